From an optimization exercise on the open Yosys and OpenROAD flow, aimed at small area and a short achievable clock period; shortcuts taken in it are not production practice. RTL that was checked went through simulation tests only; none was proved equivalent to the original. Order is by start time. A run may have started before the one above it ended, and the first run may already hold edits. Not every run is shown, and edits may drop behaviour that the tests do not exercise. For runs 9, 10 and 18 to 20, only the layout was checked, not whether the RTL still works. Power is estimated from default activity; no workload was simulated.

`design/flow/run.sh`:
```
#!/bin/bash
# synth_recipe.tcl (not shown) runs the flow's synth.tcl, then flattens the netlist and writes it again
# the make line also repeats each setting of config.mk as NAME=value (left out here)
make -C /OpenROAD-flow-scripts/flow DESIGN_CONFIG=/design/flow/config.mk WORK_HOME=/design/flow/orfs CLKGATE_MAP_FILE= SYNTH_SCRIPT=/design/flow/synth_recipe.tcl finish
```
`design/flow/config.mk`:
```
export PLATFORM = sky130hd
export DESIGN_NAME = ipod_player
export DESIGN_NICKNAME = ipod_player
export VERILOG_FILES = /design/flow/design.v
export SDC_FILE = /design/flow/constraint.sdc
export NUM_CORES = 4
export LEC_CHECK = 0
export CAP_MARGIN = 20
export CORE_MARGIN = 2
export CORE_UTILIZATION = 40
export SETUP_SLACK_MARGIN = 5
export SLEW_MARGIN = 20
```
`design/flow/constraint.sdc`:
```
create_clock -name core_clock -period 100.0 [get_ports {clk}]
set_input_delay 20.0000 -clock core_clock [delete_from_list [all_inputs] [get_ports {clk}]]
set_output_delay 20.0000 -clock core_clock [all_outputs]
set_load 0.01 [all_outputs]
```
`design/flow/design.v`:
```
module fsm(
input logic CLK_50M,
output logic [15:0] audiodata,
input logic [31:0] flash_mem_readdata,
input logic flash_mem_readdatavalid,
input logic reset,
input logic direction,
output logic [6:0] state,
input logic newclock1,
output flash_mem_read,
input logic idle,
output logic [15:0] out,
output [3:0] flash_mem_byteenable
);
parameter [6:0] start = 7'b000_0000;
parameter [6:0] read = 7'b010_0000;
parameter [6:0] waitread = 7'b110_1111;
parameter [6:0] play1 = 7'b101_1111;
parameter [6:0] play2 = 7'b111_1111;
always_ff @ (posedge CLK_50M, posedge reset)
	begin
	if (reset) begin
		state<=start;
		audiodata<=16'b0;
		end
	else 
		begin
		case(state)
		start: if(idle)begin
			state<=read;
			end
			else
			state<=start;
		read:begin
			state<=waitread;
			end
		waitread:begin
			if ( flash_mem_readdatavalid==1'b1) state<= play1;
			end	
		play1:
			begin 
			if (direction)
				begin
				if(newclock1) 
					begin
					state<=start;
					audiodata<= flash_mem_readdata [31:16];
					end
				else 
				audiodata<= flash_mem_readdata [31:16];
				end
			else
				begin 
				if(newclock1) 
					begin
					audiodata<= flash_mem_readdata [15:0];
					state<=play2;
					end
				else
				audiodata<= flash_mem_readdata [15:0];
				end
			end
		play2:
			begin 
			if (direction)
				begin
				if(newclock1) 
					begin
					state<=start;
					audiodata<= flash_mem_readdata [15:0];
					end
				else 
				audiodata<= flash_mem_readdata [15:0];
				end
			else
				begin
				if(newclock1) 
					begin
					state<=start;
					audiodata<= flash_mem_readdata [31:16];
					end
				else 
				audiodata<= flash_mem_readdata [31:16];
				end
			end
		default: state<=start;
		endcase
end 
		end 
assign flash_mem_read=~state[4];
assign flash_mem_byteenable={~state[3],~state[2],~state[1],~state[0]};
assign out =flash_mem_readdata[15:0];
endmodule 
module clockdiv (input logic [31:0] d,input logic [31:0] desiredfreq,input logic clk, input logic rst, output logic reset, output logic newclock);
always_ff @ (posedge clk, posedge rst)
begin
	if (rst)
		begin
		newclock<=1'b0;
		reset<=1'b0;
		end
	else if (d==((32'd25000000/(desiredfreq))-32'd1))
		begin
		newclock<=1'b1;
		reset<=1'b0;
		end
	else if (d>=((32'd50000000/(desiredfreq))-32'b1))
		begin
		newclock<=1'b0;
		reset<=1'b1;
		end
	else
		begin
		newclock<= newclock;
		reset<=1'b0;
		end
end
endmodule
module counter(input logic clk, input logic rst, input logic reset, output logic [31:0] Q);
always_ff @ (posedge clk, posedge rst)
begin 
	if (rst)
		Q<=32'b0;
	else if (reset)
		begin
		Q<=32'b1;
		end
	else
		Q<=Q+32'b1;
end
endmodule
module flipflop #(parameter width = 23)(input logic clk, input logic rst, input logic [width-1:0] d, output logic [width-1:0] q);
always_ff @(posedge clk, posedge rst)
if (rst) q<={width{1'b0}};
else q<=d;
endmodule
module keyboardaddr (input logic [22:0]  currentaddr,
	input logic D, E, B, F, R,
	output logic [1:0] state,
	input logic clk,
	input logic rst,
	input logic en,
output logic idle,
	output logic [22:0] nextaddr
	);
	parameter idleFW = 2'b00;
	parameter idleBW = 2'b01;
	parameter FW = 2'b10;
	parameter BW = 2'b11;
assign idle=state[1];	
	always_ff @ (posedge clk, posedge rst)
	begin
				if (rst) begin
					state<=idleFW;
					nextaddr<=23'b0;
				end
				else if (en)
					case(state)
					idleFW:	 
							if(R) begin		 
								state<=idleFW;
								nextaddr<=1'b0;
								end
							else if(B) begin  
								state<=idleBW;
								nextaddr<=currentaddr;	
								end
							else if(E) begin	 
								state<=FW;
								nextaddr<=currentaddr+1'b1;
								end
							else begin		 
								state<=idleFW;
								nextaddr<=currentaddr;
								end
					idleBW:
							if(R) begin		 
								state<=idleBW;
								nextaddr<=1'b0;
								end
							else if(F) begin		 
								state<=idleFW;
								nextaddr<=currentaddr;	
								end
							else if(B) begin		 
								state<=BW;
								nextaddr<=currentaddr+1'b1;
								end
							else begin		 
								state<=idleBW;
								nextaddr<=currentaddr;
								end
					FW:			
							if(currentaddr==32'h7ffff) begin
						nextaddr<=32'b0;
							end
							else if(R) begin		 
									state<=FW;
									nextaddr<=32'b0;
								end
								else if(B) begin		 
									state<=BW;
									nextaddr<=currentaddr-1'b1;	
								end
								else if(D) begin		 
									state<=idleFW;
									nextaddr<=currentaddr;
								end
								else begin		 
									state<=FW;
									nextaddr<=currentaddr+1'b1;						
								end
					BW:
			if(currentaddr==32'b0) begin
				nextaddr<=32'h7ffff;
				end
							else if(R) begin 
								state<=BW;
								nextaddr<=32'h7ffff;
								end
							else if(F) begin		 
								state<=FW;
								nextaddr<=currentaddr+1'b1;	
								end
							else if(D) begin		 
								state<=idleBW;
								nextaddr<=currentaddr;
								end
							else begin		 
								state<=BW;
								nextaddr<=currentaddr-1'b1;
								end
						default: state<= idleFW;
				endcase
			end
endmodule
module vDFF(clk, rst, en, in, out);
	input logic clk;
	input logic rst;
	input logic en;
	input logic [22:0] in;
	output logic [22:0] out;
	always_ff @(posedge clk, posedge rst)
		if (rst) out<=23'b0;
		else if (en) out<=in;
endmodule 
module keyboardint(kbd, D,E,B,F,R);
	input logic [7:0] kbd;
	output D,E,B,F,R;
parameter character_B =8'h42;
parameter character_D =8'h44;
parameter character_E =8'h45;
parameter character_F =8'h46;
parameter character_R =8'h52;
parameter character_lowercase_b= 8'h62;
parameter character_lowercase_d= 8'h64;
parameter character_lowercase_e= 8'h65;
parameter character_lowercase_f= 8'h66;
parameter character_lowercase_r= 8'h72;
		assign D = (character_D == kbd)| (character_lowercase_d == kbd);
		assign E = (character_E == kbd)| (character_lowercase_e == kbd);
		assign B = (character_B == kbd)| (character_lowercase_b == kbd);
		assign F = (character_F == kbd)| (character_lowercase_f == kbd);
		assign R = (character_R == kbd)| (character_lowercase_r == kbd);
endmodule
module keyintegration(clk,rst,addvalue,prevaddvalue,keys);
	input logic clk;
	input logic rst;
	input logic [2:0] keys;
	output logic [31:0] addvalue;
	input logic [31:0] prevaddvalue;
	always_ff @(posedge clk, posedge rst)begin
			if(rst) begin
				addvalue<=0;
			end
			else if(keys[2]) begin
				addvalue<=0;
			end
			else if(keys[1]) begin
				addvalue<=prevaddvalue+32'd1000;
			end
			else if(keys[0]) begin
				addvalue<=prevaddvalue-32'd1000;
			end
			else begin
				addvalue<=prevaddvalue;
			end
		end
endmodule
`default_nettype none
module ipod_player(
    input  logic        clk,
    input  logic        reset,
    input  logic [7:0]  kbd_ascii,
    input  logic        speed_up,
    input  logic        speed_down,
    input  logic        speed_reset,
    input  logic        direction,
    input  logic [31:0] flash_readdata,
    input  logic        flash_readdatavalid,
    output logic        flash_read,
    output logic [3:0]  flash_byteenable,
    output logic [22:0] flash_address,
    output logic [15:0] audio_data,
    output logic        sample_clk
);
logic D,B,E,F,R;
logic [1:0] state2;
logic idle;
logic [6:0] state;
logic [15:0] out;
logic [22:0] nextaddress;
logic [22:0] currentaddress;
logic newclock1;
logic newclock1_q;
logic addr_en;
logic [31:0] d1;
logic resetcounter1;
logic [31:0] prevaddvalue;
logic [31:0] addvalue;
logic edgeclock1;
keyintegration speedcontrol(.clk(clk),.rst(reset),.addvalue(addvalue),.prevaddvalue(prevaddvalue),.keys({speed_reset,speed_up,speed_down}));
flipflop #(32) addvalueff (.clk(clk), .rst(reset), .d(addvalue), .q(prevaddvalue));
clockdiv div1 (.d(d1),.desiredfreq(32'd22000+addvalue),.clk(clk),.rst(reset),.reset(resetcounter1),.newclock(newclock1));
counter counter1 (.clk(clk), .rst(reset), .reset(resetcounter1), .Q(d1));
always_ff @(posedge clk, posedge reset)
    if (reset) newclock1_q <= 1'b0;
    else       newclock1_q <= newclock1;
assign addr_en = newclock1 & ~newclock1_q;
keyboardaddr addressset (.currentaddr(currentaddress),.clk(clk),.rst(reset),.en(addr_en),.idle(idle),.state(state2),.D(D),.E(E),.B(B),.F(F),.R(R),.nextaddr(nextaddress));
keyboardint keyboardinput (.kbd(kbd_ascii), .D(D), .E(E), .B(B), .F(F), .R(R));
vDFF addrVDFF(.clk(clk),.rst(reset),.en(addr_en),.in(nextaddress),.out(currentaddress));
doublesync newclock_doublsync(.indata(newclock1), .outdata(edgeclock1), .clk(clk), .reset(reset));
fsm flash(
.CLK_50M(clk),
.direction(direction),
.audiodata(audio_data),
.flash_mem_readdata(flash_readdata),
.flash_mem_readdatavalid(flash_readdatavalid),
.reset(reset),
.state(state),
.out(out),
.idle(idle),
.newclock1(edgeclock1),
.flash_mem_byteenable(flash_byteenable),
.flash_mem_read(flash_read)
);
assign flash_address = currentaddress[22:0];
assign sample_clk = newclock1;
endmodule
module doublesync(input logic indata, input logic clk, input logic reset, output logic outdata);
logic reg1;
always_ff @(posedge clk, posedge reset)
    if (reset) begin
        reg1 <= 1'b0;
        outdata <= 1'b0;
    end else begin
        reg1 <= indata;
        outdata <= reg1;
    end
endmodule
`default_nettype wire
```
==> results of run 1 <==
==> repair_timing <==
item | 4_1_cts | 5_1_grt
buffers inserted | 0 | 15
setup endpoints to repair | 2 | 2
pin swaps | 1 | 5
gates resized for setup | 7 | 83
cloned | 1 | 0
hold buffers | 0 | 0
==> area by class of cell <==
type	count	area [µm²]
Fill cell	18300	101000
Tap cell	2355	2950
Clock inverter	13	151
Multi-Input combinational cell	9605	65200
Timing Repair Buffer	341	2810
Sequential cell	171	4290
Clock buffer	19	443
Inverter	359	1360
Antenna cell	1	2.50
==> registers in the layout (all words and copies together) (netlist names) <==
name and count:
speedcontrol.addvalue 32, newclock1_q 1, addvalueff.q 32, flash.state 7
addrVDFF.out 23, div1.newclock 1, div1.reset 1, addressset.state 2
newclock_doublsync.outdata 1, counter1.Q 32, flash.audiodata 16, addressset.nextaddr 23
==> worst reg2reg max path, delay by kind of cell (launching register included) <==
family          cells  cell delay, ns
compound gates    162           46.08
fa+ha+maj          32           10.69
flops               1            0.61
mux                 5            1.73
simple gates      102           24.29
xor+xnor            2            0.24
buf+inv            26            6.52
==> cells by family (layout without fill, tap and decap cells) <==
logic type,Yosys count,in the layout,synth area share (%)
compound gates,3557,3558,32.5
simple gates,3955,3955,26.0
flops,171,171,5.97
mux,200,200,3.01
buf+inv,749,732,4.07
fa+ha+maj,1011,1011,17.6
xor+xnor,880,880,10.8
other cells,1,2,0.00523
==> final timing paths <==
kind | from | end | cells after the start
setup / recovery | speedcontrol.addvalue[4] | div1.reset | 329
hold / removal | newclock1_q | newclock_doublsync.outdata | 0
setup reg to reg | speedcontrol.addvalue[4] | div1.reset | 329
hold reg to reg | newclock1_q | newclock_doublsync.outdata | 0
max in group asynchronous | reset | counter1.Q[15] | 3
min in group asynchronous | reset | counter1.Q[1] | 2
==> synth_stat cells, drive strengths merged (42+ instances only) <==
cell type,instances,area [µm²]
o211ai,90,681
clkbuf,268,1010
nand4,114,747
nand3,300,1500
mux2i,74,741
o22ai,63,407
nand2b,162,1010
o21bai,84,631
a211o,48,420
ha,1011,12600
dfrtp,171,4280
and2,75,469
or2,70,438
a31o,42,368
o21a,249,1870
or3,139,870
a21boi,47,353
nor2,1200,4510
and3,130,813
nor3,324,1650
a31oi,155,976
o21ai,737,3700
a21oi,941,4710
mux2,126,1420
a211oi,99,748
buf,122,567
a21o,402,3020
xnor2,554,4860
o31ai,108,821
nand2,1101,4140
inv,358,1340
xor2,326,2860
nor4,79,528
nor2b,113,707
==> layer usage <==
layer	track usage (%)	share of wire, %	vias up
met2	49.6	44	3447
met4	13.7	5.1	0
met3	3.37	7.6	688
li1	-	-	39000
met5	0	0	-
met1	41.1	43	39000
==> per-stage QoR <==
stage	worst slack, ns	std cells	utilization (%)
5_1_grt	4.91	12900	43.3
2_1_floorplan	16.96	10500	-
3_5_place_dp	4.32	12800	42.7
6_report	9.68	12900	43.3
3_3_place_gp	5.00	12800	42.7
4_1_cts	5.11	12800	43.1
==> results by group, run 1 <==
STA
  – RSZ-0062 raised after global routing: no
  – Sum Neg Setup Slack: 0 ns
  – Final hold violation count: 0
  – Final Cycle Share: 90.3%
  – Clock skew: 0.0146 ns
  – Max frequency: around 11 MHz
  – Fin crit period: approximately 90 ns
  – Tightest Pin Transition: 1.10 ns
  – Relative slew margins: 25.1%
  – Slew Viols, Final: 0
  – WHS: between 0.4 and 0.5 ns
  – Endpoints failing setup: 0

Layout
  – Nets: 11600
  – Area grow syn2layout: 7.74%
  – Commonest non-fill, non-tap cells in the layout: nor2_1 (1179), nand2_1 (1094), ha_1 (1010), a21oi_1 (931), o21ai_0 (707)
  – Layout cells sized above 1: 6.91%
  – Fin area: approximately 0.077 mm²
  – Most common cell after layout, fill and taps aside: nor2_1

Placed design
  – Post-DP HPWL: between 200000 and 250000 µm
  – Area after DPL: around 0.076 mm²
  – Number of buffers added on ports: 90
  – Gpl congestion: ~1.0

Hold path
  – Hold Crit Class: reg2reg

Clock network
  – Clock buffer depth: 2
  – Worst-Skew Late Latency: about 0.47 ns
  – CTS Sinks: around 170
  – Inserted Clock Buffers: 17
  – Root buffer cell: clkbuf_16
  – H-tree lvl count: 4
  – CTS tree: built
  – Clock slew at reported path FFs: 0.07 ns

Worst setup path
  – Crit Path Class: reg2reg
  – Top delay family on crit path: compound AO/OA/AOI/OAI gates
  – CP Max Fanout: 35
  – Startpoint Class: register
  – Crit path top cell by count: ha_1
  – Reg2reg setup slack: just under 10 ns
  – Buf/Inv on CP: 26
  – Setup crit end kind: register
  – Arr. time, crit path: between 90 and 100 ns
  – Cell at the slowest stage of the critical path: o31ai_1
  – Worst EP required: between 100 and 150 ns
  – Max incr delay on CP: around 0.69 ns

Synthesis
  – Post-Syn Area: between 0.07 and 0.08 mm²
  – Sequential-to-total area share from yosys stat: under 10%
  – Syn_area_per_cell: around 6.8 µm²
  – Cells after Synth: between 10000 and 15000
  – Post-synthesis async set-or-reset flop share: 100%
  – Synth Flop Type: dfrtp_1
  – FF+latch count, synth: 171
  – Post-synthesis cell type count: approximately 120
  – Synth warn: 9
  – EDFF count, synth: 0

Route
  – DRC violations left: 0
  – Vias/cell: roughly 6.4
  – Via count: 82200
  – Final wirelength: roughly 300000 µm
  – Initial DRC Count: 8164
  – Routed len/inst: 22.8 µm
  – Pre-Repair DR Iteration Count: 6
  – Antenna-violating nets left: 0

Global routing
  – Largest net degree at the start of global routing: 98
  – First-pass GRT wire length: 447000 µm
  – Number of global-route vias before repair: about 76000
  – Grt total ovfl: 0
  – Tot GR Track Use: a little under a third
  – Initial antenna violation count: 3

Die
  – Core area: approximately 0.18 mm²
  – Starting Density: a little over 40%
  – DIE HEIGHT: between 400 and 500 µm
  – IO Count: 92
  – Die area: 0.183 mm²
  – Row count: about 160
  – Die W: around 430 µm

Flow run
  – Maxcap violations: 0

Run status
  – Status: no timing/DRC/antenna violations
Power of run 1 is not shown: default switching activity piles up to over one toggle a cycle in this logic, so the estimate is an artifact.
==> inputs of run 2 (changes only) <==
==> design/flow/design.v (replaced) <==
`default_nettype none
module rate_divider(
    input  logic clk,
    input  logic rst,
    input  logic speed_up,
    input  logic speed_down,
    input  logic speed_reset,
    output logic newclock
);
localparam logic [16:0] SAT = 17'h1FFFF;
logic [15:0] mA, mP;
logic [31:0] d;
logic        rc;
logic [16:0] WA, WP;
function automatic logic [16:0] sat17(input logic [17:0] x);
    sat17 = x[17] ? SAT : x[16:0];
endfunction
logic [15:0] mA_n;
always_comb
    if (speed_reset)     mA_n = 16'd22;
    else if (speed_up)   mA_n = mP + 16'd1;
    else if (speed_down) mA_n = mP - 16'd1;
    else                 mA_n = mP;
wire [31:0] e    = d + 32'd1;
wire        dmax = &d;
wire        ebig = |e[31:16];
wire [17:0] VA       = {1'b0, WA} + {2'b0, mA};       
wire        mA_gt25k = mA > 16'd25000;
wire        mA_gt50k = mA > 16'd50000;
wire        mP_gt50k = mP > 16'd50000;
wire        E1 = dmax ? mA_gt25k
                      : (~mA_gt50k & ~ebig & (WA <= 17'd25000) & (VA > 18'd25000));
wire        E2 = dmax | (~mA_gt50k & (ebig | (VA > 18'd50000)));
wire [17:0] B   = {1'b0, WP} + {2'b0, mP};                  
wire [17:0] Gp  = B + {2'b0, e[15:0]} + 18'd1;              
wire [17:0] Gm  = B + {2'b11, ~e[15:0]};                    
wire [12:0] x13 = {1'b0, e[11:0]} + 13'd1;                  
wire [17:0] T22 = {5'b0, x13} * 18'd22;                     
logic [16:0] WA_n;
always_comb
    if (rc)                   WA_n = {mA_n, 1'b0};
    else if (speed_reset)     WA_n = (|e[31:12]) ? SAT : T22[16:0];
    else if (mP_gt50k | ebig) WA_n = SAT;
    else if (speed_up)        WA_n = sat17(Gp);
    else if (speed_down)      WA_n = sat17(Gm);
    else                      WA_n = sat17(B);
always_ff @(posedge clk, posedge rst)
    if (rst) begin
        mA <= 16'd22;
        mP <= 16'd22;
        d  <= 32'd0;
        rc <= 1'b0;
        newclock <= 1'b0;
        WA <= 17'd22;
        WP <= 17'd22;
    end else begin
        mA <= mA_n;
        mP <= mA;
        d  <= rc ? 32'd1 : e;
        WA <= WA_n;
        WP <= rc ? {mA, 1'b0} : sat17(VA);
        if (E1) begin
            newclock <= 1'b1;
            rc <= 1'b0;
        end else if (E2) begin
            newclock <= 1'b0;
            rc <= 1'b1;
        end else begin
            rc <= 1'b0;
        end
    end
endmodule
module address_gen(
    input  logic        clk,
    input  logic        rst,
    input  logic        en,
    input  logic [7:0]  kbd,
    output logic        idle,
    output logic [22:0] addr
);
localparam logic [1:0] idleFW = 2'b00, idleBW = 2'b01, FW = 2'b10, BW = 2'b11;
logic [1:0]  state;
logic [22:0] nextaddr;
wire D = (kbd == 8'h44) | (kbd == 8'h64);
wire E = (kbd == 8'h45) | (kbd == 8'h65);
wire B = (kbd == 8'h42) | (kbd == 8'h62);
wire F = (kbd == 8'h46) | (kbd == 8'h66);
wire R = (kbd == 8'h52) | (kbd == 8'h72);
wire wrapF = addr == 23'h7ffff;
wire wrapB = addr == 23'd0;
assign idle = state[1];
logic [1:0] state_n;
logic       clear, top, step, down;
always_comb begin
    state_n = state;
    clear = 1'b0; top = 1'b0; step = 1'b0; down = 1'b0;
    case (state)
    idleFW:
        if (R)      clear = 1'b1;
        else if (B) state_n = idleBW;
        else if (E) begin state_n = FW; step = 1'b1; end
    idleBW:
        if (R)      clear = 1'b1;
        else if (F) state_n = idleFW;
        else if (B) begin state_n = BW; step = 1'b1; end
    FW:
        if (wrapF | R) clear = 1'b1;
        else if (B) begin state_n = BW; step = 1'b1; down = 1'b1; end
        else if (D) state_n = idleFW;
        else        step = 1'b1;
    default:  
        if (wrapB | R) top = 1'b1;
        else if (F) begin state_n = FW; step = 1'b1; end
        else if (D) state_n = idleBW;
        else        begin step = 1'b1; down = 1'b1; end
    endcase
end
wire [22:0] t = addr ^ {23{down}};
logic [22:0] flip;
always_comb begin
    flip[0] = 1'b1;
    for (int i = 1; i < 23; i++) flip[i] = flip[i-1] & t[i-1];
end
wire [22:0] next_n = clear ? 23'd0 :
                     top   ? 23'h7ffff :
                     addr ^ (flip & {23{step}});
always_ff @(posedge clk, posedge rst)
    if (rst) begin
        state    <= idleFW;
        nextaddr <= 23'd0;
        addr     <= 23'd0;
    end else if (en) begin
        addr     <= nextaddr;
        nextaddr <= next_n;
        state    <= state_n;
    end
endmodule
module flash_fsm(
    input  logic        clk,
    input  logic        rst,
    input  logic        direction,
    input  logic [31:0] readdata,
    input  logic        readdatavalid,
    input  logic        idle,
    input  logic        newclock1,
    output logic [15:0] audiodata,
    output logic        flash_read,
    output logic [3:0]  flash_byteenable
);
localparam logic [2:0] START = 3'b110, READ = 3'b111, WAITREAD = 3'b100,
                       PLAY1 = 3'b000, PLAY2 = 3'b001;
logic [2:0] state;
always_ff @(posedge clk, posedge rst)
    if (rst) begin
        state     <= START;
        audiodata <= 16'b0;
    end else
        case (state)
        START:    if (idle) state <= READ;
        READ:     state <= WAITREAD;
        WAITREAD: if (readdatavalid) state <= PLAY1;
        PLAY1: begin
            audiodata <= direction ? readdata[31:16] : readdata[15:0];
            if (newclock1) state <= direction ? START : PLAY2;
        end
        PLAY2: begin
            audiodata <= direction ? readdata[15:0] : readdata[31:16];
            if (newclock1) state <= START;
        end
        default:  state <= START;
        endcase
assign flash_read       = state[2];
assign flash_byteenable = {4{state[1]}};
endmodule
`default_nettype wire
`default_nettype none
module ipod_player(
    input  logic        clk,
    input  logic        reset,
    input  logic [7:0]  kbd_ascii,
    input  logic        speed_up,
    input  logic        speed_down,
    input  logic        speed_reset,
    input  logic        direction,
    input  logic [31:0] flash_readdata,
    input  logic        flash_readdatavalid,
    output logic        flash_read,
    output logic [3:0]  flash_byteenable,
    output logic [22:0] flash_address,
    output logic [15:0] audio_data,
    output logic        sample_clk
);
logic newclock1;      
logic newclock1_q;    
logic edgeclock1;     
logic idle;
rate_divider div1 (
    .clk(clk), .rst(reset),
    .speed_up(speed_up), .speed_down(speed_down), .speed_reset(speed_reset),
    .newclock(newclock1)
);
always_ff @(posedge clk, posedge reset)
    if (reset) begin
        newclock1_q <= 1'b0;
        edgeclock1  <= 1'b0;
    end else begin
        newclock1_q <= newclock1;
        edgeclock1  <= newclock1_q;
    end
address_gen addressset (
    .clk(clk), .rst(reset),
    .en(newclock1 & ~newclock1_q),
    .kbd(kbd_ascii),
    .idle(idle),
    .addr(flash_address)
);
flash_fsm flash (
    .clk(clk), .rst(reset),
    .direction(direction),
    .readdata(flash_readdata),
    .readdatavalid(flash_readdatavalid),
    .idle(idle),
    .newclock1(edgeclock1),
    .audiodata(audio_data),
    .flash_read(flash_read),
    .flash_byteenable(flash_byteenable)
);
assign sample_clk = newclock1;
endmodule
`default_nettype wire
==> results by group, run 2 <==
Layout
  – Number of diodes: 0 (-1)
  – Fill cells: 3289 (-82%)
  – Most common cell after layout, fill and taps aside: dfrtp_1
  – Area grow syn2layout: 13.7%
  – Regs by FF count: div1.d x32, addressset.addr x23, addressset.nextaddr x23
  – Layout cells sized above 1: 8.02% (+1.1 points)
  – Nets: 1753 (-85%)
  – Commonest non-fill, non-tap cells in the layout: dfrtp_1 (154), nor2_1 (138), nand2_1 (118), inv_1 (115), ha_1 (96)
  – Fin cells: 2057 (-84%)
  – Most flops, register: div1.d
  – Fin area: 0.0153 mm² (-80%)
  – Finished Core Util: 45.9% (+2.6 points)
  – Max FFs per register: 32

Run status
  – Status: no timing/DRC/antenna violations

Route
  – Vias/cell: 5.46 (-14%)
  – Initial DRC Count: 696 (-91%)
  – Via count: 11200 (-86%)
  – Antenna-violating nets left: 0 (unchanged)
  – Pre-Repair DR Iteration Count: 6 (unchanged)
  – Routed len/inst: 16.6 µm (-27%)
  – DRC violations left: 0 (unchanged)
  – Final wirelength: 34200 µm (-88%)

STA
  – WHS: 0.373 ns (-0.0386 ns)
  – Relative slew margins: 37.7% (+13 points)
  – Tightest Pin Transition: 0.928 ns (-0.167 ns)
  – Sum Neg Setup Slack: 0 ns (unchanged)
  – Fin crit period: 22.90 ns (-67.42 ns)
  – Endpoints failing setup: 0 (unchanged)
  – Clock skew: 0.0154 ns (+0.000766 ns)
  – RSZ-0062 raised after global routing: no
  – Final Cycle Share: 22.9% (-67 points)
  – Max frequency: 43.7 MHz (+290%)
  – Final hold violation count: 0 (unchanged)
  – Slew Viols, Final: 0 (unchanged)

Synthesis
  – Largest cells by area after synthesis: dfrtp_1 (29%), ha_1 (8.9%), xnor2_1 (5.7%), xor2_1 (3.9%), nor2_1 (3.9%)
  – Cell with the most instances after synthesis: dfrtp_1
  – Commonest cells post-synth: dfrtp_1 (155), nor2_1 (138), nand2_1 (118)
  – Cell accounting for the most synthesized area: dfrtp_1
  – EDFF count, synth: 0 (unchanged)
  – Syn_area_per_cell: 8.71 µm² (+28%)
  – Post-Syn Area: 0.0134 mm² (-81%)
  – Sequential-to-total area share from yosys stat: 31.6% (+26 points)
  – Post-synthesis cell type count: 90 (-23%)
  – FF+latch count, synth: 169 (-1.2%)
  – Synth warn: 4 (-5)
  – Synth Flop Type: dfrtp_1
  – Post-synth top area share: 28.9% (+11 points)
  – Post-synthesis async set-or-reset flop share: 100% (unchanged)
  – Cells after Synth: 1543 (-85%)

Placed design
  – Placed insts: 2025 (-84%)
  – Area after DPL: 0.0147 mm² (-81%)
  – Post-DP HPWL: 25800 µm (-89%)
  – Number of buffers added on ports: 90 (unchanged)
  – Gpl congestion: 0.856 (-16%)

Worst setup path
  – Arr. time, crit path: 23.25 ns (-67.39 ns)
  – Crit Path Class: in2reg
  – Worst EP required: 100.35 ns (+0.02 ns)
  – Crit path top cell by count: nor3b_1
  – Max incr delay on CP: 0.57 ns (-0.12 ns)
  – Cell at the slowest stage of the critical path: nor4b_1
  – Crit-path cells: clkdlybuf4s50_1 > nor4b_1 > nor3b_1 > a21boi_0 > o221ai_2 > buf_4 > nor3b_1 > o211a_1 > and2b_1 > nand2_1 > xor2_1 > o21ai_1
  – Setup crit end kind: register
  – Startpoint Class: input pin
  – CP Max Fanout: 28 (-20%)
  – Reg2reg setup slack: 94.41 ns (+84.73 ns)

Power
  – Combinational power share: 62.3%
  – Fraction of power spent switching nets: approximately 46%
  – Int Power: ~250 µW
  – Power per cell area: 29.9 mW/mm²
  – Lkg Pwr: a little under 0.007 µW
  – Reg power frac: roughly a quarter
  – Switch Pwr: about 210 µW
  – Clock Power Share: roughly 14%
  – VDD IR max: 0.0000333 V

Global routing
  – Number of global-route vias before repair: 11000 (-86%)
  – Tot GR Track Use: 19.9% (-11 points)
  – Grt total ovfl: 0 (unchanged)
  – Initial antenna violation count: 0 (-3)
  – Largest net degree at the start of global routing: 99 (+1.0%)
  – First-pass GRT wire length: 57000 µm (-87%)

Die
  – Die area: 0.0351 mm² (-81%)
  – Starting Density: 40.4% (+0.15 points)
  – DIE HEIGHT: 187 µm (-56%)
  – Row count: 67 (-57%)
  – IO Count: 92 (unchanged)
  – Core area: 0.0333 mm² (-81%)
  – Die W: 187 µm (-56%)

Flow run
  – Maxcap violations: 0 (unchanged)

Hold path
  – Hold Crit Class: reg2reg

Clock network
  – Setup Fix Bufs, Post-CTS: 0 (unchanged)
  – Post-CTS Resized: 0 (-7)
  – Inserted Clock Buffers: 17 (unchanged)
  – CTS Sinks: 169 (-1.2%)
  – Hold buffers post-CTS: 0 (unchanged)
  – Root buffer cell: clkbuf_16
  – H-tree lvl count: 4 (unchanged)
  – Clock buffer depth: 2 (unchanged)
  – CTS tree: built
  – Clock slew at reported path FFs: 0.06 ns (about the same)
  – Worst-Skew Late Latency: 0.44 ns (-0.03 ns)
## run 2: changes by cell type in the layout (fill, tap and decap cells not counted), moves of 235 or more
cell and change:
nand3_1 -269, xor2_1 -263, a21oi_1 -841, nor2_1 -1041
a21o_1 -369, xnor2_1 -457, buf_4 -239, o21ai_0 -621
ha_1 -914, nand2_1 -976, o21a_1 -235, nor3_1 -268
## run 2: metal layers
layer  wire length, µm  up-vias  GRT usage [%]
met5                 0        -              0
met4               488        0           4.73
met3              1470       29           3.21
met2             16100      223           33.6
met1             16100     5387           26.7
li1                  -     5595              -
## run 2: per-stage QoR
stage               total power [µW]  setup WS (ns)
floorplan                        317          75.45
global placement                 387          76.78
detailed placement               391          76.69
CTS                              459          77.13
global route                     498          76.76
finish                           456          77.10
## run 2: cells by family (layout without fill, tap and decap cells)
family                   after synthesis  in the layout  share of synthesized area [%]
AND/OR/NAND/NOR                      501            501                           19.0
AO/OA/AOI/OAI                        385            385                           19.4
buffers and inverters                181            247                           5.44
flip-flops                           169            169                           31.6
XOR/XNOR                             148            148                           9.65
adder cells (fa/ha/maj)              110            110                           11.0
multiplexers                          49             49                           3.92
## run 2: area by class of cell
| type | count | area [µm²] | area share, % |
|---|---|---|---|
| Clock buffer | 20 | 467 | 3.06 |
| Clock inverter | 12 | 108 | 0.705 |
| Inverter | 116 | 440 | 2.88 |
| Multi-Input combinational cell | 1193 | 8480 | 55.5 |
| Sequential cell | 169 | 4250 | 27.8 |
| Tap cell | 448 | 561 | 3.67 |
| Timing Repair Buffer | 99 | 968 | 6.34 |
## run 2: power groups by stage
stage / Clock [µW] / Combinational (µW) / Sequential [µW]
finish: 64.8 / 284 / 107
global route: 69.8 / 318 / 110
CTS: 66.8 / 285 / 107
detailed placement: 0 / 283 / 109
global placement: 0 / 279 / 108
floorplan: 0 / 215 / 102
## run 2: worst max-delay path: cells and delay by family
kind / cells / cell delay, ns
and+or+nand+nor: 5 / 1.60
xor gates and xnor gates: 1 / 0.14
AOI/OAI and AO/OA: 4 / 0.70
buffers and inverters: 2 / 0.78
## run 2: path summary, 6_finish.rpt
check / startpoint / cells after the start / end
setup / recovery: kbd_ascii[4] / 12 / addressset.nextaddr[22]
hold / removal: newclock1_q / 0 / edgeclock1
setup reg to reg: div1.d[0] / 22 / div1.WA[16]
hold reg to reg: newclock1_q / 0 / edgeclock1
max in group asynchronous: reset / 3 / edgeclock1
min in group asynchronous: reset / 2 / flash.audiodata[10]
==> inputs of run 3 (changes only) <==
--- a/design/flow/design.v
+++ b/design/flow/design.v
@@ -7,13 +7,13 @@
     input  logic speed_reset,
     output logic newclock
 );
-localparam logic [16:0] SAT = 17'h1FFFF;
+localparam logic [15:0] SAT = 16'hFFFF;
 logic [15:0] mA, mP;
 logic [31:0] d;
 logic        rc;
-logic [16:0] WA, WP;
-function automatic logic [16:0] sat17(input logic [17:0] x);
-    sat17 = x[17] ? SAT : x[16:0];
+logic [15:0] WA, WP;
+function automatic logic [15:0] sat16(input logic [17:0] x);
+    sat16 = (|x[17:16]) ? SAT : x[15:0];
 endfunction
 logic [15:0] mA_n;
 always_comb
@@ -21,29 +21,30 @@
     else if (speed_up)   mA_n = mP + 16'd1;
     else if (speed_down) mA_n = mP - 16'd1;
     else                 mA_n = mP;
-wire [31:0] e    = d + 32'd1;
-wire        dmax = &d;
+wire [32:0] e33  = {1'b0, d} + 33'd1;
+wire [31:0] e    = e33[31:0];
+wire        dmax = e33[32];
 wire        ebig = |e[31:16];
-wire [17:0] VA       = {1'b0, WA} + {2'b0, mA};       
+wire [16:0] VA       = {1'b0, WA} + {1'b0, mA};       
 wire        mA_gt25k = mA > 16'd25000;
 wire        mA_gt50k = mA > 16'd50000;
 wire        mP_gt50k = mP > 16'd50000;
 wire        E1 = dmax ? mA_gt25k
-                      : (~mA_gt50k & ~ebig & (WA <= 17'd25000) & (VA > 18'd25000));
-wire        E2 = dmax | (~mA_gt50k & (ebig | (VA > 18'd50000)));
-wire [17:0] B   = {1'b0, WP} + {2'b0, mP};                  
+                      : (~mA_gt50k & ~ebig & (WA <= 16'd25000) & (VA > 17'd25000));
+wire        E2 = dmax | (~mA_gt50k & (ebig | (VA > 17'd50000)));
+wire [17:0] B   = {2'b0, WP} + {2'b0, mP};                  
 wire [17:0] Gp  = B + {2'b0, e[15:0]} + 18'd1;              
 wire [17:0] Gm  = B + {2'b11, ~e[15:0]};                    
 wire [12:0] x13 = {1'b0, e[11:0]} + 13'd1;                  
 wire [17:0] T22 = {5'b0, x13} * 18'd22;                     
-logic [16:0] WA_n;
+logic [15:0] WA_n;
 always_comb
-    if (rc)                   WA_n = {mA_n, 1'b0};
-    else if (speed_reset)     WA_n = (|e[31:12]) ? SAT : T22[16:0];
+    if (rc)                   WA_n = (mA_n[15]) ? SAT : {mA_n[14:0], 1'b0};
+    else if (speed_reset)     WA_n = (|e[31:12]) ? SAT : sat16(T22);
     else if (mP_gt50k | ebig) WA_n = SAT;
-    else if (speed_up)        WA_n = sat17(Gp);
-    else if (speed_down)      WA_n = sat17(Gm);
-    else                      WA_n = sat17(B);
+    else if (speed_up)        WA_n = sat16(Gp);
+    else if (speed_down)      WA_n = sat16(Gm);
+    else                      WA_n = sat16(B);
 always_ff @(posedge clk, posedge rst)
     if (rst) begin
         mA <= 16'd22;
@@ -51,14 +52,14 @@
         d  <= 32'd0;
         rc <= 1'b0;
         newclock <= 1'b0;
-        WA <= 17'd22;
-        WP <= 17'd22;
+        WA <= 16'd22;
+        WP <= 16'd22;
     end else begin
         mA <= mA_n;
         mP <= mA;
         d  <= rc ? 32'd1 : e;
         WA <= WA_n;
-        WP <= rc ? {mA, 1'b0} : sat17(VA);
+        WP <= rc ? ((mA[15]) ? SAT : {mA[14:0], 1'b0}) : sat16({1'b0, VA});
         if (E1) begin
             newclock <= 1'b1;
             rc <= 1'b0;
@@ -115,15 +116,18 @@
         else        begin step = 1'b1; down = 1'b1; end
     endcase
 end
-wire [22:0] t = addr ^ {23{down}};
-logic [22:0] flip;
+logic [22:0] flip_up, flip_dn;
 always_comb begin
-    flip[0] = 1'b1;
-    for (int i = 1; i < 23; i++) flip[i] = flip[i-1] & t[i-1];
+    flip_up[0] = 1'b1;
+    flip_dn[0] = 1'b1;
+    for (int i = 1; i < 23; i++) begin
+        flip_up[i] = flip_up[i-1] & addr[i-1];
+        flip_dn[i] = flip_dn[i-1] & ~addr[i-1];
+    end
 end
 wire [22:0] next_n = clear ? 23'd0 :
                      top   ? 23'h7ffff :
-                     addr ^ (flip & {23{step}});
+                     addr ^ ((flip_up & {23{step & ~down}}) | (flip_dn & {23{step & down}}));
 always_ff @(posedge clk, posedge rst)
     if (rst) begin
         state    <= idleFW;
==> results by group, run 3 <==
Flow run
  – Maxcap violations: 0 (unchanged)

STA
  – Final Cycle Share: 23.0% (+0.11 points)
  – Fin crit period: 23.01 ns (+0.110 ns)
  – Max frequency: 43.5 MHz (-0.48%)
  – Relative slew margins: 40.5% (+2.8 points)
  – Clock skew: 0.0188 ns (+0.00346 ns)
  – Sum Neg Setup Slack: 0 ns (unchanged)
  – Final hold violation count: 0 (unchanged)
  – Setup WS post-layout: 76.99 ns (-0.110 ns)
  – Tightest Pin Transition: 0.885 ns (-0.0431 ns)
  – RSZ-0062 raised after global routing: no
  – Slew Viols, Final: 0 (unchanged)
  – Endpoints failing setup: 0 (unchanged)

Hold path
  – Hold depth: 0 (unchanged)
  – Hold Crit Class: reg2reg

Clock network
  – Clock buffer depth: 2 (unchanged)
  – Clock slew at reported path FFs: 0.07 ns (about the same)
  – Setup Fix Bufs, Post-CTS: 0 (unchanged)
  – H-tree lvl count: 4 (unchanged)
  – CTS tree: built
  – Root buffer cell: clkbuf_16
  – Hold buffers post-CTS: 0 (unchanged)
  – Inserted Clock Buffers: 17 (unchanged)
  – CTS Sinks: 167 (-1.2%)
  – Worst-Skew Late Latency: 0.43 ns (about the same)
  – Post-CTS Resized: 0 (unchanged)

Layout
  – Layout cells sized above 1: 7.53% (-0.49 points)
  – Fill cells: 3243 (-1.4%)
  – Multi-input logic area: 0.00861 mm² (+1.5%)
  – Most common cell after layout, fill and taps aside: dfrtp_1
  – FF/Latch Area: 0.00420 mm² (-1.2%)
  – Number of diodes: 0 (unchanged)
  – Most flops, register: div1.d
  – Max FFs per register: 32 (unchanged)
  – Commonest non-fill, non-tap cells in the layout: dfrtp_1 (153), nor2_1 (136), nand2_1 (117), inv_1 (101), o21ai_0 (99)
  – Regs by FF count: div1.d x32, addressset.addr x23, addressset.nextaddr x23
  – Finished Core Util: 46.0% (+0.15 points)
  – Area grow syn2layout: 13.7% (about the same)
  – Nets: 1779 (+1.5%)

Placed design
  – Number of buffers added on ports: 90 (unchanged)
  – Gpl congestion: 0.869 (+1.4%)
  – Post-DP HPWL: 27300 µm (+5.5%)
  – DP Worst Slack: 76.71 ns (+0.0208 ns)

Synthesis
  – Cells after Synth: 1572 (+1.9%)
  – Mux cell area share after synthesis: 3.63% (-0.29 points)
  – Cell accounting for the most synthesized area: dfrtp_1
  – Main combinational cell family by area after synthesis: simple AND/OR/NAND/NOR gates
  – Cell with the most instances after synthesis: dfrtp_1
  – Post-Syn Area: 0.0135 mm² (+0.54%)
  – Largest cells by area after synthesis: dfrtp_1 (28%), ha_1 (9.1%), xnor2_1 (5.1%), nor2_1 (3.8%), o21ai_0 (3.7%)
  – Synth Flop Type: dfrtp_1
  – Post-synthesis cell type count: 95 (+5.6%)
  – FF+latch count, synth: 167 (-1.2%)
  – Post-synthesis async set-or-reset flop share: 100% (unchanged)
  – Synth warn: 4 (unchanged)
  – Synth Area in Compound Gates: 19.6% (+0.18 points)
  – XOR/XNOR share of the synthesized area: 8.43% (-1.2 points)
  – Syn_area_per_cell: 8.59 µm² (-1.3%)
  – Post-Synth Adder-Cell Area: 11.2% (+0.13 points)
  – Commonest cells post-synth: dfrtp_1 (153), nor2_1 (136), nand2_1 (117)
  – Post-Synth Simple-Gate Area: 20.8% (+1.9 points)
  – Post-synth top area share: 28.3% (-0.53 points)
  – Sequential-to-total area share from yosys stat: 31.1% (-0.54 points)
  – EDFF count, synth: 0 (unchanged)

Run status
  – Status: no timing/DRC/antenna violations

Power
  – VDD IR max: 0.0000605 V (+81%)
  – Lkg Pwr: 0.00676 µW (-2.7%)
  – Design Power: 506 µW (+11%)
  – Power per cell area: 32.9 mW/mm² (+10%)

Global routing
  – First-pass GRT wire length: 59200 µm (+3.8%)
  – Largest net degree at the start of global routing: 101 (+2.0%)
  – Grt total ovfl: 0 (unchanged)
  – Initial antenna violation count: 0 (unchanged)
  – Number of global-route vias before repair: 11400 (+3.9%)
  – Tot GR Track Use: 20.6% (+0.69 points)

Die
  – IO Count: 92 (unchanged)
  – Die W: 188 µm (+0.26%)
  – Core area: 0.0334 mm² (+0.25%)
  – Die area: 0.0353 mm² (+0.53%)
  – Starting Density: 40.5% (+0.12 points)
  – DIE HEIGHT: 188 µm (+0.26%)
  – Row count: 67 (unchanged)

Route
  – Pre-Repair DR Iteration Count: 5 (-1)
  – DRC violations left: 0 (unchanged)
  – Antenna-violating nets left: 0 (unchanged)
  – Routed len/inst: 17.3 µm (+4.1%)
  – Final wirelength: 36000 µm (+5.3%)
  – Highest routed layer: met4
  – Routed wl met3: 1530 µm (+3.9%)
  – Via count: 11700 (+4.1%)
  – Vias/cell: 5.62 (+2.9%)
  – Initial DRC Count: 825 (+19%)
  – Metal2 WL: 16800 µm (+4.5%)
  – Met1 WL: 17000 µm (+5.1%)

Worst setup path
  – Setup crit end kind: register
  – Worst EP required: 100.28 ns (-0.07 ns)
  – R2R cell count: 24 (+9.1%)
  – Startpoint Class: input pin
  – Cell at the slowest stage of the critical path: clkdlybuf4s50_1
  – Reg2reg setup slack: 93.37 ns (-1.04 ns)
  – Crit-path cells: clkdlybuf4s50_1 > nor2b_1 > nand4_1 > nor4_1 > a31oi_1 > or2_0 > a21oi_1 > nand2b_1 > nand2_1 > a311oi_1
  – Max incr delay on CP: 0.91 ns (+0.34 ns)
  – Arr. time, crit path: 23.28 ns (+0.03 ns)
  – CP Max Fanout: 16 (-43%)
  – Crit Path Class: in2reg
## run 3: cell types whose count changed after synthesis, moves of 10 or more
cell     before  now
nand3_1      27   47
inv_1       116  102
a21o_1       31   15
a21oi_1      90   80
o21ai_0      86   99
a31oi_1      14   25
## run 3: final cells by class
| class | count | area share (%) |
|---|---|---|
| clock buffer | 17 | 2.77 |
| clock inverter | 15 | 1.14 |
| inverter | 104 | 2.57 |
| multi-input combinational | 1227 | 56.0 |
| sequential | 167 | 27.3 |
| tap | 448 | 3.65 |
| timing repair buffer | 103 | 6.52 |
## run 3: critical path, delay by kind of cell
kind                   cells  cell delay (ns)
AND/OR/NAND/NOR            6             1.65
buffers and inverters      1             0.91
AO/OA/AOI/OAI              3             0.70
## run 3: worst paths after layout
kind                             from                   to
max                        speed_down           div1.WA[0]
min reg2reg                div1.mA[4]           div1.mP[4]
min                        div1.mA[4]           div1.mP[4]
max in group asynchronous       reset          div1.WA[15]
max reg2reg                 div1.d[0]           div1.WA[5]
min in group asynchronous       reset  flash.audiodata[14]
## run 3: kinds of logic after synthesis
logic type,after synthesis
simple gates,542
compound gates,397
buf+inv,178
flops,167
xor+xnor,130
fa+ha+maj,112
mux,46
## run 3: metal layers
metal	track usage, %	up-vias
met3	2.70	41
met5	0	-
met1	28.0	5582
met4	5.45	0
li1	-	5774
met2	34.5	296
## run 3: power breakdown
group | leakage (µW) | switching, µW | internal (µW)
Combinational | 0.00433 | 189 | 139
Clock | 0.000289 | 32.0 | 35.9
Sequential | 0.00215 | 21.6 | 89.2
## run 3: through the flow
step                cell area (µm²)  cells  hold slack [ns]
detailed placement            14800   2049            0.395
finish                        15400   2081            0.411
CTS                           15400   2081            0.410
global route                  15400   2081            0.418
global placement              14800   2048            0.395
floorplan                     13500   1572            0.346
==> inputs of run 4 (changes only) <==
--- a/design/flow/config.mk
+++ b/design/flow/config.mk
@@ -5,6 +5,7 @@
 export SDC_FILE = /design/flow/constraint.sdc
 export NUM_CORES = 4
 export LEC_CHECK = 0
+export ABC_AREA = 1
 export CAP_MARGIN = 20
 export CORE_MARGIN = 2
 export CORE_UTILIZATION = 40
==> results by group, run 4 <==
Worst setup path
  – Worst EP required: 100.32 ns (+0.04 ns)
  – Arr. time, crit path: 23.02 ns (-0.26 ns)
  – CP Max Fanout: 17 (+1)
  – Startpoint Class: input pin
  – Setup crit end kind: register
  – Crit Path Class: in2reg

Clock network
  – H-tree lvl count: 4 (unchanged)
  – Worst-Skew Late Latency: 0.44 ns (about the same)
  – Hold buffers post-CTS: 0 (unchanged)
  – CTS Sinks: 167 (unchanged)
  – Clock buffer depth: 2 (unchanged)
  – Post-CTS Resized: 0 (unchanged)
  – Root buffer cell: clkbuf_16
  – CTS tree: built
  – Inserted Clock Buffers: 17 (unchanged)
  – Clock slew at reported path FFs: 0.07 ns (about the same)
  – Setup Fix Bufs, Post-CTS: 0 (unchanged)

Route
  – DRC violations left: 0 (unchanged)
  – Routed len/inst: 15.5 µm (-11%)
  – Vias/cell: 5.21 (-7.2%)
  – Initial DRC Count: 1040 (+26%)
  – Pre-Repair DR Iteration Count: 5 (unchanged)
  – Via count: 14200 (+21%)
  – Antenna-violating nets left: 0 (unchanged)
  – Final wirelength: 42000 µm (+17%)

STA
  – Final hold violation count: 0 (unchanged)
  – Fin crit period: 22.70 ns (-0.307 ns)
  – Relative slew margins: 39.1% (-1.5 points)
  – Slew Viols, Final: 0 (unchanged)
  – Setup WS post-layout: 77.30 ns (+0.307 ns)
  – Clock skew: 0.0171 ns (-0.00170 ns)
  – Final Cycle Share: 22.7% (-0.31 points)
  – Tightest Pin Transition: 0.914 ns (+0.0287 ns)
  – Max frequency: 44.1 MHz (+1.4%)
  – RSZ-0062 raised after global routing: no
  – Sum Neg Setup Slack: 0 ns (unchanged)
  – Endpoints failing setup: 0 (unchanged)

Synthesis
  – Synth warn: 4 (unchanged)
  – Post-Synth Adder-Cell Area: 10.5% (-0.69 points)
  – Post-Syn Area: 0.0144 mm² (+6.6%)
  – Commonest cells post-synth: nand2_1 (605), inv_1 (313), nor2_1 (217)
  – Largest cells by area after synthesis: dfrtp_1 (27%), nand2_1 (16%), ha_1 (8.5%), inv_1 (8.2%), nand3_1 (6.4%)
  – XOR/XNOR share of the synthesized area: 4.08% (-4.4 points)
  – Main combinational cell family by area after synthesis: simple AND/OR/NAND/NOR gates
  – Mux cell area share after synthesis: 0% (-3.6 points)
  – Cell with the most instances after synthesis: nand2_1
  – Cell accounting for the most synthesized area: dfrtp_1
  – Cells after Synth: 2181 (+39%)
  – Post-synth top area share: 26.6% (-1.7 points)
  – Post-synthesis async set-or-reset flop share: 100% (unchanged)
  – Sequential-to-total area share from yosys stat: 29.2% (-1.9 points)
  – Synth Area in Compound Gates: 13.3% (-6.3 points)
  – Synth Flop Type: dfrtp_1
  – FF+latch count, synth: 167 (unchanged)
  – Post-synthesis cell type count: 53 (-44%)
  – Syn_area_per_cell: 6.60 µm² (-23%)
  – Post-Synth Simple-Gate Area: 33.0% (+12 points)
  – EDFF count, synth: 0 (unchanged)

Power
  – Lkg Pwr: 0.00844 µW (+25%)
  – Fraction of power spent switching nets: 51.7% (+3.8 points)
  – VDD IR max: 0.0000383 V (-37%)
  – Combinational power share: 67.8% (+3.1 points)
  – Int Power: 261 µW (-0.99%)
  – Clock Power Share: 12.5% (-0.9 points)
  – Reg power frac: 19.7% (-2.2 points)
  – Power per cell area: 33.1 mW/mm² (+0.60%)
  – Switch Pwr: 280 µW (+15%)

Placed design
  – Gpl congestion: 0.922 (+6.2%)
  – DP Worst Slack: 76.96 ns (+0.249 ns)
  – Area after DPL: 0.0157 mm² (+6.5%)
  – Number of buffers added on ports: 90 (unchanged)
  – Post-DP HPWL: 32900 µm (+21%)

Die
  – Row count: 69 (+3.0%)
  – Starting Density: 40.6% (+0.083 points)
  – IO Count: 92 (unchanged)
  – Die area: 0.0375 mm² (+6.4%)
  – DIE HEIGHT: 194 µm (+3.2%)
  – Core area: 0.0355 mm² (+6.3%)
  – Die W: 194 µm (+3.2%)

Global routing
  – Largest net degree at the start of global routing: 94 (-6.9%)
  – Grt total ovfl: 0 (unchanged)
  – Number of global-route vias before repair: 13600 (+19%)
  – Tot GR Track Use: 22.9% (+2.3 points)
  – Initial antenna violation count: 0 (unchanged)
  – First-pass GRT wire length: 70200 µm (+19%)

Layout
  – Fill cells: 3709 (+14%)
  – Number of diodes: 0 (unchanged)
  – Regs by FF count: div1.d x32, addressset.addr x23, addressset.nextaddr x23
  – Commonest non-fill, non-tap cells in the layout: nand2_1 (605), inv_1 (312), nor2_1 (216), nand3_1 (183), dfrtp_1 (153)
  – Max FFs per register: 32 (unchanged)
  – Most flops, register: div1.d
  – Nets: 2405 (+35%)
  – Area grow syn2layout: 13.4%
  – Layout cells sized above 1: 3.90% (-3.6 points)
  – Fin area: 0.0163 mm² (+6.2%)
  – Most common cell after layout, fill and taps aside: nand2_1

Flow run
  – Maxcap violations: 0 (unchanged)

Run status
  – Status: no timing/DRC/antenna violations

Hold path
  – Hold Crit Class: reg2reg
## run 4: cell types whose count changed after synthesis, sizes merged, moves of 24 or more
cell / previous run / this run
o21ai: 100 / 139
a21oi: 80 / 119
or3: 25 / 1
nand3: 48 / 184
xnor2: 79 / 15
mux2: 24 / 0
nor2: 136 / 226
inv: 102 / 318
nand2: 117 / 607
## run 4: per-stage QoR
stage	util [%]	power (µW)	cells	hold WS, ns
floorplan	-	365	2181	0.354
global placement	44.3	468	2688	0.384
detailed placement	44.3	473	2688	0.387
CTS	46.0	544	2720	0.398
global route	46.0	598	2720	0.407
finish	46.0	541	2720	0.398
## run 4: area by class of cell
cell class	instances	area [µm²]	share of cell area, %
tap	461	577	3.53
multi-input combinational	1641	8770	53.8
timing repair buffer	99	968	5.93
inverter	320	1210	7.39
clock buffer	18	429	2.63
clock inverter	14	169	1.04
sequential	167	4200	25.7
## run 4: path summary, 6_finish.rpt
path	from	end	slack, ns	cells past startpoint
worst min-delay path	div1.mA[2]	div1.mP[2]	0.40	0
min in group asynchronous	reset	flash.audiodata[10]	20.14	2
worst min register to register	div1.mA[2]	div1.mP[2]	0.40	0
worst max register to register	div1.d[0]	div1.WA[9]	94.11	24
max in group asynchronous	reset	div1.mP[14]	78.37	3
worst max-delay path	speed_down	div1.WA[6]	77.30	12
## run 4: worst max-delay path, cell delays in order
cell and delay (ns):
clkdlybuf4s50_1 0.84, inv_1 0.40, nor2_1 0.20, nand4_1 0.20
nor3_1 0.33, nand4_1 0.14, o21ai_0 0.13, a21oi_1 0.08
o21ai_0 0.08, inv_1 0.26, o21ai_0 0.25, nand2_1 0.09
## run 4: cell families (layout without fill, tap and decap cells)
kind of cell	Yosys count	after routing
adders and majority gates	112	112
and+or+nand+nor	1124	1124
DFF	167	167
xor gates and xnor gates	67	67
AOI/OAI and AO/OA	338	338
buffers and inverters	373	451
## run 4: metal layers
layer  track usage (%)  part of all wire [%]
met1              32.0                    48
met2              37.6                    45
met3              2.73                   5.3
met4              5.85                   1.7
met5                 0                     0
## run 4: power groups by stage
| stage | sequential [µW] | combinational [µW] | clock [µW] |
|---|---|---|---|
| 2_1_floorplan | 105 | 260 | 0 |
| 3_3_place_gp | 108 | 361 | 0 |
| 3_5_place_dp | 108 | 365 | 0 |
| 4_1_cts | 107 | 367 | 69.7 |
| 5_1_grt | 109 | 417 | 72.3 |
| 6_report | 106 | 367 | 67.6 |
==> inputs of run 5 (changes only) <==
--- a/design/flow/design.v
+++ b/design/flow/design.v
@@ -12,39 +12,90 @@
 logic [31:0] d;
 logic        rc;
 logic [15:0] WA, WP;
-function automatic logic [15:0] sat16(input logic [17:0] x);
-    sat16 = (|x[17:16]) ? SAT : x[15:0];
+function automatic logic gt16(input logic [15:0] a, input logic [15:0] c);
+    logic g;
+    g = 1'b0;
+    for (int i = 0; i < 16; i++) g = c[i] ? (a[i] & g) : (a[i] | g);
+    gt16 = g;
 endfunction
+function automatic logic gt17(input logic [16:0] a, input logic [16:0] c);
+    logic g;
+    g = 1'b0;
+    for (int i = 0; i < 17; i++) g = c[i] ? (a[i] & g) : (a[i] | g);
+    gt17 = g;
+endfunction
+logic [15:0] mP_inc, mP_dec;
+logic [16:0] ci, cd;
+always_comb begin
+    ci[0] = 1'b1;
+    cd[0] = 1'b1;
+    for (int i = 0; i < 16; i++) begin
+        mP_inc[i] = mP[i] ^ ci[i];
+        mP_dec[i] = mP[i] ^ cd[i];
+        ci[i+1] = ci[i] & mP[i];
+        cd[i+1] = cd[i] & ~mP[i];
+    end
+end
 logic [15:0] mA_n;
 always_comb
     if (speed_reset)     mA_n = 16'd22;
-    else if (speed_up)   mA_n = mP + 16'd1;
-    else if (speed_down) mA_n = mP - 16'd1;
+    else if (speed_up)   mA_n = mP_inc;
+    else if (speed_down) mA_n = mP_dec;
     else                 mA_n = mP;
-wire [32:0] e33  = {1'b0, d} + 33'd1;
-wire [31:0] e    = e33[31:0];
-wire        dmax = e33[32];
-wire        ebig = |e[31:16];
-wire [16:0] VA       = {1'b0, WA} + {1'b0, mA};       
-wire        mA_gt25k = mA > 16'd25000;
-wire        mA_gt50k = mA > 16'd50000;
-wire        mP_gt50k = mP > 16'd50000;
+logic [31:0] e;
+logic [32:0] ce;
+always_comb begin
+    ce[0] = 1'b1;
+    for (int i = 0; i < 32; i++) begin
+        e[i] = d[i] ^ ce[i];
+        ce[i+1] = ce[i] & d[i];
+    end
+end
+wire dmax = ce[32];
+wire ebig = |e[31:16];
+wire [15:0] VA_s;
+wire        VA_c;
+rca #(16) addVA (.a(WA), .b(mA), .ci(1'b0), .s(VA_s), .co(VA_c));
+wire [16:0] VA = {VA_c, VA_s};                           
+wire        mA_gt25k = gt16(mA, 16'd25000);
+wire        mA_gt50k = gt16(mA, 16'd50000);
+wire        mP_gt50k = gt16(mP, 16'd50000);
 wire        E1 = dmax ? mA_gt25k
-                      : (~mA_gt50k & ~ebig & (WA <= 16'd25000) & (VA > 17'd25000));
-wire        E2 = dmax | (~mA_gt50k & (ebig | (VA > 17'd50000)));
-wire [17:0] B   = {2'b0, WP} + {2'b0, mP};                  
-wire [17:0] Gp  = B + {2'b0, e[15:0]} + 18'd1;              
-wire [17:0] Gm  = B + {2'b11, ~e[15:0]};                    
-wire [12:0] x13 = {1'b0, e[11:0]} + 13'd1;                  
-wire [17:0] T22 = {5'b0, x13} * 18'd22;                     
+                      : (~mA_gt50k & ~ebig & ~gt16(WA, 16'd25000) & gt17(VA, 17'd25000));
+wire        E2 = dmax | (~mA_gt50k & (ebig | gt17(VA, 17'd50000)));
+wire [15:0] B_s;
+wire        B_c;
+rca #(16) addB (.a(WP), .b(mP), .ci(1'b0), .s(B_s), .co(B_c));
+wire [16:0] B = {B_c, B_s};                              
+wire [16:0] Gp_s, Gm_s;
+wire        Gp_c, Gm_c;
+rca #(17) addGp (.a(B), .b({1'b0, e[15:0]}), .ci(1'b1), .s(Gp_s), .co(Gp_c));   
+rca #(17) addGm (.a(B), .b({1'b1, ~e[15:0]}), .ci(1'b0), .s(Gm_s), .co(Gm_c));   
+logic [12:0] x;
+logic [12:0] cx;
+always_comb begin
+    cx[0] = 1'b1;
+    for (int i = 0; i < 12; i++) begin
+        x[i] = e[i] ^ cx[i];
+        cx[i+1] = cx[i] & e[i];
+    end
+    x[12] = cx[12];
+end
+wire [13:0] x3_s;
+wire        x3_c;
+rca #(14) add3x (.a({1'b0, x}), .b({x, 1'b0}), .ci(1'b0), .s(x3_s), .co(x3_c));
+wire [12:0] x11_s;
+wire        x11_c;
+rca #(13) add11x (.a({x3_c, x3_s[13:3]}), .b(x), .ci(1'b0), .s(x11_s), .co(x11_c));
+wire [16:0] x11 = {x11_c, x11_s, x3_s[2:0]};             
 logic [15:0] WA_n;
 always_comb
-    if (rc)                   WA_n = (mA_n[15]) ? SAT : {mA_n[14:0], 1'b0};
-    else if (speed_reset)     WA_n = (|e[31:12]) ? SAT : sat16(T22);
+    if (rc)                   WA_n = mA_n[15] ? SAT : {mA_n[14:0], 1'b0};
+    else if (speed_reset)     WA_n = ((|e[31:12]) | x11[16] | x11[15]) ? SAT : {x11[14:0], 1'b0};
     else if (mP_gt50k | ebig) WA_n = SAT;
-    else if (speed_up)        WA_n = sat16(Gp);
-    else if (speed_down)      WA_n = sat16(Gm);
-    else                      WA_n = sat16(B);
+    else if (speed_up)        WA_n = (Gp_c | Gp_s[16]) ? SAT : Gp_s[15:0];
+    else if (speed_down)      WA_n = Gm_s[16] ? SAT : Gm_s[15:0];
+    else                      WA_n = B_c ? SAT : B_s;
 always_ff @(posedge clk, posedge rst)
     if (rst) begin
         mA <= 16'd22;
@@ -59,7 +110,7 @@
         mP <= mA;
         d  <= rc ? 32'd1 : e;
         WA <= WA_n;
-        WP <= rc ? ((mA[15]) ? SAT : {mA[14:0], 1'b0}) : sat16({1'b0, VA});
+        WP <= rc ? (mA[15] ? SAT : {mA[14:0], 1'b0}) : (VA_c ? SAT : VA_s);
         if (E1) begin
             newclock <= 1'b1;
             rc <= 1'b0;
@@ -70,6 +121,21 @@
             rc <= 1'b0;
         end
     end
+endmodule
+module rca #(parameter int N = 8) (
+    input  logic [N-1:0] a,
+    input  logic [N-1:0] b,
+    input  logic         ci,
+    output logic [N-1:0] s,
+    output logic         co
+);
+logic [N:0] c;
+assign c[0] = ci;
+for (genvar i = 0; i < N; i++) begin : g_bit
+    assign s[i]   = a[i] ^ b[i] ^ c[i];
+    assign c[i+1] = (a[i] & b[i]) | (c[i] & (a[i] ^ b[i]));
+end
+assign co = c[N];
 endmodule
 module address_gen(
     input  logic        clk,
--- a/design/flow/config.mk
+++ b/design/flow/config.mk
@@ -5,7 +5,6 @@
 export SDC_FILE = /design/flow/constraint.sdc
 export NUM_CORES = 4
 export LEC_CHECK = 0
-export ABC_AREA = 1
 export CAP_MARGIN = 20
 export CORE_MARGIN = 2
 export CORE_UTILIZATION = 40
==> results by group, run 5 <==
Clock network
  – Clock buffer depth: 2 (unchanged)
  – Post-CTS Resized: 0 (unchanged)
  – Setup Fix Bufs, Post-CTS: 0 (unchanged)
  – Root buffer cell: clkbuf_16
  – CTS Sinks: 167 (unchanged)
  – Hold buffers post-CTS: 0 (unchanged)
  – Inserted Clock Buffers: 17 (unchanged)
  – CTS tree: built
  – Worst-Skew Late Latency: 0.44 ns (about the same)
  – Clock slew at reported path FFs: 0.07 ns (about the same)
  – H-tree lvl count: 4 (unchanged)

STA
  – Fin crit period: 22.89 ns (+0.190 ns)
  – Endpoints failing setup: 0 (unchanged)
  – Clock skew: 0.0177 ns (+0.000599 ns)
  – RSZ-0062 raised after global routing: no
  – Slew Viols, Final: 0 (unchanged)
  – Relative slew margins: 37.4% (-1.7 points)
  – Max frequency: 43.7 MHz (-0.83%)
  – Tightest Pin Transition: 0.931 ns (+0.0169 ns)
  – Final hold violation count: 0 (unchanged)
  – Sum Neg Setup Slack: 0 ns (unchanged)
  – WHS: 0.367 ns (-0.0308 ns)
  – Final Cycle Share: 22.9% (+0.19 points)

Placed design
  – Post-DP HPWL: 19200 µm (-42%)
  – Area after DPL: 0.0128 mm² (-19%)
  – Gpl congestion: 0.847 (-8.2%)
  – Number of buffers added on ports: 90 (unchanged)
  – Placed insts: 1559 (-42%)

Synthesis
  – Synth Flop Type: dfrtp_1
  – Commonest cells post-synth: dfrtp_1 (153), inv_1 (125), ha_1 (83)
  – EDFF count, synth: 0 (unchanged)
  – Cells after Synth: 1141 (-48%)
  – Post-synth top area share: 33.0% (+6.4 points)
  – Cell with the most instances after synthesis: dfrtp_1
  – Post-synthesis async set-or-reset flop share: 100% (unchanged)
  – Sequential-to-total area share from yosys stat: 36.2% (+7.0 points)
  – Syn_area_per_cell: 10.2 µm² (+54%)
  – Post-Syn Area: 0.0116 mm² (-19%)
  – FF+latch count, synth: 167 (unchanged)
  – Largest cells by area after synthesis: dfrtp_1 (33%), fa_1 (14%), ha_1 (9.0%), inv_1 (4.0%), mux2_2 (3.3%)
  – Synth warn: 5 (+1)
  – Post-synthesis cell type count: 77 (+45%)
  – Cell accounting for the most synthesized area: dfrtp_1

Layout
  – Max FFs per register: 32 (unchanged)
  – FF/Latch Area: 0.00420 mm² (about the same)
  – Most flops, register: div1.d
  – Regs by FF count: div1.d x32, addressset.addr x23, addressset.nextaddr x23
  – Layout cells sized above 1: 9.36% (+5.5 points)
  – Number of diodes: 0 (unchanged)
  – Fill cells: 2649 (-29%)
  – Area grow syn2layout: 15.3%
  – Fin cells: 1591 (-42%)
  – Multi-input logic area: 0.00668 mm² (-24%)
  – Commonest non-fill, non-tap cells in the layout: dfrtp_1 (152), inv_1 (124), clkdlybuf4s50_1 (90), ha_1 (83), fa_1 (79)
  – Nets: 1403 (-42%)
  – Most common cell after layout, fill and taps aside: dfrtp_1
  – Fin area: 0.0134 mm² (-18%)

Global routing
  – Largest net degree at the start of global routing: 100 (+6.4%)
  – Tot GR Track Use: 18.2% (-4.7 points)
  – First-pass GRT wire length: 44800 µm (-36%)
  – Number of global-route vias before repair: 8682 (-36%)
  – Grt total ovfl: 0 (unchanged)
  – Initial antenna violation count: 0 (unchanged)

Worst setup path
  – Reg2reg setup slack: 90.53 ns (-3.58 ns)
  – Worst Setup EP: addressset.nextaddr[15]
  – Worst EP required: 100.30 ns (-0.02 ns)
  – Worst r2r src: div1.mP[1]
  – Worst r2r dst: div1.WA[15]
  – R2R cell count: 26 (+8.3%)
  – Worst Setup SP: kbd_ascii[6]
  – Arr. time, crit path: 23.19 ns (+0.17 ns)
  – Setup crit end kind: register
  – Crit Path Class: in2reg
  – CP Max Fanout: 12 (-5)
  – Startpoint Class: input pin

Route
  – DRC violations left: 0 (unchanged)
  – Pre-Repair DR Iteration Count: 5 (unchanged)
  – Vias/cell: 5.36 (+2.8%)
  – Final wirelength: 26000 µm (-38%)
  – Initial DRC Count: 577 (-45%)
  – Routed len/inst: 16.4 µm (+5.9%)
  – Via count: 8530 (-40%)
  – Antenna-violating nets left: 0 (unchanged)

Power
  – Design Power: 368 µW (-32%)
  – Lkg Pwr: 0.00621 µW (-26%)
  – Power per cell area: 27.5 mW/mm² (-17%)
  – VDD IR max: 0.0000163 V (-58%)

Die
  – Starting Density: 40.5% (-0.050 points)
  – Die area: 0.0304 mm² (-19%)
  – Die W: 174 µm (-10%)
  – Row count: 62 (-10%)
  – IO Count: 92 (unchanged)
  – Core area: 0.0286 mm² (-19%)
  – DIE HEIGHT: 174 µm (-10%)

Hold path
  – Hold Crit Class: reg2reg

Flow run
  – Maxcap violations: 0 (unchanged)

Run status
  – Status: no timing/DRC/antenna violations
run 5: changes by cell type after synthesis, sizes merged, moves of 65 or more:
cell   change
nand2    -542
inv      -193
nand3    -169
nor2     -165
a21oi     -71
o21ai     -70
fa        +65
run 5: metal layers:
metal	track usage [%]	routed length [µm]	up-vias
met5	0	0	-
met4	4.62	319	0
met3	3.13	1380	26
met2	28.3	11600	223
met1	26.5	12800	4183
li1	-	-	4098
run 5: power by group:
| group | total [µW] | switching [µW] | internal (µW) |
|---|---|---|---|
| sequential | 104 | 16.1 | 87.9 |
| combinational | 199 | 106 | 92.9 |
| clock | 65.0 | 31.6 | 33.4 |
| total | 368 | 154 | 214 |
run 5: area by class of cell:
class                           count  area share [%]
Clock buffer                       17            3.18
Clock inverter                     15            1.19
Multi-Input combinational cell    786            50.0
Tap cell                          384            3.59
Sequential cell                   167            31.4
Timing Repair Buffer               97            7.13
Inverter                          125            3.55
run 5: how the worst min path moves through the flow:
stage | from | cells past startpoint | endpoint
final | newclock1_q | 0 | edgeclock1
after global routing | newclock1_q | 0 | edgeclock1
after CTS | newclock1_q | 0 | edgeclock1
after detailed placement | newclock1_q | 0 | edgeclock1
after global placement | newclock1_q | 0 | edgeclock1
after floorplan | newclock1_q | 0 | edgeclock1
run 5: kinds of logic after synthesis:
kind of cell,Yosys count,synth area share (%)
DFF,167,36.2
muxes,54,5.03
buffers and inverters,188,6.47
and+or+nand+nor,312,14.7
xor gates and xnor gates,21,1.59
adders and majority gates,162,22.6
AOI/OAI and AO/OA,237,13.4
run 5: stage by stage:
step | util, % | setup slack, ns
floorplan | - | 75.50
global placement | 44.6 | 76.77
detailed placement | 44.6 | 76.70
CTS | 46.7 | 77.16
global route | 46.7 | 76.85
finish | 46.7 | 77.11
run 5: critical path, cell delays in order:
cell	delay [ns]
clkdlybuf4s50_1	0.46
or3b_1	0.46
nor4b_1	0.60
o21a_1	0.48
nand2_1	0.27
or3_1	0.40
a2111oi_0	0.41
nor3_1	0.11
==> inputs of run 6 (changes only) <==
==> design/flow/flow/run.sh (new file) <==
#!/bin/bash
# The standard layout, with the port buffers made from the smallest
# buffer cell (buf_1) instead of the one buffer_ports picks by itself.
set -euo pipefail
export BUFFER_PORTS_ARGS="-buffer_cell sky130_fd_sc_hd__buf_1"
bash standard.sh finish > standard_flow.log 2>&1
==> design/flow/standard.sh (new file) <==
#!/bin/bash
# synth_recipe.tcl (not shown) runs the flow's synth.tcl, then flattens the netlist and writes it again
# the make line also repeats each setting of config.mk as NAME=value (left out here)
make -C /OpenROAD-flow-scripts/flow DESIGN_CONFIG=/design/flow/config.mk WORK_HOME=/design/flow/orfs CLKGATE_MAP_FILE= SYNTH_SCRIPT=/design/flow/synth_recipe.tcl "${@:-finish}"
removed: design/flow/run.sh
==> results by group, run 6 <==
Clock network
  – Post-CTS Resized: 0 (unchanged)
  – Inserted Clock Buffers: 17 (unchanged)
  – Clock buffer depth: 2 (unchanged)
  – Root buffer cell: clkbuf_16
  – Setup Fix Bufs, Post-CTS: 0 (unchanged)
  – Worst-Skew Late Latency: 0.44 ns (about the same)
  – CTS tree: built
  – H-tree lvl count: 4 (unchanged)
  – Hold buffers post-CTS: 0 (unchanged)
  – CTS Sinks: 167 (unchanged)
  – Clock slew at reported path FFs: 0.07 ns (about the same)

Layout
  – Area grow syn2layout: 10.2%
  – Most flops, register: div1.d
  – Nets: 1402 (-0.071%)
  – Fin area: 0.0128 mm² (-4.4%)
  – Commonest non-fill, non-tap cells in the layout: dfrtp_1 (152), inv_1 (124), buf_1 (89), ha_1 (83), fa_1 (79)
  – Number of diodes: 0 (unchanged)
  – Layout cells sized above 1: 9.29% (-0.075 points)
  – Max FFs per register: 32 (unchanged)
  – Regs by FF count: div1.d x32, addressset.addr x23, addressset.nextaddr x23
  – Fin cells: 1590 (-0.063%)
  – Most common cell after layout, fill and taps aside: dfrtp_1

Synthesis
  – Cell with the most instances after synthesis: dfrtp_1
  – EDFF count, synth: 0 (unchanged)
  – Synth warn: 5 (unchanged)
  – Largest cells by area after synthesis: dfrtp_1 (33%), fa_1 (14%), ha_1 (9.0%), inv_1 (4.0%), mux2_2 (3.3%)
  – Sequential-to-total area share from yosys stat: 36.2% (unchanged)
  – Cells after Synth: 1141 (unchanged)
  – Synth Flop Type: dfrtp_1
  – Post-synthesis cell type count: 77 (unchanged)
  – FF+latch count, synth: 167 (unchanged)
  – Cell accounting for the most synthesized area: dfrtp_1
  – Post-synthesis async set-or-reset flop share: 100% (unchanged)
  – Syn_area_per_cell: 10.2 µm² (unchanged)
  – Post-Syn Area: 0.0116 mm² (unchanged)
  – Commonest cells post-synth: dfrtp_1 (153), inv_1 (125), ha_1 (83)
  – Post-synth top area share: 33.0% (unchanged)

Worst setup path
  – Startpoint Class: input pin
  – Setup crit end kind: register
  – CP Max Fanout: 12 (unchanged)
  – Arr. time, crit path: 22.86 ns (-0.33 ns)
  – Crit Path Class: in2reg
  – Worst EP required: 100.31 ns (about the same)

Placed design
  – Number of buffers added on ports: 90 (unchanged)
  – Gpl congestion: 0.837 (-1.3%)
  – DP Worst Slack: 77.11 ns (+0.408 ns)
  – Area after DPL: 0.0122 mm² (-4.4%)
  – Placed insts: 1558 (-0.064%)
  – Post-DP HPWL: 19000 µm (-1.2%)

Global routing
  – First-pass GRT wire length: 43700 µm (-2.4%)
  – Initial antenna violation count: 0 (unchanged)
  – Largest net degree at the start of global routing: 93 (-7.0%)
  – Grt total ovfl: 0 (unchanged)
  – Tot GR Track Use: 17.9% (-0.37 points)
  – Number of global-route vias before repair: 8551 (-1.5%)

Die
  – Core area: 0.0286 mm² (unchanged)
  – DIE HEIGHT: 174 µm (unchanged)
  – Starting Density: 40.5% (unchanged)
  – IO Count: 92 (unchanged)
  – Die W: 174 µm (unchanged)
  – Row count: 62 (unchanged)
  – Die area: 0.0304 mm² (unchanged)

Route
  – Antenna-violating nets left: 0 (unchanged)
  – Met1 WL: 12500 µm (-2.0%)
  – Via count: 8514 (-0.19%)
  – Metal2 WL: 11600 µm (-0.19%)
  – Routed len/inst: 16.2 µm (-1.1%)
  – Highest routed layer: met4
  – Initial DRC Count: 477 (-17%)
  – DRC violations left: 0 (unchanged)
  – Pre-Repair DR Iteration Count: 5 (unchanged)
  – Final wirelength: 25800 µm (-1.1%)
  – Vias/cell: 5.35 (-0.12%)
  – Routed wl met3: 1360 µm (-1.2%)

STA
  – Fin crit period: 22.55 ns (-0.339 ns)
  – Clock skew: 0.0116 ns (-0.00608 ns)
  – Final Cycle Share: 22.6% (-0.34 points)
  – Setup WS post-layout: 77.45 ns (+0.339 ns)
  – WHS: 0.368 ns (+0.000895 ns)
  – Endpoints failing setup: 0 (unchanged)
  – Final hold violation count: 0 (unchanged)
  – RSZ-0062 raised after global routing: no
  – Relative slew margins: 29.3% (-8.1 points)
  – Tightest Pin Transition: 1.06 ns (+0.129 ns)
  – Slew Viols, Final: 0 (unchanged)
  – Sum Neg Setup Slack: 0 ns (unchanged)
  – Max frequency: 44.3 MHz (+1.5%)

Run status
  – Status: no timing/DRC/antenna violations

Hold path
  – Hold Crit Class: reg2reg

Power
  – Lkg Pwr: 0.00596 µW (-3.9%)
  – Power per cell area: 27.9 mW/mm² (+1.5%)
  – VDD IR max: 0.0000141 V (-13%)

Flow run
  – Maxcap violations: 0 (unchanged)
==> run 6: logic make-up after synthesis <==
logic type      share of synthesized area, %
simple gates                            14.7
mux                                     5.03
buf+inv                                 6.47
fa+ha+maj                               22.6
flops                                   36.2
xor+xnor                                1.59
compound gates                          13.4
==> run 6: path summary, 6_finish.rpt <==
check	from	slack, ns	cells after the start	endpoint
hold reg to reg	newclock1_q	0.37	0	edgeclock1
setup reg to reg	div1.mP[1]	90.49	25	div1.WA[3]
setup / recovery	kbd_ascii[3]	77.45	8	addressset.nextaddr[15]
hold / removal	newclock1_q	0.37	0	edgeclock1
min in group asynchronous	reset	19.75	2	div1.mA[3]
max in group asynchronous	reset	78.69	3	div1.rc
==> run 6: cell type report <==
cell class                 count  area (µm²)
fill                        2714       15800
multi-input combinational    786        6670
sequential                   167        4200
tap                          384         480
inverter                     125         474
clock buffer                  18         429
timing repair buffer          96         384
clock inverter                14         139
==> run 6: where the power goes <==
group	leakage, µW	switching (µW)	total [µW]	internal [µW]
registers	0.00216	18.4	106	87.9
logic	0.00353	103	186	82.6
clock network	0.000276	29.7	64.8	35.0
==> run 6: through the flow <==
| stage | total power [µW] | util [%] |
|---|---|---|
| finish | 357 | 44.6 |
| global route | 394 | 44.6 |
| CTS | 360 | 44.6 |
| detailed placement | 292 | 42.6 |
| global placement | 287 | 42.6 |
| floorplan | 245 | - |
==> run 6: layer usage <==
layer	vias to the layer above	global-route usage, %
met3	21	2.84
met5	-	0
met2	233	28.0
met4	0	4.66
met1	4175	25.9
li1	4085	-
==> run 6: critical path: stages <==
cell       delay [ns]
buf_1            0.08
or3b_1           0.49
nor4b_1          0.60
o21a_1           0.47
nand2_1          0.29
or3_1            0.40
a2111oi_0        0.42
nor3_1           0.11
==> inputs of run 7 (changes only) <==
--- a/design/flow/config.mk
+++ b/design/flow/config.mk
@@ -8,5 +8,6 @@
 export CAP_MARGIN = 20
 export CORE_MARGIN = 2
 export CORE_UTILIZATION = 40
+export CTS_BUF_LIST = sky130_fd_sc_hd__clkbuf_8
 export SETUP_SLACK_MARGIN = 5
 export SLEW_MARGIN = 20
==> results by group, run 7 <==
Run status
  – Status: no timing/DRC/antenna violations

Route
  – Met1 WL: 12300 µm (-1.7%)
  – Antenna-violating nets left: 0 (unchanged)
  – Final wirelength: 25700 µm (-0.33%)
  – Metal2 WL: 11600 µm (+0.60%)
  – Vias/cell: 5.37 (+0.33%)
  – Pre-Repair DR Iteration Count: 8 (+3)
  – Via count: 8542 (+0.33%)
  – Initial DRC Count: 521 (+9.2%)
  – Highest routed layer: met4
  – Routed len/inst: 16.1 µm (-0.33%)
  – DRC violations left: 0 (unchanged)
  – Routed wl met3: 1510 µm (+10%)

Layout
  – Number of diodes: 0 (unchanged)
  – Regs by FF count: div1.d x32, addressset.addr x23, addressset.nextaddr x23
  – FF/Latch Area: 0.00420 mm² (unchanged)
  – Most common cell after layout, fill and taps aside: dfrtp_1
  – Multi-input logic area: 0.00667 mm² (unchanged)
  – Finished Core Util: 44.0% (-0.67 points)
  – Nets: 1402 (unchanged)
  – Max FFs per register: 32 (unchanged)
  – Fin cells: 1590 (unchanged)
  – Layout cells sized above 1: 9.29% (unchanged)
  – Area grow syn2layout: 8.53%
  – Fill cells: 2741 (+0.99%)
  – Commonest non-fill, non-tap cells in the layout: dfrtp_1 (152), inv_1 (125), buf_1 (89), ha_1 (83), fa_1 (79)
  – Most flops, register: div1.d

Global routing
  – Grt total ovfl: 0 (unchanged)
  – Largest net degree at the start of global routing: 93 (unchanged)
  – First-pass GRT wire length: 43700 µm (about the same)
  – Initial antenna violation count: 0 (unchanged)
  – Number of global-route vias before repair: 8535 (-0.19%)
  – Tot GR Track Use: 17.9% (about the same)

STA
  – Final hold violation count: 0 (unchanged)
  – Endpoints failing setup: 0 (unchanged)
  – RSZ-0062 raised after global routing: no
  – Sum Neg Setup Slack: 0 ns (unchanged)
  – Tightest Pin Transition: 1.06 ns (-0.000000238 ns)
  – Slew Viols, Final: 0 (unchanged)
  – Max frequency: 44.4 MHz (+0.19%)
  – Clock skew: 0.0180 ns (+0.00639 ns)
  – Fin crit period: 22.51 ns (-0.0433 ns)
  – Setup WS post-layout: 77.49 ns (+0.0433 ns)
  – Final Cycle Share: 22.5% (-0.043 points)
  – Relative slew margins: 29.3% (about the same)

Synthesis
  – Commonest cells post-synth: dfrtp_1 (153), inv_1 (125), ha_1 (83)
  – EDFF count, synth: 0 (unchanged)
  – Post-synthesis cell type count: 77 (unchanged)
  – Post-synthesis async set-or-reset flop share: 100% (unchanged)
  – Cell with the most instances after synthesis: dfrtp_1
  – Sequential-to-total area share from yosys stat: 36.2% (unchanged)
  – Post-Syn Area: 0.0116 mm² (unchanged)
  – Post-Synth Simple-Gate Area: 14.7% (unchanged)
  – Post-Synth Adder-Cell Area: 22.6% (unchanged)
  – Post-synth top area share: 33.0% (unchanged)
  – Cells after Synth: 1141 (unchanged)
  – FF+latch count, synth: 167 (unchanged)
  – Main combinational cell family by area after synthesis: adder cells
  – Mux cell area share after synthesis: 5.03% (unchanged)
  – Syn_area_per_cell: 10.2 µm² (unchanged)
  – Synth warn: 5 (unchanged)
  – Synth Flop Type: dfrtp_1
  – Largest cells by area after synthesis: dfrtp_1 (33%), fa_1 (14%), ha_1 (9.0%), inv_1 (4.0%), mux2_2 (3.3%)
  – Cell accounting for the most synthesized area: dfrtp_1
  – XOR/XNOR share of the synthesized area: 1.59% (unchanged)
  – Synth Area in Compound Gates: 13.4% (unchanged)

Power
  – Int Power: 191 µW (-7.3%)
  – VDD IR max: 0.0000147 V (+4.5%)
  – Clock Power Share: 14.2% (-3.9 points)
  – Power per cell area: 27.0 mW/mm² (-3.4%)
  – Combinational power share: 54.6% (+2.5 points)
  – Fraction of power spent switching nets: 43.9% (+1.5 points)
  – Reg power frac: 31.3% (+1.5 points)
  – Lkg Pwr: 0.00588 µW (-1.4%)
  – Switch Pwr: 149 µW (-1.6%)

Die
  – IO Count: 92 (unchanged)
  – Die area: 0.0304 mm² (unchanged)
  – Row count: 62 (unchanged)
  – Die W: 174 µm (unchanged)
  – DIE HEIGHT: 174 µm (unchanged)
  – Starting Density: 40.5% (unchanged)
  – Core area: 0.0286 mm² (unchanged)

Worst setup path
  – Max incr delay on CP: 0.60 ns (about the same)
  – Worst r2r src: div1.mP[1]
  – Worst Setup SP: kbd_ascii[3]
  – Worst Setup EP: addressset.nextaddr[15]
  – Arr. time, crit path: 22.87 ns (about the same)
  – Crit Path Class: in2reg
  – Cell at the slowest stage of the critical path: nor4b_1
  – Worst r2r dst: div1.WA[3]
  – Reg2reg setup slack: 90.53 ns (+0.04 ns)
  – Startpoint Class: input pin
  – CP Max Fanout: 12 (unchanged)
  – Setup crit end kind: register
  – Worst EP required: 100.36 ns (+0.05 ns)
  – R2R cell count: 25 (unchanged)
  – Crit-path cells: buf_1 > or3b_1 > nor4b_1 > o21a_1 > nand2_1 > or3_1 > a2111oi_0 > nor3_1

Flow run
  – Maxcap violations: 0 (unchanged)

Clock network
  – Hold buffers post-CTS: 0 (unchanged)
  – H-tree lvl count: 4 (unchanged)
  – Inserted Clock Buffers: 17 (unchanged)
  – Worst-Skew Late Latency: 0.49 ns (+0.05 ns)
  – CTS tree: built
  – CTS Sinks: 167 (unchanged)
  – Root buffer cell: clkbuf_8
  – Clock buffer depth: 2 (unchanged)
  – Clock slew at reported path FFs: 0.10 ns (+0.03 ns)
  – Post-CTS Resized: 0 (unchanged)
  – Setup Fix Bufs, Post-CTS: 0 (unchanged)

Placed design
  – Gpl congestion: 0.837 (unchanged)
  – Placed insts: 1558 (unchanged)
  – DP Worst Slack: 77.11 ns (unchanged)
  – Post-DP HPWL: 19000 µm (unchanged)
  – Number of buffers added on ports: 90 (unchanged)

Hold path
  – Hold depth: 0 (unchanged)
  – Hold Crit Class: reg2reg
==> run 7: cell counts after synthesis <==
No cell type changed its count.
==> run 7: worst min-delay path by stage <==
stage | start | endpoint | slack, ns
after floorplan | newclock1_q | edgeclock1 | 0.35
after global placement | newclock1_q | edgeclock1 | 0.35
after detailed placement | newclock1_q | edgeclock1 | 0.35
after CTS | newclock1_q | edgeclock1 | 0.38
after global routing | newclock1_q | edgeclock1 | 0.39
final | newclock1_q | edgeclock1 | 0.38
==> run 7: layout make-up <==
cell class / instances / share of cell area [%]
multi-input cells: 786 / 53.0
well taps: 384 / 3.82
inverters: 125 / 3.77
flip-flops and latches: 167 / 33.4
repair buffers: 96 / 3.05
clock inverters: 15 / 1.13
clock buffers: 17 / 1.86
==> run 7: power by group through the flow <==
stage                     registers (µW)  clock network (µW)  logic (µW)
after floorplan                      102                   0         144
after detailed placement             108                   0         185
final                                106                48.1         185
after global placement               107                   0         180
after CTS                            106                50.0         186
after global routing                 110                52.9         215
==> run 7: critical path: cells and delay by family <==
family	cells	cell delay, ns
simple gates	5	1.89
buf+inv	1	0.08
compound gates	2	0.89
==> run 7: per-stage QoR <==
stage	power, µW	hold WS, ns	cell area (µm²)
final	340	0.376	12600
after global placement	287	0.350	12200
after global routing	377	0.392	12600
after floorplan	245	0.346	11600
after CTS	343	0.376	12600
after detailed placement	292	0.351	12200
==> run 7: cell families after synthesis <==
group | Yosys count
compound gates | 237
xor+xnor | 21
fa+ha+maj | 162
buf+inv | 188
flops | 167
mux | 54
simple gates | 312
==> run 7: routing by layer <==
layer / GRT usage (%) / vias to the layer above
li1: - / 4085
met1: 25.8 / 4187
met2: 28.0 / 257
met3: 3.06 / 13
met4: 4.52 / 0
met5: 0 / -
==> inputs of run 8 (changes only) <==
--- a/design/flow/design.v
+++ b/design/flow/design.v
@@ -88,14 +88,17 @@
 wire        x11_c;
 rca #(13) add11x (.a({x3_c, x3_s[13:3]}), .b(x), .ci(1'b0), .s(x11_s), .co(x11_c));
 wire [16:0] x11 = {x11_c, x11_s, x3_s[2:0]};             
-logic [15:0] WA_n;
-always_comb
-    if (rc)                   WA_n = mA_n[15] ? SAT : {mA_n[14:0], 1'b0};
-    else if (speed_reset)     WA_n = ((|e[31:12]) | x11[16] | x11[15]) ? SAT : {x11[14:0], 1'b0};
-    else if (mP_gt50k | ebig) WA_n = SAT;
-    else if (speed_up)        WA_n = (Gp_c | Gp_s[16]) ? SAT : Gp_s[15:0];
-    else if (speed_down)      WA_n = Gm_s[16] ? SAT : Gm_s[15:0];
-    else                      WA_n = B_c ? SAT : B_s;
+wire [15:0] W_rc  = mA_n[15] ? SAT : {mA_n[14:0], 1'b0};
+wire [15:0] W_sr  = ((|e[31:12]) | x11[16] | x11[15]) ? SAT : {x11[14:0], 1'b0};
+wire        big   = mP_gt50k | ebig;
+wire [15:0] W_up  = (big | Gp_c | Gp_s[16]) ? SAT : Gp_s[15:0];
+wire [15:0] W_dn  = (big | Gm_s[16]) ? SAT : Gm_s[15:0];
+wire [15:0] W_hd  = (big | B_c) ? SAT : B_s;
+wire [15:0] WA_n  = rc ? W_rc
+                  : ({16{speed_reset}} & W_sr)
+                  | ({16{~speed_reset & speed_up}} & W_up)
+                  | ({16{~speed_reset & ~speed_up & speed_down}} & W_dn)
+                  | ({16{~speed_reset & ~speed_up & ~speed_down}} & W_hd);
 always_ff @(posedge clk, posedge rst)
     if (rst) begin
         mA <= 16'd22;
@@ -156,30 +159,28 @@
 wire wrapF = addr == 23'h7ffff;
 wire wrapB = addr == 23'd0;
 assign idle = state[1];
+wire s_iF = state == idleFW;
+wire s_iB = state == idleBW;
+wire s_F  = state == FW;
+wire s_B  = state == BW;
+wire sel_up   = (s_iF & E) | (s_iB & B) | (s_F & ~wrapF & ~R & ~B & ~D)
+              | (s_B & ~wrapB & ~R & F);
+wire sel_dn   = (s_F & ~wrapF & ~R & B) | (s_B & ~wrapB & ~R & ~F & ~D);
+wire sel_top  = s_B & (wrapB | R);
+wire sel_hold = ((s_iF | s_iB) & ~R & ~sel_up)
+              | ((s_F | s_B) & ~(s_F ? wrapF : wrapB) & ~R & D);
 logic [1:0] state_n;
-logic       clear, top, step, down;
 always_comb begin
     state_n = state;
-    clear = 1'b0; top = 1'b0; step = 1'b0; down = 1'b0;
     case (state)
-    idleFW:
-        if (R)      clear = 1'b1;
-        else if (B) state_n = idleBW;
-        else if (E) begin state_n = FW; step = 1'b1; end
-    idleBW:
-        if (R)      clear = 1'b1;
-        else if (F) state_n = idleFW;
-        else if (B) begin state_n = BW; step = 1'b1; end
-    FW:
-        if (wrapF | R) clear = 1'b1;
-        else if (B) begin state_n = BW; step = 1'b1; down = 1'b1; end
-        else if (D) state_n = idleFW;
-        else        step = 1'b1;
-    default:  
-        if (wrapB | R) top = 1'b1;
-        else if (F) begin state_n = FW; step = 1'b1; end
-        else if (D) state_n = idleBW;
-        else        begin step = 1'b1; down = 1'b1; end
+    idleFW: if (~R & B) state_n = idleBW;
+            else if (~R & E) state_n = FW;
+    idleBW: if (~R & F) state_n = idleFW;
+            else if (~R & B) state_n = BW;
+    FW:     if (~wrapF & ~R & B) state_n = BW;
+            else if (~wrapF & ~R & D) state_n = idleFW;
+    default: if (~wrapB & ~R & F) state_n = FW;
+            else if (~wrapB & ~R & D) state_n = idleBW;
     endcase
 end
 logic [22:0] flip_up, flip_dn;
@@ -191,9 +192,10 @@
         flip_dn[i] = flip_dn[i-1] & ~addr[i-1];
     end
 end
-wire [22:0] next_n = clear ? 23'd0 :
-                     top   ? 23'h7ffff :
-                     addr ^ ((flip_up & {23{step & ~down}}) | (flip_dn & {23{step & down}}));
+wire [22:0] next_n = ({23{sel_up}}   & (addr ^ flip_up))
+                   | ({23{sel_dn}}   & (addr ^ flip_dn))
+                   | ({23{sel_hold}} & addr)
+                   | ({23{sel_top}}  & 23'h7ffff);
 always_ff @(posedge clk, posedge rst)
     if (rst) begin
         state    <= idleFW;
==> results by group, run 8 <==
Run status
  – Status: no timing/DRC/antenna violations

Synthesis
  – Post-synthesis async set-or-reset flop share: 100% (unchanged)
  – Largest cells by area after synthesis: dfrtp_1 (33%), ha_1 (14%), fa_1 (14%), inv_1 (4.9%), nand2_1 (3.3%)
  – EDFF count, synth: 0 (unchanged)
  – Post-Syn Area: 0.0114 mm² (-1.4%)
  – Post-synthesis cell type count: 63 (-18%)
  – Commonest cells post-synth: dfrtp_1 (153), inv_1 (149), ha_1 (129)
  – Sequential-to-total area share from yosys stat: 36.7% (+0.51 points)
  – Post-synth top area share: 33.5% (+0.47 points)
  – Cell accounting for the most synthesized area: dfrtp_1
  – Synth Flop Type: dfrtp_1
  – Synth warn: 5 (unchanged)
  – Syn_area_per_cell: 10.2 µm² (about the same)
  – FF+latch count, synth: 167 (unchanged)
  – Cells after Synth: 1126 (-1.3%)
  – Cell with the most instances after synthesis: dfrtp_1

Layout
  – Regs by FF count: div1.d x32, addressset.addr x23, addressset.nextaddr x23
  – Fin area: 0.0125 mm² (-0.48%)
  – Most flops, register: div1.d
  – Layout cells sized above 1: 6.32% (-3.0 points)
  – Most common cell after layout, fill and taps aside: dfrtp_1
  – Max FFs per register: 32 (unchanged)
  – Fill cells: 2674 (-2.4%)
  – Nets: 1446 (+3.1%)
  – Area grow syn2layout: 9.54%
  – Commonest non-fill, non-tap cells in the layout: dfrtp_1 (153), inv_1 (148), ha_1 (129), nand2_1 (100), buf_1 (90)
  – Number of diodes: 0 (unchanged)

Route
  – Vias/cell: 5.11 (-4.9%)
  – Via count: 8076 (-5.5%)
  – Pre-Repair DR Iteration Count: 5 (-3)
  – Final wirelength: 24400 µm (-4.9%)
  – DRC violations left: 0 (unchanged)
  – Antenna-violating nets left: 0 (unchanged)
  – Initial DRC Count: 484 (-7.1%)
  – Routed len/inst: 15.4 µm (-4.4%)

Die
  – Starting Density: 40.9% (+0.42 points)
  – Row count: 61 (-1.6%)
  – IO Count: 92 (unchanged)
  – Core area: 0.0279 mm² (-2.4%)
  – Die area: 0.0300 mm² (-1.4%)
  – Die W: 173 µm (-0.68%)
  – DIE HEIGHT: 173 µm (-0.68%)

Worst setup path
  – CP Max Fanout: 24 (+12)
  – Setup crit end kind: register
  – Startpoint Class: input pin
  – Worst EP required: 100.40 ns (+0.04 ns)
  – Arr. time, crit path: 22.70 ns (-0.17 ns)
  – Crit Path Class: in2reg

STA
  – RSZ-0062 raised after global routing: no
  – Final Cycle Share: 22.3% (-0.21 points)
  – Endpoints failing setup: 0 (unchanged)
  – Sum Neg Setup Slack: 0 ns (unchanged)
  – Max frequency: 44.8 MHz (+0.93%)
  – Slew Viols, Final: 0 (unchanged)
  – Tightest Pin Transition: 1.05 ns (-0.00614 ns)
  – Fin crit period: 22.30 ns (-0.208 ns)
  – Final hold violation count: 0 (unchanged)
  – Clock skew: 0.0241 ns (+0.00608 ns)
  – Relative slew margins: 29.8% (+0.47 points)

Power
  – Lkg Pwr: 0.00603 µW (+2.5%)
  – Clock Power Share: 13.4% (-0.8 points)
  – Fraction of power spent switching nets: 44.5% (+0.60 points)
  – Switch Pwr: 166 µW (+11%)
  – VDD IR max: 0.0000168 V (+14%)
  – Reg power frac: 29.6% (-1.7 points)
  – Int Power: 207 µW (+8.5%)
  – Combinational power share: 57.0% (+2.4 points)
  – Power per cell area: 29.7 mW/mm² (+10%)

Placed design
  – Number of buffers added on ports: 90 (unchanged)
  – Area after DPL: 0.0121 mm² (-0.81%)
  – Post-DP HPWL: 18000 µm (-5.3%)
  – Gpl congestion: 0.812 (-2.9%)

Clock network
  – Post-CTS Resized: 0 (unchanged)
  – Hold buffers post-CTS: 0 (unchanged)
  – Inserted Clock Buffers: 17 (unchanged)
  – Setup Fix Bufs, Post-CTS: 0 (unchanged)
  – Clock slew at reported path FFs: 0.11 ns (about the same)
  – Clock buffer depth: 2 (unchanged)
  – Worst-Skew Late Latency: 0.49 ns (about the same)
  – H-tree lvl count: 4 (unchanged)
  – CTS tree: built
  – Root buffer cell: clkbuf_8
  – CTS Sinks: 167 (unchanged)

Global routing
  – Largest net degree at the start of global routing: 95 (+2.2%)
  – Tot GR Track Use: 17.4% (-0.47 points)
  – Initial antenna violation count: 0 (unchanged)
  – First-pass GRT wire length: 42300 µm (-3.2%)
  – Grt total ovfl: 0 (unchanged)
  – Number of global-route vias before repair: 8314 (-2.6%)

Flow run
  – Maxcap violations: 0 (unchanged)

Hold path
  – Hold Crit Class: reg2reg
## run 8: area by class of cell
| cell class | instances | area (µm²) | share of cell area, % |
|---|---|---|---|
| clock buffers | 17 | 234 | 1.87 |
| clock inverters | 15 | 171 | 1.37 |
| inverters | 149 | 564 | 4.50 |
| multi-input cells | 757 | 6490 | 51.8 |
| flip-flops and latches | 167 | 4200 | 33.5 |
| well taps | 378 | 473 | 3.78 |
| repair buffers | 98 | 398 | 3.18 |
## run 8: per-layer routing
layer | vias up | wire, µm | global-route usage [%]
li1 | 3945 | - | -
met1 | 3940 | 11900 | 24.1
met4 | 0 | 283 | 4.38
met3 | 27 | 910 | 3.03
met2 | 164 | 11300 | 28.5
met5 | - | 0 | 0
## run 8: stage by stage
stage	hold WS [ns]	instances	power, µW	worst slack (ns)	utilization [%]
after floorplan	0.366	1126	270	75.50	-
after global placement	0.384	1549	316	77.25	43.3
after detailed placement	0.382	1549	323	77.24	43.3
after CTS	0.387	1581	375	77.74	44.8
after global routing	0.407	1581	417	77.54	44.8
final	0.388	1581	373	77.70	44.8
## run 8: power by group through the flow
| stage | logic [µW] | registers, µW | clock network, µW |
|---|---|---|---|
| CTS | 214 | 110 | 51.5 |
| global placement | 206 | 111 | 0 |
| detailed placement | 212 | 112 | 0 |
| global route | 249 | 114 | 54.4 |
| finish | 212 | 110 | 50.0 |
| floorplan | 160 | 110 | 0 |
## run 8: critical path: stages
cell and delay, ns:
buf_1 0.09, nor4b_2 0.56, nand3_1 0.21, a211oi_2 0.39, a311o_1 0.88, nor2b_1 0.25, nor4b_2 0.06, o31ai_1 0.25
## run 8: final timing paths
kind                                           end  slack, ns  cells after the start    startpoint
max                        addressset.nextaddr[22]      77.70                      8  kbd_ascii[3]
min                                     div1.mP[4]       0.39                      0    div1.mA[4]
max reg2reg                            div1.WA[15]      89.81                     24    div1.mP[1]
min reg2reg                             div1.mP[4]       0.39                      0    div1.mA[4]
max in group asynchronous               div1.d[30]      78.83                      3         reset
min in group asynchronous      flash.audiodata[13]      19.68                      2         reset
## run 8: cells by family (layout without fill, tap and decap cells)
group                    count (synthesis)  after routing  share of synthesized area, %
AND/OR/NAND/NOR                        268            268                          11.3
AO/OA/AOI/OAI                          248            248                          14.3
adder cells (fa/ha/maj)                209            209                          28.1
buffers and inverters                  202            279                          6.82
flip-flops                             167            167                          36.7
multiplexers                            24             24                          2.17
XOR/XNOR                                 8              8                         0.613
==> inputs of run 9 (changes only) <==
--- a/design/flow/design.v
+++ b/design/flow/design.v
@@ -9,7 +9,8 @@
 );
 localparam logic [15:0] SAT = 16'hFFFF;
 logic [15:0] mA, mP;
-logic [31:0] d;
+logic [15:0] d;        
+logic        hi;       
 logic        rc;
 logic [15:0] WA, WP;
 function automatic logic gt16(input logic [15:0] a, input logic [15:0] c);
@@ -42,13 +43,14 @@
     else if (speed_up)   mA_n = mP_inc;
     else if (speed_down) mA_n = mP_dec;
     else                 mA_n = mP;
+wire [15:0] d_hi = hi ? WP : 16'd0;
 logic [31:0] e;
 logic [32:0] ce;
 always_comb begin
     ce[0] = 1'b1;
     for (int i = 0; i < 32; i++) begin
-        e[i] = d[i] ^ ce[i];
-        ce[i+1] = ce[i] & d[i];
+        e[i] = (i < 16 ? d[i % 16] : d_hi[i % 16]) ^ ce[i];
+        ce[i+1] = ce[i] & (i < 16 ? d[i % 16] : d_hi[i % 16]);
     end
 end
 wire dmax = ce[32];
@@ -103,7 +105,8 @@
     if (rst) begin
         mA <= 16'd22;
         mP <= 16'd22;
-        d  <= 32'd0;
+        d  <= 16'd0;
+        hi <= 1'b0;
         rc <= 1'b0;
         newclock <= 1'b0;
         WA <= 16'd22;
@@ -111,9 +114,10 @@
     end else begin
         mA <= mA_n;
         mP <= mA;
-        d  <= rc ? 32'd1 : e;
+        d  <= rc ? 16'd1 : e[15:0];
+        hi <= ~rc & ebig;
         WA <= WA_n;
-        WP <= rc ? (mA[15] ? SAT : {mA[14:0], 1'b0}) : (VA_c ? SAT : VA_s);
+        WP <= rc ? (mA[15] ? SAT : {mA[14:0], 1'b0}) : ebig ? e[31:16] : (VA_c ? SAT : VA_s);
         if (E1) begin
             newclock <= 1'b1;
             rc <= 1'b0;
==> design/flow/flow/run.sh (replaced) <==
#!/bin/bash
# The standard layout, with the port buffers made from the smallest
# buffer cell (buf_1), and timing repair aimed at a larger setup margin so
# that it also works on the paths from the inputs and to the outputs.
set -euo pipefail
export BUFFER_PORTS_ARGS="-buffer_cell sky130_fd_sc_hd__buf_1"
bash standard.sh finish SETUP_SLACK_MARGIN=78.8 > standard_flow.log 2>&1
==> results by group, run 9 <==
Clock network
  – CTS tree: built
  – Worst-Skew Late Latency: 0.47 ns (-0.02 ns)
  – Clock buffer depth: 2 (unchanged)
  – CTS Sinks: 152 (-9.0%)
  – Root buffer cell: clkbuf_8
  – Clock slew at reported path FFs: 0.10 ns (about the same)
  – Inserted Clock Buffers: 17 (unchanged)
  – H-tree lvl count: 4 (unchanged)

Synthesis
  – Cell accounting for the most synthesized area: dfrtp_1
  – Sequential-to-total area share from yosys stat: 34.1% (-2.6 points)
  – Commonest cells post-synth: inv_1 (146), dfrtp_1 (138), ha_1 (129)
  – FF+latch count, synth: 152 (-9.0%)
  – Post-synthesis cell type count: 66 (+4.8%)
  – Syn_area_per_cell: 9.66 µm² (-4.9%)
  – Synth Flop Type: dfrtp_1
  – EDFF count, synth: 0 (unchanged)
  – Largest cells by area after synthesis: dfrtp_1 (31%), ha_1 (14%), fa_1 (14%), inv_1 (4.9%), nor2_1 (4.0%)
  – Synth warn: 5 (unchanged)
  – Post-Syn Area: 0.0112 mm² (-2.1%)
  – Cell with the most instances after synthesis: inv_1
  – Post-synth top area share: 30.8% (-2.6 points)
  – Post-synthesis async set-or-reset flop share: 100% (unchanged)
  – Cells after Synth: 1160 (+3.0%)

STA
  – Tightest Pin Transition: 1.06 ns (+0.00594 ns)
  – Final Cycle Share: 21.5% (-0.79 points)
  – Setup WS post-layout: 78.49 ns (+0.786 ns)
  – Relative slew margins: 29.1% (-0.66 points)
  – Max frequency: 46.5 MHz (+3.7%)
  – Endpoints failing setup: 0 (unchanged)
  – Clock skew: 0.0212 ns (-0.00290 ns)
  – Sum Neg Setup Slack: 0 ns (unchanged)
  – Slew Viols, Final: 0 (unchanged)
  – WHS: 0.398 ns (+0.00994 ns)
  – Final hold violation count: 0 (unchanged)
  – Fin crit period: 21.51 ns (-0.786 ns)
  – RSZ-0062 raised after global routing: yes

Die
  – Core area: 0.0277 mm² (-0.82%)
  – Starting Density: 40.4% (-0.51 points)
  – IO Count: 92 (unchanged)
  – Die W: 171 µm (-1.0%)
  – DIE HEIGHT: 171 µm (-1.0%)
  – Die area: 0.0294 mm² (-2.0%)
  – Row count: 61 (unchanged)

Route
  – Vias/cell: 5.17 (+1.2%)
  – Initial DRC Count: 524 (+8.3%)
  – DRC violations left: 0 (unchanged)
  – Routed len/inst: 15.7 µm (+1.8%)
  – Pre-Repair DR Iteration Count: 5 (unchanged)
  – Antenna-violating nets left: 0 (unchanged)
  – Via count: 8471 (+4.9%)
  – Final wirelength: 25800 µm (+5.5%)

Global routing
  – Grt total ovfl: 0 (unchanged)
  – Grt peak-use layer: met2
  – Number of global-route vias before repair: 8573 (+3.1%)
  – First-pass GRT wire length: 42500 µm (+0.52%)
  – Tot GR Track Use: 18.4% (+0.96 points)
  – Routing usage on met3: 3.41% (+0.37 points)
  – Largest net degree at the start of global routing: 74 (-22%)
  – Met2 Use GR: 29.7% (+1.2 points)
  – Initial antenna violation count: 0 (unchanged)
  – Met1 Usage GRT: 25.1% (+1.1 points)

Worst setup path
  – Arr. time, crit path: 21.90 ns (-0.80 ns)
  – Crit Path Class: in2reg
  – Setup crit end kind: register
  – Max incr delay on CP: 0.56 ns (-0.32 ns)
  – CP Max Fanout: 6 (-75%)
  – R2R cell count: 27 (+13%)
  – Startpoint Class: input pin
  – Cell at the slowest stage of the critical path: or4b_4
  – Crit-path cells: buf_8 > or4b_4 > nor2_4 > buf_4 > nand2_4 > o31ai_4 > buf_6 > buf_16 > nand2_1 > a31oi_1
  – Worst EP required: 100.39 ns (about the same)

Hold path
  – Hold Crit Class: reg2reg
  – Hold depth: 0 (unchanged)

Layout
  – Commonest non-fill, non-tap cells in the layout: inv_1 (145), dfrtp_1 (135), ha_1 (129), nor2_1 (117), buf_1 (81)
  – FF/Latch Area: 0.00382 mm² (-8.9%)
  – Layout cells sized above 1: 11.3% (+4.9 points)
  – Area grow syn2layout: 14.6%
  – Number of diodes: 0 (unchanged)
  – Fill cells: 2635 (-1.5%)
  – Most common cell after layout, fill and taps aside: inv_1
  – Regs by FF count: addressset.addr x23, addressset.nextaddr x23
  – Nets: 1504 (+4.0%)
  – Finished Core Util: 46.3% (+1.5 points)
  – Multi-input logic area: 0.00686 mm² (+5.6%)

Placed design
  – Post-DP HPWL: 18900 µm (+5.1%)
  – Number of buffers added on ports: 90 (unchanged)
  – DP Worst Slack: 77.43 ns (+0.192 ns)
  – Gpl congestion: 0.878 (+8.1%)

Flow run
  – Maxcap violations: 0 (unchanged)

Power
  – VDD IR max: 0.0000259 V (+54%)
  – Power per cell area: 29.7 mW/mm² (-0.23%)
  – Lkg Pwr: 0.00614 µW (+1.8%)

Run status
  – Status: no timing/DRC/antenna violations
run 9: metal layers:
metal / routed length (µm) / share of wire (%) / vias to the layer above
li1: - / - / 4130
met1: 12400 / 48 / 4091
met2: 11700 / 45 / 218
met3: 1220 / 4.7 / 32
met4: 430 / 1.7 / 0
met5: 0 / 0 / -
run 9: area by class of cell:
type                            count  share of cell area [%]
Clock buffer                       17                    1.82
Tap cell                          378                    3.68
Sequential cell                   152                    29.8
Multi-Input combinational cell    811                    53.4
Inverter                          146                    4.30
Clock inverter                     15                    1.41
Timing Repair Buffer              120                    5.56
run 9: metrics by stage:
| step | area, µm² | std cells | total power, µW |
|---|---|---|---|
| floorplan | 11300 | 1160 | 266 |
| global placement | 11900 | 1583 | 312 |
| detailed placement | 11900 | 1583 | 319 |
| CTS | 12700 | 1634 | 381 |
| global route | 12800 | 1639 | 427 |
| finish | 12800 | 1639 | 381 |
run 9: final timing paths:
kind	startpoint	end	slack, ns
setup / recovery	kbd_ascii[7]	addressset.nextaddr[5]	78.49
hold / removal	div1.mA[4]	div1.mP[4]	0.40
setup reg to reg	div1.WP[0]	div1.WA[5]	90.43
hold reg to reg	div1.mA[4]	div1.mP[4]	0.40
max in group asynchronous	reset	addressset.addr[2]	79.23
min in group asynchronous	reset	flash.audiodata[14]	19.51
run 9: power breakdown:
part           switching (µW)  total [µW]  internal, µW
sequential               18.4         104          85.8
clock                    27.4        50.6          23.2
combinational             125         226           101
run 9: worst max-delay path: cells and delay by family:
kind,cells,cell delay (ns)
buf+inv,4,0.51
simple gates,4,0.85
compound gates,2,0.52
run 9: timing repair:
action	CTS	global route
gates resized for setup	37	24
endpoints found under the hold margin	0	0
buffers inserted	16	4
hold buffers	0	0
setup endpoints to repair	44	48
gates cloned	3	1
pin swaps	19	16
run 9: logic make-up after synthesis:
| family | after synthesis | synth area share (%) |
|---|---|---|
| xor+xnor | 8 | 0.625 |
| fa+ha+maj | 209 | 28.7 |
| mux | 23 | 2.11 |
| flops | 152 | 34.1 |
| buf+inv | 199 | 6.97 |
| compound gates | 266 | 14.7 |
| simple gates | 303 | 12.7 |
==> inputs of run 10 (changes only) <==
==> design/flow/flow/run.sh (replaced) <==
#!/bin/bash
# The standard layout, with the port buffers made from the smallest
# buffer cell (buf_1) instead of the one buffer_ports picks by itself.
set -euo pipefail
export BUFFER_PORTS_ARGS="-buffer_cell sky130_fd_sc_hd__buf_1"
bash standard.sh finish > standard_flow.log 2>&1
==> results by group, run 10 <==
Clock network
  – H-tree lvl count: 4 (unchanged)
  – Clock slew at reported path FFs: 0.09 ns (about the same)
  – Inserted Clock Buffers: 17 (unchanged)
  – CTS tree: built
  – Root buffer cell: clkbuf_8
  – Post-CTS Resized: 0 (-100%)
  – Hold buffers post-CTS: 0 (unchanged)
  – Clock buffer depth: 2 (unchanged)
  – Setup Fix Bufs, Post-CTS: 0 (-16)
  – Worst-Skew Late Latency: 0.46 ns (about the same)
  – CTS Sinks: 152 (unchanged)

Die
  – Die W: 171 µm (unchanged)
  – DIE HEIGHT: 171 µm (unchanged)
  – Row count: 61 (unchanged)
  – IO Count: 92 (unchanged)
  – Die area: 0.0294 mm² (unchanged)
  – Starting Density: 40.4% (unchanged)
  – Core area: 0.0277 mm² (unchanged)

Placed design
  – Placed insts: 1583 (unchanged)
  – DP Worst Slack: 77.31 ns (-0.121 ns)
  – Post-DP HPWL: 18800 µm (-0.35%)
  – Gpl congestion: 0.864 (-1.6%)
  – Number of buffers added on ports: 90 (unchanged)
  – Area after DPL: 0.0119 mm² (-0.59%)

STA
  – Setup WS post-layout: 77.80 ns (-0.685 ns)
  – Relative slew margins: 27.2% (-2.0 points)
  – Fin crit period: 22.20 ns (+0.685 ns)
  – Slew Viols, Final: 0 (unchanged)
  – RSZ-0062 raised after global routing: no
  – Tightest Pin Transition: 1.09 ns (+0.0302 ns)
  – Final hold violation count: 0 (unchanged)
  – Clock skew: 0.0137 ns (-0.00751 ns)
  – Max frequency: 45.0 MHz (-3.1%)
  – Final Cycle Share: 22.2% (+0.69 points)
  – Endpoints failing setup: 0 (unchanged)
  – Sum Neg Setup Slack: 0 ns (unchanged)

Synthesis
  – Largest cells by area after synthesis: dfrtp_1 (31%), ha_1 (14%), fa_1 (14%), inv_1 (4.9%), nor2_1 (4.0%)
  – Synth Flop Type: dfrtp_1
  – Post-synthesis cell type count: 66 (unchanged)
  – Cells after Synth: 1160 (unchanged)
  – Syn_area_per_cell: 9.66 µm² (unchanged)
  – Post-synth top area share: 30.8% (unchanged)
  – Cell accounting for the most synthesized area: dfrtp_1
  – Cell with the most instances after synthesis: inv_1
  – EDFF count, synth: 0 (unchanged)
  – Commonest cells post-synth: inv_1 (146), dfrtp_1 (138), ha_1 (129)
  – Sequential-to-total area share from yosys stat: 34.1% (unchanged)
  – Post-synthesis async set-or-reset flop share: 100% (unchanged)
  – Synth warn: 5 (unchanged)
  – Post-Syn Area: 0.0112 mm² (unchanged)
  – FF+latch count, synth: 152 (unchanged)

Layout
  – Layout cells sized above 1: 5.58% (-5.7 points)
  – Most common cell after layout, fill and taps aside: inv_1
  – Nets: 1480 (-1.6%)
  – Commonest non-fill, non-tap cells in the layout: inv_1 (148), dfrtp_1 (138), ha_1 (129), nor2_1 (118), buf_1 (90)
  – Number of diodes: 0 (unchanged)
  – Fin area: 0.0123 mm² (-4.3%)
  – Fin cells: 1615 (-1.5%)
  – Fill cells: 2683 (+1.8%)
  – Area grow syn2layout: 9.66%
  – Regs by FF count: addressset.addr x23, addressset.nextaddr x23

Route
  – Pre-Repair DR Iteration Count: 5 (unchanged)
  – DRC violations left: 0 (unchanged)
  – Via count: 8300 (-2.0%)
  – Antenna-violating nets left: 0 (unchanged)
  – Final wirelength: 24700 µm (-4.2%)
  – Vias/cell: 5.14 (-0.56%)
  – Initial DRC Count: 428 (-18%)
  – Routed len/inst: 15.3 µm (-2.8%)

Worst setup path
  – Crit-path cells: buf_1 > nor4b_1 > nand4_1 > a21oi_1 > a311o_1 > a22oi_1 > o311ai_1
  – Buf/Inv on CP: 1 (-3)
  – CP Max Fanout: 24 (+18)
  – Setup crit end kind: register
  – Worst EP required: 100.36 ns (-0.03 ns)
  – Startpoint Class: input pin
  – Max incr delay on CP: 0.88 ns (+0.32 ns)
  – Cell at the slowest stage of the critical path: a311o_1
  – Crit Path Class: in2reg
  – Top delay family on crit path: compound AO/OA/AOI/OAI gates
  – Arr. time, crit path: 22.56 ns (+0.66 ns)

Hold path
  – Hold Crit Class: reg2reg

Global routing
  – First-pass GRT wire length: 41700 µm (-1.9%)
  – Largest net degree at the start of global routing: 80 (+8.1%)
  – Met1 Usage GRT: 25.6% (+0.45 points)
  – Grt peak-use layer: met2
  – Met2 Use GR: 28.6% (-1.0 points)
  – Number of global-route vias before repair: 8362 (-2.5%)
  – Initial antenna violation count: 0 (unchanged)
  – Grt total ovfl: 0 (unchanged)
  – Routing usage on met3: 2.55% (-0.85 points)
  – Tot GR Track Use: 17.9% (-0.50 points)

Power
  – Lkg Pwr: 0.00591 µW (-3.7%)
  – Power per cell area: 29.7 mW/mm² (about the same)
  – VDD IR max: 0.0000167 V (-36%)

Run status
  – Status: no timing/DRC/antenna violations

Flow run
  – Maxcap violations: 0 (unchanged)
-- run 10: cell count changes in the layout (fill, tap and decap cells not counted), sizes merged --
cell      before  now
buf          119   98
inv          153  150
a311o          3    2
bufinv         2    3
clkbuf        18   19
clkinv         4    3
clkinvlp       2    3
o31ai          8    7
-- run 10: stage by stage --
stage / power, µW / hold WS [ns] / utilization, %
final: 364 / 0.397 / 44.3
after floorplan: 264 / 0.361 / -
after global routing: 411 / 0.406 / 44.3
after CTS: 368 / 0.397 / 44.3
after global placement: 312 / 0.381 / 42.8
after detailed placement: 317 / 0.385 / 42.8
-- run 10: routing by layer --
layer | part of all wire, % | vias to the layer above | wire length [µm]
li1 | - | 4067 | -
met1 | 50 | 4003 | 12300
met2 | 45 | 209 | 11100
met3 | 4.0 | 21 | 995
met4 | 1.2 | 0 | 289
met5 | 0 | - | 0
-- run 10: where the power goes --
part	switching, µW	internal (µW)
Clock	23.9	25.8
Sequential	19.2	85.8
Combinational	118	91.6
-- run 10: logic make-up after synthesis --
kind of cell | after synthesis | synth area share [%]
AOI/OAI and AO/OA | 266 | 14.7
xor gates and xnor gates | 8 | 0.625
and+or+nand+nor | 303 | 12.7
buffers and inverters | 199 | 6.97
DFF | 152 | 34.1
adders and majority gates | 209 | 28.7
muxes | 23 | 2.11
-- run 10: path summary, 6_finish.rpt --
| kind | start | endpoint | slack (ns) | cells after the start |
|---|---|---|---|---|
| max | kbd_ascii[4] | addressset.nextaddr[22] | 77.80 | 7 |
| min reg2reg | div1.mA[4] | div1.mP[4] | 0.40 | 0 |
| max in group asynchronous | reset | addressset.nextaddr[12] | 79.19 | 3 |
| min in group asynchronous | reset | div1.newclock | 19.66 | 2 |
| min | div1.mA[4] | div1.mP[4] | 0.40 | 0 |
| max reg2reg | div1.WP[0] | div1.WA[9] | 90.43 | 27 |
-- run 10: layout make-up --
cell class / instances / area [µm²] / share of cell area, %
clock inverter: 13 / 155 / 1.26
multi-input combinational: 809 / 6620 / 53.9
inverter: 146 / 553 / 4.50
timing repair buffer: 98 / 402 / 3.27
sequential: 152 / 3820 / 31.1
tap: 378 / 473 / 3.85
clock buffer: 19 / 262 / 2.13
==> inputs of run 11 (changes only) <==
--- a/design/flow/design.v
+++ b/design/flow/design.v
@@ -9,7 +9,7 @@
 );
 localparam logic [15:0] SAT = 16'hFFFF;
 logic [15:0] mA, mP;
-logic [15:0] d;        
+logic [15:0] el;       
 logic        hi;       
 logic        rc;
 logic [15:0] WA, WP;
@@ -43,18 +43,20 @@
     else if (speed_up)   mA_n = mP_inc;
     else if (speed_down) mA_n = mP_dec;
     else                 mA_n = mP;
-wire [15:0] d_hi = hi ? WP : 16'd0;
-logic [31:0] e;
-logic [32:0] ce;
+wire [15:0] e_hi = hi ? WP : 16'd0;
+wire [31:0] e    = {e_hi, el};
+logic [31:0] x;
+logic [32:0] cx;
 always_comb begin
-    ce[0] = 1'b1;
+    cx[0] = 1'b1;
     for (int i = 0; i < 32; i++) begin
-        e[i] = (i < 16 ? d[i % 16] : d_hi[i % 16]) ^ ce[i];
-        ce[i+1] = ce[i] & (i < 16 ? d[i % 16] : d_hi[i % 16]);
+        x[i] = e[i] ^ cx[i];
+        cx[i+1] = cx[i] & e[i];
     end
 end
-wire dmax = ce[32];
-wire ebig = |e[31:16];
+wire dmax  = ~hi & ~(|el);
+wire ebig  = hi;
+wire xbig  = |x[31:16];    
 wire [15:0] VA_s;
 wire        VA_c;
 rca #(16) addVA (.a(WA), .b(mA), .ci(1'b0), .s(VA_s), .co(VA_c));
@@ -73,25 +75,15 @@
 wire        Gp_c, Gm_c;
 rca #(17) addGp (.a(B), .b({1'b0, e[15:0]}), .ci(1'b1), .s(Gp_s), .co(Gp_c));   
 rca #(17) addGm (.a(B), .b({1'b1, ~e[15:0]}), .ci(1'b0), .s(Gm_s), .co(Gm_c));   
-logic [12:0] x;
-logic [12:0] cx;
-always_comb begin
-    cx[0] = 1'b1;
-    for (int i = 0; i < 12; i++) begin
-        x[i] = e[i] ^ cx[i];
-        cx[i+1] = cx[i] & e[i];
-    end
-    x[12] = cx[12];
-end
 wire [13:0] x3_s;
 wire        x3_c;
-rca #(14) add3x (.a({1'b0, x}), .b({x, 1'b0}), .ci(1'b0), .s(x3_s), .co(x3_c));
+rca #(14) add3x (.a({1'b0, x[12:0]}), .b({x[12:0], 1'b0}), .ci(1'b0), .s(x3_s), .co(x3_c));
 wire [12:0] x11_s;
 wire        x11_c;
-rca #(13) add11x (.a({x3_c, x3_s[13:3]}), .b(x), .ci(1'b0), .s(x11_s), .co(x11_c));
+rca #(13) add11x (.a({1'b0, x3_c, x3_s[13:3]}), .b(x[12:0]), .ci(1'b0), .s(x11_s), .co(x11_c));
 wire [16:0] x11 = {x11_c, x11_s, x3_s[2:0]};             
 wire [15:0] W_rc  = mA_n[15] ? SAT : {mA_n[14:0], 1'b0};
-wire [15:0] W_sr  = ((|e[31:12]) | x11[16] | x11[15]) ? SAT : {x11[14:0], 1'b0};
+wire [15:0] W_sr  = ((|x[31:12]) | x11[16] | x11[15]) ? SAT : {x11[14:0], 1'b0};
 wire        big   = mP_gt50k | ebig;
 wire [15:0] W_up  = (big | Gp_c | Gp_s[16]) ? SAT : Gp_s[15:0];
 wire [15:0] W_dn  = (big | Gm_s[16]) ? SAT : Gm_s[15:0];
@@ -105,7 +97,7 @@
     if (rst) begin
         mA <= 16'd22;
         mP <= 16'd22;
-        d  <= 16'd0;
+        el <= 16'd1;
         hi <= 1'b0;
         rc <= 1'b0;
         newclock <= 1'b0;
@@ -114,10 +106,10 @@
     end else begin
         mA <= mA_n;
         mP <= mA;
-        d  <= rc ? 16'd1 : e[15:0];
-        hi <= ~rc & ebig;
+        el <= rc ? 16'd2 : x[15:0];
+        hi <= ~rc & xbig;
         WA <= WA_n;
-        WP <= rc ? (mA[15] ? SAT : {mA[14:0], 1'b0}) : ebig ? e[31:16] : (VA_c ? SAT : VA_s);
+        WP <= rc ? (mA[15] ? SAT : {mA[14:0], 1'b0}) : xbig ? x[31:16] : (VA_c ? SAT : VA_s);
         if (E1) begin
             newclock <= 1'b1;
             rc <= 1'b0;
--- a/design/flow/config.mk
+++ b/design/flow/config.mk
@@ -8,6 +8,8 @@
 export CAP_MARGIN = 20
 export CORE_MARGIN = 2
 export CORE_UTILIZATION = 40
-export CTS_BUF_LIST = sky130_fd_sc_hd__clkbuf_8
+export CTS_BUF_LIST = sky130_fd_sc_hd__clkbuf_16
+export CTS_CLUSTER_DIAMETER = 100
+export CTS_CLUSTER_SIZE = 40
 export SETUP_SLACK_MARGIN = 5
 export SLEW_MARGIN = 20
==> results by group, run 11 <==
Run status
  – Status: no timing/DRC/antenna violations

Layout
  – Nets: 1439 (-2.8%)
  – Area grow syn2layout: 11.2%
  – Most common cell after layout, fill and taps aside: inv_1
  – Fill cells: 2634 (-1.8%)
  – Multi-input logic area: 0.00651 mm² (-1.6%)
  – Commonest non-fill, non-tap cells in the layout: inv_1 (151), dfrtp_1 (137), nor2_1 (129), ha_1 (118), buf_1 (90)
  – Number of diodes: 0 (unchanged)
  – Fin cells: 1585 (-1.9%)
  – Regs by FF count: addressset.addr x23, addressset.nextaddr x23
  – FF/Latch Area: 0.00382 mm² (about the same)
  – Layout cells sized above 1: 8.53% (+3.0 points)
  – Finished Core Util: 44.8% (+0.50 points)

STA
  – WHS: 0.396 ns (-0.000811 ns)
  – RSZ-0062 raised after global routing: no
  – Clock skew: 0.0133 ns (-0.000436 ns)
  – Endpoints failing setup: 0 (unchanged)
  – Sum Neg Setup Slack: 0 ns (unchanged)
  – Fin crit period: 21.89 ns (-0.309 ns)
  – Relative slew margins: 30.6% (+3.5 points)
  – Tightest Pin Transition: 1.04 ns (-0.0498 ns)
  – Slew Viols, Final: 0 (unchanged)
  – Max frequency: 45.7 MHz (+1.4%)
  – Final hold violation count: 0 (unchanged)
  – Final Cycle Share: 21.9% (-0.31 points)

Die
  – Starting Density: 40.3% (-0.11 points)
  – DIE HEIGHT: 171 µm (-0.40%)
  – IO Count: 92 (unchanged)
  – Die area: 0.0291 mm² (-0.79%)
  – Core area: 0.0276 mm² (-0.55%)
  – Die W: 171 µm (-0.40%)
  – Row count: 61 (unchanged)

Power
  – Lkg Pwr: 0.00581 µW (-1.7%)
  – Power per cell area: 28.6 mW/mm² (-3.6%)
  – Design Power: 353 µW (-3.1%)
  – VDD IR max: 0.0000125 V (-25%)

Global routing
  – Routing usage on met3: 3.26% (+0.71 points)
  – Initial antenna violation count: 0 (unchanged)
  – Largest net degree at the start of global routing: 84 (+5.0%)
  – Grt peak-use layer: met2
  – Number of global-route vias before repair: 8033 (-3.9%)
  – Tot GR Track Use: 18.0% (+0.082 points)
  – First-pass GRT wire length: 41000 µm (-1.7%)
  – Met2 Use GR: 28.4% (-0.18 points)
  – Grt total ovfl: 0 (unchanged)
  – Met1 Usage GRT: 24.8% (-0.82 points)

Flow run
  – Maxcap violations: 0 (unchanged)

Worst setup path
  – Cell at the slowest stage of the critical path: a21bo_2
  – Arr. time, crit path: 22.25 ns (-0.31 ns)
  – CP Max Fanout: 23 (-4.2%)
  – Worst EP required: 100.36 ns (about the same)
  – Crit path top cell by count: nor2_1
  – Startpoint Class: input pin
  – Max incr delay on CP: 0.71 ns (-0.17 ns)
  – Setup crit end kind: register
  – Crit Path Class: in2reg
  – Crit-path cells: buf_1 > nor4b_2 > nand3b_1 > nor2_1 > o21ai_1 > a21bo_2 > a221oi_1 > nor2_1

Synthesis
  – Cell accounting for the most synthesized area: dfrtp_1
  – Sequential-to-total area share from yosys stat: 34.4% (+0.29 points)
  – Post-synth top area share: 30.9% (about the same)
  – Post-Synth Adder-Cell Area: 27.7% (-1.0 points)
  – FF+latch count, synth: 152 (unchanged)
  – Main combinational cell family by area after synthesis: adder cells
  – Synth warn: 4 (-1)
  – EDFF count, synth: 0 (unchanged)
  – Syn_area_per_cell: 9.86 µm² (+2.1%)
  – Cell with the most instances after synthesis: inv_1
  – Mux cell area share after synthesis: 2.64% (+0.52 points)
  – Post-Syn Area: 0.0111 mm² (-0.82%)
  – Commonest cells post-synth: inv_1 (152), dfrtp_1 (137), nor2_1 (129)
  – Post-Synth Simple-Gate Area: 11.7% (-1.0 points)
  – Synth Area in Compound Gates: 15.5% (+0.76 points)
  – Largest cells by area after synthesis: dfrtp_1 (31%), fa_1 (14%), ha_1 (13%), inv_1 (5.1%), nor2_1 (4.4%)
  – Synth Flop Type: dfrtp_1
  – Post-synthesis async set-or-reset flop share: 100% (unchanged)
  – Post-synthesis cell type count: 69 (+4.5%)
  – Cells after Synth: 1127 (-2.8%)
  – XOR/XNOR share of the synthesized area: 0.788% (+0.16 points)

Clock network
  – Inserted Clock Buffers: 17 (unchanged)
  – CTS tree: built
  – Setup Fix Bufs, Post-CTS: 0 (unchanged)
  – Hold buffers post-CTS: 0 (unchanged)
  – H-tree lvl count: 4 (unchanged)
  – Clock buffer depth: 2 (unchanged)
  – Worst-Skew Late Latency: 0.44 ns (-0.02 ns)
  – Root buffer cell: clkbuf_16
  – Post-CTS Resized: 0 (unchanged)
  – CTS Sinks: 152 (unchanged)
  – Clock slew at reported path FFs: 0.07 ns (-0.02 ns)

Hold path
  – Hold Crit Class: reg2reg

Placed design
  – Placed insts: 1553 (-1.9%)
  – Number of buffers added on ports: 90 (unchanged)
  – Gpl congestion: 0.832 (-3.8%)
  – Post-DP HPWL: 18700 µm (-0.55%)

Route
  – Via count: 8096 (-2.5%)
  – Antenna-violating nets left: 0 (unchanged)
  – DRC violations left: 0 (unchanged)
  – Routed len/inst: 15.7 µm (+2.5%)
  – Final wirelength: 24800 µm (+0.56%)
  – Vias/cell: 5.11 (-0.61%)
  – Initial DRC Count: 401 (-6.3%)
  – Pre-Repair DR Iteration Count: 5 (unchanged)
==> run 11: cell count changes in the layout (fill, tap and decap cells not counted), sizes merged, moves of 11 or more <==
cell and change:
a21o -11, a211oi -11, ha -11, nor2b -11
nand2 -24, o221ai +12, nor2 +11, a31oi -13
a221oi +15
==> run 11: worst max-delay path, delay by kind of cell <==
kind            cells  cell delay, ns
compound gates      3            1.01
buf+inv             1            0.09
simple gates        4            1.14
==> run 11: layer usage <==
layer	vias up	part of all wire (%)
met2	166	45
met1	3903	49
met5	-	0
met3	35	3.5
met4	0	2.4
li1	3992	-
==> run 11: path summary, 6_finish.rpt <==
check / start / endpoint / slack, ns / cells past startpoint
max: kbd_ascii[3] / addressset.nextaddr[19] / 78.11 / 8
min: div1.mA[1] / div1.mP[1] / 0.40 / 0
max reg2reg: div1.mP[1] / div1.WA[6] / 90.56 / 24
min reg2reg: div1.mA[1] / div1.mP[1] / 0.40 / 0
max in group asynchronous: reset / div1.WA[5] / 79.12 / 3
min in group asynchronous: reset / addressset.addr[3] / 19.65 / 2
==> run 11: cell families (layout without fill, tap and decap cells) <==
logic type	after synthesis	in the layout
DFF	152	152
xor gates and xnor gates	10	10
AOI/OAI and AO/OA	255	255
adders and majority gates	198	198
and+or+nand+nor	278	278
muxes	28	28
buffers and inverters	206	286
==> run 11: layout make-up <==
class / instances / share of cell area [%]
clock inverter: 15 / 0.962
clock buffer: 17 / 3.44
inverter: 153 / 4.69
sequential: 152 / 30.9
tap: 378 / 3.83
multi-input combinational: 769 / 52.7
timing repair buffer: 101 / 3.43
==> run 11: metrics by stage <==
step                      cell area [µm²]  setup WS, ns
after floorplan                     11100         75.93
after global placement              11800         77.72
after detailed placement            11800         77.73
after CTS                           12300         78.17
after global routing                12400         77.96
final                               12400         78.11
==> run 11: power breakdown <==
group | total (µW) | leakage, µW | switching [µW] | internal [µW]
logic | 185 | 0.00367 | 109 | 76.3
clock network | 60.6 | 0.000259 | 28.4 | 32.2
registers | 107 | 0.00188 | 20.8 | 86.5
total | 353 | 0.00581 | 158 | 195
==> inputs of run 12 (changes only) <==
==> design/flow/flow/run.sh (replaced) <==
#!/bin/bash
# Layout flow: the standard synthesis, then its combinational logic is
# mapped again by ABC with an area-oriented script (registers, their names and
# cell types are left as the standard synthesis made them), then the standard flow's
# standard layout with port buffers made from buf_1.
set -euo pipefail
WORK=$(pwd)
R=$WORK/orfs/results/sky130hd/ipod_player/base
LIB=$FLOW_HOME/platforms/sky130hd/lib/sky130_fd_sc_hd__tt_025C_1v80.lib
YOSYS=$FLOW_HOME/../tools/install/yosys/bin/yosys
export BUFFER_PORTS_ARGS="-buffer_cell sky130_fd_sc_hd__buf_1"

# 1. standard synthesis
bash standard.sh synth > flow_1_synth.log 2>&1
cp $R/1_2_yosys.v $WORK/netlist_standard.v

# 2. re-map the combinational cells
python3 flow/genmodels.py $LIB $WORK/comb_models.v > flow_2_models.log 2>&1
DONT_USE=$(sed 's/^/-dont_use /' flow/dont_use.txt | tr '\n' ' ')
cat > $WORK/remap.ys <<EOS
read_liberty -lib $LIB
read_verilog $WORK/netlist_standard.v
hierarchy -top $FLOW_TOP
techmap -map $WORK/comb_models.v
opt -purge
techmap
opt -fast -purge
abc -liberty $LIB $DONT_USE -script $WORK/flow/abc_area.script
splitnets
opt_clean -purge
hilomap -singleton -hicell sky130_fd_sc_hd__conb_1 HI -locell sky130_fd_sc_hd__conb_1 LO
insbuf -buf sky130_fd_sc_hd__buf_4 A X
check -assert -mapped
stat -liberty $LIB
write_verilog -noattr -nohex -nodec $WORK/netlist_remapped.v
EOS
$YOSYS -s $WORK/remap.ys > flow_3_remap_yosys.log 2>&1
cp $WORK/netlist_remapped.v $R/1_2_yosys.v
rm -f $R/1_synth.odb

# 3. standard layout of the re-mapped netlist
bash standard.sh finish > flow_4_layout.log 2>&1
==> design/flow/flow/abc_area.script (new file) <==
strash
&get -n
&fraig -x
&put
scorr
dc2
strash
&get -n
&dch -f
&nf -R 1000
&put
==> design/flow/flow/dont_use.txt (new file) <==
sky130_fd_sc_hd__probe_p_8
sky130_fd_sc_hd__probec_p_8
sky130_fd_sc_hd__lpflow_bleeder_1
sky130_fd_sc_hd__lpflow_clkbufkapwr_1
sky130_fd_sc_hd__lpflow_clkbufkapwr_16
sky130_fd_sc_hd__lpflow_clkbufkapwr_2
sky130_fd_sc_hd__lpflow_clkbufkapwr_4
sky130_fd_sc_hd__lpflow_clkbufkapwr_8
sky130_fd_sc_hd__lpflow_clkinvkapwr_1
sky130_fd_sc_hd__lpflow_clkinvkapwr_16
sky130_fd_sc_hd__lpflow_clkinvkapwr_2
sky130_fd_sc_hd__lpflow_clkinvkapwr_4
sky130_fd_sc_hd__lpflow_clkinvkapwr_8
sky130_fd_sc_hd__lpflow_decapkapwr_12
sky130_fd_sc_hd__lpflow_decapkapwr_3
sky130_fd_sc_hd__lpflow_decapkapwr_4
sky130_fd_sc_hd__lpflow_decapkapwr_6
sky130_fd_sc_hd__lpflow_decapkapwr_8
sky130_fd_sc_hd__lpflow_inputiso0n_1
sky130_fd_sc_hd__lpflow_inputiso0p_1
sky130_fd_sc_hd__lpflow_inputiso1n_1
sky130_fd_sc_hd__lpflow_inputiso1p_1
sky130_fd_sc_hd__lpflow_inputisolatch_1
sky130_fd_sc_hd__lpflow_isobufsrc_1
sky130_fd_sc_hd__lpflow_isobufsrc_16
sky130_fd_sc_hd__lpflow_isobufsrc_2
sky130_fd_sc_hd__lpflow_isobufsrc_4
sky130_fd_sc_hd__lpflow_isobufsrc_8
sky130_fd_sc_hd__lpflow_isobufsrckapwr_16
sky130_fd_sc_hd__lpflow_lsbuf_lh_hl_isowell_tap_1
sky130_fd_sc_hd__lpflow_lsbuf_lh_hl_isowell_tap_2
sky130_fd_sc_hd__lpflow_lsbuf_lh_hl_isowell_tap_4
sky130_fd_sc_hd__lpflow_lsbuf_lh_isowell_4
sky130_fd_sc_hd__lpflow_lsbuf_lh_isowell_tap_1
sky130_fd_sc_hd__lpflow_lsbuf_lh_isowell_tap_2
sky130_fd_sc_hd__lpflow_lsbuf_lh_isowell_tap_4
sky130_fd_sc_hd__fill_1
sky130_fd_sc_hd__fill_2
sky130_fd_sc_hd__fill_4
sky130_fd_sc_hd__fill_8
==> design/flow/flow/genmodels.py (new file) <==
# Writes Verilog models (one assign per output, from the liberty 'function')
# of the combinational cells of a liberty file.
# usage: genmodels.py LIBERTY OUT.v
import re, sys
lib = open(sys.argv[1]).read()
out = []
names = []
pos = 0
for m in re.finditer(r'\n\s*cell\s*\(\s*"?(\w+)"?\s*\)\s*\{', lib):
    name = m.group(1)
    # find the cell body by brace matching
    i = m.end(); depth = 1
    while depth:
        c = lib[i]
        if c == '{': depth += 1
        elif c == '}': depth -= 1
        i += 1
    body = lib[m.end():i]
    if re.search(r'\b(ff|latch|statetable)\s*\(', body) or 'three_state' in body: continue
    pins = []
    for pm in re.finditer(r'\n\s*pin\s*\(\s*"?(\w+)"?\s*\)\s*\{', body):
        j = pm.end(); d = 1
        while d:
            c = body[j]
            if c == '{': d += 1
            elif c == '}': d -= 1
            j += 1
        pb = body[pm.end():j]
        dirm = re.search(r'direction\s*:\s*"?(\w+)"?', pb)
        fm = re.search(r'\bfunction\s*:\s*"([^"]*)"', pb)
        pins.append((pm.group(1), dirm.group(1) if dirm else None, fm.group(1) if fm else None))
    outs = [p for p in pins if p[1] == 'output']
    ins = [p for p in pins if p[1] == 'input']
    if not outs or any(o[2] is None for o in outs): continue
    def conv(f):
        f = f.replace('!', '~').replace('*', '&').replace('+', '|')
        # juxtaposition AND: "A B" -> "A & B"
        f = re.sub(r'(\w|\))\s+(?=(\w|\(|~))', r'\1 & ', f)
        return f
    decl = ', '.join([f'input {p[0]}' for p in ins] + [f'output {p[0]}' for p in outs])
    lines = [f'module {name}({decl});'] + [f'  assign {o[0]} = {conv(o[2])};' for o in outs] + ['endmodule']
    out.append('\n'.join(lines)); names.append(name)
open(sys.argv[2], 'w').write('\n'.join(out) + '\n')
print(len(names), 'models')
--- a/design/flow/config.mk
+++ b/design/flow/config.mk
@@ -8,8 +8,6 @@
 export CAP_MARGIN = 20
 export CORE_MARGIN = 2
 export CORE_UTILIZATION = 40
-export CTS_BUF_LIST = sky130_fd_sc_hd__clkbuf_16
-export CTS_CLUSTER_DIAMETER = 100
-export CTS_CLUSTER_SIZE = 40
+export CTS_BUF_LIST = sky130_fd_sc_hd__clkbuf_8
 export SETUP_SLACK_MARGIN = 5
 export SLEW_MARGIN = 20
==> results by group, run 12 <==
Layout
  – Fin area: 0.0117 mm² (-5.3%)
  – Number of diodes: 0 (unchanged)
  – Fin cells: 1769 (+12%)
  – Layout cells sized above 1: 4.46% (-4.1 points)
  – Most common cell after layout, fill and taps aside: nor2_1
  – Nets: 1468 (+2.0%)
  – Regs by FF count: addressset.addr x23, addressset.nextaddr x23
  – Area grow syn2layout: 11.9%
  – Commonest non-fill, non-tap cells in the layout: nor2_1 (174), a21oi_1 (171), nand2_1 (146), dfrtp_1 (137), o21ai_0 (96)
  – Finished Core Util: 45.3% (+0.44 points)

Route
  – Final wirelength: 28100 µm (+13%)
  – Via count: 9958 (+23%)
  – Routed len/inst: 15.9 µm (+1.4%)
  – Vias/cell: 5.63 (+10%)
  – Pre-Repair DR Iteration Count: 5 (unchanged)
  – DRC violations left: 0 (unchanged)
  – Initial DRC Count: 693 (+73%)
  – Antenna-violating nets left: 0 (unchanged)

Worst setup path
  – Cell at the slowest stage of the critical path: nand2_1
  – CP Max Fanout: 16 (-30%)
  – Setup crit end kind: register
  – Max incr delay on CP: 0.45 ns (-0.26 ns)
  – Worst EP required: 100.37 ns (about the same)
  – Crit-path cells: buf_1 > nand2_1 > nor3_1 > nand2_1 > nor3_1 > nand3b_1 > or3_1 > mux2i_1 > nor2_1 > nor2_1 > nand2_1 > nand2_1 > nor2_1 > a31oi_1
  – Arr. time, crit path: 22.99 ns (+0.74 ns)
  – Crit Path Class: in2reg
  – Crit path top cell by count: nand2_1
  – Startpoint Class: input pin

Clock network
  – H-tree lvl count: 4 (unchanged)
  – Setup Fix Bufs, Post-CTS: 0 (unchanged)
  – Clock slew at reported path FFs: 0.09 ns (+0.02 ns)
  – Worst-Skew Late Latency: 0.46 ns (+0.02 ns)
  – Root buffer cell: clkbuf_8
  – CTS Sinks: 152 (unchanged)
  – Hold buffers post-CTS: 0 (unchanged)
  – CTS tree: built
  – Clock buffer depth: 2 (unchanged)
  – Post-CTS Resized: 0 (unchanged)
  – Inserted Clock Buffers: 17 (unchanged)

Global routing
  – Largest net degree at the start of global routing: 83 (-1.2%)
  – First-pass GRT wire length: 46700 µm (+14%)
  – Number of global-route vias before repair: 9455 (+18%)
  – Tot GR Track Use: 20.5% (+2.5 points)
  – Initial antenna violation count: 0 (unchanged)
  – Grt total ovfl: 0 (unchanged)

Power
  – Combinational power share: 52.6% (about the same)
  – VDD IR max: 0.0000165 V (+32%)
  – Fraction of power spent switching nets: 47.1% (+2.3 points)
  – Reg power frac: 33.3% (+2.9 points)
  – Clock Power Share: 14.1% (-3.1 points)
  – Lkg Pwr: 0.00451 µW (-22%)
  – Switch Pwr: 163 µW (+3.0%)
  – Power per cell area: 29.6 mW/mm² (+3.4%)
  – Int Power: 183 µW (-6.2%)

Placed design
  – Post-DP HPWL: 20500 µm (+9.7%)
  – Gpl congestion: 0.855 (+2.7%)
  – Placed insts: 1737 (+12%)
  – Area after DPL: 0.0113 mm² (-4.3%)
  – Number of buffers added on ports: 90 (unchanged)
  – DP Worst Slack: 76.99 ns (-0.738 ns)

STA
  – Sum Neg Setup Slack: 0 ns (unchanged)
  – Final Cycle Share: 22.6% (+0.72 points)
  – Tightest Pin Transition: 1.08 ns (+0.0421 ns)
  – Setup WS post-layout: 77.38 ns (-0.725 ns)
  – Final hold violation count: 0 (unchanged)
  – Relative slew margins: 27.2% (-3.4 points)
  – Slew Viols, Final: 0 (unchanged)
  – Max frequency: 44.2 MHz (-3.2%)
  – Endpoints failing setup: 0 (unchanged)
  – Fin crit period: 22.62 ns (+0.725 ns)
  – RSZ-0062 raised after global routing: no
  – Clock skew: 0.0186 ns (+0.00534 ns)

Synthesis
  – Syn_area_per_cell: 8.01 µm² (-19%)
  – Synth warn: 4 (unchanged)
  – Cells after Synth: 1305 (+16%)
  – Post-Syn Area: 0.0105 mm² (-5.9%)

Die
  – Die area: 0.0274 mm² (-5.8%)
  – Core area: 0.0258 mm² (-6.2%)
  – Die W: 166 µm (-2.9%)
  – DIE HEIGHT: 166 µm (-2.9%)
  – Row count: 59 (-3.3%)
  – IO Count: 92 (unchanged)
  – Starting Density: 40.5% (+0.14 points)

Run status
  – Status: no timing/DRC/antenna violations

Hold path
  – Hold Crit Class: reg2reg

Flow run
  – Maxcap violations: 0 (unchanged)
## run 12: layout make-up
cell class,count,area [µm²]
Fill cell,2667,14100
Multi-Input combinational cell,1114,6500
Sequential cell,152,3820
Timing Repair Buffer,101,420
Tap cell,335,419
Clock buffer,18,248
Clock inverter,14,154
Inverter,35,136
## run 12: final timing paths
path,startpoint,endpoint,slack (ns),cells past startpoint
min in group asynchronous,reset,flash.audiodata[6],19.67,2
setup reg to reg,div1.el[0],div1.WA[13],91.46,32
max in group asynchronous,reset,addressset.addr[19],78.94,3
hold / removal,div1.mA[4],div1.mP[4],0.41,0
hold reg to reg,div1.mA[4],div1.mP[4],0.41,0
setup / recovery,speed_down,div1.WA[3],77.38,14
## run 12: power groups by stage
stage	logic (µW)	registers, µW	clock network, µW
6_report	182	115	48.8
5_1_grt	206	119	52.5
4_1_cts	182	115	50.3
3_5_place_dp	181	116	0
3_3_place_gp	178	115	0
2_1_floorplan	138	112	0
## run 12: critical path, delay by kind of cell
kind            cells  cell delay [ns]
simple gates       11             2.19
compound gates      1             0.20
mux                 1             0.20
buf+inv             1             0.39
## run 12: stage by stage
| stage | hold slack [ns] | power [µW] |
|---|---|---|
| global route | 0.427 | 378 |
| finish | 0.414 | 346 |
| floorplan | 0.354 | 250 |
| CTS | 0.420 | 347 |
| detailed placement | 0.404 | 297 |
| global placement | 0.404 | 292 |
## run 12: per-layer routing
metal  track usage [%]  up-vias  routed length [µm]
li1                  -     4970                   -
met1              27.3     4728               13300
met2              34.3      230               13100
met3              3.08       30                1060
met4              6.39        0                 605
met5                 0        -                   0
==> inputs of run 13 (changes only) <==
==> design/flow/flow/run.sh (replaced) <==
#!/bin/bash
# The standard layout, with the port buffers made from the smallest
# buffer cell (buf_1) instead of the one buffer_ports picks by itself.
set -euo pipefail
export BUFFER_PORTS_ARGS="-buffer_cell sky130_fd_sc_hd__buf_1"
bash standard.sh finish > standard_flow.log 2>&1
removed: design/flow/flow/abc_area.script
removed: design/flow/flow/dont_use.txt
removed: design/flow/flow/genmodels.py
==> results by group, run 13 <==
Die
  – Row count: 61 (+3.4%)
  – Die area: 0.0291 mm² (+6.1%)
  – Core area: 0.0276 mm² (+6.6%)
  – IO Count: 92 (unchanged)
  – Die W: 171 µm (+3.0%)
  – DIE HEIGHT: 171 µm (+3.0%)
  – Starting Density: 40.3% (-0.14 points)

Synthesis
  – Post-synth top area share: 30.9%
  – EDFF count, synth: 0
  – Cells after Synth: 1127 (-14%)
  – Post-Syn Area: 0.0111 mm² (+6.3%)
  – Syn_area_per_cell: 9.86 µm² (+23%)
  – Post-synthesis cell type count: 69
  – Synth warn: 4 (unchanged)
  – FF+latch count, synth: about 150
  – Sequential-to-total area share from yosys stat: 34.4%
  – Synth Flop Type: dfrtp_1
  – Cell accounting for the most synthesized area: dfrtp_1
  – Commonest cells post-synth: inv_1 (152), dfrtp_1 (137), nor2_1 (129)
  – Largest cells by area after synthesis: dfrtp_1 (31%), fa_1 (14%), ha_1 (13%), inv_1 (5.1%), nor2_1 (4.4%)
  – Post-synthesis async set-or-reset flop share: 100%
  – Cell with the most instances after synthesis: inv_1

Worst setup path
  – R2R cell count: 25 (-22%)
  – Worst r2r src: div1.mP[0]
  – CP Max Fanout: 23 (+7)
  – Setup crit end kind: register
  – Worst Setup EP: addressset.nextaddr[19]
  – Worst Setup SP: kbd_ascii[3]
  – Reg2reg setup slack: 90.61 ns (-0.85 ns)
  – Worst EP required: 100.38 ns (about the same)
  – Startpoint Class: input pin
  – Arr. time, crit path: 22.23 ns (-0.76 ns)
  – Crit Path Class: in2reg
  – Worst r2r dst: div1.WA[15]

STA
  – Clock skew: 0.0197 ns (+0.00110 ns)
  – Tightest Pin Transition: 1.04 ns (-0.0421 ns)
  – Slew Viols, Final: 0 (unchanged)
  – Max frequency: 45.8 MHz (+3.5%)
  – Endpoints failing setup: 0 (unchanged)
  – Final Cycle Share: 21.9% (-0.77 points)
  – RSZ-0062 raised after global routing: no
  – Final hold violation count: 0 (unchanged)
  – Relative slew margins: 30.6% (+3.4 points)
  – Sum Neg Setup Slack: 0 ns (unchanged)
  – Fin crit period: 21.85 ns (-0.765 ns)

Clock network
  – Setup Fix Bufs, Post-CTS: 0 (unchanged)
  – Clock buffer depth: 2 (unchanged)
  – Worst-Skew Late Latency: 0.46 ns (about the same)
  – Post-CTS Resized: 0 (unchanged)
  – CTS tree: built
  – CTS Sinks: 152 (unchanged)
  – Inserted Clock Buffers: 17 (unchanged)
  – Clock slew at reported path FFs: 0.09 ns (about the same)
  – Hold buffers post-CTS: 0 (unchanged)
  – H-tree lvl count: 4 (unchanged)
  – Root buffer cell: clkbuf_8

Layout
  – Most common cell after layout, fill and taps aside: inv_1
  – Number of diodes: 0 (unchanged)
  – Fill cells: 2666 (-0.037%)
  – Regs by FF count: addressset.addr x23, addressset.nextaddr x23
  – Commonest non-fill, non-tap cells in the layout: inv_1 (151), dfrtp_1 (137), nor2_1 (129), ha_1 (118), buf_1 (90)
  – Nets: 1439 (-2.0%)
  – Layout cells sized above 1: 8.70% (+4.2 points)
  – Area grow syn2layout: 9.64%

Route
  – Initial DRC Count: 399 (-42%)
  – Antenna-violating nets left: 0 (unchanged)
  – Pre-Repair DR Iteration Count: 5 (unchanged)
  – DRC violations left: 0 (unchanged)
  – Via count: 8076 (-19%)
  – Vias/cell: 5.10 (-9.5%)
  – Final wirelength: 24600 µm (-12%)
  – Routed len/inst: 15.5 µm (-2.1%)

Flow run
  – Maxcap violations: 0 (unchanged)

Global routing
  – Number of global-route vias before repair: 8041 (-15%)
  – Largest net degree at the start of global routing: 84 (+1.2%)
  – Tot GR Track Use: 17.8% (-2.7 points)
  – Grt total ovfl: 0 (unchanged)
  – Initial antenna violation count: 0 (unchanged)
  – First-pass GRT wire length: 40900 µm (-12%)

Hold path
  – Hold Crit Class: reg2reg

Placed design
  – Number of buffers added on ports: 90 (unchanged)
  – Gpl congestion: 0.832 (-2.7%)
  – Post-DP HPWL: 18700 µm (-8.8%)

Power
  – Lkg Pwr: 0.00573 µW (+27%)
  – VDD IR max: 0.0000110 V (-33%)
  – Power per cell area: 27.7 mW/mm² (-6.3%)
  – Design Power: 337 µW (-2.4%)

Run status
  – Status: no timing/DRC/antenna violations
[run 13: how the worst min path moves through the flow]
stage / start / to / slack [ns] / depth (start not counted)
6_report: div1.mA[4] / div1.mP[4] / 0.40 / 0
5_1_grt: div1.mA[1] / div1.mP[1] / 0.41 / 0
4_1_cts: div1.mA[1] / div1.mP[1] / 0.40 / 0
3_5_place_dp: div1.mA[1] / div1.mP[1] / 0.39 / 0
3_3_place_gp: div1.mA[1] / div1.mP[1] / 0.39 / 0
2_1_floorplan: newclock1_q / edgeclock1 / 0.37 / 0
[run 13: cell families (layout without fill, tap and decap cells)]
family                     Yosys count  in the layout  synth area share [%]
AOI/OAI and AO/OA                  255            255                  15.5
xor gates and xnor gates            10             10                 0.788
adders and majority gates          198            198                  27.7
buffers and inverters              206            286                  7.26
DFF                                152            152                  34.4
muxes                               28             28                  2.64
and+or+nand+nor                    278            278                  11.7
[run 13: power breakdown]
| group | leakage [µW] | switching (µW) | internal [µW] | total [µW] |
|---|---|---|---|---|
| logic | 0.00367 | 108 | 76.3 | 185 |
| registers | 0.00188 | 20.8 | 86.4 | 107 |
| clock network | 0.000183 | 26.3 | 19.1 | 45.5 |
[run 13: per-stage QoR]
stage	hold slack, ns	instance area, µm²	worst slack (ns)	util (%)	instances
2_1_floorplan	0.366	11100	75.93	-	1127
3_5_place_dp	0.388	11800	77.73	42.8	1553
3_3_place_gp	0.385	11800	77.72	42.8	1553
5_1_grt	0.408	12200	78.00	44.2	1585
4_1_cts	0.399	12200	78.22	44.2	1585
6_report	0.400	12200	78.15	44.2	1585
[run 13: worst max-delay path, stage by stage]
cell and delay, ns:
buf_1 0.09, nor4b_2 0.59, nand3b_1 0.25, nor2_1 0.15, o21ai_1 0.07, a21bo_2 0.71
a221oi_1 0.23, nor2_1 0.13
[run 13: area by class of cell]
type	instances	area, µm²	share of cell area, %
timing repair buffer	101	424	3.48
inverter	153	579	4.76
clock inverter	13	111	0.914
tap	378	473	3.88
sequential	152	3820	31.4
multi-input combinational	769	6510	53.4
clock buffer	19	262	2.15
[run 13: per-layer routing]
metal | wire length, µm | vias to the layer above | GRT usage, %
li1 | - | 3985 | -
met1 | 12000 | 3877 | 24.8
met2 | 11100 | 178 | 28.4
met3 | 977 | 36 | 3.05
met4 | 540 | 0 | 5.61
met5 | 0 | - | 0
==> inputs of run 14 (changes only) <==
==> design/flow/flow/run.sh (replaced) <==
#!/bin/bash
# Layout flow: the standard synthesis, then its combinational logic is
# mapped again by ABC with an area-oriented script (registers, their names and
# cell types are left as the standard synthesis made them), then the standard flow's
# standard layout with port buffers made from buf_1.
set -euo pipefail
WORK=$(pwd)
R=$WORK/orfs/results/sky130hd/ipod_player/base
LIB=$FLOW_HOME/platforms/sky130hd/lib/sky130_fd_sc_hd__tt_025C_1v80.lib
YOSYS=$FLOW_HOME/../tools/install/yosys/bin/yosys
export BUFFER_PORTS_ARGS="-buffer_cell sky130_fd_sc_hd__buf_1"

# 1. standard synthesis
bash standard.sh synth > flow_1_synth.log 2>&1
cp $R/1_2_yosys.v $WORK/netlist_standard.v

# 2. re-map the combinational cells
python3 flow/genmodels.py $LIB $WORK/comb_models.v > flow_2_models.log 2>&1
DONT_USE=$(sed 's/^/-dont_use /' flow/dont_use.txt | tr '\n' ' ')
cat > $WORK/remap.ys <<EOS
read_liberty -lib $LIB
read_verilog $WORK/netlist_standard.v
hierarchy -top $FLOW_TOP
techmap -map $WORK/comb_models.v
opt -purge
techmap
opt -fast -purge
abc -liberty $LIB $DONT_USE -script $WORK/flow/abc_area.script
splitnets
opt_clean -purge
hilomap -singleton -hicell sky130_fd_sc_hd__conb_1 HI -locell sky130_fd_sc_hd__conb_1 LO
insbuf -buf sky130_fd_sc_hd__buf_4 A X
check -assert -mapped
stat -liberty $LIB
write_verilog -noattr -nohex -nodec $WORK/netlist_remapped.v
EOS
$YOSYS -s $WORK/remap.ys > flow_3_remap_yosys.log 2>&1
cp $WORK/netlist_remapped.v $R/1_2_yosys.v
rm -f $R/1_synth.odb

# 3. standard layout of the re-mapped netlist
bash standard.sh finish SETUP_SLACK_MARGIN=78.3 > flow_4_layout.log 2>&1
==> design/flow/flow/abc_area.script (new file) <==
strash
&get -n
&fraig -x
&put
scorr
dc2
strash
&get -n
&dch -f
&nf -R 1000
&put
==> design/flow/flow/dont_use.txt (new file) <==
sky130_fd_sc_hd__probe_p_8
sky130_fd_sc_hd__probec_p_8
sky130_fd_sc_hd__lpflow_bleeder_1
sky130_fd_sc_hd__lpflow_clkbufkapwr_1
sky130_fd_sc_hd__lpflow_clkbufkapwr_16
sky130_fd_sc_hd__lpflow_clkbufkapwr_2
sky130_fd_sc_hd__lpflow_clkbufkapwr_4
sky130_fd_sc_hd__lpflow_clkbufkapwr_8
sky130_fd_sc_hd__lpflow_clkinvkapwr_1
sky130_fd_sc_hd__lpflow_clkinvkapwr_16
sky130_fd_sc_hd__lpflow_clkinvkapwr_2
sky130_fd_sc_hd__lpflow_clkinvkapwr_4
sky130_fd_sc_hd__lpflow_clkinvkapwr_8
sky130_fd_sc_hd__lpflow_decapkapwr_12
sky130_fd_sc_hd__lpflow_decapkapwr_3
sky130_fd_sc_hd__lpflow_decapkapwr_4
sky130_fd_sc_hd__lpflow_decapkapwr_6
sky130_fd_sc_hd__lpflow_decapkapwr_8
sky130_fd_sc_hd__lpflow_inputiso0n_1
sky130_fd_sc_hd__lpflow_inputiso0p_1
sky130_fd_sc_hd__lpflow_inputiso1n_1
sky130_fd_sc_hd__lpflow_inputiso1p_1
sky130_fd_sc_hd__lpflow_inputisolatch_1
sky130_fd_sc_hd__lpflow_isobufsrc_1
sky130_fd_sc_hd__lpflow_isobufsrc_16
sky130_fd_sc_hd__lpflow_isobufsrc_2
sky130_fd_sc_hd__lpflow_isobufsrc_4
sky130_fd_sc_hd__lpflow_isobufsrc_8
sky130_fd_sc_hd__lpflow_isobufsrckapwr_16
sky130_fd_sc_hd__lpflow_lsbuf_lh_hl_isowell_tap_1
sky130_fd_sc_hd__lpflow_lsbuf_lh_hl_isowell_tap_2
sky130_fd_sc_hd__lpflow_lsbuf_lh_hl_isowell_tap_4
sky130_fd_sc_hd__lpflow_lsbuf_lh_isowell_4
sky130_fd_sc_hd__lpflow_lsbuf_lh_isowell_tap_1
sky130_fd_sc_hd__lpflow_lsbuf_lh_isowell_tap_2
sky130_fd_sc_hd__lpflow_lsbuf_lh_isowell_tap_4
sky130_fd_sc_hd__fill_1
sky130_fd_sc_hd__fill_2
sky130_fd_sc_hd__fill_4
sky130_fd_sc_hd__fill_8
==> design/flow/flow/genmodels.py (new file) <==
# Writes Verilog models (one assign per output, from the liberty 'function')
# of the combinational cells of a liberty file.
# usage: genmodels.py LIBERTY OUT.v
import re, sys
lib = open(sys.argv[1]).read()
out = []
names = []
pos = 0
for m in re.finditer(r'\n\s*cell\s*\(\s*"?(\w+)"?\s*\)\s*\{', lib):
    name = m.group(1)
    # find the cell body by brace matching
    i = m.end(); depth = 1
    while depth:
        c = lib[i]
        if c == '{': depth += 1
        elif c == '}': depth -= 1
        i += 1
    body = lib[m.end():i]
    if re.search(r'\b(ff|latch|statetable)\s*\(', body) or 'three_state' in body: continue
    pins = []
    for pm in re.finditer(r'\n\s*pin\s*\(\s*"?(\w+)"?\s*\)\s*\{', body):
        j = pm.end(); d = 1
        while d:
            c = body[j]
            if c == '{': d += 1
            elif c == '}': d -= 1
            j += 1
        pb = body[pm.end():j]
        dirm = re.search(r'direction\s*:\s*"?(\w+)"?', pb)
        fm = re.search(r'\bfunction\s*:\s*"([^"]*)"', pb)
        pins.append((pm.group(1), dirm.group(1) if dirm else None, fm.group(1) if fm else None))
    outs = [p for p in pins if p[1] == 'output']
    ins = [p for p in pins if p[1] == 'input']
    if not outs or any(o[2] is None for o in outs): continue
    def conv(f):
        f = f.replace('!', '~').replace('*', '&').replace('+', '|')
        # juxtaposition AND: "A B" -> "A & B"
        f = re.sub(r'(\w|\))\s+(?=(\w|\(|~))', r'\1 & ', f)
        return f
    decl = ', '.join([f'input {p[0]}' for p in ins] + [f'output {p[0]}' for p in outs])
    lines = [f'module {name}({decl});'] + [f'  assign {o[0]} = {conv(o[2])};' for o in outs] + ['endmodule']
    out.append('\n'.join(lines)); names.append(name)
open(sys.argv[2], 'w').write('\n'.join(out) + '\n')
print(len(names), 'models')
==> results by group, run 14 <==
Placed design
  – Placed insts: 1736 (+12%)
  – Area after DPL: 0.0114 mm² (-3.4%)
  – Number of buffers added on ports: 90 (unchanged)
  – Gpl congestion: 0.862 (+3.6%)
  – Post-DP HPWL: 20500 µm (+9.7%)

Layout
  – Fill cells: 2555 (-4.2%)
  – Most common cell after layout, fill and taps aside: a21oi_1
  – Area grow syn2layout: 16.1%
  – Fin area: 0.0121 mm² (-0.36%)
  – Fin cells: 1794 (+13%)
  – Number of diodes: 0 (unchanged)
  – Nets: 1493 (+3.8%)
  – Layout cells sized above 1: 8.43% (-0.27 points)
  – Commonest non-fill, non-tap cells in the layout: a21oi_1 (169), nor2_1 (167), nand2_1 (140), dfrtp_1 (137), o21ai_0 (93)
  – Regs by FF count: addressset.addr x23, addressset.nextaddr x23

Worst setup path
  – Buf/Inv on CP: 13 (+12)
  – R2R cell count: 33 (+32%)
  – Worst Setup SP: speed_down
  – Crit path top cell by count: buf_4
  – Reg2reg setup slack: 91.87 ns (+1.26 ns)
  – Arr. time, crit path: 22.11 ns (-0.12 ns)
  – Crit-path cells: buf_12 > nand2_8 > nor3_4 > buf_4 > buf_4 > buf_4 > buf_4 > buf_4 > buf_4 > buf_4 > buf_4 > buf_4 > buf_4 > buf_4 > buf_4 > nor2_2 > a211oi_2 > o22a_1
  – Crit Path Class: in2reg
  – CP Max Fanout: 6 (-74%)
  – Worst EP required: 100.40 ns (+0.02 ns)
  – Crit. path cell count: 18 (+10)
  – Worst r2r dst: div1.WA[1]
  – Worst Setup EP: div1.WA[4]
  – Cell at the slowest stage of the critical path: o22a_1
  – Setup crit end kind: register
  – Top delay family on crit path: buffers and inverters
  – Max incr delay on CP: 0.23 ns (-0.48 ns)
  – Startpoint Class: input pin
  – Worst r2r src: div1.el[0]

Power
  – Fraction of power spent switching nets: 47.0% (+0.91 points)
  – Int Power: 187 µW (+3.1%)
  – Design Power: 354 µW (+4.8%)
  – Combinational power share: 52.9% (-1.9 points)
  – Power per cell area: 29.1 mW/mm² (+5.2%)
  – Reg power frac: 32.6% (+0.8 points)
  – Clock Power Share: 14.4% (+0.9 points)
  – VDD IR max: 0.0000176 V (+60%)
  – Switch Pwr: 166 µW (+6.9%)
  – Lkg Pwr: 0.00471 µW (-18%)

STA
  – RSZ-0062 raised after global routing: yes
  – Final hold violation count: 0 (unchanged)
  – Final Cycle Share: 21.7% (-0.14 points)
  – Clock skew: 0.0203 ns (+0.000566 ns)
  – Max frequency: 46.1 MHz (+0.63%)
  – Tightest Pin Transition: 1.03 ns (-0.0144 ns)
  – Fin crit period: 21.71 ns (-0.136 ns)
  – Slew Viols, Final: 0 (unchanged)
  – Relative slew margins: 31.0% (+0.39 points)
  – Sum Neg Setup Slack: 0 ns (unchanged)
  – Endpoints failing setup: 0 (unchanged)

Die
  – Starting Density: 40.5% (+0.14 points)
  – DIE HEIGHT: 166 µm (-2.9%)
  – Core area: 0.0258 mm² (-6.2%)
  – Die area: 0.0274 mm² (-5.8%)
  – IO Count: 92 (unchanged)
  – Row count: 59 (-3.3%)
  – Die W: 166 µm (-2.9%)

Route
  – DRC violations left: 0 (unchanged)
  – Antenna-violating nets left: 0 (unchanged)
  – Routed len/inst: 16.2 µm (+4.3%)
  – Pre-Repair DR Iteration Count: 5 (unchanged)
  – Vias/cell: 5.61 (+10%)
  – Initial DRC Count: 746 (+87%)
  – Via count: 10100 (+25%)
  – Final wirelength: 29100 µm (+18%)

Global routing
  – Tot GR Track Use: 20.8% (+3.0 points)
  – Grt total ovfl: 0 (unchanged)
  – First-pass GRT wire length: 47400 µm (+16%)
  – Largest net degree at the start of global routing: 92 (+9.5%)
  – Initial antenna violation count: 0 (unchanged)
  – Number of global-route vias before repair: 9237 (+15%)

Hold path
  – Hold Crit Class: reg2reg
  – Hold depth: 0 (unchanged)

Clock network
  – Worst-Skew Late Latency: 0.47 ns (about the same)
  – Inserted Clock Buffers: 17 (unchanged)
  – CTS Sinks: 152 (unchanged)
  – Clock slew at reported path FFs: 0.10 ns (about the same)
  – Hold buffers post-CTS: 0 (unchanged)
  – Root buffer cell: clkbuf_8
  – H-tree lvl count: 4 (unchanged)
  – CTS tree: built
  – Clock buffer depth: 2 (unchanged)

Synthesis
  – Syn_area_per_cell: 8.01 µm² (-19%)
  – Post-Syn Area: 0.0105 mm² (-5.9%)
  – Synth warn: 4 (unchanged)
  – Cells after Synth: 1305 (+16%)

Flow run
  – Maxcap violations: 0 (unchanged)

Run status
  – Status: no timing/DRC/antenna violations
-- run 14: cell types whose count changed in the layout (fill, tap and decap cells not counted), sizes merged, moves of 26 or more --
cell,delta
a21oi,+103
clkinv,+31
fa,-80
ha,-118
inv,-147
nand2,+85
nand3,+26
nor2,+47
nor3,+29
xnor2,+57
xor2,+33
-- run 14: power by group through the flow --
| stage | clock (µW) | combinational [µW] | sequential (µW) |
|---|---|---|---|
| after floorplan | 0 | 140 | 112 |
| after global placement | 0 | 180 | 115 |
| after detailed placement | 0 | 183 | 116 |
| after CTS | 52.4 | 184 | 115 |
| after global routing | 55.3 | 211 | 120 |
| final | 51.1 | 187 | 115 |
-- run 14: layout make-up --
type                    instances  area [µm²]  share of cell area [%]
multi-input cells            1116        6730                    55.5
inverters                      35         136                    1.12
clock inverters                15         179                    1.47
repair buffers                124         613                    5.05
well taps                     335         419                    3.45
flip-flops and latches        152        3820                    31.5
clock buffers                  17         234                    1.93
-- run 14: per-stage QoR --
step	hold slack (ns)	setup WS, ns	utilization [%]
2_1_floorplan	0.354	78.20	-
3_3_place_gp	0.406	77.48	44.1
3_5_place_dp	0.404	77.48	44.1
4_1_cts	0.414	78.27	46.2
5_1_grt	0.430	78.26	47.0
6_report	0.412	78.29	47.0
-- run 14: worst min path at each step --
stage / start / endpoint / slack, ns
after floorplan: newclock1_q / edgeclock1 / 0.35
after global placement: div1.mA[4] / div1.mP[4] / 0.41
after detailed placement: div1.mA[4] / div1.mP[4] / 0.40
after CTS: div1.mA[4] / div1.mP[4] / 0.41
after global routing: div1.mA[1] / div1.mP[1] / 0.43
final: div1.mA[4] / div1.mP[4] / 0.41
-- run 14: timing repair --
item,4_1_cts,5_1_grt
resized for setup,10,18
buffers inserted,13,11
setup endpoints to repair,20,39
cloned,1,1
pin swaps,6,11
-- run 14: layer usage --
layer | global-route usage (%) | part of all wire [%]
met1 | 29.6 | 48
met2 | 32.8 | 45
met3 | 3.18 | 4.2
met4 | 6.43 | 2.3
met5 | 0 | 0
-- run 14: worst reg2reg max path: cells and delay by family (launching register included) --
kind	cells	cell delay, ns
and+or+nand+nor	27	5.99
AOI/OAI and AO/OA	3	0.85
DFF	1	0.66
buffers and inverters	3	0.55
==> inputs of run 15 (changes only) <==
--- a/design/flow/flow/run.sh
+++ b/design/flow/flow/run.sh
@@ -39,4 +39,4 @@
 rm -f $R/1_synth.odb
 
 # 3. standard layout of the re-mapped netlist
-bash standard.sh finish SETUP_SLACK_MARGIN=78.3 > flow_4_layout.log 2>&1
+bash standard.sh finish SETUP_SLACK_MARGIN=78.6 > flow_4_layout.log 2>&1
==> results by group, run 15 <==
Die
  – Die area: 0.0274 mm² (unchanged)
  – Core area: 0.0258 mm² (unchanged)
  – Row count: 59 (unchanged)
  – DIE HEIGHT: 166 µm (unchanged)
  – IO Count: 92 (unchanged)
  – Die W: 166 µm (unchanged)
  – Starting Density: 40.5% (unchanged)

Worst setup path
  – Setup crit end kind: register
  – Reg2reg setup slack: 91.86 ns (about the same)
  – R2R cell count: 33 (unchanged)
  – Worst r2r dst: div1.WA[1]
  – Cell at the slowest stage of the critical path: or3_4
  – CP Max Fanout: 8 (+2)
  – Startpoint Class: input pin
  – Max incr delay on CP: 0.41 ns (+0.18 ns)
  – Worst EP required: 100.41 ns (about the same)
  – Crit Path Class: in2reg
  – Arr. time, crit path: 22.01 ns (-0.10 ns)
  – Crit-path cells: buf_12 > nand2_8 > nor3_4 > nand2_2 > nor3_4 > nand3b_1 > or3_4 > mux2i_4 > nor2_2 > nor2_2 > nand2_4 > buf_12 > nand2_8 > o32a_1
  – Worst r2r src: div1.el[0]

STA
  – Sum Neg Setup Slack: 0 ns (unchanged)
  – Final hold violation count: 0 (unchanged)
  – Endpoints failing setup: 0 (unchanged)
  – Max frequency: 46.3 MHz (+0.53%)
  – Fin crit period: 21.60 ns (-0.114 ns)
  – Relative slew margins: 30.6% (-0.42 points)
  – Final Cycle Share: 21.6% (-0.11 points)
  – Tightest Pin Transition: 1.03 ns (+0.00621 ns)
  – Slew Viols, Final: 0 (unchanged)
  – RSZ-0062 raised after global routing: yes
  – Clock skew: 0.0207 ns (+0.000378 ns)

Clock network
  – Root buffer cell: clkbuf_8
  – CTS tree: built
  – Clock slew at reported path FFs: 0.10 ns (about the same)
  – CTS Sinks: 152 (unchanged)
  – H-tree lvl count: 4 (unchanged)
  – Worst-Skew Late Latency: 0.49 ns (+0.02 ns)
  – Clock buffer depth: 2 (unchanged)
  – Hold buffers post-CTS: 0 (unchanged)
  – Inserted Clock Buffers: 17 (unchanged)

Layout
  – Commonest non-fill, non-tap cells in the layout: nor2_1 (157), a21oi_1 (153), nand2_1 (138), dfrtp_1 (137), buf_1 (86)
  – Finished Core Util: 48.9% (+1.9 points)
  – Fill cells: 2517 (-1.5%)
  – Fin area: 0.0126 mm² (+4.1%)
  – Number of diodes: 0 (unchanged)
  – Area grow syn2layout: 20.9%
  – Regs by FF count: addressset.addr x23, addressset.nextaddr x23
  – Layout cells sized above 1: 12.9% (+4.4 points)
  – Most common cell after layout, fill and taps aside: nor2_1
  – Nets: 1510 (+1.1%)

Hold path
  – Worst hold endpoint: div1.mP[1]
  – Hold Crit Class: reg2reg
  – Hold_sp: div1.mA[1]
  – Hold depth: 0 (unchanged)

Run status
  – Status: no timing/DRC/antenna violations

Synthesis
  – Syn_area_per_cell: 8.01 µm² (unchanged)
  – Post-Syn Area: 0.0105 mm² (unchanged)
  – Cells after Synth: 1305 (unchanged)
  – Synth warn: 4 (unchanged)

Power
  – Lkg Pwr: 0.00488 µW (+3.8%)
  – VDD IR max: 0.0000181 V (+2.7%)
  – Power per cell area: 29.0 mW/mm² (-0.50%)

Placed design
  – Area after DPL: 0.0114 mm² (+0.46%)
  – Post-DP HPWL: 20900 µm (+1.6%)
  – Gpl congestion: 0.873 (+1.3%)
  – Number of buffers added on ports: 90 (unchanged)

Route
  – Via count: 10200 (+1.7%)
  – Vias/cell: 5.65 (+0.71%)
  – Initial DRC Count: 705 (-5.5%)
  – DRC violations left: 0 (unchanged)
  – Routed len/inst: 16.7 µm (+2.7%)
  – Pre-Repair DR Iteration Count: 5 (unchanged)
  – Antenna-violating nets left: 0 (unchanged)
  – Final wirelength: 30200 µm (+3.7%)

Global routing
  – Tot GR Track Use: 21.8% (+0.94 points)
  – Number of global-route vias before repair: 9592 (+3.8%)
  – Grt total ovfl: 0 (unchanged)
  – Initial antenna violation count: 0 (unchanged)
  – First-pass GRT wire length: 49200 µm (+3.8%)
  – Largest net degree at the start of global routing: 79 (-14%)

Flow run
  – Maxcap violations: 0 (unchanged)
run 15: cell type report:
cell class                 instances  area [µm²]  area share, %
clock inverter                    15         170           1.35
timing repair buffer             139         817           6.47
clock buffer                      17         234           1.85
tap                              335         419           3.32
sequential                       152        3820           30.2
multi-input combinational       1118        7040           55.7
inverter                          35         136           1.08
run 15: repair_timing:
action                                  CTS  global route
resized for setup                        35            67
setup buffers                            23            16
endpoints found under the setup margin   44            60
pin swaps                                18            43
gates cloned                              4             0
run 15: where the power goes:
part / switching, µW / leakage (µW) / internal, µW
logic: 117 / 0.00286 / 85.3
registers: 30.0 / 0.00182 / 85.7
clock network: 29.5 / 0.000203 / 19.2
run 15: critical path: cells and delay by family:
family / cells / cell delay [ns]
muxes: 1 / 0.16
buffers and inverters: 2 / 0.24
AOI/OAI and AO/OA: 1 / 0.19
and+or+nand+nor: 10 / 1.43
run 15: worst max-delay path by stage:
stage | from | to | slack [ns] | cells after the start
floorplan | kbd_ascii[7] | addressset.nextaddr[21] | 78.22 | 11
global placement | speed_down | div1.WA[12] | 77.47 | 14
detailed placement | speed_down | div1.WA[12] | 77.48 | 14
CTS | speed_down | div1.WA[12] | 78.44 | 14
global route | speed_down | div1.WA[1] | 78.34 | 14
finish | speed_down | div1.WA[1] | 78.40 | 14
run 15: through the flow:
stage | hold slack [ns] | cells | setup WS (ns) | total power (µW)
6_report | 0.421 | 1811 | 78.40 | 366
5_1_grt | 0.428 | 1811 | 78.34 | 399
4_1_cts | 0.419 | 1794 | 78.44 | 357
3_5_place_dp | 0.405 | 1735 | 77.48 | 299
3_3_place_gp | 0.403 | 1735 | 77.47 | 295
2_1_floorplan | 0.354 | 1305 | 78.22 | 252
run 15: per-layer routing:
metal	share of wire [%]	GRT usage (%)	vias up
li1	-	-	5080
met1	47	30.0	4815
met2	46	35.2	287
met3	5.6	3.66	45
met4	2.2	6.35	0
met5	0	0	-
==> inputs of run 16 (changes only) <==
--- a/design/flow/flow/run.sh
+++ b/design/flow/flow/run.sh
@@ -39,4 +39,4 @@
 rm -f $R/1_synth.odb
 
 # 3. standard layout of the re-mapped netlist
-bash standard.sh finish SETUP_SLACK_MARGIN=78.6 > flow_4_layout.log 2>&1
+bash standard.sh finish SETUP_SLACK_MARGIN=78.3 CTS_ARGS="-sink_clustering_enable -repair_clock_nets -buf_list sky130_fd_sc_hd__clkbuf_8 -dont_use_dummy_load" > flow_4_layout.log 2>&1
==> results by group, run 16 <==
Run status
  – Status: no timing/DRC/antenna violations

Route
  – Pre-Repair DR Iteration Count: 5 (unchanged)
  – Via count: 10100 (-1.6%)
  – Routed len/inst: 16.3 µm (-2.2%)
  – Final wirelength: 29100 µm (-3.6%)
  – Antenna-violating nets left: 0 (unchanged)
  – DRC violations left: 0 (unchanged)
  – Vias/cell: 5.64 (-0.18%)
  – Initial DRC Count: 788 (+12%)

Worst setup path
  – Worst Setup EP: div1.WA[4]
  – Buf/Inv on CP: 13 (+11)
  – Worst Setup SP: speed_down
  – Crit-path cells: buf_12 > nand2_8 > nor3_4 > buf_4 > buf_4 > buf_4 > buf_4 > buf_4 > buf_4 > buf_4 > buf_4 > buf_4 > buf_4 > buf_4 > buf_4 > nor2_2 > a211oi_2 > o22a_1
  – Crit path top cell by count: buf_4
  – R2R cell count: 33 (unchanged)
  – Max incr delay on CP: 0.23 ns (-0.18 ns)
  – Arr. time, crit path: 22.11 ns (+0.10 ns)
  – Reg2reg setup slack: 91.91 ns (+0.05 ns)
  – Setup crit end kind: register
  – Worst r2r dst: div1.WA[1]
  – Crit Path Class: in2reg
  – Worst r2r src: div1.el[0]
  – Top delay family on crit path: buffers and inverters
  – Crit. path cell count: 18 (+4)
  – Startpoint Class: input pin
  – CP Max Fanout: 6 (-2)
  – Cell at the slowest stage of the critical path: o22a_1
  – Worst EP required: 100.38 ns (-0.03 ns)

Power
  – Design Power: 340 µW (-7.2%)
  – VDD IR max: 0.0000175 V (-3.1%)
  – Power per cell area: 28.2 mW/mm² (-2.8%)
  – Lkg Pwr: 0.00467 µW (-4.5%)

Synthesis
  – Syn_area_per_cell: 8.01 µm² (unchanged)
  – Cells after Synth: 1305 (unchanged)
  – Synth warn: 4 (unchanged)
  – Post-Syn Area: 0.0105 mm² (unchanged)

Global routing
  – Initial antenna violation count: 0 (unchanged)
  – Tot GR Track Use: 20.9% (-0.85 points)
  – Grt total ovfl: 0 (unchanged)
  – Largest net degree at the start of global routing: 92 (+16%)
  – Number of global-route vias before repair: 9253 (-3.5%)
  – First-pass GRT wire length: 47700 µm (-3.1%)

Die
  – Row count: 59 (unchanged)
  – IO Count: 92 (unchanged)
  – Die W: 166 µm (unchanged)
  – Core area: 0.0258 mm² (unchanged)
  – Starting Density: 40.5% (unchanged)
  – DIE HEIGHT: 166 µm (unchanged)
  – Die area: 0.0274 mm² (unchanged)

Placed design
  – Number of buffers added on ports: 90 (unchanged)
  – Gpl congestion: 0.862 (-1.2%)
  – Post-DP HPWL: 20500 µm (-1.6%)

STA
  – Final Cycle Share: 21.7% (+0.13 points)
  – Relative slew margins: 28.5% (-2.1 points)
  – Max frequency: 46.0 MHz (-0.60%)
  – Final hold violation count: 0 (unchanged)
  – Tightest Pin Transition: 1.06 ns (+0.0306 ns)
  – Sum Neg Setup Slack: 0 ns (unchanged)
  – Slew Viols, Final: 0 (unchanged)
  – RSZ-0062 raised after global routing: yes
  – Endpoints failing setup: 0 (unchanged)
  – Fin crit period: 21.73 ns (+0.130 ns)
  – Clock skew: 0.0422 ns (+0.0215 ns)

Clock network
  – Root buffer cell: clkbuf_8
  – H-tree lvl count: 4 (unchanged)
  – Clock buffer depth: 2 (unchanged)
  – Worst-Skew Late Latency: 0.46 ns (-0.03 ns)
  – Inserted Clock Buffers: 17 (unchanged)
  – CTS Sinks: 152 (unchanged)
  – CTS tree: built
  – Clock slew at reported path FFs: 0.08 ns (-0.02 ns)
  – Hold buffers post-CTS: 0 (unchanged)

Layout
  – Area grow syn2layout: 15.4%
  – Layout cells sized above 1: 8.07% (-4.8 points)
  – Number of diodes: 0 (unchanged)
  – Commonest non-fill, non-tap cells in the layout: a21oi_1 (168), nor2_1 (166), nand2_1 (140), dfrtp_1 (137), o21ai_0 (93)
  – Fill cells: 2565 (+1.9%)
  – Regs by FF count: addressset.addr x23, addressset.nextaddr x23
  – Nets: 1499 (-0.73%)
  – Most common cell after layout, fill and taps aside: a21oi_1

Hold path
  – Hold_sp: div1.mA[1]
  – Hold Crit Class: reg2reg

Flow run
  – Maxcap violations: 0 (unchanged)
-- run 16: per-stage QoR --
stage / instance area (µm²) / utilization [%] / setup WS, ns / instances / hold slack (ns)
3_5_place_dp: 11400 / 44.1 / 77.48 / 1736 / 0.404
6_report: 12100 / 46.7 / 78.27 / 1785 / 0.418
3_3_place_gp: 11400 / 44.1 / 77.48 / 1736 / 0.406
4_1_cts: 11800 / 45.6 / 78.29 / 1768 / 0.419
2_1_floorplan: 10600 / - / 78.20 / 1305 / 0.354
5_1_grt: 12100 / 46.7 / 78.19 / 1785 / 0.428
-- run 16: repair_timing --
item | 4_1_cts | 5_1_grt
setup buffers | 13 | 16
gates cloned | 2 | 1
endpoints found under the setup margin | 20 | 30
gates resized for setup | 13 | 22
pin swaps | 7 | 14
-- run 16: layout make-up --
class	count	area, µm²	share of cell area, %
multi-input combinational	1117	6790	56.3
sequential	152	3820	31.7
timing repair buffer	129	663	5.50
tap	335	419	3.47
clock buffer	17	234	1.94
inverter	35	136	1.13
-- run 16: routing by layer --
layer  GRT usage [%]  vias up  share of wire, %
met5               0        -                 0
met4            5.67        0               1.9
met3            3.25       27               4.1
met2            33.2      227                46
met1            29.7     4780                48
li1                -     5028                 -
-- run 16: worst min-delay path by stage --
stage	to	slack, ns	cells after the start
floorplan	edgeclock1	0.35	0
global placement	div1.mP[4]	0.41	0
detailed placement	div1.mP[4]	0.40	0
CTS	div1.mP[1]	0.42	0
global route	div1.mP[1]	0.43	0
finish	div1.mP[1]	0.42	0
-- run 16: power by group --
part,switching [µW],internal (µW)
sequential,29.8,85.8
combinational,109,79.0
clock,21.1,15.0
total,160,180
==> inputs of run 17 (changes only) <==
--- a/design/flow/flow/run.sh
+++ b/design/flow/flow/run.sh
@@ -39,4 +39,4 @@
 rm -f $R/1_synth.odb
 
 # 3. standard layout of the re-mapped netlist
-bash standard.sh finish SETUP_SLACK_MARGIN=78.3 CTS_ARGS="-sink_clustering_enable -repair_clock_nets -buf_list sky130_fd_sc_hd__clkbuf_8 -dont_use_dummy_load" > flow_4_layout.log 2>&1
+bash standard.sh finish SETUP_SLACK_MARGIN=78.3 CTS_ARGS="-sink_clustering_enable -repair_clock_nets -buf_list sky130_fd_sc_hd__clkbuf_8 -dont_use_dummy_load -sink_buffer_max_cap_derate 0.5" > flow_4_layout.log 2>&1
==> results by group, run 17 <==
STA
  – Final Cycle Share: 21.7% (unchanged)
  – Endpoints failing setup: 0 (unchanged)
  – Fin crit period: 21.73 ns (unchanged)
  – Max frequency: 46.0 MHz (unchanged)
  – WHS: 0.418 ns (unchanged)
  – Tightest Pin Transition: 1.06 ns (unchanged)
  – RSZ-0062 raised after global routing: yes
  – Sum Neg Setup Slack: 0 ns (unchanged)
  – Clock skew: 0.0422 ns (unchanged)
  – Relative slew margins: 28.5% (unchanged)
  – Final hold violation count: 0 (unchanged)
  – Slew Viols, Final: 0 (unchanged)
  – Setup WS post-layout: 78.27 ns (unchanged)

Synthesis
  – Syn_area_per_cell: 8.01 µm² (unchanged)
  – Cells after Synth: 1305 (unchanged)
  – Post-Syn Area: 0.0105 mm² (unchanged)
  – Synth warn: 4 (unchanged)

Clock network
  – Clock buffer depth: 2 (unchanged)
  – Clock slew at reported path FFs: 0.08 ns (about the same)
  – Inserted Clock Buffers: 17 (unchanged)
  – Hold buffers post-CTS: 0 (unchanged)
  – CTS Sinks: 152 (unchanged)
  – Root buffer cell: clkbuf_8
  – CTS tree: built
  – H-tree lvl count: 4 (unchanged)
  – Worst-Skew Late Latency: 0.46 ns (about the same)

Layout
  – Area grow syn2layout: 15.4% (unchanged)
  – Layout cells sized above 1: 8.07% (unchanged)
  – Most common cell after layout, fill and taps aside: a21oi_1
  – Number of diodes: 0 (unchanged)
  – Regs by FF count: addressset.addr x23, addressset.nextaddr x23
  – Nets: 1499 (unchanged)
  – Commonest non-fill, non-tap cells in the layout: a21oi_1 (168), nor2_1 (166), nand2_1 (140), dfrtp_1 (137), o21ai_0 (93)
  – Fin cells: 1785 (unchanged)

Die
  – IO Count: 92 (unchanged)
  – Die W: 166 µm (unchanged)
  – Starting Density: 40.5% (unchanged)
  – Core area: 0.0258 mm² (unchanged)
  – DIE HEIGHT: 166 µm (unchanged)
  – Row count: 59 (unchanged)
  – Die area: 0.0274 mm² (unchanged)

Worst setup path
  – Arr. time, crit path: 22.11 ns (about the same)
  – Crit Path Class: in2reg
  – Worst r2r src: div1.el[0]
  – Setup crit end kind: register
  – CP Max Fanout: 6 (unchanged)
  – Startpoint Class: input pin
  – Worst Setup SP: speed_down
  – Worst EP required: 100.38 ns (about the same)

Flow run
  – Maxcap violations: 0 (unchanged)

Power
  – Power per cell area: 28.2 mW/mm² (unchanged)
  – VDD IR max: 0.0000175 V (unchanged)
  – Lkg Pwr: 0.00467 µW (unchanged)

Placed design
  – Number of buffers added on ports: 90 (unchanged)
  – Post-DP HPWL: 20500 µm (unchanged)
  – DP Worst Slack: 77.48 ns (unchanged)
  – Gpl congestion: 0.862 (unchanged)
  – Placed insts: 1736 (unchanged)

Route
  – Pre-Repair DR Iteration Count: 5 (unchanged)
  – Via count: 10100 (unchanged)
  – Vias/cell: 5.64 (unchanged)
  – DRC violations left: 0 (unchanged)
  – Initial DRC Count: 788 (unchanged)
  – Antenna-violating nets left: 0 (unchanged)
  – Routed len/inst: 16.3 µm (unchanged)
  – Final wirelength: 29100 µm (unchanged)

Global routing
  – First-pass GRT wire length: 47700 µm (unchanged)
  – Number of global-route vias before repair: 9253 (unchanged)
  – Grt total ovfl: 0 (unchanged)
  – Largest net degree at the start of global routing: 92 (unchanged)
  – Grt peak-use layer: met2
  – Tot GR Track Use: 20.9% (unchanged)
  – Initial antenna violation count: 0 (unchanged)
  – Routing usage on met3: 3.25% (unchanged)
  – Met1 Usage GRT: 29.7% (unchanged)
  – Met2 Use GR: 33.2% (unchanged)

Hold path
  – Hold_sp: div1.mA[1]
  – Hold Crit Class: reg2reg

Run status
  – Status: no timing/DRC/antenna violations
run 17: power breakdown:
part	internal (µW)	switching (µW)	total, µW
sequential	85.8	29.8	116
clock	15.0	21.1	36.1
combinational	79.0	109	188
total	180	160	340
run 17: area by class of cell:
type	instances	area, µm²
multi-input cells	1117	6790
inverters	35	136
clock buffers	17	234
fillers	2565	13800
flip-flops and latches	152	3820
well taps	335	419
repair buffers	129	663
run 17: final timing paths:
path / end / slack (ns) / cells past startpoint
setup / recovery: div1.WA[4] / 78.27 / 18
hold / removal: div1.mP[1] / 0.42 / 0
setup reg to reg: div1.WA[1] / 91.91 / 33
hold reg to reg: div1.mP[1] / 0.42 / 0
max in group asynchronous: div1.mA[9] / 78.86 / 3
min in group asynchronous: addressset.addr[10] / 19.66 / 2
run 17: routing by layer:
layer / wire, µm / share of wire [%] / up-vias
met4: 541 / 1.9 / 0
met1: 14100 / 48 / 4780
met2: 13300 / 46 / 227
met3: 1200 / 4.1 / 27
li1: - / - / 5028
met5: 0 / 0 / -
run 17: what timing repair did:
item | 4_1_cts | 5_1_grt
gates resized for setup | 13 | 22
buffers inserted | 13 | 16
pin swaps | 7 | 14
setup endpoints to repair | 20 | 30
cloned | 2 | 1
run 17: critical path, cell delays in order:
cell,delay [ns]
buf_12,0.12
nand2_8,0.06
nor3_4,0.05
buf_4,0.14
buf_4,0.12
buf_4,0.12
buf_4,0.12
buf_4,0.13
buf_4,0.12
buf_4,0.12
buf_4,0.12
buf_4,0.12
buf_4,0.12
buf_4,0.12
buf_4,0.12
nor2_2,0.09
a211oi_2,0.09
o22a_1,0.23
run 17: per-stage QoR:
step | area [µm²] | util [%] | power (µW)
3_3_place_gp | 11400 | 44.1 | 294
5_1_grt | 12100 | 46.7 | 372
2_1_floorplan | 10600 | - | 252
3_5_place_dp | 11400 | 44.1 | 298
6_report | 12100 | 46.7 | 340
4_1_cts | 11800 | 45.6 | 337
==> inputs of run 18 (changes only) <==
--- a/design/flow/design.v
+++ b/design/flow/design.v
@@ -85,14 +85,12 @@
 wire [15:0] W_rc  = mA_n[15] ? SAT : {mA_n[14:0], 1'b0};
 wire [15:0] W_sr  = ((|x[31:12]) | x11[16] | x11[15]) ? SAT : {x11[14:0], 1'b0};
 wire        big   = mP_gt50k | ebig;
-wire [15:0] W_up  = (big | Gp_c | Gp_s[16]) ? SAT : Gp_s[15:0];
-wire [15:0] W_dn  = (big | Gm_s[16]) ? SAT : Gm_s[15:0];
-wire [15:0] W_hd  = (big | B_c) ? SAT : B_s;
-wire [15:0] WA_n  = rc ? W_rc
-                  : ({16{speed_reset}} & W_sr)
-                  | ({16{~speed_reset & speed_up}} & W_up)
-                  | ({16{~speed_reset & ~speed_up & speed_down}} & W_dn)
-                  | ({16{~speed_reset & ~speed_up & ~speed_down}} & W_hd);
+wire        s_up  = ~speed_reset & speed_up;
+wire        s_dn  = ~speed_reset & ~speed_up & speed_down;
+wire        s_hd  = ~speed_reset & ~speed_up & ~speed_down;
+wire [15:0] G     = ({16{s_up}} & Gp_s[15:0]) | ({16{s_dn}} & Gm_s[15:0]) | ({16{s_hd}} & B_s);
+wire        G_sat = big | (s_up & (Gp_c | Gp_s[16])) | (s_dn & Gm_s[16]) | (s_hd & B_c);
+wire [15:0] WA_n  = rc ? W_rc : speed_reset ? W_sr : (G | {16{G_sat}});
 always_ff @(posedge clk, posedge rst)
     if (rst) begin
         mA <= 16'd22;
@@ -152,9 +150,18 @@
 wire B = (kbd == 8'h42) | (kbd == 8'h62);
 wire F = (kbd == 8'h46) | (kbd == 8'h66);
 wire R = (kbd == 8'h52) | (kbd == 8'h72);
-wire wrapF = addr == 23'h7ffff;
-wire wrapB = addr == 23'd0;
 assign idle = state[1];
+logic [23:0] flip_up, flip_dn;
+always_comb begin
+    flip_up[0] = 1'b1;
+    flip_dn[0] = 1'b1;
+    for (int i = 1; i < 24; i++) begin
+        flip_up[i] = flip_up[i-1] & addr[i-1];
+        flip_dn[i] = flip_dn[i-1] & ~addr[i-1];
+    end
+end
+wire wrapF = flip_up[19] & ~(|addr[22:19]);
+wire wrapB = flip_dn[23];
 wire s_iF = state == idleFW;
 wire s_iB = state == idleBW;
 wire s_F  = state == FW;
@@ -179,19 +186,9 @@
             else if (~wrapB & ~R & D) state_n = idleBW;
     endcase
 end
-logic [22:0] flip_up, flip_dn;
-always_comb begin
-    flip_up[0] = 1'b1;
-    flip_dn[0] = 1'b1;
-    for (int i = 1; i < 23; i++) begin
-        flip_up[i] = flip_up[i-1] & addr[i-1];
-        flip_dn[i] = flip_dn[i-1] & ~addr[i-1];
-    end
-end
-wire [22:0] next_n = ({23{sel_up}}   & (addr ^ flip_up))
-                   | ({23{sel_dn}}   & (addr ^ flip_dn))
-                   | ({23{sel_hold}} & addr)
-                   | ({23{sel_top}}  & 23'h7ffff);
+wire        keep   = sel_up | sel_dn | sel_hold;
+wire [22:0] flip   = ({23{sel_up}} & flip_up[22:0]) | ({23{sel_dn}} & flip_dn[22:0]);
+wire [22:0] next_n = ({23{keep}} & (addr ^ flip)) | ({23{sel_top}} & 23'h7ffff);
 always_ff @(posedge clk, posedge rst)
     if (rst) begin
         state    <= idleFW;
--- a/design/flow/flow/run.sh
+++ b/design/flow/flow/run.sh
@@ -14,8 +14,8 @@
 bash standard.sh synth > flow_1_synth.log 2>&1
 cp $R/1_2_yosys.v $WORK/netlist_standard.v
 
-# 2. re-map the combinational cells
-python3 flow/genmodels.py $LIB $WORK/comb_models.v > flow_2_models.log 2>&1
+# 2. re-map the combinational cells (the full adders are kept as they are)
+python3 flow/genmodels.py $LIB $WORK/comb_models.v '__fa_[0-9]' > flow_2_models.log 2>&1
 DONT_USE=$(sed 's/^/-dont_use /' flow/dont_use.txt | tr '\n' ' ')
 cat > $WORK/remap.ys <<EOS
 read_liberty -lib $LIB
@@ -39,4 +39,4 @@
 rm -f $R/1_synth.odb
 
 # 3. standard layout of the re-mapped netlist
-bash standard.sh finish SETUP_SLACK_MARGIN=78.3 CTS_ARGS="-sink_clustering_enable -repair_clock_nets -buf_list sky130_fd_sc_hd__clkbuf_8 -dont_use_dummy_load -sink_buffer_max_cap_derate 0.5" > flow_4_layout.log 2>&1
+bash standard.sh finish SETUP_SLACK_MARGIN=78.3 CTS_ARGS="-sink_clustering_enable -repair_clock_nets -buf_list sky130_fd_sc_hd__clkbuf_8 -dont_use_dummy_load" > flow_4_layout.log 2>&1
--- a/design/flow/flow/genmodels.py
+++ b/design/flow/flow/genmodels.py
@@ -1,6 +1,7 @@
 # Writes Verilog models (one assign per output, from the liberty 'function')
 # of the combinational cells of a liberty file.
-# usage: genmodels.py LIBERTY OUT.v
+# usage: genmodels.py LIBERTY OUT.v [SKIP_REGEX]
+# Cells whose names match SKIP_REGEX get no model (they stay as they are).
 import re, sys
 lib = open(sys.argv[1]).read()
 out = []
@@ -8,6 +9,7 @@
 pos = 0
 for m in re.finditer(r'\n\s*cell\s*\(\s*"?(\w+)"?\s*\)\s*\{', lib):
     name = m.group(1)
+    if len(sys.argv) > 3 and re.search(sys.argv[3], name): continue
     # find the cell body by brace matching
     i = m.end(); depth = 1
     while depth:
==> results by group, run 18 <==
Run status
  – Status: no timing/DRC/antenna violations

Die
  – IO Count: 92 (unchanged)
  – Row count: 57 (-3.4%)
  – Core area: 0.0242 mm² (-6.4%)
  – Die area: 0.0258 mm² (-5.9%)
  – Starting Density: 40.6% (+0.15 points)
  – Die W: 161 µm (-3.0%)
  – DIE HEIGHT: 161 µm (-3.0%)

Clock network
  – H-tree lvl count: 4 (unchanged)
  – Root buffer cell: clkbuf_8
  – Hold buffers post-CTS: 0 (unchanged)
  – Clock slew at reported path FFs: 0.07 ns (about the same)
  – CTS tree: built
  – Worst-Skew Late Latency: 0.46 ns (about the same)
  – Clock buffer depth: 2 (unchanged)
  – Inserted Clock Buffers: 17 (unchanged)
  – CTS Sinks: 152 (unchanged)

STA
  – Tightest Pin Transition: 0.892 ns (-0.170 ns)
  – RSZ-0062 raised after global routing: yes
  – Slew Viols, Final: 0 (unchanged)
  – Endpoints failing setup: 0 (unchanged)
  – Relative slew margins: 40.4% (+12 points)
  – WHS: 0.397 ns (-0.0206 ns)
  – Max frequency: 43.4 MHz (-5.8%)
  – Final hold violation count: 0 (unchanged)
  – Clock skew: 0.0394 ns (-0.00280 ns)
  – Fin crit period: 23.06 ns (+1.33 ns)
  – Final Cycle Share: 23.1% (+1.3 points)
  – Sum Neg Setup Slack: 0 ns (unchanged)

Power
  – Lkg Pwr: 0.00486 µW (+4.2%)
  – Reg power frac: 35.8% (+1.8 points)
  – Power per cell area: 26.1 mW/mm² (-7.4%)
  – Clock Power Share: 11.7% (+1.1 points)
  – VDD IR max: 0.0000110 V (-37%)
  – Int Power: 167 µW (-7.3%)
  – Combinational power share: 52.6% (-2.7 points)
  – Switch Pwr: 137 µW (-14%)
  – Fraction of power spent switching nets: 45.1% (-2.0 points)

Route
  – Final wirelength: 25600 µm (-12%)
  – Via count: 8285 (-18%)
  – Pre-Repair DR Iteration Count: 5 (unchanged)
  – Vias/cell: 5.41 (-4.0%)
  – Initial DRC Count: 584 (-26%)
  – Routed len/inst: 16.7 µm (+2.4%)
  – DRC violations left: 0 (unchanged)
  – Antenna-violating nets left: 0 (unchanged)

Placed design
  – Post-DP HPWL: 17700 µm (-14%)
  – Area after DPL: 0.0106 mm² (-6.8%)
  – Number of buffers added on ports: 90 (unchanged)
  – Placed insts: 1465 (-16%)
  – Gpl congestion: 0.844 (-2.0%)

Global routing
  – First-pass GRT wire length: 42100 µm (-12%)
  – Largest net degree at the start of global routing: 83 (-9.8%)
  – Initial antenna violation count: 0 (unchanged)
  – Tot GR Track Use: 20.3% (-0.60 points)
  – Grt total ovfl: 0 (unchanged)
  – Number of global-route vias before repair: 8200 (-11%)

Synthesis
  – Synth warn: 4 (unchanged)
  – Cells after Synth: 1053 (-19%)
  – Syn_area_per_cell: 9.33 µm² (+16%)
  – Post-Syn Area: 0.00982 mm² (-6.1%)

Layout
  – Fin area: 0.0116 mm² (-3.5%)
  – Fin cells: 1531 (-14%)
  – Nets: 1336 (-11%)
  – Most common cell after layout, fill and taps aside: dfrtp_1
  – Number of diodes: 0 (unchanged)
  – Commonest non-fill, non-tap cells in the layout: dfrtp_1 (137), nand2_1 (125), clkinv_1 (114), nor2_1 (104), buf_1 (90)
  – Layout cells sized above 1: 12.3% (+4.3 points)
  – Regs by FF count: addressset.addr x23, addressset.nextaddr x23
  – Area grow syn2layout: 18.5%
  – Fill cells: 2287 (-11%)

Worst setup path
  – Worst EP required: 100.32 ns (-0.06 ns)
  – Cell at the slowest stage of the critical path: or4_4
  – CP Max Fanout: 4 (-2)
  – Buf/Inv on CP: 1 (-12)
  – Crit-path cells: buf_1 > nor3b_2 > nor2b_4 > nand2_2 > nor2_4 > nand2_2 > o21ai_2 > nand2_4 > nor4_4 > nand2b_1 > or4_4 > or4_4 > nor4_4 > nand3_2 > or3_4 > nor2_4 > a22o_1 > nand2_1 > a32o_1
  – Crit Path Class: in2reg
  – Startpoint Class: input pin
  – Max incr delay on CP: 0.45 ns (+0.22 ns)
  – Setup crit end kind: register
  – Arr. time, crit path: 23.37 ns (+1.26 ns)
  – Top delay family on crit path: simple AND/OR/NAND/NOR gates

Flow run
  – Maxcap violations: 0 (unchanged)

Hold path
  – Hold Crit Class: reg2reg
## run 18: stage by stage
step | util, % | worst slack (ns) | total power, µW
after global placement | 44.0 | 76.39 | 256
after global routing | 48.1 | 76.75 | 334
after detailed placement | 44.0 | 76.34 | 261
after CTS | 47.0 | 77.01 | 303
final | 48.1 | 76.94 | 304
after floorplan | - | 76.81 | 217
## run 18: worst reg2reg max path, delay by kind of cell (launching register included)
kind            cells  cell delay, ns
flops               1            0.58
fa+ha+maj          16            7.12
compound gates      4            0.55
simple gates        2            0.62
buf+inv             4            0.39
## run 18: worst paths after layout
check	endpoint	startpoint	slack, ns	depth (start not counted)
max	addressset.nextaddr[22]	kbd_ascii[7]	76.94	19
min	div1.mP[4]	div1.mA[4]	0.40	0
max reg2reg	div1.WA[10]	div1.mP[1]	90.58	26
min reg2reg	div1.mP[4]	div1.mA[4]	0.40	0
max in group asynchronous	addressset.addr[21]	reset	79.10	3
min in group asynchronous	addressset.addr[2]	reset	19.67	2
## run 18: repair_timing
item,4_1_cts,5_1_grt
pin swaps,11,24
gates cloned,3,0
setup endpoints to repair,40,41
resized for setup,55,46
setup buffers,35,11
## run 18: layout make-up
type	instances	area [µm²]	area share [%]
clock buffers	17	234	2.01
inverters	115	437	3.75
multi-input cells	776	5870	50.5
flip-flops and latches	152	3820	32.8
well taps	324	405	3.48
repair buffers	147	868	7.46
## run 18: power groups by stage
stage               logic (µW)  clock network, µW  registers (µW)
global route               183               39.4             112
detailed placement         153                  0             108
floorplan                  112                  0             105
finish                     160               35.5             109
global placement           149                  0             107
CTS                        159               36.8             108
## run 18: layer usage
layer,up-vias,wire [µm],global-route usage [%]
met2,199,11900,32.4
met4,0,426,5.56
met1,4100,12100,29.0
met3,30,1080,3.02
li1,3956,-,-
met5,-,0,0
==> inputs of run 19 (changes only) <==
--- a/design/flow/flow/run.sh
+++ b/design/flow/flow/run.sh
@@ -39,4 +39,4 @@
 rm -f $R/1_synth.odb
 
 # 3. standard layout of the re-mapped netlist
-bash standard.sh finish SETUP_SLACK_MARGIN=78.3 CTS_ARGS="-sink_clustering_enable -repair_clock_nets -buf_list sky130_fd_sc_hd__clkbuf_8 -dont_use_dummy_load" > flow_4_layout.log 2>&1
+bash standard.sh finish CTS_ARGS="-sink_clustering_enable -repair_clock_nets -buf_list sky130_fd_sc_hd__clkbuf_8 -dont_use_dummy_load" > flow_4_layout.log 2>&1
==> results by group, run 19 <==
Placed design
  – Post-DP HPWL: 17700 µm (about the same)
  – Gpl congestion: 0.855 (+1.3%)
  – Number of buffers added on ports: 90 (unchanged)
  – Placed insts: 1466 (+0.068%)
  – Area after DPL: 0.0106 mm² (-0.52%)

Layout
  – Number of diodes: 0 (unchanged)
  – Fin cells: 1484 (-3.1%)
  – Regs by FF count: addressset.addr x23, addressset.nextaddr x23
  – Fill cells: 2354 (+2.9%)
  – Most common cell after layout, fill and taps aside: dfrtp_1
  – Fin area: 0.0108 mm² (-6.9%)
  – Area grow syn2layout: 10.4%
  – Nets: 1289 (-3.5%)
  – Commonest non-fill, non-tap cells in the layout: dfrtp_1 (137), nand2_1 (134), clkinv_1 (114), nor2_1 (108), buf_1 (90)
  – Layout cells sized above 1: 4.05% (-8.3 points)
  – Finished Core Util: 44.8% (-3.3 points)

Route
  – Initial DRC Count: 590 (+1.0%)
  – Final wirelength: 24000 µm (-6.2%)
  – DRC violations left: 0 (unchanged)
  – Pre-Repair DR Iteration Count: 5 (unchanged)
  – Antenna-violating nets left: 0 (unchanged)
  – Routed len/inst: 16.2 µm (-3.2%)
  – Vias/cell: 5.36 (-0.92%)
  – Via count: 7957 (-4.0%)

Global routing
  – Grt peak-use layer: met2
  – First-pass GRT wire length: 39900 µm (-5.1%)
  – Number of global-route vias before repair: 7774 (-5.2%)
  – Grt total ovfl: 0 (unchanged)
  – Initial antenna violation count: 0 (unchanged)
  – Routing usage on met3: 3.54% (+0.52 points)
  – Tot GR Track Use: 19.3% (-0.97 points)
  – Largest net degree at the start of global routing: 80 (-3.6%)
  – Met1 Usage GRT: 27.7% (-1.3 points)
  – Met2 Use GR: 30.3% (-2.1 points)

Worst setup path
  – Crit Path Class: in2reg
  – Setup crit end kind: register
  – Reg2reg setup slack: 90.39 ns (-0.19 ns)
  – Worst EP required: 100.34 ns (+0.02 ns)
  – Arr. time, crit path: 23.90 ns (+0.53 ns)
  – Startpoint Class: input pin
  – CP Max Fanout: 4 (unchanged)

STA
  – Final Cycle Share: 23.6% (+0.50 points)
  – Final hold violation count: 0 (unchanged)
  – Endpoints failing setup: 0 (unchanged)
  – Relative slew margins: 44.3% (+3.9 points)
  – Fin crit period: 23.56 ns (+0.501 ns)
  – Max frequency: 42.4 MHz (-2.1%)
  – Slew Viols, Final: 0 (unchanged)
  – Tightest Pin Transition: 0.836 ns (-0.0555 ns)
  – Sum Neg Setup Slack: 0 ns (unchanged)
  – RSZ-0062 raised after global routing: no
  – Clock skew: 0.0442 ns (+0.00478 ns)

Clock network
  – Worst-Skew Late Latency: 0.47 ns (about the same)
  – Post-CTS Resized: 0 (-100%)
  – CTS Sinks: 152 (unchanged)
  – Setup Fix Bufs, Post-CTS: 0 (-100%)
  – Root buffer cell: clkbuf_8
  – Hold buffers post-CTS: 0 (unchanged)
  – Inserted Clock Buffers: 17 (unchanged)
  – Clock buffer depth: 2 (unchanged)
  – H-tree lvl count: 4 (unchanged)
  – CTS tree: built
  – Clock slew at reported path FFs: 0.07 ns (about the same)

Synthesis
  – Post-Syn Area: 0.00982 mm² (unchanged)
  – Cells after Synth: 1053 (unchanged)
  – Syn_area_per_cell: 9.33 µm² (unchanged)
  – Synth warn: 4 (unchanged)

Die
  – Die area: 0.0258 mm² (unchanged)
  – Core area: 0.0242 mm² (unchanged)
  – IO Count: 92 (unchanged)
  – Die W: 161 µm (unchanged)
  – Starting Density: 40.6% (unchanged)
  – Row count: 57 (unchanged)
  – DIE HEIGHT: 161 µm (unchanged)

Flow run
  – Maxcap violations: 0 (unchanged)

Run status
  – Status: no timing/DRC/antenna violations

Hold path
  – Hold Crit Class: reg2reg

Power
  – Design Power: 293 µW (-3.5%)
  – VDD IR max: 0.0000106 V (-4.0%)
  – Power per cell area: 27.1 mW/mm² (+3.7%)
  – Lkg Pwr: 0.00450 µW (-7.5%)
[run 19: path summary, 6_finish.rpt]
kind                              start                       to  cells past startpoint
max in group asynchronous         reset               div1.WP[4]                      4
hold / removal               div1.mA[2]               div1.mP[2]                      0
min in group asynchronous         reset       addressset.addr[2]                      2
hold reg to reg              div1.mA[2]               div1.mP[2]                      0
setup reg to reg             div1.mP[0]              div1.WA[11]                     26
setup / recovery           kbd_ascii[7]  addressset.nextaddr[22]                     19
[run 19: metal layers]
layer | vias to the layer above | wire length [µm] | share of wire [%]
li1 | 3846 | - | -
met1 | 3843 | 11300 | 47
met2 | 239 | 10900 | 45
met3 | 29 | 1400 | 5.9
met4 | 0 | 385 | 1.6
met5 | - | 0 | 0
[run 19: report_power, final]
group / switching [µW] / internal [µW] / total [µW]
clock network: 20.6 / 15.0 / 35.6
logic: 87.4 / 64.0 / 151
registers: 22.9 / 83.4 / 106
total: 131 / 162 / 293
[run 19: final cells by class]
class	instances	area, µm²	area share, %
clock buffer	17	234	2.16
multi-input combinational	775	5500	50.7
sequential	152	3820	35.3
inverter	115	437	4.03
timing repair buffer	101	440	4.06
tap	324	405	3.74
[run 19: critical path, stage by stage]
cell      delay (ns)
buf_1           0.07
nor3b_1         0.23
nor2b_1         0.19
nand2_1         0.08
nor2_1          0.17
nand2_1         0.10
o21ai_0         0.08
nand2_1         0.12
nor4_1          0.31
nand2b_1        0.17
or4_1           0.50
or4_1           0.44
nor4_1          0.23
nand3_1         0.15
or3_1           0.38
nor2_1          0.20
a22o_1          0.17
nand2_1         0.05
a32o_1          0.25
[run 19: metrics by stage]
step	setup slack [ns]	hold slack, ns
3_5_place_dp	75.98	0.389
6_report	76.44	0.399
2_1_floorplan	76.59	0.346
4_1_cts	76.47	0.403
5_1_grt	76.05	0.415
3_3_place_gp	76.07	0.393
==> inputs of run 20 (changes only) <==
--- a/design/flow/design.v
+++ b/design/flow/design.v
@@ -13,6 +13,76 @@
 logic        hi;       
 logic        rc;
 logic [15:0] WA, WP;
+logic [15:0] mP_inc, mP_dec, G_up, G_dn, G_hd, W_sr, el_n, WP_n;
+logic        sat_up, sat_dn, sat_hd, hi_n, newclock_n, rc_n;
+div_core core (
+    .mA(mA), .mP(mP), .el(el), .hi(hi), .rc(rc), .WA(WA), .WP(WP),
+    .newclock(newclock),
+    .mP_inc(mP_inc), .mP_dec(mP_dec),
+    .G_up(G_up), .G_dn(G_dn), .G_hd(G_hd),
+    .sat_up(sat_up), .sat_dn(sat_dn), .sat_hd(sat_hd),
+    .W_sr(W_sr), .el_n(el_n), .hi_n(hi_n), .WP_n(WP_n),
+    .newclock_n(newclock_n), .rc_n(rc_n)
+);
+logic [15:0] mA_n;
+always_comb
+    if (speed_reset)     mA_n = 16'd22;
+    else if (speed_up)   mA_n = mP_inc;
+    else if (speed_down) mA_n = mP_dec;
+    else                 mA_n = mP;
+wire        s_up  = ~speed_reset & speed_up;
+wire        s_dn  = ~speed_reset & ~speed_up & speed_down;
+wire        s_hd  = ~speed_reset & ~speed_up & ~speed_down;
+wire [15:0] W_rc  = mA_n[15] ? SAT : {mA_n[14:0], 1'b0};
+wire [15:0] G     = ({16{s_up}} & G_up) | ({16{s_dn}} & G_dn) | ({16{s_hd}} & G_hd);
+wire        G_sat = (s_up & sat_up) | (s_dn & sat_dn) | (s_hd & sat_hd);
+wire [15:0] WA_n  = rc ? W_rc : speed_reset ? W_sr : (G | {16{G_sat}});
+always_ff @(posedge clk, posedge rst)
+    if (rst) begin
+        mA <= 16'd22;
+        mP <= 16'd22;
+        el <= 16'd1;
+        hi <= 1'b0;
+        rc <= 1'b0;
+        newclock <= 1'b0;
+        WA <= 16'd22;
+        WP <= 16'd22;
+    end else begin
+        mA <= mA_n;
+        mP <= mA;
+        el <= el_n;
+        hi <= hi_n;
+        WA <= WA_n;
+        WP <= WP_n;
+        rc <= rc_n;
+        newclock <= newclock_n;
+    end
+endmodule
+module div_core(
+    input  logic [15:0] mA,
+    input  logic [15:0] mP,
+    input  logic [15:0] el,
+    input  logic        hi,
+    input  logic        rc,
+    input  logic [15:0] WA,
+    input  logic [15:0] WP,
+    input  logic        newclock,
+    output logic [15:0] mP_inc,       
+    output logic [15:0] mP_dec,       
+    output logic [15:0] G_up,         
+    output logic [15:0] G_dn,
+    output logic [15:0] G_hd,
+    output logic        sat_up,       
+    output logic        sat_dn,
+    output logic        sat_hd,
+    output logic [15:0] W_sr,         
+    output logic [15:0] el_n,
+    output logic        hi_n,
+    output logic [15:0] WP_n,
+    output logic        newclock_n,
+    output logic        rc_n
+);
+localparam logic [15:0] SAT = 16'hFFFF;
 function automatic logic gt16(input logic [15:0] a, input logic [15:0] c);
     logic g;
     g = 1'b0;
@@ -25,7 +95,6 @@
     for (int i = 0; i < 17; i++) g = c[i] ? (a[i] & g) : (a[i] | g);
     gt17 = g;
 endfunction
-logic [15:0] mP_inc, mP_dec;
 logic [16:0] ci, cd;
 always_comb begin
     ci[0] = 1'b1;
@@ -37,12 +106,6 @@
         cd[i+1] = cd[i] & ~mP[i];
     end
 end
-logic [15:0] mA_n;
-always_comb
-    if (speed_reset)     mA_n = 16'd22;
-    else if (speed_up)   mA_n = mP_inc;
-    else if (speed_down) mA_n = mP_dec;
-    else                 mA_n = mP;
 wire [15:0] e_hi = hi ? WP : 16'd0;
 wire [31:0] e    = {e_hi, el};
 logic [31:0] x;
@@ -67,6 +130,11 @@
 wire        E1 = dmax ? mA_gt25k
                       : (~mA_gt50k & ~ebig & ~gt16(WA, 16'd25000) & gt17(VA, 17'd25000));
 wire        E2 = dmax | (~mA_gt50k & (ebig | gt17(VA, 17'd50000)));
+assign newclock_n = E1 | (~E2 & newclock);
+assign rc_n       = ~E1 & E2;
+assign el_n       = rc ? 16'd2 : x[15:0];
+assign hi_n       = ~rc & xbig;
+assign WP_n       = rc ? (mA[15] ? SAT : {mA[14:0], 1'b0}) : xbig ? x[31:16] : (VA_c ? SAT : VA_s);
 wire [15:0] B_s;
 wire        B_c;
 rca #(16) addB (.a(WP), .b(mP), .ci(1'b0), .s(B_s), .co(B_c));
@@ -81,43 +149,15 @@
 wire [12:0] x11_s;
 wire        x11_c;
 rca #(13) add11x (.a({1'b0, x3_c, x3_s[13:3]}), .b(x[12:0]), .ci(1'b0), .s(x11_s), .co(x11_c));
-wire [16:0] x11 = {x11_c, x11_s, x3_s[2:0]};             
-wire [15:0] W_rc  = mA_n[15] ? SAT : {mA_n[14:0], 1'b0};
-wire [15:0] W_sr  = ((|x[31:12]) | x11[16] | x11[15]) ? SAT : {x11[14:0], 1'b0};
-wire        big   = mP_gt50k | ebig;
-wire        s_up  = ~speed_reset & speed_up;
-wire        s_dn  = ~speed_reset & ~speed_up & speed_down;
-wire        s_hd  = ~speed_reset & ~speed_up & ~speed_down;
-wire [15:0] G     = ({16{s_up}} & Gp_s[15:0]) | ({16{s_dn}} & Gm_s[15:0]) | ({16{s_hd}} & B_s);
-wire        G_sat = big | (s_up & (Gp_c | Gp_s[16])) | (s_dn & Gm_s[16]) | (s_hd & B_c);
-wire [15:0] WA_n  = rc ? W_rc : speed_reset ? W_sr : (G | {16{G_sat}});
-always_ff @(posedge clk, posedge rst)
-    if (rst) begin
-        mA <= 16'd22;
-        mP <= 16'd22;
-        el <= 16'd1;
-        hi <= 1'b0;
-        rc <= 1'b0;
-        newclock <= 1'b0;
-        WA <= 16'd22;
-        WP <= 16'd22;
-    end else begin
-        mA <= mA_n;
-        mP <= mA;
-        el <= rc ? 16'd2 : x[15:0];
-        hi <= ~rc & xbig;
-        WA <= WA_n;
-        WP <= rc ? (mA[15] ? SAT : {mA[14:0], 1'b0}) : xbig ? x[31:16] : (VA_c ? SAT : VA_s);
-        if (E1) begin
-            newclock <= 1'b1;
-            rc <= 1'b0;
-        end else if (E2) begin
-            newclock <= 1'b0;
-            rc <= 1'b1;
-        end else begin
-            rc <= 1'b0;
-        end
-    end
+wire [16:0] x11 = {x11_c, x11_s, x3_s[2:0]};
+wire big = mP_gt50k | ebig;
+assign G_up   = Gp_s[15:0];
+assign G_dn   = Gm_s[15:0];
+assign G_hd   = B_s;
+assign sat_up = big | Gp_c | Gp_s[16];
+assign sat_dn = big | Gm_s[16];
+assign sat_hd = big | B_c;
+assign W_sr   = ((|x[31:12]) | x11[16] | x11[15]) ? SAT : {x11[14:0], 1'b0};
 endmodule
 module rca #(parameter int N = 8) (
     input  logic [N-1:0] a,
@@ -145,23 +185,16 @@
 localparam logic [1:0] idleFW = 2'b00, idleBW = 2'b01, FW = 2'b10, BW = 2'b11;
 logic [1:0]  state;
 logic [22:0] nextaddr;
+logic [22:0] addr_inc, addr_dec;
+logic        wrapF, wrapB;
+addr_core core (.addr(addr), .addr_inc(addr_inc), .addr_dec(addr_dec),
+                .wrapF(wrapF), .wrapB(wrapB));
 wire D = (kbd == 8'h44) | (kbd == 8'h64);
 wire E = (kbd == 8'h45) | (kbd == 8'h65);
 wire B = (kbd == 8'h42) | (kbd == 8'h62);
 wire F = (kbd == 8'h46) | (kbd == 8'h66);
 wire R = (kbd == 8'h52) | (kbd == 8'h72);
 assign idle = state[1];
-logic [23:0] flip_up, flip_dn;
-always_comb begin
-    flip_up[0] = 1'b1;
-    flip_dn[0] = 1'b1;
-    for (int i = 1; i < 24; i++) begin
-        flip_up[i] = flip_up[i-1] & addr[i-1];
-        flip_dn[i] = flip_dn[i-1] & ~addr[i-1];
-    end
-end
-wire wrapF = flip_up[19] & ~(|addr[22:19]);
-wire wrapB = flip_dn[23];
 wire s_iF = state == idleFW;
 wire s_iB = state == idleBW;
 wire s_F  = state == FW;
@@ -186,9 +219,10 @@
             else if (~wrapB & ~R & D) state_n = idleBW;
     endcase
 end
-wire        keep   = sel_up | sel_dn | sel_hold;
-wire [22:0] flip   = ({23{sel_up}} & flip_up[22:0]) | ({23{sel_dn}} & flip_dn[22:0]);
-wire [22:0] next_n = ({23{keep}} & (addr ^ flip)) | ({23{sel_top}} & 23'h7ffff);
+wire [22:0] next_n = ({23{sel_up}}   & addr_inc)
+                   | ({23{sel_dn}}   & addr_dec)
+                   | ({23{sel_hold}} & addr)
+                   | ({23{sel_top}}  & 23'h7ffff);
 always_ff @(posedge clk, posedge rst)
     if (rst) begin
         state    <= idleFW;
@@ -200,6 +234,27 @@
         state    <= state_n;
     end
 endmodule
+module addr_core(
+    input  logic [22:0] addr,
+    output logic [22:0] addr_inc,
+    output logic [22:0] addr_dec,
+    output logic        wrapF,
+    output logic        wrapB
+);
+logic [23:0] flip_up, flip_dn;
+always_comb begin
+    flip_up[0] = 1'b1;
+    flip_dn[0] = 1'b1;
+    for (int i = 1; i < 24; i++) begin
+        flip_up[i] = flip_up[i-1] & addr[i-1];
+        flip_dn[i] = flip_dn[i-1] & ~addr[i-1];
+    end
+end
+assign addr_inc = addr ^ flip_up[22:0];
+assign addr_dec = addr ^ flip_dn[22:0];
+assign wrapF    = flip_up[19] & ~(|addr[22:19]);
+assign wrapB    = flip_dn[23];
+endmodule
 module flash_fsm(
     input  logic        clk,
     input  logic        rst,
==> design/flow/flow/run.sh (replaced) <==
#!/bin/bash
# Layout flow:
#  2. the same synthesis again with the modules kept apart and each module's
#     combinational logic mapped again by ABC for area (flow/synth_remap.tcl);
#     the registers must come out exactly as in 1 (names and cell types),
#     otherwise the flow goes on with the standard synthesis;
#  3. the standard layout, with port buffers made from buf_1 and a clock
#     tree without dummy loads.
set -euo pipefail
WORK=$(pwd)
R=$WORK/orfs/results/sky130hd/ipod_player/base
LIB=$FLOW_HOME/platforms/sky130hd/lib/sky130_fd_sc_hd__tt_025C_1v80.lib
export BUFFER_PORTS_ARGS="-buffer_cell sky130_fd_sc_hd__buf_1"
CTS="-sink_clustering_enable -repair_clock_nets -buf_list sky130_fd_sc_hd__clkbuf_8 -dont_use_dummy_load"

# list of (register instance, cell type) in a netlist
regs() { grep -oE '^\s*sky130_fd_sc_hd__(df|sdf|edf)\w+\s+\S+' "$1" | awk '{print $2, $1}' | sort; }

# 1. standard synthesis
bash standard.sh synth > flow_1_synth_standard.log 2>&1
cp $R/1_2_yosys.v $WORK/netlist_standard.v
regs $WORK/netlist_standard.v > $WORK/regs_standard.txt

# 2. synthesis with re-mapping
python3 flow/genmodels.py $LIB $WORK/comb_models.v '__fa_[0-9]' > flow_2_models.log 2>&1
export REMAP_MODELS=$WORK/comb_models.v
export REMAP_ABC_SCRIPT=$WORK/flow/abc_area.script
sed "s|SYNTH_SCRIPT=[^ ]*|SYNTH_SCRIPT=$WORK/flow/synth_remap.tcl|" standard.sh > $WORK/remap_standard.sh
rm -rf $WORK/orfs
if bash remap_standard.sh synth SYNTH_HIERARCHICAL=1 > flow_3_synth_remap.log 2>&1 \
   && regs $R/1_2_yosys.v > $WORK/regs_remap.txt \
   && cmp -s $WORK/regs_standard.txt $WORK/regs_remap.txt; then
  echo "re-mapped synthesis used" > flow_choice.txt
  SH=remap_standard.sh
else
  echo "re-mapped synthesis not used; standard synthesis instead" > flow_choice.txt
  rm -rf $WORK/orfs
  bash standard.sh synth > flow_3_synth_standard_again.log 2>&1
  SH=standard.sh
fi

# 3. layout
bash $SH finish SYNTH_HIERARCHICAL=1 CTS_ARGS="$CTS" > flow_4_layout.log 2>&1
==> design/flow/flow/synth_remap.tcl (new file) <==
# The standard flow's synthesis script (synth_recipe.tcl) with one step added: after ORFS's
# synthesis, which keeps each module apart (SYNTH_HIERARCHICAL=1), the
# combinational cells of each module are mapped again by ABC with an
# area-oriented script. The full adders and the registers are left as they
# are. The modules are then flattened and renamed as synth_recipe.tcl does.
proc synth {args} { yosys synth -nofsm -noshare {*}$args }
source $::env(SCRIPTS_DIR)/synth.tcl

techmap -map $::env(REMAP_MODELS)
opt -purge
techmap
opt -fast -purge
abc {*}$lib_args {*}$lib_dont_use_args -script $::env(REMAP_ABC_SCRIPT)
opt_clean -purge

# left out here: clear keep_hierarchy, flatten, clean up
splitnets
opt_clean -purge
hilomap -singleton \
    -hicell {*}$::env(TIEHI_CELL_AND_PORT) \
    -locell {*}$::env(TIELO_CELL_AND_PORT)
insbuf -buf {*}$::env(MIN_BUF_CELL_AND_PORTS)
check -assert -mapped
tee -o $::env(REPORTS_DIR)/synth_remap_stat.txt stat {*}$lib_args
# left out here: hide names made inside functions, write 1_2_yosys.v
removed: design/flow/flow/dont_use.txt
==> results by group, run 20 <==
Run status
  – Status: no timing/DRC/antenna violations

Worst setup path
  – Buf/Inv on CP: 1 (unchanged)
  – Top delay family on crit path: compound AO/OA/AOI/OAI gates
  – Startpoint Class: input pin
  – Cell at the slowest stage of the critical path: a32o_1
  – Reg2reg setup slack: 90.29 ns (-0.10 ns)
  – Crit Path Class: in2reg
  – Arr. time, crit path: 22.36 ns (-1.54 ns)
  – Worst EP required: 100.38 ns (+0.04 ns)
  – CP Max Fanout: 23 (+19)
  – Crit-path cells: buf_1 > nor3b_1 > nand2b_1 > nor3b_1 > a32o_1 > a222oi_1 > a21oi_1
  – Max incr delay on CP: 0.91 ns (+0.41 ns)
  – Setup crit end kind: register
  – Crit path top cell by count: nor3b_1

Layout
  – Area grow syn2layout: 10.8%
  – Number of diodes: 0 (unchanged)
  – Fin area: 0.0117 mm² (+8.4%)
  – Layout cells sized above 1: 4.58% (+0.52 points)
  – Fill cells: 2604 (+11%)
  – Most common cell after layout, fill and taps aside: dfrtp_1
  – Regs by FF count: addressset.addr x23, addressset.nextaddr x23
  – Nets: 1366 (+6.0%)
  – Commonest non-fill, non-tap cells in the layout: dfrtp_1 (137), nand2_1 (116), clkinv_1 (110), nor2_1 (102), fa_1 (93)
  – Fin cells: 1559 (+5.1%)

Route
  – Routed len/inst: 15.7 µm (-2.5%)
  – Pre-Repair DR Iteration Count: 7 (+2)
  – DRC violations left: 0 (unchanged)
  – Final wirelength: 24500 µm (+2.4%)
  – Vias/cell: 5.29 (-1.3%)
  – Via count: 8254 (+3.7%)
  – Antenna-violating nets left: 0 (unchanged)
  – Initial DRC Count: 630 (+6.8%)

Clock network
  – Hold buffers post-CTS: 0 (unchanged)
  – H-tree lvl count: 4 (unchanged)
  – Post-CTS Resized: 0 (unchanged)
  – CTS tree: built
  – Clock slew at reported path FFs: 0.10 ns (+0.03 ns)
  – Root buffer cell: clkbuf_8
  – Clock buffer depth: 2 (unchanged)
  – Worst-Skew Late Latency: 0.46 ns (about the same)
  – Inserted Clock Buffers: 17 (unchanged)
  – Setup Fix Bufs, Post-CTS: 0 (unchanged)
  – CTS Sinks: 152 (unchanged)

Placed design
  – Gpl congestion: 0.830 (-3.0%)
  – Post-DP HPWL: 18000 µm (+2.0%)
  – Number of buffers added on ports: 90 (unchanged)
  – Area after DPL: 0.0115 mm² (+8.7%)
  – DP Worst Slack: 77.50 ns (+1.52 ns)
  – Placed insts: 1541 (+5.1%)

STA
  – Max frequency: 45.5 MHz (+7.2%)
  – Sum Neg Setup Slack: 0 ns (unchanged)
  – Clock skew: 0.0380 ns (-0.00619 ns)
  – Slew Viols, Final: 0 (unchanged)
  – Final Cycle Share: 22.0% (-1.6 points)
  – Fin crit period: 21.97 ns (-1.59 ns)
  – Tightest Pin Transition: 1.00 ns (+0.166 ns)
  – Endpoints failing setup: 0 (unchanged)
  – RSZ-0062 raised after global routing: no
  – Setup WS post-layout: 78.03 ns (+1.59 ns)
  – Relative slew margins: 32.8% (-11 points)
  – Final hold violation count: 0 (unchanged)

Power
  – VDD IR max: 0.0000174 V (+64%)
  – Lkg Pwr: 0.00460 µW (+2.3%)
  – Power per cell area: 29.0 mW/mm² (+7.3%)
  – Design Power: 341 µW (+16%)

Die
  – IO Count: 92 (unchanged)
  – Die W: 167 µm (+3.8%)
  – DIE HEIGHT: 167 µm (+3.8%)
  – Core area: 0.0261 mm² (+7.8%)
  – Starting Density: 40.7% (+0.072 points)
  – Row count: 59 (+3.5%)
  – Die area: 0.0278 mm² (+7.8%)

Synthesis
  – Synth warn: 12 (+8)
  – Cells after Synth: 1100 (+4.5%)
  – Post-Syn Area: 0.0106 mm² (+8.0%)
  – Syn_area_per_cell: 9.64 µm² (+3.4%)

Hold path
  – Hold Crit Class: reg2reg

Global routing
  – Largest net degree at the start of global routing: 84 (+5.0%)
  – Initial antenna violation count: 0 (unchanged)
  – First-pass GRT wire length: 41800 µm (+4.8%)
  – Grt total ovfl: 0 (unchanged)
  – Number of global-route vias before repair: 8168 (+5.1%)
  – Tot GR Track Use: 18.6% (-0.75 points)

Flow run
  – Maxcap violations: 0 (unchanged)
[run 20: worst register-to-register path: cells and delay by family (launching register included)]
kind                       cells  cell delay (ns)
buffers and inverters         10             0.88
AOI/OAI and AO/OA              2             0.44
DFF                            1             0.63
adders and majority gates     15             5.59
and+or+nand+nor                6             2.05
[run 20: worst paths after layout]
kind | depth (start not counted) | from | end
worst min-delay path | 0 | div1.mA[4] | div1.mP[4]
worst max-delay path | 7 | kbd_ascii[7] | addressset.nextaddr[14]
worst max register to register | 33 | div1.el[0] | div1.WA[11]
min in group asynchronous | 2 | reset | newclock1_q
worst min register to register | 0 | div1.mA[4] | div1.mP[4]
max in group asynchronous | 3 | reset | div1.mP[6]
[run 20: where the power goes]
part | leakage [µW] | switching, µW | total (µW) | internal (µW)
Clock | 0.000122 | 20.2 | 35.2 | 15.0
Sequential | 0.00179 | 27.9 | 114 | 86.3
Combinational | 0.00269 | 105 | 192 | 86.7
[run 20: through the flow]
step / util (%) / hold WS (ns)
after floorplan: - / 0.354
final: 45.1 / 0.410
after global routing: 45.1 / 0.413
after CTS: 45.0 / 0.405
after detailed placement: 44.1 / 0.400
after global placement: 44.1 / 0.400
[run 20: area by class of cell]
type                    instances  area [µm²]  share of cell area (%)
multi-input cells             841        6420                    54.6
flip-flops and latches        152        3820                    32.5
repair buffers                102         430                    3.66
inverters                     112         423                    3.60
well taps                     335         419                    3.57
clock buffers                  17         234                    1.99
[run 20: metal layers]
layer | GRT usage, % | vias up | wire, µm
met2 | 29.3 | 210 | 11300
met1 | 26.5 | 3981 | 11800
li1 | - | 4052 | -
met3 | 3.42 | 11 | 1170
met4 | 4.76 | 0 | 289
met5 | 0 | - | 0
==> inputs of run 21 (changes only) <==
--- a/design/flow/design.v
+++ b/design/flow/design.v
@@ -95,6 +95,16 @@
     for (int i = 0; i < 17; i++) g = c[i] ? (a[i] & g) : (a[i] | g);
     gt17 = g;
 endfunction
+function automatic logic [17:0] add17(input logic [16:0] a, input logic [16:0] b,
+                                      input logic ci);
+    logic c;
+    c = ci;
+    for (int i = 0; i < 17; i++) begin
+        add17[i] = a[i] ^ b[i] ^ c;
+        c = (a[i] & b[i]) | (c & (a[i] ^ b[i]));
+    end
+    add17[17] = c;
+endfunction
 logic [16:0] ci, cd;
 always_comb begin
     ci[0] = 1'b1;
@@ -120,10 +130,10 @@
 wire dmax  = ~hi & ~(|el);
 wire ebig  = hi;
 wire xbig  = |x[31:16];    
-wire [15:0] VA_s;
-wire        VA_c;
-rca #(16) addVA (.a(WA), .b(mA), .ci(1'b0), .s(VA_s), .co(VA_c));
-wire [16:0] VA = {VA_c, VA_s};                           
+wire [17:0] VA_r = add17({1'b0, WA}, {1'b0, mA}, 1'b0);
+wire [16:0] VA   = VA_r[16:0];                           
+wire [15:0] VA_s = VA[15:0];
+wire        VA_c = VA[16];
 wire        mA_gt25k = gt16(mA, 16'd25000);
 wire        mA_gt50k = gt16(mA, 16'd50000);
 wire        mP_gt50k = gt16(mP, 16'd50000);
@@ -135,21 +145,18 @@
 assign el_n       = rc ? 16'd2 : x[15:0];
 assign hi_n       = ~rc & xbig;
 assign WP_n       = rc ? (mA[15] ? SAT : {mA[14:0], 1'b0}) : xbig ? x[31:16] : (VA_c ? SAT : VA_s);
-wire [15:0] B_s;
-wire        B_c;
-rca #(16) addB (.a(WP), .b(mP), .ci(1'b0), .s(B_s), .co(B_c));
-wire [16:0] B = {B_c, B_s};                              
-wire [16:0] Gp_s, Gm_s;
-wire        Gp_c, Gm_c;
-rca #(17) addGp (.a(B), .b({1'b0, e[15:0]}), .ci(1'b1), .s(Gp_s), .co(Gp_c));   
-rca #(17) addGm (.a(B), .b({1'b1, ~e[15:0]}), .ci(1'b0), .s(Gm_s), .co(Gm_c));   
-wire [13:0] x3_s;
-wire        x3_c;
-rca #(14) add3x (.a({1'b0, x[12:0]}), .b({x[12:0], 1'b0}), .ci(1'b0), .s(x3_s), .co(x3_c));
-wire [12:0] x11_s;
-wire        x11_c;
-rca #(13) add11x (.a({1'b0, x3_c, x3_s[13:3]}), .b(x[12:0]), .ci(1'b0), .s(x11_s), .co(x11_c));
-wire [16:0] x11 = {x11_c, x11_s, x3_s[2:0]};
+wire [17:0] B_r  = add17({1'b0, WP}, {1'b0, mP}, 1'b0);
+wire [16:0] B    = B_r[16:0];                            
+wire [15:0] B_s  = B[15:0];
+wire        B_c  = B[16];
+wire [17:0] Gp_r = add17(B, {1'b0, e[15:0]}, 1'b1);      
+wire [17:0] Gm_r = add17(B, {1'b1, ~e[15:0]}, 1'b0);     
+wire [16:0] Gp_s = Gp_r[16:0];
+wire        Gp_c = Gp_r[17];
+wire [16:0] Gm_s = Gm_r[16:0];
+wire [17:0] x3  = add17({4'b0, x[12:0]}, {3'b0, x[12:0], 1'b0}, 1'b0);
+wire [17:0] x8  = add17({3'b0, x3[16:3]}, {4'b0, x[12:0]}, 1'b0);
+wire [16:0] x11 = {x8[13:0], x3[2:0]};
 wire big = mP_gt50k | ebig;
 assign G_up   = Gp_s[15:0];
 assign G_dn   = Gm_s[15:0];
@@ -159,21 +166,6 @@
 assign sat_hd = big | B_c;
 assign W_sr   = ((|x[31:12]) | x11[16] | x11[15]) ? SAT : {x11[14:0], 1'b0};
 endmodule
-module rca #(parameter int N = 8) (
-    input  logic [N-1:0] a,
-    input  logic [N-1:0] b,
-    input  logic         ci,
-    output logic [N-1:0] s,
-    output logic         co
-);
-logic [N:0] c;
-assign c[0] = ci;
-for (genvar i = 0; i < N; i++) begin : g_bit
-    assign s[i]   = a[i] ^ b[i] ^ c[i];
-    assign c[i+1] = (a[i] & b[i]) | (c[i] & (a[i] ^ b[i]));
-end
-assign co = c[N];
-endmodule
 module address_gen(
     input  logic        clk,
     input  logic        rst,
==> results by group, run 21 <==
Placed design
  – Number of buffers added on ports: 90 (unchanged)
  – Area after DPL: 0.0114 mm² (-0.85%)
  – Gpl congestion: 0.889 (+7.1%)
  – Post-DP HPWL: 18400 µm (+1.9%)
  – DP Worst Slack: 77.52 ns (+0.0207 ns)

Hold path
  – Hold Crit Class: reg2reg
  – Hold_sp: div1.mA[4]
  – Worst hold endpoint: div1.mP[4]
  – Hold depth: 0 (unchanged)

Clock network
  – Clock buffer depth: 2 (unchanged)
  – Setup Fix Bufs, Post-CTS: 0 (unchanged)
  – Worst-Skew Late Latency: 0.47 ns (about the same)
  – H-tree lvl count: 4 (unchanged)
  – CTS tree: built
  – Hold buffers post-CTS: 0 (unchanged)
  – Root buffer cell: clkbuf_8
  – Inserted Clock Buffers: 17 (unchanged)
  – Clock slew at reported path FFs: 0.09 ns (about the same)
  – CTS Sinks: 152 (unchanged)
  – Post-CTS Resized: 0 (unchanged)

Global routing
  – Grt total ovfl: 0 (unchanged)
  – First-pass GRT wire length: 42200 µm (+0.94%)
  – Number of global-route vias before repair: 8313 (+1.8%)
  – Initial antenna violation count: 0 (unchanged)
  – Largest net degree at the start of global routing: 84 (unchanged)
  – Tot GR Track Use: 18.6% (+0.058 points)

Power
  – Lkg Pwr: 0.00443 µW (-3.8%)
  – Combinational power share: 57.9% (+1.7 points)
  – Clock Power Share: 10.2% (about the same)
  – Power per cell area: 29.8 mW/mm² (+2.6%)
  – Reg power frac: 31.9% (-1.6 points)
  – Fraction of power spent switching nets: 44.9% (about the same)
  – VDD IR max: 0.0000127 V (-27%)
  – Switch Pwr: 156 µW (+1.8%)
  – Int Power: 191 µW (+1.8%)

Worst setup path
  – Crit Path Class: in2reg
  – CP Max Fanout: 23 (unchanged)
  – Worst r2r src: div1.mP[1]
  – R2R cell count: 27 (-18%)
  – Worst r2r dst: div1.WA[9]
  – Worst EP required: 100.38 ns (about the same)
  – Startpoint Class: input pin
  – Setup crit end kind: register
  – Reg2reg setup slack: 91.15 ns (+0.86 ns)
  – Arr. time, crit path: 22.30 ns (-0.06 ns)

STA
  – Slew Viols, Final: 0 (unchanged)
  – Final Cycle Share: 21.9% (-0.052 points)
  – Tightest Pin Transition: 1.02 ns (+0.0136 ns)
  – Clock skew: 0.0361 ns (-0.00192 ns)
  – Endpoints failing setup: 0 (unchanged)
  – Max frequency: 45.6 MHz (+0.24%)
  – RSZ-0062 raised after global routing: no
  – Final hold violation count: 0 (unchanged)
  – Sum Neg Setup Slack: 0 ns (unchanged)
  – Setup WS post-layout: 78.08 ns (+0.0521 ns)
  – Fin crit period: 21.92 ns (-0.0521 ns)
  – Relative slew margins: 32.3% (-0.54 points)

Route
  – Initial DRC Count: 609 (-3.3%)
  – DRC violations left: 0 (unchanged)
  – Routed len/inst: 15.7 µm (-0.15%)
  – Antenna-violating nets left: 0 (unchanged)
  – Vias/cell: 5.36 (+1.2%)
  – Pre-Repair DR Iteration Count: 5 (-2)
  – Via count: 8467 (+2.6%)
  – Final wirelength: 24800 µm (+1.2%)

Synthesis
  – Synth warn: 12 (unchanged)
  – Cells after Synth: 1132 (+2.9%)
  – Post-Syn Area: 0.0105 mm² (-0.54%)
  – Syn_area_per_cell: 9.32 µm² (-3.4%)

Run status
  – Status: no timing/DRC/antenna violations

Layout
  – Most common cell after layout, fill and taps aside: clkinv_1
  – Fill cells: 2565 (-1.5%)
  – Area grow syn2layout: 10.5%
  – Number of diodes: 0 (unchanged)
  – Nets: 1375 (+0.66%)
  – Regs by FF count: addressset.addr x23, addressset.nextaddr x23
  – Commonest non-fill, non-tap cells in the layout: clkinv_1 (153), dfrtp_1 (136), nand2_1 (120), nor2_1 (103), buf_1 (89)
  – Fin area: 0.0117 mm² (-0.81%)
  – Finished Core Util: 44.8% (-0.24 points)
  – Layout cells sized above 1: 4.58% (about the same)

Die
  – IO Count: 92 (unchanged)
  – Die W: 166 µm (-0.27%)
  – DIE HEIGHT: 166 µm (-0.27%)
  – Die area: 0.0277 mm² (-0.53%)
  – Core area: 0.0260 mm² (-0.28%)
  – Starting Density: 40.6% (-0.11 points)
  – Row count: 59 (unchanged)

Flow run
  – Maxcap violations: 0 (unchanged)
run 21: critical path, cell delays in order:
cell	delay, ns
buf_1	0.07
nor3b_1	0.22
nand2b_1	0.19
nor3b_1	0.48
a32o_1	0.92
a222oi_1	0.20
a21oi_1	0.20
run 21: stage by stage:
step	instances	power (µW)	hold slack (ns)
4_1_cts	1580	352	0.395
3_5_place_dp	1563	315	0.387
6_report	1580	347	0.393
2_1_floorplan	1132	263	0.354
3_3_place_gp	1563	310	0.385
5_1_grt	1580	384	0.404
run 21: power groups by stage:
stage	Combinational (µW)	Clock, µW	Sequential [µW]
CTS	205	37.2	110
global route	230	39.5	115
floorplan	152	0	111
finish	201	35.5	111
global placement	200	0	110
detailed placement	203	0	112
run 21: routing by layer:
metal / share of wire [%] / GRT usage (%)
met1: 47 / 26.5
met2: 47 / 29.9
met3: 5.0 / 3.12
met4: 1.2 / 4.42
met5: 0 / 0
run 21: area by class of cell:
type	instances	area (µm²)	share of cell area (%)
Sequential cell	152	3820	32.8
Tap cell	335	419	3.60
Clock buffer	17	234	2.01
Inverter	155	584	5.02
Multi-Input combinational cell	821	6170	53.0
Timing Repair Buffer	100	418	3.59
run 21: worst max path at each step:
stage	slack, ns	start	cells after the start	endpoint
finish	78.08	kbd_ascii[7]	7	addressset.nextaddr[13]
global route	77.89	kbd_ascii[7]	7	addressset.nextaddr[9]
CTS	77.96	speed_up	7	div1.WA[9]
detailed placement	77.52	speed_up	7	div1.WA[0]
global placement	77.52	speed_up	7	div1.WA[0]
floorplan	77.58	kbd_ascii[7]	7	addressset.nextaddr[10]
==> inputs of run 22 (changes only) <==
--- a/design/flow/flow/run.sh
+++ b/design/flow/flow/run.sh
@@ -40,4 +40,4 @@
 fi
 
 # 3. layout
-bash $SH finish SYNTH_HIERARCHICAL=1 CTS_ARGS="$CTS" > flow_4_layout.log 2>&1
+bash $SH finish SYNTH_HIERARCHICAL=1 SETUP_SLACK_MARGIN=78.6 CTS_ARGS="$CTS" > flow_4_layout.log 2>&1
==> results by group, run 22 <==
Worst setup path
  – Setup crit end kind: register
  – CP Max Fanout: 6 (-74%)
  – Arr. time, crit path: 21.68 ns (-0.62 ns)
  – Worst EP required: 100.32 ns (-0.06 ns)
  – Crit Path Class: in2reg
  – Startpoint Class: input pin

Clock network
  – CTS tree: built
  – Worst-Skew Late Latency: 0.47 ns (about the same)
  – Hold buffers post-CTS: 0 (unchanged)
  – Inserted Clock Buffers: 17 (unchanged)
  – H-tree lvl count: 4 (unchanged)
  – CTS Sinks: 152 (unchanged)
  – Root buffer cell: clkbuf_8
  – Clock buffer depth: 2 (unchanged)
  – Clock slew at reported path FFs: 0.09 ns (about the same)

Power
  – VDD IR max: 0.0000123 V (-3.0%)
  – Design Power: 358 µW (+3.2%)
  – Power per cell area: 29.6 mW/mm² (-0.58%)
  – Lkg Pwr: 0.00462 µW (+4.4%)

Placed design
  – Number of buffers added on ports: 90 (unchanged)
  – Placed insts: 1557 (-0.38%)
  – Post-DP HPWL: 18300 µm (-0.34%)
  – DP Worst Slack: 77.35 ns (-0.170 ns)
  – Area after DPL: 0.0114 mm² (about the same)
  – Gpl congestion: 0.855 (-3.8%)

Global routing
  – Tot GR Track Use: 19.8% (+1.2 points)
  – Number of global-route vias before repair: 8487 (+2.1%)
  – First-pass GRT wire length: 44400 µm (+5.2%)
  – Initial antenna violation count: 0 (unchanged)
  – Grt total ovfl: 0 (unchanged)
  – Largest net degree at the start of global routing: 57 (-32%)

Route
  – DRC violations left: 0 (unchanged)
  – Via count: 8566 (+1.2%)
  – Initial DRC Count: 678 (+11%)
  – Vias/cell: 5.36 (about the same)
  – Routed len/inst: 16.4 µm (+4.0%)
  – Final wirelength: 26100 µm (+5.2%)
  – Pre-Repair DR Iteration Count: 9 (+4)
  – Antenna-violating nets left: 0 (unchanged)

Layout
  – Nets: 1393 (+1.3%)
  – Area grow syn2layout: 14.7%
  – Fin area: 0.0121 mm² (+3.8%)
  – Commonest non-fill, non-tap cells in the layout: clkinv_1 (152), dfrtp_1 (136), nand2_1 (119), nor2_1 (101), buf_1 (84)
  – Fill cells: 2550 (-0.58%)
  – Most common cell after layout, fill and taps aside: clkinv_1
  – Regs by FF count: addressset.addr x23, addressset.nextaddr x23
  – Fin cells: 1598 (+1.1%)
  – Number of diodes: 0 (unchanged)
  – Multi-input logic area: 0.00644 mm² (+4.3%)
  – FF/Latch Area: 0.00382 mm² (unchanged)
  – Layout cells sized above 1: 8.08% (+3.5 points)

STA
  – Tightest Pin Transition: 1.02 ns (+0.00687 ns)
  – Final Cycle Share: 21.4% (-0.57 points)
  – Fin crit period: 21.36 ns (-0.566 ns)
  – Sum Neg Setup Slack: 0 ns (unchanged)
  – Clock skew: 0.0337 ns (-0.00237 ns)
  – Endpoints failing setup: 0 (unchanged)
  – Slew Viols, Final: 0 (unchanged)
  – Max frequency: 46.8 MHz (+2.7%)
  – Final hold violation count: 0 (unchanged)
  – Setup WS post-layout: 78.64 ns (+0.566 ns)
  – RSZ-0062 raised after global routing: yes
  – Relative slew margins: 31.4% (-0.83 points)

Synthesis
  – Synth warn: 12 (unchanged)
  – Syn_area_per_cell: 9.32 µm² (unchanged)
  – Cells after Synth: 1132 (unchanged)
  – Post-Syn Area: 0.0105 mm² (unchanged)

Die
  – Die area: 0.0277 mm² (unchanged)
  – IO Count: 92 (unchanged)
  – Row count: 59 (unchanged)
  – DIE HEIGHT: 166 µm (unchanged)
  – Starting Density: 40.6% (unchanged)
  – Core area: 0.0260 mm² (unchanged)
  – Die W: 166 µm (unchanged)

Flow run
  – Maxcap violations: 0 (unchanged)

Run status
  – Status: no timing/DRC/antenna violations

Hold path
  – Hold Crit Class: reg2reg
==> run 22: metal layers <==
layer	global-route usage, %	wire, µm	vias to the layer above
met3	3.43	1370	26
met4	5.32	425	0
met1	28.5	12400	4175
met2	31.1	11900	202
met5	0	0	-
li1	-	-	4163
==> run 22: report_power, final <==
part	internal (µW)	switching [µW]
Combinational	95.5	116
Sequential	86.0	25.1
Clock	15.0	20.7
Total	197	162
==> run 22: final cells by class <==
| type | instances | area share [%] |
|---|---|---|
| clock buffers | 17 | 1.93 |
| flip-flops and latches | 152 | 31.6 |
| inverters | 155 | 4.85 |
| multi-input cells | 827 | 53.2 |
| repair buffers | 112 | 4.94 |
| well taps | 335 | 3.46 |
==> run 22: what timing repair did <==
item,in CTS,in global routing
endpoints found under the setup margin,52,33
buffers inserted,7,11
pin swaps,13,16
gates cloned,5,1
resized for setup,33,22
==> run 22: worst paths after layout <==
path	startpoint	end	slack, ns	cells past startpoint
max	kbd_ascii[1]	addressset.nextaddr[16]	78.64	8
min	div1.mA[4]	div1.mP[4]	0.39	0
max reg2reg	div1.mP[1]	div1.WA[7]	91.24	27
min reg2reg	div1.mA[4]	div1.mP[4]	0.39	0
max in group asynchronous	reset	div1.el[1]	79.22	3
min in group asynchronous	reset	newclock1_q	19.46	2
==> run 22: worst max-delay path, cell delays in order <==
cell      delay, ns
buf_12         0.10
or4b_4         0.52
o21a_1         0.16
o21ai_4        0.21
buf_12         0.15
o31ai_4        0.11
a222oi_1       0.34
a21oi_1        0.10
==> run 22: per-stage QoR <==
step           hold WS [ns]  utilization, %
2_1_floorplan         0.354               -
3_3_place_gp          0.387            43.8
3_5_place_dp          0.387            43.8
4_1_cts               0.387            45.8
5_1_grt               0.402            46.6
6_report              0.389            46.6
==> inputs of run 23 (changes only) <==
--- a/design/flow/flow/run.sh
+++ b/design/flow/flow/run.sh
@@ -40,4 +40,4 @@
 fi
 
 # 3. layout
-bash $SH finish SYNTH_HIERARCHICAL=1 SETUP_SLACK_MARGIN=78.6 CTS_ARGS="$CTS" > flow_4_layout.log 2>&1
+bash $SH finish SYNTH_HIERARCHICAL=1 SETUP_SLACK_MARGIN=78.3 CTS_ARGS="$CTS" > flow_4_layout.log 2>&1
==> results by group, run 23 <==
STA
  – RSZ-0062 raised after global routing: yes
  – Final Cycle Share: 21.6% (+0.24 points)
  – Max frequency: 46.3 MHz (-1.1%)
  – Slew Viols, Final: 0 (unchanged)
  – Clock skew: 0.0314 ns (-0.00235 ns)
  – Sum Neg Setup Slack: 0 ns (unchanged)
  – Final hold violation count: 0 (unchanged)
  – Relative slew margins: 22.4% (-9.1 points)
  – Fin crit period: 21.60 ns (+0.245 ns)
  – Endpoints failing setup: 0 (unchanged)
  – Tightest Pin Transition: 1.16 ns (+0.133 ns)

Global routing
  – Number of global-route vias before repair: 8459 (-0.33%)
  – Tot GR Track Use: 19.2% (-0.59 points)
  – First-pass GRT wire length: 43400 µm (-2.3%)
  – Grt total ovfl: 0 (unchanged)
  – Largest net degree at the start of global routing: 57 (unchanged)
  – Initial antenna violation count: 0 (unchanged)

Synthesis
  – Synth warn: 12 (unchanged)
  – Cells after Synth: 1132 (unchanged)
  – Post-Syn Area: 0.0105 mm² (unchanged)
  – Syn_area_per_cell: 9.32 µm² (unchanged)

Worst setup path
  – Setup crit end kind: register
  – Crit-path cells: buf_2 > clkinv_1 > or4b_1 > o21a_1 > o21ai_4 > buf_4 > o31ai_4 > a222oi_1 > a21oi_1
  – Worst EP required: 100.32 ns (about the same)
  – Cell at the slowest stage of the critical path: or4b_1
  – Max incr delay on CP: 0.54 ns (+0.02 ns)
  – CP Max Fanout: 11 (+5)
  – Startpoint Class: input pin
  – Arr. time, crit path: 21.92 ns (+0.24 ns)
  – Crit Path Class: in2reg

Layout
  – Fin cells: 1584 (-0.88%)
  – Regs by FF count: addressset.addr x23, addressset.nextaddr x23
  – Layout cells sized above 1: 5.68% (-2.4 points)
  – Fill cells: 2533 (-0.67%)
  – Nets: 1379 (-1.0%)
  – Most common cell after layout, fill and taps aside: clkinv_1
  – Number of diodes: 0 (unchanged)
  – Area grow syn2layout: 12.0%
  – Multi-input logic area: 0.00629 mm² (-2.2%)
  – Commonest non-fill, non-tap cells in the layout: clkinv_1 (153), dfrtp_1 (136), nand2_1 (120), nor2_1 (103), buf_1 (85)
  – FF/Latch Area: 0.00382 mm² (unchanged)

Power
  – Lkg Pwr: 0.00448 µW (-3.1%)
  – VDD IR max: 0.0000172 V (+40%)
  – Power per cell area: 30.0 mW/mm² (+1.3%)

Die
  – Starting Density: 40.6% (unchanged)
  – Die area: 0.0277 mm² (unchanged)
  – IO Count: 92 (unchanged)
  – Row count: 59 (unchanged)
  – DIE HEIGHT: 166 µm (unchanged)
  – Core area: 0.0260 mm² (unchanged)
  – Die W: 166 µm (unchanged)

Clock network
  – Inserted Clock Buffers: 17 (unchanged)
  – Worst-Skew Late Latency: 0.47 ns (about the same)
  – CTS Sinks: 152 (unchanged)
  – Root buffer cell: clkbuf_8
  – CTS tree: built
  – H-tree lvl count: 4 (unchanged)
  – Clock buffer depth: 2 (unchanged)
  – Clock slew at reported path FFs: 0.10 ns (about the same)

Route
  – Routed len/inst: 16.1 µm (-1.4%)
  – Antenna-violating nets left: 0 (unchanged)
  – DRC violations left: 0 (unchanged)
  – Pre-Repair DR Iteration Count: 6 (-3)
  – Initial DRC Count: 604 (-11%)
  – Final wirelength: 25500 µm (-2.3%)
  – Via count: 8604 (+0.44%)
  – Vias/cell: 5.43 (+1.3%)

Placed design
  – Gpl congestion: 0.871 (+1.9%)
  – Number of buffers added on ports: 90 (unchanged)
  – Post-DP HPWL: 18400 µm (+0.63%)
  – Placed insts: 1557 (unchanged)

Hold path
  – Hold Crit Class: reg2reg

Flow run
  – Maxcap violations: 0 (unchanged)

Run status
  – Status: no timing/DRC/antenna violations
## run 23: worst paths after layout
path | to | cells past startpoint | from | slack [ns]
max | addressset.nextaddr[16] | 9 | kbd_ascii[2] | 78.40
min | div1.mP[4] | 0 | div1.mA[4] | 0.40
max reg2reg | div1.WA[9] | 27 | div1.mP[1] | 91.19
min reg2reg | div1.mP[4] | 0 | div1.mA[4] | 0.40
max in group asynchronous | div1.mA[7] | 3 | reset | 79.25
min in group asynchronous | newclock1_q | 2 | reset | 19.47
## run 23: area by class of cell
cell class | instances | area share (%)
repair buffers | 101 | 3.88
multi-input cells | 824 | 53.3
well taps | 335 | 3.55
flip-flops and latches | 152 | 32.4
clock buffers | 17 | 1.98
inverters | 155 | 4.95
## run 23: report_power, final
part,leakage [µW],switching [µW],internal (µW),total (µW)
combinational,0.00256,114,93.6,207
sequential,0.00180,24.7,86.0,111
clock,0.000122,21.1,15.0,36.1
## run 23: per-layer routing
metal	vias up	GRT usage (%)	part of all wire [%]
met3	29	4.12	6.3
met5	-	0	0
met2	248	30.9	47
li1	4139	-	-
met1	4188	27.0	46
met4	0	4.12	1.3
## run 23: per-stage QoR
stage	util [%]	setup WS (ns)	cell area [µm²]	hold WS [ns]	total power (µW)
after floorplan	-	78.34	10600	0.354	264
after global placement	43.7	77.12	11400	0.385	310
after detailed placement	43.8	77.14	11400	0.387	317
after CTS	45.2	78.35	11700	0.391	358
after global routing	45.5	78.26	11800	0.400	395
final	45.5	78.40	11800	0.395	354
## run 23: repair_timing
| item | in CTS | in global routing |
|---|---|---|
| gates cloned | 3 | 0 |
| resized for setup | 14 | 7 |
| pin swaps | 3 | 3 |
| endpoints found under the hold margin | 0 | 0 |
| hold buffers | 0 | 0 |
| setup endpoints to repair | 39 | 38 |
| buffers inserted | 2 | 5 |
## run 23: worst max-delay path, delay by kind of cell
kind / cells / cell delay, ns
buffers and inverters: 3 / 0.44
AND/OR/NAND/NOR: 1 / 0.54
AO/OA/AOI/OAI: 5 / 0.94
==> inputs of run 24 (changes only) <==
--- a/design/flow/design.v
+++ b/design/flow/design.v
@@ -116,20 +116,19 @@
         cd[i+1] = cd[i] & ~mP[i];
     end
 end
-wire [15:0] e_hi = hi ? WP : 16'd0;
-wire [31:0] e    = {e_hi, el};
-logic [31:0] x;
-logic [32:0] cx;
+logic [15:0] xl;
+logic [16:0] cx;
 always_comb begin
     cx[0] = 1'b1;
-    for (int i = 0; i < 32; i++) begin
-        x[i] = e[i] ^ cx[i];
-        cx[i+1] = cx[i] & e[i];
+    for (int i = 0; i < 16; i++) begin
+        xl[i] = el[i] ^ cx[i];
+        cx[i+1] = cx[i] & el[i];
     end
 end
-wire dmax  = ~hi & ~(|el);
-wire ebig  = hi;
-wire xbig  = |x[31:16];    
+wire        c16  = cx[16];                  
+wire        dmax = ~hi & ~(|el);
+wire        ebig = hi;
+wire [15:0] e16  = el;
 wire [17:0] VA_r = add17({1'b0, WA}, {1'b0, mA}, 1'b0);
 wire [16:0] VA   = VA_r[16:0];                           
 wire [15:0] VA_s = VA[15:0];
@@ -142,18 +141,21 @@
 wire        E2 = dmax | (~mA_gt50k & (ebig | gt17(VA, 17'd50000)));
 assign newclock_n = E1 | (~E2 & newclock);
 assign rc_n       = ~E1 & E2;
-assign el_n       = rc ? 16'd2 : x[15:0];
+wire [15:0] x_hi = hi ? B[15:0] : {15'b0, c16};
+wire        xbig = |x_hi;
+assign el_n       = rc ? 16'd2 : xl;
 assign hi_n       = ~rc & xbig;
-assign WP_n       = rc ? (mA[15] ? SAT : {mA[14:0], 1'b0}) : xbig ? x[31:16] : (VA_c ? SAT : VA_s);
-wire [17:0] B_r  = add17({1'b0, WP}, {1'b0, mP}, 1'b0);
-wire [16:0] B    = B_r[16:0];                            
+assign WP_n       = rc ? (mA[15] ? SAT : {mA[14:0], 1'b0}) : xbig ? x_hi : (VA_c ? SAT : VA_s);
+wire [17:0] B_r  = add17({1'b0, WP}, hi ? {16'b0, c16} : {1'b0, mP}, 1'b0);
+wire [16:0] B    = B_r[16:0];
 wire [15:0] B_s  = B[15:0];
 wire        B_c  = B[16];
-wire [17:0] Gp_r = add17(B, {1'b0, e[15:0]}, 1'b1);      
-wire [17:0] Gm_r = add17(B, {1'b1, ~e[15:0]}, 1'b0);     
+wire [17:0] Gp_r = add17(B, {1'b0, e16}, 1'b1);          
+wire [17:0] Gm_r = add17(B, {1'b1, ~e16}, 1'b0);         
 wire [16:0] Gp_s = Gp_r[16:0];
 wire        Gp_c = Gp_r[17];
 wire [16:0] Gm_s = Gm_r[16:0];
+wire [12:0] x   = xl[12:0];                                
 wire [17:0] x3  = add17({4'b0, x[12:0]}, {3'b0, x[12:0], 1'b0}, 1'b0);
 wire [17:0] x8  = add17({3'b0, x3[16:3]}, {4'b0, x[12:0]}, 1'b0);
 wire [16:0] x11 = {x8[13:0], x3[2:0]};
@@ -164,7 +166,7 @@
 assign sat_up = big | Gp_c | Gp_s[16];
 assign sat_dn = big | Gm_s[16];
 assign sat_hd = big | B_c;
-assign W_sr   = ((|x[31:12]) | x11[16] | x11[15]) ? SAT : {x11[14:0], 1'b0};
+assign W_sr   = (xbig | (|xl[15:12]) | x11[16] | x11[15]) ? SAT : {x11[14:0], 1'b0};
 endmodule
 module address_gen(
     input  logic        clk,
==> results by group, run 24 <==
STA
  – Fin crit period: 21.61 ns (+0.00640 ns)
  – Clock skew: 0.0415 ns (+0.0101 ns)
  – Endpoints failing setup: 0 (unchanged)
  – Sum Neg Setup Slack: 0 ns (unchanged)
  – Final hold violation count: 0 (unchanged)
  – Tightest Pin Transition: 0.994 ns (-0.162 ns)
  – Relative slew margins: 33.7% (+11 points)
  – Slew Viols, Final: 0 (unchanged)
  – RSZ-0062 raised after global routing: no
  – Final Cycle Share: 21.6% (about the same)
  – Max frequency: 46.3 MHz (about the same)

Worst setup path
  – Crit Path Class: in2reg
  – Worst EP required: 100.31 ns (about the same)
  – Setup crit end kind: register
  – Arr. time, crit path: 21.92 ns (about the same)
  – Startpoint Class: input pin
  – CP Max Fanout: 12 (+1)

Die
  – Die W: 166 µm (-0.37%)
  – Row count: 59 (unchanged)
  – Die area: 0.0275 mm² (-0.74%)
  – DIE HEIGHT: 166 µm (-0.37%)
  – Starting Density: 40.4% (-0.19 points)
  – IO Count: 92 (unchanged)
  – Core area: 0.0259 mm² (-0.28%)

Layout
  – Area grow syn2layout: 12.0% (about the same)
  – Number of diodes: 0 (unchanged)
  – Fin cells: 1571 (-0.82%)
  – Most common cell after layout, fill and taps aside: clkinv_1
  – Commonest non-fill, non-tap cells in the layout: clkinv_1 (143), dfrtp_1 (136), nand2_1 (117), nor2_1 (105), buf_1 (85)
  – Nets: 1366 (-0.94%)
  – Regs by FF count: addressset.addr x23, addressset.nextaddr x23
  – Layout cells sized above 1: 5.50% (-0.18 points)

Route
  – Met1 WL: 12200 µm (+4.1%)
  – Initial DRC Count: 607 (+0.50%)
  – Via count: 8541 (-0.73%)
  – Pre-Repair DR Iteration Count: 5 (-1)
  – Routed wl met3: 1340 µm (-17%)
  – Highest routed layer: met5
  – Routed len/inst: 16.9 µm (+5.1%)
  – Final wirelength: 26600 µm (+4.2%)
  – Metal2 WL: 12400 µm (+4.6%)
  – Antenna-violating nets left: 0 (unchanged)
  – DRC violations left: 0 (unchanged)
  – Vias/cell: 5.44 (about the same)

Flow run
  – Maxcap violations: 0 (unchanged)

Placed design
  – Gpl congestion: 0.863 (-0.95%)
  – Post-DP HPWL: 18700 µm (+1.6%)
  – Number of buffers added on ports: 90 (unchanged)
  – Placed insts: 1549 (-0.51%)

Global routing
  – Grt total ovfl: 0 (unchanged)
  – Number of global-route vias before repair: 8412 (-0.56%)
  – Tot GR Track Use: 19.9% (+0.66 points)
  – Largest net degree at the start of global routing: 65 (+14%)
  – First-pass GRT wire length: 44500 µm (+2.5%)
  – Initial antenna violation count: 1 (+1)

Clock network
  – CTS Sinks: 152 (unchanged)
  – Clock buffer depth: 2 (unchanged)
  – CTS tree: built
  – Inserted Clock Buffers: 17 (unchanged)
  – Clock slew at reported path FFs: 0.07 ns (-0.03 ns)
  – H-tree lvl count: 4 (unchanged)
  – Worst-Skew Late Latency: 0.47 ns (about the same)
  – Hold buffers post-CTS: 0 (unchanged)
  – Root buffer cell: clkbuf_8

Power
  – Design Power: 357 µW (+0.74%)
  – Power per cell area: 30.5 mW/mm² (+1.5%)
  – VDD IR max: 0.0000139 V (-19%)
  – Lkg Pwr: 0.00452 µW (+0.81%)

Synthesis
  – Synth warn: 12 (unchanged)
  – Cells after Synth: 1116 (-1.4%)
  – Syn_area_per_cell: 9.38 µm² (+0.66%)
  – Post-Syn Area: 0.0105 mm² (-0.76%)

Run status
  – Status: no timing/DRC/antenna violations

Hold path
  – Hold Crit Class: reg2reg
-- run 24: area by class of cell --
type / instances / area, µm²
well taps: 335 / 419
fillers: 2547 / 14200
multi-input cells: 817 / 6200
repair buffers: 105 / 493
flip-flops and latches: 152 / 3820
clock buffers: 17 / 234
inverters: 145 / 547
-- run 24: worst paths after layout --
path | startpoint | slack [ns] | cells past startpoint | endpoint
max reg2reg | div1.el[0] | 87.51 | 37 | div1.WA[7]
min reg2reg | div1.mA[4] | 0.40 | 0 | div1.mP[4]
min in group asynchronous | reset | 19.48 | 2 | newclock1_q
max | kbd_ascii[2] | 78.39 | 9 | addressset.nextaddr[16]
min | div1.mA[4] | 0.40 | 0 | div1.mP[4]
max in group asynchronous | reset | 79.23 | 3 | div1.rc
-- run 24: stage by stage --
step	hold slack [ns]	utilization, %	worst slack, ns	area (µm²)
6_report	0.397	45.2	78.39	11700
5_1_grt	0.403	45.2	78.28	11700
4_1_cts	0.391	45.0	78.35	11700
3_5_place_dp	0.386	43.8	77.32	11300
3_3_place_gp	0.390	43.7	77.33	11300
2_1_floorplan	0.354	-	78.34	10500
-- run 24: worst max-delay path, stage by stage --
cell and delay [ns]:
buf_2 0.18, clkinv_1 0.11, or4b_1 0.53, o21a_1 0.14, o21ai_2 0.25, o31ai_4 0.13, buf_12 0.17, a222oi_1 0.28
a21oi_1 0.11
-- run 24: what timing repair did --
item | CTS | global route
pin swaps | 2 | 1
resized for setup | 12 | 7
setup endpoints to repair | 39 | 33
gates cloned | 2 | 0
buffers inserted | 0 | 3
-- run 24: per-layer routing --
layer  up-vias  GRT usage, %
met2       271          32.2
met1      4150          27.4
met4         2          6.09
met3        46          3.46
li1       4072             -
met5         -             0
-- run 24: where the power goes --
part	switching, µW	leakage (µW)	internal, µW
Combinational	120	0.00260	92.4
Clock	20.8	0.000122	15.0
Sequential	23.2	0.00180	85.8
==> inputs of run 25 (changes only) <==
==> design/flow/flow/abc_area.script (replaced) <==
strash
&get -n
&fraig -x
&put
scorr
dc2
strash
&get -n
&dch -f
&nf -R 1000
&put
strash
&get -n
&dch -f
&nf -R 1000
&put
strash
&get -n
&dch -f
&nf -R 1000
&put
==> results by group, run 25 <==
Global routing
  – Number of global-route vias before repair: 8187 (-2.7%)
  – Largest net degree at the start of global routing: 80 (+23%)
  – First-pass GRT wire length: 42200 µm (-5.1%)
  – Tot GR Track Use: 19.7% (-0.18 points)
  – Grt total ovfl: 0 (unchanged)
  – Initial antenna violation count: 0 (-1)

Die
  – DIE HEIGHT: 165 µm (-0.40%)
  – Die area: 0.0273 mm² (-0.81%)
  – Starting Density: 41.0% (+0.59 points)
  – Die W: 165 µm (-0.40%)
  – Row count: 58 (-1.7%)
  – IO Count: 92 (unchanged)
  – Core area: 0.0253 mm² (-2.3%)

Layout
  – Area grow syn2layout: 11.0%
  – Fill cells: 2466 (-3.2%)
  – Nets: 1347 (-1.4%)
  – Layout cells sized above 1: 4.68% (-0.82 points)
  – Regs by FF count: addressset.addr x23, addressset.nextaddr x23
  – Number of diodes: 0 (unchanged)
  – Finished Core Util: 45.5% (+0.24 points)
  – Commonest non-fill, non-tap cells in the layout: clkinv_1 (136), dfrtp_1 (136), nor2_1 (124), nand2_1 (100), a21oi_1 (92)

Placed design
  – Gpl congestion: 0.817 (-5.3%)
  – Post-DP HPWL: 18500 µm (-1.2%)
  – Number of buffers added on ports: 90 (unchanged)

Power
  – Reg power frac: 30.3% (-0.2 points)
  – VDD IR max: 0.0000174 V (+25%)
  – Power per cell area: 31.4 mW/mm² (+3.1%)
  – Clock Power Share: 10.0% (about the same)
  – Design Power: 361 µW (+1.3%)
  – Int Power: 196 µW (+1.5%)
  – Lkg Pwr: 0.00445 µW (-1.4%)
  – Fraction of power spent switching nets: 45.7% (-0.13 points)
  – Switch Pwr: 165 µW (+0.99%)
  – Combinational power share: 59.7% (+0.3 points)

Synthesis
  – Synth warn: 12 (unchanged)
  – Syn_area_per_cell: 9.41 µm² (+0.34%)
  – Cells after Synth: 1103 (-1.2%)
  – Post-Syn Area: 0.0104 mm² (-0.82%)

Worst setup path
  – Worst EP required: 100.36 ns (+0.05 ns)
  – Max incr delay on CP: 0.73 ns (+0.20 ns)
  – Crit-path cells: buf_2 > mux2i_1 > nand2_1 > o21ai_0 > buf_4 > a221oi_1 > a211o_1
  – Buf/Inv on CP: 2 (-1)
  – CP Max Fanout: 46 (+34)
  – Cell at the slowest stage of the critical path: buf_2
  – Startpoint Class: input pin
  – Arr. time, crit path: 21.99 ns (+0.07 ns)
  – Setup crit end kind: register
  – Top delay family on crit path: buffers and inverters
  – Crit Path Class: in2reg

STA
  – WHS: 0.367 ns (-0.0294 ns)
  – Endpoints failing setup: 0 (unchanged)
  – Final Cycle Share: 21.6% (about the same)
  – Tightest Pin Transition: 1.08 ns (+0.0870 ns)
  – RSZ-0062 raised after global routing: yes
  – Sum Neg Setup Slack: 0 ns (unchanged)
  – Relative slew margins: 27.7% (-6.1 points)
  – Clock skew: 0.0479 ns (+0.00644 ns)
  – Final hold violation count: 0 (unchanged)
  – Fin crit period: 21.63 ns (+0.0200 ns)
  – Max frequency: 46.2 MHz (about the same)
  – Slew Viols, Final: 0 (unchanged)

Flow run
  – Maxcap violations: 0 (unchanged)

Route
  – Pre-Repair DR Iteration Count: 5 (unchanged)
  – Vias/cell: 5.47 (+0.53%)
  – Via count: 8455 (-1.0%)
  – Routed len/inst: 16.9 µm (-0.22%)
  – Initial DRC Count: 654 (+7.7%)
  – DRC violations left: 0 (unchanged)
  – Final wirelength: 26200 µm (-1.7%)
  – Antenna-violating nets left: 0 (unchanged)

Clock network
  – Inserted Clock Buffers: 17 (unchanged)
  – Worst-Skew Late Latency: 0.47 ns (about the same)
  – CTS tree: built
  – Root buffer cell: clkbuf_8
  – Clock slew at reported path FFs: 0.09 ns (+0.02 ns)
  – H-tree lvl count: 4 (unchanged)
  – Clock buffer depth: 2 (unchanged)
  – Hold buffers post-CTS: 0 (unchanged)
  – CTS Sinks: 152 (unchanged)

Hold path
  – Hold Crit Class: reg2reg

Run status
  – Status: no timing/DRC/antenna violations
==> run 25: what timing repair did <==
| action | CTS | global route |
|---|---|---|
| setup buffers | 0 | 0 |
| cloned | 0 | 1 |
| gates resized for setup | 5 | 5 |
| pin swaps | 0 | 1 |
| endpoints found under the setup margin | 26 | 34 |
==> run 25: cell type report <==
type / count / area (µm²) / area share, %
clock buffer: 17 / 234 / 2.03
sequential: 152 / 3820 / 33.2
inverter: 138 / 520 / 4.52
timing repair buffer: 100 / 427 / 3.70
multi-input combinational: 810 / 6100 / 53.0
tap: 330 / 413 / 3.59
==> run 25: per-layer routing <==
layer / vias to the layer above / wire (µm) / GRT usage (%)
li1: 4053 / - / -
met1: 4133 / 12100 / 27.3
met2: 246 / 12300 / 32.4
met3: 23 / 1390 / 3.52
met4: 0 / 287 / 4.51
met5: - / 0 / 0
==> run 25: worst register-to-register path: cells and delay by family, from the launching register on <==
family                     cells  cell delay (ns)
adders and majority gates     15             6.64
muxes                          1             0.14
and+or+nand+nor               12             4.12
AOI/OAI and AO/OA              2             0.45
DFF                            1             0.69
buffers and inverters          3             0.52
==> run 25: worst paths after layout <==
path / start / endpoint / slack, ns / cells past startpoint
worst max-delay path: speed_down / div1.WA[14] / 78.37 / 7
worst min-delay path: div1.mA[1] / div1.mP[1] / 0.37 / 0
worst max register to register: div1.el[0] / div1.WA[14] / 87.33 / 33
worst min register to register: div1.mA[1] / div1.mP[1] / 0.37 / 0
max in group asynchronous: reset / div1.rc / 79.58 / 3
min in group asynchronous: reset / newclock1_q / 19.49 / 2
==> run 25: power by group through the flow <==
stage	registers [µW]	logic [µW]	clock network, µW
after floorplan	110	159	0
after global placement	109	210	0
after detailed placement	110	214	0
after CTS	109	216	37.6
after global routing	113	246	40.2
final	110	216	36.2
==> run 25: per-stage QoR <==
stage	area (µm²)	instances	worst slack [ns]
after floorplan	10400	1103	78.32
after global placement	11200	1529	77.44
after detailed placement	11200	1529	77.41
after CTS	11500	1546	78.35
after global routing	11500	1547	78.27
final	11500	1547	78.37
==> inputs of run 26 (changes only) <==
--- a/design/flow/config.mk
+++ b/design/flow/config.mk
@@ -7,7 +7,7 @@
 export LEC_CHECK = 0
 export CAP_MARGIN = 20
 export CORE_MARGIN = 2
-export CORE_UTILIZATION = 40
+export CORE_UTILIZATION = 60
 export CTS_BUF_LIST = sky130_fd_sc_hd__clkbuf_8
 export SETUP_SLACK_MARGIN = 5
 export SLEW_MARGIN = 20
==> results by group, run 26 <==
Worst setup path
  – Arr. time, crit path: 22.05 ns (+0.06 ns)
  – Worst EP required: 100.38 ns (+0.02 ns)
  – Startpoint Class: input pin
  – Setup crit end kind: register
  – Crit Path Class: in2reg
  – CP Max Fanout: 46 (unchanged)

STA
  – Tightest Pin Transition: 1.05 ns (-0.0352 ns)
  – Slew Viols, Final: 0 (unchanged)
  – RSZ-0062 raised after global routing: yes
  – Final hold violation count: 0 (unchanged)
  – Fin crit period: 21.68 ns (+0.0508 ns)
  – Clock skew: 0.0285 ns (-0.0194 ns)
  – Sum Neg Setup Slack: 0 ns (unchanged)
  – Relative slew margins: 30.3% (+2.6 points)
  – Endpoints failing setup: 0 (unchanged)
  – Max frequency: 46.1 MHz (-0.23%)
  – Final Cycle Share: 21.7% (+0.051 points)

Route
  – Antenna-violating nets left: 0 (unchanged)
  – Via count: 8543 (+1.0%)
  – Pre-Repair DR Iteration Count: 5 (unchanged)
  – Routed len/inst: 17.7 µm (+4.4%)
  – Vias/cell: 5.93 (+8.5%)
  – Initial DRC Count: 615 (-6.0%)
  – DRC violations left: 0 (unchanged)
  – Final wirelength: 25400 µm (-2.7%)

Global routing
  – Number of global-route vias before repair: 8209 (+0.27%)
  – Grt total ovfl: 0 (unchanged)
  – Tot GR Track Use: 29.0% (+9.3 points)
  – Initial antenna violation count: 0 (unchanged)
  – First-pass GRT wire length: 41500 µm (-1.8%)
  – Largest net degree at the start of global routing: 55 (-31%)

Synthesis
  – Cells after Synth: 1103 (unchanged)
  – Syn_area_per_cell: 9.41 µm² (unchanged)
  – Post-Syn Area: 0.0104 mm² (unchanged)
  – Synth warn: 12 (unchanged)

Die
  – Die W: 136 µm (-18%)
  – IO Count: 92 (unchanged)
  – Die area: 0.0184 mm² (-33%)
  – Starting Density: 60.6% (+20 points)
  – Core area: 0.0171 mm² (-32%)
  – Row count: 48 (-17%)
  – DIE HEIGHT: 136 µm (-18%)

Layout
  – Fin cells: 1441 (-6.9%)
  – Fill cells: 1486 (-40%)
  – Nets: 1346 (-0.074%)
  – Regs by FF count: addressset.addr x23, addressset.nextaddr x23
  – Finished Core Util: 66.5% (+21 points)
  – Area grow syn2layout: 9.68%
  – Commonest non-fill, non-tap cells in the layout: clkinv_1 (136), dfrtp_1 (136), nor2_1 (123), nand2_1 (100), a21oi_1 (92)
  – Number of diodes: 0 (unchanged)
  – Layout cells sized above 1: 4.77% (+0.086 points)

Clock network
  – H-tree lvl count: 4 (unchanged)
  – Clock slew at reported path FFs: 0.09 ns (about the same)
  – Clock buffer depth: 2 (unchanged)
  – Root buffer cell: clkbuf_8
  – Inserted Clock Buffers: 17 (unchanged)
  – CTS tree: built
  – Worst-Skew Late Latency: 0.46 ns (about the same)
  – Setup Fix Bufs, Post-CTS: 0 (unchanged)
  – CTS Sinks: 152 (unchanged)

Placed design
  – Gpl congestion: 0.883 (+8.1%)
  – Post-DP HPWL: 18100 µm (-2.2%)
  – Number of buffers added on ports: 90 (unchanged)
  – Placed insts: 1423 (-6.9%)

Power
  – VDD IR max: 0.0000136 V (-21%)
  – Lkg Pwr: 0.00445 µW (about the same)
  – Power per cell area: 32.0 mW/mm² (+1.8%)
  – Design Power: 364 µW (+0.66%)

Run status
  – Status: no timing/DRC/antenna violations

Flow run
  – Maxcap violations: 0 (unchanged)

Hold path
  – Hold Crit Class: reg2reg
-- run 26: cell count changes in the layout (fill, tap and decap cells not counted) --
cell             delta
buf_1               -1
buf_6               -1
clkdlybuf4s15_2     +1
nor2_1              -1
nor2_2              +1
-- run 26: cell type report --
| type | count | area, µm² | share of cell area, % |
|---|---|---|---|
| Inverter | 138 | 520 | 4.57 |
| Tap cell | 225 | 282 | 2.47 |
| Clock buffer | 17 | 234 | 2.06 |
| Timing Repair Buffer | 99 | 423 | 3.71 |
| Multi-Input combinational cell | 810 | 6100 | 53.6 |
| Sequential cell | 152 | 3820 | 33.6 |
-- run 26: worst paths after layout --
check / slack, ns / endpoint / from / depth (start not counted)
setup / recovery: 78.32 / div1.WA[11] / speed_down / 7
hold / removal: 0.38 / div1.mP[4] / div1.mA[4] / 0
setup reg to reg: 87.65 / div1.WA[11] / div1.el[0] / 33
hold reg to reg: 0.38 / div1.mP[4] / div1.mA[4] / 0
max in group asynchronous: 79.24 / div1.rc / reset / 3
min in group asynchronous: 19.45 / newclock1_q / reset / 2
-- run 26: per-layer routing --
| metal | track usage, % | vias up | wire length, µm |
|---|---|---|---|
| met2 | 49.0 | 245 | 12800 |
| li1 | - | 4051 | - |
| met4 | 11.9 | 0 | 918 |
| met1 | 37.9 | 4198 | 10700 |
| met5 | 0 | - | 0 |
| met3 | 4.45 | 49 | 1040 |
-- run 26: metrics by stage --
stage | instance area (µm²) | worst slack (ns) | hold WS [ns]
2_1_floorplan | 10400 | 78.32 | 0.354
3_3_place_gp | 11100 | 77.60 | 0.391
3_5_place_dp | 11100 | 77.56 | 0.394
4_1_cts | 11300 | 78.30 | 0.383
5_1_grt | 11400 | 78.26 | 0.397
6_report | 11400 | 78.32 | 0.382
-- run 26: worst max-delay path, stage by stage --
cell and delay [ns]:
buf_2 0.75, mux2i_1 0.17, nand2_1 0.10, o21ai_0 0.07
buf_4 0.21, a221oi_1 0.56, a211o_1 0.18
-- run 26: timing repair --
action / CTS / global route
gates cloned: 0 / 1
resized for setup: 8 / 4
endpoints found under the hold margin: 0 / 0
setup endpoints to repair: 39 / 32
hold buffers: 0 / 0
pin swaps: 0 / 1
-- run 26: power breakdown --
group	internal [µW]	switching, µW	leakage (µW)
clock network	15.0	20.5	0.000122
registers	85.9	24.8	0.00180
logic	95.7	122	0.00253
==> inputs of run 27 (changes only) <==
--- a/design/flow/design.v
+++ b/design/flow/design.v
@@ -8,74 +8,64 @@
     output logic newclock
 );
 localparam logic [15:0] SAT = 16'hFFFF;
-logic [15:0] mA, mP;
+logic [15:0] mB, mP;
+logic        st_up, st_dn;   
 logic [15:0] el;       
 logic        hi;       
 logic        rc;
-logic [15:0] WA, WP;
-logic [15:0] mP_inc, mP_dec, G_up, G_dn, G_hd, W_sr, el_n, WP_n;
-logic        sat_up, sat_dn, sat_hd, hi_n, newclock_n, rc_n;
+logic [15:0] SA, WP;
+logic [15:0] mA, S_rc, S_rc22, S_sr, S_hd, el_n, WP_n;
+logic        hi_n, newclock_n, rc_n;
 div_core core (
-    .mA(mA), .mP(mP), .el(el), .hi(hi), .rc(rc), .WA(WA), .WP(WP),
-    .newclock(newclock),
-    .mP_inc(mP_inc), .mP_dec(mP_dec),
-    .G_up(G_up), .G_dn(G_dn), .G_hd(G_hd),
-    .sat_up(sat_up), .sat_dn(sat_dn), .sat_hd(sat_hd),
-    .W_sr(W_sr), .el_n(el_n), .hi_n(hi_n), .WP_n(WP_n),
+    .mB(mB), .st_up(st_up), .st_dn(st_dn), .mP(mP), .el(el), .hi(hi), .rc(rc),
+    .SA(SA), .WP(WP), .newclock(newclock),
+    .mA(mA), .S_rc(S_rc), .S_sr(S_sr), .S_hd(S_hd),
+    .el_n(el_n), .hi_n(hi_n), .WP_n(WP_n),
     .newclock_n(newclock_n), .rc_n(rc_n)
 );
-logic [15:0] mA_n;
-always_comb
-    if (speed_reset)     mA_n = 16'd22;
-    else if (speed_up)   mA_n = mP_inc;
-    else if (speed_down) mA_n = mP_dec;
-    else                 mA_n = mP;
-wire        s_up  = ~speed_reset & speed_up;
-wire        s_dn  = ~speed_reset & ~speed_up & speed_down;
-wire        s_hd  = ~speed_reset & ~speed_up & ~speed_down;
-wire [15:0] W_rc  = mA_n[15] ? SAT : {mA_n[14:0], 1'b0};
-wire [15:0] G     = ({16{s_up}} & G_up) | ({16{s_dn}} & G_dn) | ({16{s_hd}} & G_hd);
-wire        G_sat = (s_up & sat_up) | (s_dn & sat_dn) | (s_hd & sat_hd);
-wire [15:0] WA_n  = rc ? W_rc : speed_reset ? W_sr : (G | {16{G_sat}});
+wire [15:0] mB_n = speed_reset ? 16'd22 : mP;
+wire [15:0] SA_n = rc ? (speed_reset ? 16'd44 : S_rc)
+                      : (speed_reset ? S_sr : S_hd);
 always_ff @(posedge clk, posedge rst)
     if (rst) begin
-        mA <= 16'd22;
+        mB <= 16'd22;
+        st_up <= 1'b0;
+        st_dn <= 1'b0;
         mP <= 16'd22;
         el <= 16'd1;
         hi <= 1'b0;
         rc <= 1'b0;
         newclock <= 1'b0;
-        WA <= 16'd22;
+        SA <= 16'd22;
         WP <= 16'd22;
     end else begin
-        mA <= mA_n;
+        mB <= mB_n;
+        st_up <= ~speed_reset & speed_up;
+        st_dn <= ~speed_reset & ~speed_up & speed_down;
         mP <= mA;
         el <= el_n;
         hi <= hi_n;
-        WA <= WA_n;
+        SA <= SA_n;
         WP <= WP_n;
         rc <= rc_n;
         newclock <= newclock_n;
     end
 endmodule
 module div_core(
-    input  logic [15:0] mA,
+    input  logic [15:0] mB,
+    input  logic        st_up,
+    input  logic        st_dn,
     input  logic [15:0] mP,
     input  logic [15:0] el,
     input  logic        hi,
     input  logic        rc,
-    input  logic [15:0] WA,
+    input  logic [15:0] SA,
     input  logic [15:0] WP,
     input  logic        newclock,
-    output logic [15:0] mP_inc,       
-    output logic [15:0] mP_dec,       
-    output logic [15:0] G_up,         
-    output logic [15:0] G_dn,
-    output logic [15:0] G_hd,
-    output logic        sat_up,       
-    output logic        sat_dn,
-    output logic        sat_hd,
-    output logic [15:0] W_sr,         
+    output logic [15:0] mA,           
+    output logic [15:0] S_rc,         
+    output logic [15:0] S_sr,         
+    output logic [15:0] S_hd,         
     output logic [15:0] el_n,
     output logic        hi_n,
     output logic [15:0] WP_n,
@@ -105,15 +95,12 @@
     end
     add17[17] = c;
 endfunction
-logic [16:0] ci, cd;
+logic [16:0] cm;
 always_comb begin
-    ci[0] = 1'b1;
-    cd[0] = 1'b1;
+    cm[0] = st_up | st_dn;
     for (int i = 0; i < 16; i++) begin
-        mP_inc[i] = mP[i] ^ ci[i];
-        mP_dec[i] = mP[i] ^ cd[i];
-        ci[i+1] = ci[i] & mP[i];
-        cd[i+1] = cd[i] & ~mP[i];
+        mA[i] = mB[i] ^ cm[i];
+        cm[i+1] = cm[i] & (mB[i] ^ st_dn);
     end
 end
 logic [15:0] xl;
@@ -128,7 +115,8 @@
 wire        c16  = cx[16];                  
 wire        dmax = ~hi & ~(|el);
 wire        ebig = hi;
-wire [15:0] e16  = el;
+wire [17:0] WA_r = add17({1'b0, SA}, st_dn ? {1'b1, ~el} : st_up ? {1'b0, el} : 17'd0, st_dn);
+wire [15:0] WA   = (&SA | WA_r[16]) ? SAT : WA_r[15:0];
 wire [17:0] VA_r = add17({1'b0, WA}, {1'b0, mA}, 1'b0);
 wire [16:0] VA   = VA_r[16:0];                           
 wire [15:0] VA_s = VA[15:0];
@@ -141,32 +129,20 @@
 wire        E2 = dmax | (~mA_gt50k & (ebig | gt17(VA, 17'd50000)));
 assign newclock_n = E1 | (~E2 & newclock);
 assign rc_n       = ~E1 & E2;
+wire [17:0] B_r  = add17({1'b0, WP}, hi ? {16'b0, c16} : {1'b0, mP}, 1'b0);
+wire [16:0] B    = B_r[16:0];
 wire [15:0] x_hi = hi ? B[15:0] : {15'b0, c16};
 wire        xbig = |x_hi;
 assign el_n       = rc ? 16'd2 : xl;
 assign hi_n       = ~rc & xbig;
 assign WP_n       = rc ? (mA[15] ? SAT : {mA[14:0], 1'b0}) : xbig ? x_hi : (VA_c ? SAT : VA_s);
-wire [17:0] B_r  = add17({1'b0, WP}, hi ? {16'b0, c16} : {1'b0, mP}, 1'b0);
-wire [16:0] B    = B_r[16:0];
-wire [15:0] B_s  = B[15:0];
-wire        B_c  = B[16];
-wire [17:0] Gp_r = add17(B, {1'b0, e16}, 1'b1);          
-wire [17:0] Gm_r = add17(B, {1'b1, ~e16}, 1'b0);         
-wire [16:0] Gp_s = Gp_r[16:0];
-wire        Gp_c = Gp_r[17];
-wire [16:0] Gm_s = Gm_r[16:0];
 wire [12:0] x   = xl[12:0];                                
 wire [17:0] x3  = add17({4'b0, x[12:0]}, {3'b0, x[12:0], 1'b0}, 1'b0);
 wire [17:0] x8  = add17({3'b0, x3[16:3]}, {4'b0, x[12:0]}, 1'b0);
 wire [16:0] x11 = {x8[13:0], x3[2:0]};
-wire big = mP_gt50k | ebig;
-assign G_up   = Gp_s[15:0];
-assign G_dn   = Gm_s[15:0];
-assign G_hd   = B_s;
-assign sat_up = big | Gp_c | Gp_s[16];
-assign sat_dn = big | Gm_s[16];
-assign sat_hd = big | B_c;
-assign W_sr   = (xbig | (|xl[15:12]) | x11[16] | x11[15]) ? SAT : {x11[14:0], 1'b0};
+assign S_rc = mP[15] ? SAT : {mP[14:0], 1'b0};
+assign S_sr = (xbig | (|xl[15:12]) | x11[16] | x11[15]) ? SAT : {x11[14:0], 1'b0};
+assign S_hd = (mP_gt50k | ebig | B[16]) ? SAT : B[15:0];
 endmodule
 module address_gen(
     input  logic        clk,
--- a/design/flow/flow/run.sh
+++ b/design/flow/flow/run.sh
@@ -40,4 +40,4 @@
 fi
 
 # 3. layout
-bash $SH finish SYNTH_HIERARCHICAL=1 SETUP_SLACK_MARGIN=78.3 CTS_ARGS="$CTS" > flow_4_layout.log 2>&1
+bash $SH finish SYNTH_HIERARCHICAL=1 SETUP_SLACK_MARGIN=78.0 CTS_ARGS="$CTS" > flow_4_layout.log 2>&1
==> results by group, run 27 <==
Run status
  – Status: no timing/DRC/antenna violations

STA
  – Sum Neg Setup Slack: 0 ns (unchanged)
  – Clock skew: 0.0220 ns (-0.00652 ns)
  – RSZ-0062 raised after global routing: no
  – Endpoints failing setup: 0 (unchanged)
  – Final hold violation count: 0 (unchanged)
  – Max frequency: 46.3 MHz (+0.26%)
  – Final Cycle Share: 21.6% (-0.056 points)
  – Relative slew margins: 28.4% (-1.9 points)
  – Tightest Pin Transition: 1.07 ns (+0.0278 ns)
  – Fin crit period: 21.62 ns (-0.0561 ns)
  – Setup WS post-layout: 78.38 ns (+0.0561 ns)
  – Slew Viols, Final: 0 (unchanged)

Die
  – Core area: 0.0166 mm² (-2.8%)
  – DIE HEIGHT: 135 µm (-0.70%)
  – Row count: 47 (-2.1%)
  – IO Count: 92 (unchanged)
  – Starting Density: 61.5% (+0.83 points)
  – Die area: 0.0181 mm² (-1.4%)
  – Die W: 135 µm (-0.70%)

Clock network
  – Inserted Clock Buffers: 17 (unchanged)
  – Clock slew at reported path FFs: 0.07 ns (-0.02 ns)
  – CTS Sinks: 154 (+1.3%)
  – H-tree lvl count: 4 (unchanged)
  – Root buffer cell: clkbuf_8
  – Clock buffer depth: 2 (unchanged)
  – Hold buffers post-CTS: 0 (unchanged)
  – Worst-Skew Late Latency: 0.47 ns (about the same)
  – CTS tree: built

Global routing
  – Grt total ovfl: 0 (unchanged)
  – Initial antenna violation count: 0 (unchanged)
  – Tot GR Track Use: 28.3% (-0.72 points)
  – First-pass GRT wire length: 40400 µm (-2.6%)
  – Largest net degree at the start of global routing: 54 (-1.8%)
  – Number of global-route vias before repair: 8227 (+0.22%)

Synthesis
  – Post-Syn Area: 0.0102 mm² (-1.4%)
  – Syn_area_per_cell: 9.18 µm² (-2.5%)
  – Synth warn: 12 (unchanged)
  – Cells after Synth: 1115 (+1.1%)

Hold path
  – Hold Crit Class: reg2reg
  – Hold depth: 0 (unchanged)
  – Worst hold endpoint: edgeclock1
  – Hold_sp: newclock1_q

Placed design
  – Gpl congestion: 0.936 (+5.9%)
  – Number of buffers added on ports: 90 (unchanged)
  – Post-DP HPWL: 17600 µm (-2.8%)
  – DP Worst Slack: 77.77 ns (+0.205 ns)

Worst setup path
  – Crit-path cells: buf_1 > nor2_1 > nand2_1 > nor4_1 > a31o_1 > o21ai_1 > buf_4 > a222oi_1 > a21oi_1
  – Reg2reg setup slack: 84.47 ns (-3.18 ns)
  – Top delay family on crit path: simple AND/OR/NAND/NOR gates
  – Startpoint Class: input pin
  – Worst r2r src: div1.st_dn
  – Setup crit end kind: register
  – Cell at the slowest stage of the critical path: nor4_1
  – Buf/Inv on CP: 2 (unchanged)
  – Max incr delay on CP: 0.66 ns (-0.09 ns)
  – Worst r2r dst: div1.newclock
  – CP Max Fanout: 23 (-50%)
  – Arr. time, crit path: 21.93 ns (-0.12 ns)
  – Worst EP required: 100.31 ns (-0.07 ns)
  – R2R cell count: 58 (+76%)
  – Crit Path Class: in2reg

Power
  – VDD IR max: 0.0000140 V (+3.0%)
  – Lkg Pwr: 0.00440 µW (-1.2%)
  – Power per cell area: 29.9 mW/mm² (-6.5%)

Route
  – Antenna-violating nets left: 0 (unchanged)
  – Vias/cell: 5.85 (-1.4%)
  – Final wirelength: 24200 µm (-4.7%)
  – Routed len/inst: 16.7 µm (-5.4%)
  – Pre-Repair DR Iteration Count: 5 (unchanged)
  – Initial DRC Count: 669 (+8.8%)
  – DRC violations left: 0 (unchanged)
  – Via count: 8484 (-0.69%)

Layout
  – Area grow syn2layout: 9.39%
  – Most common cell after layout, fill and taps aside: dfrtp_1
  – Number of diodes: 0 (unchanged)
  – Regs by FF count: addressset.addr x23, addressset.nextaddr x23
  – Nets: 1347 (+0.074%)
  – Layout cells sized above 1: 4.31% (-0.46 points)
  – Commonest non-fill, non-tap cells in the layout: dfrtp_1 (138), nand2_1 (129), nor2_1 (109), a21oi_1 (106), clkinv_1 (91)

Flow run
  – Maxcap violations: 0 (unchanged)
[run 27: how the worst max path moves through the flow]
stage | startpoint | end | slack [ns] | depth (start not counted)
floorplan | kbd_ascii[7] | addressset.nextaddr[19] | 78.13 | 7
global placement | kbd_ascii[7] | addressset.nextaddr[1] | 77.77 | 8
detailed placement | kbd_ascii[7] | addressset.nextaddr[0] | 77.77 | 8
CTS | kbd_ascii[7] | addressset.nextaddr[0] | 78.24 | 8
global route | kbd_ascii[7] | addressset.nextaddr[17] | 78.20 | 9
finish | kbd_ascii[7] | addressset.nextaddr[20] | 78.38 | 9
[run 27: metrics by stage]
| stage | utilization [%] | area (µm²) | hold slack (ns) | total power (µW) | cells |
|---|---|---|---|---|---|
| finish | 67.3 | 11200 | 0.446 | 334 | 1451 |
| global route | 67.3 | 11200 | 0.453 | 369 | 1451 |
| CTS | 67.1 | 11200 | 0.442 | 336 | 1450 |
| detailed placement | 65.7 | 10900 | 0.424 | 300 | 1433 |
| global placement | 65.7 | 10900 | 0.415 | 294 | 1433 |
| floorplan | - | 10200 | 0.354 | 249 | 1115 |
[run 27: timing repair]
item / 4_1_cts / 5_1_grt
setup buffers: 0 / 0
setup endpoints to repair: 0 / 14
gates resized for setup: 0 / 1
[run 27: where the power goes]
| group | switching (µW) | internal [µW] |
|---|---|---|
| Combinational | 107 | 83.8 |
| Sequential | 22.0 | 86.2 |
| Clock | 20.3 | 15.0 |
[run 27: area by class of cell]
| type | count | area, µm² |
|---|---|---|
| Multi-Input combinational cell | 864 | 6010 |
| Sequential cell | 154 | 3870 |
| Tap cell | 220 | 275 |
| Fill cell | 1471 | 5450 |
| Inverter | 93 | 350 |
| Timing Repair Buffer | 103 | 448 |
| Clock buffer | 17 | 234 |
[run 27: layer usage]
metal	vias up	share of wire, %	global-route usage [%]
li1	4072	-	-
met1	4132	43	37.1
met2	233	50	47.8
met3	47	4.5	4.28
met4	0	3.1	11.0
met5	-	0	0
[run 27: worst register-to-register path: cells and delay by family (launching register included)]
family | cells | cell delay [ns]
buffers and inverters | 11 | 1.19
and+or+nand+nor | 9 | 1.49
adders and majority gates | 31 | 11.29
xor gates and xnor gates | 1 | 0.25
AOI/OAI and AO/OA | 6 | 0.89
DFF | 1 | 0.36
==> inputs of run 28 (changes only) <==
--- a/design/flow/flow/run.sh
+++ b/design/flow/flow/run.sh
@@ -40,4 +40,4 @@
 fi
 
 # 3. layout
-bash $SH finish SYNTH_HIERARCHICAL=1 SETUP_SLACK_MARGIN=78.0 CTS_ARGS="$CTS" > flow_4_layout.log 2>&1
+bash $SH finish SYNTH_HIERARCHICAL=1 SETUP_SLACK_MARGIN=78.3 CTS_ARGS="$CTS" > flow_4_layout.log 2>&1
==> results by group, run 28 <==
Run status
  – Status: no timing/DRC/antenna violations

Worst setup path
  – CP Max Fanout: 11 (-52%)
  – Crit Path Class: in2reg
  – Startpoint Class: input pin
  – Setup crit end kind: register
  – Max incr delay on CP: 0.72 ns (+0.06 ns)
  – Worst r2r dst: div1.newclock
  – Arr. time, crit path: 21.87 ns (-0.06 ns)
  – Reg2reg setup slack: 84.34 ns (-0.13 ns)
  – Crit path top cell by count: nand2_1
  – Buf/Inv on CP: 1 (-1)
  – Worst EP required: 100.37 ns (+0.06 ns)
  – Cell at the slowest stage of the critical path: o32ai_2
  – Worst r2r src: div1.st_dn
  – R2R cell count: 58 (unchanged)
  – Top delay family on crit path: compound AO/OA/AOI/OAI gates
  – Crit-path cells: buf_1 > nor2_1 > nand2_1 > nor3_1 > nand2_1 > o32ai_2 > a222oi_1 > a21oi_1

Route
  – Met1 WL: 10600 µm (+2.1%)
  – DRC violations left: 0 (unchanged)
  – Final wirelength: 24100 µm (-0.54%)
  – Vias/cell: 5.82 (-0.53%)
  – Routed wl met3: 941 µm (-13%)
  – Metal2 WL: 12100 µm (+0.38%)
  – Via count: 8427 (-0.67%)
  – Highest routed layer: met4
  – Antenna-violating nets left: 0 (unchanged)
  – Routed len/inst: 16.6 µm (-0.41%)
  – Initial DRC Count: 552 (-17%)
  – Pre-Repair DR Iteration Count: 7 (+2)

STA
  – Setup WS post-layout: 78.50 ns (+0.117 ns)
  – Relative slew margins: 25.1% (-3.3 points)
  – Final hold violation count: 0 (unchanged)
  – Sum Neg Setup Slack: 0 ns (unchanged)
  – Endpoints failing setup: 0 (unchanged)
  – WHS: 0.438 ns (-0.00789 ns)
  – Final Cycle Share: 21.5% (-0.12 points)
  – Tightest Pin Transition: 1.12 ns (+0.0497 ns)
  – Max frequency: 46.5 MHz (+0.54%)
  – RSZ-0062 raised after global routing: no
  – Fin crit period: 21.50 ns (-0.117 ns)
  – Slew Viols, Final: 0 (unchanged)
  – Clock skew: 0.0267 ns (+0.00479 ns)

Global routing
  – Tot GR Track Use: 28.0% (-0.29 points)
  – Largest net degree at the start of global routing: 59 (+9.3%)
  – First-pass GRT wire length: 40100 µm (-0.72%)
  – Initial antenna violation count: 0 (unchanged)
  – Grt total ovfl: 0 (unchanged)
  – Number of global-route vias before repair: 8194 (-0.40%)

Synthesis
  – Post-Syn Area: 0.0102 mm² (unchanged)
  – Syn_area_per_cell: 9.18 µm² (unchanged)
  – Synth warn: 12 (unchanged)
  – Cells after Synth: 1115 (unchanged)

Die
  – Die W: 135 µm (unchanged)
  – Die area: 0.0181 mm² (unchanged)
  – Row count: 47 (unchanged)
  – DIE HEIGHT: 135 µm (unchanged)
  – Core area: 0.0166 mm² (unchanged)
  – Starting Density: 61.5% (unchanged)
  – IO Count: 92 (unchanged)

Layout
  – Area grow syn2layout: 9.51%
  – Most common cell after layout, fill and taps aside: dfrtp_1
  – Commonest non-fill, non-tap cells in the layout: dfrtp_1 (138), nand2_1 (129), nor2_1 (109), a21oi_1 (106), clkinv_1 (91)
  – Nets: 1345 (-0.15%)
  – Fill cells: 1456 (-1.0%)
  – Finished Core Util: 67.3% (+0.075 points)
  – Regs by FF count: addressset.addr x23, addressset.nextaddr x23
  – Layout cells sized above 1: 4.39% (+0.088 points)
  – Number of diodes: 0 (unchanged)

Clock network
  – CTS tree: built
  – Clock slew at reported path FFs: 0.07 ns (about the same)
  – CTS Sinks: 154 (unchanged)
  – Root buffer cell: clkbuf_8
  – Worst-Skew Late Latency: 0.45 ns (-0.02 ns)
  – Setup Fix Bufs, Post-CTS: 0 (unchanged)
  – Hold buffers post-CTS: 0 (unchanged)
  – Inserted Clock Buffers: 17 (unchanged)
  – Clock buffer depth: 2 (unchanged)
  – H-tree lvl count: 4 (unchanged)

Placed design
  – Number of buffers added on ports: 90 (unchanged)
  – Gpl congestion: 0.937 (+0.13%)
  – Post-DP HPWL: 17300 µm (-1.4%)
  – DP Worst Slack: 77.78 ns (+0.0107 ns)

Hold path
  – Hold_sp: newclock1_q
  – Hold depth: 0 (unchanged)
  – Worst hold endpoint: edgeclock1
  – Hold Crit Class: reg2reg

Power
  – Power per cell area: 29.7 mW/mm² (-0.50%)
  – Lkg Pwr: 0.00439 µW (-0.17%)
  – VDD IR max: 0.0000146 V (+4.1%)

Flow run
  – Maxcap violations: 0 (unchanged)
run 28: worst max path at each step:
| stage | startpoint | end | slack, ns | cells past startpoint |
|---|---|---|---|---|
| after detailed placement | kbd_ascii[7] | addressset.nextaddr[13] | 77.78 | 8 |
| after global placement | kbd_ascii[7] | addressset.nextaddr[14] | 77.74 | 8 |
| after global routing | kbd_ascii[2] | addressset.nextaddr[21] | 78.34 | 9 |
| after floorplan | kbd_ascii[7] | addressset.nextaddr[19] | 78.32 | 7 |
| after CTS | kbd_ascii[7] | addressset.nextaddr[20] | 78.34 | 8 |
| final | kbd_ascii[7] | addressset.nextaddr[16] | 78.50 | 8 |
run 28: through the flow:
stage / instances / instance area (µm²) / total power, µW
floorplan: 1115 / 10300 / 250
global placement: 1431 / 10900 / 294
detailed placement: 1431 / 10900 / 299
global route: 1449 / 11200 / 368
CTS: 1448 / 11200 / 335
finish: 1449 / 11200 / 333
run 28: what timing repair did:
action | in CTS | in global routing
gates cloned | 0 | 1
endpoints found under the setup margin | 7 | 23
resized for setup | 1 | 3
pin swaps | 0 | 1
run 28: layout make-up:
| class | count | area, µm² | share of cell area [%] |
|---|---|---|---|
| clock buffers | 17 | 234 | 2.09 |
| multi-input cells | 865 | 6060 | 54.0 |
| repair buffers | 100 | 414 | 3.70 |
| flip-flops and latches | 154 | 3870 | 34.6 |
| inverters | 93 | 352 | 3.14 |
| well taps | 220 | 275 | 2.46 |
run 28: power breakdown:
part           total [µW]  switching, µW  internal [µW]
sequential            108           22.2           86.2
clock                34.9           19.9           15.0
combinational         190            106           83.4
run 28: metal layers:
metal  up-vias  track usage [%]
met1      4110             36.6
met2       209             49.0
li1       4075                -
met3        33             4.13
met5         -                0
met4         0             7.95
==> inputs of run 29 (changes only) <==
--- a/design/flow/design.v
+++ b/design/flow/design.v
@@ -155,15 +155,14 @@
 localparam logic [1:0] idleFW = 2'b00, idleBW = 2'b01, FW = 2'b10, BW = 2'b11;
 logic [1:0]  state;
 logic [22:0] nextaddr;
-logic [22:0] addr_inc, addr_dec;
-logic        wrapF, wrapB;
-addr_core core (.addr(addr), .addr_inc(addr_inc), .addr_dec(addr_dec),
-                .wrapF(wrapF), .wrapB(wrapB));
+logic        op_up, op_dn, op_set;    
 wire D = (kbd == 8'h44) | (kbd == 8'h64);
 wire E = (kbd == 8'h45) | (kbd == 8'h65);
 wire B = (kbd == 8'h42) | (kbd == 8'h62);
 wire F = (kbd == 8'h46) | (kbd == 8'h66);
 wire R = (kbd == 8'h52) | (kbd == 8'h72);
+wire wrapF = addr == 23'h7ffff;
+wire wrapB = addr == 23'd0;
 assign idle = state[1];
 wire s_iF = state == idleFW;
 wire s_iB = state == idleBW;
@@ -189,42 +188,34 @@
             else if (~wrapB & ~R & D) state_n = idleBW;
     endcase
 end
-wire [22:0] next_n = ({23{sel_up}}   & addr_inc)
-                   | ({23{sel_dn}}   & addr_dec)
-                   | ({23{sel_hold}} & addr)
-                   | ({23{sel_top}}  & 23'h7ffff);
+logic [22:0] flip;
+always_comb begin
+    flip[0] = op_up | op_dn;
+    for (int i = 1; i < 23; i++) flip[i] = flip[i-1] & (nextaddr[i-1] ^ op_dn);
+end
+wire [22:0] applied = op_set ? (op_dn ? 23'h7ffff : 23'd0) : (nextaddr ^ flip);
 always_ff @(posedge clk, posedge rst)
     if (rst) begin
         state    <= idleFW;
         nextaddr <= 23'd0;
         addr     <= 23'd0;
+        op_up    <= 1'b0;
+        op_dn    <= 1'b0;
+        op_set   <= 1'b0;
     end else if (en) begin
         addr     <= nextaddr;
-        nextaddr <= next_n;
+        nextaddr <= addr;
         state    <= state_n;
+        op_up    <= sel_up;
+        op_dn    <= sel_dn | sel_top;
+        op_set   <= ~(sel_up | sel_dn | sel_hold);
+    end else begin
+        nextaddr <= applied;
+        op_up    <= 1'b0;
+        op_dn    <= 1'b0;
+        op_set   <= 1'b0;
     end
 endmodule
-module addr_core(
-    input  logic [22:0] addr,
-    output logic [22:0] addr_inc,
-    output logic [22:0] addr_dec,
-    output logic        wrapF,
-    output logic        wrapB
-);
-logic [23:0] flip_up, flip_dn;
-always_comb begin
-    flip_up[0] = 1'b1;
-    flip_dn[0] = 1'b1;
-    for (int i = 1; i < 24; i++) begin
-        flip_up[i] = flip_up[i-1] & addr[i-1];
-        flip_dn[i] = flip_dn[i-1] & ~addr[i-1];
-    end
-end
-assign addr_inc = addr ^ flip_up[22:0];
-assign addr_dec = addr ^ flip_dn[22:0];
-assign wrapF    = flip_up[19] & ~(|addr[22:19]);
-assign wrapB    = flip_dn[23];
-endmodule
 module flash_fsm(
     input  logic        clk,
     input  logic        rst,
--- a/design/flow/flow/run.sh
+++ b/design/flow/flow/run.sh
@@ -27,7 +27,7 @@
 export REMAP_ABC_SCRIPT=$WORK/flow/abc_area.script
 sed "s|SYNTH_SCRIPT=[^ ]*|SYNTH_SCRIPT=$WORK/flow/synth_remap.tcl|" standard.sh > $WORK/remap_standard.sh
 rm -rf $WORK/orfs
-if bash remap_standard.sh synth SYNTH_HIERARCHICAL=1 > flow_3_synth_remap.log 2>&1 \
+if bash remap_standard.sh synth > flow_3_synth_remap.log 2>&1 \
    && regs $R/1_2_yosys.v > $WORK/regs_remap.txt \
    && cmp -s $WORK/regs_standard.txt $WORK/regs_remap.txt; then
   echo "re-mapped synthesis used" > flow_choice.txt
@@ -40,4 +40,4 @@
 fi
 
 # 3. layout
-bash $SH finish SYNTH_HIERARCHICAL=1 SETUP_SLACK_MARGIN=78.3 CTS_ARGS="$CTS" > flow_4_layout.log 2>&1
+bash $SH finish SETUP_SLACK_MARGIN=78.3 CTS_ARGS="$CTS" > flow_4_layout.log 2>&1
==> results by group, run 29 <==
Run status
  – Status: no timing/DRC/antenna violations

Power
  – Lkg Pwr: 0.00442 µW (+0.57%)
  – VDD IR max: 0.0000135 V (-7.7%)
  – Combinational power share: 54.0% (-3.0 points)
  – Power per cell area: 27.9 mW/mm² (-6.2%)
  – Int Power: 166 µW (-9.8%)
  – Reg power frac: 34.1% (+1.5 points)
  – Switch Pwr: 134 µW (-9.4%)
  – Clock Power Share: 11.9% (+1.4 points)
  – Fraction of power spent switching nets: 44.7% (+0.11 points)

Global routing
  – Tot GR Track Use: 29.1% (+1.0 points)
  – Grt total ovfl: 0 (unchanged)
  – First-pass GRT wire length: 40600 µm (+1.3%)
  – Largest net degree at the start of global routing: 103 (+75%)
  – Number of global-route vias before repair: 8234 (+0.49%)
  – Initial antenna violation count: 0 (unchanged)

Layout
  – Regs by FF count: addressset.addr x23, addressset.nextaddr x23
  – Most common cell after layout, fill and taps aside: nand2_1
  – Number of diodes: 0 (unchanged)
  – Nets: 1337 (-0.59%)
  – Fill cells: 1428 (-1.9%)
  – Commonest non-fill, non-tap cells in the layout: nand2_1 (188), dfrtp_1 (142), nor2_1 (99), a21oi_1 (96), o21ai_0 (93)
  – Layout cells sized above 1: 3.69% (-0.71 points)
  – Area grow syn2layout: 9.17%

STA
  – Setup WS post-layout: 78.71 ns (+0.215 ns)
  – Endpoints failing setup: 0 (unchanged)
  – Clock skew: 0.0250 ns (-0.00170 ns)
  – Final hold violation count: 0 (unchanged)
  – Slew Viols, Final: 0 (unchanged)
  – Fin crit period: 21.29 ns (-0.215 ns)
  – RSZ-0062 raised after global routing: no
  – Sum Neg Setup Slack: 0 ns (unchanged)
  – Relative slew margins: 25.4% (+0.30 points)
  – Max frequency: 47.0 MHz (+1.0%)
  – Tightest Pin Transition: 1.11 ns (-0.00869 ns)
  – Final Cycle Share: 21.3% (-0.21 points)

Route
  – Antenna-violating nets left: 0 (unchanged)
  – DRC violations left: 0 (unchanged)
  – Initial DRC Count: 658 (+19%)
  – Pre-Repair DR Iteration Count: 5 (-2)
  – Routed len/inst: 17.2 µm (+3.1%)
  – Via count: 8435 (+0.095%)
  – Vias/cell: 5.87 (+0.93%)
  – Final wirelength: 24600 µm (+2.2%)

Worst setup path
  – R2R cell count: 52 (-10%)
  – Arr. time, crit path: 21.63 ns (-0.24 ns)
  – Crit Path Class: in2reg
  – Setup crit end kind: register
  – CP Max Fanout: 4 (-7)
  – Startpoint Class: input pin
  – Worst EP required: 100.34 ns (-0.03 ns)

Hold path
  – Hold Crit Class: reg2reg
  – Hold depth: 0 (unchanged)

Placed design
  – Post-DP HPWL: 17900 µm (+3.2%)
  – Number of buffers added on ports: 90 (unchanged)
  – DP Worst Slack: 78.28 ns (+0.499 ns)
  – Gpl congestion: 0.937 (about the same)

Synthesis
  – Syn_area_per_cell: 8.93 µm² (-2.7%)
  – Synth warn: 5 (-7)
  – Post-Syn Area: 0.00989 mm² (-3.3%)
  – Cells after Synth: 1108 (-0.63%)

Die
  – Die W: 132 µm (-1.6%)
  – Row count: 46 (-2.1%)
  – IO Count: 92 (unchanged)
  – Starting Density: 61.8% (+0.35 points)
  – DIE HEIGHT: 132 µm (-1.6%)
  – Core area: 0.0160 mm² (-3.9%)
  – Die area: 0.0175 mm² (-3.2%)

Clock network
  – Worst-Skew Late Latency: 0.46 ns (about the same)
  – Hold buffers post-CTS: 0 (unchanged)
  – Setup Fix Bufs, Post-CTS: 0 (unchanged)
  – Root buffer cell: clkbuf_8
  – CTS Sinks: 157 (+1.9%)
  – CTS tree: built
  – H-tree lvl count: 4 (unchanged)
  – Clock buffer depth: 2 (unchanged)
  – Post-CTS Resized: 0 (-1)
  – Inserted Clock Buffers: 17 (unchanged)
  – Clock slew at reported path FFs: 0.08 ns (about the same)

Flow run
  – Maxcap violations: 0 (unchanged)
-- run 29: worst max-delay path, stage by stage --
cell       delay [ns]
buf_1            0.07
nor3b_1          0.32
nand3b_1         0.19
nor2_1           0.15
nand2_1          0.10
nor2_1           0.15
a2111oi_0        0.08
nor2_1           0.10
nand3_1          0.13
mux2_1           0.34
-- run 29: path summary, 6_finish.rpt --
path	end	slack (ns)	from
worst max-delay path	addressset.state[1]	78.71	kbd_ascii[7]
worst min-delay path	edgeclock1	0.46	newclock1_q
worst max register to register	div1.newclock	84.55	div1.st_dn
worst min register to register	edgeclock1	0.46	newclock1_q
max in group asynchronous	div1.SA[7]	78.98	reset
min in group asynchronous	flash.audiodata[9]	19.73	reset
-- run 29: power by group through the flow --
stage	registers [µW]	clock network (µW)	logic [µW]
6_report	103	35.9	162
3_5_place_dp	103	0	163
5_1_grt	105	38.9	183
3_3_place_gp	103	0	160
4_1_cts	102	36.6	163
2_1_floorplan	102	0	116
-- run 29: through the flow --
stage | cell area (µm²) | util [%] | hold WS [ns] | cells | total power [µW]
floorplan | 9890 | - | 0.366 | 1108 | 218
global placement | 10600 | 66.0 | 0.430 | 1420 | 263
detailed placement | 10600 | 66.0 | 0.436 | 1420 | 266
CTS | 10800 | 67.5 | 0.459 | 1437 | 302
global route | 10800 | 67.5 | 0.479 | 1437 | 328
finish | 10800 | 67.5 | 0.461 | 1437 | 301
-- run 29: metal layers --
metal / track usage (%) / wire [µm] / up-vias / share of wire [%]
met5: 0 / 0 / - / 0
met3: 4.79 / 1150 / 53 / 4.6
met1: 38.4 / 10500 / 4075 / 43
li1: - / - / 4056 / -
met2: 48.3 / 12300 / 251 / 50
met4: 11.4 / 715 / 0 / 2.9
-- run 29: layout make-up --
class	count	area [µm²]	share of cell area, %
Multi-Input combinational cell	860	5600	51.9
Sequential cell	157	3950	36.5
Timing Repair Buffer	100	413	3.82
Inverter	87	332	3.07
Tap cell	216	270	2.50
Clock buffer	17	234	2.17
==> inputs of run 30 (changes only) <==
--- a/design/flow/flow/run.sh
+++ b/design/flow/flow/run.sh
@@ -40,4 +40,4 @@
 fi
 
 # 3. layout
-bash $SH finish SETUP_SLACK_MARGIN=78.3 CTS_ARGS="$CTS" > flow_4_layout.log 2>&1
+bash $SH finish CTS_ARGS="$CTS" > flow_4_layout.log 2>&1
==> results by group, run 30 <==
Die
  – DIE HEIGHT: 132 µm (unchanged)
  – IO Count: 92 (unchanged)
  – Row count: 46 (unchanged)
  – Core area: 0.0160 mm² (unchanged)
  – Die area: 0.0175 mm² (unchanged)
  – Starting Density: 61.8% (unchanged)
  – Die W: 132 µm (unchanged)

Hold path
  – Hold Crit Class: reg2reg

Layout
  – Commonest non-fill, non-tap cells in the layout: nand2_1 (188), dfrtp_1 (142), nor2_1 (99), a21oi_1 (96), o21ai_0 (93)
  – Nets: 1339 (+0.15%)
  – Number of diodes: 0 (unchanged)
  – Fin cells: 1439 (+0.14%)
  – Most common cell after layout, fill and taps aside: nand2_1
  – Multi-input logic area: 0.00560 mm² (unchanged)
  – FF/Latch Area: 0.00395 mm² (unchanged)
  – Regs by FF count: addressset.addr x23, addressset.nextaddr x23
  – Area grow syn2layout: 9.32%
  – Fill cells: 1380 (-3.4%)
  – Layout cells sized above 1: 3.84% (+0.16 points)

STA
  – Tightest Pin Transition: 0.939 ns (-0.176 ns)
  – Slew Viols, Final: 0 (unchanged)
  – Relative slew margins: 36.8% (+11 points)
  – RSZ-0062 raised after global routing: no
  – Clock skew: 0.0192 ns (-0.00588 ns)
  – Final Cycle Share: 21.3% (about the same)
  – Fin crit period: 21.29 ns (-0.00310 ns)
  – Endpoints failing setup: 0 (unchanged)
  – Sum Neg Setup Slack: 0 ns (unchanged)
  – Max frequency: 47.0 MHz (about the same)
  – Final hold violation count: 0 (unchanged)

Flow run
  – Maxcap violations: 0 (unchanged)

Power
  – Power per cell area: 27.8 mW/mm² (-0.17%)
  – Lkg Pwr: 0.00443 µW (+0.23%)
  – VDD IR max: 0.0000130 V (-3.5%)

Global routing
  – Number of global-route vias before repair: 8102 (-1.6%)
  – Largest net degree at the start of global routing: 93 (-9.7%)
  – Grt total ovfl: 0 (unchanged)
  – First-pass GRT wire length: 40800 µm (+0.32%)
  – Initial antenna violation count: 0 (unchanged)
  – Tot GR Track Use: 29.1% (+0.074 points)

Placed design
  – Gpl congestion: 0.942 (+0.56%)
  – Placed insts: 1422 (+0.14%)
  – Number of buffers added on ports: 90 (unchanged)
  – Post-DP HPWL: 17800 µm (-0.43%)

Clock network
  – Root buffer cell: clkbuf_8
  – H-tree lvl count: 4 (unchanged)
  – CTS Sinks: 157 (unchanged)
  – Inserted Clock Buffers: 17 (unchanged)
  – Clock slew at reported path FFs: 0.07 ns (about the same)
  – CTS tree: built
  – Hold buffers post-CTS: 0 (unchanged)
  – Setup Fix Bufs, Post-CTS: 0 (unchanged)
  – Clock buffer depth: 2 (unchanged)
  – Worst-Skew Late Latency: 0.45 ns (about the same)
  – Post-CTS Resized: 0 (unchanged)

Route
  – Pre-Repair DR Iteration Count: 5 (unchanged)
  – Final wirelength: 24600 µm (-0.33%)
  – DRC violations left: 0 (unchanged)
  – Initial DRC Count: 628 (-4.6%)
  – Vias/cell: 5.90 (+0.58%)
  – Via count: 8496 (+0.72%)
  – Routed len/inst: 17.1 µm (-0.47%)
  – Antenna-violating nets left: 0 (unchanged)

Run status
  – Status: no timing/DRC/antenna violations

Worst setup path
  – Crit Path Class: in2reg
  – Arr. time, crit path: 21.62 ns (about the same)
  – CP Max Fanout: 4 (unchanged)
  – Startpoint Class: input pin
  – Setup crit end kind: register
  – Worst EP required: 100.33 ns (about the same)

Synthesis
  – Post-Syn Area: 0.00989 mm² (unchanged)
  – Synth warn: 5 (unchanged)
  – Syn_area_per_cell: 8.93 µm² (unchanged)
  – Cells after Synth: 1108 (unchanged)
run 30: area by class of cell:
type                    instances  share of cell area (%)
well taps                     216                    2.50
multi-input cells             860                    51.8
clock buffers                  17                    2.16
repair buffers                102                    3.96
inverters                      87                    3.07
flip-flops and latches        157                    36.5
run 30: worst max-delay path, cell delays in order:
cell and delay (ns):
buf_1 0.07, nor3b_1 0.32, nand3b_1 0.18, nor2_1 0.15
nand2_1 0.10, nor2_1 0.15, a2111oi_0 0.08, nor2_1 0.10
nand3_1 0.11, mux2_1 0.34
run 30: per-stage QoR:
stage	instance area, µm²	hold WS, ns	total power [µW]	worst slack [ns]	utilization, %
final	10800	0.454	301	78.71	67.6
after global routing	10800	0.476	328	78.40	67.6
after CTS	10800	0.454	302	78.74	67.5
after detailed placement	10600	0.440	266	78.27	66.1
after global placement	10600	0.432	263	78.29	66.1
after floorplan	9890	0.366	218	77.22	-
run 30: final timing paths:
kind | start | end | slack (ns) | cells after the start
worst max-delay path | kbd_ascii[7] | addressset.state[1] | 78.71 | 10
worst min-delay path | newclock1_q | edgeclock1 | 0.45 | 0
worst max register to register | div1.st_dn | div1.newclock | 84.63 | 52
worst min register to register | newclock1_q | edgeclock1 | 0.45 | 0
max in group asynchronous | reset | div1.SA[0] | 78.93 | 3
min in group asynchronous | reset | flash.audiodata[15] | 19.71 | 2
run 30: metal layers:
metal  vias up  global-route usage, %  wire (µm)
met2       311                   48.8      12400
met3        47                   4.44       1330
met1      4078                   38.7      10200
met4         0                   11.0        607
li1       4060                      -          -
met5         -                      0          0
run 30: power breakdown:
group | leakage, µW | switching, µW | total (µW) | internal, µW
combinational | 0.00231 | 94.7 | 163 | 68.2
sequential | 0.00200 | 18.8 | 102 | 83.7
clock | 0.000122 | 20.4 | 35.4 | 15.0
==> inputs of run 31 (changes only) <==
--- a/design/flow/flow/run.sh
+++ b/design/flow/flow/run.sh
@@ -1,7 +1,7 @@
 #!/bin/bash
 # Layout flow:
-#  2. the same synthesis again with the modules kept apart and each module's
-#     combinational logic mapped again by ABC for area (flow/synth_remap.tcl);
+#  2. the same synthesis again, with its combinational logic mapped again by
+#     ABC for area (flow/synth_remap.tcl);
 #     the registers must come out exactly as in 1 (names and cell types),
 #     otherwise the flow goes on with the standard synthesis;
 #  3. the standard layout, with port buffers made from buf_1 and a clock
--- a/design/flow/flow/synth_remap.tcl
+++ b/design/flow/flow/synth_remap.tcl
@@ -1,8 +1,8 @@
 # The standard flow's synthesis script (synth_recipe.tcl) with one step added: after ORFS's
-# synthesis, which keeps each module apart (SYNTH_HIERARCHICAL=1), the
-# combinational cells of each module are mapped again by ABC with an
-# area-oriented script. The full adders and the registers are left as they
-# are. The modules are then flattened and renamed as synth_recipe.tcl does.
+# synthesis, the combinational cells are mapped again by ABC with an
+# area-oriented script (flow/abc_area.script). The full adders and the
+# registers are left as they are. The design is then flattened and renamed as
+# synth_recipe.tcl does.
 proc synth {args} { yosys synth -nofsm -noshare {*}$args }
 source $::env(SCRIPTS_DIR)/synth.tcl
 
==> results by group, run 31 <==
Placed design
  – Number of buffers added on ports: 90 (unchanged)
  – Placed insts: 1422 (unchanged)
  – Area after DPL: 0.0106 mm² (unchanged)
  – Gpl congestion: 0.942 (unchanged)
  – Post-DP HPWL: 17800 µm (unchanged)

Clock network
  – Hold buffers post-CTS: 0 (unchanged)
  – CTS tree: built
  – Post-CTS Resized: 0 (unchanged)
  – Worst-Skew Late Latency: 0.45 ns (about the same)
  – Inserted Clock Buffers: 17 (unchanged)
  – H-tree lvl count: 4 (unchanged)
  – Root buffer cell: clkbuf_8
  – Setup Fix Bufs, Post-CTS: 0 (unchanged)
  – Clock slew at reported path FFs: 0.07 ns (about the same)
  – CTS Sinks: 157 (unchanged)
  – Clock buffer depth: 2 (unchanged)

Layout
  – Fill cells: 1380 (unchanged)
  – Finished Core Util: 67.6% (unchanged)
  – FF/Latch Area: 0.00395 mm² (unchanged)
  – Fin area: 0.0108 mm² (unchanged)
  – Most common cell after layout, fill and taps aside: nand2_1
  – Number of diodes: 0 (unchanged)
  – Fin cells: 1439 (unchanged)
  – Regs by FF count: addressset.addr x23, addressset.nextaddr x23
  – Nets: 1339 (unchanged)
  – Multi-input logic area: 0.00560 mm² (unchanged)
  – Layout cells sized above 1: 3.84% (unchanged)
  – Area grow syn2layout: 9.32% (unchanged)
  – Commonest non-fill, non-tap cells in the layout: nand2_1 (188), dfrtp_1 (142), nor2_1 (99), a21oi_1 (96), o21ai_0 (93)

Worst setup path
  – Cell at the slowest stage of the critical path: mux2_1
  – Buf/Inv on CP: 1 (unchanged)
  – Worst EP required: 100.33 ns (about the same)
  – Max incr delay on CP: 0.34 ns (about the same)
  – Startpoint Class: input pin
  – Worst r2r src: div1.st_dn
  – Reg2reg setup slack: 84.63 ns (about the same)
  – Setup crit end kind: register
  – Top delay family on crit path: simple AND/OR/NAND/NOR gates
  – Arr. time, crit path: 21.62 ns (about the same)
  – CP Max Fanout: 4 (unchanged)
  – R2R cell count: 52 (unchanged)
  – Crit Path Class: in2reg
  – Crit-path cells: buf_1 > nor3b_1 > nand3b_1 > nor2_1 > nand2_1 > nor2_1 > a2111oi_0 > nor2_1 > nand3_1 > mux2_1
  – Worst r2r dst: div1.newclock
  – Crit path top cell by count: nor2_1

Route
  – Final wirelength: 24600 µm (unchanged)
  – Routed len/inst: 17.1 µm (unchanged)
  – Antenna-violating nets left: 0 (unchanged)
  – Initial DRC Count: 628 (unchanged)
  – Pre-Repair DR Iteration Count: 5 (unchanged)
  – DRC violations left: 0 (unchanged)
  – Vias/cell: 5.90 (unchanged)
  – Via count: 8496 (unchanged)

Power
  – VDD IR max: 0.0000130 V (unchanged)
  – Lkg Pwr: 0.00443 µW (unchanged)
  – Power per cell area: 27.8 mW/mm² (unchanged)

STA
  – Final Cycle Share: 21.3% (unchanged)
  – Clock skew: 0.0192 ns (unchanged)
  – Endpoints failing setup: 0 (unchanged)
  – Sum Neg Setup Slack: 0 ns (unchanged)
  – Relative slew margins: 36.8% (unchanged)
  – WHS: 0.454 ns (unchanged)
  – Max frequency: 47.0 MHz (unchanged)
  – Final hold violation count: 0 (unchanged)
  – Fin crit period: 21.29 ns (unchanged)
  – RSZ-0062 raised after global routing: no
  – Tightest Pin Transition: 0.939 ns (unchanged)
  – Slew Viols, Final: 0 (unchanged)

Hold path
  – Hold Crit Class: reg2reg
  – Worst hold endpoint: edgeclock1
  – Hold_sp: newclock1_q
  – Hold depth: 0 (unchanged)

Die
  – Core area: 0.0160 mm² (unchanged)
  – DIE HEIGHT: 132 µm (unchanged)
  – Starting Density: 61.8% (unchanged)
  – Die area: 0.0175 mm² (unchanged)
  – Die W: 132 µm (unchanged)
  – IO Count: 92 (unchanged)
  – Row count: 46 (unchanged)

Flow run
  – Maxcap violations: 0 (unchanged)

Synthesis
  – Synth warn: 5 (unchanged)
  – Syn_area_per_cell: 8.93 µm² (unchanged)
  – Cells after Synth: 1108 (unchanged)
  – Post-Syn Area: 0.00989 mm² (unchanged)

Global routing
  – Number of global-route vias before repair: 8102 (unchanged)
  – Grt total ovfl: 0 (unchanged)
  – Tot GR Track Use: 29.1% (unchanged)
  – First-pass GRT wire length: 40800 µm (unchanged)
  – Initial antenna violation count: 0 (unchanged)
  – Largest net degree at the start of global routing: 93 (unchanged)

Run status
  – Status: no timing/DRC/antenna violations
[run 31: cell counts in the layout (fill, tap and decap cells not counted)]
Identical to the previous run, type by type.
[run 31: worst max-delay path by stage]
stage	to	slack (ns)	start	depth (start not counted)
global route	addressset.state[1]	78.40	kbd_ascii[7]	10
global placement	addressset.state[1]	78.29	kbd_ascii[7]	10
CTS	flash_byteenable[0]	78.74	flash.state[1]	1
finish	addressset.state[1]	78.71	kbd_ascii[7]	10
floorplan	addressset.addr[0]	77.22	reset	1
detailed placement	addressset.state[1]	78.27	kbd_ascii[7]	10
[run 31: per-stage QoR]
step                      power, µW  worst slack (ns)
after floorplan                 218             77.22
after global placement          263             78.29
after detailed placement        266             78.27
after CTS                       302             78.74
after global routing            328             78.40
final                           301             78.71
[run 31: layout make-up]
class	instances	area share, %
Tap cell	216	2.50
Inverter	87	3.07
Clock buffer	17	2.16
Multi-Input combinational cell	860	51.8
Timing Repair Buffer	102	3.96
Sequential cell	157	36.5
[run 31: power by group]
group	switching [µW]	internal, µW	leakage, µW
clock network	20.4	15.0	0.000122
registers	18.8	83.7	0.00200
logic	94.7	68.2	0.00231
total	134	167	0.00443
[run 31: per-layer routing]
| metal | vias to the layer above | GRT usage [%] | part of all wire [%] |
|---|---|---|---|
| li1 | 4060 | - | - |
| met1 | 4078 | 38.7 | 42 |
| met2 | 311 | 48.8 | 50 |
| met3 | 47 | 4.44 | 5.4 |
| met4 | 0 | 11.0 | 2.5 |
| met5 | - | 0 | 0 |
[run 31: worst register-to-register path, delay by kind of cell, from the launching register on]
kind	cells	cell delay, ns
adders and majority gates	31	10.87
and+or+nand+nor	6	1.46
buffers and inverters	10	1.05
AOI/OAI and AO/OA	4	0.93
DFF	1	0.70
xor gates and xnor gates	1	0.28
==> inputs of run 32 (changes only) <==
--- a/design/flow/design.v
+++ b/design/flow/design.v
@@ -10,6 +10,7 @@
 localparam logic [15:0] SAT = 16'hFFFF;
 logic [15:0] mB, mP;
 logic        st_up, st_dn;   
+logic        st_22;          
 logic [15:0] el;       
 logic        hi;       
 logic        rc;
@@ -17,7 +18,7 @@
 logic [15:0] mA, S_rc, S_rc22, S_sr, S_hd, el_n, WP_n;
 logic        hi_n, newclock_n, rc_n;
 div_core core (
-    .mB(mB), .st_up(st_up), .st_dn(st_dn), .mP(mP), .el(el), .hi(hi), .rc(rc),
+    .mB(mB), .st_up(st_up), .st_dn(st_dn), .st_22(st_22), .mP(mP), .el(el), .hi(hi), .rc(rc),
     .SA(SA), .WP(WP), .newclock(newclock),
     .mA(mA), .S_rc(S_rc), .S_sr(S_sr), .S_hd(S_hd),
     .el_n(el_n), .hi_n(hi_n), .WP_n(WP_n),
@@ -31,6 +32,7 @@
         mB <= 16'd22;
         st_up <= 1'b0;
         st_dn <= 1'b0;
+        st_22 <= 1'b0;
         mP <= 16'd22;
         el <= 16'd1;
         hi <= 1'b0;
@@ -42,6 +44,7 @@
         mB <= mB_n;
         st_up <= ~speed_reset & speed_up;
         st_dn <= ~speed_reset & ~speed_up & speed_down;
+        st_22 <= speed_reset & ~rc;
         mP <= mA;
         el <= el_n;
         hi <= hi_n;
@@ -55,6 +58,7 @@
     input  logic [15:0] mB,
     input  logic        st_up,
     input  logic        st_dn,
+    input  logic        st_22,
     input  logic [15:0] mP,
     input  logic [15:0] el,
     input  logic        hi,
@@ -115,7 +119,8 @@
 wire        c16  = cx[16];                  
 wire        dmax = ~hi & ~(|el);
 wire        ebig = hi;
-wire [17:0] WA_r = add17({1'b0, SA}, st_dn ? {1'b1, ~el} : st_up ? {1'b0, el} : 17'd0, st_dn);
+wire [16:0] WA_b = st_22 ? {1'b0, el[11:0], 4'b0} : st_dn ? {1'b1, ~el} : st_up ? {1'b0, el} : 17'd0;
+wire [17:0] WA_r = add17({1'b0, SA}, WA_b, st_dn);
 wire [15:0] WA   = (&SA | WA_r[16]) ? SAT : WA_r[15:0];
 wire [17:0] VA_r = add17({1'b0, WA}, {1'b0, mA}, 1'b0);
 wire [16:0] VA   = VA_r[16:0];                           
@@ -138,10 +143,8 @@
 assign WP_n       = rc ? (mA[15] ? SAT : {mA[14:0], 1'b0}) : xbig ? x_hi : (VA_c ? SAT : VA_s);
 wire [12:0] x   = xl[12:0];                                
 wire [17:0] x3  = add17({4'b0, x[12:0]}, {3'b0, x[12:0], 1'b0}, 1'b0);
-wire [17:0] x8  = add17({3'b0, x3[16:3]}, {4'b0, x[12:0]}, 1'b0);
-wire [16:0] x11 = {x8[13:0], x3[2:0]};
 assign S_rc = mP[15] ? SAT : {mP[14:0], 1'b0};
-assign S_sr = (xbig | (|xl[15:12]) | x11[16] | x11[15]) ? SAT : {x11[14:0], 1'b0};
+assign S_sr = (xbig | (|xl[15:12])) ? SAT : {x3[14:0], 1'b0};
 assign S_hd = (mP_gt50k | ebig | B[16]) ? SAT : B[15:0];
 endmodule
 module address_gen(
==> design/flow/flow/abc_area.script (replaced) <==
strash
&get -n
&fraig -x
&put
scorr
dc2
strash
&get -n
&dch -f
&nf -R 2000
&put
strash
&get -n
&dch -f
&nf -R 2000
&put
strash
&get -n
&dch -f
&nf -R 2000
&put
strash
&get -n
&dch -f
&nf -R 2000
&put
==> results by group, run 32 <==
Worst setup path
  – Worst EP required: 100.38 ns (+0.05 ns)
  – Startpoint Class: input pin
  – Worst r2r src: div1.st_dn
  – CP Max Fanout: 9 (+5)
  – R2R cell count: 55 (+5.8%)
  – Worst Setup SP: kbd_ascii[7]
  – Worst r2r dst: div1.newclock
  – Arr. time, crit path: 21.86 ns (+0.24 ns)
  – Reg2reg setup slack: 85.03 ns (+0.40 ns)
  – Setup crit end kind: register
  – Crit Path Class: in2reg
  – Worst Setup EP: addressset.state[0]

Clock network
  – Clock buffer depth: 2 (unchanged)
  – CTS Sinks: 158 (+0.64%)
  – Hold buffers post-CTS: 0 (unchanged)
  – Inserted Clock Buffers: 17 (unchanged)
  – CTS tree: built
  – H-tree lvl count: 4 (unchanged)
  – Clock slew at reported path FFs: 0.08 ns (about the same)
  – Setup Fix Bufs, Post-CTS: 0 (unchanged)
  – Worst-Skew Late Latency: 0.46 ns (about the same)
  – Root buffer cell: clkbuf_8
  – Post-CTS Resized: 0 (unchanged)

Global routing
  – Initial antenna violation count: 0 (unchanged)
  – Grt total ovfl: 0 (unchanged)
  – First-pass GRT wire length: 40600 µm (-0.48%)
  – Largest net degree at the start of global routing: 95 (+2.2%)
  – Tot GR Track Use: 29.6% (+0.43 points)
  – Number of global-route vias before repair: 8167 (+0.80%)

Layout
  – Fill cells: 1383 (+0.22%)
  – Most common cell after layout, fill and taps aside: nor2_1
  – Finished Core Util: 67.0% (-0.56 points)
  – Fin cells: 1429 (-0.69%)
  – Layout cells sized above 1: 4.04% (+0.20 points)
  – Commonest non-fill, non-tap cells in the layout: nor2_1 (192), dfrtp_1 (142), nand2_1 (126), o21ai_0 (92), buf_1 (90)
  – Area grow syn2layout: 9.57%
  – Number of diodes: 0 (unchanged)
  – Regs by FF count: addressset.addr x23, addressset.nextaddr x23
  – Nets: 1319 (-1.5%)

Synthesis
  – Syn_area_per_cell: 8.84 µm² (-0.95%)
  – Synth warn: 5 (unchanged)
  – Post-Syn Area: 0.00972 mm² (-1.8%)
  – Cells after Synth: 1099 (-0.81%)

Route
  – DRC violations left: 0 (unchanged)
  – Initial DRC Count: 593 (-5.6%)
  – Pre-Repair DR Iteration Count: 5 (unchanged)
  – Antenna-violating nets left: 0 (unchanged)
  – Final wirelength: 24400 µm (-0.74%)
  – Routed len/inst: 17.1 µm (about the same)
  – Vias/cell: 5.89 (-0.31%)
  – Via count: 8411 (-1.0%)

Die
  – Row count: 46 (unchanged)
  – Core area: 0.0159 mm² (-0.72%)
  – IO Count: 92 (unchanged)
  – Die area: 0.0172 mm² (-1.7%)
  – Starting Density: 61.2% (-0.65 points)
  – Die W: 131 µm (-0.86%)
  – DIE HEIGHT: 131 µm (-0.86%)

STA
  – Clock skew: 0.0172 ns (-0.00199 ns)
  – Slew Viols, Final: 0 (unchanged)
  – WHS: 0.456 ns (+0.00278 ns)
  – Final Cycle Share: 21.5% (+0.19 points)
  – Tightest Pin Transition: 1.12 ns (+0.183 ns)
  – RSZ-0062 raised after global routing: no
  – Sum Neg Setup Slack: 0 ns (unchanged)
  – Endpoints failing setup: 0 (unchanged)
  – Relative slew margins: 25.2% (-12 points)
  – Max frequency: 46.6 MHz (-0.88%)
  – Final hold violation count: 0 (unchanged)
  – Fin crit period: 21.48 ns (+0.189 ns)

Hold path
  – Hold Crit Class: reg2reg

Power
  – Power per cell area: 28.5 mW/mm² (+2.6%)
  – VDD IR max: 0.0000176 V (+35%)
  – Lkg Pwr: 0.00432 µW (-2.4%)

Placed design
  – Number of buffers added on ports: 90 (unchanged)
  – Placed insts: 1412 (-0.70%)
  – Gpl congestion: 0.899 (-4.5%)
  – Post-DP HPWL: 18000 µm (+0.89%)

Flow run
  – Maxcap violations: 0 (unchanged)

Run status
  – Status: no timing/DRC/antenna violations
[run 32: final cells by class]
cell class / instances / area [µm²] / area share (%)
multi-input combinational: 871 / 5500 / 51.6
clock buffer: 17 / 234 / 2.20
timing repair buffer: 101 / 420 / 3.95
tap: 216 / 270 / 2.54
inverter: 66 / 253 / 2.37
sequential: 158 / 3970 / 37.3
[run 32: metrics by stage]
stage / worst slack [ns] / cell area [µm²] / total power (µW)
floorplan: 77.20 / 9720 / 223
finish: 78.52 / 10600 / 304
detailed placement: 77.79 / 10400 / 269
global placement: 77.76 / 10400 / 266
CTS: 78.24 / 10600 / 306
global route: 78.26 / 10600 / 334
[run 32: routing by layer]
metal	GRT usage, %	vias up	share of wire, %
li1	-	4046	-
met1	37.3	4099	42
met2	51.7	219	51
met3	4.63	47	4.4
met4	11.1	0	2.6
met5	0	-	0
[run 32: how the worst min path moves through the flow]
stage	startpoint	endpoint	cells after the start
floorplan	newclock1_q	edgeclock1	0
global placement	newclock1_q	edgeclock1	0
detailed placement	newclock1_q	edgeclock1	0
CTS	newclock1_q	edgeclock1	0
global route	newclock1_q	edgeclock1	0
finish	newclock1_q	edgeclock1	0
[run 32: power breakdown]
part | internal [µW] | leakage [µW] | switching [µW]
clock network | 15.0 | 0.000122 | 20.6
logic | 65.9 | 0.00228 | 90.4
registers | 87.6 | 0.00192 | 24.5
total | 168 | 0.00432 | 135
[run 32: critical path, cell delays in order]
cell	delay, ns
buf_1	0.07
nor2_1	0.13
nand2_1	0.09
nor4_2	0.58
o21ai_0	0.20
nor2_1	0.14
o21ai_0	0.13
a311oi_1	0.33
a22o_1	0.19
==> inputs of run 33 (changes only) <==
--- a/design/flow/flow/run.sh
+++ b/design/flow/flow/run.sh
@@ -11,7 +11,7 @@
 R=$WORK/orfs/results/sky130hd/ipod_player/base
 LIB=$FLOW_HOME/platforms/sky130hd/lib/sky130_fd_sc_hd__tt_025C_1v80.lib
 export BUFFER_PORTS_ARGS="-buffer_cell sky130_fd_sc_hd__buf_1"
-CTS="-sink_clustering_enable -repair_clock_nets -buf_list sky130_fd_sc_hd__clkbuf_8 -dont_use_dummy_load"
+CTS="-sink_clustering_enable -repair_clock_nets -buf_list sky130_fd_sc_hd__clkbuf_8 -dont_use_dummy_load -sink_clustering_size 30 -sink_clustering_max_diameter 200 -sink_clustering_levels 1"
 
 # list of (register instance, cell type) in a netlist
 regs() { grep -oE '^\s*sky130_fd_sc_hd__(df|sdf|edf)\w+\s+\S+' "$1" | awk '{print $2, $1}' | sort; }
==> results by group, run 33 <==
Worst setup path
  – Crit Path Class: in2reg
  – Setup crit end kind: register
  – Startpoint Class: input pin
  – CP Max Fanout: 9 (unchanged)
  – Max incr delay on CP: 0.58 ns (about the same)
  – R2R cell count: 55 (unchanged)
  – Worst r2r src: div1.st_dn
  – Worst r2r dst: div1.newclock
  – Arr. time, crit path: 21.86 ns (about the same)
  – Crit-path cells: buf_1 > nor2_1 > nand2_1 > nor4_2 > o21ai_0 > nor2_1 > o21ai_0 > a311oi_1 > a22o_1
  – Worst EP required: 100.38 ns (about the same)
  – Cell at the slowest stage of the critical path: nor4_2
  – Reg2reg setup slack: 85.03 ns (about the same)

Route
  – Final wirelength: 24400 µm (unchanged)
  – DRC violations left: 0 (unchanged)
  – Vias/cell: 5.89 (unchanged)
  – Pre-Repair DR Iteration Count: 5 (unchanged)
  – Routed len/inst: 17.1 µm (unchanged)
  – Antenna-violating nets left: 0 (unchanged)
  – Via count: 8411 (unchanged)
  – Initial DRC Count: 593 (unchanged)

Run status
  – Status: no timing/DRC/antenna violations

Synthesis
  – Syn_area_per_cell: 8.84 µm² (unchanged)
  – Cells after Synth: 1099 (unchanged)
  – Post-Syn Area: 0.00972 mm² (unchanged)
  – Synth warn: 5 (unchanged)

Hold path
  – Hold depth: 0 (unchanged)
  – Worst hold endpoint: edgeclock1
  – Hold Crit Class: reg2reg
  – Hold_sp: newclock1_q

Power
  – Lkg Pwr: 0.00432 µW (unchanged)
  – Design Power: 304 µW (unchanged)
  – Power per cell area: 28.5 mW/mm² (unchanged)
  – VDD IR max: 0.0000176 V (unchanged)

Layout
  – Most common cell after layout, fill and taps aside: nor2_1
  – Area grow syn2layout: 9.57% (unchanged)
  – Layout cells sized above 1: 4.04% (unchanged)
  – Nets: 1319 (unchanged)
  – Number of diodes: 0 (unchanged)
  – Commonest non-fill, non-tap cells in the layout: nor2_1 (192), dfrtp_1 (142), nand2_1 (126), o21ai_0 (92), buf_1 (90)
  – Regs by FF count: addressset.addr x23, addressset.nextaddr x23

Global routing
  – Number of global-route vias before repair: 8167 (unchanged)
  – Tot GR Track Use: 29.6% (unchanged)
  – Initial antenna violation count: 0 (unchanged)
  – Grt total ovfl: 0 (unchanged)
  – Largest net degree at the start of global routing: 95 (unchanged)
  – First-pass GRT wire length: 40600 µm (unchanged)

STA
  – Setup WS post-layout: 78.52 ns (unchanged)
  – Tightest Pin Transition: 1.12 ns (unchanged)
  – Sum Neg Setup Slack: 0 ns (unchanged)
  – Clock skew: 0.0172 ns (unchanged)
  – Max frequency: 46.6 MHz (unchanged)
  – Fin crit period: 21.48 ns (unchanged)
  – RSZ-0062 raised after global routing: no
  – Final hold violation count: 0 (unchanged)
  – Final Cycle Share: 21.5% (unchanged)
  – Slew Viols, Final: 0 (unchanged)
  – Relative slew margins: 25.2% (unchanged)
  – Endpoints failing setup: 0 (unchanged)

Placed design
  – Gpl congestion: 0.899 (unchanged)
  – Post-DP HPWL: 18000 µm (unchanged)
  – Number of buffers added on ports: 90 (unchanged)
  – DP Worst Slack: 77.79 ns (unchanged)

Die
  – Starting Density: 61.2% (unchanged)
  – DIE HEIGHT: 131 µm (unchanged)
  – IO Count: 92 (unchanged)
  – Die area: 0.0172 mm² (unchanged)
  – Core area: 0.0159 mm² (unchanged)
  – Die W: 131 µm (unchanged)
  – Row count: 46 (unchanged)

Clock network
  – Clock buffer depth: 2 (unchanged)
  – Hold buffers post-CTS: 0 (unchanged)
  – CTS tree: built
  – Worst-Skew Late Latency: 0.46 ns (about the same)
  – Post-CTS Resized: 0 (unchanged)
  – Inserted Clock Buffers: 17 (unchanged)
  – Root buffer cell: clkbuf_8
  – Setup Fix Bufs, Post-CTS: 0 (unchanged)
  – Clock slew at reported path FFs: 0.08 ns (about the same)
  – H-tree lvl count: 4 (unchanged)
  – CTS Sinks: 158 (unchanged)

Flow run
  – Maxcap violations: 0 (unchanged)
run 33: area by class of cell:
type                            count  area (µm²)
Timing Repair Buffer              101         420
Clock buffer                       17         234
Tap cell                          216         270
Multi-Input combinational cell    871        5500
Inverter                           66         253
Sequential cell                   158        3970
Fill cell                        1383        5240
run 33: routing by layer:
layer | track usage (%) | vias to the layer above | part of all wire (%)
li1 | - | 4046 | -
met3 | 4.63 | 47 | 4.4
met1 | 37.3 | 4099 | 42
met2 | 51.7 | 219 | 51
met4 | 11.1 | 0 | 2.6
met5 | 0 | - | 0
run 33: worst max-delay path: cells and delay by family:
family | cells | cell delay, ns
buf+inv | 1 | 0.07
compound gates | 4 | 0.85
simple gates | 4 | 0.94
run 33: worst max-delay path by stage:
stage	slack [ns]	endpoint	startpoint
floorplan	77.20	addressset.addr[0]	reset
global placement	77.76	addressset.state[0]	kbd_ascii[0]
detailed placement	77.79	addressset.state[0]	kbd_ascii[7]
CTS	78.24	addressset.state[0]	kbd_ascii[7]
global route	78.26	addressset.state[0]	kbd_ascii[7]
finish	78.52	addressset.state[0]	kbd_ascii[7]
run 33: power breakdown:
group          switching (µW)  internal [µW]
Sequential               24.5           87.6
Combinational            90.4           65.9
Clock                    20.6           15.0
run 33: per-stage QoR:
step	hold WS (ns)	area [µm²]	cells	utilization [%]
6_report	0.456	10600	1429	67.0
5_1_grt	0.479	10600	1429	67.0
4_1_cts	0.464	10600	1429	67.0
3_5_place_dp	0.445	10400	1412	65.5
3_3_place_gp	0.433	10400	1412	65.5
2_1_floorplan	0.366	9720	1099	-
==> inputs of run 34 (changes only) <==
--- a/design/flow/flow/run.sh
+++ b/design/flow/flow/run.sh
@@ -11,7 +11,7 @@
 R=$WORK/orfs/results/sky130hd/ipod_player/base
 LIB=$FLOW_HOME/platforms/sky130hd/lib/sky130_fd_sc_hd__tt_025C_1v80.lib
 export BUFFER_PORTS_ARGS="-buffer_cell sky130_fd_sc_hd__buf_1"
-CTS="-sink_clustering_enable -repair_clock_nets -buf_list sky130_fd_sc_hd__clkbuf_8 -dont_use_dummy_load -sink_clustering_size 30 -sink_clustering_max_diameter 200 -sink_clustering_levels 1"
+CTS="-sink_clustering_enable -repair_clock_nets -buf_list sky130_fd_sc_hd__clkbuf_8 -dont_use_dummy_load"
 
 # list of (register instance, cell type) in a netlist
 regs() { grep -oE '^\s*sky130_fd_sc_hd__(df|sdf|edf)\w+\s+\S+' "$1" | awk '{print $2, $1}' | sort; }
--- a/design/flow/flow/synth_remap.tcl
+++ b/design/flow/flow/synth_remap.tcl
@@ -1,6 +1,7 @@
 # The standard flow's synthesis script (synth_recipe.tcl) with one step added: after ORFS's
-# synthesis, the combinational cells are mapped again by ABC with an
-# area-oriented script (flow/abc_area.script). The full adders and the
+# synthesis, the combinational cells are mapped again by ABC: the logic fed by
+# the keyboard input with ORFS's own (delay-oriented) ABC script, the rest with
+# an area-oriented script (flow/abc_area.script). The full adders and the
 # registers are left as they are. The design is then flattened and renamed as
 # synth_recipe.tcl does.
 proc synth {args} { yosys synth -nofsm -noshare {*}$args }
@@ -10,7 +11,10 @@
 opt -purge
 techmap
 opt -fast -purge
-abc {*}$lib_args {*}$lib_dont_use_args -script $::env(REMAP_ABC_SCRIPT)
+select -set kbd_cone {w:kbd_ascii} %coe* {t:$_*} %i
+abc {*}$abc_args @kbd_cone
+select -clear
+abc {*}$lib_args {*}$lib_dont_use_args -script $::env(REMAP_ABC_SCRIPT) {t:$_*}
 opt_clean -purge
 
 # left out here: clear keep_hierarchy, flatten, clean up
==> results by group, run 34 <==
Clock network
  – H-tree lvl count: 4 (unchanged)
  – Clock buffer depth: 2 (unchanged)
  – Setup Fix Bufs, Post-CTS: 0 (unchanged)
  – Post-CTS Resized: 0 (unchanged)
  – Hold buffers post-CTS: 0 (unchanged)
  – Worst-Skew Late Latency: 0.46 ns (about the same)
  – Root buffer cell: clkbuf_8
  – Clock slew at reported path FFs: 0.09 ns (about the same)
  – CTS tree: built
  – CTS Sinks: 158 (unchanged)
  – Inserted Clock Buffers: 17 (unchanged)

Worst setup path
  – Max incr delay on CP: 0.61 ns (+0.03 ns)
  – Setup crit end kind: output port
  – Cell at the slowest stage of the critical path: dfstp_2
  – Top delay family on crit path: flip-flops
  – Crit Path Class: reg2out
  – Crit-path cells: buf_1
  – Buf/Inv on CP: 1 (unchanged)
  – Startpoint Class: register
  – Worst EP required: 80.00 ns (-20.38 ns)
  – Worst r2r src: div1.st_dn
  – CP Max Fanout: 9 (unchanged)
  – Worst Setup SP: flash.state[1]
  – Arr. time, crit path: 1.24 ns (-20.62 ns)

STA
  – Fin crit period: 21.24 ns (-0.235 ns)
  – Relative slew margins: 30.2% (+5.0 points)
  – Slew Viols, Final: 0 (unchanged)
  – Sum Neg Setup Slack: 0 ns (unchanged)
  – Final Cycle Share: 21.2% (-0.24 points)
  – Tightest Pin Transition: 1.04 ns (-0.0766 ns)
  – RSZ-0062 raised after global routing: no
  – Endpoints failing setup: 0 (unchanged)
  – Max frequency: 47.1 MHz (+1.1%)
  – Clock skew: 0.0227 ns (+0.00548 ns)
  – Final hold violation count: 0 (unchanged)

Global routing
  – Initial antenna violation count: 0 (unchanged)
  – Grt total ovfl: 0 (unchanged)
  – Number of global-route vias before repair: 8107 (-0.73%)
  – Largest net degree at the start of global routing: 85 (-11%)
  – First-pass GRT wire length: 41600 µm (+2.6%)
  – Tot GR Track Use: 30.3% (+0.77 points)

Route
  – Metal2 WL: 12700 µm (+1.8%)
  – Final wirelength: 25500 µm (+4.7%)
  – Vias/cell: 5.93 (+0.68%)
  – Via count: 8516 (+1.2%)
  – Highest routed layer: met4
  – Pre-Repair DR Iteration Count: 5 (unchanged)
  – Routed wl met3: 1250 µm (+17%)
  – Antenna-violating nets left: 0 (unchanged)
  – Routed len/inst: 17.8 µm (+4.1%)
  – Met1 WL: 10800 µm (+5.9%)
  – Initial DRC Count: 707 (+19%)
  – DRC violations left: 0 (unchanged)

Power
  – Design Power: 317 µW (+4.4%)
  – Reg power frac: 35.3% (-1.6 points)
  – Lkg Pwr: 0.00441 µW (+2.0%)
  – Switch Pwr: 144 µW (+6.3%)
  – Int Power: 173 µW (+2.9%)
  – Power per cell area: 29.6 mW/mm² (+3.6%)
  – Fraction of power spent switching nets: 45.4% (+0.79 points)
  – Clock Power Share: 11.3% (-0.4 points)
  – Combinational power share: 53.4% (+2.0 points)
  – VDD IR max: 0.0000135 V (-23%)

Placed design
  – Number of buffers added on ports: 90 (unchanged)
  – Gpl congestion: 0.923 (+2.7%)
  – Placed insts: 1420 (+0.57%)
  – Post-DP HPWL: 18700 µm (+4.0%)
  – Area after DPL: 0.0105 mm² (+0.72%)

Die
  – Die area: 0.0174 mm² (+0.73%)
  – Core area: 0.0159 mm² (+0.36%)
  – Die W: 132 µm (+0.36%)
  – IO Count: 92 (unchanged)
  – DIE HEIGHT: 132 µm (+0.36%)
  – Row count: 46 (unchanged)
  – Starting Density: 61.4% (+0.23 points)

Hold path
  – Hold Crit Class: reg2reg
  – Hold_sp: div1.newclock

Flow run
  – Maxcap violations: 0 (unchanged)

Layout
  – Area grow syn2layout: 9.60% (about the same)
  – Fin cells: 1437 (+0.56%)
  – Most common cell after layout, fill and taps aside: nor2_1
  – Number of diodes: 0 (unchanged)
  – Layout cells sized above 1: 5.00% (+0.96 points)
  – Commonest non-fill, non-tap cells in the layout: nor2_1 (173), dfrtp_1 (143), nand2_1 (126), a21oi_1 (119), o21ai_0 (93)
  – Regs by FF count: addressset.addr x23, addressset.nextaddr x23
  – Fin area: 0.0107 mm² (+0.77%)
  – Fill cells: 1420 (+2.7%)
  – Nets: 1327 (+0.61%)
  – Finished Core Util: 67.3% (+0.28 points)

Synthesis
  – Post-Syn Area: 0.00979 mm² (+0.75%)
  – Synth warn: 5 (unchanged)
  – Cells after Synth: 1106 (+0.64%)
  – Syn_area_per_cell: 8.85 µm² (+0.11%)

Run status
  – Status: no timing/DRC/antenna violations
-- run 34: worst paths after layout --
path,to,slack (ns),cells past startpoint
max,flash_byteenable[0],78.76,1
max in group asynchronous,div1.el[1],78.79,3
max reg2reg,div1.newclock,84.63,53
min reg2reg,newclock1_q,0.41,0
min in group asynchronous,flash.audiodata[8],19.71,2
min,newclock1_q,0.41,0
-- run 34: area by class of cell --
type,count,area (µm²),area share (%)
clock buffers,17,234,2.18
inverters,71,272,2.53
multi-input cells,871,5540,51.6
flip-flops and latches,158,3970,37.0
well taps,216,270,2.52
repair buffers,104,443,4.13
-- run 34: per-layer routing --
layer | vias up | track usage (%)
li1 | 4081 | -
met1 | 4114 | 40.2
met2 | 273 | 51.1
met3 | 48 | 3.81
met4 | 0 | 12.4
met5 | - | 0
-- run 34: power groups by stage --
stage,combinational (µW),clock [µW],sequential [µW]
after floorplan,119,0,112
after global placement,164,0,112
after detailed placement,169,0,113
after CTS,170,36.5,111
after global routing,192,38.7,115
final,170,35.8,112
-- run 34: stage by stage --
stage	worst slack (ns)	hold slack (ns)
6_report	78.76	0.410
5_1_grt	78.46	0.424
4_1_cts	78.58	0.412
3_5_place_dp	78.12	0.394
3_3_place_gp	78.18	0.390
2_1_floorplan	77.20	0.355
==> inputs of run 35 (changes only) <==
--- a/design/flow/flow/synth_remap.tcl
+++ b/design/flow/flow/synth_remap.tcl
@@ -23,7 +23,7 @@
 hilomap -singleton \
     -hicell {*}$::env(TIEHI_CELL_AND_PORT) \
     -locell {*}$::env(TIELO_CELL_AND_PORT)
-insbuf -buf {*}$::env(MIN_BUF_CELL_AND_PORTS)
+insbuf -buf sky130_fd_sc_hd__buf_1 A X
 check -assert -mapped
 tee -o $::env(REPORTS_DIR)/synth_remap_stat.txt stat {*}$lib_args
 # left out here: hide names made inside functions, write 1_2_yosys.v
==> results by group, run 35 <==
Clock network
  – Worst-Skew Late Latency: 0.45 ns (about the same)
  – Clock buffer depth: 2 (unchanged)
  – Post-CTS Resized: 0 (unchanged)
  – H-tree lvl count: 4 (unchanged)
  – Setup Fix Bufs, Post-CTS: 0 (unchanged)
  – CTS tree: built
  – CTS Sinks: 158 (unchanged)
  – Root buffer cell: clkbuf_8
  – Inserted Clock Buffers: 17 (unchanged)
  – Hold buffers post-CTS: 0 (unchanged)
  – Clock slew at reported path FFs: 0.09 ns (about the same)

Hold path
  – Hold Crit Class: reg2reg
  – Hold depth: 0 (unchanged)
  – Worst hold endpoint: newclock1_q
  – Hold_sp: div1.newclock

Layout
  – Most common cell after layout, fill and taps aside: nor2_1
  – Layout cells sized above 1: 4.84% (-0.16 points)
  – Number of diodes: 0 (unchanged)
  – Regs by FF count: addressset.addr x23, addressset.nextaddr x23
  – Multi-input logic area: 0.00554 mm² (unchanged)
  – Finished Core Util: 67.5% (+0.15 points)
  – Commonest non-fill, non-tap cells in the layout: nor2_1 (173), dfrtp_1 (143), nand2_1 (126), a21oi_1 (119), o21ai_0 (92)
  – Fin area: 0.0107 mm² (-0.14%)
  – Fill cells: 1385 (-2.5%)
  – FF/Latch Area: 0.00397 mm² (unchanged)
  – Area grow syn2layout: 9.61% (about the same)
  – Nets: 1325 (-0.15%)

Route
  – Routed len/inst: 17.7 µm (-0.34%)
  – Final wirelength: 25400 µm (-0.48%)
  – Via count: 8468 (-0.56%)
  – Vias/cell: 5.90 (-0.43%)
  – Antenna-violating nets left: 0 (unchanged)
  – DRC violations left: 0 (unchanged)
  – Initial DRC Count: 596 (-16%)
  – Pre-Repair DR Iteration Count: 7 (+2)

Placed design
  – Area after DPL: 0.0105 mm² (about the same)
  – Gpl congestion: 0.951 (+3.0%)
  – Post-DP HPWL: 18600 µm (-0.47%)
  – Number of buffers added on ports: 90 (unchanged)

Worst setup path
  – Setup crit end kind: register
  – Crit Path Class: in2reg
  – Worst r2r src: div1.st_dn
  – CP Max Fanout: 12 (+3)
  – Worst EP required: 100.32 ns (+20.32 ns)
  – Arr. time, crit path: 21.59 ns (+20.35 ns)
  – Reg2reg setup slack: 84.77 ns (+0.14 ns)
  – R2R cell count: 52 (-1.9%)
  – Startpoint Class: input pin
  – Worst r2r dst: div1.WP[11]

STA
  – RSZ-0062 raised after global routing: no
  – Final Cycle Share: 21.3% (+0.033 points)
  – Tightest Pin Transition: 1.03 ns (-0.0101 ns)
  – Clock skew: 0.0265 ns (+0.00386 ns)
  – Endpoints failing setup: 0 (unchanged)
  – Fin crit period: 21.27 ns (+0.0329 ns)
  – Final hold violation count: 0 (unchanged)
  – Sum Neg Setup Slack: 0 ns (unchanged)
  – Relative slew margins: 31.0% (+0.82 points)
  – WHS: 0.430 ns (+0.0192 ns)
  – Max frequency: 47.0 MHz (-0.15%)
  – Slew Viols, Final: 0 (unchanged)

Power
  – Design Power: 316 µW (-0.43%)
  – Combinational power share: 53.4% (about the same)
  – VDD IR max: 0.0000168 V (+25%)
  – Fraction of power spent switching nets: 45.3% (about the same)
  – Lkg Pwr: 0.00440 µW (-0.22%)
  – Switch Pwr: 143 µW (-0.52%)
  – Clock Power Share: 11.2% (about the same)
  – Reg power frac: 35.4% (about the same)
  – Power per cell area: 29.5 mW/mm² (-0.29%)
  – Int Power: 173 µW (-0.36%)

Synthesis
  – Post-Syn Area: 0.00978 mm² (-0.15%)
  – Syn_area_per_cell: 8.84 µm² (-0.15%)
  – Cells after Synth: 1106 (unchanged)
  – Synth warn: 5 (unchanged)

Die
  – IO Count: 92 (unchanged)
  – Core area: 0.0159 mm² (-0.36%)
  – Starting Density: 61.5% (+0.13 points)
  – Row count: 46 (unchanged)
  – DIE HEIGHT: 132 µm (about the same)
  – Die area: 0.0173 mm² (-0.15%)
  – Die W: 132 µm (about the same)

Global routing
  – Number of global-route vias before repair: 7938 (-2.1%)
  – Largest net degree at the start of global routing: 92 (+8.2%)
  – Grt total ovfl: 0 (unchanged)
  – First-pass GRT wire length: 41400 µm (-0.60%)
  – Initial antenna violation count: 0 (unchanged)
  – Tot GR Track Use: 30.0% (-0.31 points)

Run status
  – Status: no timing/DRC/antenna violations

Flow run
  – Maxcap violations: 0 (unchanged)
run 35: cell types whose count changed in the layout (fill, tap and decap cells not counted):
cell / change
buf_4: -2
o21ai_0: -1
o21ai_1: +1
run 35: metal layers:
metal / wire length, µm / up-vias / track usage, %
li1: - / 4079 / -
met1: 11000 / 4111 / 40.4
met2: 12900 / 245 / 51.1
met3: 1060 / 33 / 4.75
met4: 475 / 0 / 7.91
met5: 0 / - / 0
run 35: per-stage QoR:
| step | instances | worst slack (ns) |
|---|---|---|
| 6_report | 1435 | 78.73 |
| 5_1_grt | 1435 | 78.56 |
| 4_1_cts | 1435 | 78.76 |
| 3_5_place_dp | 1418 | 78.32 |
| 3_3_place_gp | 1418 | 78.16 |
| 2_1_floorplan | 1106 | 77.20 |
run 35: worst max-delay path by stage:
stage | end | from | slack [ns]
after floorplan | addressset.addr[0] | reset | 77.20
after global placement | div1.SA[0] | speed_reset | 78.16
after detailed placement | addressset.state[0] | kbd_ascii[1] | 78.32
after CTS | addressset.state[1] | kbd_ascii[1] | 78.76
after global routing | div1.el[1] | reset | 78.56
final | addressset.state[1] | kbd_ascii[1] | 78.73
run 35: power by group through the flow:
stage	clock, µW	sequential (µW)	combinational [µW]
after CTS	36.4	111	169
after global placement	0	112	164
after detailed placement	0	113	168
after floorplan	0	112	119
final	35.4	112	169
after global routing	38.6	115	189
run 35: area by class of cell:
| cell class | count | area share [%] |
|---|---|---|
| inverter | 71 | 2.53 |
| timing repair buffer | 102 | 3.99 |
| sequential | 158 | 37.1 |
| tap | 216 | 2.52 |
| multi-input combinational | 871 | 51.7 |
| clock buffer | 17 | 2.18 |
run 35: critical path: stages:
cell and delay [ns]:
buf_1 0.36, and4b_1 0.25, a31o_1 0.21, a311oi_1 0.27, or3_4 0.20, mux2_4 0.29
==> inputs of run 36 (changes only) <==
--- a/design/flow/flow/run.sh
+++ b/design/flow/flow/run.sh
@@ -11,7 +11,7 @@
 R=$WORK/orfs/results/sky130hd/ipod_player/base
 LIB=$FLOW_HOME/platforms/sky130hd/lib/sky130_fd_sc_hd__tt_025C_1v80.lib
 export BUFFER_PORTS_ARGS="-buffer_cell sky130_fd_sc_hd__buf_1"
-CTS="-sink_clustering_enable -repair_clock_nets -buf_list sky130_fd_sc_hd__clkbuf_8 -dont_use_dummy_load"
+CTS="-sink_clustering_enable -repair_clock_nets -buf_list {sky130_fd_sc_hd__clkbuf_4 sky130_fd_sc_hd__clkbuf_8} -dont_use_dummy_load"
 
 # list of (register instance, cell type) in a netlist
 regs() { grep -oE '^\s*sky130_fd_sc_hd__(df|sdf|edf)\w+\s+\S+' "$1" | awk '{print $2, $1}' | sort; }
--- a/design/flow/flow/synth_remap.tcl
+++ b/design/flow/flow/synth_remap.tcl
@@ -23,7 +23,7 @@
 hilomap -singleton \
     -hicell {*}$::env(TIEHI_CELL_AND_PORT) \
     -locell {*}$::env(TIELO_CELL_AND_PORT)
-insbuf -buf sky130_fd_sc_hd__buf_1 A X
+insbuf -buf {*}$::env(MIN_BUF_CELL_AND_PORTS)
 check -assert -mapped
 tee -o $::env(REPORTS_DIR)/synth_remap_stat.txt stat {*}$lib_args
 # left out here: hide names made inside functions, write 1_2_yosys.v
==> results by group, run 36 <==
STA
  – Fin crit period: 21.24 ns (-0.0329 ns)
  – Endpoints failing setup: 0 (unchanged)
  – Tightest Pin Transition: 1.04 ns (+0.0101 ns)
  – RSZ-0062 raised after global routing: no
  – Sum Neg Setup Slack: 0 ns (unchanged)
  – Max frequency: 47.1 MHz (+0.15%)
  – Clock skew: 0.0227 ns (-0.00386 ns)
  – Relative slew margins: 30.2% (-0.82 points)
  – Final Cycle Share: 21.2% (-0.033 points)
  – Slew Viols, Final: 0 (unchanged)
  – Final hold violation count: 0 (unchanged)

Synthesis
  – Syn_area_per_cell: 8.85 µm² (+0.15%)
  – Synth warn: 5 (unchanged)
  – Post-Syn Area: 0.00979 mm² (+0.15%)
  – Cells after Synth: 1106 (unchanged)

Power
  – Switch Pwr: 144 µW (+0.52%)
  – Fraction of power spent switching nets: 45.4% (about the same)
  – Lkg Pwr: 0.00441 µW (+0.22%)
  – VDD IR max: 0.0000135 V (-20%)
  – Reg power frac: 35.3% (about the same)
  – Int Power: 173 µW (+0.36%)
  – Combinational power share: 53.4% (about the same)
  – Clock Power Share: 11.3% (about the same)
  – Power per cell area: 29.6 mW/mm² (+0.30%)

Worst setup path
  – Buf/Inv on CP: 1 (unchanged)
  – Setup crit end kind: output port
  – Top delay family on crit path: flip-flops
  – Startpoint Class: register
  – Crit-path cells: buf_1
  – Crit Path Class: reg2out
  – CP Max Fanout: 9 (-3)
  – Worst EP required: 80.00 ns (-20.32 ns)
  – Arr. time, crit path: 1.24 ns (-20.35 ns)
  – Max incr delay on CP: 0.61 ns (+0.25 ns)
  – Cell at the slowest stage of the critical path: dfstp_2

Layout
  – Most common cell after layout, fill and taps aside: nor2_1
  – Layout cells sized above 1: 5.00% (+0.16 points)
  – Number of diodes: 0 (unchanged)
  – Nets: 1327 (+0.15%)
  – FF/Latch Area: 0.00397 mm² (unchanged)
  – Area grow syn2layout: 9.60% (about the same)
  – Multi-input logic area: 0.00554 mm² (unchanged)
  – Finished Core Util: 67.3% (-0.15 points)
  – Fin cells: 1437 (+0.14%)
  – Commonest non-fill, non-tap cells in the layout: nor2_1 (173), dfrtp_1 (143), nand2_1 (126), a21oi_1 (119), o21ai_0 (93)
  – Regs by FF count: addressset.addr x23, addressset.nextaddr x23
  – Fill cells: 1420 (+2.5%)

Placed design
  – Placed insts: 1420 (+0.14%)
  – Post-DP HPWL: 18700 µm (+0.47%)
  – Number of buffers added on ports: 90 (unchanged)
  – Gpl congestion: 0.923 (-2.9%)

Clock network
  – Root buffer cell: clkbuf_8
  – Inserted Clock Buffers: 17 (unchanged)
  – CTS tree: built
  – CTS Sinks: 158 (unchanged)
  – Setup Fix Bufs, Post-CTS: 0 (unchanged)
  – Clock buffer depth: 2 (unchanged)
  – H-tree lvl count: 4 (unchanged)
  – Post-CTS Resized: 0 (unchanged)
  – Hold buffers post-CTS: 0 (unchanged)
  – Clock slew at reported path FFs: 0.09 ns (about the same)
  – Worst-Skew Late Latency: 0.46 ns (about the same)

Global routing
  – Largest net degree at the start of global routing: 85 (-7.6%)
  – Number of global-route vias before repair: 8107 (+2.1%)
  – First-pass GRT wire length: 41600 µm (+0.60%)
  – Initial antenna violation count: 0 (unchanged)
  – Grt total ovfl: 0 (unchanged)
  – Tot GR Track Use: 30.3% (+0.31 points)

Route
  – Via count: 8516 (+0.57%)
  – Routed len/inst: 17.8 µm (+0.34%)
  – DRC violations left: 0 (unchanged)
  – Pre-Repair DR Iteration Count: 5 (-2)
  – Vias/cell: 5.93 (+0.43%)
  – Antenna-violating nets left: 0 (unchanged)
  – Final wirelength: 25500 µm (+0.48%)
  – Initial DRC Count: 707 (+19%)

Die
  – Row count: 46 (unchanged)
  – Core area: 0.0159 mm² (+0.36%)
  – DIE HEIGHT: 132 µm (about the same)
  – Die W: 132 µm (about the same)
  – Die area: 0.0174 mm² (+0.15%)
  – IO Count: 92 (unchanged)
  – Starting Density: 61.4% (-0.13 points)

Flow run
  – Maxcap violations: 0 (unchanged)

Hold path
  – Hold Crit Class: reg2reg

Run status
  – Status: no timing/DRC/antenna violations
[run 36: final timing paths]
check	from	endpoint	slack, ns	cells past startpoint
worst min register to register	div1.newclock	newclock1_q	0.41	0
min in group asynchronous	reset	flash.audiodata[8]	19.71	2
worst max-delay path	flash.state[1]	flash_byteenable[0]	78.76	1
worst max register to register	div1.st_dn	div1.newclock	84.63	53
max in group asynchronous	reset	div1.el[1]	78.79	3
worst min-delay path	div1.newclock	newclock1_q	0.41	0
[run 36: area by class of cell]
type	instances	area share, %
inverters	71	2.53
well taps	216	2.52
flip-flops and latches	158	37.0
clock buffers	17	2.18
repair buffers	104	4.13
multi-input cells	871	51.6
[run 36: routing by layer]
layer  vias up  track usage, %  share of wire (%)
met1      4114            40.2                 42
met4         0            12.4                3.0
met3        48            3.81                4.9
met2       273            51.1                 50
met5         -               0                  0
li1       4081               -                  -
[run 36: through the flow]
stage	setup WS (ns)	hold WS (ns)	power, µW	area, µm²
after floorplan	77.20	0.355	231	9790
after global placement	78.18	0.390	276	10500
after detailed placement	78.12	0.394	282	10500
after CTS	78.58	0.412	318	10700
after global routing	78.46	0.424	346	10700
final	78.76	0.410	317	10700
[run 36: power groups by stage]
stage	Clock [µW]	Combinational, µW	Sequential (µW)
final	35.8	170	112
after global routing	38.7	192	115
after CTS	36.5	170	111
after detailed placement	0	169	113
after global placement	0	164	112
after floorplan	0	119	112

==> re-timing with driven ports <==
No port has a modelled driver above. Below, the same layouts with a new extraction and two added sets of constraints. Step 1, drivers: a clkbuf_16 drives clk and a buf_2 each remaining input, both assumed. Step 2 times the ports against the registers' clock, not the clock port: input delays grow and output delays shrink by t, the midpoint of the rising clock arrivals with the driver on. Three values: ideal ports, drivers, drivers and shift; two values: the first two.
run | t (ns) | setup slack, ns | slew at the worst register clock pin (ns)
run 1 | 0.533 | 9.683 / 9.683 / 9.683 | 0.08 / 0.08
run 2 | 0.479 | 77.102 / 77.128 / 76.649 | 0.08 / 0.08
run 3 | 0.475 | 76.992 / 77.022 / 76.547 | 0.08 / 0.08
run 4 | 0.481 | 77.299 / 77.323 / 76.841 | 0.07 / 0.07
run 5 | 0.481 | 77.109 / 77.125 / 76.644 | 0.08 / 0.08
run 6 | 0.478 | 77.448 / 77.473 / 76.994 | 0.08 / 0.08
run 7 | 0.523 | 77.491 / 77.513 / 76.990 | 0.10 / 0.10
run 8 | 0.518 | 77.699 / 77.721 / 77.203 | 0.12 / 0.12
run 9 | 0.501 | 78.486 / 78.488 / 77.987 | 0.11 / 0.11
run 10 | 0.498 | 77.800 / 77.821 / 77.323 | 0.09 / 0.09
run 11 | 0.479 | 78.109 / 78.137 / 77.658 | 0.07 / 0.07
run 12 | 0.500 | 77.384 / 77.374 / 76.873 | 0.10 / 0.10
run 13 | 0.496 | 78.150 / 78.171 / 77.674 | 0.10 / 0.10
run 14 | 0.502 | 78.286 / 78.263 / 77.761 | 0.11 / 0.11
run 15 | 0.522 | 78.401 / 78.382 / 77.860 | 0.12 / 0.12
run 16 | 0.487 | 78.270 / 78.249 / 77.763 | 0.10 / 0.10
run 17 | 0.487 | 78.270 / 78.249 / 77.763 | 0.10 / 0.10
run 18 | 0.479 | 76.941 / 76.955 / 76.477 | 0.09 / 0.09
run 19 | 0.495 | 76.440 / 76.466 / 75.971 | 0.10 / 0.10
run 20 | 0.471 | 78.026 / 78.041 / 77.570 | 0.10 / 0.10
run 21 | 0.489 | 78.078 / 78.096 / 77.607 | 0.10 / 0.10
run 22 | 0.489 | 78.645 / 78.639 / 78.150 | 0.10 / 0.10
run 23 | 0.489 | 78.400 / 78.417 / 77.928 | 0.10 / 0.10
run 24 | 0.491 | 78.394 / 78.413 / 77.921 | 0.11 / 0.11
run 25 | 0.486 | 78.374 / 78.388 / 77.902 | 0.11 / 0.11
run 26 | 0.488 | 78.323 / 78.344 / 77.856 | 0.09 / 0.09
run 27 | 0.501 | 78.379 / 78.403 / 77.902 | 0.08 / 0.08
run 28 | 0.479 | 78.495 / 78.516 / 78.037 | 0.09 / 0.09
run 29 | 0.493 | 78.710 / 78.711 / 78.239 | 0.09 / 0.09
run 30 | 0.483 | 78.714 / 78.729 / 78.250 | 0.08 / 0.08
run 31 | 0.483 | 78.714 / 78.729 / 78.250 | 0.08 / 0.08
run 32 | 0.493 | 78.525 / 78.547 / 78.054 | 0.08 / 0.08
run 33 | 0.493 | 78.525 / 78.547 / 78.054 | 0.08 / 0.08
run 34 | 0.492 | 78.760 / 78.718 / 78.304 | 0.09 / 0.09
run 35 | 0.481 | 78.727 / 78.740 / 78.260 | 0.09 / 0.09
run 36 | 0.492 | 78.760 / 78.718 / 78.304 | 0.09 / 0.09
After both steps setup and hold are still met in every run listed. The setup slack of run 15, which loses most, moves by -0.019 ns with the drivers and by -0.541 ns with both steps.
